What follows belongs to an exercise in optimizing a design on an open flow for small area; a production flow would make more cautious choices.
At most, simulation tests tie the RTL to the original design; equivalence was not proved.
The runs stand in the order in which they began. Some may have run side by side, so a run need not build on the results above it, and the first need not be the original design.
Not every run is shown, and edits may drop behaviour that the tests do not exercise.
Function not checked in runs 2, 8, 9, 16, 17, 28 and 29: the RTL went through the layout flow alone.
The clock port is modelled as an ideal driver; clocking choices that lean on that would not hold on a real chip.
No activity file was given, so power comes from the tool's default toggle rates.

$ cat flow/config.mk
export PLATFORM = sky130hd
export DESIGN_NAME = fp16_sum
export DESIGN_NICKNAME = fp16_sum
export VERILOG_FILES = /design/flow/design.v
export SDC_FILE = /design/flow/constraint.sdc
export NUM_CORES = 4
export LEC_CHECK = 0
export CAP_MARGIN = 20
export CORE_MARGIN = 2
export CORE_UTILIZATION = 40
export SLEW_MARGIN = 20
$ cat flow/constraint.sdc
create_clock -name core_clock -period 4.5 [get_ports {clk}]
set_input_delay 0.9000 -clock core_clock [delete_from_list [all_inputs] [get_ports {clk}]]
set_output_delay 0.9000 -clock core_clock [all_outputs]
set_load 0.01 [all_outputs]
$ cat flow/design.v
`default_nettype none
module fp16_sum(input wire clk,input wire [15:0] num1,num2,output reg [15:0] out);
	reg big_sign,sma_sign;
	reg [4:0] big_exp,sma_exp;
	reg [9:0] big_mant,sma_mant;
	always @(posedge clk) begin
		if (num2[14:10] > num1[14:10]) begin
				 {big_sign,big_exp,big_mant} <= num2; 
				 {sma_sign,sma_exp,sma_mant} <= num1; 
		end
		else if (num2[14:10] == num1[14:10]) begin
			if (num2[9:0] > num1[9:0]) begin
				 {big_sign,big_exp,big_mant} <= num2;
				 {sma_sign,sma_exp,sma_mant} <= num1;
			end	
			else begin
				 {big_sign,big_exp,big_mant} <= num1;		 
				 {sma_sign,sma_exp,sma_mant} <= num2;				 
			end
		end
		else begin
			{big_sign,big_exp,big_mant} <= num1;		 
			{sma_sign,sma_exp,sma_mant} <= num2;
		end
	end
	reg [4:0] tobig_exp;
	reg tobig_sign;
	reg[10:0] big_norm_mant, sma_norm_mant;
	always@(posedge clk)begin
		tobig_sign <= big_sign;
		tobig_exp <= big_exp;
		big_norm_mant <= {1'b1,big_mant};
		sma_norm_mant <= {1'b1,sma_mant} >> (big_exp - sma_exp);
	end
	reg f_add_sub;
	reg add_sub;
	reg t_add_sub;
	always@(posedge clk)begin
		t_add_sub <= (num1[15] == num2[15]);  
		add_sub <= t_add_sub;                 
		f_add_sub <= add_sub;                 
	end
	reg tbig_sign;
	reg [4:0] tbig_exp;
	reg [11:0] pre_mant;
		always @(posedge clk) begin
		  tbig_sign <= tobig_sign;
		  tbig_exp <= tobig_exp;
        if (add_sub) begin  
            pre_mant <= big_norm_mant + sma_norm_mant;
        end
        else begin  
            pre_mant <= big_norm_mant - sma_norm_mant;
        end
	end
	reg res_sign;
	reg [4:0] res_exp;
	reg [9:0] res_mant;
	always @(posedge clk)begin
		res_sign <= tbig_sign;
		if(f_add_sub)begin
			res_exp <= pre_mant[11] ? tbig_exp+1:tbig_exp;
			res_mant <= pre_mant[11] ? pre_mant[10:1] : pre_mant[9:0];  
		end
		else begin
			casez (pre_mant)
				12'b0_1???_????_???: begin res_mant <= pre_mant[11:2] << 2; res_exp <= tbig_exp ; end
				12'b0_01??_????_???: begin res_mant <= pre_mant[11:2] << 3; res_exp <= tbig_exp - 1; end
				12'b0_001?_????_???: begin res_mant <= pre_mant[11:2] << 4; res_exp <= tbig_exp - 2; end
				12'b0_0001_????_???: begin res_mant <= pre_mant[11:2] << 5; res_exp <= tbig_exp - 3; end
				12'b0_0000_1???_???: begin res_mant <= pre_mant[11:2] << 6; res_exp <= tbig_exp - 4; end
				12'b0_0000_01??_???: begin res_mant <= pre_mant[11:2] << 7; res_exp <= tbig_exp - 5; end
				12'b0_0000_001?_???: begin res_mant <= pre_mant[11:2] << 8; res_exp <= tbig_exp - 6; end
				12'b0_0000_0001_???: begin res_mant <= pre_mant[11:2] << 9; res_exp <= tbig_exp - 7; end
				12'b0_0000_0000_1??: begin res_mant <= pre_mant[11:2] << 10; res_exp <= tbig_exp - 8; end
				12'b0_0000_0000_01?: begin res_mant <= pre_mant[11:2] << 11; res_exp <= tbig_exp - 9; end
				12'b0_0000_0000_001: begin res_mant <= pre_mant[11:2] << 12; res_exp <= tbig_exp - 10; end
				default: begin res_mant <= 10'b00_0000_0000; res_exp <= 5'b00_000; end
			endcase
		end
	end
	always @(posedge clk)begin
		out <= {res_sign,res_exp,res_mant};
	end
endmodule
$ cat flow/run.sh
#!/bin/bash
# synth_recipe.tcl (not shown) runs the flow's synth.tcl, then flattens the netlist and writes it again
# the make line also repeats each setting of config.mk as NAME=value (left out here)
make -C /OpenROAD-flow-scripts/flow DESIGN_CONFIG=/design/flow/config.mk WORK_HOME=/design/flow/orfs CLKGATE_MAP_FILE= SYNTH_SCRIPT=/design/flow/synth_recipe.tcl finish
==> flow_summary.yaml, run 1 <==
run_status:
  outcome: "complete, no violations"
final_layout:
  stdcell_count: 754
  num-fill-cells: 1277
  final_core_util: 0.4748
  fin_nets: 648
  layout-drive-gt1-share: 0.1107
  flow.area_growth_from_synthesis_pct: 17.18
  antenna_cells_inserted: 0
timing:
  timing.hold.ws_ns: 0.3277
  period_minus_slack_ns: 3.098
  relative_slew_slack: 0.3890
  report.final.hold_viol_count: 0
  finalSetupViolCount: 0
  timing.final.crit_share: 0.6884
  maxSlewViolCount: 0
  rsz0062_at_grt: "no"
  fin_setup_tns_ns: 0
  clock_skew_ns: 0.005250
  fmax_ghz: 0.3228
  transition_time_at_the_pin_with_the_least_slew_margin_ns: 0.9134
run:
  cap_viol_max_count: 0
logic_synthesis:
  fraction_of_the_mapped_netlist_area_in_compound_gates: 0.1356
  proportion_of_synthesized_flip_flops_having_asynchronous_set_or_reset: 0
  synth.lib_cells_used.distinct: 62
  synth_seq_cells: 111
  synth_area_leaders: "sky130_fd_sc_hd__dfxtp_1 42%, sky130_fd_sc_hd__ha_1 8.9%, sky130_fd_sc_hd__mux2_2 6.6%, sky130_fd_sc_hd__mux2i_1 3.6%, sky130_fd_sc_hd__a21oi_1 3.2%"
  adder_and_majority_gate_portion_of_the_synthesized_area: 0.1044
  syn_nets: 610
  yosysWarnings: 1
  post_synth_design_cell_area_mm2: 0.005323
  synth_top_area_frac: 0.4175
  synth_top_family_by_area: "compound AO/OA/AOI/OAI gates"
  synth_ff_type: "sky130_fd_sc_hd__dfxtp_1"
  syn-instance-count: 535
  synth_sequential_area_ratio: 0.4175
  simple_logic_cell_fraction_of_the_synthesized_area: 0.1201
  postSynthAreaPerCell_um2: 9.949
  cell_accounting_for_the_most_synthesized_area: "sky130_fd_sc_hd__dfxtp_1"
  synth-edff-count: 0
  synthXorXnorAreaFrac: 0.04937
  synth.area.mux_share: 0.1246
setup_path:
  regToRegSetupSlack_ns: 1.60
  end_kind: "register"
  cp_num_buf_inv: 3
  worstSetupPathDepth: 10
  timing.critical_path.max_delay_family: "buffers and inverters"
  crit_path_top_delay_cell: "sky130_fd_sc_hd__clkdlybuf4s50_1"
  worst_r2r_startpoint: "pre_mant[9]$_DFF_P_"
  delay_contributed_by_the_slowest_stage_of_the_critical_path_ns: 0.50
  startpoint: "num1[7]"
  critical_path_class: "in2reg"
  worstReg2RegEnd: "res_exp[4]$_DFF_P_"
  timing.critical_path.arrival_ns: 3.34
  start_kind: "input port"
  worstPathMaxFanout: 31
  critPathMostFrequentCell: "sky130_fd_sc_hd__a21o_1"
  crit_chain: "clkdlybuf4s50_1 > inv_1 > ha_1 > a21o_1 > a21o_1 > a21oi_1 > o21ai_1 > a22oi_2 > buf_4 > mux2_2"
  reg2regPathDepth: 10
  cp-endpoint: "big_mant[3]$_DFF_P_"
  worst-endpoint-required_ns: 4.74
global_routing:
  first_global_vias: 3697
  grt_first_pass_wirelength_um: 17570
  grt_antenna_before_repair: 0
  global_route.usage.total: 0.1539
  grt_max_degree: 32
  gr-total-overflow: 0
cts:
  cts_resized: 0
  clock_tree_from_tritoncts: "yes"
  cts_setup_buffers: 0
  cts_root_buffer: "sky130_fd_sc_hd__clkbuf_16"
  clock_path_buffers: 2
  clock-sinks: 111
  worstSkewPairLatency_ns: 0.36
  post_cts_hold_buffer_count: 0
  numCtsBuffers: 9
  cts-htree-levels: 3
  clkSlewWorstSetupHoldPaths_ns: 0.07
route:
  initialDrtViolationCount: 183
  detailed_route_wire_length_um: 10420
  vias: 3880
  viasPerCell: 5.146
  drt-wirelength-per-cell_um: 13.82
  route.detailed.drc: 0
  first_pass_iters: 5
  antenna_violating_nets_post_route: 0
die:
  row_count: 42
  floorplan.die_area_mm2: 0.01425
  initial_core_util: 0.4051
  dieWidth_um: 119.4
  io_pins: 49
  die_height_um: 119.4
  core-area_mm2: 0.01314
power:
  p_sw_frac: 0.3769
  power.internal_mw: 2.575
  p_sw_mw: 1.558
  total_power_mw: 4.133
  total_leakage_power_nw: 2.669
  power.share.clock: 0.200
  irDropWorstVdd_v: 0.0002271
  power.density_mw_per_mm2: 662.6
  comb_power_share: 0.424
  power_frac_seq: 0.377
worst_hold_path:
  worst_hold_path_type: "reg2reg"
place:
  gpl.final_weighted_congestion: 0.8874
  port_buffers: 48
  dpl.cell_count: 738
  place_hpwl_um: 7912
## synth_stat cells (all sizes together), types with 5 or more instances
library cell,number
mux2i,19
nor2b,10
nor2,36
nand3,10
clkbuf,14
nor3,11
a31oi,5
ha,38
dfxtp,111
a21oi,34
nand2,27
mux2,34
a21o,12
inv,38
o21ai,20
o22ai,10
xor2,14
xnor2,16
buf,9
nand2b,5
## layout make-up
type	instances	area, um2	area share
Clock inverter	6	75.07	0.01204
Timing Repair Buffer	50	495.5	0.07944
Clock buffer	10	239.0	0.03831
Sequential cell	111	2222	0.3563
Multi-Input combinational cell	363	2843	0.4558
Inverter	38	142.6	0.02287
Tap cell	176	220.2	0.03531
## layer usage
metal / routed length (um) / GRT usage / vias up
met5: 0 / 0 / -
met4: 250 / 0.06838 / 0
met3: 473 / 0.03161 / 21
met2: 4959 / 0.2601 / 100
met1: 4733 / 0.1894 / 1797
li1: - / - / 1962
## stage by stage
stage                     setup WS, ns  instance area (um2)
after floorplan                  1.806                 5323
after global placement           1.018                 5923
after detailed placement        0.9917                 5923
after CTS                        1.362                 6237
after global routing             1.282                 6237
final                            1.402                 6237
## state kept, by name, indices dropped and copies added (netlist names), 5 cells and up
name	flops
sma_mant	10
pre_mant	12
sma_exp	5
tbig_exp	5
big_mant	10
out	16
res_mant	10
big_norm_mant	10
sma_norm_mant	11
big_exp	5
res_exp	5
tobig_exp	5
## worst min path at each step
stage,startpoint,end,depth (start not counted)
6_report,res_mant[3]$_DFF_P_,out[3]$_DFF_P_,0
5_1_grt,res_mant[4]$_DFF_P_,out[4]$_DFF_P_,0
4_1_cts,res_sign$_DFF_P_,out[15]$_DFF_P_,0
3_5_place_dp,res_mant[4]$_DFF_P_,out[4]$_DFF_P_,0
3_3_place_gp,res_mant[4]$_DFF_P_,out[4]$_DFF_P_,0
2_1_floorplan,t_add_sub$_DFF_P_,add_sub$_DFF_P_,0
## placed cells by master (no fill, tap or decap), drive strengths merged, types with 2 or more instances in the layout
cell type      count
nand2b             5
buf                2
nor2              36
o31ai              4
nand3             10
dfxtp            111
or3                2
mux2              34
and3               4
o22ai             10
a211oi             3
xor2              14
clkdlybuf4s50     48
o2111ai            2
nand4              3
nor2b             10
xnor2             16
nand2             27
clkbuf            10
mux2i             19
a221oi             4
nor4               4
o221ai             3
fa                 4
or2                2
o21ai             20
inv               41
and2               3
nand3b             3
nor3              11
a21o              12
a31oi              5
ha                38
a21oi             34
mux4               4
## cell families (layout without fill, tap and decap cells)
kind of cell	count (synthesis)	count (layout)
simple gates	124	124
xor+xnor	30	30
fa+ha+maj	42	42
mux	57	57
buf+inv	61	104
compound gates	110	110
flops	111	111
## worst register-to-register path: cells and delay by family, from the launching register on
family	cells	cell delay, ns
AO/OA/AOI/OAI	4	0.58
adder cells (fa/ha/maj)	1	0.33
flip-flops	1	0.52
AND/OR/NAND/NOR	5	1.40
## power by group through the flow
stage          sequential (mW)  clock, mW  combinational [mW]
6_report                  1.56      0.825                1.75
5_1_grt                   1.59      0.885                1.97
4_1_cts                   1.56      0.849                1.76
3_5_place_dp              1.58          0                1.75
3_3_place_gp              1.57          0                1.73
2_1_floorplan             1.44          0                1.42
==> inputs of run 2 (changes only) <==
==> flow/design.v (replaced) <==
`default_nettype none
module fp16_sum(input wire clk,input wire [15:0] num1,num2,output reg [15:0] out);
	function automatic [12:0] radd12(input [11:0] a, input [11:0] b, input ci);
		integer k;
		reg c;
		begin
			c = ci;
			for (k = 0; k < 12; k = k + 1) begin
				radd12[k] = a[k] ^ b[k] ^ c;
				c = (a[k] & b[k]) | (c & (a[k] ^ b[k]));
			end
			radd12[12] = c;
		end
	endfunction
	function automatic gt15(input [14:0] a, input [14:0] b);
		integer k;
		reg g;
		begin
			g = 1'b0;
			for (k = 0; k < 15; k = k + 1)
				g = (a[k] & ~b[k]) | (~(a[k] ^ b[k]) & g);
			gt15 = g;
		end
	endfunction
	wire        swap = gt15(num2[14:0], num1[14:0]);
	wire [15:0] big  = swap ? num2 : num1;
	wire [15:0] sma  = swap ? num1 : num2;
	wire        sub  = num1[15] ^ num2[15];
	wire [12:0] dd = radd12({7'd0, big[14:10]}, {7'h7f, ~sma[14:10]}, 1'b1);
	wire [4:0]  d  = dd[4:0];
	wire [10:0] bn = {1'b1, big[9:0]};
	wire [10:0] sn = {1'b1, sma[9:0]} >> d;
	wire [12:0] ps  = radd12({1'b0, bn}, {1'b0, sn ^ {11{sub}}}, sub);
	wire [11:0] pre = {ps[11] ^ sub, ps[10:0]};
	reg  [3:0]  p;
	integer i;
	always @* begin
		p = 4'd0;
		for (i = 0; i < 12; i = i + 1)
			if (pre[i]) p = i;
	end
	wire [11:0] x  = {pre[11:2], pre[1:0] & {2{~sub}}};
	wire [11:0] xs = x << (4'd11 - p);
	wire        nz = |pre;
	wire [12:0] ee = radd12({7'd0, big[14:10]}, {8'd0, p} + 12'hff6, 1'b0);
	wire [4:0]  re = nz ? ee[4:0] : 5'd0;
	wire [9:0]  rm = xs[10:1];
	reg [15:0] s1, s2, s3, s4;
	always @(posedge clk) begin
		s1  <= {big[15], re, rm};
		s2  <= s1;
		s3  <= s2;
		s4  <= s3;
		out <= s4;
	end
endmodule
--- a/flow/config.mk
+++ b/flow/config.mk
@@ -7,5 +7,6 @@
 export LEC_CHECK = 0
+export ABC_AREA = 1
 export CAP_MARGIN = 20
 export CORE_MARGIN = 2
-export CORE_UTILIZATION = 40
+export CORE_UTILIZATION = 70
 export SLEW_MARGIN = 20
==> run 2 against run 1 <==
- the flow now stops in detailed placement (3_5_place_dp)
- area after synthesis decreased by 23%
- synthesized cell count decreased by 7.3%
==> flow_summary.yaml, run 2 <==
logic_synthesis:
  synth_sequential_area_ratio: 0.3930
  cell_accounting_for_the_most_synthesized_area: "sky130_fd_sc_hd__dfxtp_1"
  postSynthAreaPerCell_um2: 8.216
  yosysWarnings: 1
  synth_seq_cells: 80
  synth_ff_type: "sky130_fd_sc_hd__dfxtp_1"
  syn_nets: 564
  proportion_of_synthesized_flip_flops_having_asynchronous_set_or_reset: 0
  synth_top_area_frac: 0.3930
  syn-instance-count: 496
  synth_area_leaders: "sky130_fd_sc_hd__dfxtp_1 39%, sky130_fd_sc_hd__nand2_1 12%, sky130_fd_sc_hd__ha_1 7.1%, sky130_fd_sc_hd__inv_1 6.6%, sky130_fd_sc_hd__fa_1 5.9%"
  synth-edff-count: 0
  synth.most_common_cell: "sky130_fd_sc_hd__nand2_1"
  synth_common_cells: "128 x sky130_fd_sc_hd__nand2_1, 80 x sky130_fd_sc_hd__dfxtp_1, 72 x sky130_fd_sc_hd__inv_1, 35 x sky130_fd_sc_hd__nand3_1, 34 x sky130_fd_sc_hd__o21ai_0"
  post_synth_design_cell_area_mm2: 0.004075
  synth.lib_cells_used.distinct: 45
die:
  row_count: 27
  dieWidth_um: 80.30
  io_pins: 49
  die_height_um: 80.30
  initial_core_util: 0.7311
place:
  place_hpwl_um: 13520
  gpl.final_weighted_congestion: 0.9176
  port_buffers: 48
run_status:
  failing_step: "detailed placement (3_5_place_dp)"
  outcome: "stopped before the end"
  flow.first_error: "[ERROR DPL-0033] detailed placement checks failed during check placement."
[run 2: cell types whose count changed after synthesis, sizes merged, moves of 20 or more]
cell	before	now
dfxtp	111	80
mux2	34	0
nand3	10	41
a21oi	34	5
nand2	27	138
inv	38	77
o21ai	20	40
[run 2: power groups by stage]
stage	Sequential, mW	Clock [mW]	Combinational, mW
2_1_floorplan	1.18	0	1.28
3_3_place_gp	1.15	0	2.02
[run 2: worst min path at each step]
stage                           start             end  depth (start not counted)
after floorplan         s4[0]$_DFF_P_  out[0]$_DFF_P_                          0
after global placement  s3[5]$_DFF_P_   s4[5]$_DFF_P_                          0
[run 2: logic make-up after synthesis]
logic type | Yosys count | share of synthesized area
and+or+nand+nor | 211 | 0.2558
buffers and inverters | 91 | 0.09180
DFF | 80 | 0.3930
AOI/OAI and AO/OA | 65 | 0.09917
adders and majority gates | 35 | 0.1296
xor gates and xnor gates | 12 | 0.02579
muxes | 2 | 0.004913
[run 2: through the flow]
step                    power [mW]  std cells  setup TNS (ns)  worst slack (ns)  hold WS, ns
after floorplan              2.461        496          -63.25            -5.000       0.3096
after global placement       3.172        708          -72.43            -5.438       0.3098
==> inputs of run 3 (changes only) <==
==> flow/design.v (replaced) <==
`default_nettype none
module fp16_sum(input wire clk,input wire [15:0] num1,num2,output reg [15:0] out);
	function automatic [12:0] radd12(input [11:0] a, input [11:0] b, input ci);
		integer k;
		reg c;
		begin
			c = ci;
			for (k = 0; k < 12; k = k + 1) begin
				radd12[k] = a[k] ^ b[k] ^ c;
				c = (a[k] & b[k]) | (c & (a[k] ^ b[k]));
			end
			radd12[12] = c;
		end
	endfunction
	function automatic gt10(input [9:0] a, input [9:0] b);
		integer k;
		reg g;
		begin
			g = 1'b0;
			for (k = 0; k < 10; k = k + 1)
				g = (a[k] & ~b[k]) | (~(a[k] ^ b[k]) & g);
			gt10 = g;
		end
	endfunction
	wire [4:0]  e1   = num1[14:10];
	wire [4:0]  e2   = num2[14:10];
	wire [12:0] a12  = radd12({7'd0, e1}, {7'h7f, ~e2}, 1'b1);    
	wire [12:0] a21  = radd12({7'd0, e2}, {7'h7f, ~e1}, 1'b1);    
	wire        egt  = ~a12[12];                    
	wire        eeq  = e1 == e2;
	wire [4:0]  d    = egt ? a21[4:0] : a12[4:0];
	wire        swap = egt | (eeq & gt10(num2[9:0], num1[9:0]));    
	wire [9:0]  bm   = swap ? num2[9:0] : num1[9:0];
	wire [9:0]  sm   = swap ? num1[9:0] : num2[9:0];
	wire [10:0] sn   = {1'b1, sm} >> d;
	reg        r1_sign, r1_sub;
	reg [4:0]  r1_exp;
	reg [9:0]  r1_bm;
	reg [10:0] r1_sn;
	always @(posedge clk) begin
		r1_sign <= swap ? num2[15] : num1[15];
		r1_sub  <= num1[15] ^ num2[15];
		r1_exp  <= egt ? e2 : e1;
		r1_bm   <= bm;
		r1_sn   <= sn;
	end
	wire [12:0] ps  = radd12({1'b0, 1'b1, r1_bm}, {1'b0, r1_sn ^ {11{r1_sub}}}, r1_sub);
	wire [11:0] pre = {ps[11] ^ r1_sub, ps[10:0]};
	wire        clr = r1_sub & pre[10];
	reg        r2_sign;
	reg [4:0]  r2_exp;
	reg [11:0] r2_pre;
	always @(posedge clk) begin
		r2_sign <= r1_sign;
		r2_exp  <= r1_exp;
		r2_pre  <= {pre[11:2], pre[1:0] & {2{~clr}}};
	end
	reg  [3:0]  p;
	integer i;
	always @* begin
		p = 4'd0;
		for (i = 0; i < 12; i = i + 1)
			if (r2_pre[i]) p = i;
	end
	wire        lo = ~r2_pre[11] & ~r2_pre[10];
	wire [11:0] x  = {r2_pre[11:2], r2_pre[1:0] & {2{~lo}}};
	wire [11:0] xs = x << (4'd11 - p);
	wire        nz = |r2_pre;
	wire [12:0] ee = radd12({7'd0, r2_exp}, {8'd0, p} + 12'hff6, 1'b0);
	wire [4:0]  re = nz ? ee[4:0] : 5'd0;
	wire [9:0]  rm = xs[10:1];
	reg [15:0] s3, s4;
	always @(posedge clk) begin
		s3  <= {r2_sign, re, rm};
		s4  <= s3;
		out <= s4;
	end
endmodule
--- a/flow/config.mk
+++ b/flow/config.mk
@@ -11,2 +11,3 @@
 export CORE_UTILIZATION = 70
+export PLACE_DENSITY = 0.8
 export SLEW_MARGIN = 20
==> run 3 against run 2 <==
- the run now finishes clean
- area after synthesis increased by 2.1%
- synthesized cell count unchanged
==> flow_summary.yaml, run 3 <==
run_status:
  outcome: "complete, no violations"
global_routing:
  grt_max_degree: 32
  global_route.usage.total: 0.3051
  gr-total-overflow: 0
  grt_first_pass_wirelength_um: 14680
  first_global_vias: 3309
  grt_antenna_before_repair: 0
final_layout:
  fin_nets: 621
  layout_top_registers: "out (16), s3 (16), s4 (16)"
  num-fill-cells: 338
  final_area_mm2: 0.004997
  final_common_cell: "sky130_fd_sc_hd__nand2_1"
  antenna_cells_inserted: 0
  flow.area_growth_from_synthesis_pct: 20.05
  layout-drive-gt1-share: 0.07568
  final_cell_mix: "95 x sky130_fd_sc_hd__nand2_1, 92 x sky130_fd_sc_hd__dfxtp_1, 85 x sky130_fd_sc_hd__inv_1"
power:
  comb_power_share: 0.402
  power.density_mw_per_mm2: 631.3
  p_sw_mw: 1.162
  power.internal_mw: 1.993
  power_frac_seq: 0.400
  irDropWorstVdd_v: 0.0004761
  total_leakage_power_nw: 2.375
  power.share.clock: 0.199
  p_sw_frac: 0.3683
timing:
  report.final.hold_viol_count: 0
  finalSetupViolCount: 0
  fin_setup_tns_ns: 0
  timing.final.ws_setup_ns: 0.1095
  transition_time_at_the_pin_with_the_least_slew_margin_ns: 0.8632
  timing.hold.ws_ns: 0.3268
  period_minus_slack_ns: 4.390
  relative_slew_slack: 0.4207
  fmax_ghz: 0.2278
  rsz0062_at_grt: "yes"
  maxSlewViolCount: 0
  clock_skew_ns: 0.01358
  timing.final.crit_share: 0.9757
place:
  dp_slack_ns: 0.1057
  place_hpwl_um: 6421
  port_buffers: 48
  gpl.final_weighted_congestion: 0.9225
  postPlaceCellArea_mm2: 0.004723
run:
  cap_viol_max_count: 0
setup_path:
  worstReg2RegEnd: "r2_pre[0]$_DFF_P_"
  worst-endpoint-required_ns: 4.75
  critical_path_class: "reg2reg"
  reg2regPathDepth: 17
  regToRegSetupSlack_ns: 0.11
  crit_chain: "inv_1 > a21oi_2 > fa_2 > inv_1 > fa_2 > fa_2 > fa_2 > fa_2 > fa_2 > fa_2 > fa_1 > inv_1 > fa_1 > inv_2 > xor2_2 > o22ai_1 > inv_1"
  end_kind: "register"
  critPathMostFrequentCell: "sky130_fd_sc_hd__fa_2"
  worstPathMaxFanout: 3
  timing.critical_path.arrival_ns: 4.64
  start_kind: "register"
  worst_r2r_startpoint: "r1_sub$_DFF_P_"
  delay_contributed_by_the_slowest_stage_of_the_critical_path_ns: 0.42
  crit_path_top_delay_cell: "sky130_fd_sc_hd__fa_2"
cts:
  clock-sinks: 94
  clkSlewWorstSetupHoldPaths_ns: 0.09
  cts-htree-levels: 3
  worstSkewPairLatency_ns: 0.36
  clock_path_buffers: 2
  numCtsBuffers: 9
  clock_tree_from_tritoncts: "yes"
  cts_root_buffer: "sky130_fd_sc_hd__clkbuf_8"
die:
  io_pins: 49
  floorplan.die_area_mm2: 0.006580
  dieWidth_um: 81.12
  row_count: 28
  initial_core_util: 0.7158
  die_height_um: 81.12
  core-area_mm2: 0.005816
logic_synthesis:
  post_synth_design_cell_area_mm2: 0.004163
  synth_sequential_area_ratio: 0.4521
  synth_seq_cells: 94
  synth_common_cells: "95 x sky130_fd_sc_hd__nand2_1, 94 x sky130_fd_sc_hd__dfxtp_1, 87 x sky130_fd_sc_hd__inv_1, 41 x sky130_fd_sc_hd__nand3_1, 37 x sky130_fd_sc_hd__nor2_1"
  synth-edff-count: 0
  syn-instance-count: 496
  yosysWarnings: 1
  synth.most_common_cell: "sky130_fd_sc_hd__nand2_1"
  synth.lib_cells_used.distinct: 32
  postSynthAreaPerCell_um2: 8.393
  synth_ff_type: "sky130_fd_sc_hd__dfxtp_1"
  cell_accounting_for_the_most_synthesized_area: "sky130_fd_sc_hd__dfxtp_1"
  synth_area_leaders: "sky130_fd_sc_hd__dfxtp_1 45%, sky130_fd_sc_hd__fa_1 9.1%, sky130_fd_sc_hd__nand2_1 8.6%, sky130_fd_sc_hd__inv_1 7.8%, sky130_fd_sc_hd__ha_1 5.7%"
  proportion_of_synthesized_flip_flops_having_asynchronous_set_or_reset: 0
  synth_top_area_frac: 0.4521
  syn_nets: 567
route:
  route.detailed.drc: 0
  antenna_violating_nets_post_route: 0
  detailed_route_wire_length_um: 9153
  viasPerCell: 5.370
  drt-wirelength-per-cell_um: 14.53
  initialDrtViolationCount: 140
  vias: 3383
  first_pass_iters: 6
worst_hold_path:
  worst_hold_path_type: "reg2reg"
  worst_hold_startpoint: "r1_exp[0]$_DFF_P_"
  cell_depth_of_the_worst_min_delay_path: 0
  hold_path_end: "r2_exp[0]$_DFF_P_"
[run 3: cell count changes after synthesis, sizes merged, moves of 10 or more]
cell,delta
nand2,-36
nor2,+17
dfxtp,+14
inv,+10
o211ai,-10
[run 3: worst max path at each step]
stage | cells after the start | start | end | slack, ns
detailed placement | 14 | num1[10] | r1_sn[2]$_SDFF_PP0_ | 0.11
global route | 17 | r1_sub$_DFF_P_ | r2_pre[0]$_DFF_P_ | -0.01
finish | 17 | r1_sub$_DFF_P_ | r2_pre[0]$_DFF_P_ | 0.11
CTS | 17 | r1_sub$_DFF_P_ | r2_pre[0]$_DFF_P_ | 0.02
floorplan | 16 | r1_sub$_DFF_P_ | r2_pre[1]$_DFF_P_ | 0.15
global placement | 14 | num1[10] | r1_sn[2]$_SDFF_PP0_ | 0.15
[run 3: repair_timing]
action / CTS / global route
hold buffers: 0 / 0
endpoints found under the setup margin: 3 / 3
pin swaps: 0 / 4
endpoints found under the hold margin: 0 / 0
buffers inserted: 0 / 0
gates resized for setup: 7 / 8
[run 3: area by class of cell]
cell class                      instances  area, um2  share of cell area
Clock buffer                           11      151.4             0.03030
Clock inverter                          5      81.33             0.01627
Inverter                               90      337.8             0.06760
Multi-Input combinational cell        302       1928              0.3858
Sequential cell                        94       1887              0.3776
Tap cell                               75      93.84             0.01878
Timing Repair Buffer                   53      518.0              0.1037
[run 3: worst max-delay path: cells and delay by family, from the launching register on]
kind            cells  cell delay [ns]
buf+inv             5             0.34
fa+ha+maj           9             3.01
xor+xnor            1             0.19
flops               1             0.38
compound gates      2             0.36
[run 3: kinds of logic (layout without fill, tap and decap cells)]
group	after synthesis	count (layout)	share of synthesized area
AO/OA/AOI/OAI	62	62	0.08296
flip-flops	94	94	0.4521
adder cells (fa/ha/maj)	38	38	0.1485
XOR/XNOR	15	15	0.03156
buffers and inverters	100	159	0.09347
AND/OR/NAND/NOR	187	187	0.1915
[run 3: metal layers]
metal / routed length [um] / vias to the layer above / global-route usage
met5: 0 / - / 0
met4: 361 / 0 / 0.1576
met3: 483 / 43 / 0.07111
met2: 4889 / 146 / 0.5711
met1: 3419 / 1542 / 0.3140
li1: - / 1652 / -
[run 3: power by group through the flow]
stage	clock, mW	sequential (mW)	combinational [mW]
2_1_floorplan	0	1.28	0.742
3_3_place_gp	0	1.26	1.09
3_5_place_dp	0	1.28	1.16
4_1_cts	0.631	1.26	1.23
5_1_grt	0.664	1.28	1.40
6_report	0.627	1.26	1.27
[run 3: stage by stage]
stage | total power, mW | std cells | utilization
after floorplan | 2.017 | 496 | -
after global placement | 2.349 | 614 | 0.8122
after detailed placement | 2.435 | 614 | 0.8122
after CTS | 3.127 | 630 | 0.8569
after global routing | 3.348 | 630 | 0.8593
final | 3.155 | 630 | 0.8593
==> inputs of run 4 (changes only) <==
--- a/flow/config.mk
+++ b/flow/config.mk
@@ -10,4 +10,3 @@
 export CORE_MARGIN = 2
-export CORE_UTILIZATION = 70
-export PLACE_DENSITY = 0.8
+export CORE_UTILIZATION = 55
 export SLEW_MARGIN = 20
==> run 4 against run 3 <==
- via count is 7.3% lower
- clock skew fell by 0.0038 ns
- sequential power about the same
- clock-buffer cell count did not move
- critical path depth up 1
- maximum frequency increased by 3.3%
- sequential share of layout area is 0.37 points lower
- final cell count grew 4.4%
- design area increased by 0.80%
- sequential cell count is the same
- global-route usage shrank 11 points
- non-clock buffer count rose by 4
- largest cell class unchanged
==> flow_summary.yaml, run 4 <==
power:
  total_leakage_power_nw: 2.389
  irDropWorstVdd_v: 0.0002186
  power.density_mw_per_mm2: 591.6
cts:
  clkSlewWorstSetupHoldPaths_ns: 0.08
  clock_tree_from_tritoncts: "yes"
  cts_root_buffer: "sky130_fd_sc_hd__clkbuf_8"
  cts-htree-levels: 3
  cts_resized: 0
  numCtsBuffers: 9
  clock-sinks: 94
  post_cts_hold_buffer_count: 0
  worstSkewPairLatency_ns: 0.35
  clock_path_buffers: 2
  cts_setup_buffers: 0
final_layout:
  antenna_cells_inserted: 0
  fin_nets: 625
  final_core_util: 0.6908
  stdcell_count: 658
  final_cell_mix: "95 x sky130_fd_sc_hd__nand2_1, 93 x sky130_fd_sc_hd__dfxtp_1, 87 x sky130_fd_sc_hd__inv_1"
  layout_top_registers: "out (16), s3 (16), s4 (16)"
  flow.area_growth_from_synthesis_pct: 21.01
  layout-drive-gt1-share: 0.06440
  multi_input_comb_area_mm2: 0.001908
  num-fill-cells: 638
  final_common_cell: "sky130_fd_sc_hd__nand2_1"
  area.sequential_mm2: 0.001883
die:
  io_pins: 49
  dieWidth_um: 91.00
  die_height_um: 91.00
  floorplan.die_area_mm2: 0.008280
  row_count: 31
  core-area_mm2: 0.007292
  initial_core_util: 0.5709
logic_synthesis:
  synth_area_leaders: "sky130_fd_sc_hd__dfxtp_1 45%, sky130_fd_sc_hd__fa_1 9.1%, sky130_fd_sc_hd__nand2_1 8.6%, sky130_fd_sc_hd__inv_1 7.8%, sky130_fd_sc_hd__ha_1 5.7%"
  syn-instance-count: 496
  cell_accounting_for_the_most_synthesized_area: "sky130_fd_sc_hd__dfxtp_1"
  synth.most_common_cell: "sky130_fd_sc_hd__nand2_1"
  synth_top_area_frac: 0.4521
  syn_nets: 567
  synth-edff-count: 0
  yosysWarnings: 1
  synth_ff_type: "sky130_fd_sc_hd__dfxtp_1"
  synth_common_cells: "95 x sky130_fd_sc_hd__nand2_1, 94 x sky130_fd_sc_hd__dfxtp_1, 87 x sky130_fd_sc_hd__inv_1, 41 x sky130_fd_sc_hd__nand3_1, 37 x sky130_fd_sc_hd__nor2_1"
  synth.lib_cells_used.distinct: 32
  synth_seq_cells: 94
  post_synth_design_cell_area_mm2: 0.004163
  postSynthAreaPerCell_um2: 8.393
  proportion_of_synthesized_flip_flops_having_asynchronous_set_or_reset: 0
  synth_sequential_area_ratio: 0.4521
route:
  antenna_violating_nets_post_route: 0
  detailed_route_wire_length_um: 7405
  vias: 3136
  viasPerCell: 4.766
  initialDrtViolationCount: 122
  first_pass_iters: 4
  drt-wirelength-per-cell_um: 11.25
  route.detailed.drc: 0
place:
  port_buffers: 48
  place_hpwl_um: 6153
  dp_slack_ns: 0.08795
  gpl.final_weighted_congestion: 0.8579
  dpl.cell_count: 642
run_status:
  outcome: "complete, no violations"
global_routing:
  global_route.usage.total: 0.1940
  grt_antenna_before_repair: 0
  grtUsageMet1: 0.2038
  grt_use_met2: 0.3654
  grt_first_pass_wirelength_um: 12770
  gr-total-overflow: 0
  met3_usage: 0.03154
  first_global_vias: 3037
  top_usage_layer: "met2"
  grt_max_degree: 21
timing:
  timing.final.ws_setup_ns: 0.2488
  report.final.hold_viol_count: 0
  fmax_ghz: 0.2352
  transition_time_at_the_pin_with_the_least_slew_margin_ns: 0.7735
  clock_skew_ns: 0.009830
  maxSlewViolCount: 0
  relative_slew_slack: 0.4809
  period_minus_slack_ns: 4.251
  finalSetupViolCount: 0
  timing.final.crit_share: 0.9447
setup_path:
  worst_r2r_startpoint: "r1_sn[0]$_SDFF_PP0_"
  timing.critical_path.arrival_ns: 4.50
  start_kind: "register"
  worstReg2RegEnd: "r2_pre[0]$_DFF_P_"
  reg2regPathDepth: 18
  critical_path_class: "reg2reg"
  worstPathMaxFanout: 3
  end_kind: "register"
  worst-endpoint-required_ns: 4.75
  regToRegSetupSlack_ns: 0.25
worst_hold_path:
  worst_hold_path_type: "reg2reg"
  hold_path_end: "s4[5]$_DFF_P_"
  cell_depth_of_the_worst_min_delay_path: 0
  worst_hold_startpoint: "s3[5]$_SDFF_PP0_"
run:
  cap_viol_max_count: 0
==> run 4: cell count changes in the layout (fill, tap and decap cells not counted), sizes merged <==
cell	delta
clkinvlp	+2
buf	+4
clkinv	-2
==> run 4: logic make-up (layout without fill, tap and decap cells) <==
group	count (synthesis)	in the layout	synth area share
buf+inv	100	163	0.09347
fa+ha+maj	38	38	0.1485
xor+xnor	15	15	0.03156
flops	94	94	0.4521
simple gates	187	187	0.1915
compound gates	62	62	0.08296
==> run 4: power by group <==
part	switching, mW	leakage (nW)	internal (mW)
logic	0.661	1.50	0.486
registers	0.0964	0.789	1.15
clock network	0.262	0.102	0.328
total	1.02	2.39	1.96
==> run 4: worst max-delay path by stage <==
stage                         from                   to  slack, ns  cells after the start
2_1_floorplan       r1_sub$_DFF_P_    r2_pre[1]$_DFF_P_       0.15                     16
5_1_grt             r1_sub$_DFF_P_    r2_pre[0]$_DFF_P_     -0.006                     17
3_3_place_gp              num1[10]  r1_sn[3]$_SDFF_PP0_       0.22                     17
6_report       r1_sn[0]$_SDFF_PP0_    r2_pre[0]$_DFF_P_       0.25                     18
4_1_cts             r1_sub$_DFF_P_    r2_pre[1]$_DFF_P_        0.1                     16
3_5_place_dp              num1[10]  r1_sn[3]$_SDFF_PP0_       0.09                     17
==> run 4: final cells by class <==
| class | count | area share |
|---|---|---|
| clock buffers | 11 | 0.02807 |
| repair buffers | 57 | 0.1113 |
| multi-input cells | 302 | 0.3788 |
| inverters | 90 | 0.06706 |
| flip-flops and latches | 94 | 0.3738 |
| well taps | 99 | 0.02459 |
| clock inverters | 5 | 0.01639 |
==> run 4: per-layer routing <==
| layer | up-vias | wire (um) |
|---|---|---|
| met2 | 68 | 3896 |
| met5 | - | 0 |
| met3 | 18 | 283 |
| met1 | 1395 | 2992 |
| met4 | 0 | 233 |
| li1 | 1655 | - |
==> run 4: critical path: stages, from the launching register on <==
cell                      delay [ns]
sky130_fd_sc_hd__dfxtp_1        0.31
sky130_fd_sc_hd__inv_1          0.08
sky130_fd_sc_hd__nor2_1         0.07
sky130_fd_sc_hd__a21oi_2        0.12
sky130_fd_sc_hd__fa_1           0.18
sky130_fd_sc_hd__inv_1          0.06
sky130_fd_sc_hd__fa_1           0.38
sky130_fd_sc_hd__fa_2           0.36
sky130_fd_sc_hd__fa_2           0.34
sky130_fd_sc_hd__fa_1           0.40
sky130_fd_sc_hd__fa_1           0.40
sky130_fd_sc_hd__fa_1           0.39
sky130_fd_sc_hd__fa_1           0.36
sky130_fd_sc_hd__inv_1          0.08
sky130_fd_sc_hd__fa_1           0.17
sky130_fd_sc_hd__inv_1          0.08
sky130_fd_sc_hd__xor2_2         0.19
sky130_fd_sc_hd__o22ai_1        0.13
sky130_fd_sc_hd__inv_1          0.05
==> run 4: stage by stage <==
step / power, mW / hold slack, ns / area, um2 / TNS (ns)
final: 2.980 / 0.3201 / 5037 / 0
after floorplan: 2.017 / 0.3096 / 4164 / 0
after global routing: 3.234 / 0.3376 / 5037 / -0.006084
after detailed placement: 2.409 / 0.3121 / 4796 / 0
after global placement: 2.364 / 0.3100 / 4796 / 0
after CTS: 2.999 / 0.3190 / 5020 / 0
==> inputs of run 5 (changes only) <==
==> flow/flow/run.sh (new file) <==
#!/bin/bash
# The standard layout, with plain buf_1 cells as the port buffers.
set -euo pipefail
export BUFFER_PORTS_ARGS="-buffer_cell sky130_fd_sc_hd__buf_1"
bash standard.sh > standard.log 2>&1
==> flow/standard.sh (new file) <==
#!/bin/bash
# synth_recipe.tcl (not shown) runs the flow's synth.tcl, then flattens the netlist and writes it again
# the make line also repeats each setting of config.mk as NAME=value (left out here)
make -C /OpenROAD-flow-scripts/flow DESIGN_CONFIG=/design/flow/config.mk WORK_HOME=/design/flow/orfs CLKGATE_MAP_FILE= SYNTH_SCRIPT=/design/flow/synth_recipe.tcl "${@:-finish}"
removed: flow/run.sh
==> run 5 against run 4 <==
- clock power grew 3%
- non-clock buffer count is 6 lower
- sequential cell count unchanged
- setup slack worse by 0.054 ns
- critical endpoint unchanged
- largest power group unchanged
- highest routed layer unchanged
==> flow_summary.yaml, run 5 <==
run_status:
  outcome: "complete, no violations"
cts:
  clock-sinks: 94
  cts_setup_buffers: 0
  numCtsBuffers: 9
  cts_resized: 0
  post_cts_hold_buffer_count: 0
  clock_path_buffers: 2
  worstSkewPairLatency_ns: 0.35
  cts_root_buffer: "sky130_fd_sc_hd__clkbuf_8"
  cts-htree-levels: 3
  clkSlewWorstSetupHoldPaths_ns: 0.08
  clock_tree_from_tritoncts: "yes"
route:
  drt-wirelength-per-cell_um: 10.81
  route.detailed.drc: 0
  initialDrtViolationCount: 120
  vias: 3114
  viasPerCell: 4.776
  first_pass_iters: 5
  detailed_route_wire_length_um: 7047
  antenna_violating_nets_post_route: 0
die:
  die_height_um: 91.00
  row_count: 31
  dieWidth_um: 91.00
  floorplan.die_area_mm2: 0.008280
  core-area_mm2: 0.007292
  initial_core_util: 0.5709
  io_pins: 49
timing:
  transition_time_at_the_pin_with_the_least_slew_margin_ns: 0.7620
  timing.final.crit_share: 0.9566
  timing.final.ws_setup_ns: 0.1952
  period_minus_slack_ns: 4.305
  clock_skew_ns: 0.009701
  fin_setup_tns_ns: 0
  maxSlewViolCount: 0
  finalSetupViolCount: 0
  timing.hold.ws_ns: 0.3258
  rsz0062_at_grt: "no"
  report.final.hold_viol_count: 0
  relative_slew_slack: 0.4886
  fmax_ghz: 0.2323
power:
  irDropWorstVdd_v: 0.0002102
  power.density_mw_per_mm2: 610.9
  p_sw_mw: 0.9922
  power.internal_mw: 1.880
  power.share.clock: 0.212
  power_frac_seq: 0.433
  p_sw_frac: 0.3454
  total_leakage_power_nw: 2.244
  comb_power_share: 0.355
setup_path:
  crit_chain: "inv_1 > a21oi_2 > fa_2 > inv_1 > fa_1 > fa_1 > fa_1 > fa_1 > fa_2 > fa_2 > fa_1 > inv_1 > fa_1 > inv_1 > xor2_2 > o22ai_1 > inv_1"
  critPathMostFrequentCell: "sky130_fd_sc_hd__fa_1"
  worstPathMaxFanout: 3
  end_kind: "register"
  worst-endpoint-required_ns: 4.75
  critical_path_class: "reg2reg"
  timing.critical_path.max_delay_family: "adder cells"
  start_kind: "register"
  cp_num_buf_inv: 5
  delay_contributed_by_the_slowest_stage_of_the_critical_path_ns: 0.41
  crit_path_top_delay_cell: "sky130_fd_sc_hd__fa_1"
  timing.critical_path.arrival_ns: 4.55
global_routing:
  first_global_vias: 3082
  grt_max_degree: 32
  gr-total-overflow: 0
  grt_antenna_before_repair: 0
  global_route.usage.total: 0.1885
  grt_first_pass_wirelength_um: 12590
place:
  gpl.final_weighted_congestion: 0.9159
  place_hpwl_um: 5845
  port_buffers: 48
  dpl.cell_count: 636
  dp_slack_ns: 0.05611
final_layout:
  stdcell_count: 652
  antenna_cells_inserted: 0
  layout-drive-gt1-share: 0.05787
  layout_top_registers: "out (16), s3 (16), s4 (16)"
  final_core_util: 0.6448
  final_common_cell: "sky130_fd_sc_hd__nand2_1"
  flow.area_growth_from_synthesis_pct: 12.95
  fin_nets: 619
  final_cell_mix: "95 x sky130_fd_sc_hd__nand2_1, 93 x sky130_fd_sc_hd__dfxtp_1, 87 x sky130_fd_sc_hd__inv_1"
logic_synthesis:
  synth_top_area_frac: 0.4521
  proportion_of_synthesized_flip_flops_having_asynchronous_set_or_reset: 0
  post_synth_design_cell_area_mm2: 0.004163
  synth_ff_type: "sky130_fd_sc_hd__dfxtp_1"
  synth_area_leaders: "sky130_fd_sc_hd__dfxtp_1 45%, sky130_fd_sc_hd__fa_1 9.1%, sky130_fd_sc_hd__nand2_1 8.6%, sky130_fd_sc_hd__inv_1 7.8%, sky130_fd_sc_hd__ha_1 5.7%"
  synth_seq_cells: 94
  postSynthAreaPerCell_um2: 8.393
  synth.most_common_cell: "sky130_fd_sc_hd__nand2_1"
  synth_sequential_area_ratio: 0.4521
  cell_accounting_for_the_most_synthesized_area: "sky130_fd_sc_hd__dfxtp_1"
  syn-instance-count: 496
  synth-edff-count: 0
  yosysWarnings: 1
  synth.lib_cells_used.distinct: 32
  syn_nets: 567
  synth_common_cells: "95 x sky130_fd_sc_hd__nand2_1, 94 x sky130_fd_sc_hd__dfxtp_1, 87 x sky130_fd_sc_hd__inv_1, 41 x sky130_fd_sc_hd__nand3_1, 37 x sky130_fd_sc_hd__nor2_1"
worst_hold_path:
  worst_hold_path_type: "reg2reg"
run:
  cap_viol_max_count: 0
## run 5: cell counts after synthesis
Identical to the previous run, type by type.
## run 5: power by group through the flow
stage | clock, mW | sequential (mW) | combinational (mW)
after global placement | 0 | 1.26 | 0.993
after global routing | 0.657 | 1.28 | 1.20
after floorplan | 0 | 1.28 | 0.742
after detailed placement | 0 | 1.27 | 1.02
after CTS | 0.624 | 1.25 | 1.02
final | 0.609 | 1.24 | 1.02
## run 5: logic make-up after synthesis
group / Yosys count / share of synthesized area
AO/OA/AOI/OAI: 62 / 0.08296
XOR/XNOR: 15 / 0.03156
adder cells (fa/ha/maj): 38 / 0.1485
buffers and inverters: 100 / 0.09347
flip-flops: 94 / 0.4521
AND/OR/NAND/NOR: 187 / 0.1915
## run 5: worst register-to-register path, delay by kind of cell, from the launching register on
kind	cells	cell delay [ns]
xor+xnor	1	0.19
flops	1	0.37
compound gates	2	0.29
fa+ha+maj	9	3.05
buf+inv	5	0.32
## run 5: per-layer routing
metal  vias to the layer above  wire length, um  global-route usage
li1                       1646                -                   -
met2                        84             3607              0.3623
met1                      1362             2926              0.1971
met5                         -                0                   0
met4                         0              233             0.08333
met3                        22              279             0.03485
## run 5: path summary, 6_finish.rpt
path | start | end | slack (ns) | cells past startpoint
worst max-delay path | r1_sub$_DFF_P_ | r2_pre[0]$_DFF_P_ | 0.20 | 17
worst min-delay path | s4[15]$_DFF_P_ | out[15]$_DFF_P_ | 0.33 | 0
worst max register to register | r1_sub$_DFF_P_ | r2_pre[0]$_DFF_P_ | 0.20 | 17
worst min register to register | s4[15]$_DFF_P_ | out[15]$_DFF_P_ | 0.33 | 0
## run 5: stage by stage
stage               instance area (um2)  power (mW)
floorplan                          4164       2.017
global placement                   4438       2.250
detailed placement                 4438       2.285
CTS                                4672       2.891
global route                       4702       3.134
finish                             4702       2.873
## run 5: layout make-up
class | instances | area [um2]
clock buffers | 13 | 168.9
clock inverters | 3 | 65.06
fillers | 652 | 2590
inverters | 90 | 337.8
multi-input cells | 302 | 1918
flip-flops and latches | 94 | 1886
well taps | 99 | 123.9
repair buffers | 51 | 202.7
==> inputs of run 6 (changes only) <==
==> flow/run.sh (new file) <==
#!/bin/bash
# synth_recipe.tcl (not shown) runs the flow's synth.tcl, then flattens the netlist and writes it again
# the make line also repeats each setting of config.mk as NAME=value (left out here)
make -C /OpenROAD-flow-scripts/flow DESIGN_CONFIG=/design/flow/config.mk WORK_HOME=/design/flow/orfs CLKGATE_MAP_FILE= SYNTH_SCRIPT=/design/flow/synth_recipe.tcl finish
--- a/flow/config.mk
+++ b/flow/config.mk
@@ -11,2 +11,5 @@
 export CORE_UTILIZATION = 55
+export CTS_BUF_LIST = sky130_fd_sc_hd__clkbuf_4 sky130_fd_sc_hd__clkbuf_8
+export CTS_CLUSTER_DIAMETER = 50
+export CTS_CLUSTER_SIZE = 20
 export SLEW_MARGIN = 20
removed: flow/flow/run.sh
removed: flow/standard.sh
==> run 6 against run 5 <==
- core utilization grew 4.6 points
- clock skew is essentially flat
- register-to-register slack gained 0.05 ns
- still clean
- largest cell class unchanged
- global-route usage grew 0.59 points
- clock-buffer cell count shrank 2
- largest power group unchanged
- sequential cell count is the same
- hold slack lost 0.0056 ns
- critical path depth grew 1
- non-clock buffer count grew 6
==> flow_summary.yaml, run 6 <==
run_status:
  outcome: "complete, no violations"
logic_synthesis:
  synth.lib_cells_used.distinct: 32
  synth_seq_cells: 94
  synth_area_leaders: "sky130_fd_sc_hd__dfxtp_1 45%, sky130_fd_sc_hd__fa_1 9.1%, sky130_fd_sc_hd__nand2_1 8.6%, sky130_fd_sc_hd__inv_1 7.8%, sky130_fd_sc_hd__ha_1 5.7%"
  proportion_of_synthesized_flip_flops_having_asynchronous_set_or_reset: 0
  syn-instance-count: 496
  synth_common_cells: "95 x sky130_fd_sc_hd__nand2_1, 94 x sky130_fd_sc_hd__dfxtp_1, 87 x sky130_fd_sc_hd__inv_1, 41 x sky130_fd_sc_hd__nand3_1, 37 x sky130_fd_sc_hd__nor2_1"
  synth_sequential_area_ratio: 0.4521
  synth-edff-count: 0
  synth_ff_type: "sky130_fd_sc_hd__dfxtp_1"
  synth_top_area_frac: 0.4521
  cell_accounting_for_the_most_synthesized_area: "sky130_fd_sc_hd__dfxtp_1"
  postSynthAreaPerCell_um2: 8.393
  post_synth_design_cell_area_mm2: 0.004163
  yosysWarnings: 1
  synth.most_common_cell: "sky130_fd_sc_hd__nand2_1"
  syn_nets: 567
timing:
  clock_skew_ns: 0.009812
  timing.final.crit_share: 0.9447
  timing.final.ws_setup_ns: 0.2488
  timing.hold.ws_ns: 0.3201
  finalSetupViolCount: 0
  maxSlewViolCount: 0
  transition_time_at_the_pin_with_the_least_slew_margin_ns: 0.7732
  report.final.hold_viol_count: 0
  period_minus_slack_ns: 4.251
  fmax_ghz: 0.2352
  relative_slew_slack: 0.4811
die:
  core-area_mm2: 0.007292
  floorplan.die_area_mm2: 0.008280
  row_count: 31
  io_pins: 49
  dieWidth_um: 91.00
  die_height_um: 91.00
  initial_core_util: 0.5709
route:
  route.detailed.drc: 0
  antenna_violating_nets_post_route: 0
  initialDrtViolationCount: 113
  viasPerCell: 4.761
  first_pass_iters: 4
  drt-wirelength-per-cell_um: 11.29
  vias: 3133
  detailed_route_wire_length_um: 7426
setup_path:
  timing.critical_path.arrival_ns: 4.51
  end_kind: "register"
  start_kind: "register"
  crit_chain: "inv_1 > nor2_1 > a21oi_2 > fa_1 > inv_1 > fa_1 > fa_2 > fa_2 > fa_1 > fa_1 > fa_1 > fa_1 > inv_1 > fa_1 > inv_1 > xor2_2 > o22ai_1 > inv_1"
  crit_path_top_delay_cell: "sky130_fd_sc_hd__fa_1"
  worstPathMaxFanout: 3
  worst-endpoint-required_ns: 4.75
  critical_path_class: "reg2reg"
  critPathMostFrequentCell: "sky130_fd_sc_hd__fa_1"
  delay_contributed_by_the_slowest_stage_of_the_critical_path_ns: 0.40
place:
  port_buffers: 48
  dp_slack_ns: 0.08795
  gpl.final_weighted_congestion: 0.8579
  place_hpwl_um: 6153
  postPlaceCellArea_mm2: 0.004796
global_routing:
  global_route.usage.total: 0.1944
  grt_max_degree: 21
  first_global_vias: 3049
  grt_antenna_before_repair: 0
  grt_first_pass_wirelength_um: 12790
  gr-total-overflow: 0
cts:
  cts_root_buffer: "sky130_fd_sc_hd__clkbuf_8"
  clock_path_buffers: 2
  clock-sinks: 94
  clkSlewWorstSetupHoldPaths_ns: 0.08
  cts_setup_buffers: 0
  clock_tree_from_tritoncts: "yes"
  worstSkewPairLatency_ns: 0.36
  numCtsBuffers: 9
  cts-htree-levels: 3
power:
  power.density_mw_per_mm2: 593.1
  total_power_mw: 2.990
  total_leakage_power_nw: 2.392
  irDropWorstVdd_v: 0.0002200
final_layout:
  layout-drive-gt1-share: 0.06619
  num-fill-cells: 638
  layout_top_registers: "out (16), s3 (16), s4 (16)"
  flow.area_growth_from_synthesis_pct: 21.10
  antenna_cells_inserted: 0
  fin_nets: 625
  final_cell_mix: "95 x sky130_fd_sc_hd__nand2_1, 93 x sky130_fd_sc_hd__dfxtp_1, 87 x sky130_fd_sc_hd__inv_1"
  final_common_cell: "sky130_fd_sc_hd__nand2_1"
  final_core_util: 0.6913
  final_area_mm2: 0.005041
run:
  cap_viol_max_count: 0
worst_hold_path:
  worst_hold_path_type: "reg2reg"
==> run 6: changes by cell type in the layout (fill, tap and decap cells not counted), moves of 2 or more <==
cell,before,now
sky130_fd_sc_hd__buf_1,48,0
sky130_fd_sc_hd__buf_4,3,8
sky130_fd_sc_hd__clkbuf_8,12,10
sky130_fd_sc_hd__clkdlybuf4s50_1,0,48
sky130_fd_sc_hd__clkinvlp_4,0,3
==> run 6: kinds of logic (layout without fill, tap and decap cells) <==
logic type	Yosys count	in the layout	share of synthesized area
simple gates	187	187	0.1915
buf+inv	100	163	0.09347
flops	94	94	0.4521
compound gates	62	62	0.08296
fa+ha+maj	38	38	0.1485
xor+xnor	15	15	0.03156
==> run 6: through the flow <==
step                std cells  setup TNS, ns
floorplan                 496              0
global placement          642              0
detailed placement        642              0
CTS                       658              0
global route              658      -0.006084
finish                    658              0
==> run 6: layout make-up <==
| cell class | instances | area [um2] | share of cell area |
|---|---|---|---|
| tap | 99 | 123.9 | 0.02457 |
| timing repair buffer | 57 | 560.5 | 0.1112 |
| multi-input combinational | 302 | 1908 | 0.3785 |
| clock buffer | 11 | 145.1 | 0.02879 |
| inverter | 90 | 337.8 | 0.06701 |
| sequential | 94 | 1883 | 0.3735 |
| clock inverter | 5 | 82.58 | 0.01638 |
==> run 6: worst max-delay path, delay by kind of cell (launching register included) <==
family                     cells  cell delay [ns]
buffers and inverters          5             0.35
adders and majority gates      9             2.98
DFF                            1             0.31
xor gates and xnor gates       1             0.19
AOI/OAI and AO/OA              2             0.25
and+or+nand+nor                1             0.07
==> run 6: worst paths after layout <==
kind / from / end / slack, ns / depth (start not counted)
worst max-delay path: r1_sn[0]$_SDFF_PP0_ / r2_pre[0]$_DFF_P_ / 0.25 / 18
worst max register to register: r1_sn[0]$_SDFF_PP0_ / r2_pre[0]$_DFF_P_ / 0.25 / 18
worst min-delay path: s3[5]$_SDFF_PP0_ / s4[5]$_DFF_P_ / 0.32 / 0
worst min register to register: s3[5]$_SDFF_PP0_ / s4[5]$_DFF_P_ / 0.32 / 0
==> run 6: metal layers <==
metal / part of all wire / vias to the layer above / track usage
li1: - / 1656 / -
met1: 0.41 / 1398 / 0.2038
met2: 0.53 / 60 / 0.3667
met3: 0.035 / 19 / 0.03154
met4: 0.032 / 0 / 0.1061
met5: 0 / - / 0
==> run 6: timing repair <==
action / in CTS / in global routing
hold buffers: 0 / 0
gates resized for setup: 0 / 5
setup endpoints to repair: 0 / 3
==> run 6: power breakdown <==
part / total [mW] / internal, mW / switching (mW) / leakage (nW)
logic: 1.15 / 0.485 / 0.663 / 1.50
clock network: 0.597 / 0.334 / 0.263 / 0.105
registers: 1.24 / 1.15 / 0.0971 / 0.789
==> inputs of run 7 (changes only) <==
==> flow/flow/run.sh (new file) <==
#!/bin/bash
# The standard layout with three changes:
#  - synthesis maps with flow/abc.script and without the adder cell step;
#  - the port buffers are plain buf_1 cells.
set -euo pipefail
here=$(pwd)
inner=$(grep -o 'SYNTH_SCRIPT=[^ ]*' standard.sh | head -1 | cut -d= -f2-)
export OWN_INNER_SYNTH=$inner
export OWN_ABC_SCRIPT=$here/flow/abc.script
export BUFFER_PORTS_ARGS="-buffer_cell sky130_fd_sc_hd__buf_1"
sed "s#SYNTH_SCRIPT=[^ ]*#SYNTH_SCRIPT=$here/flow/synth.tcl ADDER_MAP_FILE=#" standard.sh > own.sh
bash own.sh > flow.log 2>&1
==> flow/flow/abc.script (new file) <==
strash
dch -f
map -D 3400 -B 0.2
topo
stime -c
buffer -c
upsize -c
dnsize -c
==> flow/flow/synth.tcl (new file) <==
# The standard flow's synthesis script, with our own ABC script for the technology
# mapping (the registers and their names are unchanged).
proc abc {args} {
  set i [lsearch -exact $args -script]
  if {$i >= 0} { lset args [expr {$i + 1}] $::env(OWN_ABC_SCRIPT) }
  yosys abc {*}$args
}
source $::env(OWN_INNER_SYNTH)
==> flow/standard.sh (new file) <==
#!/bin/bash
# synth_recipe.tcl (not shown) runs the flow's synth.tcl, then flattens the netlist and writes it again
# the make line also repeats each setting of config.mk as NAME=value (left out here)
make -C /OpenROAD-flow-scripts/flow DESIGN_CONFIG=/design/flow/config.mk WORK_HOME=/design/flow/orfs CLKGATE_MAP_FILE= SYNTH_SCRIPT=/design/flow/synth_recipe.tcl "${@:-finish}"
--- a/flow/config.mk
+++ b/flow/config.mk
@@ -11,5 +11,2 @@
 export CORE_UTILIZATION = 55
-export CTS_BUF_LIST = sky130_fd_sc_hd__clkbuf_4 sky130_fd_sc_hd__clkbuf_8
-export CTS_CLUSTER_DIAMETER = 50
-export CTS_CLUSTER_SIZE = 20
 export SLEW_MARGIN = 20
removed: flow/run.sh
==> run 7 against run 6 <==
- routed wire length down 11%
- still clean on timing, DRC and antenna
- hold slack about the same
- clock skew is 0.0025 ns higher
- sequential share of layout area rose by 6.6 points
- combinational power decreased by 11%
- maximum frequency increased by 9.4%
- first-iteration DRC count decreased by 35%
- critical path type is now in2reg
- sequential power barely moved
- setup slack gained 0.36 ns
- register-to-register slack gained 1.1 ns
- die area decreased by 7.6%
==> flow_summary.yaml, run 7 <==
run_status:
  outcome: "complete, no violations"
power:
  p_sw_mw: 1.027
  power.internal_mw: 1.752
  comb_power_share: 0.368
  total_leakage_power_nw: 1.967
  power_frac_seq: 0.452
  power.density_mw_per_mm2: 650.0
  p_sw_frac: 0.3696
  power.share.clock: 0.180
  irDropWorstVdd_v: 0.0002303
logic_synthesis:
  synth_sequential_area_ratio: 0.4909
  synth_common_cells: "94 x sky130_fd_sc_hd__dfxtp_1, 93 x sky130_fd_sc_hd__nand2_1, 61 x sky130_fd_sc_hd__inv_1, 54 x sky130_fd_sc_hd__nor2_1, 31 x sky130_fd_sc_hd__o21ai_0"
  syn-instance-count: 480
  syn_nets: 513
  proportion_of_synthesized_flip_flops_having_asynchronous_set_or_reset: 0
  synth_top_family_by_area: "simple AND/OR/NAND/NOR gates"
  synth-edff-count: 0
  synth_seq_cells: 94
  cell_accounting_for_the_most_synthesized_area: "sky130_fd_sc_hd__dfxtp_1"
  fraction_of_the_mapped_netlist_area_in_compound_gates: 0.1426
  post_synth_design_cell_area_mm2: 0.003834
  adder_and_majority_gate_portion_of_the_synthesized_area: 0.008812
  synthXorXnorAreaFrac: 0.07507
  synth_top_area_frac: 0.4909
  synth.lib_cells_used.distinct: 39
  yosysWarnings: 1
  synth.most_common_cell: "sky130_fd_sc_hd__dfxtp_1"
  synth_area_leaders: "sky130_fd_sc_hd__dfxtp_1 49%, sky130_fd_sc_hd__nand2_1 9.1%, sky130_fd_sc_hd__inv_1 6.0%, sky130_fd_sc_hd__nor2_1 5.3%, sky130_fd_sc_hd__o21ai_0 4.0%"
  postSynthAreaPerCell_um2: 7.987
  simple_logic_cell_fraction_of_the_synthesized_area: 0.1965
  synth_ff_type: "sky130_fd_sc_hd__dfxtp_1"
  synth.area.mux_share: 0.01044
timing:
  period_minus_slack_ns: 3.886
  relative_slew_slack: 0.5067
  clock_skew_ns: 0.01236
  fin_setup_tns_ns: 0
  rsz0062_at_grt: "no"
  finalSetupViolCount: 0
  fmax_ghz: 0.2573
  timing.final.crit_share: 0.8637
  maxSlewViolCount: 0
  report.final.hold_viol_count: 0
  timing.hold.ws_ns: 0.3200
  transition_time_at_the_pin_with_the_least_slew_margin_ns: 0.7331
global_routing:
  grt_max_degree: 41
  gr-total-overflow: 0
  global_route.usage.total: 0.1831
  grt_antenna_before_repair: 0
  first_global_vias: 2657
  grt_first_pass_wirelength_um: 10960
route:
  first_pass_iters: 4
  initialDrtViolationCount: 74
  detailed_route_wire_length_um: 6574
  viasPerCell: 4.858
  drt-wirelength-per-cell_um: 10.62
  route.detailed.drc: 0
  antenna_violating_nets_post_route: 0
  vias: 3007
final_layout:
  final_common_cell: "sky130_fd_sc_hd__dfxtp_1"
  layout_top_registers: "out (16), s3 (16), s4 (16)"
  antenna_cells_inserted: 0
  final_cell_mix: "94 x sky130_fd_sc_hd__dfxtp_1, 93 x sky130_fd_sc_hd__nand2_1, 61 x sky130_fd_sc_hd__inv_1"
  final_core_util: 0.6330
  layout-drive-gt1-share: 0.07978
  flow.area_growth_from_synthesis_pct: 11.55
  fin_nets: 568
  stdcell_count: 619
place:
  dpl.cell_count: 604
  gpl.final_weighted_congestion: 0.8906
  port_buffers: 48
  place_hpwl_um: 5331
cts:
  clock_path_buffers: 2
  worstSkewPairLatency_ns: 0.35
  clkSlewWorstSetupHoldPaths_ns: 0.10
  cts_resized: 0
  cts-htree-levels: 3
  cts_root_buffer: "sky130_fd_sc_hd__clkbuf_8"
  clock-sinks: 94
  numCtsBuffers: 9
  post_cts_hold_buffer_count: 0
  clock_tree_from_tritoncts: "yes"
  cts_setup_buffers: 0
die:
  die_height_um: 87.49
  io_pins: 49
  core-area_mm2: 0.006756
  row_count: 30
  floorplan.die_area_mm2: 0.007655
  initial_core_util: 0.5674
  dieWidth_um: 87.49
setup_path:
  start_kind: "input port"
  worst-endpoint-required_ns: 4.75
  timing.critical_path.arrival_ns: 4.13
  critical_path_class: "in2reg"
  worstPathMaxFanout: 40
  end_kind: "register"
run:
  cap_viol_max_count: 0
worst_hold_path:
  worst_hold_path_type: "reg2reg"
==> run 7: kinds of logic after synthesis <==
kind of cell | after synthesis
simple gates | 180
compound gates | 95
flops | 94
buf+inv | 72
xor+xnor | 32
mux | 4
fa+ha+maj | 3
==> run 7: area by class of cell <==
class,count,area (um2)
Fill cell,623,2480
Clock inverter,6,55.05
Sequential cell,94,1882
Timing Repair Buffer,53,217.7
Inverter,63,236.5
Tap cell,80,100.1
Multi-Input combinational cell,314,1662
Clock buffer,9,123.9
==> run 7: worst paths after layout <==
check                        end  cells past startpoint      startpoint  slack [ns]
max          r1_sn[1]$_SDFF_PP0_                     22        num2[11]        0.61
min               out[8]$_DFF_P_                      0   s4[8]$_DFF_P_        0.32
max reg2reg    r2_pre[1]$_DFF_P_                     24  r1_sub$_DFF_P_        1.39
min reg2reg       out[8]$_DFF_P_                      0   s4[8]$_DFF_P_        0.32
==> run 7: layer usage <==
layer | up-vias | GRT usage | wire length [um]
li1 | 1644 | - | -
met1 | 1281 | 0.2043 | 2857
met2 | 67 | 0.3278 | 3336
met3 | 15 | 0.03981 | 212
met4 | 0 | 0.08671 | 167
met5 | - | 0 | 0
==> run 7: power groups by stage <==
stage	registers (mW)	logic (mW)	clock network (mW)
5_1_grt	1.29	1.17	0.552
2_1_floorplan	1.29	0.758	0
4_1_cts	1.26	1.03	0.519
3_5_place_dp	1.28	1.03	0
3_3_place_gp	1.27	1.01	0
6_report	1.26	1.02	0.500
==> run 7: per-stage QoR <==
stage / total power [mW] / setup slack, ns / area, um2
floorplan: 2.051 / 0.9397 / 3834
global placement: 2.282 / 0.3801 / 4098
detailed placement: 2.308 / 0.2680 / 4098
CTS: 2.811 / 0.6321 / 4277
global route: 3.018 / 0.2342 / 4277
finish: 2.780 / 0.6136 / 4277
==> run 7: critical path: stages <==
cell	delay [ns]
sky130_fd_sc_hd__buf_1	0.07
sky130_fd_sc_hd__inv_1	0.07
sky130_fd_sc_hd__nand2_1	0.08
sky130_fd_sc_hd__a21oi_2	0.18
sky130_fd_sc_hd__a21oi_2	0.08
sky130_fd_sc_hd__o21ai_1	0.15
sky130_fd_sc_hd__inv_2	0.06
sky130_fd_sc_hd__o21ai_2	0.28
sky130_fd_sc_hd__mux2i_1	0.31
sky130_fd_sc_hd__xor2_2	0.31
sky130_fd_sc_hd__inv_1	0.13
sky130_fd_sc_hd__nand2_2	0.17
sky130_fd_sc_hd__nor2_2	0.06
sky130_fd_sc_hd__nand2_2	0.09
sky130_fd_sc_hd__nand2_4	0.20
sky130_fd_sc_hd__nor2_1	0.16
sky130_fd_sc_hd__a21oi_1	0.08
sky130_fd_sc_hd__o21ai_2	0.15
sky130_fd_sc_hd__nor2_1	0.05
sky130_fd_sc_hd__a31oi_1	0.24
sky130_fd_sc_hd__nand2_1	0.08
sky130_fd_sc_hd__a32o_1	0.22
==> inputs of run 8 (changes only) <==
--- a/flow/design.v
+++ b/flow/design.v
@@ -2,2 +2,3 @@
 module fp16_sum(input wire clk,input wire [15:0] num1,num2,output reg [15:0] out);
+	localparam K = 5;
 	function automatic [12:0] radd12(input [11:0] a, input [11:0] b, input ci);
@@ -35,24 +36,19 @@
 	wire [10:0] sn   = {1'b1, sm} >> d;
+	wire        sub  = num1[15] ^ num2[15];
+	wire [12:0] lsum = radd12({{(12-K){1'b0}}, bm[K-1:0]}, {{(12-K){1'b0}}, sn[K-1:0] ^ {K{sub}}}, sub);
 	reg        r1_sign, r1_sub;
 	reg [4:0]  r1_exp;
-	reg [9:0]  r1_bm;
-	reg [10:0] r1_sn;
+	reg [9:K]  r1_bm;
+	reg [10:K] r1_sn;
+	reg [K:0]  r1_lo;        
 	always @(posedge clk) begin
 		r1_sign <= swap ? num2[15] : num1[15];
-		r1_sub  <= num1[15] ^ num2[15];
+		r1_sub  <= sub;
 		r1_exp  <= egt ? e2 : e1;
-		r1_bm   <= bm;
-		r1_sn   <= sn;
+		r1_bm   <= bm[9:K];
+		r1_sn   <= sn[10:K];
+		r1_lo   <= lsum[K:0];
 	end
-	wire [12:0] ps  = radd12({1'b0, 1'b1, r1_bm}, {1'b0, r1_sn ^ {11{r1_sub}}}, r1_sub);
-	wire [11:0] pre = {ps[11] ^ r1_sub, ps[10:0]};
-	wire        clr = r1_sub & pre[10];
-	reg        r2_sign;
-	reg [4:0]  r2_exp;
-	reg [11:0] r2_pre;
-	always @(posedge clk) begin
-		r2_sign <= r1_sign;
-		r2_exp  <= r1_exp;
-		r2_pre  <= {pre[11:2], pre[1:0] & {2{~clr}}};
-	end
+	wire [12:0] ps  = radd12({{(K+1){1'b0}}, 1'b1, r1_bm}, {{(K+1){1'b0}}, r1_sn ^ {(11-K){r1_sub}}}, r1_lo[K]);
+	wire [11:0] pre = {ps[11-K] ^ r1_sub, ps[10-K:0], r1_lo[K-1:0]};
 	reg  [3:0]  p;
@@ -62,14 +58,14 @@
 		for (i = 0; i < 12; i = i + 1)
-			if (r2_pre[i]) p = i;
+			if (pre[i]) p = i;
 	end
-	wire        lo = ~r2_pre[11] & ~r2_pre[10];
-	wire [11:0] x  = {r2_pre[11:2], r2_pre[1:0] & {2{~lo}}};
+	wire [11:0] x  = {pre[11:2], pre[1:0] & {2{~r1_sub}}};
 	wire [11:0] xs = x << (4'd11 - p);
-	wire        nz = |r2_pre;
-	wire [12:0] ee = radd12({7'd0, r2_exp}, {8'd0, p} + 12'hff6, 1'b0);
+	wire        nz = |pre;
+	wire [12:0] ee = radd12({7'd0, r1_exp}, {8'd0, p} + 12'hff6, 1'b0);
 	wire [4:0]  re = nz ? ee[4:0] : 5'd0;
 	wire [9:0]  rm = xs[10:1];
-	reg [15:0] s3, s4;
+	reg [15:0] s2, s3, s4;
 	always @(posedge clk) begin
-		s3  <= {r2_sign, re, rm};
+		s2  <= {r1_sign, re, rm};
+		s3  <= s2;
 		s4  <= s3;
==> run 8 against run 7 <==
- total power grew 4.1%
- sequential cell count decreased by 6
- clock-buffer cell count rose by 1
- area after synthesis down 0.88%
- highest routed layer unchanged
==> flow_summary.yaml, run 8 <==
run_status:
  outcome: "complete, no violations"
power:
  total_power_mw: 2.894
  irDropWorstVdd_v: 0.0002673
  total_leakage_power_nw: 1.925
  power.density_mw_per_mm2: 679.2
setup_path:
  crit_path_top_delay_cell: "sky130_fd_sc_hd__xor2_2"
  critical_path_class: "in2reg"
  end_kind: "register"
  worst-endpoint-required_ns: 4.77
  reg2regPathDepth: 26
  worstPathMaxFanout: 11
  regToRegSetupSlack_ns: 0.95
  start_kind: "input port"
  timing.critical_path.arrival_ns: 4.34
  critPathMostFrequentCell: "sky130_fd_sc_hd__o21ai_2"
  delay_contributed_by_the_slowest_stage_of_the_critical_path_ns: 0.31
logic_synthesis:
  yosysWarnings: 1
  synth_seq_cells: 88
  synth_area_leaders: "sky130_fd_sc_hd__dfxtp_1 46%, sky130_fd_sc_hd__nand2_1 8.2%, sky130_fd_sc_hd__inv_1 5.3%, sky130_fd_sc_hd__xor2_1 5.3%, sky130_fd_sc_hd__nor2_1 5.2%"
  proportion_of_synthesized_flip_flops_having_asynchronous_set_or_reset: 0
  syn_nets: 508
  postSynthAreaPerCell_um2: 8.000
  adder_and_majority_gate_portion_of_the_synthesized_area: 0.002963
  synth_top_area_frac: 0.4636
  synth_top_family_by_area: "simple AND/OR/NAND/NOR gates"
  synth.lib_cells_used.distinct: 44
  synth_ff_type: "sky130_fd_sc_hd__dfxtp_1"
  synth.area.mux_share: 0.01383
  cell_accounting_for_the_most_synthesized_area: "sky130_fd_sc_hd__dfxtp_1"
  synth_common_cells: "88 x sky130_fd_sc_hd__dfxtp_1, 83 x sky130_fd_sc_hd__nand2_1, 54 x sky130_fd_sc_hd__inv_1, 53 x sky130_fd_sc_hd__nor2_1, 36 x sky130_fd_sc_hd__o21ai_0"
  fraction_of_the_mapped_netlist_area_in_compound_gates: 0.1673
  synthXorXnorAreaFrac: 0.08034
  synth_sequential_area_ratio: 0.4636
  syn-instance-count: 475
  post_synth_design_cell_area_mm2: 0.003800
  simple_logic_cell_fraction_of_the_synthesized_area: 0.1949
  synth.most_common_cell: "sky130_fd_sc_hd__dfxtp_1"
  synth-edff-count: 0
route:
  route.detailed.drc: 0
  initialDrtViolationCount: 74
  viasPerCell: 4.929
  drt-wirelength-per-cell_um: 10.55
  detailed_route_wire_length_um: 6496
  first_pass_iters: 5
  vias: 3036
  antenna_violating_nets_post_route: 0
die:
  die_height_um: 87.12
  dieWidth_um: 87.12
  row_count: 30
  initial_core_util: 0.5624
  io_pins: 49
  core-area_mm2: 0.006756
  floorplan.die_area_mm2: 0.007590
timing:
  fin_setup_tns_ns: 0
  report.final.hold_viol_count: 0
  finalSetupViolCount: 0
  period_minus_slack_ns: 4.071
  transition_time_at_the_pin_with_the_least_slew_margin_ns: 0.6031
  relative_slew_slack: 0.5948
  timing.final.ws_setup_ns: 0.4286
  fmax_ghz: 0.2456
  maxSlewViolCount: 0
  timing.hold.ws_ns: 0.3200
  timing.final.crit_share: 0.9048
  clock_skew_ns: 0.008895
  rsz0062_at_grt: "no"
cts:
  numCtsBuffers: 9
  cts_setup_buffers: 0
  clock_path_buffers: 2
  cts_root_buffer: "sky130_fd_sc_hd__clkbuf_8"
  post_cts_hold_buffer_count: 0
  clkSlewWorstSetupHoldPaths_ns: 0.08
  cts_resized: 0
  worstSkewPairLatency_ns: 0.34
  clock_tree_from_tritoncts: "yes"
  clock-sinks: 88
  cts-htree-levels: 3
run:
  cap_viol_max_count: 0
global_routing:
  gr-total-overflow: 0
  first_global_vias: 2650
  grt_first_pass_wirelength_um: 11000
  grt_antenna_before_repair: 0
  grt_max_degree: 32
  global_route.usage.total: 0.1848
place:
  postPlaceCellArea_mm2: 0.004065
  dpl.cell_count: 600
  dp_slack_ns: 0.06574
  gpl.final_weighted_congestion: 0.8694
  place_hpwl_um: 5151
  port_buffers: 48
final_layout:
  num-fill-cells: 625
  fin_nets: 564
  antenna_cells_inserted: 0
  final_area_mm2: 0.004260
  area.sequential_mm2: 0.001762
  final_core_util: 0.6306
  final_cell_mix: "88 x sky130_fd_sc_hd__dfxtp_1, 83 x sky130_fd_sc_hd__nand2_1, 54 x sky130_fd_sc_hd__inv_1"
  layout-drive-gt1-share: 0.1119
  final_common_cell: "sky130_fd_sc_hd__dfxtp_1"
  stdcell_count: 616
  multi_input_comb_area_mm2: 0.001745
  flow.area_growth_from_synthesis_pct: 12.12
worst_hold_path:
  worst_hold_path_type: "reg2reg"
  cell_depth_of_the_worst_min_delay_path: 0
==> run 8: worst max-delay path: cells and delay by family <==
| kind | cells | cell delay [ns] |
|---|---|---|
| and+or+nand+nor | 9 | 0.76 |
| buffers and inverters | 4 | 0.50 |
| AOI/OAI and AO/OA | 11 | 1.23 |
| xor gates and xnor gates | 4 | 0.94 |
==> run 8: layer usage <==
metal / global-route usage / wire length, um / vias up
met2: 0.3387 / 3247 / 52
met5: 0 / 0 / -
li1: - / - / 1657
met1: 0.2068 / 2950 / 1317
met4: 0.07273 / 115 / 0
met3: 0.04076 / 183 / 10
==> run 8: cells by family after synthesis <==
group	Yosys count
muxes	5
buffers and inverters	70
DFF	88
and+or+nand+nor	172
AOI/OAI and AO/OA	105
adders and majority gates	1
xor gates and xnor gates	34
==> run 8: worst paths after layout <==
kind	to	start
setup / recovery	r1_lo[4]$_DFF_P_	num1[11]
hold / removal	out[2]$_DFF_P_	s4[2]$_DFF_P_
setup reg to reg	s2[14]$_SDFF_PN0_	r1_sub$_DFF_P_
hold reg to reg	out[2]$_DFF_P_	s4[2]$_DFF_P_
==> run 8: area by class of cell <==
| type | instances | area share |
|---|---|---|
| sequential | 88 | 0.4135 |
| multi-input combinational | 317 | 0.4097 |
| timing repair buffer | 55 | 0.05463 |
| inverter | 60 | 0.05286 |
| clock buffer | 10 | 0.02996 |
| tap | 80 | 0.02349 |
| clock inverter | 6 | 0.01586 |
==> run 8: power by group <==
group,leakage [nW],switching [mW],internal [mW]
logic,1.09,0.737,0.429
registers,0.740,0.0821,1.12
clock network,0.0933,0.267,0.260
total,1.93,1.09,1.81
==> inputs of run 9 (changes only) <==
--- a/flow/design.v
+++ b/flow/design.v
@@ -2,3 +2,3 @@
 module fp16_sum(input wire clk,input wire [15:0] num1,num2,output reg [15:0] out);
-	localparam K = 5;
+	localparam K = 9;
 	function automatic [12:0] radd12(input [11:0] a, input [11:0] b, input ci);
==> flow/flow/abc.script (replaced) <==
strash
dch -f
map -D 3400 -B 0.2
strash
dch -f
map -D 3400 -B 0.2
topo
stime -c
buffer -c
upsize -c
dnsize -c
==> run 9 against run 8 <==
- maximum frequency fell by 0.79%
- synthesized cell count rose by 2.5%
- sequential share of layout area fell by 2.4 points
- highest routed layer unchanged
- core utilization rose by 4.2 points
- hold slack improved by 0.0049 ns
- first-iteration DRC count rose by 76%
- final cell count rose by 3.4%
- global-route usage rose by 1.9 points
- sequential cell count fell by 4
==> flow_summary.yaml, run 9 <==
run_status:
  outcome: "complete, no violations"
timing:
  clock_skew_ns: 0.01051
  fmax_ghz: 0.2437
  timing.final.ws_setup_ns: 0.3963
  relative_slew_slack: 0.5333
  finalSetupViolCount: 0
  timing.hold.ws_ns: 0.3248
  timing.final.crit_share: 0.9119
  fin_setup_tns_ns: 0
  transition_time_at_the_pin_with_the_least_slew_margin_ns: 0.6947
  period_minus_slack_ns: 4.104
  rsz0062_at_grt: "no"
  report.final.hold_viol_count: 0
  maxSlewViolCount: 0
logic_synthesis:
  postSynthAreaPerCell_um2: 7.618
  synth_top_area_frac: 0.4533
  proportion_of_synthesized_flip_flops_having_asynchronous_set_or_reset: 0
  synth.most_common_cell: "sky130_fd_sc_hd__nand2_1"
  synth_ff_type: "sky130_fd_sc_hd__dfxtp_1"
  syn-instance-count: 487
  synth_common_cells: "115 x sky130_fd_sc_hd__nand2_1, 84 x sky130_fd_sc_hd__dfxtp_1, 62 x sky130_fd_sc_hd__inv_1, 46 x sky130_fd_sc_hd__nor2_1, 31 x sky130_fd_sc_hd__o21ai_0"
  yosysWarnings: 1
  synth-edff-count: 0
  synth_sequential_area_ratio: 0.4533
  synth_seq_cells: 84
  synth.lib_cells_used.distinct: 42
  syn_nets: 520
  post_synth_design_cell_area_mm2: 0.003710
  cell_accounting_for_the_most_synthesized_area: "sky130_fd_sc_hd__dfxtp_1"
  synth_area_leaders: "sky130_fd_sc_hd__dfxtp_1 45%, sky130_fd_sc_hd__nand2_1 12%, sky130_fd_sc_hd__inv_1 6.3%, sky130_fd_sc_hd__xor2_1 4.7%, sky130_fd_sc_hd__nor2_1 4.7%"
power:
  comb_power_share: 0.362
  total_leakage_power_nw: 2.030
  power_frac_seq: 0.441
  power.density_mw_per_mm2: 620.5
  p_sw_mw: 0.9550
  power.internal_mw: 1.724
  power.share.clock: 0.198
  p_sw_frac: 0.3565
  irDropWorstVdd_v: 0.0002245
global_routing:
  gr-total-overflow: 0
  first_global_vias: 2824
  grt_max_degree: 20
  grt_antenna_before_repair: 0
  grt_first_pass_wirelength_um: 11940
  global_route.usage.total: 0.2042
final_layout:
  area.sequential_mm2: 0.001682
  num-fill-cells: 543
  stdcell_count: 637
  final_core_util: 0.6723
  fin_nets: 588
  final_cell_mix: "114 x sky130_fd_sc_hd__nand2_1, 84 x sky130_fd_sc_hd__dfxtp_1, 62 x sky130_fd_sc_hd__inv_1"
  final_common_cell: "sky130_fd_sc_hd__nand2_1"
  flow.area_growth_from_synthesis_pct: 16.39
  layout-drive-gt1-share: 0.1107
  multi_input_comb_area_mm2: 0.001774
  antenna_cells_inserted: 0
setup_path:
  worstPathMaxFanout: 10
  timing.critical_path.arrival_ns: 4.33
  critical_path_class: "in2reg"
  crit_chain: "buf_1 > inv_1 > or2_1 > a21oi_2 > o21ai_1 > o21a_1 > o21ai_1 > buf_4 > o21ai_0 > xnor2_1 > inv_1 > buf_4 > a21oi_1 > o21ai_0 > nand2_1 > xor2_1 > xnor2_1 > o21ai_2 > a21oi_2 > o21ai_2 > a21oi_4 > o2111ai_1 > nand2_1"
  delay_contributed_by_the_slowest_stage_of_the_critical_path_ns: 0.27
  end_kind: "register"
  regToRegSetupSlack_ns: 1.12
  start_kind: "input port"
  worst-endpoint-required_ns: 4.73
  crit_path_top_delay_cell: "sky130_fd_sc_hd__xnor2_1"
place:
  place_hpwl_um: 5588
  port_buffers: 48
  gpl.final_weighted_congestion: 0.8577
  dp_slack_ns: 0.0002069
  dpl.cell_count: 616
die:
  initial_core_util: 0.5776
  io_pins: 49
  floorplan.die_area_mm2: 0.007418
  core-area_mm2: 0.006422
  die_height_um: 86.13
  row_count: 29
  dieWidth_um: 86.13
cts:
  cts-htree-levels: 3
  worstSkewPairLatency_ns: 0.34
  cts_root_buffer: "sky130_fd_sc_hd__clkbuf_8"
  clock_path_buffers: 2
  clock_tree_from_tritoncts: "yes"
  clkSlewWorstSetupHoldPaths_ns: 0.08
  clock-sinks: 84
  numCtsBuffers: 9
  post_cts_hold_buffer_count: 0
route:
  vias: 3165
  detailed_route_wire_length_um: 7154
  drt-wirelength-per-cell_um: 11.23
  first_pass_iters: 4
  initialDrtViolationCount: 130
  viasPerCell: 4.969
  antenna_violating_nets_post_route: 0
  route.detailed.drc: 0
worst_hold_path:
  worst_hold_path_type: "reg2reg"
run:
  cap_viol_max_count: 0
[run 9: per-stage QoR]
step | power [mW] | cell area [um2]
final | 2.679 | 4318
after global routing | 2.906 | 4318
after CTS | 2.667 | 4243
after detailed placement | 2.130 | 4035
after global placement | 2.099 | 4035
after floorplan | 1.882 | 3710
[run 9: cells by family after synthesis]
logic type | Yosys count | synth area share
flops | 84 | 0.4533
simple gates | 196 | 0.2162
compound gates | 104 | 0.1754
xor+xnor | 27 | 0.06577
mux | 3 | 0.009106
buf+inv | 73 | 0.08027
[run 9: power by group through the flow]
stage / Sequential, mW / Clock [mW] / Combinational (mW)
global route: 1.22 / 0.580 / 1.11
floorplan: 1.21 / 0 / 0.674
CTS: 1.19 / 0.545 / 0.936
global placement: 1.18 / 0 / 0.916
detailed placement: 1.20 / 0 / 0.930
finish: 1.18 / 0.530 / 0.969
[run 9: what timing repair did]
item | CTS | global route
resized for setup | 0 | 6
buffers inserted | 0 | 4
endpoints found under the setup margin | 0 | 3
[run 9: final timing paths]
path,startpoint,to,cells after the start
max,num1[11],r1_lo[8]$_DFF_P_,23
min,s4[7]$_DFF_P_,out[7]$_DFF_P_,0
max reg2reg,r1_sub$_DFF_P_,s2[14]$_SDFF_PN0_,20
min reg2reg,s4[7]$_DFF_P_,out[7]$_DFF_P_,0
[run 9: cell type report]
class / instances / area share
multi-input cells: 331 / 0.4109
clock buffers: 10 / 0.03187
well taps: 77 / 0.02231
inverters: 65 / 0.05651
repair buffers: 64 / 0.07273
flip-flops and latches: 84 / 0.3895
clock inverters: 6 / 0.01623
[run 9: worst max-delay path: cells and delay by family]
| family | cells | cell delay [ns] |
|---|---|---|
| and+or+nand+nor | 3 | 0.46 |
| buffers and inverters | 5 | 0.68 |
| AOI/OAI and AO/OA | 12 | 1.64 |
| xor gates and xnor gates | 3 | 0.65 |
[run 9: metal layers]
layer	GRT usage	part of all wire	vias to the layer above
met5	0	0	-
met4	0.09957	0.029	0
met3	0.04235	0.039	17
met2	0.3693	0.51	82
met1	0.2256	0.42	1364
li1	-	-	1702
==> inputs of run 10 (changes only) <==
--- a/flow/design.v
+++ b/flow/design.v
@@ -2,3 +2,3 @@
 module fp16_sum(input wire clk,input wire [15:0] num1,num2,output reg [15:0] out);
-	localparam K = 9;
+	localparam K = 7;
 	function automatic [12:0] radd12(input [11:0] a, input [11:0] b, input ci);
==> run 10 against run 9 <==
- largest power group unchanged
- hold slack improved by 0.0037 ns
- maximum frequency increased by 4.1%
- non-clock buffer count decreased by 6
- sequential cell count increased by 2
- combinational power decreased by 1%
- largest cell class is now flip-flops and latches
- sequential power about the same
==> flow_summary.yaml, run 10 <==
logic_synthesis:
  synth_top_area_frac: 0.4588
  simple_logic_cell_fraction_of_the_synthesized_area: 0.1891
  synth_sequential_area_ratio: 0.4588
  post_synth_design_cell_area_mm2: 0.003752
  synth_area_leaders: "sky130_fd_sc_hd__dfxtp_1 46%, sky130_fd_sc_hd__nand2_1 9.9%, sky130_fd_sc_hd__inv_1 5.9%, sky130_fd_sc_hd__nor2_1 4.2%, sky130_fd_sc_hd__o21ai_0 4.1%"
  synth.lib_cells_used.distinct: 43
  synthXorXnorAreaFrac: 0.07669
  proportion_of_synthesized_flip_flops_having_asynchronous_set_or_reset: 0
  synth_top_family_by_area: "simple AND/OR/NAND/NOR gates"
  synth.most_common_cell: "sky130_fd_sc_hd__nand2_1"
  synth_common_cells: "99 x sky130_fd_sc_hd__nand2_1, 86 x sky130_fd_sc_hd__dfxtp_1, 59 x sky130_fd_sc_hd__inv_1, 42 x sky130_fd_sc_hd__nor2_1, 31 x sky130_fd_sc_hd__o21ai_0"
  postSynthAreaPerCell_um2: 7.817
  fraction_of_the_mapped_netlist_area_in_compound_gates: 0.1861
  adder_and_majority_gate_portion_of_the_synthesized_area: 0
  syn-instance-count: 480
  synth_ff_type: "sky130_fd_sc_hd__dfxtp_1"
  synth.area.mux_share: 0.005335
  syn_nets: 513
  synth-edff-count: 0
  cell_accounting_for_the_most_synthesized_area: "sky130_fd_sc_hd__dfxtp_1"
  synth_seq_cells: 86
  yosysWarnings: 1
power:
  comb_power_share: 0.361
  p_sw_frac: 0.3602
  power.density_mw_per_mm2: 620.9
  power.internal_mw: 1.693
  p_sw_mw: 0.9531
  power.share.clock: 0.188
  irDropWorstVdd_v: 0.0002219
  total_power_mw: 2.646
  total_leakage_power_nw: 1.959
  power_frac_seq: 0.451
setup_path:
  critical_path_class: "in2reg"
  worstPathMaxFanout: 19
  reg2regPathDepth: 26
  cp-endpoint: "r1_lo[6]$_DFF_P_"
  end_kind: "register"
  startpoint: "num2[1]"
  timing.critical_path.arrival_ns: 4.23
  start_kind: "input port"
  worst_r2r_startpoint: "r1_sub$_DFF_P_"
  regToRegSetupSlack_ns: 0.92
  worstReg2RegEnd: "s2[14]$_SDFF_PN0_"
  worst-endpoint-required_ns: 4.78
run:
  cap_viol_max_count: 0
final_layout:
  final_core_util: 0.6378
  layout-drive-gt1-share: 0.1158
  flow.area_growth_from_synthesis_pct: 13.57
  antenna_cells_inserted: 0
  final_area_mm2: 0.004262
  final_cell_mix: "99 x sky130_fd_sc_hd__nand2_1, 86 x sky130_fd_sc_hd__dfxtp_1, 59 x sky130_fd_sc_hd__inv_1"
  final_common_cell: "sky130_fd_sc_hd__nand2_1"
  fin_nets: 572
timing:
  finalSetupViolCount: 0
  clock_skew_ns: 0.006615
  transition_time_at_the_pin_with_the_least_slew_margin_ns: 0.5732
  fin_setup_tns_ns: 0
  fmax_ghz: 0.2537
  rsz0062_at_grt: "no"
  period_minus_slack_ns: 3.942
  timing.final.crit_share: 0.8760
  maxSlewViolCount: 0
  report.final.hold_viol_count: 0
  relative_slew_slack: 0.6170
route:
  vias: 3095
  drt-wirelength-per-cell_um: 10.78
  antenna_violating_nets_post_route: 0
  initialDrtViolationCount: 105
  detailed_route_wire_length_um: 6728
  viasPerCell: 4.960
  route.detailed.drc: 0
  first_pass_iters: 4
cts:
  clock_path_buffers: 2
  clkSlewWorstSetupHoldPaths_ns: 0.08
  cts_root_buffer: "sky130_fd_sc_hd__clkbuf_8"
  clock-sinks: 86
  worstSkewPairLatency_ns: 0.35
  numCtsBuffers: 9
  cts-htree-levels: 3
  clock_tree_from_tritoncts: "yes"
die:
  initial_core_util: 0.5616
  dieWidth_um: 86.60
  die_height_um: 86.60
  floorplan.die_area_mm2: 0.007500
  core-area_mm2: 0.006681
  row_count: 30
  io_pins: 49
global_routing:
  global_route.usage.total: 0.1946
  grt_max_degree: 22
  gr-total-overflow: 0
  grt_antenna_before_repair: 0
  first_global_vias: 2880
  grt_first_pass_wirelength_um: 11470
place:
  place_hpwl_um: 5416
  port_buffers: 48
  gpl.final_weighted_congestion: 0.9796
  postPlaceCellArea_mm2: 0.004064
run_status:
  outcome: "complete, no violations"
worst_hold_path:
  worst_hold_path_type: "reg2reg"
[run 10: worst min path at each step]
stage | start | end | slack, ns | cells after the start
6_report | s4[11]$_DFF_P_ | out[11]$_DFF_P_ | 0.33 | 0
5_1_grt | s4[0]$_DFF_P_ | out[0]$_DFF_P_ | 0.33 | 0
4_1_cts | s2[6]$_SDFF_PP0_ | s3[6]$_DFF_P_ | 0.33 | 0
3_5_place_dp | s2[6]$_SDFF_PP0_ | s3[6]$_DFF_P_ | 0.31 | 0
3_3_place_gp | s4[13]$_DFF_P_ | out[13]$_DFF_P_ | 0.31 | 0
2_1_floorplan | s4[0]$_DFF_P_ | out[0]$_DFF_P_ | 0.31 | 0
[run 10: final cells by class]
type / instances / area (um2)
Timing Repair Buffer: 58 / 267.8
Clock buffer: 11 / 151.4
Multi-Input combinational cell: 315 / 1720
Sequential cell: 86 / 1722
Inverter: 69 / 259.0
Tap cell: 80 / 100.1
Clock inverter: 5 / 41.29
Fill cell: 621 / 2420
[run 10: power groups by stage]
stage	Sequential, mW	Clock [mW]	Combinational [mW]
after floorplan	1.22	0	0.704
after global placement	1.20	0	0.941
after detailed placement	1.22	0	0.955
after CTS	1.20	0.514	0.959
after global routing	1.23	0.547	1.10
final	1.19	0.496	0.956
[run 10: metal layers]
| metal | routed length, um | GRT usage | vias to the layer above |
|---|---|---|---|
| met4 | 178 | 0.1080 | 0 |
| met1 | 2879 | 0.1998 | 1353 |
| li1 | - | - | 1667 |
| met2 | 3455 | 0.3587 | 63 |
| met5 | 0 | 0 | - |
| met3 | 215 | 0.04762 | 12 |
[run 10: what timing repair did]
action                     4_1_cts  5_1_grt
hold buffers                     0        0
setup endpoints to repair        0        2
setup buffers                    0        0
resized for setup                0        1
[run 10: per-stage QoR]
step | hold WS [ns] | setup WS [ns] | std cells
final | 0.3286 | 0.5579 | 624
after global placement | 0.3095 | 0.2203 | 608
after CTS | 0.3316 | 0.4580 | 624
after floorplan | 0.3096 | 0.6567 | 480
after detailed placement | 0.3121 | 0.08147 | 608
after global routing | 0.3312 | 0.05124 | 624
[run 10: cell families (layout without fill, tap and decap cells)]
group / count (synthesis) / in the layout
muxes: 2 / 2
and+or+nand+nor: 171 / 171
DFF: 86 / 86
xor gates and xnor gates: 29 / 29
buffers and inverters: 79 / 143
AOI/OAI and AO/OA: 113 / 113
[run 10: worst max-delay path, cell delays in order]
cell and delay (ns):
sky130_fd_sc_hd__buf_1 0.08, sky130_fd_sc_hd__inv_1 0.10, sky130_fd_sc_hd__o22ai_1 0.09, sky130_fd_sc_hd__a21oi_1 0.18
sky130_fd_sc_hd__nor2_1 0.06, sky130_fd_sc_hd__o21ai_0 0.19, sky130_fd_sc_hd__a21oi_1 0.11, sky130_fd_sc_hd__o21ai_1 0.21
sky130_fd_sc_hd__nand2_4 0.18, sky130_fd_sc_hd__buf_4 0.18, sky130_fd_sc_hd__a21oi_1 0.19, sky130_fd_sc_hd__o21ai_1 0.12
sky130_fd_sc_hd__a22oi_1 0.16, sky130_fd_sc_hd__nand3_1 0.10, sky130_fd_sc_hd__a31oi_1 0.17, sky130_fd_sc_hd__xor2_1 0.20
sky130_fd_sc_hd__nor2_1 0.09, sky130_fd_sc_hd__o21ai_2 0.13, sky130_fd_sc_hd__nand2_1 0.06, sky130_fd_sc_hd__o21ai_1 0.11
sky130_fd_sc_hd__nand2_1 0.09, sky130_fd_sc_hd__o21ai_2 0.08, sky130_fd_sc_hd__nand2_1 0.08, sky130_fd_sc_hd__o21ai_2 0.08
sky130_fd_sc_hd__nand2_1 0.08, sky130_fd_sc_hd__nand2_2 0.09, sky130_fd_sc_hd__xor2_2 0.12
==> inputs of run 11 (changes only) <==
--- a/flow/flow/run.sh
+++ b/flow/flow/run.sh
@@ -10,2 +10,3 @@
 export BUFFER_PORTS_ARGS="-buffer_cell sky130_fd_sc_hd__buf_1"
+export CTS_ARGS="-sink_clustering_enable -repair_clock_nets -dont_use_dummy_load"
 sed "s#SYNTH_SCRIPT=[^ ]*#SYNTH_SCRIPT=$here/flow/synth.tcl ADDER_MAP_FILE=#" standard.sh > own.sh
==> run 11 against run 10 <==
- still clean on timing, DRC and antenna
- design area fell by 1.6%
- hold slack got worse by 0.015 ns
- global-route usage barely moved
- critical path depth fell by 2
- sequential power barely moved
- combinational power barely moved
- non-clock buffer count did not move
- critical endpoint unchanged
- highest routed layer unchanged
==> flow_summary.yaml, run 11 <==
global_routing:
  global_route.usage.total: 0.1945
  gr-total-overflow: 0
  grt_max_degree: 22
  grt_first_pass_wirelength_um: 11440
  first_global_vias: 2876
  grt_antenna_before_repair: 0
final_layout:
  antenna_cells_inserted: 0
  layout-drive-gt1-share: 0.1043
  final_common_cell: "sky130_fd_sc_hd__nand2_1"
  num-fill-cells: 630
  flow.area_growth_from_synthesis_pct: 11.74
  area.sequential_mm2: 0.001722
  final_cell_mix: "99 x sky130_fd_sc_hd__nand2_1, 86 x sky130_fd_sc_hd__dfxtp_1, 59 x sky130_fd_sc_hd__inv_1"
  final_area_mm2: 0.004193
  multi_input_comb_area_mm2: 0.001720
  fin_nets: 572
cts:
  worstSkewPairLatency_ns: 0.34
  clock-sinks: 86
  numCtsBuffers: 9
  clkSlewWorstSetupHoldPaths_ns: 0.07
  cts-htree-levels: 3
  cts_root_buffer: "sky130_fd_sc_hd__clkbuf_8"
  cts_setup_buffers: 0
  clock_path_buffers: 2
  clock_tree_from_tritoncts: "yes"
logic_synthesis:
  postSynthAreaPerCell_um2: 7.817
  synth_common_cells: "99 x sky130_fd_sc_hd__nand2_1, 86 x sky130_fd_sc_hd__dfxtp_1, 59 x sky130_fd_sc_hd__inv_1, 42 x sky130_fd_sc_hd__nor2_1, 31 x sky130_fd_sc_hd__o21ai_0"
  syn_nets: 513
  synth_seq_cells: 86
  yosysWarnings: 1
  synth_top_area_frac: 0.4588
  synth-edff-count: 0
  post_synth_design_cell_area_mm2: 0.003752
  syn-instance-count: 480
  cell_accounting_for_the_most_synthesized_area: "sky130_fd_sc_hd__dfxtp_1"
  proportion_of_synthesized_flip_flops_having_asynchronous_set_or_reset: 0
  synth.lib_cells_used.distinct: 43
  synth_area_leaders: "sky130_fd_sc_hd__dfxtp_1 46%, sky130_fd_sc_hd__nand2_1 9.9%, sky130_fd_sc_hd__inv_1 5.9%, sky130_fd_sc_hd__nor2_1 4.2%, sky130_fd_sc_hd__o21ai_0 4.1%"
  synth_sequential_area_ratio: 0.4588
  synth.most_common_cell: "sky130_fd_sc_hd__nand2_1"
  synth_ff_type: "sky130_fd_sc_hd__dfxtp_1"
setup_path:
  timing.critical_path.arrival_ns: 4.19
  crit_path_top_delay_cell: "sky130_fd_sc_hd__a32o_2"
  delay_contributed_by_the_slowest_stage_of_the_critical_path_ns: 0.28
  critPathMostFrequentCell: "sky130_fd_sc_hd__nand2_1"
  critical_path_class: "in2reg"
  cp_num_buf_inv: 2
  end_kind: "register"
  worst_r2r_startpoint: "r1_sub$_DFF_P_"
  worst-endpoint-required_ns: 4.72
  start_kind: "input port"
  startpoint: "num1[10]"
  timing.critical_path.max_delay_family: "simple AND/OR/NAND/NOR gates"
  worstPathMaxFanout: 19
run:
  cap_viol_max_count: 0
power:
  p_sw_frac: 0.3566
  irDropWorstVdd_v: 0.0001702
  power.share.clock: 0.155
  p_sw_mw: 0.9081
  power_frac_seq: 0.469
  power.internal_mw: 1.639
  comb_power_share: 0.375
  power.density_mw_per_mm2: 607.4
  total_leakage_power_nw: 1.932
route:
  antenna_violating_nets_post_route: 0
  initialDrtViolationCount: 100
  detailed_route_wire_length_um: 6697
  drt-wirelength-per-cell_um: 10.85
  vias: 3098
  first_pass_iters: 4
  route.detailed.drc: 0
  viasPerCell: 5.021
timing:
  report.final.hold_viol_count: 0
  clock_skew_ns: 0.02008
  transition_time_at_the_pin_with_the_least_slew_margin_ns: 0.5796
  fmax_ghz: 0.2517
  relative_slew_slack: 0.6126
  period_minus_slack_ns: 3.973
  rsz0062_at_grt: "no"
  fin_setup_tns_ns: 0
  timing.hold.ws_ns: 0.3140
  maxSlewViolCount: 0
  finalSetupViolCount: 0
  timing.final.crit_share: 0.8828
worst_hold_path:
  worst_hold_startpoint: "s2[4]$_SDFF_PP0_"
  worst_hold_path_type: "reg2reg"
place:
  port_buffers: 48
  gpl.final_weighted_congestion: 0.9796
  place_hpwl_um: 5416
  postPlaceCellArea_mm2: 0.004064
die:
  row_count: 30
  dieWidth_um: 86.60
  core-area_mm2: 0.006681
  io_pins: 49
  die_height_um: 86.60
  floorplan.die_area_mm2: 0.007500
  initial_core_util: 0.5616
run_status:
  outcome: "complete, no violations"
## run 11: cell counts after synthesis
Identical to the previous run, type by type.
## run 11: metal layers
layer,vias up,global-route usage,wire [um],share of wire
met5,-,0,0,0
met4,0,0.1122,199,0.030
met3,14,0.04762,199,0.030
met2,63,0.3580,3416,0.51
met1,1358,0.1982,2882,0.43
li1,1663,-,-,-
## run 11: final timing paths
| check | slack [ns] | depth (start not counted) | endpoint |
|---|---|---|---|
| min reg2reg | 0.31 | 0 | s3[4]$_DFF_P_ |
| min | 0.31 | 0 | s3[4]$_DFF_P_ |
| max | 0.53 | 25 | r1_lo[6]$_DFF_P_ |
| max reg2reg | 0.95 | 26 | s2[14]$_SDFF_PN0_ |
## run 11: worst reg2reg max path: stages (launching register included)
cell and delay (ns):
sky130_fd_sc_hd__dfxtp_1 0.50, sky130_fd_sc_hd__xnor2_1 0.18, sky130_fd_sc_hd__nor2_1 0.06, sky130_fd_sc_hd__inv_1 0.08, sky130_fd_sc_hd__nand3_1 0.09, sky130_fd_sc_hd__nand2_1 0.09
sky130_fd_sc_hd__and3_1 0.17, sky130_fd_sc_hd__nor2_1 0.05, sky130_fd_sc_hd__or2_2 0.28, sky130_fd_sc_hd__nand2_1 0.13, sky130_fd_sc_hd__inv_1 0.09, sky130_fd_sc_hd__a21oi_1 0.13
sky130_fd_sc_hd__nand2_1 0.13, sky130_fd_sc_hd__inv_2 0.10, sky130_fd_sc_hd__nand2_1 0.07, sky130_fd_sc_hd__nor2_2 0.26, sky130_fd_sc_hd__nor2_1 0.12, sky130_fd_sc_hd__inv_1 0.07
sky130_fd_sc_hd__nand2_1 0.07, sky130_fd_sc_hd__nand2_1 0.06, sky130_fd_sc_hd__inv_1 0.05, sky130_fd_sc_hd__nor3_1 0.23, sky130_fd_sc_hd__nor2_1 0.09, sky130_fd_sc_hd__nor2_1 0.13
sky130_fd_sc_hd__a21oi_1 0.06, sky130_fd_sc_hd__xor2_1 0.14, sky130_fd_sc_hd__nor2_1 0.05
## run 11: what timing repair did
item	CTS	global route
hold buffers	0	0
setup endpoints to repair	0	2
gates resized for setup	0	1
## run 11: cells by family (layout without fill, tap and decap cells)
kind of cell,count (synthesis),after routing,share of synthesized area
AO/OA/AOI/OAI,113,113,0.1861
XOR/XNOR,29,29,0.07669
AND/OR/NAND/NOR,171,171,0.1891
multiplexers,2,2,0.005335
flip-flops,86,86,0.4588
buffers and inverters,79,136,0.08402
## run 11: through the flow
| stage | utilization | worst slack [ns] | std cells | power [mW] |
|---|---|---|---|---|
| final | 0.6275 | 0.5275 | 617 | 2.547 |
| after global routing | 0.6275 | 0.03027 | 617 | 2.773 |
| after CTS | 0.6268 | 0.4376 | 617 | 2.571 |
| after detailed placement | 0.6082 | 0.08147 | 608 | 2.173 |
| after global placement | 0.6082 | 0.2203 | 608 | 2.139 |
| after floorplan | - | 0.6567 | 480 | 1.927 |
## run 11: final cells by class
type                    instances  share of cell area
clock buffers                   9             0.02954
inverters                      69             0.06177
multi-input cells             315              0.4103
flip-flops and latches         86              0.4106
well taps                      80             0.02387
repair buffers                 58             0.06386
## run 11: power by group through the flow
| stage | Combinational [mW] | Sequential, mW | Clock (mW) |
|---|---|---|---|
| floorplan | 0.704 | 1.22 | 0 |
| global placement | 0.941 | 1.20 | 0 |
| global route | 1.10 | 1.23 | 0.442 |
| CTS | 0.958 | 1.20 | 0.411 |
| finish | 0.956 | 1.19 | 0.396 |
| detailed placement | 0.955 | 1.22 | 0 |
==> inputs of run 12 (changes only) <==
--- a/flow/config.mk
+++ b/flow/config.mk
@@ -11,2 +11,3 @@
 export CORE_UTILIZATION = 55
+export GPL_TIMING_DRIVEN = 0
 export SLEW_MARGIN = 20
==> run 12 against run 11 <==
- sequential cell count is the same
- design area shrank 0.87%
- non-clock buffer count is the same
- sequential power is essentially flat
- global-route usage shrank 0.48 points
- setup slack lost 0.16 ns
- largest power group unchanged
- highest routed layer unchanged
==> flow_summary.yaml, run 12 <==
logic_synthesis:
  synth.most_common_cell: "sky130_fd_sc_hd__nand2_1"
  syn-instance-count: 480
  syn_nets: 513
  synth_sequential_area_ratio: 0.4588
  proportion_of_synthesized_flip_flops_having_asynchronous_set_or_reset: 0
  synth_area_leaders: "sky130_fd_sc_hd__dfxtp_1 46%, sky130_fd_sc_hd__nand2_1 9.9%, sky130_fd_sc_hd__inv_1 5.9%, sky130_fd_sc_hd__nor2_1 4.2%, sky130_fd_sc_hd__o21ai_0 4.1%"
  synth_common_cells: "99 x sky130_fd_sc_hd__nand2_1, 86 x sky130_fd_sc_hd__dfxtp_1, 59 x sky130_fd_sc_hd__inv_1, 42 x sky130_fd_sc_hd__nor2_1, 31 x sky130_fd_sc_hd__o21ai_0"
  postSynthAreaPerCell_um2: 7.817
  synth_seq_cells: 86
  yosysWarnings: 1
  synth-edff-count: 0
  synth_top_area_frac: 0.4588
  post_synth_design_cell_area_mm2: 0.003752
  synth.lib_cells_used.distinct: 43
  cell_accounting_for_the_most_synthesized_area: "sky130_fd_sc_hd__dfxtp_1"
  synth_ff_type: "sky130_fd_sc_hd__dfxtp_1"
setup_path:
  timing.critical_path.arrival_ns: 4.38
  worst-endpoint-required_ns: 4.75
  start_kind: "input port"
  regToRegSetupSlack_ns: 0.88
  reg2regPathDepth: 27
  critical_path_class: "in2reg"
  end_kind: "register"
  worstPathMaxFanout: 10
place:
  place_hpwl_um: 5397
  dp_slack_ns: 0.02159
  dpl.cell_count: 608
  port_buffers: 48
  gpl.final_weighted_congestion: 0.9625
global_routing:
  grt_first_pass_wirelength_um: 11230
  first_global_vias: 2689
  global_route.usage.total: 0.1898
  grt_antenna_before_repair: 0
  grt_max_degree: 16
  gr-total-overflow: 0
route:
  detailed_route_wire_length_um: 6641
  first_pass_iters: 4
  route.detailed.drc: 0
  drt-wirelength-per-cell_um: 10.76
  vias: 3050
  viasPerCell: 4.943
  initialDrtViolationCount: 107
  antenna_violating_nets_post_route: 0
timing:
  timing.final.ws_setup_ns: 0.3705
  fin_setup_tns_ns: 0
  finalSetupViolCount: 0
  clock_skew_ns: 0.02862
  relative_slew_slack: 0.3109
  rsz0062_at_grt: "no"
  transition_time_at_the_pin_with_the_least_slew_margin_ns: 1.024
  report.final.hold_viol_count: 0
  fmax_ghz: 0.2422
  period_minus_slack_ns: 4.130
  timing.final.crit_share: 0.9177
  maxSlewViolCount: 0
cts:
  cts_setup_buffers: 0
  clock-sinks: 86
  post_cts_hold_buffer_count: 0
  worstSkewPairLatency_ns: 0.34
  clkSlewWorstSetupHoldPaths_ns: 0.07
  numCtsBuffers: 9
  cts_root_buffer: "sky130_fd_sc_hd__clkbuf_8"
  clock_path_buffers: 2
  cts-htree-levels: 3
  cts_resized: 0
  clock_tree_from_tritoncts: "yes"
die:
  core-area_mm2: 0.006681
  floorplan.die_area_mm2: 0.007500
  row_count: 30
  dieWidth_um: 86.60
  die_height_um: 86.60
  io_pins: 49
  initial_core_util: 0.5616
final_layout:
  final_cell_mix: "99 x sky130_fd_sc_hd__nand2_1, 86 x sky130_fd_sc_hd__dfxtp_1, 59 x sky130_fd_sc_hd__inv_1"
  num-fill-cells: 645
  antenna_cells_inserted: 0
  stdcell_count: 617
  fin_nets: 572
  flow.area_growth_from_synthesis_pct: 10.77
  final_core_util: 0.6221
  final_common_cell: "sky130_fd_sc_hd__nand2_1"
  layout-drive-gt1-share: 0.09497
run:
  cap_viol_max_count: 0
worst_hold_path:
  cell_depth_of_the_worst_min_delay_path: 0
  worst_hold_path_type: "reg2reg"
run_status:
  outcome: "complete, no violations"
power:
  total_power_mw: 2.530
  power.density_mw_per_mm2: 608.6
  total_leakage_power_nw: 1.908
  irDropWorstVdd_v: 0.0001591
[run 12: cell counts after synthesis]
Identical to the previous run, type by type.
[run 12: report_power, final]
part	switching, mW	internal (mW)	leakage, nW
sequential	0.0857	1.10	0.723
combinational	0.609	0.347	1.12
clock	0.208	0.178	0.0647
[run 12: layout make-up]
type	instances	area, um2	share of cell area
well taps	80	100.1	0.02408
multi-input cells	315	1715	0.4127
plain buffers	10	56.30	0.01355
clock buffers	9	123.9	0.02980
inverters	69	259.0	0.06231
repair buffers	48	180.2	0.04335
flip-flops and latches	86	1722	0.4142
[run 12: layer usage]
layer | share of wire | wire length [um] | vias to the layer above | GRT usage
li1 | - | - | 1651 | -
met1 | 0.44 | 2910 | 1322 | 0.2037
met2 | 0.49 | 3287 | 59 | 0.3434
met3 | 0.033 | 216 | 18 | 0.04476
met4 | 0.034 | 226 | 0 | 0.09943
met5 | 0 | 0 | - | 0
[run 12: cells by family after synthesis]
group	count (synthesis)	share of synthesized area
simple gates	171	0.1891
flops	86	0.4588
buf+inv	79	0.08402
compound gates	113	0.1861
mux	2	0.005335
xor+xnor	29	0.07669
[run 12: worst paths after layout]
path | end | startpoint
min | out[8]$_DFF_P_ | s4[8]$_DFF_P_
max reg2reg | s2[14]$_SDFF_PN0_ | r1_sub$_DFF_P_
min reg2reg | out[8]$_DFF_P_ | s4[8]$_DFF_P_
max | r1_lo[6]$_DFF_P_ | num1[10]
[run 12: worst max-delay path, cell delays in order]
cell	delay, ns
sky130_fd_sc_hd__buf_1	0.15
sky130_fd_sc_hd__nor2_2	0.07
sky130_fd_sc_hd__or2_1	0.27
sky130_fd_sc_hd__nor2_4	0.17
sky130_fd_sc_hd__inv_2	0.08
sky130_fd_sc_hd__nor4_1	0.22
sky130_fd_sc_hd__o21ai_1	0.13
sky130_fd_sc_hd__nand2_2	0.11
sky130_fd_sc_hd__buf_6	0.14
sky130_fd_sc_hd__nand2_1	0.05
sky130_fd_sc_hd__o21ai_1	0.11
sky130_fd_sc_hd__mux2i_1	0.13
sky130_fd_sc_hd__o21ai_0	0.26
sky130_fd_sc_hd__nand2_1	0.15
sky130_fd_sc_hd__a32o_2	0.28
sky130_fd_sc_hd__nand2_1	0.06
sky130_fd_sc_hd__o21ai_1	0.11
sky130_fd_sc_hd__o21ai_2	0.20
sky130_fd_sc_hd__nand2_1	0.06
sky130_fd_sc_hd__o21ai_1	0.11
sky130_fd_sc_hd__nand2_1	0.09
sky130_fd_sc_hd__o21ai_2	0.07
sky130_fd_sc_hd__nand2_1	0.08
sky130_fd_sc_hd__o21ai_2	0.07
sky130_fd_sc_hd__nand2_1	0.08
sky130_fd_sc_hd__nand2_2	0.09
sky130_fd_sc_hd__xor2_2	0.12
[run 12: stage by stage]
step                      hold slack (ns)  instance area (um2)
after floorplan                    0.3096                 3752
after global placement             0.3096                 4033
after detailed placement           0.3121                 4033
after CTS                          0.3110                 4156
after global routing               0.3116                 4156
final                              0.3094                 4156
==> inputs of run 13 (changes only) <==
==> flow/flow/abc.script (replaced) <==
strash
dch -f
amap
topo
stime -c
buffer -c
upsize -c
dnsize -c
==> run 13 against run 12 <==
- now fails the layout checks on negative setup slack
- non-clock buffer count grew 24
- routed wire length rose by 17%
- combinational power increased by 1%
- core utilization increased by 9.0 points
- total power increased by 0.27%
- area after synthesis decreased by 1.8%
- die area shrank 1.7%
- register-to-register slack worse by 0.39 ns
- sequential power about the same
- maximum frequency down 15%
- setup slack worse by 0.75 ns
- critical path type unchanged
- largest power group unchanged
==> flow_summary.yaml, run 13 <==
run_status:
  outcome: "finished with violations"
  failed_layout_checks: "negative setup slack"
final_layout:
  antenna_cells_inserted: 0
  fin_nets: 561
  final_cell_mix: "86 x sky130_fd_sc_hd__dfxtp_1, 64 x sky130_fd_sc_hd__nor2_1, 45 x sky130_fd_sc_hd__buf_1"
  stdcell_count: 603
  flow.area_growth_from_synthesis_pct: 24.00
  final_common_cell: "sky130_fd_sc_hd__dfxtp_1"
  layout-drive-gt1-share: 0.2319
cts:
  cts-htree-levels: 3
  clock_path_buffers: 2
  clock-sinks: 86
  cts_root_buffer: "sky130_fd_sc_hd__clkbuf_8"
  clkSlewWorstSetupHoldPaths_ns: 0.08
  numCtsBuffers: 9
  worstSkewPairLatency_ns: 0.34
  clock_tree_from_tritoncts: "yes"
  post_cts_hold_buffer_count: 0
logic_synthesis:
  synth-edff-count: 0
  synth.most_common_cell: "sky130_fd_sc_hd__dfxtp_1"
  syn-instance-count: 443
  post_synth_design_cell_area_mm2: 0.003686
  synth_sequential_area_ratio: 0.4671
  synth_ff_type: "sky130_fd_sc_hd__dfxtp_1"
  yosysWarnings: 1
  postSynthAreaPerCell_um2: 8.321
  synth_seq_cells: 86
  synth_common_cells: "86 x sky130_fd_sc_hd__dfxtp_1, 66 x sky130_fd_sc_hd__nor2_1, 44 x sky130_fd_sc_hd__o22ai_1, 41 x sky130_fd_sc_hd__nand2_1, 36 x sky130_fd_sc_hd__inv_1"
  synth_area_leaders: "sky130_fd_sc_hd__dfxtp_1 47%, sky130_fd_sc_hd__o22ai_1 7.5%, sky130_fd_sc_hd__nor2_1 6.7%, sky130_fd_sc_hd__a21oi_1 4.2%, sky130_fd_sc_hd__nand2_1 4.2%"
  syn_nets: 476
  proportion_of_synthesized_flip_flops_having_asynchronous_set_or_reset: 0
  cell_accounting_for_the_most_synthesized_area: "sky130_fd_sc_hd__dfxtp_1"
  synth.lib_cells_used.distinct: 45
  synth_top_area_frac: 0.4671
setup_path:
  worstPathMaxFanout: 5
  crit_path_top_delay_cell: "sky130_fd_sc_hd__a211o_1"
  end_kind: "register"
  timing.critical_path.max_delay_family: "compound AO/OA/AOI/OAI gates"
  critPathMostFrequentCell: "sky130_fd_sc_hd__nand2_2"
  timing.critical_path.arrival_ns: 5.10
  critical_path_class: "in2reg"
  cp_num_buf_inv: 4
  worst-endpoint-required_ns: 4.72
  delay_contributed_by_the_slowest_stage_of_the_critical_path_ns: 0.29
  start_kind: "input port"
run:
  cap_viol_max_count: 0
timing:
  period_minus_slack_ns: 4.882
  maxSlewViolCount: 0
  relative_slew_slack: 0.4200
  report.final.hold_viol_count: 0
  transition_time_at_the_pin_with_the_least_slew_margin_ns: 0.8579
  finalSetupViolCount: 5
  timing.final.ws_setup_ns: -0.3819
  fmax_ghz: 0.2048
  clock_skew_ns: 0.02221
  fin_setup_tns_ns: -1.217
  rsz0062_at_grt: "yes"
  timing.final.crit_share: 1.085
place:
  gpl.final_weighted_congestion: 0.8800
  dpl.cell_count: 568
  port_buffers: 48
  place_hpwl_um: 5629
global_routing:
  grt_antenna_before_repair: 0
  met3_usage: 0.05294
  grt_use_met2: 0.4066
  grt_max_degree: 16
  grt_first_pass_wirelength_um: 12630
  grtUsageMet1: 0.2321
  gr-total-overflow: 0
  top_usage_layer: "met2"
  global_route.usage.total: 0.2178
  first_global_vias: 2993
die:
  dieWidth_um: 85.87
  io_pins: 49
  initial_core_util: 0.5739
  die_height_um: 85.87
  floorplan.die_area_mm2: 0.007373
  core-area_mm2: 0.006422
  row_count: 29
route:
  drt-wirelength-per-cell_um: 12.85
  antenna_violating_nets_post_route: 0
  detailed_route_wire_length_um: 7746
  initialDrtViolationCount: 112
  viasPerCell: 5.486
  first_pass_iters: 22
  vias: 3308
  route.detailed.drc: 0
power:
  power.density_mw_per_mm2: 554.9
  irDropWorstVdd_v: 0.0001813
  total_leakage_power_nw: 1.889
worst_hold_path:
  worst_hold_path_type: "reg2reg"
==> run 13: cell types whose count changed in the layout (fill, tap and decap cells not counted), sizes merged, moves of 5 or more <==
cell / previous run / this run
o22ai: 4 / 52
nand2: 102 / 55
inv: 68 / 43
buf: 53 / 77
nor2: 48 / 72
o21ai: 55 / 33
xor2: 20 / 0
a21oi: 28 / 39
o21a: 4 / 14
xnor2: 9 / 0
o22a: 0 / 8
nand3: 6 / 0
a22oi: 8 / 3
==> run 13: per-layer routing <==
| layer | wire (um) | part of all wire |
|---|---|---|
| met1 | 3169 | 0.41 |
| met2 | 4098 | 0.53 |
| met3 | 282 | 0.036 |
| met4 | 195 | 0.025 |
| met5 | 0 | 0 |
==> run 13: cell type report <==
type,count,area [um2]
Multi-Input combinational cell,303,1942
Fill cell,516,1852
Sequential cell,86,1722
Timing Repair Buffer,74,429.2
Inverter,46,197.7
Clock buffer,9,123.9
Tap cell,77,96.34
Buffer,8,60.06
==> run 13: where the power goes <==
| group | total, mW | internal, mW | switching (mW) | leakage, nW |
|---|---|---|---|---|
| Clock | 0.385 | 0.178 | 0.207 | 0.0647 |
| Combinational | 0.969 | 0.400 | 0.569 | 1.10 |
| Sequential | 1.18 | 1.09 | 0.0931 | 0.723 |
| Total | 2.54 | 1.67 | 0.869 | 1.89 |
==> run 13: worst register-to-register path, delay by kind of cell, from the launching register on <==
family	cells	cell delay, ns
and+or+nand+nor	11	1.15
AOI/OAI and AO/OA	13	1.94
DFF	1	0.34
buffers and inverters	4	0.46
==> run 13: path summary, 6_finish.rpt <==
| check | slack [ns] | start | cells after the start | endpoint |
|---|---|---|---|---|
| max | -0.38 | num2[11] | 36 | r1_lo[6]$_DFF_P_ |
| min reg2reg | 0.31 | s2[0]$_SDFF_PP0_ | 0 | s3[0]$_DFF_P_ |
| min | 0.31 | s2[0]$_SDFF_PP0_ | 0 | s3[0]$_DFF_P_ |
| max reg2reg | 0.49 | r1_sub$_DFF_P_ | 28 | s2[14]$_SDFF_PN0_ |
==> run 13: what timing repair did <==
action	CTS	global route
endpoints found under the hold margin	0	0
cloned	0	1
resized for setup	18	28
buffers inserted	18	7
setup endpoints to repair	6	11
pin swaps	10	29
==> run 13: cell families (layout without fill, tap and decap cells) <==
group / Yosys count / after routing / share of synthesized area
AO/OA/AOI/OAI: 163 / 163 / 0.2984
buffers and inverters: 54 / 137 / 0.06280
flip-flops: 86 / 86 / 0.4671
AND/OR/NAND/NOR: 140 / 140 / 0.1718
==> run 13: stage by stage <==
stage	total power [mW]	hold slack, ns	setup slack, ns	util	cell area (um2)
after floorplan	1.833	0.3096	-0.2831	-	3761
after global placement	2.020	0.3095	-0.9450	0.6287	4038
after detailed placement	2.052	0.3121	-0.9967	0.6287	4038
after CTS	2.503	0.3075	-0.3445	0.6856	4403
after global routing	2.729	0.3113	-0.7159	0.7117	4571
final	2.536	0.3067	-0.3819	0.7117	4571
==> inputs of run 14 (changes only) <==
==> flow/flow/abc.script (replaced) <==
strash
&get -n
&deepsyn -T 30
&put
dch -f
map -a
topo
stime -c
buffer -c
upsize -c
dnsize -c
==> run 14 against run 13 <==
- the layout still fails its checks (negative setup slack)
- register-to-register slack worse by 0.02 ns
- area after synthesis grew 0.14%
- sequential cell count unchanged
- clock-buffer cell count stayed put
- critical path type unchanged
==> flow_summary.yaml, run 14 <==
cts:
  post_cts_hold_buffer_count: 0
  cts_root_buffer: "sky130_fd_sc_hd__clkbuf_8"
  worstSkewPairLatency_ns: 0.35
  clock-sinks: 86
  cts-htree-levels: 3
  numCtsBuffers: 9
  clock_tree_from_tritoncts: "yes"
  clock_path_buffers: 2
  clkSlewWorstSetupHoldPaths_ns: 0.07
route:
  first_pass_iters: 4
  drt-wirelength-per-cell_um: 12.42
  initialDrtViolationCount: 80
  vias: 3324
  viasPerCell: 5.106
  detailed_route_wire_length_um: 8087
  route.detailed.drc: 0
  antenna_violating_nets_post_route: 0
logic_synthesis:
  synth_seq_cells: 86
  syn_nets: 508
  synthXorXnorAreaFrac: 0.07492
  yosysWarnings: 1
  syn-instance-count: 475
  synth.lib_cells_used.distinct: 42
  post_synth_design_cell_area_mm2: 0.003691
  synth_top_family_by_area: "simple AND/OR/NAND/NOR gates"
  adder_and_majority_gate_portion_of_the_synthesized_area: 0.003051
  synth_ff_type: "sky130_fd_sc_hd__dfxtp_1"
  synth_top_area_frac: 0.4664
  synth.most_common_cell: "sky130_fd_sc_hd__nand2_1"
  fraction_of_the_mapped_netlist_area_in_compound_gates: 0.1766
  proportion_of_synthesized_flip_flops_having_asynchronous_set_or_reset: 0
  synth.area.mux_share: 0.002712
  cell_accounting_for_the_most_synthesized_area: "sky130_fd_sc_hd__dfxtp_1"
  synth-edff-count: 0
  postSynthAreaPerCell_um2: 7.771
  synth_sequential_area_ratio: 0.4664
  simple_logic_cell_fraction_of_the_synthesized_area: 0.1986
  synth_area_leaders: "sky130_fd_sc_hd__dfxtp_1 47%, sky130_fd_sc_hd__nand2_1 9.4%, sky130_fd_sc_hd__inv_1 5.9%, sky130_fd_sc_hd__nor2_1 4.6%, sky130_fd_sc_hd__o21ai_0 4.3%"
  synth_common_cells: "92 x sky130_fd_sc_hd__nand2_1, 86 x sky130_fd_sc_hd__dfxtp_1, 58 x sky130_fd_sc_hd__inv_1, 45 x sky130_fd_sc_hd__nor2_1, 32 x sky130_fd_sc_hd__o21ai_0"
global_routing:
  first_global_vias: 3126
  grt_antenna_before_repair: 0
  gr-total-overflow: 0
  global_route.usage.total: 0.2176
  grt_first_pass_wirelength_um: 12740
  grt_max_degree: 17
timing:
  maxSlewViolCount: 0
  fmax_ghz: 0.1723
  timing.final.crit_share: 1.290
  report.final.hold_viol_count: 0
  period_minus_slack_ns: 5.804
  clock_skew_ns: 0.03056
  relative_slew_slack: 0.4253
  transition_time_at_the_pin_with_the_least_slew_margin_ns: 0.8541
  timing.final.ws_setup_ns: -1.304
  rsz0062_at_grt: "yes"
  finalSetupViolCount: 6
run_status:
  outcome: "finished with violations"
  failed_layout_checks: "negative setup slack"
power:
  power.share.clock: 0.140
  p_sw_frac: 0.3723
  comb_power_share: 0.441
  p_sw_mw: 1.055
  power.density_mw_per_mm2: 597.4
  total_power_mw: 2.834
  power.internal_mw: 1.779
  power_frac_seq: 0.420
  total_leakage_power_nw: 2.151
  irDropWorstVdd_v: 0.0002008
setup_path:
  end_kind: "register"
  startpoint: "num1[11]"
  cp_num_buf_inv: 6
  start_kind: "input port"
  timing.critical_path.max_delay_family: "compound AO/OA/AOI/OAI gates"
  delay_contributed_by_the_slowest_stage_of_the_critical_path_ns: 0.33
  timing.critical_path.arrival_ns: 6.08
  worstPathMaxFanout: 5
  crit_path_top_delay_cell: "sky130_fd_sc_hd__maj3_2"
  worst_r2r_startpoint: "r1_bm[7]$_DFF_P_"
  worst-endpoint-required_ns: 4.77
  critical_path_class: "in2reg"
final_layout:
  layout-drive-gt1-share: 0.2387
  final_core_util: 0.7387
  final_common_cell: "sky130_fd_sc_hd__nand2_1"
  area.sequential_mm2: 0.001723
  fin_nets: 609
  multi_input_comb_area_mm2: 0.001934
  flow.area_growth_from_synthesis_pct: 28.54
  final_cell_mix: "87 x sky130_fd_sc_hd__nand2_1, 85 x sky130_fd_sc_hd__dfxtp_1, 51 x sky130_fd_sc_hd__inv_1"
  antenna_cells_inserted: 0
  num-fill-cells: 481
worst_hold_path:
  worst_hold_startpoint: "s4[5]$_DFF_P_"
  worst_hold_path_type: "reg2reg"
die:
  initial_core_util: 0.5747
  die_height_um: 85.92
  row_count: 29
  core-area_mm2: 0.006422
  dieWidth_um: 85.92
  floorplan.die_area_mm2: 0.007382
  io_pins: 49
place:
  port_buffers: 48
  place_hpwl_um: 5471
  gpl.final_weighted_congestion: 0.9037
run:
  cap_viol_max_count: 0
==> run 14: path summary, 6_finish.rpt <==
kind	endpoint	cells after the start	slack [ns]
worst max-delay path	r1_lo[7]$_DFF_P_	43	-1.30
worst min-delay path	out[5]$_DFF_P_	0	0.31
worst max register to register	s2[14]$_SDFF_PN0_	27	0.47
worst min register to register	out[5]$_DFF_P_	0	0.31
==> run 14: per-stage QoR <==
stage                     setup WS [ns]  cells  TNS [ns]  cell area [um2]  hold slack, ns
after floorplan                  -1.064    475    -3.475             3776          0.3096
after global placement           -2.028    600    -10.56             4053          0.3095
after detailed placement         -2.113    600    -11.78             4053          0.3121
after CTS                        -1.277    640    -4.497             4503          0.3149
after global routing             -1.726    651    -7.072             4745          0.3192
final                            -1.304    651    -4.679             4745          0.3135
==> run 14: cells by family after synthesis <==
kind of cell	count (synthesis)
AOI/OAI and AO/OA	112
xor gates and xnor gates	29
adders and majority gates	1
buffers and inverters	74
DFF	86
muxes	1
and+or+nand+nor	172
==> run 14: layout make-up <==
type,instances,share of cell area
tap,77,0.02031
multi-input combinational,316,0.4077
buffer,8,0.008175
timing repair buffer,90,0.1152
clock buffer,9,0.02611
inverter,65,0.05934
sequential,86,0.3631
==> run 14: layer usage <==
| metal | global-route usage | wire [um] | vias to the layer above | share of wire |
|---|---|---|---|---|
| met5 | 0 | 0 | - | 0 |
| li1 | - | - | 1731 | - |
| met4 | 0.1068 | 197 | 0 | 0.024 |
| met1 | 0.2186 | 3319 | 1495 | 0.41 |
| met3 | 0.04909 | 248 | 18 | 0.031 |
| met2 | 0.4158 | 4322 | 80 | 0.53 |
==> run 14: worst register-to-register path, delay by kind of cell, from the launching register on <==
family                    cells  cell delay (ns)
AOI/OAI and AO/OA             6             0.95
xor gates and xnor gates      3             0.51
buffers and inverters         4             0.36
DFF                           1             0.31
and+or+nand+nor              14             1.84
==> run 14: power by group through the flow <==
| stage | Sequential, mW | Clock, mW | Combinational [mW] |
|---|---|---|---|
| finish | 1.19 | 0.396 | 1.25 |
| global route | 1.22 | 0.443 | 1.40 |
| CTS | 1.20 | 0.407 | 1.14 |
| detailed placement | 1.21 | 0 | 1.05 |
| global placement | 1.19 | 0 | 1.03 |
| floorplan | 1.22 | 0 | 0.791 |
==> run 14: timing repair <==
action / CTS / global route
setup buffers: 30 / 11
setup endpoints to repair: 9 / 9
pin swaps: 21 / 43
gates resized for setup: 30 / 37
gates cloned: 2 / 0
==> inputs of run 15 (changes only) <==
--- a/flow/flow/run.sh
+++ b/flow/flow/run.sh
@@ -1,5 +1,6 @@
 #!/bin/bash
-# The standard layout with three changes:
+# The standard layout with these changes:
 #  - synthesis maps with flow/abc.script and without the adder cell step;
-#  - the port buffers are plain buf_1 cells.
+#  - the port buffers are plain buf_1 cells;
+#  - clock tree synthesis inserts no dummy loads.
 set -euo pipefail
==> flow/flow/abc.script (replaced) <==
strash
dch -f
map -D 3400 -B 0.2
strash
dch -f
map -D 3400 -B 0.2
topo
stime -c
buffer -c
upsize -c
dnsize -c
==> run 15 against run 14 <==
- now clean on timing, DRC and antenna
- die area rose by 1.6%
- clock skew down 0.0019 ns
- via count down 8.2%
- non-clock buffer count fell by 40
- core utilization decreased by 12 points
- sequential power hardly changed
- final cell count down 5.2%
- critical endpoint is now r1_lo[6]$_DFF_P_
- setup slack improved by 1.7 ns
- area after synthesis is 1.7% higher
- combinational power is 24% lower
- critical path depth is 16 lower
==> flow_summary.yaml, run 15 <==
global_routing:
  first_global_vias: 2689
  global_route.usage.total: 0.1898
  gr-total-overflow: 0
  grt_first_pass_wirelength_um: 11230
  grt_max_degree: 16
  grt_antenna_before_repair: 0
logic_synthesis:
  synth-edff-count: 0
  yosysWarnings: 1
  synth.most_common_cell: "sky130_fd_sc_hd__nand2_1"
  proportion_of_synthesized_flip_flops_having_asynchronous_set_or_reset: 0
  synth_area_leaders: "sky130_fd_sc_hd__dfxtp_1 46%, sky130_fd_sc_hd__nand2_1 9.9%, sky130_fd_sc_hd__inv_1 5.9%, sky130_fd_sc_hd__nor2_1 4.2%, sky130_fd_sc_hd__o21ai_0 4.1%"
  synth_top_area_frac: 0.4588
  postSynthAreaPerCell_um2: 7.817
  synth.lib_cells_used.distinct: 43
  synth_ff_type: "sky130_fd_sc_hd__dfxtp_1"
  syn_nets: 513
  synth_common_cells: "99 x sky130_fd_sc_hd__nand2_1, 86 x sky130_fd_sc_hd__dfxtp_1, 59 x sky130_fd_sc_hd__inv_1, 42 x sky130_fd_sc_hd__nor2_1, 31 x sky130_fd_sc_hd__o21ai_0"
  post_synth_design_cell_area_mm2: 0.003752
  cell_accounting_for_the_most_synthesized_area: "sky130_fd_sc_hd__dfxtp_1"
  syn-instance-count: 480
  synth_seq_cells: 86
  synth_sequential_area_ratio: 0.4588
cts:
  cts-htree-levels: 3
  numCtsBuffers: 9
  clock_path_buffers: 2
  clkSlewWorstSetupHoldPaths_ns: 0.07
  cts_root_buffer: "sky130_fd_sc_hd__clkbuf_8"
  worstSkewPairLatency_ns: 0.34
  cts_resized: 0
  clock_tree_from_tritoncts: "yes"
  post_cts_hold_buffer_count: 0
  cts_setup_buffers: 0
  clock-sinks: 86
setup_path:
  worst_r2r_startpoint: "r1_sub$_DFF_P_"
  reg2regPathDepth: 27
  critPathMostFrequentCell: "sky130_fd_sc_hd__nand2_1"
  delay_contributed_by_the_slowest_stage_of_the_critical_path_ns: 0.28
  regToRegSetupSlack_ns: 0.88
  crit_path_top_delay_cell: "sky130_fd_sc_hd__a32o_2"
  end_kind: "register"
  worstPathMaxFanout: 10
  startpoint: "num1[10]"
  worst-endpoint-required_ns: 4.75
  critical_path_class: "in2reg"
  start_kind: "input port"
  timing.critical_path.arrival_ns: 4.38
place:
  dpl.cell_count: 608
  dp_slack_ns: 0.02159
  postPlaceCellArea_mm2: 0.004033
  place_hpwl_um: 5397
  gpl.final_weighted_congestion: 0.9625
  port_buffers: 48
route:
  first_pass_iters: 4
  vias: 3050
  initialDrtViolationCount: 107
  viasPerCell: 4.943
  drt-wirelength-per-cell_um: 10.76
  route.detailed.drc: 0
  antenna_violating_nets_post_route: 0
  detailed_route_wire_length_um: 6641
power:
  comb_power_share: 0.378
  power.share.clock: 0.153
  p_sw_mw: 0.9027
  irDropWorstVdd_v: 0.0001591
  p_sw_frac: 0.3569
  total_leakage_power_nw: 1.908
  power.density_mw_per_mm2: 608.6
  power_frac_seq: 0.469
  power.internal_mw: 1.627
  total_power_mw: 2.530
timing:
  relative_slew_slack: 0.3109
  fin_setup_tns_ns: 0
  fmax_ghz: 0.2422
  rsz0062_at_grt: "no"
  clock_skew_ns: 0.02862
  period_minus_slack_ns: 4.130
  report.final.hold_viol_count: 0
  timing.final.ws_setup_ns: 0.3705
  transition_time_at_the_pin_with_the_least_slew_margin_ns: 1.024
  timing.final.crit_share: 0.9177
  maxSlewViolCount: 0
  finalSetupViolCount: 0
worst_hold_path:
  worst_hold_startpoint: "s4[8]$_DFF_P_"
  cell_depth_of_the_worst_min_delay_path: 0
  worst_hold_path_type: "reg2reg"
die:
  floorplan.die_area_mm2: 0.007500
  initial_core_util: 0.5616
  core-area_mm2: 0.006681
  row_count: 30
  dieWidth_um: 86.60
  io_pins: 49
  die_height_um: 86.60
final_layout:
  final_common_cell: "sky130_fd_sc_hd__nand2_1"
  fin_nets: 572
  stdcell_count: 617
  num-fill-cells: 645
  layout-drive-gt1-share: 0.09497
  flow.area_growth_from_synthesis_pct: 10.77
  final_cell_mix: "99 x sky130_fd_sc_hd__nand2_1, 86 x sky130_fd_sc_hd__dfxtp_1, 59 x sky130_fd_sc_hd__inv_1"
  antenna_cells_inserted: 0
  final_area_mm2: 0.004156
run_status:
  outcome: "complete, no violations"
run:
  cap_viol_max_count: 0
==> run 15: routing by layer <==
layer / up-vias / wire [um] / part of all wire / GRT usage
met5: - / 0 / 0 / 0
met4: 0 / 226 / 0.034 / 0.09943
met3: 18 / 216 / 0.033 / 0.04476
met2: 59 / 3287 / 0.49 / 0.3434
met1: 1322 / 2910 / 0.44 / 0.2037
li1: 1651 / - / - / -
==> run 15: final cells by class <==
class / instances / area (um2) / share of cell area
Inverter: 69 / 259.0 / 0.06231
Buffer: 10 / 56.30 / 0.01355
Tap cell: 80 / 100.1 / 0.02408
Clock buffer: 9 / 123.9 / 0.02980
Sequential cell: 86 / 1722 / 0.4142
Multi-Input combinational cell: 315 / 1715 / 0.4127
Timing Repair Buffer: 48 / 180.2 / 0.04335
==> run 15: worst max-delay path, delay by kind of cell <==
| family | cells | cell delay, ns |
|---|---|---|
| buf+inv | 3 | 0.37 |
| mux | 1 | 0.13 |
| compound gates | 9 | 1.34 |
| xor+xnor | 1 | 0.12 |
| simple gates | 13 | 1.50 |
==> run 15: final timing paths <==
kind,to
hold reg to reg,out[8]$_DFF_P_
hold / removal,out[8]$_DFF_P_
setup / recovery,r1_lo[6]$_DFF_P_
setup reg to reg,s2[14]$_SDFF_PN0_
==> run 15: logic make-up after synthesis <==
logic type / Yosys count / share of synthesized area
XOR/XNOR: 29 / 0.07669
AO/OA/AOI/OAI: 113 / 0.1861
flip-flops: 86 / 0.4588
AND/OR/NAND/NOR: 171 / 0.1891
multiplexers: 2 / 0.005335
buffers and inverters: 79 / 0.08402
==> run 15: power by group through the flow <==
stage | clock network [mW] | logic (mW) | registers [mW]
floorplan | 0 | 0.704 | 1.22
global placement | 0 | 0.933 | 1.19
detailed placement | 0 | 0.951 | 1.21
CTS | 0.403 | 0.954 | 1.19
global route | 0.439 | 1.09 | 1.22
finish | 0.387 | 0.955 | 1.19
==> run 15: metrics by stage <==
step | util | hold WS (ns)
floorplan | - | 0.3096
CTS | 0.6221 | 0.3110
detailed placement | 0.6036 | 0.3121
global placement | 0.6036 | 0.3096
finish | 0.6221 | 0.3094
global route | 0.6221 | 0.3116
==> inputs of run 16 (changes only) <==
--- a/flow/design.v
+++ b/flow/design.v
@@ -2,3 +2,3 @@
 module fp16_sum(input wire clk,input wire [15:0] num1,num2,output reg [15:0] out);
-	localparam K = 7;
+	localparam K = 9;
 	function automatic [12:0] radd12(input [11:0] a, input [11:0] b, input ci);
==> run 16 against run 15 <==
- setup slack got worse by 0.041 ns
- sequential share of layout area is 1.5 points lower
- first-iteration DRC count decreased by 6.5%
- sequential power about the same
- total power about the same
- largest power group unchanged
- highest routed layer unchanged
==> flow_summary.yaml, run 16 <==
run_status:
  outcome: "complete, no violations"
logic_synthesis:
  synth.lib_cells_used.distinct: 42
  adder_and_majority_gate_portion_of_the_synthesized_area: 0
  proportion_of_synthesized_flip_flops_having_asynchronous_set_or_reset: 0
  syn_nets: 520
  synth_top_area_frac: 0.4533
  synth_ff_type: "sky130_fd_sc_hd__dfxtp_1"
  cell_accounting_for_the_most_synthesized_area: "sky130_fd_sc_hd__dfxtp_1"
  synth.area.mux_share: 0.009106
  simple_logic_cell_fraction_of_the_synthesized_area: 0.2162
  postSynthAreaPerCell_um2: 7.618
  fraction_of_the_mapped_netlist_area_in_compound_gates: 0.1754
  synth_sequential_area_ratio: 0.4533
  post_synth_design_cell_area_mm2: 0.003710
  synth.most_common_cell: "sky130_fd_sc_hd__nand2_1"
  synth_area_leaders: "sky130_fd_sc_hd__dfxtp_1 45%, sky130_fd_sc_hd__nand2_1 12%, sky130_fd_sc_hd__inv_1 6.3%, sky130_fd_sc_hd__xor2_1 4.7%, sky130_fd_sc_hd__nor2_1 4.7%"
  synth_common_cells: "115 x sky130_fd_sc_hd__nand2_1, 84 x sky130_fd_sc_hd__dfxtp_1, 62 x sky130_fd_sc_hd__inv_1, 46 x sky130_fd_sc_hd__nor2_1, 31 x sky130_fd_sc_hd__o21ai_0"
  synth_top_family_by_area: "simple AND/OR/NAND/NOR gates"
  synth-edff-count: 0
  syn-instance-count: 487
  synth_seq_cells: 84
  yosysWarnings: 1
  synthXorXnorAreaFrac: 0.06577
final_layout:
  final_area_mm2: 0.004215
  fin_nets: 584
  layout-drive-gt1-share: 0.1093
  flow.area_growth_from_synthesis_pct: 13.63
  antenna_cells_inserted: 0
  stdcell_count: 626
  final_common_cell: "sky130_fd_sc_hd__nand2_1"
  final_cell_mix: "114 x sky130_fd_sc_hd__nand2_1, 84 x sky130_fd_sc_hd__dfxtp_1, 60 x sky130_fd_sc_hd__inv_1"
die:
  io_pins: 49
  floorplan.die_area_mm2: 0.007418
  row_count: 29
  core-area_mm2: 0.006422
  die_height_um: 86.13
  dieWidth_um: 86.13
  initial_core_util: 0.5776
power:
  total_leakage_power_nw: 1.975
  power.share.clock: 0.151
  irDropWorstVdd_v: 0.0002081
  comb_power_share: 0.382
  p_sw_mw: 0.9060
  p_sw_frac: 0.3584
  total_power_mw: 2.528
  power_frac_seq: 0.467
  power.density_mw_per_mm2: 599.7
  power.internal_mw: 1.622
route:
  vias: 3128
  initialDrtViolationCount: 100
  route.detailed.drc: 0
  drt-wirelength-per-cell_um: 10.90
  antenna_violating_nets_post_route: 0
  detailed_route_wire_length_um: 6826
  viasPerCell: 4.997
  first_pass_iters: 4
setup_path:
  worst_r2r_startpoint: "r1_sub$_DFF_P_"
  crit_chain: "buf_1 > or2_1 > a21oi_1 > o21ai_1 > o21a_1 > o21ai_1 > buf_4 > o21ai_0 > xnor2_2 > inv_2 > nor2_2 > nand2_1 > a32o_2 > o21ai_4 > nand2_2 > a31oi_4 > o21ai_2 > a21oi_2 > o21ai_2 > a21oi_4 > o21ai_2 > nand3_1 > nand2_1"
  regToRegSetupSlack_ns: 1.15
  timing.critical_path.arrival_ns: 4.38
  cp_num_buf_inv: 3
  startpoint: "num2[11]"
  worstPathMaxFanout: 10
  worstReg2RegEnd: "s2[14]$_SDFF_PN0_"
  critPathMostFrequentCell: "sky130_fd_sc_hd__o21ai_2"
  crit_path_top_delay_cell: "sky130_fd_sc_hd__xnor2_2"
  critical_path_class: "in2reg"
  start_kind: "input port"
  reg2regPathDepth: 20
  worst-endpoint-required_ns: 4.71
  delay_contributed_by_the_slowest_stage_of_the_critical_path_ns: 0.32
  end_kind: "register"
  timing.critical_path.max_delay_family: "compound AO/OA/AOI/OAI gates"
timing:
  period_minus_slack_ns: 4.171
  maxSlewViolCount: 0
  finalSetupViolCount: 0
  report.final.hold_viol_count: 0
  clock_skew_ns: 0.02363
  timing.hold.ws_ns: 0.3150
  timing.final.ws_setup_ns: 0.3290
  fmax_ghz: 0.2398
  transition_time_at_the_pin_with_the_least_slew_margin_ns: 0.7211
  timing.final.crit_share: 0.9269
  relative_slew_slack: 0.5156
place:
  dp_slack_ns: -0.1625
  port_buffers: 48
  place_hpwl_um: 5455
  gpl.final_weighted_congestion: 0.9007
  dpl.cell_count: 612
  postPlaceCellArea_mm2: 0.003986
cts:
  clock_tree_from_tritoncts: "yes"
  clock_path_buffers: 2
  numCtsBuffers: 9
  cts_root_buffer: "sky130_fd_sc_hd__clkbuf_8"
  clock-sinks: 84
  cts-htree-levels: 3
  clkSlewWorstSetupHoldPaths_ns: 0.08
  worstSkewPairLatency_ns: 0.33
run:
  cap_viol_max_count: 0
global_routing:
  gr-total-overflow: 0
  grt_max_degree: 15
  global_route.usage.total: 0.1980
  grt_antenna_before_repair: 0
  grt_first_pass_wirelength_um: 11610
  first_global_vias: 2835
worst_hold_path:
  hold_path_end: "s3[0]$_DFF_P_"
  worst_hold_startpoint: "s2[0]$_SDFF_PP0_"
  cell_depth_of_the_worst_min_delay_path: 0
  worst_hold_path_type: "reg2reg"
run 16: cell types whose count changed in the layout (fill, tap and decap cells not counted), moves of 3 or more:
cell / previous run / this run
sky130_fd_sc_hd__nor2_2: 5 / 2
sky130_fd_sc_hd__buf_4: 0 / 7
sky130_fd_sc_hd__nand3_1: 6 / 14
sky130_fd_sc_hd__inv_2: 9 / 4
sky130_fd_sc_hd__o21ai_2: 5 / 11
sky130_fd_sc_hd__nor3_1: 5 / 8
sky130_fd_sc_hd__xnor2_1: 9 / 5
sky130_fd_sc_hd__nand2_1: 99 / 114
sky130_fd_sc_hd__o21ai_1: 19 / 12
run 16: timing repair:
| item | 4_1_cts | 5_1_grt |
|---|---|---|
| hold buffers | 0 | 0 |
| endpoints found under the hold margin | 0 | 0 |
| setup endpoints to repair | 0 | 4 |
| setup buffers | 0 | 5 |
| resized for setup | 0 | 20 |
run 16: power groups by stage:
stage          clock (mW)  combinational [mW]  sequential (mW)
2_1_floorplan           0               0.674             1.21
3_3_place_gp            0               0.893             1.18
3_5_place_dp            0               0.909             1.20
4_1_cts             0.401               0.915             1.19
5_1_grt             0.431                1.10             1.21
6_report            0.382               0.966             1.18
run 16: metrics by stage:
step | util | TNS, ns
final | 0.6563 | 0
after global routing | 0.6563 | -0.09128
after CTS | 0.6400 | 0
after detailed placement | 0.6207 | -0.3756
after global placement | 0.6207 | -0.2471
after floorplan | - | 0
run 16: final cells by class:
type / count / area (um2)
buffer: 8 / 53.80
sequential: 84 / 1682
multi-input combinational: 330 / 1795
inverter: 65 / 244.0
timing repair buffer: 53 / 220.2
tap: 77 / 96.34
fill: 600 / 2207
clock buffer: 9 / 123.9
run 16: kinds of logic after synthesis:
group	after synthesis
flops	84
simple gates	196
buf+inv	73
xor+xnor	27
compound gates	104
mux	3
run 16: per-layer routing:
metal | vias up | part of all wire | GRT usage
met1 | 1374 | 0.43 | 0.2136
li1 | 1690 | - | -
met5 | - | 0 | 0
met3 | 7 | 0.027 | 0.03272
met2 | 57 | 0.53 | 0.3728
met4 | 0 | 0.011 | 0.09091
run 16: worst max path at each step:
stage / cells past startpoint / slack (ns) / endpoint
floorplan: 23 / 0.48 / r1_lo[9]$_DFF_P_
global placement: 24 / -0.12 / r1_lo[9]$_DFF_P_
detailed placement: 24 / -0.16 / r1_lo[9]$_DFF_P_
CTS: 24 / 0.18 / r1_lo[9]$_DFF_P_
global route: 30 / -0.05 / r1_lo[9]$_DFF_P_
finish: 23 / 0.33 / r1_lo[9]$_DFF_P_
==> inputs of run 17 (changes only) <==
--- a/flow/design.v
+++ b/flow/design.v
@@ -2,3 +2,3 @@
 module fp16_sum(input wire clk,input wire [15:0] num1,num2,output reg [15:0] out);
-	localparam K = 9;
+	localparam K = 7;
 	function automatic [12:0] radd12(input [11:0] a, input [11:0] b, input ci);
@@ -53,15 +53,17 @@
 	wire [11:0] pre = {ps[11-K] ^ r1_sub, ps[10-K:0], r1_lo[K-1:0]};
-	reg  [3:0]  p;
-	integer i;
-	always @* begin
-		p = 4'd0;
-		for (i = 0; i < 12; i = i + 1)
-			if (pre[i]) p = i;
-	end
-	wire [11:0] x  = {pre[11:2], pre[1:0] & {2{~r1_sub}}};
-	wire [11:0] xs = x << (4'd11 - p);
+	wire        hi = |pre[10:2];
+	wire [11:0] v0 = {pre[11:2],
+	                  pre[1] & ~(r1_sub & hi),
+	                  pre[0] & ~(r1_sub & (hi | pre[1]))};
+	wire        z8 = ~|v0[11:4];
+	wire [11:0] v1 = z8 ? {v0[3:0], 8'd0} : v0;
+	wire        z4 = ~|v1[11:8];
+	wire [11:0] v2 = z4 ? {v1[7:0], 4'd0} : v1;
+	wire        z2 = ~|v2[11:10];
+	wire [11:0] v3 = z2 ? {v2[9:0], 2'd0} : v2;
+	wire        z1 = ~v3[11];
+	wire [11:0] v4 = z1 ? {v3[10:0], 1'd0} : v3;
+	wire [9:0]  rm = v4[10:1];
 	wire        nz = |pre;
-	wire [12:0] ee = radd12({7'd0, r1_exp}, {8'd0, p} + 12'hff6, 1'b0);
-	wire [4:0]  re = nz ? ee[4:0] : 5'd0;
-	wire [9:0]  rm = xs[10:1];
+	wire [4:0]  re = nz ? r1_exp + 5'd1 - {1'b0, z8, z4, z2, z1} : 5'd0;
 	reg [15:0] s2, s3, s4;
==> run 17 against run 16 <==
- clock skew down 0.0012 ns
- die area up 3.0%
- global-route usage down 0.62 points
- still clean
- via count up 1.8%
- clock-buffer cell count unchanged
- total power up 4.4%
- design area up 2.2%
==> flow_summary.yaml, run 17 <==
run_status:
  outcome: "complete, no violations"
logic_synthesis:
  synth_seq_cells: 86
  synth.lib_cells_used.distinct: 45
  syn-instance-count: 500
  cell_accounting_for_the_most_synthesized_area: "sky130_fd_sc_hd__dfxtp_1"
  yosysWarnings: 1
  adder_and_majority_gate_portion_of_the_synthesized_area: 0
  synth_top_area_frac: 0.4498
  synth_top_family_by_area: "simple AND/OR/NAND/NOR gates"
  simple_logic_cell_fraction_of_the_synthesized_area: 0.2301
  synth_sequential_area_ratio: 0.4498
  synth-edff-count: 0
  synth.area.mux_share: 0.007846
  synth.most_common_cell: "sky130_fd_sc_hd__nand2_1"
  syn_nets: 533
  synth_area_leaders: "sky130_fd_sc_hd__dfxtp_1 45%, sky130_fd_sc_hd__nand2_1 12%, sky130_fd_sc_hd__o21ai_0 6.9%, sky130_fd_sc_hd__inv_1 5.7%, sky130_fd_sc_hd__nor2_1 4.4%"
  fraction_of_the_mapped_netlist_area_in_compound_gates: 0.1661
  synthXorXnorAreaFrac: 0.07290
  postSynthAreaPerCell_um2: 7.655
  post_synth_design_cell_area_mm2: 0.003827
  synth_ff_type: "sky130_fd_sc_hd__dfxtp_1"
  synth_common_cells: "125 x sky130_fd_sc_hd__nand2_1, 86 x sky130_fd_sc_hd__dfxtp_1, 58 x sky130_fd_sc_hd__inv_1, 53 x sky130_fd_sc_hd__o21ai_0, 45 x sky130_fd_sc_hd__nor2_1"
  proportion_of_synthesized_flip_flops_having_asynchronous_set_or_reset: 0
cts:
  cts-htree-levels: 3
  clock_tree_from_tritoncts: "yes"
  clock-sinks: 86
  clkSlewWorstSetupHoldPaths_ns: 0.08
  clock_path_buffers: 2
  cts_root_buffer: "sky130_fd_sc_hd__clkbuf_8"
  worstSkewPairLatency_ns: 0.34
  post_cts_hold_buffer_count: 0
  numCtsBuffers: 9
setup_path:
  worst-endpoint-required_ns: 4.76
  start_kind: "input port"
  regToRegSetupSlack_ns: 0.60
  worstSetupPathDepth: 29
  timing.critical_path.arrival_ns: 4.37
  critPathMostFrequentCell: "sky130_fd_sc_hd__nand2_1"
  end_kind: "register"
  worstPathMaxFanout: 10
  reg2regPathDepth: 24
  crit_path_top_delay_cell: "sky130_fd_sc_hd__or2_2"
  worstReg2RegEnd: "s2[14]$_SDFF_PN0_"
  timing.critical_path.max_delay_family: "simple AND/OR/NAND/NOR gates"
  critical_path_class: "in2reg"
  worst_r2r_startpoint: "r1_sub$_DFF_P_"
  delay_contributed_by_the_slowest_stage_of_the_critical_path_ns: 0.30
  cp_num_buf_inv: 5
timing:
  report.final.hold_viol_count: 0
  timing.hold.ws_ns: 0.3064
  finalSetupViolCount: 0
  relative_slew_slack: 0.5860
  clock_skew_ns: 0.02241
  transition_time_at_the_pin_with_the_least_slew_margin_ns: 0.6165
  fmax_ghz: 0.2430
  timing.final.ws_setup_ns: 0.3846
  timing.final.crit_share: 0.9145
  period_minus_slack_ns: 4.115
  maxSlewViolCount: 0
power:
  comb_power_share: 0.403
  total_leakage_power_nw: 2.046
  power.internal_mw: 1.679
  p_sw_frac: 0.3640
  power.density_mw_per_mm2: 612.6
  power.share.clock: 0.148
  power_frac_seq: 0.450
  irDropWorstVdd_v: 0.0002120
  p_sw_mw: 0.9611
worst_hold_path:
  cell_depth_of_the_worst_min_delay_path: 0
  worst_hold_startpoint: "s4[10]$_DFF_P_"
  worst_hold_path_type: "reg2reg"
  hold_path_end: "out[10]$_DFF_P_"
die:
  dieWidth_um: 87.42
  io_pins: 49
  row_count: 30
  initial_core_util: 0.5665
  floorplan.die_area_mm2: 0.007642
  die_height_um: 87.42
  core-area_mm2: 0.006756
final_layout:
  fin_nets: 597
  final_cell_mix: "125 x sky130_fd_sc_hd__nand2_1, 86 x sky130_fd_sc_hd__dfxtp_1, 58 x sky130_fd_sc_hd__inv_1"
  final_common_cell: "sky130_fd_sc_hd__nand2_1"
  layout-drive-gt1-share: 0.1032
  num-fill-cells: 624
  area.sequential_mm2: 0.001722
  final_core_util: 0.6378
  stdcell_count: 642
  flow.area_growth_from_synthesis_pct: 12.59
  antenna_cells_inserted: 0
  multi_input_comb_area_mm2: 0.001863
place:
  place_hpwl_um: 5575
  dp_slack_ns: -0.4111
  gpl.final_weighted_congestion: 0.8995
  port_buffers: 48
  dpl.cell_count: 628
run:
  cap_viol_max_count: 0
route:
  first_pass_iters: 4
  vias: 3185
  detailed_route_wire_length_um: 6919
  drt-wirelength-per-cell_um: 10.78
  route.detailed.drc: 0
  initialDrtViolationCount: 77
  antenna_violating_nets_post_route: 0
  viasPerCell: 4.961
global_routing:
  global_route.usage.total: 0.1918
  grt_max_degree: 16
  gr-total-overflow: 0
  grt_first_pass_wirelength_um: 11450
  grt_antenna_before_repair: 0
  first_global_vias: 2790
-- run 17: changes by cell type after synthesis, sizes merged, moves of 3 or more --
cell / change
nand2: +16
nand3: -10
xnor2: +6
a21oi: -5
nor3: -4
o21ai: +4
or2: +4
and3: +3
-- run 17: logic make-up after synthesis --
kind of cell / Yosys count
simple gates: 204
mux: 3
compound gates: 105
xor+xnor: 31
buf+inv: 71
flops: 86
-- run 17: area by class of cell --
class	count	share of cell area
flip-flops and latches	86	0.3995
plain buffers	9	0.01161
well taps	80	0.02323
clock buffers	9	0.02875
repair buffers	53	0.05052
multi-input cells	343	0.4323
inverters	62	0.05401
-- run 17: layer usage --
layer | wire length [um] | part of all wire | track usage | up-vias
met5 | 0 | 0 | 0 | -
met1 | 2893 | 0.42 | 0.1932 | 1389
li1 | - | - | - | 1721
met4 | 137 | 0.020 | 0.08252 | 0
met2 | 3675 | 0.53 | 0.3691 | 63
met3 | 213 | 0.031 | 0.04550 | 12
-- run 17: through the flow --
step | TNS, ns | instance area [um2] | power [mW]
floorplan | 0 | 3827 | 2.010
global route | -0.006847 | 4309 | 2.876
detailed placement | -1.115 | 4108 | 2.253
CTS | 0 | 4234 | 2.648
global placement | -0.8367 | 4108 | 2.215
finish | 0 | 4309 | 2.640
-- run 17: what timing repair did --
item,CTS,global route
resized for setup,1,10
pin swaps,0,3
buffers inserted,0,5
setup endpoints to repair,2,4
-- run 17: worst max path at each step --
stage	startpoint	endpoint
finish	num2[10]	r1_lo[6]$_DFF_P_
global route	num2[1]	r1_lo[6]$_DFF_P_
CTS	num2[10]	r1_lo[6]$_DFF_P_
detailed placement	num2[10]	r1_lo[6]$_DFF_P_
global placement	num2[10]	r1_lo[6]$_DFF_P_
floorplan	num1[12]	r1_lo[6]$_DFF_P_
-- run 17: power by group through the flow --
stage	Combinational (mW)	Sequential, mW	Clock [mW]
final	1.06	1.19	0.390
after global routing	1.21	1.22	0.446
after CTS	1.05	1.19	0.409
after detailed placement	1.04	1.21	0
after global placement	1.02	1.19	0
after floorplan	0.792	1.22	0
==> inputs of run 18 (changes only) <==
--- a/flow/design.v
+++ b/flow/design.v
@@ -53,17 +53,15 @@
 	wire [11:0] pre = {ps[11-K] ^ r1_sub, ps[10-K:0], r1_lo[K-1:0]};
-	wire        hi = |pre[10:2];
-	wire [11:0] v0 = {pre[11:2],
-	                  pre[1] & ~(r1_sub & hi),
-	                  pre[0] & ~(r1_sub & (hi | pre[1]))};
-	wire        z8 = ~|v0[11:4];
-	wire [11:0] v1 = z8 ? {v0[3:0], 8'd0} : v0;
-	wire        z4 = ~|v1[11:8];
-	wire [11:0] v2 = z4 ? {v1[7:0], 4'd0} : v1;
-	wire        z2 = ~|v2[11:10];
-	wire [11:0] v3 = z2 ? {v2[9:0], 2'd0} : v2;
-	wire        z1 = ~v3[11];
-	wire [11:0] v4 = z1 ? {v3[10:0], 1'd0} : v3;
-	wire [9:0]  rm = v4[10:1];
+	reg  [3:0]  p;
+	integer i;
+	always @* begin
+		p = 4'd0;
+		for (i = 0; i < 12; i = i + 1)
+			if (pre[i]) p = i;
+	end
+	wire [11:0] x  = {pre[11:2], pre[1:0] & {2{~r1_sub}}};
+	wire [11:0] xs = x << (4'd11 - p);
 	wire        nz = |pre;
-	wire [4:0]  re = nz ? r1_exp + 5'd1 - {1'b0, z8, z4, z2, z1} : 5'd0;
+	wire [12:0] ee = radd12({7'd0, r1_exp}, {8'd0, p} + 12'hff6, 1'b0);
+	wire [4:0]  re = nz ? ee[4:0] : 5'd0;
+	wire [9:0]  rm = xs[10:1];
 	reg [15:0] s2, s3, s4;
--- a/flow/flow/run.sh
+++ b/flow/flow/run.sh
@@ -12,2 +12,3 @@
 export CTS_ARGS="-sink_clustering_enable -repair_clock_nets -dont_use_dummy_load"
+export RECOVER_POWER=100
 sed "s#SYNTH_SCRIPT=[^ ]*#SYNTH_SCRIPT=$here/flow/synth.tcl ADDER_MAP_FILE=#" standard.sh > own.sh
==> run 18 against run 17 <==
- clock power about the same
- via count shrank 4.2%
- total power down 4.4%
- combinational power shrank 11%
- setup slack worse by 0.041 ns
- die area shrank 1.9%
- clock skew grew 0.0062 ns
- critical endpoint unchanged
- highest routed layer unchanged
==> flow_summary.yaml, run 18 <==
cts:
  cts_resized: 0
  clock_path_buffers: 2
  clock-sinks: 86
  cts_setup_buffers: 0
  cts-htree-levels: 3
  clock_tree_from_tritoncts: "yes"
  numCtsBuffers: 9
  clkSlewWorstSetupHoldPaths_ns: 0.07
  post_cts_hold_buffer_count: 0
  worstSkewPairLatency_ns: 0.34
  cts_root_buffer: "sky130_fd_sc_hd__clkbuf_8"
logic_synthesis:
  cell_accounting_for_the_most_synthesized_area: "sky130_fd_sc_hd__dfxtp_1"
  syn-instance-count: 480
  synth.lib_cells_used.distinct: 43
  yosysWarnings: 1
  postSynthAreaPerCell_um2: 7.817
  synth_seq_cells: 86
  synth_top_area_frac: 0.4588
  synth_ff_type: "sky130_fd_sc_hd__dfxtp_1"
  synth_sequential_area_ratio: 0.4588
  synth-edff-count: 0
  syn_nets: 513
  post_synth_design_cell_area_mm2: 0.003752
  proportion_of_synthesized_flip_flops_having_asynchronous_set_or_reset: 0
  synth_common_cells: "99 x sky130_fd_sc_hd__nand2_1, 86 x sky130_fd_sc_hd__dfxtp_1, 59 x sky130_fd_sc_hd__inv_1, 42 x sky130_fd_sc_hd__nor2_1, 31 x sky130_fd_sc_hd__o21ai_0"
  synth.most_common_cell: "sky130_fd_sc_hd__nand2_1"
  synth_area_leaders: "sky130_fd_sc_hd__dfxtp_1 46%, sky130_fd_sc_hd__nand2_1 9.9%, sky130_fd_sc_hd__inv_1 5.9%, sky130_fd_sc_hd__nor2_1 4.2%, sky130_fd_sc_hd__o21ai_0 4.1%"
setup_path:
  worstPathMaxFanout: 10
  end_kind: "register"
  worst-endpoint-required_ns: 4.75
  critPathMostFrequentCell: "sky130_fd_sc_hd__nand2_1"
  reg2regPathDepth: 27
  worst_r2r_startpoint: "r1_sub$_DFF_P_"
  critical_path_class: "in2reg"
  timing.critical_path.max_delay_family: "simple AND/OR/NAND/NOR gates"
  crit_path_top_delay_cell: "sky130_fd_sc_hd__a32o_1"
  regToRegSetupSlack_ns: 0.57
  worstReg2RegEnd: "s2[14]$_SDFF_PN0_"
  start_kind: "input port"
  delay_contributed_by_the_slowest_stage_of_the_critical_path_ns: 0.28
  cp_num_buf_inv: 3
  timing.critical_path.arrival_ns: 4.40
place:
  port_buffers: 48
  gpl.final_weighted_congestion: 0.9625
  dp_slack_ns: 0.02159
  place_hpwl_um: 5397
  postPlaceCellArea_mm2: 0.004033
route:
  viasPerCell: 4.943
  antenna_violating_nets_post_route: 0
  route.detailed.drc: 0
  detailed_route_wire_length_um: 6639
  vias: 3050
  initialDrtViolationCount: 93
  drt-wirelength-per-cell_um: 10.76
  first_pass_iters: 4
final_layout:
  final_cell_mix: "99 x sky130_fd_sc_hd__nand2_1, 86 x sky130_fd_sc_hd__dfxtp_1, 61 x sky130_fd_sc_hd__inv_1"
  fin_nets: 572
  layout-drive-gt1-share: 0.08007
  final_area_mm2: 0.004143
  final_core_util: 0.6200
  antenna_cells_inserted: 0
  final_common_cell: "sky130_fd_sc_hd__nand2_1"
  flow.area_growth_from_synthesis_pct: 10.40
worst_hold_path:
  hold_path_end: "out[8]$_DFF_P_"
  worst_hold_path_type: "reg2reg"
  worst_hold_startpoint: "s4[8]$_DFF_P_"
  cell_depth_of_the_worst_min_delay_path: 0
power:
  irDropWorstVdd_v: 0.0001591
  total_leakage_power_nw: 1.904
  power.density_mw_per_mm2: 609.1
  total_power_mw: 2.523
timing:
  fin_setup_tns_ns: 0
  finalSetupViolCount: 0
  rsz0062_at_grt: "no"
  relative_slew_slack: 0.3344
  period_minus_slack_ns: 4.156
  report.final.hold_viol_count: 0
  timing.final.crit_share: 0.9235
  timing.final.ws_setup_ns: 0.3441
  transition_time_at_the_pin_with_the_least_slew_margin_ns: 0.9893
  clock_skew_ns: 0.02862
  fmax_ghz: 0.2406
  maxSlewViolCount: 0
die:
  floorplan.die_area_mm2: 0.007500
  row_count: 30
  core-area_mm2: 0.006681
  dieWidth_um: 86.60
  initial_core_util: 0.5616
  io_pins: 49
  die_height_um: 86.60
global_routing:
  global_route.usage.total: 0.1898
  grt_first_pass_wirelength_um: 11230
  grt_max_degree: 16
  gr-total-overflow: 0
  first_global_vias: 2689
  grt_antenna_before_repair: 0
run_status:
  outcome: "complete, no violations"
run:
  cap_viol_max_count: 0
[run 18: worst reg2reg max path: stages (launching register included)]
cell	delay, ns
sky130_fd_sc_hd__dfxtp_1	0.30
sky130_fd_sc_hd__clkbuf_1	0.33
sky130_fd_sc_hd__xnor2_1	0.19
sky130_fd_sc_hd__nor2_1	0.06
sky130_fd_sc_hd__inv_1	0.08
sky130_fd_sc_hd__nand3_1	0.09
sky130_fd_sc_hd__nand2_1	0.10
sky130_fd_sc_hd__and3_1	0.18
sky130_fd_sc_hd__nor2_1	0.05
sky130_fd_sc_hd__or2_2	0.28
sky130_fd_sc_hd__nand2_1	0.13
sky130_fd_sc_hd__inv_1	0.09
sky130_fd_sc_hd__a21oi_1	0.13
sky130_fd_sc_hd__nand2_1	0.12
sky130_fd_sc_hd__inv_1	0.12
sky130_fd_sc_hd__nand2_1	0.07
sky130_fd_sc_hd__nor2_1	0.38
sky130_fd_sc_hd__nor2_1	0.14
sky130_fd_sc_hd__inv_1	0.08
sky130_fd_sc_hd__nand2_1	0.07
sky130_fd_sc_hd__nand2_1	0.07
sky130_fd_sc_hd__inv_1	0.05
sky130_fd_sc_hd__nor3_1	0.23
sky130_fd_sc_hd__nor2_1	0.09
sky130_fd_sc_hd__nor2_1	0.13
sky130_fd_sc_hd__a21oi_1	0.06
sky130_fd_sc_hd__xor2_1	0.14
sky130_fd_sc_hd__nor2_1	0.05
[run 18: layout make-up]
cell class	instances	area [um2]
fill	647	2539
sequential	86	1722
multi-input combinational	315	1703
inverter	69	259.0
timing repair buffer	48	180.2
clock buffer	9	123.9
tap	80	100.1
buffer	10	55.05
[run 18: power breakdown]
part	switching (mW)	total (mW)	internal, mW
Clock	0.209	0.387	0.178
Combinational	0.604	0.948	0.344
Sequential	0.0859	1.19	1.10
Total	0.899	2.52	1.62
[run 18: logic make-up (layout without fill, tap and decap cells)]
family,Yosys count,count (layout),synth area share
buffers and inverters,79,136,0.08402
AO/OA/AOI/OAI,113,113,0.1861
flip-flops,86,86,0.4588
multiplexers,2,2,0.005335
AND/OR/NAND/NOR,171,171,0.1891
XOR/XNOR,29,29,0.07669
[run 18: metrics by stage]
stage                     instances  hold slack (ns)
after floorplan                 480           0.3096
after global placement          608           0.3096
after detailed placement        608           0.3121
after CTS                       617           0.3110
after global routing            617           0.3116
final                           617           0.3090
[run 18: metal layers]
layer | global-route usage | routed length [um]
met1 | 0.2037 | 2911
met2 | 0.3434 | 3272
met3 | 0.04476 | 231
met4 | 0.09943 | 223
met5 | 0 | 0
[run 18: worst max-delay path by stage]
stage,from,endpoint,slack (ns),cells after the start
CTS,num1[10],r1_lo[6]$_DFF_P_,0.36,27
finish,num1[10],r1_lo[6]$_DFF_P_,0.34,27
detailed placement,num1[10],r1_lo[6]$_DFF_P_,0.02,27
global route,num2[10],r1_lo[7]$_DFF_P_,0.01,28
floorplan,num1[13],r1_lo[6]$_DFF_P_,0.66,25
global placement,num1[10],r1_lo[6]$_DFF_P_,0.12,27
==> inputs of run 19 (changes only) <==
==> flow/flow/abc.script (replaced) <==
strash
dch -f
map -D 3400 -B 0.2
strash
dch -f
map -D 3400 -B 0.2
topo
==> run 19 against run 18 <==
- non-clock buffer count is 3 lower
- core utilization is 3.9 points higher
- final cell count is 0.65% lower
- highest routed layer unchanged
- total power is 1.3% higher
- via count is 1.3% higher
- routed wire length is 6.4% higher
- global-route usage is 0.86 points higher
- sequential share of layout area is 0.19 points lower
- sequential power hardly changed
- design area is 0.45% higher
==> flow_summary.yaml, run 19 <==
setup_path:
  reg2regPathDepth: 26
  end_kind: "register"
  crit_path_top_delay_cell: "sky130_fd_sc_hd__a32o_1"
  worstPathMaxFanout: 10
  critPathMostFrequentCell: "sky130_fd_sc_hd__nand2_1"
  timing.critical_path.arrival_ns: 4.52
  delay_contributed_by_the_slowest_stage_of_the_critical_path_ns: 0.27
  critical_path_class: "in2reg"
  start_kind: "input port"
  worst-endpoint-required_ns: 4.76
timing:
  report.final.hold_viol_count: 0
  period_minus_slack_ns: 4.264
  fmax_ghz: 0.2345
  transition_time_at_the_pin_with_the_least_slew_margin_ns: 0.8872
  maxSlewViolCount: 0
  timing.final.crit_share: 0.9476
  finalSetupViolCount: 0
  relative_slew_slack: 0.4031
  timing.hold.ws_ns: 0.3065
  clock_skew_ns: 0.01833
logic_synthesis:
  syn-instance-count: 470
  synth_seq_cells: 86
  synth-edff-count: 0
  proportion_of_synthesized_flip_flops_having_asynchronous_set_or_reset: 0
  postSynthAreaPerCell_um2: 7.616
  post_synth_design_cell_area_mm2: 0.003580
  synth_sequential_area_ratio: 0.4810
  syn_nets: 503
  yosysWarnings: 1
  synth.most_common_cell: "sky130_fd_sc_hd__nand2_1"
  synth_top_area_frac: 0.4810
  synth_common_cells: "102 x sky130_fd_sc_hd__nand2_1, 86 x sky130_fd_sc_hd__dfxtp_1, 69 x sky130_fd_sc_hd__clkinv_1, 55 x sky130_fd_sc_hd__o21ai_0, 48 x sky130_fd_sc_hd__nor2_1"
  cell_accounting_for_the_most_synthesized_area: "sky130_fd_sc_hd__dfxtp_1"
  synth_ff_type: "sky130_fd_sc_hd__dfxtp_1"
  synth.lib_cells_used.distinct: 28
  synth_area_leaders: "sky130_fd_sc_hd__dfxtp_1 48%, sky130_fd_sc_hd__nand2_1 11%, sky130_fd_sc_hd__o21ai_0 7.7%, sky130_fd_sc_hd__clkinv_1 7.2%, sky130_fd_sc_hd__nor2_1 5.0%"
power:
  power.internal_mw: 1.628
  comb_power_share: 0.379
  total_power_mw: 2.557
  p_sw_mw: 0.9284
  irDropWorstVdd_v: 0.0004332
  p_sw_frac: 0.3632
  power.share.clock: 0.154
  power_frac_seq: 0.467
  total_leakage_power_nw: 1.702
  power.density_mw_per_mm2: 614.4
final_layout:
  flow.area_growth_from_synthesis_pct: 16.25
  area.sequential_mm2: 0.001722
  layout-drive-gt1-share: 0.09142
  antenna_cells_inserted: 0
  final_common_cell: "sky130_fd_sc_hd__nand2_1"
  fin_nets: 571
  final_area_mm2: 0.004161
  multi_input_comb_area_mm2: 0.001719
  final_core_util: 0.6591
  num-fill-cells: 585
  stdcell_count: 613
  final_cell_mix: "101 x sky130_fd_sc_hd__nand2_1, 86 x sky130_fd_sc_hd__dfxtp_1, 65 x sky130_fd_sc_hd__clkinv_1"
global_routing:
  global_route.usage.total: 0.1984
  grt_antenna_before_repair: 0
  first_global_vias: 2731
  grt_max_degree: 22
  grt_first_pass_wirelength_um: 11250
  gr-total-overflow: 0
route:
  initialDrtViolationCount: 107
  viasPerCell: 5.042
  first_pass_iters: 5
  vias: 3091
  antenna_violating_nets_post_route: 0
  drt-wirelength-per-cell_um: 11.52
  route.detailed.drc: 0
  detailed_route_wire_length_um: 7064
die:
  row_count: 29
  core-area_mm2: 0.006314
  io_pins: 49
  dieWidth_um: 84.68
  initial_core_util: 0.5670
  floorplan.die_area_mm2: 0.007170
  die_height_um: 84.68
cts:
  numCtsBuffers: 9
  clock-sinks: 86
  worstSkewPairLatency_ns: 0.34
  cts_root_buffer: "sky130_fd_sc_hd__clkbuf_8"
  cts-htree-levels: 3
  clock_tree_from_tritoncts: "yes"
  post_cts_hold_buffer_count: 0
  clock_path_buffers: 2
  clkSlewWorstSetupHoldPaths_ns: 0.07
worst_hold_path:
  cell_depth_of_the_worst_min_delay_path: 0
  worst_hold_path_type: "reg2reg"
place:
  postPlaceCellArea_mm2: 0.003872
  place_hpwl_um: 5252
  dpl.cell_count: 595
  gpl.final_weighted_congestion: 0.9095
  port_buffers: 48
run:
  cap_viol_max_count: 0
run_status:
  outcome: "complete, no violations"
## run 19: changes by cell type in the layout (fill, tap and decap cells not counted), moves of 5 or more
cell,delta
sky130_fd_sc_hd__buf_4,+5
sky130_fd_sc_hd__o21ai_0,+10
sky130_fd_sc_hd__inv_2,-5
sky130_fd_sc_hd__clkbuf_1,-6
sky130_fd_sc_hd__clkinv_1,+64
sky130_fd_sc_hd__o21ai_1,-12
sky130_fd_sc_hd__inv_1,-61
## run 19: power groups by stage
stage	clock (mW)	combinational (mW)	sequential (mW)
floorplan	0	0.651	1.23
global placement	0	0.884	1.20
detailed placement	0	0.898	1.22
CTS	0.404	0.919	1.20
global route	0.433	1.10	1.23
finish	0.394	0.968	1.19
## run 19: final timing paths
check / start / endpoint / slack (ns)
setup / recovery: num2[10] / r1_lo[6]$_DFF_P_ / 0.24
hold / removal: s3[10]$_DFF_P_ / s4[10]$_DFF_P_ / 0.31
setup reg to reg: r1_sub$_DFF_P_ / s2[14]$_SDFF_PN0_ / 0.43
hold reg to reg: s3[10]$_DFF_P_ / s4[10]$_DFF_P_ / 0.31
## run 19: critical path, delay by kind of cell
| family | cells | cell delay (ns) |
|---|---|---|
| AND/OR/NAND/NOR | 9 | 0.76 |
| buffers and inverters | 6 | 0.65 |
| AO/OA/AOI/OAI | 12 | 1.80 |
| XOR/XNOR | 2 | 0.38 |
## run 19: final cells by class
class,instances,area share
well taps,77,0.02315
inverters,69,0.06314
repair buffers,55,0.05713
multi-input cells,317,0.4131
flip-flops and latches,86,0.4137
clock buffers,9,0.02977
## run 19: logic make-up after synthesis
| logic type | after synthesis | share of synthesized area |
|---|---|---|
| multiplexers | 2 | 0.005593 |
| AO/OA/AOI/OAI | 113 | 0.1793 |
| buffers and inverters | 69 | 0.07235 |
| AND/OR/NAND/NOR | 171 | 0.1908 |
| flip-flops | 86 | 0.4810 |
| XOR/XNOR | 29 | 0.07096 |
## run 19: routing by layer
metal,share of wire,GRT usage,up-vias,routed length [um]
met3,0.045,0.04130,15,316
met2,0.52,0.3722,93,3678
met1,0.41,0.2112,1327,2904
li1,-,-,1656,-
met4,0.023,0.08947,0,165
met5,0,0,-,0
## run 19: through the flow
| step | setup TNS [ns] | setup slack, ns |
|---|---|---|
| floorplan | 0 | 0.02477 |
| global placement | -3.850 | -0.9249 |
| detailed placement | -4.507 | -1.036 |
| finish | 0 | 0.2358 |
| CTS | 0 | 0.03762 |
| global route | -0.1851 | -0.09744 |
## run 19: what timing repair did
action                                  4_1_cts  5_1_grt
endpoints found under the hold margin         0        0
pin swaps                                     3        6
endpoints found under the setup margin        5        4
resized for setup                            11       27
cloned                                        2        0
setup buffers                                 4        3
==> inputs of run 20 (changes only) <==
==> flow/flow/abc.script (replaced) <==
strash
dch -f
map -D 3400 -B 0.2
strash
dch -f
map -D 3400 -B 0.2
topo
stime -c
dnsize -c
==> run 20 against run 19 <==
- setup slack better by 0.039 ns
- sequential cell count unchanged
- sequential share of layout area down 0.39 points
- critical path depth unchanged
- still clean on timing, DRC and antenna
==> flow_summary.yaml, run 20 <==
final_layout:
  flow.area_growth_from_synthesis_pct: 17.49
  layout-drive-gt1-share: 0.1054
  final_core_util: 0.6655
  fin_nets: 576
  antenna_cells_inserted: 0
  multi_input_comb_area_mm2: 0.001718
  final_common_cell: "sky130_fd_sc_hd__nand2_1"
  area.sequential_mm2: 0.001722
  num-fill-cells: 580
  final_cell_mix: "99 x sky130_fd_sc_hd__nand2_1, 86 x sky130_fd_sc_hd__dfxtp_1, 64 x sky130_fd_sc_hd__clkinv_1"
logic_synthesis:
  synth.lib_cells_used.distinct: 28
  post_synth_design_cell_area_mm2: 0.003576
  syn-instance-count: 470
  syn_nets: 503
  postSynthAreaPerCell_um2: 7.608
  synth_ff_type: "sky130_fd_sc_hd__dfxtp_1"
  cell_accounting_for_the_most_synthesized_area: "sky130_fd_sc_hd__dfxtp_1"
  synth.most_common_cell: "sky130_fd_sc_hd__nand2_1"
  yosysWarnings: 1
  synth_common_cells: "102 x sky130_fd_sc_hd__nand2_1, 86 x sky130_fd_sc_hd__dfxtp_1, 69 x sky130_fd_sc_hd__clkinv_1, 55 x sky130_fd_sc_hd__o21ai_0, 48 x sky130_fd_sc_hd__nor2_1"
  synth_seq_cells: 86
  synth_top_area_frac: 0.4815
  synth-edff-count: 0
  synth_area_leaders: "sky130_fd_sc_hd__dfxtp_1 48%, sky130_fd_sc_hd__nand2_1 11%, sky130_fd_sc_hd__o21ai_0 7.7%, sky130_fd_sc_hd__clkinv_1 7.2%, sky130_fd_sc_hd__nor2_1 5.0%"
  synth_sequential_area_ratio: 0.4815
  proportion_of_synthesized_flip_flops_having_asynchronous_set_or_reset: 0
power:
  total_leakage_power_nw: 1.724
  power.density_mw_per_mm2: 612.7
  irDropWorstVdd_v: 0.0004588
setup_path:
  crit_path_top_delay_cell: "sky130_fd_sc_hd__or2_4"
  worst-endpoint-required_ns: 4.76
  worstPathMaxFanout: 11
  critical_path_class: "in2reg"
  start_kind: "input port"
  cp_num_buf_inv: 3
  timing.critical_path.max_delay_family: "simple AND/OR/NAND/NOR gates"
  timing.critical_path.arrival_ns: 4.48
  end_kind: "register"
  delay_contributed_by_the_slowest_stage_of_the_critical_path_ns: 0.31
  critPathMostFrequentCell: "sky130_fd_sc_hd__nand2_1"
place:
  port_buffers: 48
  gpl.final_weighted_congestion: 0.9221
  place_hpwl_um: 5344
route:
  initialDrtViolationCount: 158
  route.detailed.drc: 0
  drt-wirelength-per-cell_um: 11.73
  viasPerCell: 5.091
  first_pass_iters: 4
  vias: 3146
  detailed_route_wire_length_um: 7251
  antenna_violating_nets_post_route: 0
die:
  initial_core_util: 0.5664
  die_height_um: 84.64
  floorplan.die_area_mm2: 0.007163
  row_count: 29
  core-area_mm2: 0.006314
  io_pins: 49
  dieWidth_um: 84.64
timing:
  finalSetupViolCount: 0
  fmax_ghz: 0.2367
  timing.hold.ws_ns: 0.3107
  report.final.hold_viol_count: 0
  period_minus_slack_ns: 4.225
  relative_slew_slack: 0.3742
  clock_skew_ns: 0.01373
  transition_time_at_the_pin_with_the_least_slew_margin_ns: 0.9301
  fin_setup_tns_ns: 0
  maxSlewViolCount: 0
  timing.final.crit_share: 0.9390
cts:
  clkSlewWorstSetupHoldPaths_ns: 0.07
  clock_path_buffers: 2
  cts_root_buffer: "sky130_fd_sc_hd__clkbuf_8"
  numCtsBuffers: 9
  worstSkewPairLatency_ns: 0.34
  post_cts_hold_buffer_count: 0
  cts-htree-levels: 3
  clock_tree_from_tritoncts: "yes"
  clock-sinks: 86
run:
  cap_viol_max_count: 0
global_routing:
  global_route.usage.total: 0.2055
  grt_antenna_before_repair: 0
  grt_first_pass_wirelength_um: 11720
  grt_max_degree: 22
  gr-total-overflow: 0
  first_global_vias: 2814
worst_hold_path:
  worst_hold_path_type: "reg2reg"
run_status:
  outcome: "complete, no violations"
## run 20: changes by cell type after synthesis
cell	change
sky130_fd_sc_hd__a22o_1	+1
sky130_fd_sc_hd__a21o_2	-1
sky130_fd_sc_hd__and3_2	-1
sky130_fd_sc_hd__and3_1	+1
sky130_fd_sc_hd__a21o_1	+1
sky130_fd_sc_hd__a22o_2	-1
## run 20: metal layers
metal  global-route usage  wire, um
met3              0.04621       277
met2               0.3694      3727
met1               0.2235      3042
met4               0.1097       204
met5                    0         0
## run 20: report_power, final
| group | total [mW] | switching, mW | internal [mW] | leakage, nW |
|---|---|---|---|---|
| sequential | 1.19 | 0.0904 | 1.10 | 0.723 |
| clock | 0.392 | 0.213 | 0.179 | 0.0647 |
| combinational | 0.990 | 0.628 | 0.362 | 0.936 |
## run 20: worst paths after layout
| kind | from | endpoint | slack (ns) | cells past startpoint |
|---|---|---|---|---|
| worst max-delay path | num2[10] | r1_lo[6]$_DFF_P_ | 0.27 | 29 |
| worst min-delay path | s2[2]$_SDFF_PP0_ | s3[2]$_DFF_P_ | 0.31 | 0 |
| worst max register to register | r1_sub$_DFF_P_ | s2[14]$_SDFF_PN0_ | 0.70 | 26 |
| worst min register to register | s2[2]$_SDFF_PP0_ | s3[2]$_DFF_P_ | 0.31 | 0 |
## run 20: logic make-up (layout without fill, tap and decap cells)
logic type      Yosys count  count (layout)  share of synthesized area
mux                       2               2                   0.005599
buf+inv                  69             138                    0.07243
xor+xnor                 29              29                    0.07103
flops                    86              86                     0.4815
simple gates            171             173                     0.1907
compound gates          113             113                     0.1788
## run 20: cell type report
cell class | count | share of cell area
clock buffers | 9 | 0.02948
flip-flops and latches | 86 | 0.4098
well taps | 77 | 0.02293
multi-input cells | 317 | 0.4089
repair buffers | 60 | 0.06492
inverters | 69 | 0.06403
## run 20: worst register-to-register path, cell delays in order (launching register included)
cell and delay (ns):
sky130_fd_sc_hd__dfxtp_1 0.50, sky130_fd_sc_hd__xnor2_1 0.21, sky130_fd_sc_hd__nor2_1 0.07, sky130_fd_sc_hd__clkinv_1 0.07, sky130_fd_sc_hd__nand3_1 0.08, sky130_fd_sc_hd__nand2_1 0.13, sky130_fd_sc_hd__and3_1 0.19, sky130_fd_sc_hd__nor2_1 0.06
sky130_fd_sc_hd__or2_2 0.29, sky130_fd_sc_hd__nand2_1 0.13, sky130_fd_sc_hd__clkinv_1 0.12, sky130_fd_sc_hd__a21oi_1 0.14, sky130_fd_sc_hd__nand2_1 0.12, sky130_fd_sc_hd__clkinv_1 0.10, sky130_fd_sc_hd__nand2_1 0.08, sky130_fd_sc_hd__nor2_2 0.26
sky130_fd_sc_hd__nor2_1 0.13, sky130_fd_sc_hd__clkinv_1 0.06, sky130_fd_sc_hd__nand2_1 0.07, sky130_fd_sc_hd__nand2_1 0.07, sky130_fd_sc_hd__clkinv_1 0.08, sky130_fd_sc_hd__nor3_1 0.24, sky130_fd_sc_hd__nor2_1 0.09, sky130_fd_sc_hd__nor2_1 0.13
sky130_fd_sc_hd__a21oi_1 0.06, sky130_fd_sc_hd__xor2_1 0.14, sky130_fd_sc_hd__nor2_1 0.05
## run 20: stage by stage
step	power, mW	cell area (um2)	cells	setup slack, ns
floorplan	1.876	3592	470	0.02477
global placement	2.081	3869	595	-0.9799
detailed placement	2.116	3869	595	-1.028
CTS	2.541	4088	612	0.006898
global route	2.778	4202	618	-0.09528
finish	2.574	4202	618	0.2745
## run 20: what timing repair did
item / 4_1_cts / 5_1_grt
endpoints found under the hold margin: 0 / 0
endpoints found under the setup margin: 5 / 5
pin swaps: 4 / 9
resized for setup: 12 / 29
buffers inserted: 6 / 6
cloned: 2 / 0
==> inputs of run 21 (changes only) <==
--- a/flow/flow/run.sh
+++ b/flow/flow/run.sh
@@ -13,2 +13,3 @@
 export RECOVER_POWER=100
+export POST_CTS_TCL=$here/flow/post_cts.tcl
 sed "s#SYNTH_SCRIPT=[^ ]*#SYNTH_SCRIPT=$here/flow/synth.tcl ADDER_MAP_FILE=#" standard.sh > own.sh
==> flow/flow/abc.script (replaced) <==
strash
dch -f
map -D 3400 -B 0.2
strash
dch -f
map -D 3400 -B 0.2
topo
stime -c
buffer -c
upsize -c
dnsize -c
==> flow/flow/downsize.tcl (new file) <==
# Area recovery: give each logic cell the smallest drive strength of its
# function that keeps setup slack above a margin and adds no slew,
# capacitance or fanout violation. Registers keep their cell type.
proc own_cell_area {lib_cell_name} {
  set m [[ord::get_db] findMaster $lib_cell_name]
  return [expr {[$m getWidth] * [$m getHeight]}]
}
proc own_downsize {margin} {
  estimate_parasitics -placement
  puts "area recovery: setup slack before [sta::worst_slack_cmd max]"
  set v0 [expr {[sta::max_slew_violation_count] + [sta::max_capacitance_violation_count] + [sta::max_fanout_violation_count]}]
  set saved 0
  set n 0
  foreach inst [get_cells *] {
    if {[catch {get_name [get_lib_cells -of_objects $inst]} cur]} { continue }
    if {![regexp {^(sky130_fd_sc_hd__[a-z0-9]+)_([0-9]+)$} $cur -> base drv]} { continue }
    if {[regexp {dfxtp|dfrtp|clkbuf|clkinv|tap|fill|decap|conb|dly} $base]} { continue }
    set best $cur
    set cands {}
    foreach lc [get_lib_cells ${base}_*] { lappend cands [get_name $lc] }
    foreach cand [lsort -dictionary $cands] {
      if {![regexp {^sky130_fd_sc_hd__[a-z0-9]+_([0-9]+)$} $cand -> cdrv]} { continue }
      if {$cdrv >= $drv} { continue }
      if {[own_cell_area $cand] >= [own_cell_area $best]} { continue }
      if {[[[ord::get_db] findMaster $cand] getWidth] > [[[ord::get_db] findMaster $cur] getWidth]} { continue }
      replace_cell $inst $cand
      set ok [expr {[sta::worst_slack_cmd max] >= $margin * 1e-9}]
      if {$ok} {
        set v [expr {[sta::max_slew_violation_count] + [sta::max_capacitance_violation_count] + [sta::max_fanout_violation_count]}]
        set ok [expr {$v <= $v0}]
      }
      if {$ok} {
        set saved [expr {$saved + [own_cell_area $best] - [own_cell_area $cand]}]
        set best $cand
        incr n
        break
      }
      replace_cell $inst $best
    }
  }
  puts "area recovery: $n cells downsized, [expr {$saved / 1e6}] um^2 saved, setup slack [sta::worst_slack_cmd max]"
}
==> flow/flow/post_cts.tcl (new file) <==
# After clock tree synthesis: area recovery by downsizing logic cells.
source [file join [file dirname [info script]] downsize.tcl]
own_downsize 0.2
==> run 21 against run 20 <==
- area after synthesis up 4.9%
- register-to-register slack lost 0.08 ns
- global-route usage fell by 1.4 points
- first-iteration DRC count fell by 34%
- sequential share of layout area up 0.59 points
- via count is 2.4% lower
- hold slack got worse by 0.0017 ns
- clock power down 1%
==> flow_summary.yaml, run 21 <==
setup_path:
  start_kind: "input port"
  worst-endpoint-required_ns: 4.74
  worst_r2r_startpoint: "r1_sub$_DFF_P_"
  timing.critical_path.arrival_ns: 4.36
  end_kind: "register"
  worstReg2RegEnd: "s2[14]$_SDFF_PN0_"
  reg2regPathDepth: 27
  regToRegSetupSlack_ns: 0.62
  worstPathMaxFanout: 7
  critical_path_class: "in2reg"
route:
  detailed_route_wire_length_um: 6749
  viasPerCell: 4.945
  route.detailed.drc: 0
  drt-wirelength-per-cell_um: 10.87
  initialDrtViolationCount: 104
  first_pass_iters: 4
  vias: 3071
  antenna_violating_nets_post_route: 0
die:
  io_pins: 49
  core-area_mm2: 0.006681
  floorplan.die_area_mm2: 0.007500
  row_count: 30
  dieWidth_um: 86.60
  die_height_um: 86.60
  initial_core_util: 0.5616
global_routing:
  gr-total-overflow: 0
  first_global_vias: 2706
  grt_antenna_before_repair: 0
  grt_first_pass_wirelength_um: 11360
  global_route.usage.total: 0.1917
  grt_max_degree: 16
timing:
  timing.final.crit_share: 0.9142
  clock_skew_ns: 0.02866
  maxSlewViolCount: 0
  finalSetupViolCount: 0
  transition_time_at_the_pin_with_the_least_slew_margin_ns: 1.008
  fin_setup_tns_ns: 0
  relative_slew_slack: 0.3218
  fmax_ghz: 0.2431
  report.final.hold_viol_count: 0
  rsz0062_at_grt: "no"
  period_minus_slack_ns: 4.114
final_layout:
  fin_nets: 576
  num-fill-cells: 646
  multi_input_comb_area_mm2: 0.001668
  flow.area_growth_from_synthesis_pct: 10.37
  final_core_util: 0.6199
  final_area_mm2: 0.004141
  layout-drive-gt1-share: 0.08318
  final_cell_mix: "102 x sky130_fd_sc_hd__nand2_1, 86 x sky130_fd_sc_hd__dfxtp_1, 59 x sky130_fd_sc_hd__inv_1"
  final_common_cell: "sky130_fd_sc_hd__nand2_1"
  area.sequential_mm2: 0.001722
  antenna_cells_inserted: 0
logic_synthesis:
  synth.area.mux_share: 0.005335
  post_synth_design_cell_area_mm2: 0.003752
  synth_ff_type: "sky130_fd_sc_hd__dfxtp_1"
  fraction_of_the_mapped_netlist_area_in_compound_gates: 0.1861
  simple_logic_cell_fraction_of_the_synthesized_area: 0.1891
  adder_and_majority_gate_portion_of_the_synthesized_area: 0
  synth_common_cells: "99 x sky130_fd_sc_hd__nand2_1, 86 x sky130_fd_sc_hd__dfxtp_1, 59 x sky130_fd_sc_hd__inv_1, 42 x sky130_fd_sc_hd__nor2_1, 31 x sky130_fd_sc_hd__o21ai_0"
  syn-instance-count: 480
  postSynthAreaPerCell_um2: 7.817
  synth-edff-count: 0
  synth.most_common_cell: "sky130_fd_sc_hd__nand2_1"
  synth_seq_cells: 86
  synth.lib_cells_used.distinct: 43
  synth_top_family_by_area: "simple AND/OR/NAND/NOR gates"
  cell_accounting_for_the_most_synthesized_area: "sky130_fd_sc_hd__dfxtp_1"
  synth_sequential_area_ratio: 0.4588
  synthXorXnorAreaFrac: 0.07669
  syn_nets: 513
  yosysWarnings: 1
  proportion_of_synthesized_flip_flops_having_asynchronous_set_or_reset: 0
  synth_area_leaders: "sky130_fd_sc_hd__dfxtp_1 46%, sky130_fd_sc_hd__nand2_1 9.9%, sky130_fd_sc_hd__inv_1 5.9%, sky130_fd_sc_hd__nor2_1 4.2%, sky130_fd_sc_hd__o21ai_0 4.1%"
  synth_top_area_frac: 0.4588
worst_hold_path:
  cell_depth_of_the_worst_min_delay_path: 0
  hold_path_end: "out[8]$_DFF_P_"
  worst_hold_startpoint: "s4[8]$_DFF_P_"
  worst_hold_path_type: "reg2reg"
place:
  place_hpwl_um: 5397
  gpl.final_weighted_congestion: 0.9625
  postPlaceCellArea_mm2: 0.004033
  port_buffers: 48
power:
  irDropWorstVdd_v: 0.0001596
  total_power_mw: 2.527
  power.density_mw_per_mm2: 610.1
  total_leakage_power_nw: 1.919
cts:
  clkSlewWorstSetupHoldPaths_ns: 0.07
  clock_tree_from_tritoncts: "yes"
  clock-sinks: 86
  worstSkewPairLatency_ns: 0.34
run:
  cap_viol_max_count: 0
run_status:
  outcome: "complete, no violations"
-- run 21: changes by cell type in the layout (fill, tap and decap cells not counted), moves of 5 or more --
| cell | delta |
|---|---|
| sky130_fd_sc_hd__buf_4 | -8 |
| sky130_fd_sc_hd__clkbuf_1 | +6 |
| sky130_fd_sc_hd__o21ai_1 | +12 |
| sky130_fd_sc_hd__o21ai_0 | -11 |
| sky130_fd_sc_hd__inv_2 | +8 |
| sky130_fd_sc_hd__inv_1 | +59 |
| sky130_fd_sc_hd__nor2_2 | -5 |
| sky130_fd_sc_hd__clkinv_1 | -63 |
-- run 21: cell type report --
type	instances	area share
sequential	86	0.4157
multi-input combinational	315	0.4027
inverter	69	0.06254
timing repair buffer	52	0.05106
clock buffer	9	0.02991
tap	80	0.02417
buffer	10	0.01390
-- run 21: cell families after synthesis --
kind of cell / Yosys count
AND/OR/NAND/NOR: 171
AO/OA/AOI/OAI: 113
flip-flops: 86
buffers and inverters: 79
XOR/XNOR: 29
multiplexers: 2
-- run 21: worst max path at each step --
stage	from	endpoint	slack [ns]	depth (start not counted)
floorplan	num1[13]	r1_lo[6]$_DFF_P_	0.66	25
finish	num1[13]	r1_lo[6]$_DFF_P_	0.39	26
global route	num2[10]	r1_lo[6]$_DFF_P_	0.02	27
detailed placement	num1[10]	r1_lo[6]$_DFF_P_	0.02	27
global placement	num1[10]	r1_lo[6]$_DFF_P_	0.12	27
-- run 21: layer usage --
metal	vias to the layer above	wire, um	share of wire	GRT usage
met3	18	218	0.032	0.04571
met4	0	239	0.035	0.1094
met2	68	3340	0.49	0.3399
met1	1324	2951	0.44	0.2075
met5	-	0	0	0
li1	1661	-	-	-
-- run 21: report_power, final --
part	switching, mW	total, mW	internal [mW]
Combinational	0.604	0.953	0.349
Clock	0.208	0.387	0.178
Sequential	0.0860	1.19	1.10
-- run 21: worst max-delay path, stage by stage --
cell,delay [ns]
sky130_fd_sc_hd__buf_1,0.07
sky130_fd_sc_hd__inv_1,0.05
sky130_fd_sc_hd__or2_2,0.30
sky130_fd_sc_hd__nand2_1,0.16
sky130_fd_sc_hd__o21ai_2,0.10
sky130_fd_sc_hd__a21oi_2,0.23
sky130_fd_sc_hd__buf_6,0.16
sky130_fd_sc_hd__nor2_1,0.05
sky130_fd_sc_hd__a21oi_2,0.16
sky130_fd_sc_hd__xor2_2,0.30
sky130_fd_sc_hd__inv_2,0.15
sky130_fd_sc_hd__a31oi_1,0.16
sky130_fd_sc_hd__nand3_1,0.09
sky130_fd_sc_hd__a32o_1,0.30
sky130_fd_sc_hd__nand2_1,0.07
sky130_fd_sc_hd__o21ai_1,0.10
sky130_fd_sc_hd__o21ai_2,0.18
sky130_fd_sc_hd__nand2_1,0.07
sky130_fd_sc_hd__o21ai_1,0.11
sky130_fd_sc_hd__nand2_1,0.07
sky130_fd_sc_hd__o21ai_1,0.12
sky130_fd_sc_hd__nand2_1,0.09
sky130_fd_sc_hd__o21ai_2,0.08
sky130_fd_sc_hd__nand2_1,0.06
sky130_fd_sc_hd__nand2_1,0.09
sky130_fd_sc_hd__xor2_1,0.15
-- run 21: metrics by stage --
| stage | worst slack, ns | hold WS, ns | std cells |
|---|---|---|---|
| 2_1_floorplan | 0.6567 | 0.3096 | 480 |
| 3_3_place_gp | 0.1165 | 0.3096 | 608 |
| 3_5_place_dp | 0.02159 | 0.3121 | 608 |
| 5_1_grt | 0.02229 | 0.3116 | 621 |
| 6_report | 0.3863 | 0.3090 | 621 |
==> inputs of run 22 (changes only) <==
==> flow/flow/post_cts.tcl (replaced) <==
# After clock tree synthesis: area recovery by downsizing logic cells.
source [file join [file dirname [info script]] downsize.tcl]
own_downsize 0.4
==> run 22 against run 21 <==
- area after synthesis did not move
- maximum frequency rose by 0.40%
- clock skew barely moved
- critical path type unchanged
- largest cell class unchanged
==> flow_summary.yaml, run 22 <==
place:
  port_buffers: 48
  place_hpwl_um: 5397
  gpl.final_weighted_congestion: 0.9625
  dpl.cell_count: 608
timing:
  fin_setup_tns_ns: 0
  period_minus_slack_ns: 4.097
  timing.final.crit_share: 0.9105
  finalSetupViolCount: 0
  relative_slew_slack: 0.3115
  maxSlewViolCount: 0
  report.final.hold_viol_count: 0
  transition_time_at_the_pin_with_the_least_slew_margin_ns: 1.023
  fmax_ghz: 0.2441
  clock_skew_ns: 0.02872
  rsz0062_at_grt: "no"
route:
  detailed_route_wire_length_um: 6620
  route.detailed.drc: 0
  initialDrtViolationCount: 83
  viasPerCell: 4.917
  met2WireLength_um: 3225
  drt-wirelength-per-cell_um: 10.73
  antenna_violating_nets_post_route: 0
  vias: 3034
  wl_met1_um: 2922
  wl_met3_um: 207
  maxUsedRoutingLayer: "met4"
  first_pass_iters: 4
logic_synthesis:
  synth.lib_cells_used.distinct: 43
  syn-instance-count: 480
  postSynthAreaPerCell_um2: 7.817
  yosysWarnings: 1
  synth_common_cells: "99 x sky130_fd_sc_hd__nand2_1, 86 x sky130_fd_sc_hd__dfxtp_1, 59 x sky130_fd_sc_hd__inv_1, 42 x sky130_fd_sc_hd__nor2_1, 31 x sky130_fd_sc_hd__o21ai_0"
  syn_nets: 513
  proportion_of_synthesized_flip_flops_having_asynchronous_set_or_reset: 0
  synth_sequential_area_ratio: 0.4588
  post_synth_design_cell_area_mm2: 0.003752
  synth_ff_type: "sky130_fd_sc_hd__dfxtp_1"
  synth_area_leaders: "sky130_fd_sc_hd__dfxtp_1 46%, sky130_fd_sc_hd__nand2_1 9.9%, sky130_fd_sc_hd__inv_1 5.9%, sky130_fd_sc_hd__nor2_1 4.2%, sky130_fd_sc_hd__o21ai_0 4.1%"
  synth-edff-count: 0
  cell_accounting_for_the_most_synthesized_area: "sky130_fd_sc_hd__dfxtp_1"
  synth_top_area_frac: 0.4588
  synth_seq_cells: 86
  synth.most_common_cell: "sky130_fd_sc_hd__nand2_1"
setup_path:
  start_kind: "input port"
  end_kind: "register"
  timing.critical_path.arrival_ns: 4.34
  worst-endpoint-required_ns: 4.74
  critical_path_class: "in2reg"
  worstPathMaxFanout: 10
power:
  total_leakage_power_nw: 1.896
  irDropWorstVdd_v: 0.0001591
  power.density_mw_per_mm2: 611.6
worst_hold_path:
  worst_hold_path_type: "reg2reg"
die:
  initial_core_util: 0.5616
  row_count: 30
  die_height_um: 86.60
  core-area_mm2: 0.006681
  floorplan.die_area_mm2: 0.007500
  io_pins: 49
  dieWidth_um: 86.60
global_routing:
  global_route.usage.total: 0.1904
  first_global_vias: 2704
  grt_max_degree: 16
  grt_first_pass_wirelength_um: 11280
  gr-total-overflow: 0
  grt_antenna_before_repair: 0
final_layout:
  stdcell_count: 617
  layout-drive-gt1-share: 0.06890
  final_core_util: 0.6127
  antenna_cells_inserted: 0
  final_cell_mix: "100 x sky130_fd_sc_hd__nand2_1, 86 x sky130_fd_sc_hd__dfxtp_1, 60 x sky130_fd_sc_hd__inv_1"
  fin_nets: 572
  final_common_cell: "sky130_fd_sc_hd__nand2_1"
  flow.area_growth_from_synthesis_pct: 9.103
run_status:
  outcome: "complete, no violations"
cts:
  worstSkewPairLatency_ns: 0.34
  clock_tree_from_tritoncts: "yes"
  clkSlewWorstSetupHoldPaths_ns: 0.07
  clock-sinks: 86
run:
  cap_viol_max_count: 0
## run 22: stage by stage
stage                     hold WS [ns]  area [um2]  setup slack [ns]  power, mW
after floorplan                 0.3096        3752            0.6567      1.927
after global placement          0.3096        4033            0.1165      2.128
after detailed placement        0.3121        4033           0.02159      2.162
after global routing            0.3116        4094          0.003544      2.729
final                           0.3094        4094            0.4026      2.504
## run 22: worst max-delay path, cell delays in order
cell                      delay [ns]
sky130_fd_sc_hd__buf_1          0.15
sky130_fd_sc_hd__nor2_2         0.07
sky130_fd_sc_hd__or2_1          0.27
sky130_fd_sc_hd__nor2_4         0.17
sky130_fd_sc_hd__inv_2          0.08
sky130_fd_sc_hd__nor4_1         0.22
sky130_fd_sc_hd__o21ai_1        0.13
sky130_fd_sc_hd__nand2_2        0.11
sky130_fd_sc_hd__buf_6          0.14
sky130_fd_sc_hd__nand2_1        0.05
sky130_fd_sc_hd__o21ai_1        0.11
sky130_fd_sc_hd__mux2i_1        0.13
sky130_fd_sc_hd__o21ai_1        0.20
sky130_fd_sc_hd__nand2_1        0.12
sky130_fd_sc_hd__a32o_1         0.27
sky130_fd_sc_hd__nand2_1        0.07
sky130_fd_sc_hd__o21ai_1        0.11
sky130_fd_sc_hd__o21ai_2        0.20
sky130_fd_sc_hd__nand2_1        0.06
sky130_fd_sc_hd__o21ai_1        0.11
sky130_fd_sc_hd__nand2_1        0.07
sky130_fd_sc_hd__o21ai_1        0.12
sky130_fd_sc_hd__nand2_1        0.09
sky130_fd_sc_hd__o21ai_2        0.08
sky130_fd_sc_hd__nand2_1        0.06
sky130_fd_sc_hd__nand2_1        0.09
sky130_fd_sc_hd__xor2_1         0.15
## run 22: logic make-up (layout without fill, tap and decap cells)
logic type                count (synthesis)  after routing  share of synthesized area
muxes                                     2              2                   0.005335
AOI/OAI and AO/OA                       113            113                     0.1861
DFF                                      86             86                     0.4588
xor gates and xnor gates                 29             29                    0.07669
and+or+nand+nor                         171            171                     0.1891
buffers and inverters                    79            136                    0.08402
## run 22: final cells by class
type / instances / area, um2
plain buffers: 10 / 57.56
clock buffers: 9 / 123.9
fillers: 652 / 2587
inverters: 69 / 259.0
multi-input cells: 315 / 1652
flip-flops and latches: 86 / 1722
well taps: 80 / 100.1
repair buffers: 48 / 180.2
## run 22: final timing paths
path,start,to,slack [ns],depth (start not counted)
max,num1[10],r1_lo[6]$_DFF_P_,0.40,27
min,s4[8]$_DFF_P_,out[8]$_DFF_P_,0.31,0
max reg2reg,r1_sub$_DFF_P_,s2[14]$_SDFF_PN0_,0.58,27
min reg2reg,s4[8]$_DFF_P_,out[8]$_DFF_P_,0.31,0
## run 22: power breakdown
group | switching (mW) | leakage (nW) | internal [mW]
combinational | 0.594 | 1.11 | 0.336
clock | 0.208 | 0.0647 | 0.178
sequential | 0.0858 | 0.723 | 1.10
## run 22: routing by layer
| layer | vias to the layer above | GRT usage |
|---|---|---|
| li1 | 1652 | - |
| met1 | 1304 | 0.2050 |
| met2 | 58 | 0.3385 |
| met3 | 20 | 0.04571 |
| met4 | 0 | 0.1094 |
| met5 | - | 0 |
==> inputs of run 23 (changes only) <==
--- a/flow/flow/run.sh
+++ b/flow/flow/run.sh
@@ -14,2 +14,3 @@
 export POST_CTS_TCL=$here/flow/post_cts.tcl
+export POST_GLOBAL_ROUTE_TCL=$here/flow/post_grt.tcl
 sed "s#SYNTH_SCRIPT=[^ ]*#SYNTH_SCRIPT=$here/flow/synth.tcl ADDER_MAP_FILE=#" standard.sh > own.sh
--- a/flow/flow/downsize.tcl
+++ b/flow/flow/downsize.tcl
@@ -7,4 +7,4 @@
 }
-proc own_downsize {margin} {
-  estimate_parasitics -placement
+proc own_downsize {margin {parasitics -placement}} {
+  estimate_parasitics $parasitics
   puts "area recovery: setup slack before [sta::worst_slack_cmd max]"
==> flow/flow/post_grt.tcl (new file) <==
# After global routing: area recovery by downsizing logic cells, timed with
# global-routing parasitics, then the changed nets are routed again.
source [file join [file dirname [info script]] downsize.tcl]
global_route -start_incremental
own_downsize 0.1 -global_routing
detailed_placement
global_route -end_incremental
estimate_parasitics -global_routing
write_guides $::env(RESULTS_DIR)/route.guide
==> run 23 against run 22 <==
- clock-buffer cell count is the same
- synthesized cell count unchanged
- routed wire length did not move
- design area stayed put
- final cell count unchanged
- area after synthesis unchanged
- total power is the same
- register-to-register slack barely moved
- hold slack unchanged
- setup slack unchanged
- maximum frequency stayed put
==> flow_summary.yaml, run 23 <==
die:
  floorplan.die_area_mm2: 0.007500
  io_pins: 49
  row_count: 30
  initial_core_util: 0.5616
  die_height_um: 86.60
  dieWidth_um: 86.60
  core-area_mm2: 0.006681
worst_hold_path:
  worst_hold_path_type: "reg2reg"
route:
  vias: 3034
  route.detailed.drc: 0
  detailed_route_wire_length_um: 6620
  initialDrtViolationCount: 83
  viasPerCell: 4.917
  drt-wirelength-per-cell_um: 10.73
  antenna_violating_nets_post_route: 0
  first_pass_iters: 4
setup_path:
  end_kind: "register"
  critical_path_class: "in2reg"
  worst-endpoint-required_ns: 4.74
  timing.critical_path.arrival_ns: 4.34
  regToRegSetupSlack_ns: 0.58
  start_kind: "input port"
  worstPathMaxFanout: 10
timing:
  clock_skew_ns: 0.02872
  fmax_ghz: 0.2441
  period_minus_slack_ns: 4.097
  maxSlewViolCount: 0
  timing.final.crit_share: 0.9105
  relative_slew_slack: 0.3115
  fin_setup_tns_ns: 0
  finalSetupViolCount: 0
  report.final.hold_viol_count: 0
  transition_time_at_the_pin_with_the_least_slew_margin_ns: 1.023
cts:
  clkSlewWorstSetupHoldPaths_ns: 0.07
  clock_tree_from_tritoncts: "yes"
  clock-sinks: 86
  worstSkewPairLatency_ns: 0.34
global_routing:
  grt_max_degree: 16
  grt_antenna_before_repair: 0
  global_route.usage.total: 0.1904
  gr-total-overflow: 0
  grt_first_pass_wirelength_um: 11280
  first_global_vias: 2704
logic_synthesis:
  synth-edff-count: 0
  syn_nets: 513
  synth.lib_cells_used.distinct: 43
  synth_common_cells: "99 x sky130_fd_sc_hd__nand2_1, 86 x sky130_fd_sc_hd__dfxtp_1, 59 x sky130_fd_sc_hd__inv_1, 42 x sky130_fd_sc_hd__nor2_1, 31 x sky130_fd_sc_hd__o21ai_0"
  syn-instance-count: 480
  synth_seq_cells: 86
  synth_area_leaders: "sky130_fd_sc_hd__dfxtp_1 46%, sky130_fd_sc_hd__nand2_1 9.9%, sky130_fd_sc_hd__inv_1 5.9%, sky130_fd_sc_hd__nor2_1 4.2%, sky130_fd_sc_hd__o21ai_0 4.1%"
  post_synth_design_cell_area_mm2: 0.003752
  synth_sequential_area_ratio: 0.4588
  synth_top_area_frac: 0.4588
  synth_ff_type: "sky130_fd_sc_hd__dfxtp_1"
  synth.most_common_cell: "sky130_fd_sc_hd__nand2_1"
  cell_accounting_for_the_most_synthesized_area: "sky130_fd_sc_hd__dfxtp_1"
  proportion_of_synthesized_flip_flops_having_asynchronous_set_or_reset: 0
  yosysWarnings: 1
  postSynthAreaPerCell_um2: 7.817
final_layout:
  fin_nets: 572
  flow.area_growth_from_synthesis_pct: 9.103
  antenna_cells_inserted: 0
  final_core_util: 0.6127
  final_cell_mix: "100 x sky130_fd_sc_hd__nand2_1, 86 x sky130_fd_sc_hd__dfxtp_1, 60 x sky130_fd_sc_hd__inv_1"
  num-fill-cells: 652
  layout-drive-gt1-share: 0.06890
  stdcell_count: 617
  final_common_cell: "sky130_fd_sc_hd__nand2_1"
place:
  dpl.cell_count: 608
  gpl.final_weighted_congestion: 0.9625
  place_hpwl_um: 5397
  port_buffers: 48
power:
  irDropWorstVdd_v: 0.0001591
  total_leakage_power_nw: 1.896
  power.density_mw_per_mm2: 611.6
run_status:
  outcome: "complete, no violations"
run:
  cap_viol_max_count: 0
-- run 23: layout make-up --
class	instances	area (um2)	area share
tap	80	100.1	0.02445
timing repair buffer	48	180.2	0.04401
multi-input combinational	315	1652	0.4034
clock buffer	9	123.9	0.03026
sequential	86	1722	0.4205
buffer	10	57.56	0.01406
inverter	69	259.0	0.06326
-- run 23: path summary, 6_finish.rpt --
check,to,start,cells past startpoint
min,out[8]$_DFF_P_,s4[8]$_DFF_P_,0
max,r1_lo[6]$_DFF_P_,num1[10],27
min reg2reg,out[8]$_DFF_P_,s4[8]$_DFF_P_,0
max reg2reg,s2[14]$_SDFF_PN0_,r1_sub$_DFF_P_,27
-- run 23: critical path: stages --
cell and delay [ns]:
sky130_fd_sc_hd__buf_1 0.15, sky130_fd_sc_hd__nor2_2 0.07, sky130_fd_sc_hd__or2_1 0.27, sky130_fd_sc_hd__nor2_4 0.17
sky130_fd_sc_hd__inv_2 0.08, sky130_fd_sc_hd__nor4_1 0.22, sky130_fd_sc_hd__o21ai_1 0.13, sky130_fd_sc_hd__nand2_2 0.11
sky130_fd_sc_hd__buf_6 0.14, sky130_fd_sc_hd__nand2_1 0.05, sky130_fd_sc_hd__o21ai_1 0.11, sky130_fd_sc_hd__mux2i_1 0.13
sky130_fd_sc_hd__o21ai_1 0.20, sky130_fd_sc_hd__nand2_1 0.12, sky130_fd_sc_hd__a32o_1 0.27, sky130_fd_sc_hd__nand2_1 0.07
sky130_fd_sc_hd__o21ai_1 0.11, sky130_fd_sc_hd__o21ai_2 0.20, sky130_fd_sc_hd__nand2_1 0.06, sky130_fd_sc_hd__o21ai_1 0.11
sky130_fd_sc_hd__nand2_1 0.07, sky130_fd_sc_hd__o21ai_1 0.12, sky130_fd_sc_hd__nand2_1 0.09, sky130_fd_sc_hd__o21ai_2 0.08
sky130_fd_sc_hd__nand2_1 0.06, sky130_fd_sc_hd__nand2_1 0.09, sky130_fd_sc_hd__xor2_1 0.15
-- run 23: per-layer routing --
layer,up-vias,wire [um],global-route usage
met5,-,0,0
met4,0,264,0.1094
met3,20,207,0.04571
met2,58,3225,0.3385
met1,1304,2922,0.2050
li1,1652,-,-
-- run 23: cells by family after synthesis --
family,synth area share
AOI/OAI and AO/OA,0.1861
xor gates and xnor gates,0.07669
buffers and inverters,0.08402
DFF,0.4588
muxes,0.005335
and+or+nand+nor,0.1891
-- run 23: stage by stage --
stage	cell area, um2	worst slack (ns)	total power, mW	hold WS (ns)
after floorplan	3752	0.6567	1.927	0.3096
after detailed placement	4033	0.02159	2.162	0.3121
after global placement	4033	0.1165	2.128	0.3096
final	4094	0.4026	2.504	0.3094
-- run 23: power breakdown --
| part | internal, mW | switching, mW | total (mW) |
|---|---|---|---|
| logic | 0.336 | 0.594 | 0.930 |
| registers | 1.10 | 0.0858 | 1.19 |
| clock network | 0.178 | 0.208 | 0.387 |
==> inputs of run 24 (changes only) <==
--- a/flow/flow/run.sh
+++ b/flow/flow/run.sh
@@ -13,3 +13,2 @@
 export RECOVER_POWER=100
-export POST_CTS_TCL=$here/flow/post_cts.tcl
 export POST_GLOBAL_ROUTE_TCL=$here/flow/post_grt.tcl
removed: flow/flow/post_cts.tcl
==> run 24 against run 23 <==
- first-iteration DRC count is 12% higher
- setup slack got worse by 0.059 ns
- combinational power grew 2%
- routed wire length up 0.29%
- non-clock buffer count is the same
- clock skew about the same
- clock power barely moved
- sequential cell count stayed put
- highest routed layer unchanged
- still clean on timing, DRC and antenna
- hold slack about the same
- register-to-register slack is essentially flat
==> flow_summary.yaml, run 24 <==
run_status:
  outcome: "complete, no violations"
setup_path:
  worstPathMaxFanout: 10
  delay_contributed_by_the_slowest_stage_of_the_critical_path_ns: 0.28
  critPathMostFrequentCell: "sky130_fd_sc_hd__nand2_1"
  start_kind: "input port"
  critical_path_class: "in2reg"
  worst-endpoint-required_ns: 4.75
  end_kind: "register"
  timing.critical_path.arrival_ns: 4.40
  reg2regPathDepth: 27
  crit_path_top_delay_cell: "sky130_fd_sc_hd__a32o_1"
cts:
  clock_tree_from_tritoncts: "yes"
  cts-htree-levels: 3
  cts_setup_buffers: 0
  numCtsBuffers: 9
  cts_resized: 0
  cts_root_buffer: "sky130_fd_sc_hd__clkbuf_8"
  clock_path_buffers: 2
  clkSlewWorstSetupHoldPaths_ns: 0.07
  post_cts_hold_buffer_count: 0
  clock-sinks: 86
  worstSkewPairLatency_ns: 0.34
die:
  floorplan.die_area_mm2: 0.007500
  core-area_mm2: 0.006681
  row_count: 30
  dieWidth_um: 86.60
  io_pins: 49
  initial_core_util: 0.5616
  die_height_um: 86.60
logic_synthesis:
  synth-edff-count: 0
  synth_seq_cells: 86
  postSynthAreaPerCell_um2: 7.817
  synth_area_leaders: "sky130_fd_sc_hd__dfxtp_1 46%, sky130_fd_sc_hd__nand2_1 9.9%, sky130_fd_sc_hd__inv_1 5.9%, sky130_fd_sc_hd__nor2_1 4.2%, sky130_fd_sc_hd__o21ai_0 4.1%"
  syn_nets: 513
  proportion_of_synthesized_flip_flops_having_asynchronous_set_or_reset: 0
  synth_sequential_area_ratio: 0.4588
  synth_common_cells: "99 x sky130_fd_sc_hd__nand2_1, 86 x sky130_fd_sc_hd__dfxtp_1, 59 x sky130_fd_sc_hd__inv_1, 42 x sky130_fd_sc_hd__nor2_1, 31 x sky130_fd_sc_hd__o21ai_0"
  synth.lib_cells_used.distinct: 43
  yosysWarnings: 1
  syn-instance-count: 480
  synth_top_area_frac: 0.4588
  synth_ff_type: "sky130_fd_sc_hd__dfxtp_1"
  cell_accounting_for_the_most_synthesized_area: "sky130_fd_sc_hd__dfxtp_1"
  post_synth_design_cell_area_mm2: 0.003752
  synth.most_common_cell: "sky130_fd_sc_hd__nand2_1"
final_layout:
  final_area_mm2: 0.004143
  flow.area_growth_from_synthesis_pct: 10.40
  final_cell_mix: "99 x sky130_fd_sc_hd__nand2_1, 86 x sky130_fd_sc_hd__dfxtp_1, 61 x sky130_fd_sc_hd__inv_1"
  fin_nets: 572
  final_common_cell: "sky130_fd_sc_hd__nand2_1"
  layout-drive-gt1-share: 0.08007
  stdcell_count: 617
  antenna_cells_inserted: 0
route:
  met2WireLength_um: 3272
  wl_met1_um: 2911
  vias: 3050
  drt-wirelength-per-cell_um: 10.76
  viasPerCell: 4.943
  initialDrtViolationCount: 93
  route.detailed.drc: 0
  antenna_violating_nets_post_route: 0
  wl_met3_um: 231
  maxUsedRoutingLayer: "met4"
  detailed_route_wire_length_um: 6639
  first_pass_iters: 4
power:
  power.internal_mw: 1.624
  total_leakage_power_nw: 1.904
  p_sw_frac: 0.3563
  power_frac_seq: 0.471
  p_sw_mw: 0.8989
  power.share.clock: 0.153
  power.density_mw_per_mm2: 609.1
  irDropWorstVdd_v: 0.0001591
  comb_power_share: 0.376
timing:
  clock_skew_ns: 0.02862
  period_minus_slack_ns: 4.156
  transition_time_at_the_pin_with_the_least_slew_margin_ns: 0.9893
  fin_setup_tns_ns: 0
  finalSetupViolCount: 0
  report.final.hold_viol_count: 0
  fmax_ghz: 0.2406
  timing.final.crit_share: 0.9235
  maxSlewViolCount: 0
  relative_slew_slack: 0.3344
  timing.hold.ws_ns: 0.3090
place:
  postPlaceCellArea_mm2: 0.004033
  port_buffers: 48
  place_hpwl_um: 5397
  gpl.final_weighted_congestion: 0.9625
  dpl.cell_count: 608
global_routing:
  global_route.usage.total: 0.1898
  grt_antenna_before_repair: 0
  grt_max_degree: 16
  first_global_vias: 2689
  grt_first_pass_wirelength_um: 11230
  gr-total-overflow: 0
worst_hold_path:
  worst_hold_path_type: "reg2reg"
  cell_depth_of_the_worst_min_delay_path: 0
run:
  cap_viol_max_count: 0
==> run 24: final cells by class <==
cell class	count	area [um2]
repair buffers	48	180.2
inverters	69	259.0
well taps	80	100.1
clock buffers	9	123.9
plain buffers	10	55.05
multi-input cells	315	1703
flip-flops and latches	86	1722
fillers	647	2539
==> run 24: path summary, 6_finish.rpt <==
kind	start	end	slack [ns]
min reg2reg	s4[8]$_DFF_P_	out[8]$_DFF_P_	0.31
max	num1[10]	r1_lo[6]$_DFF_P_	0.34
min	s4[8]$_DFF_P_	out[8]$_DFF_P_	0.31
max reg2reg	r1_sub$_DFF_P_	s2[14]$_SDFF_PN0_	0.57
==> run 24: stage by stage <==
step / util / setup slack [ns] / power, mW
finish: 0.6200 / 0.3441 / 2.523
global placement: 0.6036 / 0.1165 / 2.128
CTS: 0.6221 / 0.3615 / 2.551
floorplan: - / 0.6567 / 1.927
detailed placement: 0.6036 / 0.02159 / 2.162
==> run 24: logic make-up after synthesis <==
family / Yosys count / synth area share
flops: 86 / 0.4588
compound gates: 113 / 0.1861
xor+xnor: 29 / 0.07669
simple gates: 171 / 0.1891
mux: 2 / 0.005335
buf+inv: 79 / 0.08402
==> run 24: power groups by stage <==
stage | Sequential (mW) | Combinational [mW] | Clock (mW)
floorplan | 1.22 | 0.704 | 0
CTS | 1.19 | 0.954 | 0.403
detailed placement | 1.21 | 0.951 | 0
global placement | 1.19 | 0.933 | 0
finish | 1.19 | 0.948 | 0.387
==> run 24: critical path, delay by kind of cell <==
| family | cells | cell delay [ns] |
|---|---|---|
| muxes | 1 | 0.13 |
| AOI/OAI and AO/OA | 9 | 1.35 |
| and+or+nand+nor | 13 | 1.54 |
| buffers and inverters | 3 | 0.36 |
| xor gates and xnor gates | 1 | 0.12 |
==> run 24: routing by layer <==
metal,GRT usage,vias up
li1,-,1651
met1,0.2037,1313
met3,0.04476,18
met2,0.3434,68
met4,0.09943,0
met5,0,-
==> inputs of run 25 (changes only) <==
--- a/flow/flow/run.sh
+++ b/flow/flow/run.sh
@@ -4,3 +4,5 @@
 #  - the port buffers are plain buf_1 cells;
-#  - clock tree synthesis inserts no dummy loads.
+#  - clock tree synthesis inserts no dummy loads;
+#  - after clock tree synthesis, logic cells are downsized where timing allows
+#    (flow/post_cts.tcl), and the global-route step recovers power (RECOVER_POWER).
 set -euo pipefail
@@ -13,3 +15,3 @@
 export RECOVER_POWER=100
-export POST_GLOBAL_ROUTE_TCL=$here/flow/post_grt.tcl
+export POST_CTS_TCL=$here/flow/post_cts.tcl
 sed "s#SYNTH_SCRIPT=[^ ]*#SYNTH_SCRIPT=$here/flow/synth.tcl ADDER_MAP_FILE=#" standard.sh > own.sh
==> flow/flow/post_cts.tcl (new file) <==
# After clock tree synthesis: area recovery by downsizing logic cells.
source [file join [file dirname [info script]] downsize.tcl]
own_downsize 0.4
removed: flow/flow/post_grt.tcl
==> run 25 against run 24 <==
- still clean on timing, DRC and antenna
- sequential power about the same
- total power down 0.77%
- final cell count unchanged
- die area is the same
- clock skew about the same
- clock-buffer cell count did not move
- critical endpoint unchanged
==> flow_summary.yaml, run 25 <==
final_layout:
  num-fill-cells: 652
  stdcell_count: 617
  final_cell_mix: "100 x sky130_fd_sc_hd__nand2_1, 86 x sky130_fd_sc_hd__dfxtp_1, 60 x sky130_fd_sc_hd__inv_1"
  antenna_cells_inserted: 0
  flow.area_growth_from_synthesis_pct: 9.103
  final_area_mm2: 0.004094
  layout-drive-gt1-share: 0.06890
  final_core_util: 0.6127
  final_common_cell: "sky130_fd_sc_hd__nand2_1"
  fin_nets: 572
power:
  p_sw_frac: 0.3546
  power.internal_mw: 1.616
  irDropWorstVdd_v: 0.0001591
  power.density_mw_per_mm2: 611.6
  comb_power_share: 0.371
  power.share.clock: 0.154
  p_sw_mw: 0.8880
  total_leakage_power_nw: 1.896
  power_frac_seq: 0.474
global_routing:
  grt_max_degree: 16
  grt_use_met2: 0.3385
  top_usage_layer: "met2"
  met3_usage: 0.04571
  first_global_vias: 2704
  gr-total-overflow: 0
  grt_first_pass_wirelength_um: 11280
  global_route.usage.total: 0.1904
  grtUsageMet1: 0.2050
  grt_antenna_before_repair: 0
timing:
  rsz0062_at_grt: "no"
  finalSetupViolCount: 0
  maxSlewViolCount: 0
  period_minus_slack_ns: 4.097
  fin_setup_tns_ns: 0
  clock_skew_ns: 0.02872
  transition_time_at_the_pin_with_the_least_slew_margin_ns: 1.023
  timing.final.crit_share: 0.9105
  fmax_ghz: 0.2441
  relative_slew_slack: 0.3115
  report.final.hold_viol_count: 0
setup_path:
  timing.critical_path.arrival_ns: 4.34
  critPathMostFrequentCell: "sky130_fd_sc_hd__nand2_1"
  crit_path_top_delay_cell: "sky130_fd_sc_hd__or2_1"
  startpoint: "num1[10]"
  critical_path_class: "in2reg"
  worst_r2r_startpoint: "r1_sub$_DFF_P_"
  worstPathMaxFanout: 10
  end_kind: "register"
  start_kind: "input port"
  worst-endpoint-required_ns: 4.74
  delay_contributed_by_the_slowest_stage_of_the_critical_path_ns: 0.27
route:
  detailed_route_wire_length_um: 6620
  drt-wirelength-per-cell_um: 10.73
  antenna_violating_nets_post_route: 0
  viasPerCell: 4.917
  initialDrtViolationCount: 83
  route.detailed.drc: 0
  first_pass_iters: 4
  vias: 3034
logic_synthesis:
  syn-instance-count: 480
  synth_common_cells: "99 x sky130_fd_sc_hd__nand2_1, 86 x sky130_fd_sc_hd__dfxtp_1, 59 x sky130_fd_sc_hd__inv_1, 42 x sky130_fd_sc_hd__nor2_1, 31 x sky130_fd_sc_hd__o21ai_0"
  synth.most_common_cell: "sky130_fd_sc_hd__nand2_1"
  synth.lib_cells_used.distinct: 43
  synth_ff_type: "sky130_fd_sc_hd__dfxtp_1"
  post_synth_design_cell_area_mm2: 0.003752
  synth_area_leaders: "sky130_fd_sc_hd__dfxtp_1 46%, sky130_fd_sc_hd__nand2_1 9.9%, sky130_fd_sc_hd__inv_1 5.9%, sky130_fd_sc_hd__nor2_1 4.2%, sky130_fd_sc_hd__o21ai_0 4.1%"
  yosysWarnings: 1
  syn_nets: 513
  synth-edff-count: 0
  postSynthAreaPerCell_um2: 7.817
  synth_seq_cells: 86
  synth_top_area_frac: 0.4588
  cell_accounting_for_the_most_synthesized_area: "sky130_fd_sc_hd__dfxtp_1"
  synth_sequential_area_ratio: 0.4588
  proportion_of_synthesized_flip_flops_having_asynchronous_set_or_reset: 0
die:
  core-area_mm2: 0.006681
  floorplan.die_area_mm2: 0.007500
  die_height_um: 86.60
  row_count: 30
  dieWidth_um: 86.60
  initial_core_util: 0.5616
  io_pins: 49
worst_hold_path:
  worst_hold_path_type: "reg2reg"
  worst_hold_startpoint: "s4[8]$_DFF_P_"
cts:
  clkSlewWorstSetupHoldPaths_ns: 0.07
  worstSkewPairLatency_ns: 0.34
  clock-sinks: 86
  clock_tree_from_tritoncts: "yes"
place:
  port_buffers: 48
  gpl.final_weighted_congestion: 0.9625
  place_hpwl_um: 5397
  dpl.cell_count: 608
  postPlaceCellArea_mm2: 0.004033
run_status:
  outcome: "complete, no violations"
run:
  cap_viol_max_count: 0
==> run 25: cell counts after synthesis <==
No cell type changed its count.
==> run 25: kinds of logic (layout without fill, tap and decap cells) <==
logic type / after synthesis / after routing / synth area share
DFF: 86 / 86 / 0.4588
and+or+nand+nor: 171 / 171 / 0.1891
AOI/OAI and AO/OA: 113 / 113 / 0.1861
xor gates and xnor gates: 29 / 29 / 0.07669
muxes: 2 / 2 / 0.005335
buffers and inverters: 79 / 136 / 0.08402
==> run 25: worst paths after layout <==
check | to | slack [ns] | depth (start not counted)
setup / recovery | r1_lo[6]$_DFF_P_ | 0.40 | 27
hold / removal | out[8]$_DFF_P_ | 0.31 | 0
hold reg to reg | out[8]$_DFF_P_ | 0.31 | 0
setup reg to reg | s2[14]$_SDFF_PN0_ | 0.58 | 27
==> run 25: power groups by stage <==
stage	registers [mW]	clock network, mW	logic [mW]
final	1.19	0.387	0.930
after floorplan	1.22	0	0.704
after global routing	1.22	0.439	1.07
after detailed placement	1.21	0	0.951
after global placement	1.19	0	0.933
==> run 25: worst max-delay path, delay by kind of cell <==
family | cells | cell delay [ns]
muxes | 1 | 0.13
AOI/OAI and AO/OA | 9 | 1.33
buffers and inverters | 3 | 0.37
and+or+nand+nor | 13 | 1.45
xor gates and xnor gates | 1 | 0.15
==> run 25: per-layer routing <==
metal | share of wire | vias to the layer above
met2 | 0.49 | 58
met3 | 0.031 | 20
met5 | 0 | -
li1 | - | 1652
met1 | 0.44 | 1304
met4 | 0.040 | 0
==> run 25: stage by stage <==
stage	worst slack, ns	hold slack [ns]	total power [mW]
5_1_grt	0.003544	0.3116	2.729
3_5_place_dp	0.02159	0.3121	2.162
6_report	0.4026	0.3094	2.504
2_1_floorplan	0.6567	0.3096	1.927
3_3_place_gp	0.1165	0.3096	2.128
==> run 25: layout make-up <==
class | count | area [um2] | area share
sequential | 86 | 1722 | 0.4205
buffer | 10 | 57.56 | 0.01406
clock buffer | 9 | 123.9 | 0.03026
timing repair buffer | 48 | 180.2 | 0.04401
multi-input combinational | 315 | 1652 | 0.4034
tap | 80 | 100.1 | 0.02445
inverter | 69 | 259.0 | 0.06326
==> inputs of run 26 (changes only) <==
==> flow/flow/abc.script (replaced) <==
strash
dch -f
map -D 3000 -B 0.2
strash
dch -f
map -D 3000 -B 0.2
topo
stime -c
buffer -c
upsize -c
dnsize -c
==> run 26 against run 25 <==
- critical endpoint unchanged
- combinational power is 1% higher
- final cell count grew 5.5%
- sequential cell count stayed put
- area after synthesis is 3.3% higher
- largest power group unchanged
- register-to-register slack gained 0.16 ns
- largest cell class unchanged
- die area rose by 3.1%
- clock skew down 0.0022 ns
- still clean on timing, DRC and antenna
- clock-buffer cell count unchanged
==> flow_summary.yaml, run 26 <==
run_status:
  outcome: "complete, no violations"
die:
  dieWidth_um: 87.95
  die_height_um: 87.95
  floorplan.die_area_mm2: 0.007735
  row_count: 30
  initial_core_util: 0.5705
  core-area_mm2: 0.006794
  io_pins: 49
route:
  first_pass_iters: 4
  detailed_route_wire_length_um: 7017
  antenna_violating_nets_post_route: 0
  viasPerCell: 4.869
  route.detailed.drc: 0
  vias: 3170
  initialDrtViolationCount: 61
  drt-wirelength-per-cell_um: 10.78
logic_synthesis:
  synth_top_area_frac: 0.4442
  synth_sequential_area_ratio: 0.4442
  synth.area.mux_share: 0.007747
  syn-instance-count: 495
  synth_top_family_by_area: "simple AND/OR/NAND/NOR gates"
  synth_area_leaders: "sky130_fd_sc_hd__dfxtp_1 44%, sky130_fd_sc_hd__nand2_1 9.9%, sky130_fd_sc_hd__inv_1 5.3%, sky130_fd_sc_hd__o21ai_0 4.0%, sky130_fd_sc_hd__a21oi_1 3.9%"
  cell_accounting_for_the_most_synthesized_area: "sky130_fd_sc_hd__dfxtp_1"
  synth.lib_cells_used.distinct: 45
  adder_and_majority_gate_portion_of_the_synthesized_area: 0
  yosysWarnings: 1
  synth-edff-count: 0
  synthXorXnorAreaFrac: 0.06488
  simple_logic_cell_fraction_of_the_synthesized_area: 0.2243
  synth_seq_cells: 86
  post_synth_design_cell_area_mm2: 0.003876
  synth.most_common_cell: "sky130_fd_sc_hd__nand2_1"
  postSynthAreaPerCell_um2: 7.831
  proportion_of_synthesized_flip_flops_having_asynchronous_set_or_reset: 0
  fraction_of_the_mapped_netlist_area_in_compound_gates: 0.1772
  synth_ff_type: "sky130_fd_sc_hd__dfxtp_1"
  synth_common_cells: "102 x sky130_fd_sc_hd__nand2_1, 86 x sky130_fd_sc_hd__dfxtp_1, 55 x sky130_fd_sc_hd__inv_1, 39 x sky130_fd_sc_hd__nor2_1, 31 x sky130_fd_sc_hd__o21ai_0"
  syn_nets: 528
power:
  total_leakage_power_nw: 1.926
  power.density_mw_per_mm2: 604.7
  irDropWorstVdd_v: 0.0001737
  total_power_mw: 2.524
timing:
  relative_slew_slack: 0.3329
  finalSetupViolCount: 0
  timing.final.crit_share: 0.9073
  period_minus_slack_ns: 4.083
  fmax_ghz: 0.2449
  transition_time_at_the_pin_with_the_least_slew_margin_ns: 0.9915
  clock_skew_ns: 0.02650
  fin_setup_tns_ns: 0
  rsz0062_at_grt: "no"
  report.final.hold_viol_count: 0
  maxSlewViolCount: 0
setup_path:
  worstPathMaxFanout: 10
  crit_path_top_delay_cell: "sky130_fd_sc_hd__xnor2_1"
  critPathMostFrequentCell: "sky130_fd_sc_hd__nand2_1"
  worst-endpoint-required_ns: 4.77
  delay_contributed_by_the_slowest_stage_of_the_critical_path_ns: 0.43
  timing.critical_path.max_delay_family: "simple AND/OR/NAND/NOR gates"
  critical_path_class: "in2reg"
  timing.critical_path.arrival_ns: 4.35
  end_kind: "register"
  start_kind: "input port"
  cp_num_buf_inv: 4
final_layout:
  final_common_cell: "sky130_fd_sc_hd__nand2_1"
  final_cell_mix: "112 x sky130_fd_sc_hd__nand2_1, 86 x sky130_fd_sc_hd__dfxtp_1, 57 x sky130_fd_sc_hd__inv_1"
  flow.area_growth_from_synthesis_pct: 7.682
  layout-drive-gt1-share: 0.05946
  fin_nets: 590
  num-fill-cells: 665
  area.sequential_mm2: 0.001722
  multi_input_comb_area_mm2: 0.001718
  antenna_cells_inserted: 0
global_routing:
  global_route.usage.total: 0.2031
  gr-total-overflow: 0
  grt_first_pass_wirelength_um: 12200
  grt_max_degree: 16
  grt_antenna_before_repair: 0
  first_global_vias: 2926
cts:
  clock-sinks: 86
  worstSkewPairLatency_ns: 0.34
  clock_tree_from_tritoncts: "yes"
  clkSlewWorstSetupHoldPaths_ns: 0.07
place:
  gpl.final_weighted_congestion: 0.9162
  place_hpwl_um: 5680
  port_buffers: 48
worst_hold_path:
  worst_hold_path_type: "reg2reg"
run:
  cap_viol_max_count: 0
[run 26: cell count changes after synthesis, sizes merged, moves of 3 or more]
cell and delta:
nand2 +11, nand3 +8, o21ai -5, xor2 -5, a21oi +4, inv -4, o211ai +4, clkbuf -3
[run 26: through the flow]
step	instance area, um2	setup WS, ns	utilization	hold WS [ns]	std cells
6_report	4174	0.4173	0.6144	0.3018	651
5_1_grt	4174	0.01073	0.6144	0.3119	651
3_5_place_dp	4177	0.4236	0.6147	0.3121	639
3_3_place_gp	4177	0.4698	0.6147	0.3097	639
2_1_floorplan	3876	1.013	-	0.3096	495
[run 26: kinds of logic after synthesis]
family          Yosys count
compound gates          112
mux                       3
simple gates            196
xor+xnor                 24
flops                    86
buf+inv                  74
[run 26: where the power goes]
part / switching (mW) / total (mW) / leakage [nW] / internal (mW)
registers: 0.0898 / 1.19 / 0.723 / 1.10
logic: 0.600 / 0.942 / 1.14 / 0.341
clock network: 0.210 / 0.389 / 0.0647 / 0.179
total: 0.900 / 2.52 / 1.93 / 1.62
[run 26: final cells by class]
| class | instances | share of cell area |
|---|---|---|
| flip-flops and latches | 86 | 0.4125 |
| multi-input cells | 335 | 0.4116 |
| inverters | 65 | 0.05845 |
| repair buffers | 51 | 0.04856 |
| clock buffers | 9 | 0.02968 |
| well taps | 96 | 0.02878 |
| plain buffers | 9 | 0.01049 |
[run 26: worst register-to-register path, stage by stage, from the launching register on]
cell                       delay [ns]
sky130_fd_sc_hd__dfxtp_1         0.30
sky130_fd_sc_hd__clkbuf_1        0.29
sky130_fd_sc_hd__xnor2_1         0.18
sky130_fd_sc_hd__nor2_1          0.06
sky130_fd_sc_hd__inv_1           0.08
sky130_fd_sc_hd__and2_0          0.14
sky130_fd_sc_hd__nand2_1         0.08
sky130_fd_sc_hd__nand2_1         0.06
sky130_fd_sc_hd__nand3_1         0.08
sky130_fd_sc_hd__nand2_1         0.09
sky130_fd_sc_hd__nand3_1         0.08
sky130_fd_sc_hd__nand2_1         0.13
sky130_fd_sc_hd__inv_1           0.08
sky130_fd_sc_hd__a21oi_1         0.13
sky130_fd_sc_hd__nand2_1         0.12
sky130_fd_sc_hd__inv_1           0.13
sky130_fd_sc_hd__nand2_1         0.08
sky130_fd_sc_hd__nor2_1          0.33
sky130_fd_sc_hd__inv_1           0.16
sky130_fd_sc_hd__nand2_1         0.11
sky130_fd_sc_hd__nand2_1         0.10
sky130_fd_sc_hd__xnor2_1         0.15
sky130_fd_sc_hd__nor2_1          0.13
sky130_fd_sc_hd__a21oi_1         0.07
sky130_fd_sc_hd__nor3_1          0.27
sky130_fd_sc_hd__o21a_1          0.16
sky130_fd_sc_hd__nor3_1          0.05
[run 26: routing by layer]
layer  GRT usage  routed length (um)  vias up  part of all wire
met1      0.2206                3048     1367              0.43
li1            -                   -     1722                 -
met2      0.3595                3480       67              0.50
met4      0.1287                 245        0             0.035
met3     0.04053                 243       14             0.035
met5           0                   0        -                 0
[run 26: path summary, 6_finish.rpt]
path | slack, ns | start | end | cells after the start
worst max-delay path | 0.42 | num1[10] | r1_lo[6]$_DFF_P_ | 26
worst min-delay path | 0.30 | s2[8]$_DFF_P_ | s3[8]$_DFF_P_ | 0
worst max register to register | 0.74 | r1_sub$_DFF_P_ | s2[14]$_SDFF_PN0_ | 26
worst min register to register | 0.30 | s2[8]$_DFF_P_ | s3[8]$_DFF_P_ | 0
==> inputs of run 27 (changes only) <==
==> flow/flow/abc.script (replaced) <==
strash
dch -f
map -D 3800 -B 0.2
strash
dch -f
map -D 3800 -B 0.2
topo
stime -c
buffer -c
upsize -c
dnsize -c
==> run 27 against run 26 <==
- still clean on timing, DRC and antenna
- first-iteration DRC count up 30%
- final cell count down 3.8%
- hold slack better by 0.0043 ns
- area after synthesis down 2.9%
- via count down 1.6%
- critical path type unchanged
==> flow_summary.yaml, run 27 <==
run_status:
  outcome: "complete, no violations"
logic_synthesis:
  synth_ff_type: "sky130_fd_sc_hd__dfxtp_1"
  proportion_of_synthesized_flip_flops_having_asynchronous_set_or_reset: 0
  synth_sequential_area_ratio: 0.4574
  synth_common_cells: "94 x sky130_fd_sc_hd__nand2_1, 86 x sky130_fd_sc_hd__dfxtp_1, 58 x sky130_fd_sc_hd__inv_1, 50 x sky130_fd_sc_hd__nor2_1, 40 x sky130_fd_sc_hd__o21ai_0"
  postSynthAreaPerCell_um2: 7.808
  post_synth_design_cell_area_mm2: 0.003764
  synth.most_common_cell: "sky130_fd_sc_hd__nand2_1"
  cell_accounting_for_the_most_synthesized_area: "sky130_fd_sc_hd__dfxtp_1"
  synth_top_area_frac: 0.4574
  yosysWarnings: 1
  syn_nets: 515
  synth-edff-count: 0
  synth_seq_cells: 86
  syn-instance-count: 482
  synth_area_leaders: "sky130_fd_sc_hd__dfxtp_1 46%, sky130_fd_sc_hd__nand2_1 9.4%, sky130_fd_sc_hd__inv_1 5.8%, sky130_fd_sc_hd__o21ai_0 5.3%, sky130_fd_sc_hd__nor2_1 5.0%"
  synth.lib_cells_used.distinct: 45
final_layout:
  antenna_cells_inserted: 0
  final_common_cell: "sky130_fd_sc_hd__nand2_1"
  fin_nets: 581
  flow.area_growth_from_synthesis_pct: 13.60
  layout-drive-gt1-share: 0.1209
  final_cell_mix: "94 x sky130_fd_sc_hd__nand2_1, 86 x sky130_fd_sc_hd__dfxtp_1, 59 x sky130_fd_sc_hd__inv_1"
die:
  row_count: 30
  io_pins: 49
  dieWidth_um: 86.72
  floorplan.die_area_mm2: 0.007520
  core-area_mm2: 0.006719
  initial_core_util: 0.5601
  die_height_um: 86.72
setup_path:
  worstPathMaxFanout: 5
  delay_contributed_by_the_slowest_stage_of_the_critical_path_ns: 0.33
  worst_r2r_startpoint: "r1_sub$_DFF_P_"
  cp_num_buf_inv: 2
  worstReg2RegEnd: "s2[14]$_SDFF_PN0_"
  end_kind: "register"
  start_kind: "input port"
  regToRegSetupSlack_ns: 0.75
  crit_path_top_delay_cell: "sky130_fd_sc_hd__maj3_4"
  reg2regPathDepth: 27
  critical_path_class: "in2reg"
  worst-endpoint-required_ns: 4.72
  timing.critical_path.arrival_ns: 4.44
  timing.critical_path.max_delay_family: "compound AO/OA/AOI/OAI gates"
place:
  gpl.final_weighted_congestion: 0.8818
  place_hpwl_um: 5438
  dp_slack_ns: -0.2149
  port_buffers: 48
worst_hold_path:
  hold_path_end: "s4[0]$_DFF_P_"
  worst_hold_startpoint: "s3[0]$_DFF_P_"
  worst_hold_path_type: "reg2reg"
  cell_depth_of_the_worst_min_delay_path: 0
route:
  viasPerCell: 4.984
  vias: 3120
  route.detailed.drc: 0
  first_pass_iters: 4
  drt-wirelength-per-cell_um: 10.89
  detailed_route_wire_length_um: 6817
  antenna_violating_nets_post_route: 0
  initialDrtViolationCount: 79
global_routing:
  global_route.usage.total: 0.1928
  grt_first_pass_wirelength_um: 11470
  grt_antenna_before_repair: 0
  first_global_vias: 2723
  grt_max_degree: 17
  gr-total-overflow: 0
power:
  comb_power_share: 0.379
  power_frac_seq: 0.467
  total_leakage_power_nw: 1.979
  power.share.clock: 0.154
  irDropWorstVdd_v: 0.0001763
  power.internal_mw: 1.653
  p_sw_frac: 0.3529
  p_sw_mw: 0.9012
  power.density_mw_per_mm2: 597.3
timing:
  report.final.hold_viol_count: 0
  relative_slew_slack: 0.4451
  finalSetupViolCount: 0
  transition_time_at_the_pin_with_the_least_slew_margin_ns: 0.8248
  maxSlewViolCount: 0
  clock_skew_ns: 0.02615
  period_minus_slack_ns: 4.219
  timing.final.crit_share: 0.9377
  fmax_ghz: 0.2370
  timing.hold.ws_ns: 0.3061
  timing.final.ws_setup_ns: 0.2805
cts:
  clkSlewWorstSetupHoldPaths_ns: 0.09
  clock_tree_from_tritoncts: "yes"
  worstSkewPairLatency_ns: 0.34
  clock-sinks: 86
run:
  cap_viol_max_count: 0
==> run 27: worst max-delay path by stage <==
| stage | start | endpoint | slack [ns] | cells after the start |
|---|---|---|---|---|
| 6_report | num1[2] | r1_lo[7]$_DFF_P_ | 0.28 | 27 |
| 5_1_grt | num2[1] | r1_lo[7]$_DFF_P_ | -0.04 | 30 |
| 3_5_place_dp | num2[3] | r1_lo[7]$_DFF_P_ | -0.21 | 28 |
| 3_3_place_gp | num2[3] | r1_lo[7]$_DFF_P_ | -0.17 | 28 |
| 2_1_floorplan | num2[11] | r1_lo[7]$_DFF_P_ | 0.38 | 28 |
==> run 27: power by group through the flow <==
| stage | combinational, mW | sequential, mW | clock, mW |
|---|---|---|---|
| after floorplan | 0.702 | 1.22 | 0 |
| after global placement | 0.931 | 1.20 | 0 |
| after detailed placement | 0.944 | 1.22 | 0 |
| after global routing | 1.10 | 1.23 | 0.441 |
| final | 0.968 | 1.19 | 0.392 |
==> run 27: cell type report <==
class	instances	area, um2
well taps	80	100.1
flip-flops and latches	86	1722
fillers	640	2444
plain buffers	9	62.56
repair buffers	55	236.5
inverters	69	259.0
clock buffers	9	123.9
multi-input cells	318	1772
==> run 27: per-stage QoR <==
| step | power [mW] | area (um2) | instances | utilization | TNS (ns) |
|---|---|---|---|---|---|
| floorplan | 1.927 | 3764 | 482 | - | 0 |
| global placement | 2.129 | 4044 | 610 | 0.6019 | -0.1916 |
| detailed placement | 2.160 | 4044 | 610 | 0.6019 | -0.2886 |
| global route | 2.775 | 4275 | 626 | 0.6363 | -0.03687 |
| finish | 2.554 | 4275 | 626 | 0.6363 | 0 |
==> run 27: cells by family (layout without fill, tap and decap cells) <==
family / after synthesis / in the layout / share of synthesized area
simple gates: 170 / 170 / 0.1835
compound gates: 112 / 112 / 0.1792
flops: 86 / 86 / 0.4574
buf+inv: 78 / 142 / 0.08477
xor+xnor: 33 / 33 / 0.08577
fa+ha+maj: 2 / 2 / 0.006648
mux: 1 / 1 / 0.002660
==> run 27: routing by layer <==
metal	vias up	GRT usage	wire, um
li1	1673	-	-
met2	73	0.3371	3499
met3	19	0.04190	248
met1	1355	0.2193	2795
met5	-	0	0
met4	0	0.1009	274
==> inputs of run 28 (changes only) <==
--- a/flow/design.v
+++ b/flow/design.v
@@ -2,3 +2,3 @@
 module fp16_sum(input wire clk,input wire [15:0] num1,num2,output reg [15:0] out);
-	localparam K = 7;
+	localparam K = 5;
 	function automatic [12:0] radd12(input [11:0] a, input [11:0] b, input ci);
==> flow/flow/abc.script (replaced) <==
strash
dch -f
map -D 3400 -B 0.2
strash
dch -f
map -D 3400 -B 0.2
topo
stime -c
buffer -c
upsize -c
dnsize -c
==> run 28 against run 27 <==
- non-clock buffer count decreased by 3
- still clean
- area after synthesis is 1.2% higher
- hold slack better by 0.0024 ns
- register-to-register slack got worse by 0.11 ns
- routed wire length is essentially flat
- critical path depth down 3
- sequential power about the same
- combinational power about the same
- total power grew 1.9%
- clock skew rose by 0.00098 ns
==> flow_summary.yaml, run 28 <==
run_status:
  outcome: "complete, no violations"
worst_hold_path:
  hold_path_end: "s3[11]$_DFF_P_"
  cell_depth_of_the_worst_min_delay_path: 0
  worst_hold_path_type: "reg2reg"
  worst_hold_startpoint: "s2[11]$_SDFF_PN0_"
route:
  first_pass_iters: 4
  antenna_violating_nets_post_route: 0
  detailed_route_wire_length_um: 6814
  initialDrtViolationCount: 90
  route.detailed.drc: 0
  drt-wirelength-per-cell_um: 10.71
  vias: 3086
  viasPerCell: 4.852
power:
  total_leakage_power_nw: 1.955
  power.density_mw_per_mm2: 622.7
  irDropWorstVdd_v: 0.0001824
logic_synthesis:
  synth.lib_cells_used.distinct: 46
  synth_common_cells: "97 x sky130_fd_sc_hd__nand2_1, 88 x sky130_fd_sc_hd__dfxtp_1, 61 x sky130_fd_sc_hd__inv_1, 54 x sky130_fd_sc_hd__nor2_1, 41 x sky130_fd_sc_hd__o21ai_0"
  post_synth_design_cell_area_mm2: 0.003809
  postSynthAreaPerCell_um2: 7.694
  cell_accounting_for_the_most_synthesized_area: "sky130_fd_sc_hd__dfxtp_1"
  synth.most_common_cell: "sky130_fd_sc_hd__nand2_1"
  yosysWarnings: 1
  synth-edff-count: 0
  synth_top_area_frac: 0.4625
  syn-instance-count: 495
  synth_seq_cells: 88
  synth_area_leaders: "sky130_fd_sc_hd__dfxtp_1 46%, sky130_fd_sc_hd__nand2_1 9.6%, sky130_fd_sc_hd__inv_1 6.0%, sky130_fd_sc_hd__o21ai_0 5.4%, sky130_fd_sc_hd__nor2_1 5.3%"
  synth_ff_type: "sky130_fd_sc_hd__dfxtp_1"
  syn_nets: 528
  synth_sequential_area_ratio: 0.4625
  proportion_of_synthesized_flip_flops_having_asynchronous_set_or_reset: 0
die:
  floorplan.die_area_mm2: 0.007606
  row_count: 30
  core-area_mm2: 0.006756
  dieWidth_um: 87.22
  die_height_um: 87.22
  io_pins: 49
  initial_core_util: 0.5637
timing:
  report.final.hold_viol_count: 0
  fmax_ghz: 0.2482
  relative_slew_slack: 0.6700
  timing.hold.ws_ns: 0.3085
  clock_skew_ns: 0.02713
  timing.final.crit_share: 0.8954
  finalSetupViolCount: 0
  period_minus_slack_ns: 4.029
  fin_setup_tns_ns: 0
  maxSlewViolCount: 0
  transition_time_at_the_pin_with_the_least_slew_margin_ns: 0.4951
cts:
  clock_tree_from_tritoncts: "yes"
  clkSlewWorstSetupHoldPaths_ns: 0.08
  worstSkewPairLatency_ns: 0.35
  clock-sinks: 88
setup_path:
  crit_chain: "buf_1 > inv_1 > nor2_2 > a21oi_1 > o21ai_1 > o21ai_1 > o21ai_2 > buf_2 > o21ai_0 > xnor2_2 > inv_1 > a21oi_1 > o311ai_1 > a32oi_1 > xor2_1 > xor2_1 > nand2_1 > o21ai_1 > nand2_1 > o21ai_2 > nand2_1 > o21ai_2 > nand3_1 > nand2_1"
  cp_num_buf_inv: 4
  regToRegSetupSlack_ns: 0.64
  worst_r2r_startpoint: "r1_sub$_DFF_P_"
  critical_path_class: "in2reg"
  timing.critical_path.max_delay_family: "compound AO/OA/AOI/OAI gates"
  critPathMostFrequentCell: "sky130_fd_sc_hd__nand2_1"
  delay_contributed_by_the_slowest_stage_of_the_critical_path_ns: 0.29
  worstReg2RegEnd: "s2[14]$_SDFF_PN0_"
  worstSetupPathDepth: 24
  end_kind: "register"
  start_kind: "input port"
  crit_path_top_delay_cell: "sky130_fd_sc_hd__xnor2_2"
  reg2regPathDepth: 23
  worstPathMaxFanout: 10
  worst-endpoint-required_ns: 4.77
  timing.critical_path.arrival_ns: 4.30
final_layout:
  num-fill-cells: 643
  final_common_cell: "sky130_fd_sc_hd__nand2_1"
  area.sequential_mm2: 0.001762
  multi_input_comb_area_mm2: 0.001650
  fin_nets: 591
  antenna_cells_inserted: 0
  layout-drive-gt1-share: 0.07194
  stdcell_count: 636
  final_cell_mix: "98 x sky130_fd_sc_hd__nand2_1, 88 x sky130_fd_sc_hd__dfxtp_1, 63 x sky130_fd_sc_hd__inv_1"
  flow.area_growth_from_synthesis_pct: 9.691
run:
  cap_viol_max_count: 0
place:
  gpl.final_weighted_congestion: 0.9208
  dpl.cell_count: 623
  port_buffers: 48
  place_hpwl_um: 5524
global_routing:
  first_global_vias: 2735
  global_route.usage.total: 0.1923
  grt_antenna_before_repair: 0
  grt_first_pass_wirelength_um: 11400
  gr-total-overflow: 0
  grt_max_degree: 17
## run 28: cell count changes in the layout (fill, tap and decap cells not counted), sizes merged, moves of 3 or more
| cell | delta |
|---|---|
| o21ai | +4 |
| clkinv | +4 |
| o211ai | -4 |
| nor2 | +6 |
| inv | +5 |
| a32oi | +3 |
## run 28: cell type report
| class | count | share of cell area |
|---|---|---|
| Sequential cell | 88 | 0.4217 |
| Multi-Input combinational cell | 320 | 0.3950 |
| Inverter | 78 | 0.07008 |
| Timing Repair Buffer | 52 | 0.05031 |
| Clock buffer | 9 | 0.02965 |
| Tap cell | 80 | 0.02396 |
| Buffer | 9 | 0.009284 |
## run 28: cell families after synthesis
logic type / Yosys count / synth area share
AO/OA/AOI/OAI: 114 / 0.1784
XOR/XNOR: 31 / 0.07819
buffers and inverters: 87 / 0.09034
multiplexers: 1 / 0.002628
flip-flops: 88 / 0.4625
AND/OR/NAND/NOR: 174 / 0.1879
## run 28: per-stage QoR
stage / total power, mW / utilization / cell area, um2 / setup slack (ns)
2_1_floorplan: 1.981 / - / 3809 / 0.8512
3_3_place_gp: 2.204 / 0.6052 / 4089 / 0.1535
3_5_place_dp: 2.241 / 0.6052 / 4089 / 0.07708
5_1_grt: 2.839 / 0.6183 / 4178 / -0.01552
6_report: 2.602 / 0.6183 / 4178 / 0.4705
## run 28: worst reg2reg max path, cell delays in order (launching register included)
cell and delay (ns):
sky130_fd_sc_hd__dfxtp_1 0.30, sky130_fd_sc_hd__clkbuf_1 0.39, sky130_fd_sc_hd__xnor2_1 0.20, sky130_fd_sc_hd__nand2_1 0.10, sky130_fd_sc_hd__a21oi_1 0.18, sky130_fd_sc_hd__nor2_1 0.09, sky130_fd_sc_hd__nor2_1 0.15, sky130_fd_sc_hd__nor2_1 0.07
sky130_fd_sc_hd__nor2_1 0.18, sky130_fd_sc_hd__inv_2 0.04, sky130_fd_sc_hd__a21oi_1 0.15, sky130_fd_sc_hd__or2_0 0.15, sky130_fd_sc_hd__nand2_1 0.11, sky130_fd_sc_hd__nand2_1 0.09, sky130_fd_sc_hd__nand2_1 0.10, sky130_fd_sc_hd__inv_1 0.11
sky130_fd_sc_hd__nand2_1 0.08, sky130_fd_sc_hd__nor2_2 0.28, sky130_fd_sc_hd__nor2_1 0.14, sky130_fd_sc_hd__a21oi_1 0.27, sky130_fd_sc_hd__xor2_1 0.26, sky130_fd_sc_hd__nand2_1 0.10, sky130_fd_sc_hd__and3_1 0.15, sky130_fd_sc_hd__nor3_1 0.13
## run 28: layer usage
| metal | track usage | up-vias | wire length [um] |
|---|---|---|---|
| li1 | - | 1704 | - |
| met1 | 0.2081 | 1312 | 2960 |
| met2 | 0.3546 | 52 | 3499 |
| met3 | 0.04360 | 18 | 182 |
| met4 | 0.08531 | 0 | 170 |
| met5 | 0 | - | 0 |
## run 28: worst max-delay path by stage
stage	start	end	slack, ns
6_report	num2[10]	r1_lo[5]$_DFF_P_	0.47
3_3_place_gp	num1[10]	r1_lo[4]$_DFF_P_	0.15
2_1_floorplan	num2[10]	r1_lo[4]$_DFF_P_	0.85
3_5_place_dp	num1[10]	r1_lo[5]$_DFF_P_	0.08
5_1_grt	num2[10]	r1_lo[4]$_DFF_P_	-0.02
## run 28: where the power goes
| group | switching [mW] | internal, mW |
|---|---|---|
| clock | 0.217 | 0.179 |
| combinational | 0.648 | 0.352 |
| sequential | 0.0866 | 1.12 |
==> inputs of run 29 (changes only) <==
--- a/flow/design.v
+++ b/flow/design.v
@@ -2,3 +2,3 @@
 module fp16_sum(input wire clk,input wire [15:0] num1,num2,output reg [15:0] out);
-	localparam K = 5;
+	localparam K = 9;
 	function automatic [12:0] radd12(input [11:0] a, input [11:0] b, input ci);
==> run 29 against run 28 <==
- still clean on timing, DRC and antenna
- routed wire length increased by 0.18%
- via count increased by 1.4%
- design area increased by 0.90%
- sequential cell count decreased by 4
- combinational power about the same
- sequential power about the same
- critical path depth decreased by 1
- die area decreased by 2.5%
- area after synthesis decreased by 2.6%
- critical path type unchanged
- critical endpoint is now r1_lo[9]$_DFF_P_
- largest cell class is now multi-input gates
- highest routed layer unchanged
==> flow_summary.yaml, run 29 <==
run_status:
  outcome: "complete, no violations"
route:
  viasPerCell: 4.997
  initialDrtViolationCount: 100
  antenna_violating_nets_post_route: 0
  vias: 3128
  drt-wirelength-per-cell_um: 10.90
  route.detailed.drc: 0
  detailed_route_wire_length_um: 6826
  first_pass_iters: 4
logic_synthesis:
  synth_sequential_area_ratio: 0.4533
  yosysWarnings: 1
  syn-instance-count: 487
  proportion_of_synthesized_flip_flops_having_asynchronous_set_or_reset: 0
  synth.most_common_cell: "sky130_fd_sc_hd__nand2_1"
  synth-edff-count: 0
  synth_ff_type: "sky130_fd_sc_hd__dfxtp_1"
  synth_common_cells: "115 x sky130_fd_sc_hd__nand2_1, 84 x sky130_fd_sc_hd__dfxtp_1, 62 x sky130_fd_sc_hd__inv_1, 46 x sky130_fd_sc_hd__nor2_1, 31 x sky130_fd_sc_hd__o21ai_0"
  synth_top_area_frac: 0.4533
  synth_area_leaders: "sky130_fd_sc_hd__dfxtp_1 45%, sky130_fd_sc_hd__nand2_1 12%, sky130_fd_sc_hd__inv_1 6.3%, sky130_fd_sc_hd__xor2_1 4.7%, sky130_fd_sc_hd__nor2_1 4.7%"
  synth_seq_cells: 84
  syn_nets: 520
  postSynthAreaPerCell_um2: 7.618
  post_synth_design_cell_area_mm2: 0.003710
  synth.lib_cells_used.distinct: 42
  cell_accounting_for_the_most_synthesized_area: "sky130_fd_sc_hd__dfxtp_1"
global_routing:
  global_route.usage.total: 0.1980
  grt_antenna_before_repair: 0
  top_usage_layer: "met2"
  grtUsageMet1: 0.2136
  met3_usage: 0.03272
  grt_max_degree: 15
  grt_use_met2: 0.3728
  gr-total-overflow: 0
  first_global_vias: 2835
  grt_first_pass_wirelength_um: 11610
setup_path:
  cp-endpoint: "r1_lo[9]$_DFF_P_"
  start_kind: "input port"
  worstSetupPathDepth: 23
  regToRegSetupSlack_ns: 1.15
  worstReg2RegEnd: "s2[14]$_SDFF_PN0_"
  startpoint: "num2[11]"
  delay_contributed_by_the_slowest_stage_of_the_critical_path_ns: 0.32
  crit_path_top_delay_cell: "sky130_fd_sc_hd__xnor2_2"
  worstPathMaxFanout: 10
  timing.critical_path.max_delay_family: "compound AO/OA/AOI/OAI gates"
  cp_num_buf_inv: 3
  worst_r2r_startpoint: "r1_sub$_DFF_P_"
  end_kind: "register"
  worst-endpoint-required_ns: 4.71
  critPathMostFrequentCell: "sky130_fd_sc_hd__o21ai_2"
  timing.critical_path.arrival_ns: 4.38
  reg2regPathDepth: 20
  crit_chain: "buf_1 > or2_1 > a21oi_1 > o21ai_1 > o21a_1 > o21ai_1 > buf_4 > o21ai_0 > xnor2_2 > inv_2 > nor2_2 > nand2_1 > a32o_2 > o21ai_4 > nand2_2 > a31oi_4 > o21ai_2 > a21oi_2 > o21ai_2 > a21oi_4 > o21ai_2 > nand3_1 > nand2_1"
  critical_path_class: "in2reg"
cts:
  clkSlewWorstSetupHoldPaths_ns: 0.08
  worstSkewPairLatency_ns: 0.33
  clock-sinks: 84
  clock_tree_from_tritoncts: "yes"
timing:
  relative_slew_slack: 0.5156
  report.final.hold_viol_count: 0
  transition_time_at_the_pin_with_the_least_slew_margin_ns: 0.7211
  maxSlewViolCount: 0
  timing.hold.ws_ns: 0.3150
  clock_skew_ns: 0.02363
  timing.final.crit_share: 0.9269
  period_minus_slack_ns: 4.171
  finalSetupViolCount: 0
  fmax_ghz: 0.2398
die:
  floorplan.die_area_mm2: 0.007418
  die_height_um: 86.13
  row_count: 29
  initial_core_util: 0.5776
  core-area_mm2: 0.006422
  dieWidth_um: 86.13
  io_pins: 49
power:
  total_leakage_power_nw: 1.975
  power.density_mw_per_mm2: 599.7
  irDropWorstVdd_v: 0.0002081
final_layout:
  layout-drive-gt1-share: 0.1093
  fin_nets: 584
  flow.area_growth_from_synthesis_pct: 13.63
  final_common_cell: "sky130_fd_sc_hd__nand2_1"
  final_area_mm2: 0.004215
  final_cell_mix: "114 x sky130_fd_sc_hd__nand2_1, 84 x sky130_fd_sc_hd__dfxtp_1, 60 x sky130_fd_sc_hd__inv_1"
  stdcell_count: 626
  final_core_util: 0.6563
  antenna_cells_inserted: 0
place:
  gpl.final_weighted_congestion: 0.9007
  postPlaceCellArea_mm2: 0.003986
  dpl.cell_count: 612
  port_buffers: 48
  place_hpwl_um: 5455
run:
  cap_viol_max_count: 0
worst_hold_path:
  worst_hold_path_type: "reg2reg"
## run 29: layer usage
| layer | part of all wire | routed length [um] |
|---|---|---|
| met2 | 0.53 | 3651 |
| met5 | 0 | 0 |
| met1 | 0.43 | 2919 |
| met3 | 0.027 | 181 |
| met4 | 0.011 | 74 |
## run 29: worst min-delay path by stage
stage | startpoint | endpoint | slack [ns] | cells after the start
final | s2[0]$_SDFF_PP0_ | s3[0]$_DFF_P_ | 0.31 | 0
after global routing | s2[0]$_SDFF_PP0_ | s3[0]$_DFF_P_ | 0.32 | 0
after detailed placement | s2[12]$_SDFF_PN0_ | s3[12]$_DFF_P_ | 0.31 | 0
after global placement | s4[14]$_DFF_P_ | out[14]$_DFF_P_ | 0.31 | 0
after floorplan | s4[0]$_DFF_P_ | out[0]$_DFF_P_ | 0.31 | 0
## run 29: cell families (layout without fill, tap and decap cells)
family                 Yosys count  after routing  share of synthesized area
AO/OA/AOI/OAI                  104            104                     0.1754
AND/OR/NAND/NOR                196            196                     0.2162
XOR/XNOR                        27             27                    0.06577
buffers and inverters           73            135                    0.08027
flip-flops                      84             84                     0.4533
multiplexers                     3              3                   0.009106
## run 29: power by group
| group | total [mW] | switching (mW) | internal [mW] |
|---|---|---|---|
| Sequential | 1.18 | 0.0945 | 1.09 |
| Clock | 0.382 | 0.204 | 0.178 |
| Combinational | 0.966 | 0.608 | 0.358 |
## run 29: stage by stage
stage	setup slack, ns	setup TNS [ns]	power (mW)
global route	-0.05345	-0.09128	2.748
global placement	-0.1199	-0.2471	2.074
detailed placement	-0.1625	-0.3756	2.109
finish	0.3290	0	2.528
floorplan	0.4758	0	1.882
## run 29: cell type report
cell class	count	area, um2
inverter	65	244.0
timing repair buffer	53	220.2
sequential	84	1682
buffer	8	53.80
fill	600	2207
multi-input combinational	330	1795
clock buffer	9	123.9
tap	77	96.34
==> inputs of run 30 (changes only) <==
--- a/flow/design.v
+++ b/flow/design.v
@@ -2,3 +2,3 @@
 module fp16_sum(input wire clk,input wire [15:0] num1,num2,output reg [15:0] out);
-	localparam K = 9;
+	localparam K = 7;
 	function automatic [12:0] radd12(input [11:0] a, input [11:0] b, input ci);
--- a/flow/config.mk
+++ b/flow/config.mk
@@ -10,3 +10,3 @@
 export CORE_MARGIN = 2
-export CORE_UTILIZATION = 55
+export CORE_UTILIZATION = 70
 export GPL_TIMING_DRIVEN = 0
==> run 30 against run 29 <==
- sequential power about the same
- synthesized cell count shrank 1.4%
- critical path type unchanged
- global-route usage grew 6.5 points
- critical path depth up 4
- first-iteration DRC count up 52%
- setup slack better by 0.097 ns
- clock-buffer cell count did not move
- sequential share of layout area grew 1.6 points
- clock power rose by 3%
- total power is 3.2% higher
- sequential cell count up 2
- still clean on timing, DRC and antenna
- final cell count is 1.9% lower
==> flow_summary.yaml, run 30 <==
final_layout:
  final_common_cell: "sky130_fd_sc_hd__nand2_1"
  layout-drive-gt1-share: 0.09375
  antenna_cells_inserted: 0
  flow.area_growth_from_synthesis_pct: 10.57
  fin_nets: 579
  final_core_util: 0.8072
  final_cell_mix: "100 x sky130_fd_sc_hd__nand2_1, 86 x sky130_fd_sc_hd__dfxtp_1, 59 x sky130_fd_sc_hd__inv_1"
  num-fill-cells: 378
setup_path:
  timing.critical_path.arrival_ns: 4.34
  timing.critical_path.max_delay_family: "compound AO/OA/AOI/OAI gates"
  worstPathMaxFanout: 7
  start_kind: "input port"
  startpoint: "num2[10]"
  critical_path_class: "in2reg"
  crit_path_top_delay_cell: "sky130_fd_sc_hd__xor2_1"
  worst_r2r_startpoint: "r1_sub$_DFF_P_"
  cp-endpoint: "r1_lo[6]$_DFF_P_"
  worstReg2RegEnd: "s2[14]$_SDFF_PN0_"
  end_kind: "register"
  worst-endpoint-required_ns: 4.76
  delay_contributed_by_the_slowest_stage_of_the_critical_path_ns: 0.26
  regToRegSetupSlack_ns: 0.52
  reg2regPathDepth: 27
  worstSetupPathDepth: 27
  cp_num_buf_inv: 6
global_routing:
  grt_max_degree: 15
  global_route.usage.total: 0.2631
  grt_first_pass_wirelength_um: 12550
  grt_antenna_before_repair: 0
  gr-total-overflow: 0
  first_global_vias: 3182
logic_synthesis:
  syn-instance-count: 480
  postSynthAreaPerCell_um2: 7.817
  synth-edff-count: 0
  synth_common_cells: "99 x sky130_fd_sc_hd__nand2_1, 86 x sky130_fd_sc_hd__dfxtp_1, 59 x sky130_fd_sc_hd__inv_1, 42 x sky130_fd_sc_hd__nor2_1, 31 x sky130_fd_sc_hd__o21ai_0"
  synth_sequential_area_ratio: 0.4588
  yosysWarnings: 1
  post_synth_design_cell_area_mm2: 0.003752
  synth.lib_cells_used.distinct: 43
  synth_area_leaders: "sky130_fd_sc_hd__dfxtp_1 46%, sky130_fd_sc_hd__nand2_1 9.9%, sky130_fd_sc_hd__inv_1 5.9%, sky130_fd_sc_hd__nor2_1 4.2%, sky130_fd_sc_hd__o21ai_0 4.1%"
  syn_nets: 513
  cell_accounting_for_the_most_synthesized_area: "sky130_fd_sc_hd__dfxtp_1"
  proportion_of_synthesized_flip_flops_having_asynchronous_set_or_reset: 0
  synth_seq_cells: 86
  synth_top_area_frac: 0.4588
  synth.most_common_cell: "sky130_fd_sc_hd__nand2_1"
  synth_ff_type: "sky130_fd_sc_hd__dfxtp_1"
timing:
  maxSlewViolCount: 0
  period_minus_slack_ns: 4.074
  finalSetupViolCount: 0
  transition_time_at_the_pin_with_the_least_slew_margin_ns: 0.9558
  fmax_ghz: 0.2455
  report.final.hold_viol_count: 0
  timing.final.crit_share: 0.9054
  clock_skew_ns: 0.02190
  timing.final.ws_setup_ns: 0.4259
  relative_slew_slack: 0.3569
worst_hold_path:
  worst_hold_path_type: "reg2reg"
die:
  row_count: 26
  die_height_um: 77.22
  initial_core_util: 0.7300
  floorplan.die_area_mm2: 0.005962
  dieWidth_um: 77.22
  io_pins: 49
  core-area_mm2: 0.005140
power:
  irDropWorstVdd_v: 0.0003581
  total_leakage_power_nw: 1.929
  power.density_mw_per_mm2: 628.5
place:
  dp_slack_ns: 0.05425
  port_buffers: 48
  place_hpwl_um: 5620
  gpl.final_weighted_congestion: 0.8851
cts:
  clkSlewWorstSetupHoldPaths_ns: 0.08
  clock-sinks: 86
  clock_tree_from_tritoncts: "yes"
  worstSkewPairLatency_ns: 0.34
run_status:
  outcome: "complete, no violations"
route:
  viasPerCell: 5.293
  vias: 3250
  route.detailed.drc: 0
  initialDrtViolationCount: 152
  drt-wirelength-per-cell_um: 12.14
  first_pass_iters: 4
  antenna_violating_nets_post_route: 0
  detailed_route_wire_length_um: 7456
run:
  cap_viol_max_count: 0
run 30: changes by cell type in the layout (fill, tap and decap cells not counted), sizes merged, moves of 3 or more:
cell	change
nand2	-15
nand3	-8
nor3	-3
a21oi	+3
inv	+4
run 30: routing by layer:
metal,GRT usage,up-vias,routed length [um]
met1,0.2523,1427,2982
met4,0.1857,0,413
met2,0.4922,111,3773
met3,0.05529,36,287
li1,-,1676,-
met5,0,-,0
run 30: worst reg2reg max path: stages (launching register included):
cell                       delay (ns)
sky130_fd_sc_hd__dfxtp_1         0.32
sky130_fd_sc_hd__clkbuf_1        0.36
sky130_fd_sc_hd__xnor2_1         0.21
sky130_fd_sc_hd__nor2_1          0.07
sky130_fd_sc_hd__inv_1           0.09
sky130_fd_sc_hd__nand3_1         0.09
sky130_fd_sc_hd__nand2_1         0.09
sky130_fd_sc_hd__and3_1          0.18
sky130_fd_sc_hd__nor2_1          0.06
sky130_fd_sc_hd__or2_2           0.29
sky130_fd_sc_hd__nand2_1         0.13
sky130_fd_sc_hd__inv_1           0.09
sky130_fd_sc_hd__a21oi_1         0.13
sky130_fd_sc_hd__nand2_1         0.14
sky130_fd_sc_hd__inv_2           0.10
sky130_fd_sc_hd__nand2_1         0.09
sky130_fd_sc_hd__nor2_2          0.26
sky130_fd_sc_hd__nor2_1          0.11
sky130_fd_sc_hd__inv_1           0.07
sky130_fd_sc_hd__nand2_1         0.08
sky130_fd_sc_hd__nand2_1         0.07
sky130_fd_sc_hd__inv_1           0.06
sky130_fd_sc_hd__nor3_1          0.24
sky130_fd_sc_hd__nor2_1          0.09
sky130_fd_sc_hd__nor2_1          0.14
sky130_fd_sc_hd__a21oi_1         0.07
sky130_fd_sc_hd__xor2_1          0.15
sky130_fd_sc_hd__nor2_1          0.06
run 30: worst min-delay path by stage:
stage	from	end	cells after the start
floorplan	s4[0]$_DFF_P_	out[0]$_DFF_P_	0
global placement	s4[13]$_DFF_P_	out[13]$_DFF_P_	0
detailed placement	s4[6]$_DFF_P_	out[6]$_DFF_P_	0
global route	s2[13]$_SDFF_PN0_	s3[13]$_DFF_P_	0
finish	s3[3]$_DFF_P_	s4[3]$_DFF_P_	0
run 30: final cells by class:
class	count	area, um2	share of cell area
buffer	10	53.80	0.01297
clock buffer	9	123.9	0.02986
inverter	69	259.0	0.06242
multi-input combinational	315	1669	0.4023
sequential	86	1722	0.4150
tap	70	87.58	0.02111
timing repair buffer	55	234.0	0.05639
run 30: power breakdown:
group          total, mW  internal [mW]  switching [mW]
combinational       1.01          0.364           0.647
clock              0.395          0.179           0.217
sequential          1.20           1.10          0.0988
total               2.61           1.65           0.962
run 30: kinds of logic (layout without fill, tap and decap cells):
family	Yosys count	after routing	synth area share
xor+xnor	29	29	0.07669
compound gates	113	113	0.1861
flops	86	86	0.4588
mux	2	2	0.005335
buf+inv	79	143	0.08402
simple gates	171	171	0.1891
run 30: stage by stage:
step / instances / TNS (ns) / hold WS, ns / cell area (um2) / power [mW]
2_1_floorplan: 480 / 0 / 0.3096 / 3752 / 1.927
5_1_grt: 614 / -0.03229 / 0.3070 / 4149 / 2.796
3_5_place_dp: 598 / 0 / 0.3121 / 4020 / 2.181
6_report: 614 / 0 / 0.3036 / 4149 / 2.608
3_3_place_gp: 598 / 0 / 0.3097 / 4020 / 2.114
==> inputs of run 31 (changes only) <==
--- a/flow/flow/run.sh
+++ b/flow/flow/run.sh
@@ -16,2 +16,3 @@
 export POST_CTS_TCL=$here/flow/post_cts.tcl
+export SKIP_INCREMENTAL_REPAIR=1
 sed "s#SYNTH_SCRIPT=[^ ]*#SYNTH_SCRIPT=$here/flow/synth.tcl ADDER_MAP_FILE=#" standard.sh > own.sh
==> flow/flow/post_cts.tcl (replaced) <==
# After clock tree synthesis: area recovery by downsizing logic cells.
source [file join [file dirname [info script]] downsize.tcl]
own_downsize 0.25
--- a/flow/config.mk
+++ b/flow/config.mk
@@ -10,3 +10,3 @@
 export CORE_MARGIN = 2
-export CORE_UTILIZATION = 70
+export CORE_UTILIZATION = 55
 export GPL_TIMING_DRIVEN = 0
==> run 31 against run 30 <==
- the layout now fails its checks (negative setup slack)
- maximum frequency shrank 12%
- clock-buffer cell count unchanged
- sequential cell count unchanged
- synthesized cell count is the same
- clock power is 2% lower
- critical path type unchanged
- critical endpoint unchanged
- largest cell class unchanged
- highest routed layer unchanged
==> flow_summary.yaml, run 31 <==
run_status:
  outcome: "finished with violations"
  failed_layout_checks: "negative setup slack"
global_routing:
  grt_max_degree: 16
  global_route.usage.total: 0.1916
  gr-total-overflow: 0
  grt_first_pass_wirelength_um: 11360
  grt_antenna_before_repair: 0
  first_global_vias: 2710
place:
  gpl.final_weighted_congestion: 0.9625
  place_hpwl_um: 5397
  port_buffers: 48
  dp_slack_ns: 0.02159
setup_path:
  timing.critical_path.arrival_ns: 4.90
  end_kind: "register"
  worst-endpoint-required_ns: 4.74
  startpoint: "num2[10]"
  worst_r2r_startpoint: "r1_sub$_DFF_P_"
  start_kind: "input port"
  worstPathMaxFanout: 10
  critical_path_class: "in2reg"
die:
  floorplan.die_area_mm2: 0.007500
  io_pins: 49
  dieWidth_um: 86.60
  core-area_mm2: 0.006681
  initial_core_util: 0.5616
  row_count: 30
  die_height_um: 86.60
timing:
  relative_slew_slack: 0.3032
  finalSetupViolCount: 3
  transition_time_at_the_pin_with_the_least_slew_margin_ns: 1.036
  maxSlewViolCount: 0
  period_minus_slack_ns: 4.654
  report.final.hold_viol_count: 0
  timing.final.crit_share: 1.034
  clock_skew_ns: 0.02868
  fin_setup_tns_ns: -0.2749
  timing.final.ws_setup_ns: -0.1544
  timing.hold.ws_ns: 0.3090
  fmax_ghz: 0.2148
cts:
  worstSkewPairLatency_ns: 0.34
  clock-sinks: 86
  clkSlewWorstSetupHoldPaths_ns: 0.07
  clock_tree_from_tritoncts: "yes"
power:
  total_power_mw: 2.491
  power.density_mw_per_mm2: 617.8
  irDropWorstVdd_v: 0.0001587
  total_leakage_power_nw: 1.875
logic_synthesis:
  postSynthAreaPerCell_um2: 7.817
  synth.most_common_cell: "sky130_fd_sc_hd__nand2_1"
  synth_top_area_frac: 0.4588
  synth_common_cells: "99 x sky130_fd_sc_hd__nand2_1, 86 x sky130_fd_sc_hd__dfxtp_1, 59 x sky130_fd_sc_hd__inv_1, 42 x sky130_fd_sc_hd__nor2_1, 31 x sky130_fd_sc_hd__o21ai_0"
  cell_accounting_for_the_most_synthesized_area: "sky130_fd_sc_hd__dfxtp_1"
  synth.lib_cells_used.distinct: 43
  syn_nets: 513
  synth_ff_type: "sky130_fd_sc_hd__dfxtp_1"
  synth_sequential_area_ratio: 0.4588
  synth_area_leaders: "sky130_fd_sc_hd__dfxtp_1 46%, sky130_fd_sc_hd__nand2_1 9.9%, sky130_fd_sc_hd__inv_1 5.9%, sky130_fd_sc_hd__nor2_1 4.2%, sky130_fd_sc_hd__o21ai_0 4.1%"
  yosysWarnings: 1
  post_synth_design_cell_area_mm2: 0.003752
  proportion_of_synthesized_flip_flops_having_asynchronous_set_or_reset: 0
  synth-edff-count: 0
  syn-instance-count: 480
  synth_seq_cells: 86
final_layout:
  flow.area_growth_from_synthesis_pct: 7.469
  final_cell_mix: "101 x sky130_fd_sc_hd__nand2_1, 86 x sky130_fd_sc_hd__dfxtp_1, 59 x sky130_fd_sc_hd__inv_1"
  layout-drive-gt1-share: 0.05214
  fin_nets: 572
  final_core_util: 0.6036
  antenna_cells_inserted: 0
  final_common_cell: "sky130_fd_sc_hd__nand2_1"
route:
  drt-wirelength-per-cell_um: 10.80
  first_pass_iters: 4
  vias: 3052
  antenna_violating_nets_post_route: 0
  route.detailed.drc: 0
  detailed_route_wire_length_um: 6661
  viasPerCell: 4.947
  initialDrtViolationCount: 114
run:
  cap_viol_max_count: 0
worst_hold_path:
  worst_hold_startpoint: "s4[8]$_DFF_P_"
  worst_hold_path_type: "reg2reg"
## run 31: cell counts after synthesis
Identical to the previous run, type by type.
## run 31: final cells by class
cell class,instances,area (um2)
buffer,10,40.04
clock buffer,9,123.9
fill,666,2649
inverter,69,259.0
multi-input combinational,315,1608
sequential,86,1722
tap,80,100.1
timing repair buffer,48,180.2
## run 31: path summary, 6_finish.rpt
| kind | slack (ns) | endpoint | cells past startpoint |
|---|---|---|---|
| max reg2reg | 0.60 | s2[14]$_SDFF_PN0_ | 27 |
| min | 0.31 | out[8]$_DFF_P_ | 0 |
| min reg2reg | 0.31 | out[8]$_DFF_P_ | 0 |
| max | -0.15 | r1_lo[6]$_DFF_P_ | 27 |
## run 31: worst max-delay path, stage by stage
cell	delay, ns
sky130_fd_sc_hd__buf_1	0.15
sky130_fd_sc_hd__inv_2	0.04
sky130_fd_sc_hd__nor2_1	0.11
sky130_fd_sc_hd__a21oi_1	0.10
sky130_fd_sc_hd__o21ai_0	0.24
sky130_fd_sc_hd__o21ai_0	0.15
sky130_fd_sc_hd__a21oi_1	0.29
sky130_fd_sc_hd__buf_2	0.26
sky130_fd_sc_hd__nor2_1	0.06
sky130_fd_sc_hd__a21oi_1	0.15
sky130_fd_sc_hd__xor2_1	0.45
sky130_fd_sc_hd__inv_2	0.13
sky130_fd_sc_hd__nor2_1	0.20
sky130_fd_sc_hd__nand2_1	0.13
sky130_fd_sc_hd__a32o_1	0.28
sky130_fd_sc_hd__nand2_1	0.07
sky130_fd_sc_hd__o21ai_1	0.09
sky130_fd_sc_hd__o21ai_1	0.25
sky130_fd_sc_hd__nand2_1	0.07
sky130_fd_sc_hd__o21ai_1	0.12
sky130_fd_sc_hd__nand2_1	0.07
sky130_fd_sc_hd__o21ai_1	0.12
sky130_fd_sc_hd__nand2_1	0.09
sky130_fd_sc_hd__o21ai_2	0.08
sky130_fd_sc_hd__nand2_1	0.08
sky130_fd_sc_hd__nand2_2	0.07
sky130_fd_sc_hd__xor2_1	0.14
## run 31: kinds of logic (layout without fill, tap and decap cells)
kind of cell	Yosys count	count (layout)	synth area share
AOI/OAI and AO/OA	113	113	0.1861
xor gates and xnor gates	29	29	0.07669
buffers and inverters	79	136	0.08402
DFF	86	86	0.4588
muxes	2	2	0.005335
and+or+nand+nor	171	171	0.1891
## run 31: metrics by stage
step / std cells / area [um2]
3_3_place_gp: 608 / 4033
2_1_floorplan: 480 / 3752
6_report: 617 / 4033
5_1_grt: 617 / 4033
3_5_place_dp: 608 / 4033
## run 31: report_power, final
| group | internal [mW] | switching, mW | total [mW] |
|---|---|---|---|
| Combinational | 0.329 | 0.588 | 0.917 |
| Clock | 0.178 | 0.208 | 0.387 |
| Sequential | 1.10 | 0.0860 | 1.19 |
| Total | 1.61 | 0.882 | 2.49 |
## run 31: routing by layer
layer,vias up,share of wire,global-route usage
met3,22,0.033,0.04571
met5,-,0,0
met1,1310,0.44,0.2074
met2,70,0.48,0.3399
met4,0,0.043,0.1094
li1,1650,-,-
==> inputs of run 32 (changes only) <==
==> flow/flow/post_cts.tcl (replaced) <==
# After clock tree synthesis: area recovery by downsizing logic cells.
source [file join [file dirname [info script]] downsize.tcl]
own_downsize 0.3
==> run 32 against run 31 <==
- the layout still fails its checks (negative setup slack)
- final cell count unchanged
- clock skew hardly changed
- maximum frequency is 2.3% higher
- global-route usage is essentially flat
- combinational power about the same
- critical path depth unchanged
- core utilization rose by 0.11 points
- sequential share of layout area shrank 0.079 points
- design area grew 0.19%
- largest cell class unchanged
- critical path type unchanged
- largest power group unchanged
- setup slack improved by 0.10 ns
- routed wire length fell by 0.12%
- via count shrank 0.56%
==> flow_summary.yaml, run 32 <==
run_status:
  failed_layout_checks: "negative setup slack"
  outcome: "finished with violations"
setup_path:
  worst-endpoint-required_ns: 4.74
  regToRegSetupSlack_ns: 0.60
  critPathMostFrequentCell: "sky130_fd_sc_hd__nand2_1"
  start_kind: "input port"
  end_kind: "register"
  critical_path_class: "in2reg"
  crit_path_top_delay_cell: "sky130_fd_sc_hd__xor2_2"
  reg2regPathDepth: 27
  delay_contributed_by_the_slowest_stage_of_the_critical_path_ns: 0.31
  worstPathMaxFanout: 10
  timing.critical_path.arrival_ns: 4.79
global_routing:
  gr-total-overflow: 0
  global_route.usage.total: 0.1917
  grt_antenna_before_repair: 0
  grt_first_pass_wirelength_um: 11360
  first_global_vias: 2711
  grt_max_degree: 16
timing:
  period_minus_slack_ns: 4.551
  report.final.hold_viol_count: 0
  fmax_ghz: 0.2197
  timing.final.ws_setup_ns: -0.05130
  transition_time_at_the_pin_with_the_least_slew_margin_ns: 1.012
  clock_skew_ns: 0.02855
  relative_slew_slack: 0.3190
  finalSetupViolCount: 2
  timing.final.crit_share: 1.011
  maxSlewViolCount: 0
logic_synthesis:
  synth_top_area_frac: 0.4588
  post_synth_design_cell_area_mm2: 0.003752
  synth.lib_cells_used.distinct: 43
  synth_seq_cells: 86
  synth_sequential_area_ratio: 0.4588
  synth.most_common_cell: "sky130_fd_sc_hd__nand2_1"
  cell_accounting_for_the_most_synthesized_area: "sky130_fd_sc_hd__dfxtp_1"
  syn-instance-count: 480
  proportion_of_synthesized_flip_flops_having_asynchronous_set_or_reset: 0
  synth_common_cells: "99 x sky130_fd_sc_hd__nand2_1, 86 x sky130_fd_sc_hd__dfxtp_1, 59 x sky130_fd_sc_hd__inv_1, 42 x sky130_fd_sc_hd__nor2_1, 31 x sky130_fd_sc_hd__o21ai_0"
  postSynthAreaPerCell_um2: 7.817
  synth_ff_type: "sky130_fd_sc_hd__dfxtp_1"
  synth-edff-count: 0
  yosysWarnings: 1
  syn_nets: 513
  synth_area_leaders: "sky130_fd_sc_hd__dfxtp_1 46%, sky130_fd_sc_hd__nand2_1 9.9%, sky130_fd_sc_hd__inv_1 5.9%, sky130_fd_sc_hd__nor2_1 4.2%, sky130_fd_sc_hd__o21ai_0 4.1%"
die:
  row_count: 30
  io_pins: 49
  die_height_um: 86.60
  floorplan.die_area_mm2: 0.007500
  dieWidth_um: 86.60
  core-area_mm2: 0.006681
  initial_core_util: 0.5616
power:
  irDropWorstVdd_v: 0.0001588
  power.density_mw_per_mm2: 616.7
  total_power_mw: 2.492
  total_leakage_power_nw: 1.878
route:
  viasPerCell: 4.919
  detailed_route_wire_length_um: 6653
  drt-wirelength-per-cell_um: 10.78
  first_pass_iters: 4
  vias: 3035
  antenna_violating_nets_post_route: 0
  initialDrtViolationCount: 108
  route.detailed.drc: 0
worst_hold_path:
  worst_hold_path_type: "reg2reg"
  cell_depth_of_the_worst_min_delay_path: 0
final_layout:
  final_cell_mix: "102 x sky130_fd_sc_hd__nand2_1, 86 x sky130_fd_sc_hd__dfxtp_1, 59 x sky130_fd_sc_hd__inv_1"
  antenna_cells_inserted: 0
  layout-drive-gt1-share: 0.05214
  stdcell_count: 617
  final_common_cell: "sky130_fd_sc_hd__nand2_1"
  flow.area_growth_from_synthesis_pct: 7.669
  fin_nets: 572
  num-fill-cells: 663
  final_core_util: 0.6047
place:
  port_buffers: 48
  dpl.cell_count: 608
  place_hpwl_um: 5397
  gpl.final_weighted_congestion: 0.9625
cts:
  clock_tree_from_tritoncts: "yes"
  worstSkewPairLatency_ns: 0.34
  clkSlewWorstSetupHoldPaths_ns: 0.07
  clock-sinks: 86
run:
  cap_viol_max_count: 0
[run 32: cell types whose count changed in the layout (fill, tap and decap cells not counted)]
| cell | previous run | this run |
|---|---|---|
| sky130_fd_sc_hd__buf_4 | 0 | 1 |
| sky130_fd_sc_hd__xor2_1 | 20 | 19 |
| sky130_fd_sc_hd__nand2_2 | 1 | 0 |
| sky130_fd_sc_hd__buf_2 | 2 | 1 |
| sky130_fd_sc_hd__nand2_1 | 101 | 102 |
| sky130_fd_sc_hd__xor2_2 | 0 | 1 |
[run 32: path summary, 6_finish.rpt]
check            startpoint                 to
max                num2[10]   r1_lo[6]$_DFF_P_
min           s4[8]$_DFF_P_     out[8]$_DFF_P_
max reg2reg  r1_sub$_DFF_P_  s2[14]$_SDFF_PN0_
min reg2reg   s4[8]$_DFF_P_     out[8]$_DFF_P_
[run 32: through the flow]
stage               instance area (um2)  hold slack (ns)  TNS (ns)  setup slack, ns
floorplan                          3752           0.3096         0           0.6567
global placement                   4033           0.3096         0           0.1165
detailed placement                 4033           0.3121         0          0.02159
global route                       4040           0.3116    -1.872          -0.5848
finish                             4040           0.3091  -0.06430         -0.05130
[run 32: cell type report]
type	instances	area, um2	area share
Clock buffer	9	123.9	0.03066
Sequential cell	86	1722	0.4261
Tap cell	80	100.1	0.02478
Inverter	69	259.0	0.06411
Multi-Input combinational cell	315	1613	0.3992
Buffer	10	42.54	0.01053
Timing Repair Buffer	48	180.2	0.04460
[run 32: cell families (layout without fill, tap and decap cells)]
kind of cell              count (synthesis)  after routing  synth area share
muxes                                     2              2          0.005335
xor gates and xnor gates                 29             29           0.07669
buffers and inverters                    79            136           0.08402
DFF                                      86             86            0.4588
and+or+nand+nor                         171            171            0.1891
AOI/OAI and AO/OA                       113            113            0.1861
[run 32: worst max-delay path: cells and delay by family]
kind	cells	cell delay, ns
buffers and inverters	4	0.56
AOI/OAI and AO/OA	11	1.93
xor gates and xnor gates	2	0.46
and+or+nand+nor	10	0.94
[run 32: routing by layer]
metal	wire [um]	part of all wire	track usage	vias up
met5	0	0	0	-
met4	261	0.039	0.1094	0
met3	211	0.032	0.04571	20
met2	3222	0.48	0.3399	63
met1	2958	0.44	0.2075	1302
li1	-	-	-	1650
[run 32: report_power, final]
part           switching [mW]  internal (mW)
sequential             0.0860           1.10
combinational           0.588          0.329
clock                   0.208          0.178
==> inputs of run 33 (changes only) <==
--- a/flow/flow/run.sh
+++ b/flow/flow/run.sh
@@ -16,3 +16,2 @@
 export POST_CTS_TCL=$here/flow/post_cts.tcl
-export SKIP_INCREMENTAL_REPAIR=1
 sed "s#SYNTH_SCRIPT=[^ ]*#SYNTH_SCRIPT=$here/flow/synth.tcl ADDER_MAP_FILE=#" standard.sh > own.sh
==> flow/flow/post_cts.tcl (replaced) <==
# After clock tree synthesis: area recovery by downsizing logic cells.
source [file join [file dirname [info script]] downsize.tcl]
own_downsize 0.4
--- a/flow/config.mk
+++ b/flow/config.mk
@@ -12,2 +12,3 @@
 export GPL_TIMING_DRIVEN = 0
+export SETUP_SLACK_MARGIN = -0.07
 export SLEW_MARGIN = 20
==> run 33 against run 32 <==
- the run now finishes clean
- design area is 1.3% higher
- sequential power barely moved
- clock power barely moved
- total power up 0.51%
- sequential share of layout area is 0.55 points lower
- final cell count unchanged
- critical path type unchanged
==> flow_summary.yaml, run 33 <==
logic_synthesis:
  post_synth_design_cell_area_mm2: 0.003752
  yosysWarnings: 1
  cell_accounting_for_the_most_synthesized_area: "sky130_fd_sc_hd__dfxtp_1"
  synth.lib_cells_used.distinct: 43
  synthXorXnorAreaFrac: 0.07669
  synth_top_family_by_area: "simple AND/OR/NAND/NOR gates"
  synth.area.mux_share: 0.005335
  synth-edff-count: 0
  synth.most_common_cell: "sky130_fd_sc_hd__nand2_1"
  syn_nets: 513
  postSynthAreaPerCell_um2: 7.817
  proportion_of_synthesized_flip_flops_having_asynchronous_set_or_reset: 0
  adder_and_majority_gate_portion_of_the_synthesized_area: 0
  syn-instance-count: 480
  synth_common_cells: "99 x sky130_fd_sc_hd__nand2_1, 86 x sky130_fd_sc_hd__dfxtp_1, 59 x sky130_fd_sc_hd__inv_1, 42 x sky130_fd_sc_hd__nor2_1, 31 x sky130_fd_sc_hd__o21ai_0"
  synth_seq_cells: 86
  synth_top_area_frac: 0.4588
  fraction_of_the_mapped_netlist_area_in_compound_gates: 0.1861
  synth_ff_type: "sky130_fd_sc_hd__dfxtp_1"
  synth_area_leaders: "sky130_fd_sc_hd__dfxtp_1 46%, sky130_fd_sc_hd__nand2_1 9.9%, sky130_fd_sc_hd__inv_1 5.9%, sky130_fd_sc_hd__nor2_1 4.2%, sky130_fd_sc_hd__o21ai_0 4.1%"
  synth_sequential_area_ratio: 0.4588
  simple_logic_cell_fraction_of_the_synthesized_area: 0.1891
setup_path:
  start_kind: "input port"
  regToRegSetupSlack_ns: 0.74
  timing.critical_path.arrival_ns: 4.35
  end_kind: "register"
  worstPathMaxFanout: 10
  worst-endpoint-required_ns: 4.74
  critical_path_class: "in2reg"
global_routing:
  grt_first_pass_wirelength_um: 11280
  first_global_vias: 2704
  gr-total-overflow: 0
  grt_max_degree: 16
  grt_antenna_before_repair: 0
  global_route.usage.total: 0.1904
timing:
  timing.hold.ws_ns: 0.3093
  clock_skew_ns: 0.02873
  timing.final.crit_share: 0.9137
  fmax_ghz: 0.2432
  relative_slew_slack: 0.3046
  report.final.hold_viol_count: 0
  maxSlewViolCount: 0
  finalSetupViolCount: 0
  period_minus_slack_ns: 4.112
  transition_time_at_the_pin_with_the_least_slew_margin_ns: 1.034
die:
  core-area_mm2: 0.006681
  io_pins: 49
  floorplan.die_area_mm2: 0.007500
  initial_core_util: 0.5616
  die_height_um: 86.60
  dieWidth_um: 86.60
  row_count: 30
route:
  first_pass_iters: 4
  drt-wirelength-per-cell_um: 10.75
  route.detailed.drc: 0
  initialDrtViolationCount: 88
  viasPerCell: 4.953
  vias: 3056
  detailed_route_wire_length_um: 6631
  antenna_violating_nets_post_route: 0
cts:
  clock-sinks: 86
  clkSlewWorstSetupHoldPaths_ns: 0.07
  worstSkewPairLatency_ns: 0.34
  clock_tree_from_tritoncts: "yes"
final_layout:
  final_cell_mix: "100 x sky130_fd_sc_hd__nand2_1, 86 x sky130_fd_sc_hd__dfxtp_1, 59 x sky130_fd_sc_hd__inv_1"
  multi_input_comb_area_mm2: 0.001654
  final_common_cell: "sky130_fd_sc_hd__nand2_1"
  fin_nets: 572
  num-fill-cells: 654
  final_area_mm2: 0.004093
  area.sequential_mm2: 0.001722
  layout-drive-gt1-share: 0.07076
  stdcell_count: 617
  flow.area_growth_from_synthesis_pct: 9.070
  antenna_cells_inserted: 0
worst_hold_path:
  worst_hold_path_type: "reg2reg"
power:
  power.density_mw_per_mm2: 611.9
  total_leakage_power_nw: 1.890
  irDropWorstVdd_v: 0.0001591
place:
  postPlaceCellArea_mm2: 0.004033
  port_buffers: 48
  dpl.cell_count: 608
  place_hpwl_um: 5397
  gpl.final_weighted_congestion: 0.9625
run:
  cap_viol_max_count: 0
run_status:
  outcome: "complete, no violations"
-- run 33: cell counts after synthesis --
No cell type changed its count.
-- run 33: final cells by class --
cell class / count / area share
well taps: 80 / 0.02446
inverters: 69 / 0.06328
repair buffers: 48 / 0.04402
plain buffers: 10 / 0.01315
flip-flops and latches: 86 / 0.4207
multi-input cells: 315 / 0.4042
clock buffers: 9 / 0.03027
-- run 33: final timing paths --
path | start | endpoint | depth (start not counted)
max | num2[10] | r1_lo[6]$_DFF_P_ | 26
min | s4[8]$_DFF_P_ | out[8]$_DFF_P_ | 0
max reg2reg | r1_sub$_DFF_P_ | s2[14]$_SDFF_PN0_ | 27
min reg2reg | s4[8]$_DFF_P_ | out[8]$_DFF_P_ | 0
-- run 33: stage by stage --
| stage | TNS (ns) | setup slack (ns) | power (mW) | utilization |
|---|---|---|---|---|
| detailed placement | 0 | 0.02159 | 2.162 | 0.6036 |
| floorplan | 0 | 0.6567 | 1.927 | - |
| global route | -0.01577 | -0.01577 | 2.730 | 0.6125 |
| finish | 0 | 0.3885 | 2.504 | 0.6125 |
| global placement | 0 | 0.1165 | 2.128 | 0.6036 |
-- run 33: kinds of logic after synthesis --
group | after synthesis
flops | 86
buf+inv | 79
xor+xnor | 29
compound gates | 113
mux | 2
simple gates | 171
-- run 33: routing by layer --
layer	share of wire	global-route usage	vias to the layer above
li1	-	-	1656
met4	0.040	0.1094	0
met5	0	0	-
met3	0.032	0.04571	20
met1	0.44	0.2050	1317
met2	0.49	0.3385	63
-- run 33: report_power, final --
group	internal, mW	switching, mW
clock network	0.178	0.209
registers	1.10	0.0857
logic	0.335	0.594
-- run 33: critical path: stages --
cell and delay (ns):
sky130_fd_sc_hd__buf_1 0.15, sky130_fd_sc_hd__inv_2 0.05, sky130_fd_sc_hd__nor2_2 0.10, sky130_fd_sc_hd__a21oi_2 0.08
sky130_fd_sc_hd__o21ai_2 0.15, sky130_fd_sc_hd__o21ai_2 0.10, sky130_fd_sc_hd__a21oi_4 0.17, sky130_fd_sc_hd__buf_6 0.15
sky130_fd_sc_hd__nor2_1 0.04, sky130_fd_sc_hd__a21oi_1 0.21, sky130_fd_sc_hd__xor2_2 0.31, sky130_fd_sc_hd__inv_2 0.11
sky130_fd_sc_hd__nor2_1 0.25, sky130_fd_sc_hd__inv_2 0.09, sky130_fd_sc_hd__a21oi_1 0.12, sky130_fd_sc_hd__o21ai_1 0.08
sky130_fd_sc_hd__o31ai_1 0.12, sky130_fd_sc_hd__xor2_1 0.28, sky130_fd_sc_hd__xor2_1 0.23, sky130_fd_sc_hd__nand2_1 0.07
sky130_fd_sc_hd__o21ai_1 0.12, sky130_fd_sc_hd__nand2_1 0.09, sky130_fd_sc_hd__o21ai_2 0.08, sky130_fd_sc_hd__nand2_1 0.06
sky130_fd_sc_hd__nand2_1 0.09, sky130_fd_sc_hd__xor2_1 0.15
==> inputs of run 34 (changes only) <==
--- a/flow/flow/run.sh
+++ b/flow/flow/run.sh
@@ -12,2 +12,3 @@
 export OWN_ABC_SCRIPT=$here/flow/abc.script
+export OWN_ABC_AREA_SCRIPT=$here/flow/abc_area.script
 export BUFFER_PORTS_ARGS="-buffer_cell sky130_fd_sc_hd__buf_1"
==> flow/flow/abc_area.script (new file) <==
strash
dch -f
map -D 4000 -B 0.2
strash
dch -f
map -D 4000 -B 0.2
topo
stime -c
buffer -c
upsize -c
dnsize -c
==> flow/flow/synth.tcl (replaced) <==
# The standard flow's synthesis script, with our own ABC scripts for the technology
# mapping (the registers and their names are unchanged): the logic fed by
# the input ports is mapped for delay with flow/abc.script, the rest for
# area with flow/abc_area.script.
proc abc {args} {
  set i [expr {[lsearch -exact $args -script] + 1}]
  set a $args
  set b $args
  lset a $i $::env(OWN_ABC_SCRIPT)
  lset b $i $::env(OWN_ABC_AREA_SCRIPT)
  yosys select -set own_in i:* i:clk %d {%co*:-sky130_fd_sc_hd__dfxtp_1[D]}
  yosys select -set own_in_cells @own_in c:* %i t:sky130_fd_sc_hd__dfxtp_1 %d
  yosys abc {*}$a @own_in_cells
  yosys select -set own_rest c:* t:sky130_fd_sc_hd__* %d
  yosys abc {*}$b @own_rest
  yosys select -clear
}
source $::env(OWN_INNER_SYNTH)
--- a/flow/config.mk
+++ b/flow/config.mk
@@ -12,3 +12,2 @@
 export GPL_TIMING_DRIVEN = 0
-export SETUP_SLACK_MARGIN = -0.07
 export SLEW_MARGIN = 20
==> run 34 against run 33 <==
- still clean
- setup slack worse by 0.020 ns
- maximum frequency down 0.50%
- area after synthesis is 3.4% higher
- total power rose by 8.7%
- non-clock buffer count unchanged
- combinational power grew 23%
- critical endpoint is now r1_lo[7]$_DFF_P_
- largest cell class unchanged
- highest routed layer unchanged
==> flow_summary.yaml, run 34 <==
timing:
  clock_skew_ns: 0.02073
  relative_slew_slack: 0.4229
  maxSlewViolCount: 0
  transition_time_at_the_pin_with_the_least_slew_margin_ns: 0.8577
  timing.final.ws_setup_ns: 0.3680
  finalSetupViolCount: 0
  timing.final.crit_share: 0.9182
  report.final.hold_viol_count: 0
  rsz0062_at_grt: "no"
  fmax_ghz: 0.2420
  period_minus_slack_ns: 4.132
power:
  irDropWorstVdd_v: 0.0002273
  power_frac_seq: 0.438
  power.share.clock: 0.144
  power.density_mw_per_mm2: 654.5
  p_sw_mw: 1.032
  power.internal_mw: 1.691
  comb_power_share: 0.418
  p_sw_frac: 0.3790
  total_leakage_power_nw: 1.917
setup_path:
  worst_r2r_startpoint: "r1_sub$_DFF_P_"
  delay_contributed_by_the_slowest_stage_of_the_critical_path_ns: 0.27
  timing.critical_path.max_delay_family: "compound AO/OA/AOI/OAI gates"
  cp_num_buf_inv: 4
  crit_path_top_delay_cell: "sky130_fd_sc_hd__xor2_2"
  worst-endpoint-required_ns: 4.78
  startpoint: "num2[10]"
  start_kind: "input port"
  reg2regPathDepth: 18
  end_kind: "register"
  critical_path_class: "in2reg"
  critPathMostFrequentCell: "sky130_fd_sc_hd__nand2_1"
  worstPathMaxFanout: 10
  timing.critical_path.arrival_ns: 4.41
  worstSetupPathDepth: 27
final_layout:
  final_cell_mix: "107 x sky130_fd_sc_hd__nand2_1, 86 x sky130_fd_sc_hd__dfxtp_1, 54 x sky130_fd_sc_hd__inv_1"
  final_area_mm2: 0.004159
  stdcell_count: 641
  antenna_cells_inserted: 0
  fin_nets: 580
  final_core_util: 0.6122
  flow.area_growth_from_synthesis_pct: 7.226
  layout-drive-gt1-share: 0.08073
  num-fill-cells: 655
  final_common_cell: "sky130_fd_sc_hd__nand2_1"
place:
  place_hpwl_um: 5441
  port_buffers: 48
  gpl.final_weighted_congestion: 0.8737
  dp_slack_ns: -0.03580
  postPlaceCellArea_mm2: 0.004179
  dpl.cell_count: 630
logic_synthesis:
  cell_accounting_for_the_most_synthesized_area: "sky130_fd_sc_hd__dfxtp_1"
  synth_top_area_frac: 0.4439
  yosysWarnings: 1
  proportion_of_synthesized_flip_flops_having_asynchronous_set_or_reset: 0
  syn-instance-count: 486
  syn_nets: 519
  synth_sequential_area_ratio: 0.4439
  synth_common_cells: "103 x sky130_fd_sc_hd__nand2_1, 86 x sky130_fd_sc_hd__dfxtp_1, 51 x sky130_fd_sc_hd__inv_1, 43 x sky130_fd_sc_hd__nor2_1, 36 x sky130_fd_sc_hd__o21ai_0"
  synth_area_leaders: "sky130_fd_sc_hd__dfxtp_1 44%, sky130_fd_sc_hd__nand2_1 10%, sky130_fd_sc_hd__inv_1 4.9%, sky130_fd_sc_hd__o21ai_0 4.6%, sky130_fd_sc_hd__xor2_1 4.3%"
  postSynthAreaPerCell_um2: 7.981
  post_synth_design_cell_area_mm2: 0.003879
  synth_seq_cells: 86
  synth-edff-count: 0
  synth_ff_type: "sky130_fd_sc_hd__dfxtp_1"
  synth.most_common_cell: "sky130_fd_sc_hd__nand2_1"
  synth.lib_cells_used.distinct: 48
die:
  floorplan.die_area_mm2: 0.007740
  row_count: 30
  core-area_mm2: 0.006794
  die_height_um: 87.98
  dieWidth_um: 87.98
  initial_core_util: 0.5709
  io_pins: 49
route:
  detailed_route_wire_length_um: 6699
  first_pass_iters: 4
  vias: 3098
  viasPerCell: 4.833
  drt-wirelength-per-cell_um: 10.45
  route.detailed.drc: 0
  antenna_violating_nets_post_route: 0
  initialDrtViolationCount: 99
worst_hold_path:
  worst_hold_startpoint: "s4[7]$_DFF_P_"
  worst_hold_path_type: "reg2reg"
  cell_depth_of_the_worst_min_delay_path: 0
cts:
  clkSlewWorstSetupHoldPaths_ns: 0.08
  worstSkewPairLatency_ns: 0.35
  clock_tree_from_tritoncts: "yes"
  clock-sinks: 86
global_routing:
  grt_antenna_before_repair: 0
  grt_first_pass_wirelength_um: 11290
  global_route.usage.total: 0.1864
  gr-total-overflow: 0
  grt_max_degree: 16
  first_global_vias: 2797
run_status:
  outcome: "complete, no violations"
run:
  cap_viol_max_count: 0
## run 34: cell types whose count changed after synthesis, sizes merged, moves of 3 or more
cell    before  now
a21oi       28   19
nand2      102  109
nor2        48   53
o21ai       55   60
a22oi        8    5
clkbuf       5    2
xnor2        9   12
## run 34: metal layers
| metal | up-vias | global-route usage | wire length [um] |
|---|---|---|---|
| met5 | - | 0 | 0 |
| met4 | 0 | 0.1035 | 277 |
| met1 | 1336 | 0.2017 | 2916 |
| met3 | 22 | 0.03676 | 209 |
| met2 | 68 | 0.3382 | 3296 |
| li1 | 1672 | - | - |
## run 34: worst paths after layout
| kind | to | slack [ns] |
|---|---|---|
| max | r1_lo[7]$_DFF_P_ | 0.37 |
| min | out[7]$_DFF_P_ | 0.31 |
| max reg2reg | s2[14]$_SDFF_PN0_ | 0.86 |
| min reg2reg | out[7]$_DFF_P_ | 0.31 |
## run 34: final cells by class
class,count,area (um2),share of cell area
Tap cell,96,120.1,0.02888
Clock buffer,9,123.9,0.02978
Sequential cell,86,1722,0.4140
Inverter,69,259.0,0.06227
Timing Repair Buffer,50,195.2,0.04693
Multi-Input combinational cell,323,1697,0.4079
Buffer,8,42.54,0.01023
## run 34: kinds of logic after synthesis
group | share of synthesized area
buf+inv | 0.08193
flops | 0.4439
simple gates | 0.2113
xor+xnor | 0.08807
compound gates | 0.1748
## run 34: power by group through the flow
stage / Sequential (mW) / Combinational, mW / Clock (mW)
after floorplan: 1.23 / 0.961 / 0
after global placement: 1.20 / 1.22 / 0
after detailed placement: 1.22 / 1.25 / 0
after global routing: 1.23 / 1.32 / 0.440
final: 1.19 / 1.14 / 0.393
## run 34: stage by stage
step	TNS, ns	hold WS (ns)	total power, mW
after global placement	0	0.3100	2.428
after global routing	0	0.3132	2.986
final	0	0.3066	2.722
after detailed placement	-0.05140	0.3121	2.473
after floorplan	0	0.3096	2.194
## run 34: worst reg2reg max path, delay by kind of cell, from the launching register on
kind / cells / cell delay [ns]
compound gates: 3 / 0.59
xor+xnor: 5 / 0.97
buf+inv: 3 / 0.45
flops: 1 / 0.31
simple gates: 7 / 1.20
==> inputs of run 35 (changes only) <==
==> flow/flow/abc_area.script (replaced) <==
strash
dch -f
map -a
strash
dch -f
map -a
topo
stime -c
buffer -c
upsize -c
dnsize -c
==> run 35 against run 34 <==
- still clean on timing, DRC and antenna
- sequential power barely moved
- synthesized cell count rose by 1.6%
- register-to-register slack got worse by 0.40 ns
- design area rose by 4.2%
- combinational power barely moved
- routed wire length rose by 3.0%
==> flow_summary.yaml, run 35 <==
run_status:
  outcome: "complete, no violations"
worst_hold_path:
  worst_hold_path_type: "reg2reg"
global_routing:
  grt_max_degree: 16
  gr-total-overflow: 0
  grt_first_pass_wirelength_um: 11520
  grt_antenna_before_repair: 0
  first_global_vias: 2721
  global_route.usage.total: 0.1874
route:
  vias: 3082
  antenna_violating_nets_post_route: 0
  route.detailed.drc: 0
  drt-wirelength-per-cell_um: 10.60
  first_pass_iters: 4
  detailed_route_wire_length_um: 6900
  viasPerCell: 4.734
  initialDrtViolationCount: 83
place:
  dpl.cell_count: 641
  gpl.final_weighted_congestion: 0.8661
  port_buffers: 48
  postPlaceCellArea_mm2: 0.004284
  place_hpwl_um: 5690
logic_synthesis:
  syn-instance-count: 494
  synth_sequential_area_ratio: 0.4326
  synth-edff-count: 0
  synth_seq_cells: 86
  yosysWarnings: 1
  synth_common_cells: "96 x sky130_fd_sc_hd__nand2_1, 86 x sky130_fd_sc_hd__dfxtp_1, 52 x sky130_fd_sc_hd__inv_1, 43 x sky130_fd_sc_hd__nor2_1, 36 x sky130_fd_sc_hd__o21ai_0"
  synth_area_leaders: "sky130_fd_sc_hd__dfxtp_1 43%, sky130_fd_sc_hd__nand2_1 9.1%, sky130_fd_sc_hd__inv_1 4.9%, sky130_fd_sc_hd__o21ai_0 4.5%, sky130_fd_sc_hd__nor2_1 4.1%"
  postSynthAreaPerCell_um2: 8.057
  synth.most_common_cell: "sky130_fd_sc_hd__nand2_1"
  post_synth_design_cell_area_mm2: 0.003980
  syn_nets: 527
  synth_top_area_frac: 0.4326
  proportion_of_synthesized_flip_flops_having_asynchronous_set_or_reset: 0
  cell_accounting_for_the_most_synthesized_area: "sky130_fd_sc_hd__dfxtp_1"
  synth_ff_type: "sky130_fd_sc_hd__dfxtp_1"
  synth.lib_cells_used.distinct: 54
cts:
  clkSlewWorstSetupHoldPaths_ns: 0.08
  clock-sinks: 86
  worstSkewPairLatency_ns: 0.34
  clock_tree_from_tritoncts: "yes"
die:
  initial_core_util: 0.5577
  dieWidth_um: 89.07
  floorplan.die_area_mm2: 0.007933
  row_count: 31
  core-area_mm2: 0.007137
  die_height_um: 89.07
  io_pins: 49
setup_path:
  worstSetupPathDepth: 27
  worst-endpoint-required_ns: 4.71
  timing.critical_path.arrival_ns: 4.27
  crit_path_top_delay_cell: "sky130_fd_sc_hd__clkbuf_1"
  critical_path_class: "in2reg"
  timing.critical_path.max_delay_family: "compound AO/OA/AOI/OAI gates"
  regToRegSetupSlack_ns: 0.46
  cp-endpoint: "r1_lo[6]$_DFF_P_"
  worstPathMaxFanout: 10
  worstReg2RegEnd: "s2[8]$_DFF_P_"
  start_kind: "input port"
  cp_num_buf_inv: 4
  reg2regPathDepth: 20
  worst_r2r_startpoint: "r1_sub$_DFF_P_"
  startpoint: "num2[10]"
  delay_contributed_by_the_slowest_stage_of_the_critical_path_ns: 0.34
  end_kind: "register"
final_layout:
  antenna_cells_inserted: 0
  flow.area_growth_from_synthesis_pct: 8.865
  final_core_util: 0.6071
  final_area_mm2: 0.004333
  fin_nets: 587
  final_common_cell: "sky130_fd_sc_hd__nand2_1"
  layout-drive-gt1-share: 0.1395
  num-fill-cells: 711
  stdcell_count: 651
  final_cell_mix: "98 x sky130_fd_sc_hd__nand2_1, 86 x sky130_fd_sc_hd__dfxtp_1, 55 x sky130_fd_sc_hd__inv_1"
power:
  irDropWorstVdd_v: 0.0001858
  total_leakage_power_nw: 1.968
  power.density_mw_per_mm2: 631.4
timing:
  fmax_ghz: 0.2464
  timing.hold.ws_ns: 0.3101
  maxSlewViolCount: 0
  clock_skew_ns: 0.02196
  timing.final.crit_share: 0.9018
  period_minus_slack_ns: 4.058
  finalSetupViolCount: 0
  rsz0062_at_grt: "no"
  transition_time_at_the_pin_with_the_least_slew_margin_ns: 0.6253
  report.final.hold_viol_count: 0
  relative_slew_slack: 0.5816
run:
  cap_viol_max_count: 0
-- run 35: worst min-delay path by stage --
stage	startpoint	end	slack (ns)	cells past startpoint
after floorplan	s4[0]$_DFF_P_	out[0]$_DFF_P_	0.31	0
after global placement	s2[0]$_SDFF_PP0_	s3[0]$_DFF_P_	0.31	0
after detailed placement	s4[14]$_DFF_P_	out[14]$_DFF_P_	0.31	0
after global routing	s3[4]$_DFF_P_	s4[4]$_DFF_P_	0.32	0
final	s3[4]$_DFF_P_	s4[4]$_DFF_P_	0.31	0
-- run 35: metal layers --
layer	global-route usage	vias to the layer above	wire, um
met2	0.3555	51	3661
li1	-	1698	-
met1	0.2087	1325	3003
met3	0.03601	8	165
met5	0	-	0
met4	0.06242	0	70
-- run 35: report_power, final --
part           switching, mW  internal (mW)
registers             0.0929           1.10
logic                  0.729          0.419
clock network          0.212          0.179
total                   1.03           1.70
-- run 35: through the flow --
| step | total power [mW] | setup TNS [ns] | setup slack, ns |
|---|---|---|---|
| after global routing | 2.993 | 0 | 0.03938 |
| final | 2.736 | 0 | 0.4421 |
| after global placement | 2.399 | -0.4202 | -0.1955 |
| after detailed placement | 2.436 | -0.4456 | -0.2083 |
| after floorplan | 2.170 | 0 | 0.7536 |
-- run 35: final cells by class --
cell class / count / area (um2) / area share
multi-input combinational: 330 / 1868 / 0.4311
timing repair buffer: 49 / 187.7 / 0.04332
tap: 99 / 123.9 / 0.02859
buffer: 8 / 36.28 / 0.008374
clock buffer: 9 / 123.9 / 0.02859
sequential: 86 / 1722 / 0.3973
inverter: 70 / 271.5 / 0.06266
-- run 35: logic make-up after synthesis --
| logic type | synth area share |
|---|---|
| flops | 0.4326 |
| compound gates | 0.1783 |
| buf+inv | 0.08393 |
| simple gates | 0.2317 |
| mux | 0.002515 |
| xor+xnor | 0.07105 |

what the ideal ports hide:
In the flow no input, the clock included, has a driving cell. The finished layouts below were timed again as built, in two steps. Step 1 (the two cells are an assumption about what drives the block):
set clk [get_ports {clk}]
set_driving_cell -lib_cell sky130_fd_sc_hd__clkbuf_16 $clk
set_driving_cell -lib_cell sky130_fd_sc_hd__buf_2 [delete_from_list [all_inputs] $clk]
Step 2 also shifts input and output timing later by t, the mid clock arrival at the registers, as if the neighbouring blocks saw the same clock. Three values: ideal ports, drivers, drivers and shift; two values: the first two.
run	t, ns	setup WS [ns]	clock arrival spread, ns	slew at the worst register clock pin (ns)	pins driven straight from the clock port
run 1	0.394	1.402 / 1.423 / 1.029	0.008 / 0.008	0.07 / 0.07	1
run 3	0.384	0.110 / 0.110 / -0.022	0.014 / 0.014	0.09 / 0.09	1
run 4	0.377	0.249 / 0.249 / 0.099	0.011 / 0.011	0.08 / 0.08	1
run 5	0.369	0.195 / 0.195 / 0.195	0.011 / 0.010	0.08 / 0.08	1
run 6	0.380	0.249 / 0.249 / 0.095	0.010 / 0.010	0.08 / 0.08	1
run 7	0.370	0.614 / 0.620 / 0.250	0.012 / 0.013	0.10 / 0.10	1
run 8	0.368	0.429 / 0.436 / 0.068	0.012 / 0.012	0.09 / 0.09	1
run 9	0.362	0.396 / 0.399 / 0.037	0.011 / 0.011	0.08 / 0.08	1
run 10	0.372	0.558 / 0.565 / 0.193	0.007 / 0.008	0.08 / 0.08	1
run 11	0.361	0.527 / 0.535 / 0.174	0.020 / 0.021	0.08 / 0.08	1
run 12	0.355	0.370 / 0.378 / 0.023	0.029 / 0.028	0.08 / 0.08	1
run 13	0.359	-0.382 / -0.376 / -0.736	0.023 / 0.023	0.08 / 0.08	1
run 14	0.365	-1.304 / -1.322 / -1.687	0.031 / 0.031	0.08 / 0.08	1
run 15	0.355	0.370 / 0.378 / 0.023	0.029 / 0.028	0.08 / 0.08	1
run 16	0.345	0.329 / 0.325 / -0.020	0.024 / 0.024	0.08 / 0.08	1
run 17	0.361	0.385 / 0.385 / 0.023	0.023 / 0.023	0.08 / 0.08	1
run 18	0.356	0.344 / 0.351 / -0.005	0.028 / 0.028	0.08 / 0.08	1
run 19	0.357	0.236 / 0.242 / -0.116	0.019 / 0.019	0.08 / 0.08	1
run 20	0.360	0.275 / 0.280 / -0.080	0.014 / 0.014	0.08 / 0.08	1
run 21	0.357	0.386 / 0.394 / 0.038	0.028 / 0.029	0.08 / 0.08	1
run 22	0.357	0.403 / 0.411 / 0.055	0.029 / 0.029	0.08 / 0.08	1
run 23	0.357	0.403 / 0.411 / 0.055	0.029 / 0.029	0.08 / 0.08	1
run 24	0.356	0.344 / 0.351 / -0.005	0.028 / 0.028	0.08 / 0.08	1
run 25	0.357	0.403 / 0.411 / 0.055	0.029 / 0.029	0.08 / 0.08	1
run 26	0.363	0.417 / 0.429 / 0.065	0.026 / 0.027	0.08 / 0.08	1
run 27	0.359	0.281 / 0.287 / -0.072	0.026 / 0.027	0.09 / 0.09	1
run 28	0.362	0.471 / 0.479 / 0.116	0.027 / 0.027	0.08 / 0.08	1
run 29	0.345	0.329 / 0.325 / -0.020	0.024 / 0.024	0.08 / 0.08	1
run 30	0.360	0.426 / 0.432 / 0.072	0.023 / 0.024	0.08 / 0.08	1
run 31	0.355	-0.154 / -0.146 / -0.500	0.029 / 0.029	0.08 / 0.08	1
run 32	0.355	-0.051 / -0.043 / -0.397	0.028 / 0.029	0.08 / 0.08	1
run 33	0.357	0.388 / 0.397 / 0.040	0.028 / 0.028	0.08 / 0.08	1
run 34	0.360	0.368 / 0.372 / 0.012	0.021 / 0.021	0.08 / 0.08	1
run 35	0.352	0.442 / 0.448 / 0.096	0.023 / 0.022	0.08 / 0.08	1
With both steps, setup timing fails in 8 of these runs, where it was met with ideal ports. The setup slack of run 14, which loses most, moves by -0.018 ns with the drivers and by -0.383 ns with both steps.
